Background: an optimization exercise with open tools, aiming at small area, a short achievable clock period and few clock cycles per item. Do not read the settings as production practice. Where RTL was checked, it was by simulation tests only, not by an equivalence proof against the original. Order is by start time. A run may have started before the one above it ended, and the first run may already hold edits. Some runs may be left out. An edit can pass the tests and still lose a function that they never use. No functional check of the RTL was part of runs 3 to 14, 19, 25, 32, 34, 38, 39, 48 to 50, 53 and 54. The flow treats the clock pin as an ideal source, which a real chip does not have. Power is estimated from default activity; no workload was simulated.

==> design.v <==
`timescale 1ns / 1ps
module FIXED_Arbiter#(
    parameter       P_CHANNEL_NUM   =   8
)(
    input                           i_clk               ,
    input                           i_rst               ,
    input  [P_CHANNEL_NUM - 1 : 0]  i_req               ,
    input  [P_CHANNEL_NUM - 1 : 0]  i_first_priority    ,
    input                           i_req_valid         ,
    output [P_CHANNEL_NUM - 1 : 0]  o_grant             ,
    output                          o_grant_valid       
);
reg  [P_CHANNEL_NUM - 1 : 0]    ro_grant        ;
reg                             ro_grant_valid  ;
wire [2*P_CHANNEL_NUM - 1 : 0]  req_sub_first_priority  ;
wire [2*P_CHANNEL_NUM - 1 : 0]  w_double_req    ;
wire [2*P_CHANNEL_NUM - 1 : 0]  w_double_grant  ;
assign req_sub_first_priority = w_double_req - i_first_priority;
assign w_double_req = {i_req,i_req};
assign w_double_grant = w_double_req & (~req_sub_first_priority);
assign o_grant = ro_grant;
assign o_grant_valid = i_req_valid ? 1'b1 : 1'b0;
always @(*)begin
    if(i_rst)
        ro_grant = 'd0;
    else if(i_req_valid)
        ro_grant = w_double_grant[P_CHANNEL_NUM - 1 : 0] | w_double_grant[2*P_CHANNEL_NUM - 1 : P_CHANNEL_NUM];
    else
        ro_grant = 'd0;   
end
always @(posedge i_clk or posedge i_rst)begin
    if(i_rst)
        ro_grant_valid <= 'd0;
    else if(i_req_valid)
        ro_grant_valid <= 1'b1;
    else
        ro_grant_valid <= 'd0;   
end
endmodule
`timescale 1ns / 1ps
module Optical_4x4ctrl_module#(
    parameter       P_BAR   =   1'b0,
    parameter       P_CROSS =   1'b1   
)(
    input           i_clk           ,
    input           i_rst           ,
    input  [7 :0]   i_4x4_req       ,
    input           i_4x4_valid     ,
    output [5 :0]   o_switch_grant  ,
    output          o_grant_valid   ,
    input           i_config_end   
);
reg         ro_grant_valid  ;
reg  [5 :0] ro_switch_grant ;
reg  [5 :0] ro_switch_grant_reg ;
wire [7 :0] w_4x4_req       ;  
assign o_switch_grant = {ro_switch_grant[0],ro_switch_grant[1],ro_switch_grant[2],ro_switch_grant[3],ro_switch_grant[4],ro_switch_grant[5]} ;
assign o_grant_valid  = i_4x4_valid ? 1'b1 : 1'b0  ;
assign w_4x4_req = {i_4x4_req[1:0],i_4x4_req[3:2],i_4x4_req[5:4],i_4x4_req[7:6]};
always @(*)begin
    ro_switch_grant = 'd0;
    if(i_4x4_valid)
        case (w_4x4_req)
            {2'd0,2'd1,2'd2,2'd3}   :   ro_switch_grant = {P_BAR,P_BAR,P_BAR,P_BAR,P_CROSS,P_CROSS}; 
            {2'd0,2'd1,2'd3,2'd2}   :   ro_switch_grant = {P_BAR,P_BAR,P_BAR,P_BAR,P_CROSS,P_BAR}; 
            {2'd0,2'd2,2'd1,2'd3}   :   ro_switch_grant = {P_BAR,P_CROSS,P_BAR,P_BAR,P_CROSS,P_CROSS}; 
            {2'd0,2'd2,2'd3,2'd1}   :   ro_switch_grant = {P_BAR,P_CROSS,P_BAR,P_CROSS,P_CROSS,P_CROSS}; 
            {2'd0,2'd3,2'd1,2'd2}   :   ro_switch_grant = {P_BAR,P_CROSS,P_BAR,P_BAR,P_CROSS,P_BAR}; 
            {2'd0,2'd3,2'd2,2'd1}   :   ro_switch_grant = {P_BAR,P_CROSS,P_BAR,P_CROSS,P_CROSS,P_BAR}; 
            {2'd1,2'd0,2'd2,2'd3}   :   ro_switch_grant = {P_CROSS,P_BAR,P_BAR,P_CROSS,P_CROSS,P_BAR}; 
            {2'd1,2'd0,2'd3,2'd2}   :   ro_switch_grant = {P_CROSS,P_BAR,P_BAR,P_BAR,P_CROSS,P_BAR}; 
            {2'd1,2'd2,2'd0,2'd3}   :   ro_switch_grant = {P_CROSS,P_CROSS,P_BAR,P_BAR,P_CROSS,P_CROSS}; 
            {2'd1,2'd2,2'd3,2'd0}   :   ro_switch_grant = {P_CROSS,P_CROSS,P_BAR,P_CROSS,P_CROSS,P_CROSS}; 
            {2'd1,2'd3,2'd0,2'd2}   :   ro_switch_grant = {P_CROSS,P_CROSS,P_BAR,P_BAR,P_CROSS,P_BAR}; 
            {2'd1,2'd3,2'd2,2'd0}   :   ro_switch_grant = {P_CROSS,P_CROSS,P_BAR,P_CROSS,P_CROSS,P_BAR}; 
            {2'd2,2'd0,2'd1,2'd3}   :   ro_switch_grant = {P_CROSS,P_BAR,P_CROSS,P_CROSS,P_CROSS,P_BAR}; 
            {2'd2,2'd0,2'd3,2'd1}   :   ro_switch_grant = {P_CROSS,P_BAR,P_CROSS,P_BAR,P_CROSS,P_BAR}; 
            {2'd2,2'd1,2'd0,2'd3}   :   ro_switch_grant = {P_CROSS,P_CROSS,P_CROSS,P_BAR,P_BAR,P_BAR}; 
            {2'd2,2'd1,2'd3,2'd0}   :   ro_switch_grant = {P_CROSS,P_CROSS,P_CROSS,P_CROSS,P_BAR,P_BAR}; 
            {2'd2,2'd3,2'd0,2'd1}   :   ro_switch_grant = {P_CROSS,P_CROSS,P_CROSS,P_BAR,P_CROSS,P_BAR}; 
            {2'd2,2'd3,2'd1,2'd0}   :   ro_switch_grant = {P_CROSS,P_CROSS,P_CROSS,P_CROSS,P_CROSS,P_BAR}; 
            {2'd3,2'd0,2'd1,2'd2}   :   ro_switch_grant = {P_CROSS,P_BAR,P_CROSS,P_CROSS,P_CROSS,P_CROSS}; 
            {2'd3,2'd0,2'd2,2'd1}   :   ro_switch_grant = {P_CROSS,P_BAR,P_CROSS,P_BAR,P_CROSS,P_CROSS}; 
            {2'd3,2'd1,2'd0,2'd2}   :   ro_switch_grant = {P_CROSS,P_CROSS,P_CROSS,P_BAR,P_BAR,P_CROSS}; 
            {2'd3,2'd1,2'd2,2'd0}   :   ro_switch_grant = {P_CROSS,P_CROSS,P_CROSS,P_CROSS,P_BAR,P_CROSS}; 
            {2'd3,2'd2,2'd0,2'd1}   :   ro_switch_grant = {P_CROSS,P_CROSS,P_CROSS,P_BAR,P_CROSS,P_CROSS}; 
            {2'd3,2'd2,2'd1,2'd0}   :   ro_switch_grant = {P_CROSS,P_CROSS,P_CROSS,P_CROSS,P_CROSS,P_CROSS}; 
        endcase
    else
        ro_switch_grant = ro_switch_grant_reg;
end
always @(posedge i_clk)begin
    ro_switch_grant_reg <= ro_switch_grant;
end
always @(*)begin
    ro_grant_valid = 'd0;
    if(i_4x4_valid)
        ro_grant_valid = 'd1;
end
endmodule
`timescale 1ns / 1ps
module Optical_8x8ctrl_OUT#(
    parameter       P_BAR       =   1'b0,
    parameter       P_CROSS     =   1'b1,
    parameter       P_DSTWIDTH  =   3   ,
    parameter       P_PORTNUM   =   8   ,
    parameter       P_SWITCHNUM =   4      
)(
    input                                   i_clk           ,
    input                                   i_rst           ,
    input  [P_DSTWIDTH*P_PORTNUM - 1:0]     i_8x8out_req    ,
    input                                   i_8x8out_valid  ,
    output [P_SWITCHNUM - 1:0]              o_switch_grant  ,
    output                                  o_grant_valid   ,
    input                                   i_config_end             
);
reg  [P_DSTWIDTH*P_PORTNUM - 1:0]   ri_8x8out_req   ;
reg                                 ri_8x8out_valid ;
reg  [P_SWITCHNUM - 1:0]            ro_switch_grant ;
reg                                 ro_grant_valid  ;
assign o_switch_grant = ro_switch_grant;
assign o_grant_valid  = i_8x8out_valid ? 1'b1 : 1'b0 ;
always @(posedge i_clk or posedge i_rst)begin
    if(i_rst)begin
        ri_8x8out_req   <= 'd0;
        ri_8x8out_valid <= 'd0;
    end
    else begin
        ri_8x8out_req   <= i_8x8out_req  ;
        ri_8x8out_valid <= i_8x8out_valid;        
    end
end
genvar i;
generate
    for(i = 0 ; i < P_SWITCHNUM ; i = i + 1)begin
        always @(*)begin
            if(i_rst)
                ro_switch_grant[i] = 'd0;
            else if(i_8x8out_valid && (i_8x8out_req[3*2*i +: 3] == (2*i)))
                ro_switch_grant[i] = P_BAR;
            else
                ro_switch_grant[i] = P_CROSS;
        end
    end
endgenerate
always @(posedge i_clk or posedge i_rst)begin
    if(i_rst)
        ro_grant_valid <= 'd0;
    else if(i_config_end)
        ro_grant_valid <= 'd0;
    else if(ri_8x8out_valid)
        ro_grant_valid <= 'd1;    
    else
        ro_grant_valid <= 'd0;
end
endmodule
`timescale 1ns / 1ps
module Optical_8x8ctrl_IN#(
    parameter       P_BAR       =   1'b0,
    parameter       P_CROSS     =   1'b1,
    parameter       P_DSTWIDTH  =   3   ,
    parameter       P_PORTNUM   =   8   ,
    parameter       P_SWITCHNUM =   4   ,
    parameter       P_INTER     =   4   
)(
    input                                   i_clk           ,
    input                                   i_rst           ,
    input  [P_DSTWIDTH*P_PORTNUM - 1:0]     i_8x8in_req     ,
    input                                   i_8x8in_valid   ,
    output [P_SWITCHNUM - 1:0]              o_switch_grant  ,
    output                                  o_grant_valid   ,
    output [P_DSTWIDTH*P_PORTNUM - 1:0]     o_8x8out_req    ,
    output                                  o_8x8out_valid  ,
    output [7 :0]                           o_4x4_req_1     ,
    output [7 :0]                           o_4x4_req_2     ,
    output                                  o_4x4_valid     ,
    input                                   i_config_end    
);
reg  [P_SWITCHNUM - 1:0]            r_switch_grant      ;
reg                                 r_grant_valid       ;
reg  [P_SWITCHNUM - 1:0]            ro_switch_grant [P_INTER - 1 : 0]   ;
reg  [P_SWITCHNUM - 1:0]            ro_switch_grant_reg  [P_INTER - 1 : 0];
reg                                 ro_grant_valid  [P_INTER - 1 : 0]    ;
reg                                 ro_grant_valid_1d   ;
reg                                 r_config_continue [P_INTER - 1 : 0]  ;
reg                                 r_config_continue_reg [P_INTER - 1 : 0]  ;
reg  [P_DSTWIDTH*P_PORTNUM - 1:0]   ro_8x8out_req       ;
reg  [P_DSTWIDTH*P_PORTNUM - 1:0]   ro_8x8out_req_reg      ;
reg                                 ro_8x8out_valid     ;
reg  [7 :0]                         ro_4x4_req_1     [P_INTER - 1 : 0]   ;
reg  [7 :0]                         ro_4x4_req_2     [P_INTER - 1 : 0]   ;
reg  [7 :0]                         ro_4x4_req_1_reg [P_INTER - 1 : 0]   ;
reg  [7 :0]                         ro_4x4_req_2_reg [P_INTER - 1 : 0]   ;
reg                                 ro_4x4_valid        ;
reg  [7 :0]                         ro_4x4_req_1_1d     ;
reg  [7 :0]                         ro_4x4_req_2_1d     ;
reg                                 ro_4x4_valid_1d        ;
reg                                 ri_8x8in_valid      ;
reg                                 ri_8x8in_valid_1d   ;
reg  [P_DSTWIDTH*P_PORTNUM - 1:0]   ri_8x8in_req        ;   
reg  [P_DSTWIDTH-1 :0]  dstOf_8x8port [P_PORTNUM - 1 :0];
reg  [P_DSTWIDTH-1 :0]  dstOf_8x8port_reg [P_PORTNUM - 1 :0];
reg  [P_DSTWIDTH-1 :0]  dstOf_8x8endport [P_PORTNUM - 1 :0];
reg  [P_DSTWIDTH-1 :0]  dstOf_8x8endport_reg [P_PORTNUM - 1 :0];
reg  [P_DSTWIDTH-2 :0]  dstOf_4x4port [P_PORTNUM - 1 :0];   
reg  [P_DSTWIDTH-2 :0]  dstOf_4x4port_reg [P_PORTNUM - 1 :0];
reg                     r_req_4x4module_out_valid [P_INTER - 1 : 0]      ;
reg  [3 :0]             r_first_priority  [P_INTER - 1 : 0]               ;
reg  [3 :0]             r_first_priority_reg  [P_INTER - 1 : 0]               ;
reg  [3 :0]             r_req_4x4module_out0  [P_INTER - 1 : 0]          ;
reg  [3 :0]             r_req_4x4module_out1  [P_INTER - 1 : 0]          ;
reg  [3 :0]             r_req_4x4module_out2  [P_INTER - 1 : 0]          ;
reg  [3 :0]             r_req_4x4module_out3  [P_INTER - 1 : 0]          ;
reg  [3 :0]             r_req_4x4module_out0_reg [P_INTER - 1 : 0]       ;
reg  [3 :0]             r_req_4x4module_out1_reg [P_INTER - 1 : 0]       ;
reg  [3 :0]             r_req_4x4module_out2_reg [P_INTER - 1 : 0]       ;
reg  [3 :0]             r_req_4x4module_out3_reg [P_INTER - 1 : 0]       ;
reg  [2 :0]             r_config_cnt [P_INTER - 1 : 0];
reg  [2 :0]             r_config_cnt_reg [P_INTER - 1 : 0];
wire [3 :0]             w_grant_4x4module_out0       [P_INTER - 1 : 0]  ;
wire [3 :0]             w_grant_4x4module_out1       [P_INTER - 1 : 0]  ;
wire [3 :0]             w_grant_4x4module_out2       [P_INTER - 1 : 0]  ;
wire [3 :0]             w_grant_4x4module_out3       [P_INTER - 1 : 0]  ;
wire [3 :0]             w_grant_4x4module_out_valid  [P_INTER - 1 : 0]  ; 
assign o_switch_grant   = r_switch_grant    ;
assign o_grant_valid    = r_grant_valid     ;
assign o_8x8out_req     = ro_8x8out_req     ;
assign o_8x8out_valid   = ro_4x4_valid_1d   ;
assign o_4x4_req_1      = ro_4x4_req_1_1d   ;
assign o_4x4_req_2      = ro_4x4_req_2_1d   ;
assign o_4x4_valid      = ro_4x4_valid_1d   ;
integer i;
always @(*)begin
    if(i_rst)begin
        for(i = 0 ; i < P_PORTNUM ; i = i + 1)
            dstOf_8x8port[i] = 'd0;
    end
    else if(i_8x8in_valid)begin
        for(i = 0 ; i < P_PORTNUM ; i = i + 1)
            dstOf_8x8port[i] = i_8x8in_req[P_DSTWIDTH*i +: P_DSTWIDTH];
    end
    else if(i_config_end)begin
        for(i = 0 ; i < P_PORTNUM ; i = i + 1)
            dstOf_8x8port[i] = 'd0;
    end
    else begin
        for(i = 0 ; i < P_PORTNUM ; i = i + 1)
            dstOf_8x8port[i] = dstOf_8x8port_reg[i];
    end
end
always @(posedge i_clk or posedge i_rst) begin
    if(i_rst)begin
        for(i = 0 ; i < P_PORTNUM ; i = i + 1)
            dstOf_8x8port_reg[i] <= 'd0;
    end
    else begin
        for(i = 0 ; i < P_PORTNUM ; i = i + 1)
            dstOf_8x8port_reg[i] <= dstOf_8x8port[i];
    end
end
integer j;
always @(*)begin
    if(i_rst)begin
        for(j = 0 ; j < P_PORTNUM ; j = j + 1)
            dstOf_4x4port[j] = 'd0;
    end
    else if(i_8x8in_valid)begin
        for(j = 0 ; j < P_PORTNUM ; j = j + 1)
            dstOf_4x4port[j] = dstOf_8x8port[j] >> 1;
    end
    else if(i_config_end)begin
        for(j = 0 ; j < P_PORTNUM ; j = j + 1)
            dstOf_4x4port[j] = 'd0;
    end
    else begin
        for(j = 0 ; j < P_PORTNUM ; j = j + 1)
            dstOf_4x4port[j] = dstOf_4x4port_reg[j];
    end
end
always @(posedge i_clk or posedge i_rst) begin
    if(i_rst)begin
        for(j = 0 ; j < P_PORTNUM ; j = j + 1)
            dstOf_4x4port_reg[j] <= 'd0;
    end
    else begin
        for(j = 0 ; j < P_PORTNUM ; j = j + 1)
            dstOf_4x4port_reg[j] <= dstOf_4x4port[j];
    end
end
genvar m;
genvar gen_i;
generate
    for(gen_i = 0 ; gen_i < P_INTER ; gen_i = gen_i + 1)begin
        always @(*)begin
            if(i_rst)
                r_first_priority[gen_i] = 4'b0001;
            else if(r_grant_valid)
                r_first_priority[gen_i] = 4'b0001;
            else if(i_8x8in_valid && gen_i == 0)
                r_first_priority[gen_i] = 4'b0001;
            else if(r_config_continue[gen_i - 1] && (ro_switch_grant[gen_i][0] != ro_switch_grant[gen_i - 1][0]) && gen_i > 0)
                r_first_priority[gen_i] = 4'b0001;
            else if(r_config_continue[gen_i - 1] && (ro_switch_grant[gen_i][1] != ro_switch_grant[gen_i - 1][1]) && gen_i > 0)
                r_first_priority[gen_i] = 4'b0010;
            else if(r_config_continue[gen_i - 1] && (ro_switch_grant[gen_i][2] != ro_switch_grant[gen_i - 1][2]) && gen_i > 0)
                r_first_priority[gen_i] = 4'b0100;
            else if(r_config_continue[gen_i - 1] && (ro_switch_grant[gen_i][3] != ro_switch_grant[gen_i - 1][3]) && gen_i > 0)
                r_first_priority[gen_i] = 4'b1000;
            else
                r_first_priority[gen_i] = 4'b0001;
        end
        always @(posedge i_clk or posedge i_rst)begin
            if(i_rst)
                r_first_priority_reg[gen_i] <= 4'b0001;
            else
                r_first_priority_reg[gen_i] <= r_first_priority[gen_i];
        end
        for(m = 0 ; m < 4 ; m = m + 1)begin
            always @(*)begin
                if(i_rst || r_grant_valid)
                    ro_switch_grant[gen_i][m] = P_BAR;
                else if(gen_i == 0)
                    ro_switch_grant[gen_i][m] = P_BAR;
                else if(gen_i > 0 && r_req_4x4module_out0[gen_i-1][m] && !w_grant_4x4module_out0[gen_i-1][m] && w_grant_4x4module_out_valid[gen_i-1][0])
                    ro_switch_grant[gen_i][m] = ~ro_switch_grant[gen_i-1][m];
                else if(gen_i > 0 && r_req_4x4module_out1[gen_i-1][m] && !w_grant_4x4module_out1[gen_i-1][m] && w_grant_4x4module_out_valid[gen_i-1][1])
                    ro_switch_grant[gen_i][m] = ~ro_switch_grant[gen_i-1][m];
                else if(gen_i > 0 && r_req_4x4module_out2[gen_i-1][m] && !w_grant_4x4module_out2[gen_i-1][m] && w_grant_4x4module_out_valid[gen_i-1][2])
                    ro_switch_grant[gen_i][m] = ~ro_switch_grant[gen_i-1][m];
                else if(gen_i > 0 && r_req_4x4module_out3[gen_i-1][m] && !w_grant_4x4module_out3[gen_i-1][m] && w_grant_4x4module_out_valid[gen_i-1][3])
                    ro_switch_grant[gen_i][m] = ~ro_switch_grant[gen_i-1][m];
                else
                    ro_switch_grant[gen_i][m] = ro_switch_grant[gen_i-1][m];
            end
            always @(posedge i_clk)begin
                if(i_rst)
                    ro_switch_grant_reg[gen_i][m] <= 'd0;
                else
                    ro_switch_grant_reg[gen_i][m] <= ro_switch_grant[gen_i][m];
            end
        end
        for(m = 0 ; m < 4 ; m = m + 1)begin
            always @(*)begin
                if(i_rst || r_grant_valid)begin
                    r_req_4x4module_out0[gen_i][m] = 'd0;
                    r_req_4x4module_out1[gen_i][m] = 'd0;
                    r_req_4x4module_out2[gen_i][m] = 'd0;
                    r_req_4x4module_out3[gen_i][m] = 'd0;
                end
                else if(i_8x8in_valid && gen_i == 0)begin
                    r_req_4x4module_out0[gen_i][m] = (dstOf_4x4port[2*m] == 0) ? 1'b1 : 1'b0;
                    r_req_4x4module_out1[gen_i][m] = (dstOf_4x4port[2*m] == 1) ? 1'b1 : 1'b0;
                    r_req_4x4module_out2[gen_i][m] = (dstOf_4x4port[2*m] == 2) ? 1'b1 : 1'b0;
                    r_req_4x4module_out3[gen_i][m] = (dstOf_4x4port[2*m] == 3) ? 1'b1 : 1'b0;
                end
                else if(r_config_continue[gen_i - 1] && gen_i > 0)begin
                    r_req_4x4module_out0[gen_i][m] = (ro_switch_grant[gen_i][m] == P_BAR) ? (dstOf_4x4port[2*m] == 0) : (dstOf_4x4port[2*m + 1] == 0);
                    r_req_4x4module_out1[gen_i][m] = (ro_switch_grant[gen_i][m] == P_BAR) ? (dstOf_4x4port[2*m] == 1) : (dstOf_4x4port[2*m + 1] == 1);
                    r_req_4x4module_out2[gen_i][m] = (ro_switch_grant[gen_i][m] == P_BAR) ? (dstOf_4x4port[2*m] == 2) : (dstOf_4x4port[2*m + 1] == 2);
                    r_req_4x4module_out3[gen_i][m] = (ro_switch_grant[gen_i][m] == P_BAR) ? (dstOf_4x4port[2*m] == 3) : (dstOf_4x4port[2*m + 1] == 3);         
                end
                else if(!r_config_continue[gen_i - 1] && gen_i > 0) begin
                    r_req_4x4module_out0[gen_i][m] = r_req_4x4module_out0[gen_i-1][m];
                    r_req_4x4module_out1[gen_i][m] = r_req_4x4module_out1[gen_i-1][m];
                    r_req_4x4module_out2[gen_i][m] = r_req_4x4module_out2[gen_i-1][m];
                    r_req_4x4module_out3[gen_i][m] = r_req_4x4module_out3[gen_i-1][m];
                end
                else begin
                    r_req_4x4module_out0[gen_i][m] = r_req_4x4module_out0_reg[gen_i][m];
                    r_req_4x4module_out1[gen_i][m] = r_req_4x4module_out1_reg[gen_i][m];
                    r_req_4x4module_out2[gen_i][m] = r_req_4x4module_out2_reg[gen_i][m];
                    r_req_4x4module_out3[gen_i][m] = r_req_4x4module_out3_reg[gen_i][m];                    
                end
            end
            always @(posedge i_clk or posedge i_rst) begin
                if(i_rst)begin
                    r_req_4x4module_out0_reg[gen_i][m] <= 'd0;
                    r_req_4x4module_out1_reg[gen_i][m] <= 'd0;
                    r_req_4x4module_out2_reg[gen_i][m] <= 'd0;
                    r_req_4x4module_out3_reg[gen_i][m] <= 'd0;
                end
                else begin
                    r_req_4x4module_out0_reg[gen_i][m] <= r_req_4x4module_out0[gen_i][m];
                    r_req_4x4module_out1_reg[gen_i][m] <= r_req_4x4module_out1[gen_i][m];
                    r_req_4x4module_out2_reg[gen_i][m] <= r_req_4x4module_out2[gen_i][m];
                    r_req_4x4module_out3_reg[gen_i][m] <= r_req_4x4module_out3[gen_i][m];
                end
            end
        end
        always @(*)begin
            if(i_rst || r_grant_valid)
                r_req_4x4module_out_valid[gen_i] = 'd0;
            else if(i_8x8in_valid && gen_i == 0)
                r_req_4x4module_out_valid[gen_i] = 'd1;
            else if(r_config_continue[gen_i - 1] && gen_i > 0)
                r_req_4x4module_out_valid[gen_i] = 'd1;
            else
                r_req_4x4module_out_valid[gen_i] = 'd0;
        end
        always @(*)begin
            if(i_rst || r_grant_valid)
                ro_grant_valid[gen_i] = 'd0;
            else if(&w_grant_4x4module_out_valid[gen_i])
                ro_grant_valid[gen_i] = 'd1;
            else
                ro_grant_valid[gen_i] = 'd0;
        end
        always @(*)begin
            if(i_rst || r_grant_valid)
                r_config_continue[gen_i] = 'd0;
            else if(ro_grant_valid[gen_i] && (ro_4x4_req_1[gen_i][1:0] + ro_4x4_req_1[gen_i][3:2] + ro_4x4_req_1[gen_i][5:4] + ro_4x4_req_1[gen_i][7:6] != 'd6))
                r_config_continue[gen_i] = 'd1;
            else if((ro_4x4_req_1[gen_i][1:0] + ro_4x4_req_1[gen_i][3:2] + ro_4x4_req_1[gen_i][5:4] + ro_4x4_req_1[gen_i][7:6] == 'd6) 
                    && ((ro_4x4_req_1[gen_i][1:0] == ro_4x4_req_1[gen_i][3:2]) || (ro_4x4_req_1[gen_i][1:0] == ro_4x4_req_1[gen_i][5:4])
                    ||  (ro_4x4_req_1[gen_i][1:0] == ro_4x4_req_1[gen_i][7:6]) || (ro_4x4_req_1[gen_i][3:2] == ro_4x4_req_1[gen_i][5:4])
                    ||  (ro_4x4_req_1[gen_i][3:2] == ro_4x4_req_1[gen_i][7:6]) || (ro_4x4_req_1[gen_i][5:4] == ro_4x4_req_1[gen_i][7:6])))
                r_config_continue[gen_i] = 'd1;
            else
                r_config_continue[gen_i] = r_config_continue_reg[gen_i];
        end
        always @(posedge i_clk or posedge i_rst)begin
            if(i_rst)
                r_config_continue_reg[gen_i] <= 'd0;
            else
                r_config_continue_reg[gen_i] <= r_config_continue[gen_i];
        end
        always @(*)begin
            if(i_rst || r_grant_valid)
                r_config_cnt[gen_i] = 'd0;
            else if(gen_i == 0)
                r_config_cnt[gen_i] = 'd0;
            else if(gen_i > 0 && r_config_continue[gen_i - 1] && ro_grant_valid[gen_i - 1])
                r_config_cnt[gen_i] = r_config_cnt[gen_i - 1] + 1;
            else if(gen_i > 0 && !r_config_continue[gen_i - 1] && ro_grant_valid[gen_i - 1])
                r_config_cnt[gen_i] = r_config_cnt[gen_i - 1];
            else
                r_config_cnt[gen_i] = r_config_cnt[gen_i - 1];
        end
        always @(posedge i_clk or posedge i_rst)begin
            if(i_rst)
                r_config_cnt_reg[gen_i] <= 'd0;
            else
                r_config_cnt_reg[gen_i] <= r_config_cnt[gen_i];
        end
        for(m = 0 ; m < 4 ; m = m + 1)begin
            always @(*)begin
                if(i_rst || r_grant_valid)
                    ro_4x4_req_1[gen_i][2*m +: 2] = 'd0;
                else if(ro_switch_grant[gen_i][m] == P_BAR && ro_grant_valid[gen_i])
                    ro_4x4_req_1[gen_i][2*m +: 2] = dstOf_4x4port[2*m];
                else if(ro_switch_grant[gen_i][m] != P_BAR && ro_grant_valid[gen_i])
                    ro_4x4_req_1[gen_i][2*m +: 2] = dstOf_4x4port[2*m + 1];
                else
                    ro_4x4_req_1[gen_i][2*m +: 2] = ro_4x4_req_1_reg[gen_i][2*m +: 2];
            end
            always @(posedge i_clk)begin
                ro_4x4_req_1_reg[gen_i][2*m +: 2] <= ro_4x4_req_1[gen_i][2*m +: 2];
            end
            always @(*)begin
                if(i_rst || r_grant_valid)
                    ro_4x4_req_2[gen_i][2*m +: 2] = 'd0;
                else if(ro_switch_grant[gen_i][m] == P_BAR && ro_grant_valid[gen_i])
                    ro_4x4_req_2[gen_i][2*m +: 2] = dstOf_4x4port[2*m + 1];
                else if(ro_switch_grant[gen_i][m] != P_BAR && ro_grant_valid[gen_i])
                    ro_4x4_req_2[gen_i][2*m +: 2] = dstOf_4x4port[2*m];
                else
                    ro_4x4_req_2[gen_i][2*m +: 2] = ro_4x4_req_2_reg[gen_i][2*m +: 2];
            end
            always @(posedge i_clk)begin
                ro_4x4_req_2_reg[gen_i][2*m +: 2] <= ro_4x4_req_2[gen_i][2*m +: 2];
            end
        end
        FIXED_Arbiter#(
            .P_CHANNEL_NUM      (4                                      )
        )FIXED_Arbiter_u0(      
            .i_clk              (i_clk                                  ),
            .i_rst              (i_rst                                  ),
            .i_req              (r_req_4x4module_out0[gen_i]            ),
            .i_first_priority   (r_first_priority[gen_i]                ),
            .i_req_valid        (r_req_4x4module_out_valid[gen_i]       ),
            .o_grant            (w_grant_4x4module_out0[gen_i]          ),
            .o_grant_valid      (w_grant_4x4module_out_valid[gen_i][0]  )  
        );
        FIXED_Arbiter#(
            .P_CHANNEL_NUM      (4                          )
        )FIXED_Arbiter_u1(
            .i_clk              (i_clk                      ),
            .i_rst              (i_rst                      ),
            .i_req              (r_req_4x4module_out1[gen_i]            ),
            .i_first_priority   (r_first_priority[gen_i]                ),
            .i_req_valid        (r_req_4x4module_out_valid[gen_i]       ),
            .o_grant            (w_grant_4x4module_out1[gen_i]          ),
            .o_grant_valid      (w_grant_4x4module_out_valid[gen_i][1]  ) 
        );
        FIXED_Arbiter#(
            .P_CHANNEL_NUM      (4                          )
        )FIXED_Arbiter_u2(
            .i_clk              (i_clk                      ),
            .i_rst              (i_rst                      ),
            .i_req              (r_req_4x4module_out2[gen_i]            ),
            .i_first_priority   (r_first_priority[gen_i]                ),
            .i_req_valid        (r_req_4x4module_out_valid[gen_i]       ),
            .o_grant            (w_grant_4x4module_out2[gen_i]          ),
            .o_grant_valid      (w_grant_4x4module_out_valid[gen_i][2]  ) 
        );
        FIXED_Arbiter#(
            .P_CHANNEL_NUM      (4                          )
        )FIXED_Arbiter_u3(
            .i_clk              (i_clk                      ),
            .i_rst              (i_rst                      ),
            .i_req              (r_req_4x4module_out3[gen_i]            ),
            .i_first_priority   (r_first_priority[gen_i]                ),
            .i_req_valid        (r_req_4x4module_out_valid[gen_i]       ),
            .o_grant            (w_grant_4x4module_out3[gen_i]          ),
            .o_grant_valid      (w_grant_4x4module_out_valid[gen_i][3]  ) 
        );
    end
endgenerate
always @(posedge i_clk or posedge i_rst)begin
    if(i_rst)begin
        ri_8x8in_valid <= 'd0;
        ri_8x8in_valid_1d <= 'd0;
        ri_8x8in_req <= 'd0;     
    end
    else begin
        ri_8x8in_valid <= i_8x8in_valid; 
        ri_8x8in_valid_1d <= ri_8x8in_valid;
        ri_8x8in_req <= i_8x8in_req;      
    end
end
always @(posedge i_clk or posedge i_rst)begin
    if(i_rst)
        ro_grant_valid_1d <= 'd0;
    else if(ro_grant_valid[r_config_cnt[P_INTER - 1]] && !r_config_continue[r_config_cnt[P_INTER - 1]])
        ro_grant_valid_1d  <= ro_grant_valid[r_config_cnt[P_INTER - 1]];
    else
        ro_grant_valid_1d <= 'd0;
end
always @(posedge i_clk or posedge i_rst)begin
    if(i_rst)begin
        r_switch_grant <= 'd0;
        r_grant_valid  <= 'd0;
    end
    else if(!r_config_continue[r_config_cnt[P_INTER - 1]] && ro_grant_valid[r_config_cnt[P_INTER - 1]])begin
        r_switch_grant <= ro_switch_grant[r_config_cnt[P_INTER - 1]];
        r_grant_valid  <= ro_grant_valid[r_config_cnt[P_INTER - 1]] ;
    end
    else begin
        r_switch_grant <= 'd0;
        r_grant_valid  <= 'd0;
    end
end
always @(*)begin
    if(i_rst)
        ro_4x4_valid = 'd0;
    else if(!r_config_continue[r_config_cnt[P_INTER - 1]] && ro_grant_valid[r_config_cnt[P_INTER - 1]])
        ro_4x4_valid = 'd1;
    else
        ro_4x4_valid = 'd0;
end
always @(posedge i_clk or posedge i_rst)begin
    if(i_rst)
        ro_4x4_valid_1d <= 'd0;
    else
        ro_4x4_valid_1d <= ro_4x4_valid;
end
always @(posedge i_clk)begin
    ro_4x4_req_1_1d <= ro_4x4_req_1 [r_config_cnt[P_INTER - 1]];
    ro_4x4_req_2_1d <= ro_4x4_req_2 [r_config_cnt[P_INTER - 1]];
end
integer t;
always @(posedge i_clk or posedge i_rst)begin
    if(i_rst)begin
        for(t = 0 ; t < 4 ; t = t + 1)begin
            dstOf_8x8endport[2*t] <= 'd0;
            dstOf_8x8endport[2*t + 1] <= 'd0;
        end
    end   
    else if(ro_grant_valid[r_config_cnt[P_INTER - 1]] && (!r_config_continue[r_config_cnt[P_INTER - 1]]))begin
        for(t = 0 ; t < 4 ; t = t + 1)begin
            if(ro_switch_grant[r_config_cnt[P_INTER - 1]][t] == P_BAR)begin
                if(dstOf_4x4port[2*t] == 0)
                    dstOf_8x8endport[0] <= dstOf_8x8port[2*t];            
                else if(dstOf_4x4port[2*t] == 1)
                    dstOf_8x8endport[2] <= dstOf_8x8port[2*t];             
                else if(dstOf_4x4port[2*t] == 2)
                    dstOf_8x8endport[4] <= dstOf_8x8port[2*t];          
                else if(dstOf_4x4port[2*t] == 3)
                    dstOf_8x8endport[6] <= dstOf_8x8port[2*t];   
            end
            else begin
                if(dstOf_4x4port[2*t + 1] == 0)
                    dstOf_8x8endport[0] <= dstOf_8x8port[2*t + 1];            
                else if(dstOf_4x4port[2*t + 1] == 1)
                    dstOf_8x8endport[2] <= dstOf_8x8port[2*t + 1];             
                else if(dstOf_4x4port[2*t + 1] == 2)
                    dstOf_8x8endport[4] <= dstOf_8x8port[2*t + 1];          
                else if(dstOf_4x4port[2*t + 1] == 3)
                    dstOf_8x8endport[6] <= dstOf_8x8port[2*t + 1];
            end
        end
    end
    else begin
        for(t = 0 ; t < 4 ; t = t + 1)begin
            dstOf_8x8endport[2*t] <= 'd0;
            dstOf_8x8endport[2*t + 1] <= 'd0;
        end           
    end   
end
integer out_n;
always @(*)begin
    if(i_rst)begin
        for(out_n = 0 ; out_n < P_PORTNUM ; out_n = out_n + 1)begin
            ro_8x8out_req[P_DSTWIDTH*out_n +: P_DSTWIDTH] = 'd0;
        end
    end
    else if(ro_grant_valid_1d)begin
        for(out_n = 0 ; out_n < P_PORTNUM ; out_n = out_n + 1)begin
            ro_8x8out_req[P_DSTWIDTH*out_n +: P_DSTWIDTH] = dstOf_8x8endport[out_n];
        end        
    end
    else begin
        for(out_n = 0 ; out_n < P_PORTNUM ; out_n = out_n + 1)begin
            ro_8x8out_req[P_DSTWIDTH*out_n +: P_DSTWIDTH] = ro_8x8out_req_reg[P_DSTWIDTH*out_n +: P_DSTWIDTH];
        end        
    end
end
always @(posedge i_clk)begin
    ro_8x8out_req_reg <= ro_8x8out_req;
end
endmodule
`timescale 1ns / 1ps
module Optical_8x8ctrl_top#(
    parameter       P_BAR       =   1'b0,
    parameter       P_CROSS     =   1'b1,
    parameter       P_DSTWIDTH  =   3   ,
    parameter       P_PORTNUM   =   8   ,
    parameter       P_SWITCHNUM =   4      
)(
    input                                   i_clk           ,
    input                                   i_rst           ,
    input  [P_DSTWIDTH*P_PORTNUM - 1:0]     i_8x8_req       ,
    input                                   i_8x8_valid     ,
    output [19:0]                           o_grant_8x8     ,
    output                                  o_grant_valid   
);
wire                                r_config_end        ;
reg                                 r_8x8in_grant_valid ;
reg                                 r_4x4_grant_valid_1 ;
reg                                 r_4x4_grant_valid_2 ;
reg                                 r_8x8out_grant_valid;
reg  [3 :0]                         r_grant_8x8in       ;
reg  [3 :0]                         r_grant_8x8out      ;
reg  [5 :0]                         r_grant_4x4_1       ;
reg  [5 :0]                         r_grant_4x4_2       ;
wire [3 :0]                         w_grant_8x8in       ;
wire [3 :0]                         w_grant_8x8out      ;
wire [5 :0]                         w_grant_4x4_1       ;
wire [5 :0]                         w_grant_4x4_2       ;
wire                                w_8x8in_grant_valid ;
wire                                w_4x4_grant_valid_1 ;
wire                                w_4x4_grant_valid_2 ;
wire                                w_8x8out_grant_valid;
wire [P_DSTWIDTH*P_PORTNUM - 1:0]   w_8x8out_req        ;
wire                                w_8x8out_valid      ;
wire [7 :0]                         w_4x4_req_1         ;
wire [7 :0]                         w_4x4_req_2         ;
wire                                w_4x4_valid         ;
Optical_8x8ctrl_IN#(
    .P_BAR              (P_BAR              ),
    .P_CROSS            (P_CROSS            ),
    .P_DSTWIDTH         (P_DSTWIDTH         ),
    .P_PORTNUM          (P_PORTNUM          ),
    .P_SWITCHNUM        (P_SWITCHNUM        )   
)Optical_8x8ctrl_IN_u0(
    .i_clk              (i_clk              ),
    .i_rst              (i_rst              ),
    .i_8x8in_req        (i_8x8_req          ),
    .i_8x8in_valid      (i_8x8_valid        ),
    .o_switch_grant     (w_grant_8x8in      ),
    .o_grant_valid      (w_8x8in_grant_valid),
    .o_8x8out_req       (w_8x8out_req       ),
    .o_8x8out_valid     (w_8x8out_valid     ),
    .o_4x4_req_1        (w_4x4_req_1        ),
    .o_4x4_req_2        (w_4x4_req_2        ),
    .o_4x4_valid        (w_4x4_valid        ),
    .i_config_end       (r_config_end       ) 
);
Optical_4x4ctrl_module#(
    .P_BAR              (P_BAR              ),
    .P_CROSS            (P_CROSS            )   
)Optical_4x4ctrl_module_u0(
    .i_clk              (i_clk              ),
    .i_rst              (i_rst              ),
    .i_4x4_req          (w_4x4_req_1        ),
    .i_4x4_valid        (w_4x4_valid        ),
    .o_switch_grant     (w_grant_4x4_1      ),
    .o_grant_valid      (w_4x4_grant_valid_1),
    .i_config_end       (r_config_end       ) 
);
Optical_4x4ctrl_module#(
    .P_BAR              (P_BAR              ),
    .P_CROSS            (P_CROSS            )   
)Optical_4x4ctrl_module_u1(
    .i_clk              (i_clk              ),
    .i_rst              (i_rst              ),
    .i_4x4_req          (w_4x4_req_2        ),
    .i_4x4_valid        (w_4x4_valid        ),
    .o_switch_grant     (w_grant_4x4_2      ),
    .o_grant_valid      (w_4x4_grant_valid_2),
    .i_config_end       (r_config_end       ) 
);
Optical_8x8ctrl_OUT#(
    .P_BAR              (P_BAR              ),
    .P_CROSS            (P_CROSS            ),
    .P_DSTWIDTH         (P_DSTWIDTH         ),
    .P_PORTNUM          (P_PORTNUM          ),
    .P_SWITCHNUM        (P_SWITCHNUM        )     
)Optical_8x8ctrl_OUT_u0(
    .i_clk              (i_clk              ),
    .i_rst              (i_rst              ),
    .i_8x8out_req       (w_8x8out_req       ),
    .i_8x8out_valid     (w_8x8out_valid     ),
    .o_switch_grant     (w_grant_8x8out     ),
    .o_grant_valid      (w_8x8out_grant_valid),
    .i_config_end       (r_config_end       ) 
);
assign r_config_end = o_grant_valid;
assign o_grant_8x8 = {r_grant_8x8out,r_grant_8x8in,r_grant_4x4_2,r_grant_4x4_1};
assign o_grant_valid = r_8x8in_grant_valid & r_4x4_grant_valid_1 & r_4x4_grant_valid_2 & r_8x8out_grant_valid;
always @(posedge i_clk or posedge i_rst)begin
    if(i_rst)begin
        r_8x8in_grant_valid <= 'd0;
        r_grant_8x8in       <= 'd0;
    end
    else if(r_config_end)begin
        r_8x8in_grant_valid <= 'd0;
        r_grant_8x8in       <= r_grant_8x8in;  
    end
    else if(w_8x8in_grant_valid)begin
        r_8x8in_grant_valid <= w_8x8in_grant_valid;
        r_grant_8x8in       <= w_grant_8x8in;      
    end
    else begin
        r_8x8in_grant_valid <= r_8x8in_grant_valid;
        r_grant_8x8in       <= r_grant_8x8in      ;        
    end
end
always @(posedge i_clk or posedge i_rst)begin
    if(i_rst)begin
        r_4x4_grant_valid_1 <= 'd0;
        r_grant_4x4_1       <= 'd0;
    end
    else if(r_config_end)begin
        r_4x4_grant_valid_1 <= 'd0;
        r_grant_4x4_1       <= r_grant_4x4_1;  
    end
    else if(w_4x4_grant_valid_1)begin
        r_4x4_grant_valid_1 <= w_4x4_grant_valid_1;
        r_grant_4x4_1       <= w_grant_4x4_1      ;
    end
    else begin
        r_4x4_grant_valid_1 <= r_4x4_grant_valid_1;
        r_grant_4x4_1       <= r_grant_4x4_1      ;        
    end
end
always @(posedge i_clk or posedge i_rst)begin
    if(i_rst)begin
        r_4x4_grant_valid_2 <= 'd0;
        r_grant_4x4_2       <= 'd0;
    end
    else if(r_config_end)begin
        r_4x4_grant_valid_2 <= 'd0;
        r_grant_4x4_2       <= r_grant_4x4_2;  
    end
    else if(w_4x4_grant_valid_2)begin
        r_4x4_grant_valid_2 <= w_4x4_grant_valid_2;
        r_grant_4x4_2       <= w_grant_4x4_2;      
    end
    else begin
        r_4x4_grant_valid_2 <= r_4x4_grant_valid_2;
        r_grant_4x4_2       <= r_grant_4x4_2      ;        
    end
end
always @(posedge i_clk or posedge i_rst)begin
    if(i_rst)begin
        r_8x8out_grant_valid <= 'd0;
        r_grant_8x8out       <= 'd0;
    end
    else if(r_config_end)begin
        r_8x8out_grant_valid <= 'd0;
        r_grant_8x8out       <= r_grant_8x8out;  
    end
    else if(w_8x8out_grant_valid)begin
        r_8x8out_grant_valid <= w_8x8out_grant_valid;
        r_grant_8x8out       <= w_grant_8x8out      ;
    end
    else begin
        r_8x8out_grant_valid <= r_8x8out_grant_valid;
        r_grant_8x8out       <= r_grant_8x8out      ;        
    end
end
endmodule
==> run.sh <==
#!/bin/bash
# synth_recipe.tcl (not shown) runs the flow's synth.tcl, then flattens the netlist and writes it again
# the make line also repeats each setting of config.mk as NAME=value (left out here)
make -C /OpenROAD-flow-scripts/flow DESIGN_CONFIG=/design/flow/config.mk WORK_HOME=/design/flow/orfs CLKGATE_MAP_FILE= SYNTH_SCRIPT=/design/flow/synth_recipe.tcl finish
==> config.mk <==
export PLATFORM = sky130hd
export DESIGN_NAME = Optical_8x8ctrl_top
export DESIGN_NICKNAME = Optical_8x8ctrl_top
export VERILOG_FILES = /design/flow/design.v
export SDC_FILE = /design/flow/constraint.sdc
export NUM_CORES = 4
export LEC_CHECK = 0
export CAP_MARGIN = 20
export CORE_MARGIN = 2
export CORE_UTILIZATION = 40
export SLEW_MARGIN = 20
==> constraint.sdc <==
create_clock -name core_clock -period 19.0 [get_ports {i_clk}]
set_input_delay 3.8000 -clock core_clock [delete_from_list [all_inputs] [get_ports {i_clk}]]
set_output_delay 3.8000 -clock core_clock [all_outputs]
set_load 0.01 [all_outputs]
==> results of run 1 <==
[critical path, delay by kind of cell]
kind	cells	cell delay, ns
and+or+nand+nor	14	2.38
buffers and inverters	9	1.19
adders and majority gates	19	7.14
AOI/OAI and AO/OA	17	3.96
muxes	1	0.22
[kinds of logic after synthesis]
group	count (synthesis)	share of synthesized area [%]
buf+inv	237	6.481
fa+ha+maj	61	5.716
xor+xnor	68	3.722
compound gates	630	28.04
flops	192	26.32
simple gates	843	24.17
mux	86	5.556
[final timing paths]
| kind | startpoint | endpoint | slack [ns] |
|---|---|---|---|
| setup / recovery | i_8x8_req[7] | Optical_8x8ctrl_IN_u0.dstOf_8x8endport[6][2] | 0.66 |
| hold / removal | Optical_8x8ctrl_IN_u0.ro_4x4_req_2_reg[1][1] | Optical_8x8ctrl_IN_u0.ro_4x4_req_2_reg[1][1] | 0.46 |
| max in group asynchronous | i_rst | r_grant_8x8in[2] | 13.84 |
| setup reg to reg | Optical_8x8ctrl_IN_u0.r_grant_valid | Optical_8x8ctrl_IN_u0.dstOf_8x8endport[6][2] | 3.60 |
| min in group asynchronous | i_rst | Optical_8x8ctrl_IN_u0.dstOf_4x4port_reg[7][0] | 4.20 |
| hold reg to reg | Optical_8x8ctrl_IN_u0.ro_4x4_req_2_reg[1][1] | Optical_8x8ctrl_IN_u0.ro_4x4_req_2_reg[1][1] | 0.46 |
[layout make-up]
class | count | area share, %
clock buffers | 20 | 2.526
clock inverters | 12 | 0.6832
inverters | 101 | 2.105
multi-input cells | 1688 | 61.68
flip-flops and latches | 192 | 23.96
well taps | 532 | 3.671
repair buffers | 115 | 5.376
[layer usage]
| metal | track usage, % | wire length, um |
|---|---|---|
| met5 | 0 | 8 |
| met4 | 14.11 | 3335 |
| met3 | 6.671 | 6597 |
| met2 | 45.95 | 29090 |
| met1 | 42.55 | 28770 |
[synthesized netlist by cell type (all sizes together), types with 11 or more instances]
master,count,area (um^2)
and2,21,131.4
dfxtp,92,1842
nor3,53,275.3
nand3,83,415.4
buf,69,439.2
or2,16,100.1
nor2b,24,150.1
nand4,11,75.07
a22oi,25,187.7
a21o,14,106.4
clkbuf,67,251.5
o211ai,42,330.3
mux2,26,296.5
fa,24,480.5
o21a,12,90.09
nor2,256,973.4
or3,18,112.6
a211oi,34,270.3
nand2b,30,187.7
and3,26,162.7
a21oi,137,723.2
nor4,14,93.84
nand3b,16,120.1
ha,37,462.9
mux2i,60,620.6
nand2,244,918.4
xor2,31,271.5
xnor2,37,342.8
o31ai,16,157.7
inv,93,349.1
o21ai,128,689.4
o22ai,21,150.2
dfrtp,100,2502
o221ai,11,108.9
a31oi,26,162.7
[power breakdown]
part           internal [mW]  switching, mW  leakage (nW)  total (mW)
Sequential             0.443         0.0400          2.10       0.483
Combinational          0.308          0.573          4.90       0.881
Clock                  0.192          0.176         0.283       0.368
Total                  0.943          0.790          7.29        1.73
[per-stage QoR]
stage / cell area (um^2) / std cells
after floorplan: 16510 / 2117
after global placement: 17440 / 2624
after detailed placement: 17440 / 2624
after CTS: 18030 / 2656
after global routing: 18130 / 2660
final: 18130 / 2660
[repair_timing]
item | 4_1_cts | 5_1_grt
gates resized for setup | 0 | 13
endpoints found under the hold margin | 0 | 0
setup endpoints to repair | 0 | 19
setup buffers | 0 | 3
==> results.cfg, run 1 <==
[job]
drv_cap = 0

[logic_synthesis]
synthArstFlopShare_pct = 52.08
synth_cells = 2117
avgSynthCellArea_um2 = 7.797
yosysSeqAreaShare_pct = 26.32
syn_area_mm2 = 0.01651
synth_cell_types = 118
yosys_most_used_dff = dfrtp_1
ys_ff_latch = 192
synth-edff-count = 0
ys_warn_count = 59
syn_nets = 2205

[route]
drtPass1Iterations = 7
ant_nets = 0
vias = 17168
vias_per_cell = 6.454
wl_per_cell_um = 25.49
drt_iter0_drc = 1953
finalWirelength_mm = 67.81
drcViolationCount = 0

[grt]
grt_start_max_net_pins = 59
grt_usage_pct = 30.83
grt_overflow = 0
grt_pass1_wl_mm = 102.1
grt_antenna_before_repair = 1
grt_pass1_vias = 15938

[placed_design]
pre_cts_ws_ns = -0.2354
gp_congestion = 1.008
port_buffers = 47
dpl.hpwl_mm = 51.65

[clocking]
clk_path_buf_depth = 2
cts_root_buf = clkbuf_16
clock_latency_ns = 0.47
numCtsBuffers = 17
holdBufCountCts = 0
clkTransAtPathRegs_ns = 0.08
htreeDepth = 4
cts_tree = yes
cts_sinks = 192

[setup_path]
start_kind = input port
crit_fanout = 16
path_class = input port to flip-flop
worst_ep_required_time_ns = 19.36
end_kind = flip-flop
rr_worst_depth = 60
cpMaxStageDelayCell = fa_1
crit_path_max_incr_delay_ns = 0.58
cpMostUsedCell = fa_1
arrival_ns = 18.71

[floorplanning]
dieWidth_um = 207.1
coreArea_mm2 = 0.04074
num_rows = 74
pin_count = 48
initial_core_util_pct = 40.52
die-area_mm2 = 0.04290
die_h_um = 207.1

[layout]
drive_above_1_share_pct = 10.48
n_fill_cell = 4117
diodes = 0
final_nets = 2203
final_common_cell = nor2_1
area_delta_synth_final_pct = 9.839
fin_util_pct = 44.50
layout_common_cells = nor2_1 (248), nand2_1 (242), a21oi_1 (128)
final-seq-area_mm2 = 0.004344
multi_input_area_mm2 = 0.01118

[worst_hold_path]
min_path_cells = 2
hold_path_class = flip-flop to flip-flop

[pwr]
leakagePower_nw = 7.291
finalPower_mw = 1.732
cellPowerDensity_mw_per_mm2 = 95.55
ir_drop_v = 0.00007251

[sta]
period_share_pct = 96.55
max-slew-margin-rel_pct = 28.82
tightest_slew_ns = 1.064
finalWorstSetupSlack_ns = 0.6555
hold_ws_ns = 0.4630
setup_tns_ns = 0
skew_ns = 0.01741
min_period_ns = 18.34
drv_slew = 0
max_freq_ghz = 0.05451
hold_viol_final = 0
finalSetupViolCount = 0

[outcome]
status = complete, no violations
Testbench counts, summed over its fixed seeds: cycles 4,096, items 2,048.
==> run 2, diff against run 1 <==
==> design.v (replaced) <==
`timescale 1ns / 1ps
module Optical_8x8ctrl_top#(
    parameter       P_BAR       =   1'b0,
    parameter       P_CROSS     =   1'b1,
    parameter       P_DSTWIDTH  =   3   ,
    parameter       P_PORTNUM   =   8   ,
    parameter       P_SWITCHNUM =   4
)(
    input                                   i_clk           ,
    input                                   i_rst           ,
    input  [P_DSTWIDTH*P_PORTNUM - 1:0]     i_8x8_req       ,
    input                                   i_8x8_valid     ,
    output [19:0]                           o_grant_8x8     ,
    output                                  o_grant_valid
);
wire [19:0] w_grant;
reg  [19:0] r_grant;
reg         r_valid;
benes8_route u_route (.i_req(i_8x8_req), .o_grant(w_grant));
assign o_grant_8x8   = r_grant;
assign o_grant_valid = r_valid;
always @(posedge i_clk)
    r_grant <= w_grant;
always @(posedge i_clk or posedge i_rst) begin
    if (i_rst) r_valid <= 1'b0;
    else       r_valid <= i_8x8_valid;
end
endmodule
module benes4_route(
    input  [7:0] d,
    output [5:0] g
);
wire [3:0] z0, z1, z2, z3;    
wire [3:0] hi;                
genvar i;
generate
    for (i = 0; i < 4; i = i + 1) begin : g_dec
        assign z0[i] = d[2*i +: 2] == 2'd0;
        assign z1[i] = d[2*i +: 2] == 2'd1;
        assign z2[i] = d[2*i +: 2] == 2'd2;
        assign z3[i] = d[2*i +: 2] == 2'd3;
        assign hi[i] = d[2*i+1];
    end
endgenerate
assign g[0] = ~z0[0];
assign g[1] = z0[2] | z0[3];
assign g[3] = z0[3];
assign g[2] = (hi[0] & (z1[1] | z1[2] | z1[3])) | (hi[1] & (z1[2] | z1[3])) | (hi[2] & z1[3]);
assign g[4] = ~((z1[0] & (hi[1] | hi[2] | hi[3])) | (z1[1] & (hi[2] | hi[3])) | (z1[2] & hi[3]));
assign g[5] = (z3[0] & (z2[1] | z2[2] | z2[3])) | (z3[1] & (z2[2] | z2[3])) | (z3[2] & z2[3]);
endmodule
module benes8_route(
    input  [23:0] i_req,
    output [19:0] o_grant
);
wire [2:0] dst [0:7];
wire [1:0] D   [0:7];
genvar gi;
generate
    for (gi = 0; gi < 8; gi = gi + 1) begin : g_in
        assign dst[gi] = i_req[3*gi +: 3];
        assign D[gi]   = i_req[3*gi+1 +: 2];
    end
endgenerate
wire x1_01 = (D[0] == D[2]) | (D[1] == D[3]);
wire x0_01 = (D[0] == D[3]) | (D[1] == D[2]);
wire x1_02 = (D[0] == D[4]) | (D[1] == D[5]);
wire x0_02 = (D[0] == D[5]) | (D[1] == D[4]);
wire x1_03 = (D[0] == D[6]) | (D[1] == D[7]);
wire x0_03 = (D[0] == D[7]) | (D[1] == D[6]);
wire x1_12 = (D[2] == D[4]) | (D[3] == D[5]);
wire x0_12 = (D[2] == D[5]) | (D[3] == D[4]);
wire x1_13 = (D[2] == D[6]) | (D[3] == D[7]);
wire x0_13 = (D[2] == D[7]) | (D[3] == D[6]);
wire x1_23 = (D[4] == D[6]) | (D[5] == D[7]);
wire x0_23 = (D[4] == D[7]) | (D[5] == D[6]);
wire l_01 = x1_01 | x0_01, l_02 = x1_02 | x0_02, l_03 = x1_03 | x0_03;
wire l_12 = x1_12 | x0_12, l_13 = x1_13 | x0_13, l_23 = x1_23 | x0_23;
wire p_10 = x1_01 | (x1_02 & x0_12) | (x0_02 & x1_12) | (x1_03 & x0_13) | (x0_03 & x1_13);
wire p_20 = x1_02 | (x1_01 & x0_12) | (x0_01 & x1_12) | (x1_03 & x0_23) | (x0_03 & x1_23);
wire c_20 = l_02 | (l_01 & l_12) | (l_03 & l_23);
wire p_21 = x1_12 | (x1_13 & x0_23) | (x0_13 & x1_23);
wire p_30 = x1_03 | (x1_01 & x0_13) | (x0_01 & x1_13) | (x1_02 & x0_23) | (x0_02 & x1_23);
wire c_30 = l_03 | (l_01 & l_13) | (l_02 & l_23);
wire p_31 = x1_13 | (x1_12 & x0_23) | (x0_12 & x1_23);
wire c_31 = l_13 | (l_12 & l_23);
wire [3:0] s;
assign s[0] = 1'b0;
assign s[1] = p_10;
assign s[2] = p_20 | (~c_20 & p_21);
assign s[3] = p_30 | (~c_30 & (p_31 | (~c_31 & x1_23)));
wire [2:0] e0 [0:3];
wire [7:0] d0, d1;
generate
    for (gi = 0; gi < 4; gi = gi + 1) begin : g_sub
        assign e0[gi] = s[gi] ? dst[2*gi+1] : dst[2*gi];
        assign d0[2*gi +: 2] = e0[gi][2:1];
        assign d1[2*gi +: 2] = s[gi] ? D[2*gi] : D[2*gi+1];
    end
endgenerate
wire [5:0] g0, g1;
benes4_route u_sub0 (.d(d0), .g(g0));
benes4_route u_sub1 (.d(d1), .g(g1));
wire [3:0] go;
generate
    for (gi = 0; gi < 4; gi = gi + 1) begin : g_out
        assign go[gi] = ((e0[0][2:1] == gi) & e0[0][0]) | ((e0[1][2:1] == gi) & e0[1][0]) |
                        ((e0[2][2:1] == gi) & e0[2][0]) | ((e0[3][2:1] == gi) & e0[3][0]);
    end
endgenerate
assign o_grant = {go, s, g1, g0};
endmodule
==> run 2 against run 1 <==
Net effect:
- worst hold slack better by 3.2 ns
- synthesized area is 86% lower
- sequential power is 89% lower
- largest power group unchanged
- clock-buffer cell count is 17 lower
- die area is 85% lower
- critical endpoint is now r_grant[16]
- via count is 87% lower
- total power is 88% lower
- combinational power is 87% lower
- critical path depth is 52 lower
- utilization is 4.5 points higher
- still clean
- cell count is 86% lower
- design area is 85% lower
==> results.cfg, run 2 <==
[sta]
finalWorstSetupSlack_ns = 11.93
hold_ws_ns = 3.667
min_period_ns = 7.071
tightest_slew_ns = 0.8738
rsz0062_at_grt = false
hold_viol_final = 0
period_share_pct = 37.21
finalSetupViolCount = 0
max-slew-margin-rel_pct = 41.69
drv_slew = 0
setup_tns_ns = 0
max_freq_ghz = 0.1414

[clocking]
post_cts_buffers = 0
numCtsBuffers = 3
clk_path_buf_depth = 2
cts_root_buf = clkbuf_8
htreeDepth = 1
cts_sinks = 20
ctsResizeCount = 0
clkTransAtPathRegs_ns = 0.07
holdBufCountCts = 0
cts_tree = yes

[logic_synthesis]
syn_nets = 299
ys_warn_count = 2
yosys_most_used_dff = dfxtp_1
yosysSeqAreaShare_pct = 17.82
synth_cells = 272
synth_top_area_share_pct = 17.71
synth_common_cells = xor2_1 (46), dfxtp_1 (19), nand3_1 (13), nand4_1 (13)
synth-edff-count = 0
synthArstFlopShare_pct = 5.000
synth_most_common_cell = xor2_1
avgSynthCellArea_um2 = 8.363
synth_area_leaders = xor2_1 (18%), dfxtp_1 (17%), nand4_1 (3.6%), buf_6 (3.5%), mux2_2 (3.5%)
synth_cell_types = 53
yosysTopAreaCell = xor2_1
ys_ff_latch = 20
syn_area_mm2 = 0.002275

[worst_hold_path]
hold_path_class = input port to asynchronous set/reset pin

[job]
drv_cap = 0

[setup_path]
arrival_ns = 7.26
start_kind = input port
path_class = input port to flip-flop
worst_ep_required_time_ns = 19.19
crit_fanout = 14
end_kind = flip-flop

[layout]
layout.cells.non_filler = 369
largest_register_ffs = 19
final_nets = 325
final_common_cell = xor2_1
area_delta_synth_final_pct = 18.65
top_register = r_grant
diodes = 0
drive_above_1_share_pct = 9.091
layout_common_cells = xor2_1 (46), clkdlybuf4s50_1 (45), dfxtp_1 (19)
n_fill_cell = 526

[grt]
grt_antenna_before_repair = 0
grt_pass1_wl_mm = 9.880
grt_usage_pct = 19.84
grt_start_max_net_pins = 15
grt_pass1_vias = 1880
grt_overflow = 0

[route]
ant_nets = 0
vias = 2173
drcViolationCount = 0
wl_per_cell_um = 16.77
drt_iter0_drc = 202
vias_per_cell = 5.889
finalWirelength_mm = 6.188
drtPass1Iterations = 4

[pwr]
leakagePower_nw = 1.038
finalPower_mw = 0.2068
cellPowerDensity_mw_per_mm2 = 76.63
ir_drop_v = 0.00005269

[floorplanning]
pin_count = 48
coreArea_mm2 = 0.005507
dieWidth_um = 79.41
num_rows = 27
initial_core_util_pct = 41.31
die-area_mm2 = 0.006306
die_h_um = 79.41

[placed_design]
gp_congestion = 0.8748
port_buffers = 45
dpl.hpwl_mm = 4.600
pre_cts_ws_ns = 11.74
dp.cells = 365

[outcome]
status = complete, no violations
-- run 2: cell types whose count changed after synthesis, moves of 81 or more --
cell     before  now
nor2_1      251   12
nand2_1     243   12
a21oi_1     129   12
dfrtp_1     100    1
o21ai_0     102    6
inv_1        85    4
-- run 2: path summary, 6_finish.rpt --
check	end	slack, ns	start
setup / recovery	r_grant[16]	11.93	i_8x8_req[16]
hold / removal	r_valid	3.67	i_rst
max in group asynchronous	r_valid	15.25	i_rst
min in group core_clock	r_valid	3.98	i_8x8_valid
-- run 2: power breakdown --
| part | total, mW | internal, mW | switching, mW |
|---|---|---|---|
| sequential | 0.0532 | 0.0512 | 0.00197 |
| combinational | 0.112 | 0.0501 | 0.0618 |
| clock | 0.0417 | 0.0281 | 0.0136 |
-- run 2: worst max-delay path: stages --
cell,delay (ns)
clkdlybuf4s50_1,0.95
xor2_1,0.17
o22ai_2,0.38
nor2_1,0.12
o2111ai_1,0.73
nand2_1,0.48
or4_1,0.54
nand4_1,0.09
-- run 2: metrics by stage --
stage | instance area, um^2 | util [%]
floorplan | 2275 | -
global placement | 2628 | 47.72
detailed placement | 2628 | 47.72
CTS | 2699 | 49.01
global route | 2699 | 49.01
finish | 2699 | 49.01
-- run 2: cell families (layout without fill, tap and decap cells) --
| logic type | after synthesis | after routing | share of synthesized area (%) |
|---|---|---|---|
| flops | 20 | 20 | 17.82 |
| xor+xnor | 48 | 48 | 19.14 |
| mux | 16 | 16 | 7.866 |
| buf+inv | 28 | 53 | 8.911 |
| other cells | 1 | 1 | 0.1649 |
| compound gates | 76 | 76 | 26.29 |
| simple gates | 83 | 83 | 19.80 |
-- run 2: metal layers --
layer	track usage, %	routed length, um	vias up
met1	28.07	2859	1009
met2	31.02	2761	89
li1	-	-	1062
met4	7.414	158	0
met3	2.036	409	13
met5	0	0	-
-- run 2: cell type report --
class,instances,area (um^2),share of cell area (%)
clock buffers,3,41.29,1.530
clock inverters,1,30.03,1.113
inverters,4,15.01,0.5563
multi-input cells,224,1667,61.75
flip-flops and latches,20,405.4,15.02
well taps,72,90.09,3.338
repair buffers,45,450.4,16.69
Testbench counts for the RTL of run 2, summed over its fixed seeds: cycles 2,048, items 2,048.
==> run 3, diff against run 2 <==
--- a/design.v
+++ b/design.v
@@ -74,21 +74,13 @@
 wire x0_13 = (D[2] == D[7]) | (D[3] == D[6]);
 wire x1_23 = (D[4] == D[6]) | (D[5] == D[7]);
 wire x0_23 = (D[4] == D[7]) | (D[5] == D[6]);
-wire l_01 = x1_01 | x0_01, l_02 = x1_02 | x0_02, l_03 = x1_03 | x0_03;
-wire l_12 = x1_12 | x0_12, l_13 = x1_13 | x0_13, l_23 = x1_23 | x0_23;
-wire p_10 = x1_01 | (x1_02 & x0_12) | (x0_02 & x1_12) | (x1_03 & x0_13) | (x0_03 & x1_13);
-wire p_20 = x1_02 | (x1_01 & x0_12) | (x0_01 & x1_12) | (x1_03 & x0_23) | (x0_03 & x1_23);
-wire c_20 = l_02 | (l_01 & l_12) | (l_03 & l_23);
-wire p_21 = x1_12 | (x1_13 & x0_23) | (x0_13 & x1_23);
-wire p_30 = x1_03 | (x1_01 & x0_13) | (x0_01 & x1_13) | (x1_02 & x0_23) | (x0_02 & x1_23);
-wire c_30 = l_03 | (l_01 & l_13) | (l_02 & l_23);
-wire p_31 = x1_13 | (x1_12 & x0_23) | (x0_12 & x1_23);
-wire c_31 = l_13 | (l_12 & l_23);
 wire [3:0] s;
 assign s[0] = 1'b0;
-assign s[1] = p_10;
-assign s[2] = p_20 | (~c_20 & p_21);
-assign s[3] = p_30 | (~c_30 & (p_31 | (~c_31 & x1_23)));
+assign s[1] = (D[1] == D[3]) | (D[0] == D[2]) |
+              ((D[1] == D[5]) & (D[3] == D[4])) | ((D[1] == D[4]) & (D[3] == D[5])) |
+              ((D[1] == D[7]) & (D[3] == D[6])) | ((D[1] == D[6]) & (D[3] == D[7]));
+assign s[2] = x1_02 | (x1_12 & ~s[1]) | (x0_12 & s[1]);
+assign s[3] = x1_03 | (x1_13 & ~s[1]) | (x0_13 & s[1]) | (x1_23 & ~s[2]) | (x0_23 & s[2]);
 wire [2:0] e0 [0:3];
 wire [7:0] d0, d1;
 generate
==> run 3 against run 2 <==
Net effect:
- still clean
- design area down 14%
- worst hold slack worse by 0.0029 ns
- die area is 15% lower
- total power is 11% lower
- clock-buffer cell count stayed put
- sequential power about the same
- via count down 21%
- largest cell class unchanged
==> results.cfg, run 3 <==
[placed_design]
port_buffers = 45
gp_congestion = 0.8655
dp.cells = 311
pre_cts_ws_ns = 11.52
post_dp_cell_area_mm2 = 0.002258
dpl.hpwl_mm = 3.609

[setup_path]
arrival_ns = 7.35
crit_fanout = 17
worst_ep_required_time_ns = 19.14
start_kind = input port
path_class = input port to flip-flop
worstSetupStartpoint = i_8x8_req[20]
end_kind = flip-flop

[clocking]
clk_path_buf_depth = 2
cts_sinks = 20
ctsResizeCount = 0
post_cts_buffers = 0
numCtsBuffers = 3
cts_tree = yes
htreeDepth = 1
clkTransAtPathRegs_ns = 0.07
cts_root_buf = clkbuf_8
holdBufCountCts = 0

[floorplanning]
initial_core_util_pct = 40.94
pin_count = 48
die-area_mm2 = 0.005338
dieWidth_um = 73.07
num_rows = 25
coreArea_mm2 = 0.004661
die_h_um = 73.07

[pwr]
p_clk_share_pct = 22.9
cellPowerDensity_mw_per_mm2 = 79.30
swShare_pct = 33.10
leakagePower_nw = 0.9228
pwr-share-comb_pct = 48.3
ir_drop_v = 0.00002678
finalPower_mw = 0.1847
p_sw_mw = 0.06115
p_int_mw = 0.1236
pwr-share-seq_pct = 28.8

[logic_synthesis]
yosys_most_used_dff = dfxtp_1
synth_top_area_share_pct = 19.93
synth_cell_types = 56
yosysSeqAreaShare_pct = 21.25
syn_area_mm2 = 0.001908
synth_common_cells = xor2_1 (28), dfxtp_1 (19), o21ai_0 (16), inv_1 (13)
synth_most_common_cell = xor2_1
yosysTopAreaCell = dfxtp_1
synth_area_leaders = dfxtp_1 (20%), xor2_1 (13%), mux2i_1 (6.3%), xnor2_1 (4.6%), buf_4 (4.3%)
synthArstFlopShare_pct = 5.000
avgSynthCellArea_um2 = 8.154
syn_nets = 261
synth_cells = 234
ys_warn_count = 2
ys_ff_latch = 20
synth-edff-count = 0

[grt]
grt_antenna_before_repair = 0
grt_pass1_vias = 1583
grt_pass1_wl_mm = 7.645
grt_start_max_net_pins = 20
grt_overflow = 0
grt_usage_pct = 18.55

[layout]
layout.cells.non_filler = 315
layout_common_cells = clkdlybuf4s50_1 (45), xor2_1 (28), dfxtp_1 (19)
area_delta_synth_final_pct = 22.10
drive_above_1_share_pct = 6.130
design_area_mm2 = 0.002330
final_common_cell = clkdlybuf4s50_1
diodes = 0
n_fill_cell = 441
fin_util_pct = 49.99
final_nets = 289
top_register = r_grant
largest_register_ffs = 19

[route]
wl_met1_mm = 2.233
routed-wl-met3_um = 174
drtPass1Iterations = 4
top_layer = met4
vias_per_cell = 5.457
drt_iter0_drc = 60
drcViolationCount = 0
wl_met2_mm = 2.301
vias = 1719
ant_nets = 0
wl_per_cell_um = 15.22
finalWirelength_mm = 4.795

[sta]
period_share_pct = 37.95
hold_ws_ns = 3.664
max_freq_ghz = 0.1387
finalWorstSetupSlack_ns = 11.79
drv_slew = 0
min_period_ns = 7.210
finalSetupViolCount = 0
setup_tns_ns = 0
tightest_slew_ns = 0.6849
hold_viol_final = 0
rsz0062_at_grt = false
max-slew-margin-rel_pct = 54.34

[job]
drv_cap = 0

[worst_hold_path]
hold_path_class = input port to asynchronous set/reset pin

[outcome]
status = complete, no violations
[run 3: cell count changes after synthesis, moves of 9 or more]
cell / previous run / this run
xor2_1: 46 / 28
nand4_1: 13 / 1
xnor2_1: 0 / 10
o21ai_0: 6 / 16
inv_1: 4 / 13
[run 3: area by class of cell]
type                            instances  area [um^2]  share of cell area, %
Timing Repair Buffer                   46        457.9                  19.66
Clock inverter                          1        30.03                  1.289
Multi-Input combinational cell        178         1279                  54.89
Tap cell                               54        67.56                  2.900
Clock buffer                            3        41.29                  1.772
Sequential cell                        20        405.4                  17.40
Inverter                               13        48.80                  2.095
[run 3: logic make-up after synthesis]
group / synth area share (%)
compound gates: 20.66
xor+xnor: 19.15
buf+inv: 11.74
flops: 21.25
mux: 8.066
other cells: 0.1965
simple gates: 18.95
[run 3: routing by layer]
| metal | global-route usage (%) | up-vias |
|---|---|---|
| li1 | - | 872 |
| met1 | 23.83 | 799 |
| met2 | 32.03 | 41 |
| met3 | 1.657 | 7 |
| met4 | 6.790 | 0 |
| met5 | 0 | - |
[run 3: critical path: stages]
cell and delay, ns:
clkdlybuf4s50_1 0.86, xor2_1 0.21, nor4_1 0.07, or4_4 0.61, or3_1 0.41, a21oi_2 0.21, and2_1 0.61, mux2_2 0.42
o21bai_1 0.15
[run 3: how the worst max path moves through the flow]
stage                  end  cells past startpoint  slack (ns)
3_5_place_dp    r_grant[7]                      9       11.52
2_1_floorplan  r_grant[17]                     12       12.74
5_1_grt         r_grant[7]                      9       11.59
3_3_place_gp    r_grant[7]                      9       11.55
6_report        r_grant[7]                      9       11.79
4_1_cts         r_grant[7]                      9       11.80
[run 3: power groups by stage]
stage	logic [mW]	clock network (mW)	registers (mW)
global route	0.0971	0.0444	0.0541
detailed placement	0.0888	0	0.0545
global placement	0.0884	0	0.0542
CTS	0.0891	0.0436	0.0535
finish	0.0892	0.0422	0.0533
floorplan	0.0563	0	0.0595
==> run 4, diff against run 3 <==
--- a/design.v
+++ b/design.v
@@ -13,14 +13,21 @@
     output [19:0]                           o_grant_8x8     ,
     output                                  o_grant_valid
 );
-wire [19:0] w_grant;
-reg  [19:0] r_grant;
+wire [3:0]  w_s;
+wire [11:0] w_e0;
+wire [7:0]  w_d1;
+reg  [3:1]  r_s;
+reg  [11:0] r_e0;
+reg  [7:0]  r_d1;
 reg         r_valid;
-benes8_route u_route (.i_req(i_8x8_req), .o_grant(w_grant));
-assign o_grant_8x8   = r_grant;
+benes8_route u_route (.i_req(i_8x8_req), .o_s(w_s), .o_e0(w_e0), .o_d1(w_d1));
+benes8_finish u_fin (.i_s({r_s, 1'b0}), .i_e0(r_e0), .i_d1(r_d1), .o_grant(o_grant_8x8));
 assign o_grant_valid = r_valid;
-always @(posedge i_clk)
-    r_grant <= w_grant;
+always @(posedge i_clk) begin
+    r_s  <= w_s[3:1];
+    r_e0 <= w_e0;
+    r_d1 <= w_d1;
+end
 always @(posedge i_clk or posedge i_rst) begin
     if (i_rst) r_valid <= 1'b0;
     else       r_valid <= i_8x8_valid;
@@ -51,7 +58,9 @@
 endmodule
 module benes8_route(
     input  [23:0] i_req,
-    output [19:0] o_grant
+    output [3:0]  o_s,
+    output [11:0] o_e0,
+    output [7:0]  o_d1
 );
 wire [2:0] dst [0:7];
 wire [1:0] D   [0:7];
@@ -81,18 +90,32 @@
               ((D[1] == D[7]) & (D[3] == D[6])) | ((D[1] == D[6]) & (D[3] == D[7]));
 assign s[2] = x1_02 | (x1_12 & ~s[1]) | (x0_12 & s[1]);
 assign s[3] = x1_03 | (x1_13 & ~s[1]) | (x0_13 & s[1]) | (x1_23 & ~s[2]) | (x0_23 & s[2]);
-wire [2:0] e0 [0:3];
-wire [7:0] d0, d1;
 generate
     for (gi = 0; gi < 4; gi = gi + 1) begin : g_sub
-        assign e0[gi] = s[gi] ? dst[2*gi+1] : dst[2*gi];
+        assign o_e0[3*gi +: 3] = s[gi] ? dst[2*gi+1] : dst[2*gi];
+        assign o_d1[2*gi +: 2] = s[gi] ? D[2*gi] : D[2*gi+1];
+    end
+endgenerate
+assign o_s = s;
+endmodule
+module benes8_finish(
+    input  [3:0]  i_s,
+    input  [11:0] i_e0,
+    input  [7:0]  i_d1,
+    output [19:0] o_grant
+);
+genvar gi;
+wire [2:0] e0 [0:3];
+wire [7:0] d0;
+generate
+    for (gi = 0; gi < 4; gi = gi + 1) begin : g_sub
+        assign e0[gi] = i_e0[3*gi +: 3];
         assign d0[2*gi +: 2] = e0[gi][2:1];
-        assign d1[2*gi +: 2] = s[gi] ? D[2*gi] : D[2*gi+1];
     end
 endgenerate
 wire [5:0] g0, g1;
 benes4_route u_sub0 (.d(d0), .g(g0));
-benes4_route u_sub1 (.d(d1), .g(g1));
+benes4_route u_sub1 (.d(i_d1), .g(g1));
 wire [3:0] go;
 generate
     for (gi = 0; gi < 4; gi = gi + 1) begin : g_out
@@ -100,5 +123,5 @@
                         ((e0[2][2:1] == gi) & e0[2][0]) | ((e0[3][2:1] == gi) & e0[3][0]);
     end
 endgenerate
-assign o_grant = {go, s, g1, g0};
+assign o_grant = {go, i_s, g1, g0};
 endmodule
==> run 4 against run 3 <==
Net effect:
- still clean
- worst hold slack lost 0.00076 ns
- total power rose by 0.99%
- clock power increased by 5.2%
- maximum frequency increased by 13%
- first-iteration DRC count is 110% higher
- setup slack gained 0.82 ns
- flip-flop and latch count grew 4
- design area decreased by 7.7%
- non-clock buffer count decreased by 1
- utilization rose by 2.6 points
- sequential share of layout area rose by 5.2 points
- critical path type unchanged
- largest cell class unchanged
- largest power group unchanged
==> results.cfg, run 4 <==
[route]
vias = 1387
drtPass1Iterations = 5
wl_per_cell_um = 14.93
drt_iter0_drc = 125
ant_nets = 0
finalWirelength_mm = 3.898
drcViolationCount = 0
vias_per_cell = 5.314

[outcome]
status = complete, no violations

[floorplanning]
num_rows = 23
die-area_mm2 = 0.004878
die_h_um = 69.85
initial_core_util_pct = 42.44
pin_count = 48
coreArea_mm2 = 0.004086
dieWidth_um = 69.85

[layout]
n_fill_cell = 383
final_common_cell = clkdlybuf4s50_1
area_delta_synth_final_pct = 24.03
design_area_mm2 = 0.002151
diodes = 0
top_register = r_e0
largest_register_ffs = 12
drive_above_1_share_pct = 13.27
fin_util_pct = 52.63
final_nets = 239
layout_common_cells = clkdlybuf4s50_1 (45), xnor2_1 (24), dfxtp_1 (23)
layout.cells.non_filler = 261

[sta]
setup_tns_ns = 0
finalWorstSetupSlack_ns = 12.61
finalSetupViolCount = 0
rsz0062_at_grt = false
hold_viol_final = 0
max_freq_ghz = 0.1566
min_period_ns = 6.388
period_share_pct = 33.62
hold_ws_ns = 3.663
drv_slew = 0

[logic_synthesis]
synth.area.mux_share_pct = 10.82
synth_cells = 181
syn_nets = 208
synth_cell_types = 44
synth_area_leaders = dfxtp_1 (27%), xnor2_1 (12%), xor2_1 (8.1%), buf_6 (7.1%), mux2_2 (6.5%)
ys_warn_count = 3
synth_compound_area_share_pct = 15.37
syn_area_mm2 = 0.001734
synthArstFlopShare_pct = 4.167
yosys_most_used_dff = dfxtp_1
yosys.area_share.simple_pct = 14.21
synth-edff-count = 0
synth_common_cells = xnor2_1 (24), dfxtp_1 (23), xor2_1 (16), buf_6 (11), mux2_2 (10)
synth_most_common_cell = xnor2_1
yosysSeqAreaShare_pct = 27.99
synth_top_area_share_pct = 26.55
avgSynthCellArea_um2 = 9.581
synthXorXnorAreaFrac_pct = 20.20
synth_top_family_by_area = XOR/XNOR gates
synthAdderAreaFrac_pct = 0
yosysTopAreaCell = dfxtp_1
ys_ff_latch = 24

[placed_design]
gp_congestion = 0.9015
dp.cells = 257
pre_cts_ws_ns = 12.30
port_buffers = 45
post_dp_cell_area_mm2 = 0.002079
dpl.hpwl_mm = 2.985

[clocking]
clkTransAtPathRegs_ns = 0.08
numCtsBuffers = 3
htreeDepth = 1
post_cts_buffers = 0
clk_path_buf_depth = 2
holdBufCountCts = 0
cts_root_buf = clkbuf_8
ctsResizeCount = 0
cts_tree = yes
cts_sinks = 24

[pwr]
finalPower_mw = 0.1866
pwr-share-seq_pct = 35.5
ir_drop_v = 0.00002689
leakagePower_nw = 0.8293
pwr-share-comb_pct = 40.7
swShare_pct = 30.04
cellPowerDensity_mw_per_mm2 = 86.75
p_sw_mw = 0.05605
p_clk_share_pct = 23.8
p_int_mw = 0.1305

[setup_path]
worst_ep_required_time_ns = 19.16
start_kind = input port
arrival_ns = 6.55
crit_fanout = 8
end_kind = flip-flop
path_class = input port to flip-flop

[grt]
grt_usage_pct = 16.21
grt_antenna_before_repair = 0
grt_pass1_vias = 1366
grt_pass1_wl_mm = 6.568
grt_start_max_net_pins = 15
grt_overflow = 0

[job]
drv_cap = 0

[worst_hold_path]
hold_path_class = input port to asynchronous set/reset pin
run 4: cell count changes after synthesis, moves of 5 or more:
cell     change
buf_4        -8
buf_6        +5
inv_1        -6
mux2_2       +7
mux2_4       +5
mux2i_1     -12
nor2_1       -8
o21ai_0     -14
xnor2_1     +14
xor2_1      -12
run 4: final cells by class:
cell class	count	area, um^2	share of cell area, %
clock inverter	1	30.03	1.396
inverter	7	26.28	1.222
sequential	24	485.5	22.57
multi-input combinational	131	1055	49.04
timing repair buffer	45	450.4	20.94
tap	50	62.56	2.909
clock buffer	3	41.29	1.920
run 4: final timing paths:
check	depth (start not counted)	start	slack, ns	end
max in group asynchronous	2	i_rst	15.25	r_valid
min	2	i_rst	3.66	r_valid
min in group core_clock	1	i_8x8_req[0]	3.97	r_e0[0]
max	8	i_8x8_req[22]	12.61	r_d1[6]
run 4: power groups by stage:
stage / Combinational (mW) / Clock (mW) / Sequential (mW)
after floorplan: 0.0503 / 0 / 0.0650
after global placement: 0.0749 / 0 / 0.0670
after detailed placement: 0.0763 / 0 / 0.0672
after CTS: 0.0765 / 0.0456 / 0.0661
after global routing: 0.0824 / 0.0480 / 0.0675
final: 0.0759 / 0.0444 / 0.0663
run 4: critical path, stage by stage:
cell             delay [ns]
clkdlybuf4s50_1        0.72
xor2_1                 0.26
and4bb_2               0.28
nor4_4                 0.19
nand2_2                0.20
a221o_1                0.29
a221o_1                0.46
mux2_4                 0.34
run 4: cells by family (layout without fill, tap and decap cells):
kind of cell           count (synthesis)  after routing
flip-flops                            24             24
multiplexers                          15             15
XOR/XNOR                              40             40
other                                  1              1
AO/OA/AOI/OAI                         36             36
AND/OR/NAND/NOR                       39             39
buffers and inverters                 26             56
run 4: routing by layer:
layer	up-vias	GRT usage, %	wire length (um)
li1	691	-	-
met1	653	21.59	1833
met2	39	27.30	1857
met3	4	2.326	168
met4	0	4.274	38
met5	-	0	0
==> run 5, diff against run 4 <==
==> flow/run.sh (new file) <==
#!/bin/bash
# Standard ORFS layout, with plain buffers (instead of delay buffers) on the
# ports and a smaller clock tree. Each tool's output goes to flow.log here;
# ORFS's per-step logs stay under orfs/logs/.
set -euo pipefail
cd "$(dirname "$0")/.."
export BUFFER_PORTS_ARGS="-buffer_cell sky130_fd_sc_hd__buf_2"
bash standard.sh > flow.log 2>&1
==> standard.sh (new file) <==
#!/bin/bash
# synth_recipe.tcl (not shown) runs the flow's synth.tcl, then flattens the netlist and writes it again
# the make line also repeats each setting of config.mk as NAME=value (left out here)
make -C /OpenROAD-flow-scripts/flow DESIGN_CONFIG=/design/flow/config.mk WORK_HOME=/design/flow/orfs CLKGATE_MAP_FILE= SYNTH_SCRIPT=/design/flow/synth_recipe.tcl "${@:-finish}"
removed: run.sh
==> run 5 against run 4 <==
Net effect:
- total power down 13%
- combinational power down 16%
- still clean on timing, DRC and antenna
- critical path type unchanged
- global-route usage fell by 1.4 points
- first-iteration DRC count shrank 42%
==> results.cfg, run 5 <==
[worst_hold_path]
hold_path_class = input port to asynchronous set/reset pin

[layout]
top_register = r_e0
layout_common_cells = buf_2 (45), xnor2_1 (24), dfxtp_1 (23)
design_area_mm2 = 0.001909
final_nets = 239
largest_register_ffs = 12
n_fill_cell = 412
area_delta_synth_final_pct = 10.10
drive_above_1_share_pct = 34.60
final_common_cell = buf_2
diodes = 0

[grt]
grt_overflow = 0
grt_start_max_net_pins = 14
grt_pass1_vias = 1263
grt_antenna_before_repair = 0
grt_usage_pct = 14.84
grt_pass1_wl_mm = 5.892

[logic_synthesis]
synthXorXnorAreaFrac_pct = 20.20
synth_compound_area_share_pct = 15.37
synth_top_family_by_area = XOR/XNOR gates
avgSynthCellArea_um2 = 9.581
ys_warn_count = 3
synthArstFlopShare_pct = 4.167
synth_top_area_share_pct = 26.55
yosysSeqAreaShare_pct = 27.99
synth-edff-count = 0
ys_ff_latch = 24
synth_common_cells = xnor2_1 (24), dfxtp_1 (23), xor2_1 (16), buf_6 (11), mux2_2 (10)
syn_area_mm2 = 0.001734
synth_cell_types = 44
synth_area_leaders = dfxtp_1 (27%), xnor2_1 (12%), xor2_1 (8.1%), buf_6 (7.1%), mux2_2 (6.5%)
synthAdderAreaFrac_pct = 0
yosys.area_share.simple_pct = 14.21
synth_most_common_cell = xnor2_1
synth_cells = 181
yosys_most_used_dff = dfxtp_1
synth.area.mux_share_pct = 10.82
syn_nets = 208
yosysTopAreaCell = dfxtp_1

[clocking]
clkTransAtPathRegs_ns = 0.08
cts_tree = yes
cts_root_buf = clkbuf_8
numCtsBuffers = 3
ctsResizeCount = 0
holdBufCountCts = 0
clk_path_buf_depth = 2
htreeDepth = 1
cts_sinks = 24
post_cts_buffers = 0

[sta]
finalSetupViolCount = 0
hold_viol_final = 0
max_freq_ghz = 0.1698
period_share_pct = 30.99
setup_tns_ns = 0
drv_slew = 0
min_period_ns = 5.888
rsz0062_at_grt = false

[floorplanning]
die_h_um = 69.85
dieWidth_um = 69.85
pin_count = 48
num_rows = 23
coreArea_mm2 = 0.004086
initial_core_util_pct = 42.44
die-area_mm2 = 0.004878

[pwr]
ir_drop_v = 0.00003574
pwr-share-seq_pct = 40.5
p_sw_mw = 0.05409
cellPowerDensity_mw_per_mm2 = 85.46
leakagePower_nw = 0.8246
p_clk_share_pct = 20.6
p_int_mw = 0.1091
finalPower_mw = 0.1632
pwr-share-comb_pct = 38.9
swShare_pct = 33.15

[setup_path]
worst_ep_required_time_ns = 19.15
arrival_ns = 6.04
crit_fanout = 8
end_kind = flip-flop
start_kind = input port
path_class = input port to flip-flop

[outcome]
status = complete, no violations

[route]
wl_per_cell_um = 14.23
vias = 1370
drcViolationCount = 0
finalWirelength_mm = 3.715
drtPass1Iterations = 4
vias_per_cell = 5.249
ant_nets = 0
drt_iter0_drc = 72

[job]
drv_cap = 0

[placed_design]
port_buffers = 45
dpl.hpwl_mm = 2.772
gp_congestion = 0.7913
post_dp_cell_area_mm2 = 0.001854
run 5: cell counts after synthesis:
No cell type changed its count.
run 5: worst paths after layout:
check,startpoint,endpoint,slack (ns),cells past startpoint
setup / recovery,i_8x8_req[16],r_e0[9],13.11,8
max in group asynchronous,i_rst,r_valid,15.56,2
hold / removal,i_rst,r_valid,3.35,2
min in group core_clock,i_8x8_req[0],r_e0[0],3.63,1
run 5: cells by family after synthesis:
| group | after synthesis |
|---|---|
| xor+xnor | 40 |
| compound gates | 36 |
| simple gates | 39 |
| flops | 24 |
| mux | 15 |
| buf+inv | 26 |
| other cells | 1 |
run 5: layout make-up:
class | instances | area (um^2) | share of cell area, %
clock buffers | 4 | 55.05 | 2.883
inverters | 7 | 26.28 | 1.376
multi-input cells | 131 | 1055 | 55.24
flip-flops and latches | 24 | 485.5 | 25.43
well taps | 50 | 62.56 | 3.277
repair buffers | 45 | 225.2 | 11.80
run 5: worst max-delay path, cell delays in order:
cell	delay, ns
buf_2	0.20
xor2_1	0.20
and4bb_4	0.26
nor4_4	0.26
nand2_2	0.19
a221o_1	0.31
a221o_1	0.47
mux2_4	0.35
run 5: metrics by stage:
step	hold slack, ns	instances	setup WS, ns	utilization, %
final	3.354	261	13.11	46.72
after global routing	3.347	261	13.03	46.72
after CTS	3.350	261	13.11	46.72
after detailed placement	3.634	257	12.83	45.38
after global placement	3.632	257	12.86	45.38
after floorplan	3.529	181	13.13	-
run 5: routing by layer:
metal | wire [um] | global-route usage (%) | up-vias
met5 | 0 | 0 | -
met4 | 59 | 6.624 | 0
met3 | 129 | 2.035 | 4
met2 | 1646 | 22.33 | 35
met1 | 1879 | 20.97 | 644
li1 | - | - | 687
run 5: power groups by stage:
stage	registers, mW	logic [mW]	clock network, mW
after floorplan	0.0650	0.0503	0
after global placement	0.0670	0.0633	0
after detailed placement	0.0671	0.0637	0
after CTS	0.0660	0.0640	0.0346
after global routing	0.0673	0.0695	0.0366
final	0.0661	0.0635	0.0336
==> run 6, diff against run 5 <==
--- a/design.v
+++ b/design.v
@@ -71,25 +71,17 @@
         assign D[gi]   = i_req[3*gi+1 +: 2];
     end
 endgenerate
-wire x1_01 = (D[0] == D[2]) | (D[1] == D[3]);
-wire x0_01 = (D[0] == D[3]) | (D[1] == D[2]);
-wire x1_02 = (D[0] == D[4]) | (D[1] == D[5]);
-wire x0_02 = (D[0] == D[5]) | (D[1] == D[4]);
-wire x1_03 = (D[0] == D[6]) | (D[1] == D[7]);
-wire x0_03 = (D[0] == D[7]) | (D[1] == D[6]);
-wire x1_12 = (D[2] == D[4]) | (D[3] == D[5]);
-wire x0_12 = (D[2] == D[5]) | (D[3] == D[4]);
-wire x1_13 = (D[2] == D[6]) | (D[3] == D[7]);
-wire x0_13 = (D[2] == D[7]) | (D[3] == D[6]);
-wire x1_23 = (D[4] == D[6]) | (D[5] == D[7]);
-wire x0_23 = (D[4] == D[7]) | (D[5] == D[6]);
+wire e02 = D[0] == D[2], e04 = D[0] == D[4];
+wire e13 = D[1] == D[3], e14 = D[1] == D[4], e15 = D[1] == D[5];
+wire e16 = D[1] == D[6], e17 = D[1] == D[7];
+wire e24 = D[2] == D[4], e25 = D[2] == D[5], e27 = D[2] == D[7];
+wire e34 = D[3] == D[4], e35 = D[3] == D[5], e36 = D[3] == D[6], e37 = D[3] == D[7];
+wire e47 = D[4] == D[7], e57 = D[5] == D[7];
 wire [3:0] s;
 assign s[0] = 1'b0;
-assign s[1] = (D[1] == D[3]) | (D[0] == D[2]) |
-              ((D[1] == D[5]) & (D[3] == D[4])) | ((D[1] == D[4]) & (D[3] == D[5])) |
-              ((D[1] == D[7]) & (D[3] == D[6])) | ((D[1] == D[6]) & (D[3] == D[7]));
-assign s[2] = x1_02 | (x1_12 & ~s[1]) | (x0_12 & s[1]);
-assign s[3] = x1_03 | (x1_13 & ~s[1]) | (x0_13 & s[1]) | (x1_23 & ~s[2]) | (x0_23 & s[2]);
+assign s[1] = e13 | e02 | (e15 & e34) | (e14 & e35) | (e17 & e36) | (e16 & e37);
+assign s[2] = e04 | e15 | ((e24 | e35) & ~s[1]) | ((e34 | e25) & s[1]);
+assign s[3] = e17 | (e27 & s[1]) | (e37 & ~s[1]) | (e47 & s[2]) | (e57 & ~s[2]);
 generate
     for (gi = 0; gi < 4; gi = gi + 1) begin : g_sub
         assign o_e0[3*gi +: 3] = s[gi] ? dst[2*gi+1] : dst[2*gi];
==> run 6 against run 5 <==
Net effect:
- maximum frequency decreased by 0.24%
- sequential share of layout area is 0.99 points higher
- synthesized area decreased by 9.7%
==> results.cfg, run 6 <==
[outcome]
status = complete, no violations

[logic_synthesis]
yosysSeqAreaShare_pct = 30.99
synth_cells = 170
ys_warn_count = 3
ys_ff_latch = 24
synthArstFlopShare_pct = 4.167
synth_most_common_cell = xor2_1
synth_top_area_share_pct = 29.39
synth_common_cells = xor2_1 (26), dfxtp_1 (23), mux2_2 (10), nor2_1 (9)
synth-edff-count = 0
yosys_most_used_dff = dfxtp_1
syn_nets = 197
synth_cell_types = 40
syn_area_mm2 = 0.001567
yosysTopAreaCell = dfxtp_1
avgSynthCellArea_um2 = 9.215
synth_area_leaders = dfxtp_1 (29%), xor2_1 (15%), mux2_2 (7.2%), mux2_4 (5.8%), xnor2_1 (3.4%)

[pwr]
pwr-share-comb_pct = 38.6
p_sw_mw = 0.05908
pwr-share-seq_pct = 37.7
ir_drop_v = 0.00004131
leakagePower_nw = 0.8356
p_clk_share_pct = 23.7
swShare_pct = 32.51
cellPowerDensity_mw_per_mm2 = 98.88
p_int_mw = 0.1227
finalPower_mw = 0.1817

[setup_path]
crit_path_max_incr_delay_ns = 0.55
end_kind = flip-flop
crit_buf_inv = 1
arrival_ns = 6.05
crit_fanout = 7
cpMaxStageDelayCell = nor4_1
path_class = input port to flip-flop
start_kind = input port
path_cells = buf_2 > xor2_1 > nor4_1 > nor4_4 > nand2_4 > mux2_4 > mux2i_4 > mux2_4
cpMostUsedCell = mux2_4
cpLargestDelayFamily = multiplexers
worst_ep_required_time_ns = 19.15

[layout]
design_area_mm2 = 0.001838
final_nets = 232
top_register = r_e0
final_common_cell = buf_2
layout_common_cells = buf_2 (45), xor2_1 (26), dfxtp_1 (23)
drive_above_1_share_pct = 34.80
diodes = 0
largest_register_ffs = 12
area_delta_synth_final_pct = 17.33

[sta]
min_period_ns = 5.902
finalSetupViolCount = 0
rsz0062_at_grt = false
setup_tns_ns = 0
max-slew-margin-rel_pct = 61.77
max_freq_ghz = 0.1694
tightest_slew_ns = 0.5682
period_share_pct = 31.06
hold_viol_final = 0
drv_slew = 0
finalWorstSetupSlack_ns = 13.10
hold_ws_ns = 3.356

[placed_design]
pre_cts_ws_ns = 12.82
port_buffers = 45
post_dp_cell_area_mm2 = 0.001767
dpl.hpwl_mm = 2.803
gp_congestion = 0.8836

[route]
top_layer = met4
ant_nets = 0
vias = 1354
wl_met1_mm = 1.500
wl_per_cell_um = 13.92
drt_iter0_drc = 65
wl_met2_mm = 1.768
drcViolationCount = 0
routed-wl-met3_um = 206
finalWirelength_mm = 3.507
drtPass1Iterations = 5
vias_per_cell = 5.373

[grt]
grt_antenna_before_repair = 0
grt_usage_pct = 16.53
grt_start_max_net_pins = 15
grt_pass1_wl_mm = 5.720
grt_pass1_vias = 1265
grt_overflow = 0

[floorplanning]
coreArea_mm2 = 0.003716
dieWidth_um = 66.58
pin_count = 48
die-area_mm2 = 0.004433
die_h_um = 66.58
initial_core_util_pct = 42.15
num_rows = 22

[clocking]
htreeDepth = 1
cts_sinks = 24
post_cts_buffers = 0
cts_root_buf = clkbuf_8
numCtsBuffers = 3
clk_path_buf_depth = 2
holdBufCountCts = 0
ctsResizeCount = 0
cts_tree = yes
clkTransAtPathRegs_ns = 0.08

[worst_hold_path]
hold_path_class = input port to asynchronous set/reset pin

[job]
drv_cap = 0
-- run 6: through the flow --
stage	utilization (%)	instances
3_5_place_dp	47.54	248
5_1_grt	49.46	252
3_3_place_gp	47.54	248
4_1_cts	49.46	252
2_1_floorplan	-	170
6_report	49.46	252
-- run 6: worst max path at each step --
| stage | from | to | cells after the start |
|---|---|---|---|
| 3_3_place_gp | i_8x8_req[11] | r_d1[7] | 8 |
| 2_1_floorplan | i_8x8_req[11] | r_d1[6] | 8 |
| 3_5_place_dp | i_8x8_req[11] | r_d1[6] | 8 |
| 6_report | i_8x8_req[11] | r_e0[11] | 8 |
| 4_1_cts | i_8x8_req[11] | r_e0[11] | 8 |
| 5_1_grt | i_8x8_req[11] | r_e0[11] | 8 |
-- run 6: cell type report --
| type | count | area, um^2 |
|---|---|---|
| clock inverters | 1 | 30.03 |
| multi-input cells | 123 | 965.9 |
| repair buffers | 45 | 225.2 |
| inverters | 8 | 30.03 |
| flip-flops and latches | 24 | 485.5 |
| fillers | 370 | 1878 |
| clock buffers | 3 | 41.29 |
| well taps | 48 | 60.06 |
-- run 6: cells by family (layout without fill, tap and decap cells) --
kind of cell | count (synthesis) | count (layout) | synth area share [%]
DFF | 24 | 24 | 30.99
other | 1 | 1 | 0.2394
and+or+nand+nor | 42 | 42 | 14.94
buffers and inverters | 23 | 57 | 7.349
muxes | 18 | 18 | 15.02
AOI/OAI and AO/OA | 30 | 30 | 13.58
xor gates and xnor gates | 32 | 32 | 17.89
-- run 6: routing by layer --
| metal | track usage [%] | vias to the layer above |
|---|---|---|
| li1 | - | 647 |
| met1 | 20.85 | 637 |
| met2 | 29.75 | 68 |
| met3 | 0.5068 | 2 |
| met4 | 6.122 | 0 |
| met5 | 0 | - |
-- run 6: power by group through the flow --
stage	logic [mW]	clock network (mW)	registers, mW
floorplan	0.0519	0	0.0672
global placement	0.0682	0	0.0691
detailed placement	0.0700	0	0.0695
CTS	0.0704	0.0439	0.0683
global route	0.0763	0.0459	0.0699
finish	0.0701	0.0430	0.0686
==> run 7, diff against run 6 <==
--- a/flow/run.sh
+++ b/flow/run.sh
@@ -5,4 +5,5 @@
 set -euo pipefail
 cd "$(dirname "$0")/.."
 export BUFFER_PORTS_ARGS="-buffer_cell sky130_fd_sc_hd__buf_2"
+export SETUP_SLACK_MARGIN=13.8
 bash standard.sh > flow.log 2>&1
==> run 7 against run 6 <==
Net effect:
- synthesized area is the same
- flip-flop and latch count is the same
- total power grew 6.2%
- critical path depth grew 2
- non-clock buffer count grew 13
- clock power shrank 23%
- setup slack gained 0.38 ns
- design area grew 27%
- combinational power grew 29%
- sequential share of layout area shrank 5.2 points
- global-route usage grew 2.8 points
- sequential power grew 2%
==> results.cfg, run 7 <==
[logic_synthesis]
synth_area_leaders = dfxtp_1 (29%), xor2_1 (15%), mux2_2 (7.2%), mux2_4 (5.8%), xnor2_1 (3.4%)
synth-edff-count = 0
synthArstFlopShare_pct = 4.167
ys_ff_latch = 24
avgSynthCellArea_um2 = 9.215
yosys_most_used_dff = dfxtp_1
yosysTopAreaCell = dfxtp_1
synth_cells = 170
yosysSeqAreaShare_pct = 30.99
synth_cell_types = 40
synth_common_cells = xor2_1 (26), dfxtp_1 (23), mux2_2 (10), nor2_1 (9)
syn_area_mm2 = 0.001567
syn_nets = 197
synth_most_common_cell = xor2_1
ys_warn_count = 3
synth_top_area_share_pct = 29.39

[placed_design]
dp.cells = 248
dpl.hpwl_mm = 2.834
port_buffers = 45
gp_congestion = 0.8142
pre_cts_ws_ns = 12.93
post_dp_cell_area_mm2 = 0.001822

[route]
vias = 1402
wl_per_cell_um = 15.33
drcViolationCount = 0
drtPass1Iterations = 4
ant_nets = 0
finalWirelength_mm = 4.063
drt_iter0_drc = 73
vias_per_cell = 5.291

[floorplanning]
die-area_mm2 = 0.004433
initial_core_util_pct = 42.15
dieWidth_um = 66.58
coreArea_mm2 = 0.003716
pin_count = 48
num_rows = 22
die_h_um = 66.58

[grt]
grt_pass1_vias = 1423
grt_pass1_wl_mm = 6.486
grt_antenna_before_repair = 0
grt_start_max_net_pins = 14
grt_usage_pct = 19.36
grt_overflow = 0

[job]
drv_cap = 0

[setup_path]
cpLargestDelayFamily = multiplexers
crit_fanout = 7
start_kind = input port
crit_buf_inv = 3
path_cells = buf_12 > xor2_2 > nor4_4 > nor4_4 > buf_4 > mux2i_2 > nand2_1 > mux2i_4 > buf_12 > mux2_4
crit_path_max_incr_delay_ns = 0.30
worst_ep_required_time_ns = 19.15
arrival_ns = 5.67
cpMaxStageDelayCell = mux2_4
end_kind = flip-flop
path_class = input port to flip-flop

[sta]
max_freq_ghz = 0.1812
min_period_ns = 5.518
hold_viol_final = 0
hold_ws_ns = 3.361
finalSetupViolCount = 0
finalWorstSetupSlack_ns = 13.48
rsz0062_at_grt = true
period_share_pct = 29.04
drv_slew = 0
setup_tns_ns = 0

[layout]
largest_register_ffs = 12
final_common_cell = buf_2
final_nets = 245
n_fill_cell = 297
drive_above_1_share_pct = 52.53
diodes = 0
area_delta_synth_final_pct = 48.96
design_area_mm2 = 0.002333
fin_util_pct = 62.79
layout.cells.non_filler = 265
top_register = r_e0
layout_common_cells = buf_2 (33), dfxtp_1 (16), xor2_1 (13)

[pwr]
cellPowerDensity_mw_per_mm2 = 82.71
p_sw_mw = 0.06610
p_clk_share_pct = 17.1
pwr-share-seq_pct = 36.1
swShare_pct = 34.25
leakagePower_nw = 0.9867
p_int_mw = 0.1269
ir_drop_v = 0.00004184
finalPower_mw = 0.1930
pwr-share-comb_pct = 46.8

[clocking]
cts_sinks = 24
clkTransAtPathRegs_ns = 0.08
clk_path_buf_depth = 2
htreeDepth = 1
numCtsBuffers = 3
cts_root_buf = clkbuf_8
cts_tree = yes

[worst_hold_path]
hold_path_class = input port to asynchronous set/reset pin

[outcome]
status = complete, no violations
## run 7: cell count changes in the layout (fill, tap and decap cells not counted), moves of 3 or more
| cell | before | now |
|---|---|---|
| xor2_1 | 26 | 13 |
| xor2_4 | 0 | 8 |
| dfxtp_2 | 0 | 7 |
| nor4_1 | 3 | 0 |
| dfxtp_1 | 23 | 16 |
| buf_12 | 0 | 8 |
| buf_2 | 45 | 33 |
| buf_6 | 0 | 5 |
| nor4_4 | 1 | 4 |
| buf_4 | 0 | 12 |
| xor2_2 | 0 | 5 |
## run 7: path summary, 6_finish.rpt
check	startpoint	end	slack (ns)	depth (start not counted)
min	i_rst	r_valid	3.36	2
max in group asynchronous	i_rst	r_valid	15.55	2
max	i_8x8_req[11]	r_e0[11]	13.48	10
min in group core_clock	i_8x8_req[0]	r_e0[0]	3.64	1
## run 7: final cells by class
cell class              instances  area, um^2  share of cell area, %
clock buffers                   4       55.05                  2.359
inverters                       8       30.03                  1.287
flip-flops and latches         24       494.2                  21.18
multi-input cells             123        1222                  52.39
well taps                      48       60.06                  2.574
repair buffers                 58       471.7                  20.21
## run 7: repair_timing
action | in CTS | in global routing
setup buffers | 10 | 3
pin swaps | 15 | 3
setup endpoints to repair | 13 | 17
gates resized for setup | 61 | 10
hold buffers | 0 | 0
## run 7: kinds of logic after synthesis
family / Yosys count / synth area share, %
xor+xnor: 32 / 17.89
compound gates: 30 / 13.58
buf+inv: 23 / 7.349
flops: 24 / 30.99
mux: 18 / 15.02
simple gates: 42 / 14.94
other cells: 1 / 0.2394
## run 7: per-layer routing
metal / GRT usage (%) / share of wire (%) / up-vias
met5: 0 / 0 / -
met4: 6.888 / 1.7 / 0
met3: 2.872 / 6.3 / 8
met2: 35.00 / 53 / 55
met1: 23.06 / 39 / 666
li1: - / - / 673
## run 7: power groups by stage
| stage | Clock (mW) | Combinational [mW] | Sequential, mW |
|---|---|---|---|
| after CTS | 0.0339 | 0.0880 | 0.0690 |
| after floorplan | 0 | 0.0545 | 0.0672 |
| final | 0.0330 | 0.0903 | 0.0697 |
| after detailed placement | 0 | 0.0722 | 0.0696 |
| after global placement | 0 | 0.0705 | 0.0692 |
| after global routing | 0.0358 | 0.0983 | 0.0708 |
==> run 8, diff against run 7 <==
--- a/flow/run.sh
+++ b/flow/run.sh
@@ -5,5 +5,5 @@
 set -euo pipefail
 cd "$(dirname "$0")/.."
 export BUFFER_PORTS_ARGS="-buffer_cell sky130_fd_sc_hd__buf_2"
-export SETUP_SLACK_MARGIN=13.8
+export SETUP_SLACK_MARGIN=13.3
 bash standard.sh > flow.log 2>&1
==> run 8 against run 7 <==
Net effect:
- still clean on timing, DRC and antenna
- synthesized area unchanged
- flip-flop and latch count unchanged
- sequential power decreased by 1%
- total power fell by 4.0%
- design area fell by 8.8%
- cell count is 3.0% lower
- critical path type unchanged
- critical endpoint unchanged
- highest routed layer unchanged
==> results.cfg, run 8 <==
[grt]
grt_usage_pct = 18.10
grt_antenna_before_repair = 0
grt_overflow = 0
grt_start_max_net_pins = 14
grt_pass1_vias = 1344
grt_pass1_wl_mm = 6.106

[worst_hold_path]
hold_path_class = input port to asynchronous set/reset pin

[clocking]
clkTransAtPathRegs_ns = 0.08
holdBufCountCts = 0
cts_sinks = 24
cts_tree = yes
cts_root_buf = clkbuf_8
clk_path_buf_depth = 2
numCtsBuffers = 3
htreeDepth = 1

[logic_synthesis]
yosysTopAreaCell = dfxtp_1
synth_most_common_cell = xor2_1
avgSynthCellArea_um2 = 9.215
ys_warn_count = 3
syn_area_mm2 = 0.001567
synth_cells = 170
yosysSeqAreaShare_pct = 30.99
synth-edff-count = 0
synth_cell_types = 40
synthArstFlopShare_pct = 4.167
synth_common_cells = xor2_1 (26), dfxtp_1 (23), mux2_2 (10), nor2_1 (9)
syn_nets = 197
synth_top_area_share_pct = 29.39
ys_ff_latch = 24
synth_area_leaders = dfxtp_1 (29%), xor2_1 (15%), mux2_2 (7.2%), mux2_4 (5.8%), xnor2_1 (3.4%)
yosys_most_used_dff = dfxtp_1

[sta]
finalSetupViolCount = 0
min_period_ns = 5.669
hold_viol_final = 0
period_share_pct = 29.84
rsz0062_at_grt = false
setup_tns_ns = 0
max_freq_ghz = 0.1764
drv_slew = 0
finalWorstSetupSlack_ns = 13.33

[pwr]
leakagePower_nw = 0.9025
cellPowerDensity_mw_per_mm2 = 87.05
ir_drop_v = 0.00004185

[placed_design]
port_buffers = 45
dp.cells = 248
pre_cts_ws_ns = 12.93
dpl.hpwl_mm = 2.834
gp_congestion = 0.8142

[route]
drtPass1Iterations = 4
finalWirelength_mm = 3.752
drt_iter0_drc = 73
drcViolationCount = 0
vias_per_cell = 5.163
vias = 1327
ant_nets = 0
wl_per_cell_um = 14.60

[floorplanning]
coreArea_mm2 = 0.003716
die-area_mm2 = 0.004433
initial_core_util_pct = 42.15
die_h_um = 66.58
dieWidth_um = 66.58
pin_count = 48
num_rows = 22

[setup_path]
start_kind = input port
arrival_ns = 5.82
end_kind = flip-flop
crit_fanout = 7
path_class = input port to flip-flop
worst_ep_required_time_ns = 19.15

[layout]
final_nets = 237
layout.cells.non_filler = 257
largest_register_ffs = 12
diodes = 0
layout_common_cells = buf_2 (36), dfxtp_1 (23), xor2_1 (11)
n_fill_cell = 316
drive_above_1_share_pct = 45.93
area_delta_synth_final_pct = 35.86
final_common_cell = buf_2
top_register = r_e0

[outcome]
status = complete, no violations

[job]
drv_cap = 0
## run 8: path summary, 6_finish.rpt
check,start,end,slack [ns],cells after the start
max,i_8x8_req[4],r_e0[11],13.33,9
min,i_rst,r_valid,3.36,2
max in group asynchronous,i_rst,r_valid,15.55,2
min in group core_clock,i_8x8_req[0],r_e0[0],3.64,1
## run 8: kinds of logic after synthesis
kind of cell,share of synthesized area (%)
and+or+nand+nor,14.94
AOI/OAI and AO/OA,13.58
xor gates and xnor gates,17.89
other,0.2394
buffers and inverters,7.349
DFF,30.99
muxes,15.02
## run 8: area by class of cell
class                      instances  area, um^2  share of cell area [%]
multi-input combinational        123        1192                   56.03
sequential                        24       485.5                   22.81
timing repair buffer              50       305.3                   14.34
tap                               48       60.06                   2.822
clock buffer                       4       55.05                   2.587
inverter                           8       30.03                   1.411
## run 8: timing repair
| item | 4_1_cts | 5_1_grt |
|---|---|---|
| gates cloned | 0 | 0 |
| endpoints found under the hold margin | 0 | 0 |
| pin swaps | 3 | 3 |
| resized for setup | 6 | 27 |
| setup buffers | 2 | 3 |
| endpoints found under the setup margin | 5 | 5 |
## run 8: worst max-delay path: stages
cell and delay, ns:
buf_4 0.20, xor2_2 0.19, o22ai_2 0.13, nor4_4 0.35, nand2_4 0.14, mux2_4 0.36
mux2i_4 0.20, buf_12 0.14, mux2_4 0.30
## run 8: where the power goes
group	switching (mW)	internal, mW	total (mW)
sequential	0.00969	0.0592	0.0689
combinational	0.0397	0.0435	0.0831
clock	0.0148	0.0184	0.0332
## run 8: routing by layer
layer | global-route usage, % | vias up | part of all wire, %
met5 | 0 | - | 0
met4 | 6.888 | 0 | 2.5
met3 | 2.872 | 10 | 5.6
met2 | 31.75 | 46 | 50
met1 | 22.04 | 619 | 42
li1 | - | 652 | -
## run 8: per-stage QoR
stage                     hold slack [ns]  cell area, um^2  total power, mW  util [%]
after detailed placement            3.641             1822           0.1418     49.02
after floorplan                     3.529             1668           0.1217         -
after global routing                3.362             2128           0.1967     57.27
final                               3.360             2128           0.1853     57.27
after CTS                           3.357             1941           0.1796     52.22
after global placement              3.634             1822           0.1397     49.02
==> run 9, diff against run 8 <==
--- a/flow/run.sh
+++ b/flow/run.sh
@@ -5,5 +5,4 @@
 set -euo pipefail
 cd "$(dirname "$0")/.."
 export BUFFER_PORTS_ARGS="-buffer_cell sky130_fd_sc_hd__buf_2"
-export SETUP_SLACK_MARGIN=13.3
 bash standard.sh > flow.log 2>&1
--- a/config.mk
+++ b/config.mk
@@ -5,6 +5,7 @@
 export SDC_FILE = /design/flow/constraint.sdc
 export NUM_CORES = 4
 export LEC_CHECK = 0
+export ABC_AREA = 1
 export CAP_MARGIN = 20
 export CORE_MARGIN = 2
 export CORE_UTILIZATION = 40
==> run 9 against run 8 <==
Net effect:
- die area up 11%
- utilization down 9.6 points
- clock-buffer cell count unchanged
- sequential share of layout area up 0.91 points
- synthesized cell count up 63%
- routed wire length up 16%
- design area down 3.8%
- cell count up 44%
- clock power about the same
- setup slack better by 0.39 ns
- global-route usage up 0.32 points
- largest cell class unchanged
==> results.cfg, run 9 <==
[setup_path]
start_kind = input port
worstSetupStartpoint = i_8x8_req[22]
arrival_ns = 5.43
path_class = input port to flip-flop
crit_fanout = 12
worst_ep_required_time_ns = 19.16
end_kind = flip-flop

[layout]
diodes = 0
n_fill_cell = 462
final_nets = 345
area_delta_synth_final_pct = 16.69
top_register = r_e0
largest_register_ffs = 12
multi_input_area_mm2 = 0.001052
layout.cells.non_filler = 369
design_area_mm2 = 0.002047
final-seq-area_um2 = 485.5
drive_above_1_share_pct = 26.50
layout_common_cells = nand2_1 (103), buf_2 (45), inv_1 (31)
fin_util_pct = 47.67
final_common_cell = nand2_1

[clocking]
cts_sinks = 24
ctsResizeCount = 0
htreeDepth = 1
cts_tree = yes
clk_path_buf_depth = 2
cts_root_buf = clkbuf_8
numCtsBuffers = 3
clkTransAtPathRegs_ns = 0.08
holdBufCountCts = 0
post_cts_buffers = 0

[logic_synthesis]
avgSynthCellArea_um2 = 6.333
syn_nets = 304
ys_warn_count = 3
synth_area_leaders = dfxtp_1 (26%), nand2_1 (22%), inv_1 (6.6%), nor2_1 (3.9%), nand4_1 (3.6%)
syn_area_mm2 = 0.001754
ys_ff_latch = 24
yosys_most_used_dff = dfxtp_1
synth_common_cells = nand2_1 (103), inv_1 (31), dfxtp_1 (23), nor2_1 (18), nand3_1 (12)
yosysSeqAreaShare_pct = 27.67
yosysTopAreaCell = dfxtp_1
synth_cells = 277
synth_cell_types = 34
synth_most_common_cell = nand2_1
synth-edff-count = 0
synthArstFlopShare_pct = 4.167
synth_top_area_share_pct = 26.25

[floorplanning]
coreArea_mm2 = 0.004294
initial_core_util_pct = 40.85
dieWidth_um = 70.22
num_rows = 24
die-area_mm2 = 0.004931
pin_count = 48
die_h_um = 70.22

[route]
wl_per_cell_um = 11.83
drtPass1Iterations = 4
vias = 1796
vias_per_cell = 4.867
ant_nets = 0
drcViolationCount = 0
drt_iter0_drc = 89
finalWirelength_mm = 4.364

[placed_design]
port_buffers = 45
gp_congestion = 0.9109
pre_cts_ws_ns = 13.43
dpl.hpwl_mm = 3.529
post_dp_cell_area_mm2 = 0.001992
dp.cells = 365

[pwr]
ir_drop_v = 0.00002904
cellPowerDensity_mw_per_mm2 = 82.04
leakagePower_nw = 1.143
finalPower_mw = 0.1679

[job]
drv_cap = 0

[sta]
drv_slew = 0
hold_viol_final = 0
setup_tns_ns = 0
finalWorstSetupSlack_ns = 13.72
min_period_ns = 5.277
hold_ws_ns = 3.357
rsz0062_at_grt = false
finalSetupViolCount = 0
max_freq_ghz = 0.1895
period_share_pct = 27.78

[grt]
grt_pass1_wl_mm = 7.300
grt_usage_pct = 18.42
grt_pass1_vias = 1612
grt_overflow = 0
grt_start_max_net_pins = 14
grt_antenna_before_repair = 0

[worst_hold_path]
hold_path_class = input port to asynchronous set/reset pin

[outcome]
status = complete, no violations
run 9: cell count changes after synthesis, sizes merged, moves of 12 or more:
cell   before  now
nand2       9  109
inv         8   41
xor2       26    5
mux2       16    0
nor2        9   24
nand3       5   17
o21ai       1   13
run 9: layout make-up:
class                           count  area share [%]
Clock buffer                        4           2.689
Tap cell                           52           3.178
Timing Repair Buffer               45           11.00
Inverter                           42           8.007
Sequential cell                    24           23.72
Multi-Input combinational cell    202           51.41
run 9: metal layers:
layer | track usage [%] | vias to the layer above | wire [um]
li1 | - | 948 | -
met1 | 25.35 | 802 | 2036
met2 | 31.03 | 44 | 2097
met3 | 1.587 | 2 | 211
met4 | 4.487 | 0 | 20
met5 | 0 | - | 0
run 9: power by group:
part           internal, mW  leakage, nW  switching (mW)
combinational        0.0268        0.908          0.0418
clock                0.0184       0.0288          0.0148
sequential           0.0586        0.206         0.00747
run 9: cell families (layout without fill, tap and decap cells):
group / after synthesis / after routing / share of synthesized area, %
buffers and inverters: 51 / 91 / 12.34
AO/OA/AOI/OAI: 30 / 30 / 11.77
XOR/XNOR: 9 / 9 / 4.493
flip-flops: 24 / 24 / 27.67
other: 1 / 1 / 0.2138
AND/OR/NAND/NOR: 162 / 162 / 43.51
run 9: worst max-delay path, stage by stage:
cell      delay [ns]
buf_2           0.17
inv_2           0.12
nand2_1         0.06
nand2_1         0.06
nor2_1          0.04
nand2_1         0.11
nand3_4         0.13
o21bai_2        0.19
nand3_2         0.31
nand2_4         0.21
nand3_4         0.11
nand2_1         0.07
nand2_1         0.05
run 9: worst max path at each step:
| stage | endpoint | depth (start not counted) |
|---|---|---|
| CTS | r_e0[11] | 13 |
| floorplan | r_d1[4] | 12 |
| global route | r_e0[10] | 13 |
| detailed placement | r_e0[11] | 13 |
| global placement | r_e0[11] | 13 |
| finish | r_e0[11] | 13 |
==> run 10, diff against run 9 <==
==> flow/run.sh (replaced) <==
#!/bin/bash
# Standard ORFS layout (standard.sh) with plain buffers instead of delay
# buffers on the ports and small clock-tree buffers. All tool output goes to
# flow.log in the work folder; ORFS's per-step logs stay under orfs/logs/.
set -euo pipefail
cd "$(dirname "$0")/.."
W=$(pwd)
export DONT_BUFFER_PORTS=1
export PRE_GLOBAL_PLACE_TCL=$W/flow/ports.tcl
export CTS_ARGS="-sink_clustering_enable -repair_clock_nets -buf_list {sky130_fd_sc_hd__clkbuf_2 sky130_fd_sc_hd__clkbuf_4} -root_buf sky130_fd_sc_hd__clkbuf_4 -dont_use_dummy_load"
bash standard.sh > flow.log 2>&1
==> flow/ports.tcl (new file) <==
# Port buffers: a plain buffer on every input and a minimum-size one on every output.
buffer_ports -inputs -buffer_cell sky130_fd_sc_hd__buf_2
buffer_ports -outputs -buffer_cell sky130_fd_sc_hd__buf_1
--- a/config.mk
+++ b/config.mk
@@ -5,7 +5,6 @@
 export SDC_FILE = /design/flow/constraint.sdc
 export NUM_CORES = 4
 export LEC_CHECK = 0
-export ABC_AREA = 1
 export CAP_MARGIN = 20
 export CORE_MARGIN = 2
 export CORE_UTILIZATION = 40
==> run 10 against run 9 <==
Net effect:
- still clean
- worst hold slack got worse by 0.16 ns
- sequential share of layout area is 7.3 points higher
- non-clock buffer count is 45 lower
- via count is 37% lower
==> results.cfg, run 10 <==
[floorplanning]
coreArea_mm2 = 0.003716
initial_core_util_pct = 42.15
num_rows = 22
die-area_mm2 = 0.004433
die_h_um = 66.58
dieWidth_um = 66.58
pin_count = 48

[route]
vias_per_cell = 5.466
drcViolationCount = 0
wl_per_cell_um = 16.15
drt_iter0_drc = 30
ant_nets = 0
vias = 1126
finalWirelength_mm = 3.327
drtPass1Iterations = 4

[setup_path]
path_cells = xor2_1 > nor4_1 > nor4_4 > nand2_4 > mux2_4 > mux2i_4 > mux2_4
start_kind = input port
path_class = input port to flip-flop
worst_ep_required_time_ns = 19.19
end_kind = flip-flop
cpMaxStageDelayCell = nor4_1
arrival_ns = 5.72
cpMostUsedCell = mux2_4
crit_path_max_incr_delay_ns = 0.48
crit_fanout = 7

[logic_synthesis]
synth_top_area_share_pct = 29.39
synth_most_common_cell = xor2_1
avgSynthCellArea_um2 = 9.215
synth_cell_types = 40
syn_nets = 197
yosys_most_used_dff = dfxtp_1
synth_area_leaders = dfxtp_1 (29%), xor2_1 (15%), mux2_2 (7.2%), mux2_4 (5.8%), xnor2_1 (3.4%)
synth-edff-count = 0
ys_warn_count = 3
syn_area_mm2 = 0.001567
yosysSeqAreaShare_pct = 30.99
synthArstFlopShare_pct = 4.167
yosysTopAreaCell = dfxtp_1
ys_ff_latch = 24
synth_cells = 170
synth_common_cells = xor2_1 (26), dfxtp_1 (23), mux2_2 (10), nor2_1 (9)

[layout]
fin_util_pct = 42.09
layout_common_cells = xor2_1 (26), dfxtp_1 (23), mux2_2 (10)
area_delta_synth_final_pct = -0.1597
drive_above_1_share_pct = 15.82
diodes = 0
design_area_mm2 = 0.001564
top_register = r_e0
final_nets = 187
largest_register_ffs = 12
final_common_cell = xor2_1
layout.cells.non_filler = 206
n_fill_cell = 389

[clocking]
cts_tree = yes
clkTransAtPathRegs_ns = 0.12
numCtsBuffers = 3
holdBufCountCts = 0
cts_sinks = 24
htreeDepth = 1
cts_root_buf = clkbuf_4
ctsResizeCount = 0
clk_path_buf_depth = 2
post_cts_buffers = 0

[sta]
drv_slew = 0
tightest_slew_ns = 0.4965
max_freq_ghz = 0.1809
finalWorstSetupSlack_ns = 13.47
setup_tns_ns = 0
finalSetupViolCount = 0
rsz0062_at_grt = false
max-slew-margin-rel_pct = 66.60
hold_ws_ns = 3.194
min_period_ns = 5.529
hold_viol_final = 0
period_share_pct = 29.10

[pwr]
cellPowerDensity_mw_per_mm2 = 92.33
ir_drop_v = 0.00002290
leakagePower_nw = 0.6347
finalPower_mw = 0.1444

[worst_hold_path]
hold_path_class = input port to asynchronous set/reset pin

[outcome]
status = complete, no violations

[grt]
grt_antenna_before_repair = 0
grt_start_max_net_pins = 14
grt_pass1_vias = 1022
grt_pass1_wl_mm = 4.961
grt_usage_pct = 14.68
grt_overflow = 0

[job]
drv_cap = 0

[placed_design]
dpl.hpwl_mm = 2.624
port_buffers = 35
post_dp_cell_area_mm2 = 0.001541
gp_congestion = 0.8477
dp.cells = 203
pre_cts_ws_ns = 13.16
run 10: cell types whose count changed after synthesis, sizes merged, moves of 4 or more:
cell and change:
a22oi +4, buf +5, inv -33, mux2 +16, nand2 -100, nand3 -12
nand4 -11, nor2 -15, nor2b +7, nor4 +4, o21ai -12, xor2 +21
run 10: routing by layer:
metal	global-route usage [%]	wire, um	vias to the layer above
li1	-	-	561
met1	17.51	1449	527
met2	25.25	1610	36
met3	3.716	240	2
met4	5.357	27	0
met5	0	0	-
run 10: cells by family after synthesis:
family                 after synthesis  synth area share [%]
AO/OA/AOI/OAI                       30                 13.58
XOR/XNOR                            32                 17.89
buffers and inverters               23                 7.349
flip-flops                          24                 30.99
multiplexers                        18                 15.02
other                                1                0.2394
AND/OR/NAND/NOR                     42                 14.94
run 10: report_power, final:
group / total, mW / switching (mW) / leakage [nW] / internal [mW]
combinational: 0.0537 / 0.0269 / 0.415 / 0.0267
clock: 0.0209 / 0.0135 / 0.0138 / 0.00738
sequential: 0.0698 / 0.0106 / 0.206 / 0.0593
total: 0.144 / 0.0510 / 0.635 / 0.0934
run 10: area by class of cell:
| class | instances | area [um^2] | area share (%) |
|---|---|---|---|
| well taps | 48 | 60.06 | 3.840 |
| flip-flops and latches | 24 | 485.5 | 31.04 |
| multi-input cells | 123 | 965.9 | 61.76 |
| clock buffers | 3 | 22.52 | 1.440 |
| inverters | 8 | 30.03 | 1.920 |
run 10: worst paths after layout:
path | depth (start not counted) | start | endpoint
worst max-delay path | 7 | i_8x8_req[11] | r_e0[10]
worst min-delay path | 1 | i_rst | r_valid
max in group asynchronous | 1 | i_rst | r_valid
min in group core_clock | 0 | i_8x8_valid | r_valid
run 10: worst max-delay path: cells and delay by family:
| kind | cells | cell delay, ns |
|---|---|---|
| muxes | 3 | 1.05 |
| and+or+nand+nor | 3 | 0.73 |
| xor gates and xnor gates | 1 | 0.15 |
==> run 11, diff against run 10 <==
==> flow/run.sh (replaced) <==
#!/bin/bash
# Standard ORFS layout (standard.sh) with plain buffers instead of delay
# buffers on the ports, minimum-size output-port buffers and smaller clock-tree
# buffers. All tool output goes to flow.log in the work folder; ORFS's per-step
# logs stay under orfs/logs/.
set -euo pipefail
cd "$(dirname "$0")/.."
W=$(pwd)
export BUFFER_PORTS_ARGS="-buffer_cell sky130_fd_sc_hd__buf_2"
export POST_GLOBAL_PLACE_TCL=$W/flow/outbuf.tcl
export CTS_ARGS="-sink_clustering_enable -repair_clock_nets -buf_list {${CTSBUF:-sky130_fd_sc_hd__clkbuf_8}} -root_buf ${CTSROOT:-sky130_fd_sc_hd__clkbuf_4} -dont_use_dummy_load"
bash standard.sh > flow.log 2>&1
==> flow/outbuf.tcl (new file) <==
# After port buffering and global placement: shrink each output port's buffer
# to the minimum size (it drives only the port's load).
foreach inst [get_cells output*] {
  set cell [get_property $inst ref_name]
  if {$cell eq "sky130_fd_sc_hd__buf_2"} {
    replace_cell $inst sky130_fd_sc_hd__buf_1
  }
}
removed: flow/ports.tcl
==> run 11 against run 10 <==
Net effect:
- via count grew 19%
- die area did not move
- critical endpoint is now r_e0[9]
- sequential share of layout area shrank 3.5 points
- largest cell class unchanged
- combinational power is 25% higher
- cell count grew 22%
- maximum frequency down 5.2%
- design area increased by 13%
- sequential power is 1% lower
- critical path depth up 1
==> results.cfg, run 11 <==
[floorplanning]
pin_count = 48
die_h_um = 66.58
initial_core_util_pct = 42.15
die-area_mm2 = 0.004433
dieWidth_um = 66.58
coreArea_mm2 = 0.003716
num_rows = 22

[layout]
final_nets = 232
fin_util_pct = 47.47
largest_register_ffs = 12
drive_above_1_share_pct = 24.63
area_delta_synth_final_pct = 12.62
final_common_cell = xor2_1
design_area_mm2 = 0.001764
layout.cells.non_filler = 251
layout_common_cells = xor2_1 (26), buf_2 (25), dfxtp_1 (23)
diodes = 0
top_register = r_e0

[logic_synthesis]
synth_common_cells = xor2_1 (26), dfxtp_1 (23), mux2_2 (10), nor2_1 (9)
avgSynthCellArea_um2 = 9.215
synth_top_area_share_pct = 29.39
synth-edff-count = 0
syn_nets = 197
synth_cell_types = 40
synth_most_common_cell = xor2_1
synth_cells = 170
yosysSeqAreaShare_pct = 30.99
ys_warn_count = 3
syn_area_mm2 = 0.001567
yosysTopAreaCell = dfxtp_1
yosys_most_used_dff = dfxtp_1
synthArstFlopShare_pct = 4.167
synth_area_leaders = dfxtp_1 (29%), xor2_1 (15%), mux2_2 (7.2%), mux2_4 (5.8%), xnor2_1 (3.4%)
ys_ff_latch = 24

[route]
routed-wl-met3_um = 177
ant_nets = 0
drt_iter0_drc = 81
vias = 1339
drtPass1Iterations = 4
wl_met1_mm = 1.555
vias_per_cell = 5.335
drcViolationCount = 0
wl_per_cell_um = 13.95
wl_met2_mm = 1.729
finalWirelength_mm = 3.501
top_layer = met4

[sta]
finalWorstSetupSlack_ns = 13.17
hold_ws_ns = 3.299
tightest_slew_ns = 0.5366
period_share_pct = 30.70
drv_slew = 0
max_freq_ghz = 0.1715
rsz0062_at_grt = false
min_period_ns = 5.832
max-slew-margin-rel_pct = 63.89
setup_tns_ns = 0
hold_viol_final = 0
finalSetupViolCount = 0

[setup_path]
path_cells = buf_2 > xor2_1 > nor4_1 > nor4_4 > nand2_4 > mux2_4 > mux2i_4 > mux2_4
cpMaxStageDelayCell = nor4_1
worst_ep_required_time_ns = 19.18
crit_fanout = 7
crit_path_max_incr_delay_ns = 0.52
start_kind = input port
path_class = input port to flip-flop
end_kind = flip-flop
arrival_ns = 6.01
cpMostUsedCell = mux2_4

[clocking]
cts_tree = yes
clkTransAtPathRegs_ns = 0.12
clk_path_buf_depth = 2
ctsResizeCount = 0
numCtsBuffers = 3
holdBufCountCts = 0
htreeDepth = 1
post_cts_buffers = 0
cts_sinks = 24
cts_root_buf = clkbuf_4

[grt]
grt_overflow = 0
grt_pass1_vias = 1253
grt_usage_pct = 16.50
grt_pass1_wl_mm = 5.678
grt_antenna_before_repair = 0
grt_start_max_net_pins = 15

[pwr]
finalPower_mw = 0.1558
leakagePower_nw = 0.7567
ir_drop_v = 0.00002478
cellPowerDensity_mw_per_mm2 = 88.33

[outcome]
status = complete, no violations

[placed_design]
dpl.hpwl_mm = 2.772
pre_cts_ws_ns = 12.81
port_buffers = 45
post_dp_cell_area_mm2 = 0.001742
dp.cells = 248

[job]
drv_cap = 0

[worst_hold_path]
hold_path_class = input port to asynchronous set/reset pin
run 11: cell counts after synthesis:
Identical to the previous run, type by type.
run 11: power by group:
| group | leakage [nW] | internal, mW | total [mW] | switching (mW) |
|---|---|---|---|---|
| combinational | 0.537 | 0.0324 | 0.0671 | 0.0347 |
| clock | 0.0138 | 0.00737 | 0.0199 | 0.0125 |
| sequential | 0.206 | 0.0592 | 0.0688 | 0.00964 |
| total | 0.757 | 0.0990 | 0.156 | 0.0568 |
run 11: cell families (layout without fill, tap and decap cells):
| kind of cell | after synthesis | after routing | synth area share, % |
|---|---|---|---|
| xor gates and xnor gates | 32 | 32 | 17.89 |
| muxes | 18 | 18 | 15.02 |
| DFF | 24 | 24 | 30.99 |
| buffers and inverters | 23 | 56 | 7.349 |
| AOI/OAI and AO/OA | 30 | 30 | 13.58 |
| and+or+nand+nor | 42 | 42 | 14.94 |
| other | 1 | 1 | 0.2394 |
run 11: path summary, 6_finish.rpt:
check,slack (ns),to,cells after the start,from
worst max-delay path,13.17,r_e0[9],8,i_8x8_req[11]
worst min-delay path,3.30,r_valid,2,i_rst
max in group asynchronous,15.61,r_valid,2,i_rst
min in group core_clock,3.59,r_valid,1,i_8x8_valid
run 11: cell type report:
type                    count  area (um^2)
repair buffers             45        200.2
multi-input cells         123        965.9
fillers                   363         1952
well taps                  48        60.06
inverters                   8        30.03
flip-flops and latches     24        485.5
clock buffers               3        22.52
run 11: metal layers:
layer  track usage [%]  up-vias
met3            0.5068        4
met5                 0        -
li1                  -      645
met2             29.13       50
met4             6.633        0
met1             21.07      640
run 11: critical path: cells and delay by family:
kind | cells | cell delay (ns)
and+or+nand+nor | 3 | 0.81
muxes | 3 | 1.04
xor gates and xnor gates | 1 | 0.19
buffers and inverters | 1 | 0.16
==> run 12, diff against run 11 <==
--- a/flow/run.sh
+++ b/flow/run.sh
@@ -8,5 +8,5 @@
 W=$(pwd)
 export BUFFER_PORTS_ARGS="-buffer_cell sky130_fd_sc_hd__buf_2"
 export POST_GLOBAL_PLACE_TCL=$W/flow/outbuf.tcl
-export CTS_ARGS="-sink_clustering_enable -repair_clock_nets -buf_list {${CTSBUF:-sky130_fd_sc_hd__clkbuf_8}} -root_buf ${CTSROOT:-sky130_fd_sc_hd__clkbuf_4} -dont_use_dummy_load"
+export CTS_ARGS="-sink_clustering_enable -repair_clock_nets -buf_list {${CTSBUF:-sky130_fd_sc_hd__clkbuf_8}} -root_buf ${CTSROOT:-sky130_fd_sc_hd__clkbuf_8} -dont_use_dummy_load"
 bash standard.sh > flow.log 2>&1
--- a/config.mk
+++ b/config.mk
@@ -7,5 +7,5 @@
 export LEC_CHECK = 0
 export CAP_MARGIN = 20
 export CORE_MARGIN = 2
-export CORE_UTILIZATION = 40
+export CORE_UTILIZATION = 60
 export SLEW_MARGIN = 20
==> run 12 against run 11 <==
Net effect:
- flip-flop and latch count unchanged
- synthesized cell count unchanged
- cell count decreased by 7.2%
- die area decreased by 32%
- largest cell class unchanged
- clock-buffer cell count unchanged
- still clean on timing, DRC and antenna
- highest routed layer unchanged
- first-iteration DRC count decreased by 59%
==> results.cfg, run 12 <==
[logic_synthesis]
synthXorXnorAreaFrac_pct = 17.89
synth.area.mux_share_pct = 15.02
avgSynthCellArea_um2 = 9.215
ys_warn_count = 3
ys_ff_latch = 24
synth_top_area_share_pct = 29.39
yosysSeqAreaShare_pct = 30.99
synth_area_leaders = dfxtp_1 (29%), xor2_1 (15%), mux2_2 (7.2%), mux2_4 (5.8%), xnor2_1 (3.4%)
syn_area_mm2 = 0.001567
yosysTopAreaCell = dfxtp_1
synth-edff-count = 0
yosys_most_used_dff = dfxtp_1
synth_cell_types = 40
synth_top_family_by_area = XOR/XNOR gates
synthArstFlopShare_pct = 4.167
synth_cells = 170
synthAdderAreaFrac_pct = 0
synth_compound_area_share_pct = 13.58
yosys.area_share.simple_pct = 14.94
syn_nets = 197
synth_most_common_cell = xor2_1
synth_common_cells = xor2_1 (26), dfxtp_1 (23), mux2_2 (10), nor2_1 (9)

[sta]
setup_tns_ns = 0
drv_slew = 0
period_share_pct = 30.46
hold_ws_ns = 3.360
min_period_ns = 5.787
finalSetupViolCount = 0
hold_viol_final = 0
max-slew-margin-rel_pct = 66.92
tightest_slew_ns = 0.4917
rsz0062_at_grt = false
max_freq_ghz = 0.1728

[route]
drtPass1Iterations = 4
wl_per_cell_um = 13.43
drt_iter0_drc = 33
vias_per_cell = 5.614
drcViolationCount = 0
finalWirelength_mm = 3.129
vias = 1308
ant_nets = 0

[job]
drv_cap = 0

[layout]
n_fill_cell = 218
layout.cells.non_filler = 233
area_delta_synth_final_pct = 12.38
final_common_cell = xor2_1
design_area_mm2 = 0.001760
drive_above_1_share_pct = 24.63
diodes = 0
top_register = r_e0
largest_register_ffs = 12
layout_common_cells = xor2_1 (26), buf_2 (25), dfxtp_1 (23)
final_nets = 232

[setup_path]
path_cells = buf_2 > xor2_1 > nor4_1 > nor4_4 > nand2_4 > mux2_4 > mux2i_4 > mux2_4
crit_path_max_incr_delay_ns = 0.48
cpMaxStageDelayCell = nor4_1
end_kind = flip-flop
cpMostUsedCell = mux2_4
crit_fanout = 7
path_class = input port to flip-flop
worst_ep_required_time_ns = 19.14
start_kind = input port
arrival_ns = 5.93

[clocking]
post_cts_buffers = 0
htreeDepth = 1
clkTransAtPathRegs_ns = 0.07
holdBufCountCts = 0
cts_root_buf = clkbuf_8
cts_tree = yes
numCtsBuffers = 3
cts_sinks = 24
clk_path_buf_depth = 2
ctsResizeCount = 0

[floorplanning]
dieWidth_um = 55.10
pin_count = 48
die-area_mm2 = 0.003035
initial_core_util_pct = 63.23
die_h_um = 55.10
coreArea_mm2 = 0.002477
num_rows = 18

[placed_design]
dpl.hpwl_mm = 2.443
port_buffers = 45
post_dp_cell_area_mm2 = 0.001719
dp.cells = 230

[grt]
grt_usage_pct = 23.12
grt_overflow = 0
grt_pass1_vias = 1113
grt_start_max_net_pins = 13
grt_antenna_before_repair = 0
grt_pass1_wl_mm = 4.981

[outcome]
status = complete, no violations

[pwr]
ir_drop_v = 0.00007154
leakagePower_nw = 0.7644
cellPowerDensity_mw_per_mm2 = 92.30

[worst_hold_path]
hold_path_class = input port to asynchronous set/reset pin
[run 12: changes by cell type in the layout (fill, tap and decap cells not counted)]
cell      delta
clkbuf_8     +3
clkbuf_4     -3
[run 12: where the power goes]
group	switching, mW	leakage, nW	internal, mW
registers	0.00937	0.206	0.0592
clock network	0.0136	0.0216	0.0141
logic	0.0338	0.537	0.0324
[run 12: final cells by class]
type,instances,area (um^2),share of cell area [%]
timing repair buffer,45,200.2,11.37
clock buffer,3,41.29,2.345
multi-input combinational,123,965.9,54.87
tap,30,37.54,2.132
inverter,8,30.03,1.706
sequential,24,485.5,27.58
[run 12: worst max-delay path by stage]
stage / end / slack [ns] / start / depth (start not counted)
final: r_d1[6] / 13.21 / i_8x8_req[11] / 8
after global routing: r_d1[6] / 13.14 / i_8x8_req[11] / 8
after CTS: r_d1[6] / 13.20 / i_8x8_req[11] / 8
after detailed placement: r_d1[6] / 12.93 / i_8x8_req[11] / 8
after global placement: r_d1[6] / 12.95 / i_8x8_req[11] / 8
after floorplan: r_d1[6] / 13.13 / i_8x8_req[11] / 8
[run 12: metal layers]
layer / global-route usage (%) / wire (um) / up-vias
met5: 0 / 0 / -
met4: 3.659 / 13 / 0
met3: 4.032 / 207 / 2
met2: 41.07 / 1567 / 55
met1: 29.72 / 1340 / 599
li1: - / - / 652
[run 12: through the flow]
step           utilization, %  power [mW]  setup slack (ns)
2_1_floorplan               -      0.1191             13.13
3_3_place_gp            70.40      0.1366             12.95
3_5_place_dp            69.39      0.1359             12.93
4_1_cts                 71.06      0.1635             13.20
5_1_grt                 71.06      0.1738             13.14
6_report                71.06      0.1625             13.21
[run 12: critical path: cells and delay by family]
family | cells | cell delay (ns)
xor gates and xnor gates | 1 | 0.19
buffers and inverters | 1 | 0.16
muxes | 3 | 1.03
and+or+nand+nor | 3 | 0.75
[run 12: kinds of logic after synthesis]
| kind of cell | after synthesis |
|---|---|
| DFF | 24 |
| and+or+nand+nor | 42 |
| buffers and inverters | 23 |
| xor gates and xnor gates | 32 |
| other | 1 |
| muxes | 18 |
| AOI/OAI and AO/OA | 30 |
==> run 13, diff against run 12 <==
--- a/config.mk
+++ b/config.mk
@@ -7,5 +7,5 @@
 export LEC_CHECK = 0
 export CAP_MARGIN = 20
 export CORE_MARGIN = 2
-export CORE_UTILIZATION = 60
+export CORE_UTILIZATION = 40
 export SLEW_MARGIN = 20
==> run 13 against run 12 <==
Net effect:
- design area up 1.3%
- sequential share of layout area down 0.35 points
- highest routed layer unchanged
- die area is 46% higher
- still clean
- total power is 0.69% higher
- global-route usage decreased by 6.5 points
==> results.cfg, run 13 <==
[pwr]
ir_drop_v = 0.00002827
cellPowerDensity_mw_per_mm2 = 91.76
leakagePower_nw = 0.7644
finalPower_mw = 0.1636

[logic_synthesis]
synth-edff-count = 0
avgSynthCellArea_um2 = 9.215
synth_cell_types = 40
syn_nets = 197
synthArstFlopShare_pct = 4.167
yosys_most_used_dff = dfxtp_1
syn_area_mm2 = 0.001567
synth_top_area_share_pct = 29.39
yosysSeqAreaShare_pct = 30.99
synth_cells = 170
synth_area_leaders = dfxtp_1 (29%), xor2_1 (15%), mux2_2 (7.2%), mux2_4 (5.8%), xnor2_1 (3.4%)
ys_warn_count = 3
ys_ff_latch = 24
yosysTopAreaCell = dfxtp_1
synth_common_cells = xor2_1 (26), dfxtp_1 (23), mux2_2 (10), nor2_1 (9)
synth_most_common_cell = xor2_1

[layout]
final_nets = 232
drive_above_1_share_pct = 24.63
layout_common_cells = xor2_1 (26), buf_2 (25), dfxtp_1 (23)
area_delta_synth_final_pct = 13.82
final-seq-area_um2 = 485.5
n_fill_cell = 357
multi_input_area_um2 = 965.9
top_register = r_e0
final_common_cell = xor2_1
largest_register_ffs = 12
fin_util_pct = 47.98
diodes = 0

[outcome]
status = complete, no violations

[clocking]
clkTransAtPathRegs_ns = 0.08
clk_path_buf_depth = 2
cts_root_buf = clkbuf_8
post_cts_buffers = 0
cts_tree = yes
holdBufCountCts = 0
htreeDepth = 1
cts_sinks = 24
ctsResizeCount = 0
numCtsBuffers = 3

[route]
finalWirelength_mm = 3.529
wl_per_cell_um = 14.06
drcViolationCount = 0
vias = 1367
ant_nets = 0
drt_iter0_drc = 74
drtPass1Iterations = 4
vias_per_cell = 5.446

[grt]
grt_antenna_before_repair = 0
grt_pass1_vias = 1256
grt_overflow = 0
grt_pass1_wl_mm = 5.692
grt_start_max_net_pins = 15
grt_usage_pct = 16.57

[sta]
hold_viol_final = 0
drv_slew = 0
max_freq_ghz = 0.1703
min_period_ns = 5.873
period_share_pct = 30.91
tightest_slew_ns = 0.5376
finalSetupViolCount = 0
finalWorstSetupSlack_ns = 13.13
rsz0062_at_grt = false
max-slew-margin-rel_pct = 63.83
setup_tns_ns = 0

[floorplanning]
die-area_mm2 = 0.004433
num_rows = 22
coreArea_mm2 = 0.003716
die_h_um = 66.58
pin_count = 48
initial_core_util_pct = 42.15
dieWidth_um = 66.58

[placed_design]
pre_cts_ws_ns = 12.81
port_buffers = 45
dpl.hpwl_mm = 2.772

[worst_hold_path]
hold_path_class = input port to asynchronous set/reset pin

[setup_path]
crit_path_max_incr_delay_ns = 0.52
cpMaxStageDelayCell = nor4_1
crit_fanout = 7
worst_ep_required_time_ns = 19.14
start_kind = input port
path_class = input port to flip-flop
end_kind = flip-flop
crit_buf_inv = 1
arrival_ns = 6.01
path_cells = buf_2 > xor2_1 > nor4_1 > nor4_4 > nand2_4 > mux2_4 > mux2i_4 > mux2_4
cpMostUsedCell = mux2_4
cpLargestDelayFamily = multiplexers

[job]
drv_cap = 0
## run 13: cell counts after synthesis
Identical to the previous run, type by type.
## run 13: final timing paths
kind	startpoint	to	cells after the start
max	i_8x8_req[11]	r_e0[9]	8
min	i_rst	r_valid	2
max in group asynchronous	i_rst	r_valid	2
min in group core_clock	i_8x8_valid	r_valid	1
## run 13: kinds of logic (layout without fill, tap and decap cells)
| logic type | count (synthesis) | in the layout | synth area share, % |
|---|---|---|---|
| other cells | 1 | 1 | 0.2394 |
| simple gates | 42 | 42 | 14.94 |
| xor+xnor | 32 | 32 | 17.89 |
| flops | 24 | 24 | 30.99 |
| buf+inv | 23 | 56 | 7.349 |
| compound gates | 30 | 30 | 13.58 |
| mux | 18 | 18 | 15.02 |
## run 13: stage by stage
stage               instances  instance area, um^2  hold WS [ns]
CTS                       251                 1783         3.350
global route              251                 1783         3.345
global placement          248                 1767         3.633
detailed placement        248                 1742         3.637
floorplan                 170                 1567         3.529
finish                    251                 1783         3.355
## run 13: cell type report
| class | count | area share, % |
|---|---|---|
| Multi-Input combinational cell | 123 | 54.18 |
| Sequential cell | 24 | 27.23 |
| Timing Repair Buffer | 45 | 11.23 |
| Tap cell | 48 | 3.368 |
| Clock buffer | 3 | 2.316 |
| Inverter | 8 | 1.684 |
## run 13: where the power goes
part	leakage (nW)	switching [mW]	total, mW	internal [mW]
Clock	0.0216	0.0134	0.0275	0.0141
Sequential	0.206	0.00968	0.0689	0.0592
Combinational	0.537	0.0348	0.0672	0.0324
Total	0.764	0.0579	0.164	0.106
## run 13: routing by layer
layer | wire (um) | track usage [%]
met1 | 1523 | 21.07
met2 | 1699 | 29.00
met3 | 234 | 1.014
met4 | 73 | 6.633
met5 | 0 | 0
==> run 14, diff against run 13 <==
==> flow/run.sh (replaced) <==
#!/bin/bash
# The standard layout (standard.sh), changed in four ways:
#  - synthesis maps the logic with this flow's ABC script (flow/abc.script),
#    otherwise it is the standard flow's synthesis script unchanged;
#  - ports get plain buffers (buf_2) instead of delay buffers, and output
#    port buffers are then shrunk to buf_1 (flow/outbuf.tcl);
#  - the clock tree uses clkbuf_8 without dummy loads.
# All tool output goes to flow.log in the work folder; ORFS's per-step logs
# stay under orfs/logs/.
set -euo pipefail
cd "$(dirname "$0")/.."
W=$(pwd)
{ head -n 1 synth_recipe.tcl; cat flow/abc_override.tcl; tail -n +2 synth_recipe.tcl; } > own_synth.tcl
sed "s#SYNTH_SCRIPT=[^ ]*#SYNTH_SCRIPT=$W/own_synth.tcl#" standard.sh > own_standard.sh
grep -q "SYNTH_SCRIPT=$W/own_synth.tcl" own_standard.sh
export OWN_ABC_SCRIPT=$W/flow/abc.script
export BUFFER_PORTS_ARGS="-buffer_cell sky130_fd_sc_hd__buf_2"
export POST_GLOBAL_PLACE_TCL=$W/flow/outbuf.tcl
export CTS_ARGS="-sink_clustering_enable -repair_clock_nets -buf_list {sky130_fd_sc_hd__clkbuf_8} -root_buf sky130_fd_sc_hd__clkbuf_8 -dont_use_dummy_load"
bash own_standard.sh > flow.log 2>&1
==> flow/abc.script (new file) <==
&get -n
&st
&dch
&nf
&st
&syn2
&if -g -K 6
&synch2
&nf
&st
&syn2
&if -g -K 6
&synch2
&nf
&put
==> flow/abc_override.tcl (new file) <==
# Technology mapping with this flow's own ABC script (flow/abc.script) in place
# of ORFS's; everything else in the standard flow's synthesis stays as it is.
proc abc {args} {
  set i [lsearch -exact $args -script]
  if {$i >= 0} { lset args [expr {$i + 1}] $::env(OWN_ABC_SCRIPT) }
  yosys abc {*}$args
}
==> run 14 against run 13 <==
Net effect:
- flip-flop and latch count unchanged
- non-clock buffer count unchanged
- routed wire length decreased by 0.11%
- die area decreased by 8.0%
- utilization increased by 2.9 points
- cell count decreased by 1.2%
- worst hold slack improved by 0.0055 ns
- first-iteration DRC count decreased by 1.4%
- via count decreased by 3.1%
- clock power increased by 2%
- highest routed layer unchanged
==> results.cfg, run 14 <==
[logic_synthesis]
avgSynthCellArea_um2 = 9.243
synth_area_leaders = dfxtp_1 (32%), xor2_1 (16%), mux2_1 (13%), nor2b_1 (3.9%), xnor2_1 (3.7%)
synth_cell_types = 33
syn_nets = 182
synthArstFlopShare_pct = 4.167
synth_cells = 155
yosys_most_used_dff = dfxtp_1
ys_ff_latch = 24
yosysSeqAreaShare_pct = 33.89
synth_top_area_share_pct = 32.14
ys_warn_count = 3
synth_common_cells = xor2_1 (26), dfxtp_1 (23), mux2_1 (16), nor2b_1 (9)
synth_most_common_cell = xor2_1
yosysTopAreaCell = dfxtp_1
synth-edff-count = 0
syn_area_mm2 = 0.001433

[clocking]
clk_path_buf_depth = 2
numCtsBuffers = 3
htreeDepth = 1
cts_tree = yes
clkTransAtPathRegs_ns = 0.07
holdBufCountCts = 0
ctsResizeCount = 0
cts_sinks = 24
post_cts_buffers = 0
cts_root_buf = clkbuf_8

[setup_path]
crit_fanout = 7
start_kind = input port
arrival_ns = 6.65
end_kind = flip-flop
worst_ep_required_time_ns = 19.13
path_class = input port to flip-flop

[route]
top_layer = met4
wl_met2_mm = 1.718
drcViolationCount = 0
wl_per_cell_um = 14.21
finalWirelength_mm = 3.525
ant_nets = 0
vias_per_cell = 5.343
routed-wl-met3_um = 167
drtPass1Iterations = 4
wl_met1_mm = 1.572
vias = 1325
drt_iter0_drc = 73

[sta]
max_freq_ghz = 0.1535
hold_ws_ns = 3.361
tightest_slew_ns = 0.6234
min_period_ns = 6.516
rsz0062_at_grt = false
hold_viol_final = 0
finalSetupViolCount = 0
setup_tns_ns = 0
max-slew-margin-rel_pct = 57.25
finalWorstSetupSlack_ns = 12.48
drv_slew = 0
period_share_pct = 34.29

[grt]
grt_overflow = 0
grt_usage_pct = 17.63
grt_pass1_wl_mm = 5.754
grt_pass1_vias = 1271
grt_antenna_before_repair = 0
grt_start_max_net_pins = 13

[layout]
area_delta_synth_final_pct = 20.35
largest_register_ffs = 12
drive_above_1_share_pct = 13.86
fin_util_pct = 50.87
design_area_mm2 = 0.001724
diodes = 0
final_nets = 231
layout_common_cells = xor2_1 (26), buf_2 (25), dfxtp_1 (23)
layout.cells.non_filler = 248
top_register = r_e0
final_common_cell = xor2_1

[placed_design]
dpl.hpwl_mm = 2.734
port_buffers = 45
post_dp_cell_area_mm2 = 0.001683
pre_cts_ws_ns = 12.26
dp.cells = 245

[job]
drv_cap = 0

[floorplanning]
num_rows = 21
die-area_mm2 = 0.004076
die_h_um = 63.85
dieWidth_um = 63.85
initial_core_util_pct = 42.27
pin_count = 48
coreArea_mm2 = 0.003390

[pwr]
finalPower_mw = 0.1563
swShare_pct = 36.15
pwr-share-seq_pct = 44.2
cellPowerDensity_mw_per_mm2 = 90.63
pwr-share-comb_pct = 37.9
leakagePower_nw = 0.7042
p_int_mw = 0.09977
ir_drop_v = 0.00002956
p_clk_share_pct = 17.9
p_sw_mw = 0.05649

[worst_hold_path]
hold_path_class = input port to asynchronous set/reset pin

[outcome]
status = complete, no violations
==> run 14: cell count changes after synthesis, moves of 4 or more <==
cell	change
buf_2	-8
buf_4	-4
clkinv_1	+7
inv_1	-8
mux2_1	+16
mux2_2	-10
mux2_4	-6
==> run 14: layout make-up <==
type,instances,area (um^2)
clock buffer,3,41.29
inverter,7,26.28
timing repair buffer,45,200.2
tap,46,57.56
fill,324,1665
sequential,24,485.5
multi-input combinational,123,913.4
==> run 14: critical path: stages <==
cell and delay, ns:
buf_2 0.21, xor2_1 0.22, nor4_1 0.10, nor4_1 0.46, nand2_1 0.34, mux2_1 0.51
mux2i_1 0.60, mux2_1 0.41
==> run 14: kinds of logic (layout without fill, tap and decap cells) <==
family / count (synthesis) / after routing / share of synthesized area (%)
buffers and inverters: 8 / 55 / 2.359
AO/OA/AOI/OAI: 30 / 30 / 14.50
XOR/XNOR: 32 / 32 / 19.56
flip-flops: 24 / 24 / 33.89
AND/OR/NAND/NOR: 41 / 41 / 14.76
multiplexers: 19 / 19 / 14.67
other: 1 / 1 / 0.2618
==> run 14: power by group through the flow <==
stage                     Sequential (mW)  Combinational, mW  Clock [mW]
final                              0.0691             0.0592      0.0280
after detailed placement           0.0701             0.0589           0
after global routing               0.0707             0.0652      0.0320
after global placement             0.0695             0.0602           0
after CTS                          0.0689             0.0592      0.0285
after floorplan                    0.0682             0.0392           0
==> run 14: path summary, 6_finish.rpt <==
kind	from	to	slack (ns)
setup / recovery	i_8x8_req[11]	r_d1[6]	12.48
hold / removal	i_rst	r_valid	3.36
max in group asynchronous	i_rst	r_valid	15.56
min in group core_clock	i_8x8_req[0]	r_e0[0]	3.64
==> run 14: per-layer routing <==
metal,global-route usage (%),up-vias
met5,0,-
li1,-,644
met2,30.60,49
met1,21.80,624
met3,2.465,8
met4,7.065,0
==> run 15, diff against run 14 <==
==> design.v (replaced) <==
`timescale 1ns / 1ps
module Optical_8x8ctrl_top#(
    parameter       P_BAR       =   1'b0,
    parameter       P_CROSS     =   1'b1,
    parameter       P_DSTWIDTH  =   3   ,
    parameter       P_PORTNUM   =   8   ,
    parameter       P_SWITCHNUM =   4
)(
    input                                   i_clk           ,
    input                                   i_rst           ,
    input  [P_DSTWIDTH*P_PORTNUM - 1:0]     i_8x8_req       ,
    input                                   i_8x8_valid     ,
    output [19:0]                           o_grant_8x8     ,
    output                                  o_grant_valid
);
wire [3:1] w_s;
wire [8:0] w_e0;
wire       w_b3;
wire [5:0] w_d1;
reg  [3:1] r_s;      
reg  [8:0] r_e0;     
reg        r_b3;     
reg  [5:0] r_d1;     
reg        r_valid;
benes8_in u_in (
    .i_req (i_8x8_req),
    .o_s   (w_s),
    .o_e0  (w_e0),
    .o_b3  (w_b3),
    .o_d1  (w_d1)
);
benes8_out u_out (
    .i_s     (r_s),
    .i_e0    (r_e0),
    .i_b3    (r_b3),
    .i_d1    (r_d1),
    .o_grant (o_grant_8x8)
);
assign o_grant_valid = r_valid;
always @(posedge i_clk) begin
    r_s  <= w_s;
    r_e0 <= w_e0;
    r_b3 <= w_b3;
    r_d1 <= w_d1;
end
always @(posedge i_clk or posedge i_rst) begin
    if (i_rst) r_valid <= 1'b0;
    else       r_valid <= i_8x8_valid;
end
endmodule
module benes8_in(
    input  [23:0] i_req,
    output [3:1]  o_s,
    output [8:0]  o_e0,
    output        o_b3,
    output [5:0]  o_d1
);
wire [2:0] dst [0:7];
wire [1:0] D   [0:7];
genvar gi;
generate
    for (gi = 0; gi < 8; gi = gi + 1) begin : g_in
        assign dst[gi] = i_req[3*gi +: 3];
        assign D[gi]   = i_req[3*gi+1 +: 2];
    end
endgenerate
wire e02 = D[0] == D[2], e04 = D[0] == D[4];
wire e13 = D[1] == D[3], e14 = D[1] == D[4], e15 = D[1] == D[5];
wire e16 = D[1] == D[6], e17 = D[1] == D[7];
wire e24 = D[2] == D[4], e25 = D[2] == D[5], e27 = D[2] == D[7];
wire e34 = D[3] == D[4], e35 = D[3] == D[5], e36 = D[3] == D[6], e37 = D[3] == D[7];
wire e47 = D[4] == D[7], e57 = D[5] == D[7];
wire s1 = e13 | e02 | (e15 & e34) | (e14 & e35) | (e17 & e36) | (e16 & e37);
wire s2_0 = e04 | e15 | e24 | e35;
wire s2_1 = e04 | e15 | e34 | e25;
wire s3_0 = e17 | e37 | (e47 & s2_0) | (e57 & ~s2_0);
wire s3_1 = e17 | e27 | (e47 & s2_1) | (e57 & ~s2_1);
wire s2 = s1 ? s2_1 : s2_0;
wire s3 = s1 ? s3_1 : s3_0;
wire [4:0] pass2_0 = s2_0 ? {D[4], dst[5]} : {D[5], dst[4]};
wire [4:0] pass2_1 = s2_1 ? {D[4], dst[5]} : {D[5], dst[4]};
wire [4:0] pass2   = s1 ? pass2_1 : pass2_0;
wire b3_0 = s3_0 ? dst[7][0] : dst[6][0];
wire b3_1 = s3_1 ? dst[7][0] : dst[6][0];
assign o_s     = {s3, s2, s1};
assign o_e0    = {pass2[2:0], s1 ? dst[3] : dst[2], dst[0]};
assign o_d1    = {pass2[4:3], s1 ? D[2] : D[3], D[1]};
assign o_b3    = s1 ? b3_1 : b3_0;
endmodule
module benes4_route(
    input  [5:0] d,
    output [5:0] g,
    output [3:0] z0, z1, z2, z3
);
genvar i;
generate
    for (i = 0; i < 3; i = i + 1) begin : g_dec
        assign z0[i] = d[2*i +: 2] == 2'd0;
        assign z1[i] = d[2*i +: 2] == 2'd1;
        assign z2[i] = d[2*i +: 2] == 2'd2;
        assign z3[i] = d[2*i +: 2] == 2'd3;
    end
endgenerate
assign z0[3] = ~(z0[0] | z0[1] | z0[2]);
assign z1[3] = ~(z1[0] | z1[1] | z1[2]);
assign z2[3] = ~(z2[0] | z2[1] | z2[2]);
assign z3[3] = ~(z3[0] | z3[1] | z3[2]);
wire [3:0] hi = z2 | z3;
assign g[0] = ~z0[0];
assign g[1] = z0[2] | z0[3];
assign g[3] = z0[3];
assign g[2] = (hi[0] & ~z1[0]) | (hi[1] & (z1[2] | z1[3])) | (hi[2] & z1[3]);
assign g[4] = ~((z1[0] & (hi[1] | hi[2] | hi[3])) | (z1[1] & (hi[2] | hi[3])) | (z1[2] & hi[3]));
assign g[5] = z3[0] | (z3[1] & ~z2[0]) | (z3[2] & z2[3]);
endmodule
module benes8_out(
    input  [3:1] i_s,
    input  [8:0] i_e0,
    input        i_b3,
    input  [5:0] i_d1,
    output [19:0] o_grant
);
wire [5:0] g0, g1;
wire [3:0] z0, z1, z2, z3;
wire [3:0] y0, y1, y2, y3;
benes4_route u_sub0 (
    .d  ({i_e0[8:7], i_e0[5:4], i_e0[2:1]}),
    .g  (g0), .z0 (z0), .z1 (z1), .z2 (z2), .z3 (z3)
);
benes4_route u_sub1 (
    .d  (i_d1),
    .g  (g1), .z0 (y0), .z1 (y1), .z2 (y2), .z3 (y3)
);
wire [3:0] b = {i_b3, i_e0[6], i_e0[3], i_e0[0]};
wire [3:0] go;
assign go[0] = |(z0 & b);
assign go[1] = |(z1 & b);
assign go[2] = |(z2 & b);
assign go[3] = |(z3 & b);
assign o_grant = {go, i_s, 1'b0, g1, g0};
endmodule
==> flow/run.sh (replaced) <==
#!/bin/bash
# Standard ORFS layout (standard.sh) with plain buffers instead of delay
# buffers on the ports, minimum-size output-port buffers and smaller clock-tree
# buffers. All tool output goes to flow.log in the work folder; ORFS's per-step
# logs stay under orfs/logs/.
set -euo pipefail
cd "$(dirname "$0")/.."
W=$(pwd)
export BUFFER_PORTS_ARGS="-buffer_cell sky130_fd_sc_hd__buf_2"
export POST_GLOBAL_PLACE_TCL=$W/flow/outbuf.tcl
export CTS_ARGS="-sink_clustering_enable -repair_clock_nets -buf_list {${CTSBUF:-sky130_fd_sc_hd__clkbuf_8}} -root_buf ${CTSROOT:-sky130_fd_sc_hd__clkbuf_8} -dont_use_dummy_load"
bash standard.sh > flow.log 2>&1
--- a/config.mk
+++ b/config.mk
@@ -7,5 +7,5 @@
 export LEC_CHECK = 0
 export CAP_MARGIN = 20
 export CORE_MARGIN = 2
-export CORE_UTILIZATION = 40
+export CORE_UTILIZATION = 60
 export SLEW_MARGIN = 20
removed: flow/abc.script
removed: flow/abc_override.tcl
==> run 15 against run 14 <==
Net effect:
- still clean
- sequential share of layout area shrank 3.4 points
- sequential power decreased by 18%
- worst hold slack improved by 0.0073 ns
- utilization up 22 points
- flip-flop and latch count decreased by 4
==> results.cfg, run 15 <==
[logic_synthesis]
ys_ff_latch = 20
yosys_most_used_dff = dfxtp_1
synth_most_common_cell = xor2_1
synth_cell_types = 35
synth-edff-count = 0
ys_warn_count = 2
syn_area_mm2 = 0.001449
synth_area_leaders = dfxtp_1 (26%), xor2_1 (16%), mux2_4 (5.2%), mux2_1 (4.7%), nor2_1 (3.6%)
syn_nets = 192
synth_top_area_share_pct = 26.25
avgSynthCellArea_um2 = 8.781
synth_common_cells = xor2_1 (26), dfxtp_1 (19), nor2_1 (14), nand2_1 (12)
yosysSeqAreaShare_pct = 27.98
yosysTopAreaCell = dfxtp_1
synthArstFlopShare_pct = 5.000
synth_cells = 165

[grt]
grt_pass1_vias = 1203
grt_usage_pct = 25.48
grt_start_max_net_pins = 12
grt_antenna_before_repair = 0
grt_overflow = 0
grt_pass1_wl_mm = 5.313

[placed_design]
pre_cts_ws_ns = 13.19
post_dp_cell_area_mm2 = 0.001595
dpl.hpwl_mm = 2.430
dp.cells = 222
port_buffers = 45

[setup_path]
path_class = input port to flip-flop
worst_ep_required_time_ns = 19.14
crit_fanout = 7
start_kind = input port
arrival_ns = 5.70
end_kind = flip-flop

[route]
vias_per_cell = 5.596
drcViolationCount = 0
finalWirelength_mm = 3.136
drtPass1Iterations = 4
ant_nets = 0
vias = 1259
wl_per_cell_um = 13.94
drt_iter0_drc = 24

[sta]
period_share_pct = 29.24
max_freq_ghz = 0.1800
drv_slew = 0
rsz0062_at_grt = false
hold_ws_ns = 3.368
setup_tns_ns = 0
hold_viol_final = 0
finalSetupViolCount = 0
min_period_ns = 5.556
finalWorstSetupSlack_ns = 13.44

[pwr]
leakagePower_nw = 0.6889
ir_drop_v = 0.00006951
p_sw_mw = 0.04992
swShare_pct = 36.14
pwr-share-seq_pct = 40.9
cellPowerDensity_mw_per_mm2 = 84.39
p_clk_share_pct = 18.9
pwr-share-comb_pct = 40.2
finalPower_mw = 0.1381
p_int_mw = 0.08819

[layout]
final_nets = 226
area_delta_synth_final_pct = 12.95
design_area_mm2 = 0.001637
drive_above_1_share_pct = 20.81
final_common_cell = xor2_1
layout_common_cells = xor2_1 (26), buf_2 (25), buf_1 (20)
diodes = 0
fin_util_pct = 72.59
largest_register_ffs = 9
layout.cells.non_filler = 225
top_register = r_e0

[clocking]
cts_tree = yes
htreeDepth = 1
cts_sinks = 20
holdBufCountCts = 0
post_cts_buffers = 0
clkTransAtPathRegs_ns = 0.06
numCtsBuffers = 3
ctsResizeCount = 0
clk_path_buf_depth = 2
cts_root_buf = clkbuf_8

[floorplanning]
die-area_mm2 = 0.002824
coreArea_mm2 = 0.002255
num_rows = 17
dieWidth_um = 53.14
initial_core_util_pct = 64.26
pin_count = 48
die_h_um = 53.14

[worst_hold_path]
hold_path_class = input port to asynchronous set/reset pin

[outcome]
status = complete, no violations

[job]
drv_cap = 0
-- run 15: power by group through the flow --
stage	Sequential, mW	Clock (mW)	Combinational, mW
global route	0.0578	0.0276	0.0616
CTS	0.0563	0.0268	0.0558
finish	0.0565	0.0261	0.0555
detailed placement	0.0572	0	0.0555
global placement	0.0568	0	0.0558
floorplan	0.0552	0	0.0433
-- run 15: worst max-delay path, cell delays in order --
cell	delay (ns)
buf_2	0.20
xor2_1	0.29
nor4_2	0.11
nor4_4	0.39
o31ai_4	0.21
mux2i_4	0.35
mux2_4	0.34
-- run 15: area by class of cell --
type | count | area (um^2)
clock buffer | 3 | 41.29
fill | 189 | 618.1
inverter | 4 | 15.01
multi-input combinational | 125 | 939.7
sequential | 20 | 405.4
tap | 28 | 35.03
timing repair buffer | 45 | 200.2
-- run 15: layer usage --
metal,wire [um],GRT usage [%],vias up
met2,1644,46.04,37
met3,162,5.367,2
li1,-,-,628
met5,0,0,-
met4,14,5.128,0
met1,1314,30.84,592
-- run 15: cells by family after synthesis --
kind of cell,count (synthesis),synth area share (%)
other,1,0.2588
buffers and inverters,20,7.168
muxes,14,12.78
AOI/OAI and AO/OA,33,15.80
and+or+nand+nor,45,16.67
DFF,20,27.98
xor gates and xnor gates,32,19.34
-- run 15: final timing paths --
| path | slack (ns) | depth (start not counted) | end | startpoint |
|---|---|---|---|---|
| worst max-delay path | 13.44 | 7 | r_d1[4] | i_8x8_req[11] |
| worst min-delay path | 3.37 | 2 | r_valid | i_rst |
| max in group asynchronous | 15.54 | 2 | r_valid | i_rst |
| min in group core_clock | 3.65 | 1 | r_e0[0] | i_8x8_req[0] |
Testbench counts for the RTL of run 15, summed over its fixed seeds: cycles 2,048, items 2,048.
==> run 16, diff against run 15 <==
--- a/config.mk
+++ b/config.mk
@@ -6,6 +6,6 @@
 export NUM_CORES = 4
 export LEC_CHECK = 0
 export CAP_MARGIN = 20
-export CORE_MARGIN = 2
-export CORE_UTILIZATION = 60
+export CORE_AREA = 2 2 64 64
+export DIE_AREA = 0 0 66 66
 export SLEW_MARGIN = 20
==> run 16 against run 15 <==
Net effect:
- utilization decreased by 28 points
- sequential share of layout area decreased by 0.37 points
- still clean on timing, DRC and antenna
- synthesized area did not move
- routed wire length down 2.1%
- cell count increased by 8.9%
- worst hold slack improved by 0.0021 ns
- clock power is 2% lower
- first-iteration DRC count grew to 6.1 times the previous value
- critical path type unchanged
- synthesized cell count stayed put
- highest routed layer unchanged
- maximum frequency is 0.26% higher
- largest power group unchanged
- global-route usage decreased by 11 points
==> results.cfg, run 16 <==
[layout]
top_register = r_e0
n_fill_cell = 386
drive_above_1_share_pct = 20.81
layout.cells.non_filler = 245
layout_common_cells = xor2_1 (26), buf_2 (25), buf_1 (20)
final_common_cell = xor2_1
final_nets = 226
design_area_mm2 = 0.001662
largest_register_ffs = 9
diodes = 0
area_delta_synth_final_pct = 14.68

[clocking]
numCtsBuffers = 3
clkTransAtPathRegs_ns = 0.07
htreeDepth = 1
cts_sinks = 20
clk_path_buf_depth = 2
cts_tree = yes
ctsResizeCount = 0
post_cts_buffers = 0
holdBufCountCts = 0
cts_root_buf = clkbuf_8

[floorplanning]
num_rows = 22
dieWidth_um = 66
coreArea_mm2 = 0.003689
pin_count = 48
die-area_mm2 = 0.004356
die_h_um = 66
initial_core_util_pct = 39.28

[sta]
hold_viol_final = 0
max_freq_ghz = 0.1805
min_period_ns = 5.542
period_share_pct = 29.17
finalSetupViolCount = 0
rsz0062_at_grt = false
drv_slew = 0
setup_tns_ns = 0

[logic_synthesis]
syn_area_mm2 = 0.001449
synth-edff-count = 0
synth_cells = 165
ys_warn_count = 2
avgSynthCellArea_um2 = 8.781
synth_area_leaders = dfxtp_1 (26%), xor2_1 (16%), mux2_4 (5.2%), mux2_1 (4.7%), nor2_1 (3.6%)
yosys_most_used_dff = dfxtp_1
ys_ff_latch = 20
syn_nets = 192
synth_cell_types = 35
synth_top_area_share_pct = 26.25
yosysTopAreaCell = dfxtp_1
synth_most_common_cell = xor2_1
yosysSeqAreaShare_pct = 27.98
synthArstFlopShare_pct = 5.000
synth_common_cells = xor2_1 (26), dfxtp_1 (19), nor2_1 (14), nand2_1 (12)

[setup_path]
end_kind = flip-flop
path_class = input port to flip-flop
start_kind = input port
crit_fanout = 7
arrival_ns = 5.68
worst_ep_required_time_ns = 19.14
worstSetupStartpoint = i_8x8_req[11]

[pwr]
cellPowerDensity_mw_per_mm2 = 82.45
ir_drop_v = 0.00002604
leakagePower_nw = 0.6889

[route]
finalWirelength_mm = 3.071
wl_per_cell_um = 12.53
drcViolationCount = 0
ant_nets = 0
drt_iter0_drc = 146
vias = 1221
drtPass1Iterations = 4
vias_per_cell = 4.984

[grt]
grt_usage_pct = 14.65
grt_pass1_vias = 1037
grt_pass1_wl_mm = 4.933
grt_overflow = 0
grt_start_max_net_pins = 12
grt_antenna_before_repair = 0

[placed_design]
port_buffers = 45
dpl.hpwl_mm = 2.353
post_dp_cell_area_mm2 = 0.001620
dp.cells = 242

[job]
drv_cap = 0

[worst_hold_path]
hold_path_class = input port to asynchronous set/reset pin

[outcome]
status = complete, no violations
==> run 16: cell counts after synthesis <==
Identical to the previous run, type by type.
==> run 16: metal layers <==
layer | part of all wire, % | global-route usage (%) | routed length [um]
met3 | 6.2 | 2.044 | 189
met2 | 46 | 21.84 | 1406
met4 | 1.2 | 6.122 | 38
met1 | 47 | 21.00 | 1436
met5 | 0 | 0 | 0
==> run 16: path summary, 6_finish.rpt <==
kind	endpoint	slack (ns)	cells past startpoint
max in group asynchronous	r_valid	15.54	2
worst max-delay path	r_e0[6]	13.46	7
worst min-delay path	r_valid	3.37	2
min in group core_clock	r_valid	3.66	1
==> run 16: cell families (layout without fill, tap and decap cells) <==
logic type      Yosys count  count (layout)  synth area share (%)
mux                      14              14                 12.78
flops                    20              20                 27.98
simple gates             45              45                 16.67
buf+inv                  20              52                 7.168
other cells               1               1                0.2588
xor+xnor                 32              32                 19.34
compound gates           33              33                 15.80
==> run 16: critical path, cell delays in order <==
cell and delay (ns):
buf_2 0.21, xor2_1 0.24, nor4_2 0.11, nor4_4 0.40
o31ai_4 0.21, mux2i_4 0.38, mux2_4 0.33
==> run 16: power by group <==
part           internal, mW  switching [mW]
Sequential           0.0487         0.00773
Clock                0.0140          0.0115
Combinational        0.0254          0.0297
==> run 16: stage by stage <==
step                      power (mW)  hold slack (ns)  setup WS, ns  utilization, %
after global routing          0.1477            3.366         13.38           45.05
after detailed placement      0.1125            3.636         13.20           43.93
final                         0.1370            3.370         13.46           45.05
after CTS                     0.1385            3.363         13.47           45.05
after floorplan              0.09845            3.529         13.45               -
after global placement        0.1147            3.635         13.18           44.61
==> run 16: final cells by class <==
| cell class | instances | area, um^2 | share of cell area [%] |
|---|---|---|---|
| Timing Repair Buffer | 45 | 200.2 | 12.05 |
| Inverter | 4 | 15.01 | 0.9036 |
| Clock buffer | 3 | 41.29 | 2.485 |
| Sequential cell | 20 | 405.4 | 24.40 |
| Multi-Input combinational cell | 125 | 939.7 | 56.55 |
| Tap cell | 48 | 60.06 | 3.614 |
==> run 17, diff against run 16 <==
--- a/flow/run.sh
+++ b/flow/run.sh
@@ -8,5 +8,5 @@
 W=$(pwd)
 export BUFFER_PORTS_ARGS="-buffer_cell sky130_fd_sc_hd__buf_2"
 export POST_GLOBAL_PLACE_TCL=$W/flow/outbuf.tcl
-export CTS_ARGS="-sink_clustering_enable -repair_clock_nets -buf_list {${CTSBUF:-sky130_fd_sc_hd__clkbuf_8}} -root_buf ${CTSROOT:-sky130_fd_sc_hd__clkbuf_8} -dont_use_dummy_load"
+export CTS_ARGS="-sink_clustering_enable -sink_clustering_size 30 -sink_clustering_max_diameter 200 -repair_clock_nets -buf_list {sky130_fd_sc_hd__clkbuf_8} -root_buf sky130_fd_sc_hd__clkbuf_8 -dont_use_dummy_load"
 bash standard.sh > flow.log 2>&1
==> run 17 against run 16 <==
Net effect:
- largest cell class unchanged
- highest routed layer unchanged
- cell count unchanged
- sequential power about the same
- flip-flop and latch count unchanged
==> results.cfg, run 17 <==
[logic_synthesis]
yosys_most_used_dff = dfxtp_1
synth_top_area_share_pct = 26.25
synth.area.mux_share_pct = 12.78
synth_top_family_by_area = XOR/XNOR gates
synth-edff-count = 0
syn_nets = 192
yosysSeqAreaShare_pct = 27.98
synth_common_cells = xor2_1 (26), dfxtp_1 (19), nor2_1 (14), nand2_1 (12)
ys_ff_latch = 20
ys_warn_count = 2
synth_most_common_cell = xor2_1
synth_cells = 165
synth_compound_area_share_pct = 15.80
yosys.area_share.simple_pct = 16.67
avgSynthCellArea_um2 = 8.781
synthXorXnorAreaFrac_pct = 19.34
syn_area_mm2 = 0.001449
synthArstFlopShare_pct = 5.000
synthAdderAreaFrac_pct = 0
yosysTopAreaCell = dfxtp_1
synth_cell_types = 35
synth_area_leaders = dfxtp_1 (26%), xor2_1 (16%), mux2_4 (5.2%), mux2_1 (4.7%), nor2_1 (3.6%)

[route]
vias_per_cell = 4.984
ant_nets = 0
drt_iter0_drc = 146
finalWirelength_mm = 3.071
drtPass1Iterations = 4
wl_per_cell_um = 12.53
vias = 1221
drcViolationCount = 0

[worst_hold_path]
hold_path_class = input port to asynchronous set/reset pin

[pwr]
leakagePower_nw = 0.6889
swShare_pct = 35.65
p_int_mw = 0.08815
finalPower_mw = 0.1370
p_clk_share_pct = 18.6
pwr-share-comb_pct = 40.2
cellPowerDensity_mw_per_mm2 = 82.45
pwr-share-seq_pct = 41.2
p_sw_mw = 0.04884
ir_drop_v = 0.00002604

[sta]
hold_viol_final = 0
period_share_pct = 29.17
drv_slew = 0
rsz0062_at_grt = false
max_freq_ghz = 0.1805
min_period_ns = 5.542
finalWorstSetupSlack_ns = 13.46
setup_tns_ns = 0
finalSetupViolCount = 0

[layout]
fin_util_pct = 45.05
layout.cells.non_filler = 245
diodes = 0
largest_register_ffs = 9
top_register = r_e0
final_common_cell = xor2_1
drive_above_1_share_pct = 20.81
area_delta_synth_final_pct = 14.68
final_nets = 226
layout_common_cells = xor2_1 (26), buf_2 (25), buf_1 (20)
n_fill_cell = 386

[setup_path]
arrival_ns = 5.68
start_kind = input port
end_kind = flip-flop
worst_ep_required_time_ns = 19.14
path_class = input port to flip-flop
crit_fanout = 7

[floorplanning]
num_rows = 22
die_h_um = 66
die-area_mm2 = 0.004356
initial_core_util_pct = 39.28
dieWidth_um = 66
pin_count = 48
coreArea_mm2 = 0.003689

[grt]
grt_usage_pct = 14.65
grt_start_max_net_pins = 12
grt_pass1_vias = 1037
grt_pass1_wl_mm = 4.933
grt_overflow = 0
grt_antenna_before_repair = 0

[outcome]
status = complete, no violations

[placed_design]
dpl.hpwl_mm = 2.353
pre_cts_ws_ns = 13.20
port_buffers = 45
dp.cells = 242

[job]
drv_cap = 0

[clocking]
post_cts_buffers = 0
ctsResizeCount = 0
clkTransAtPathRegs_ns = 0.07
cts_sinks = 20
cts_tree = yes
holdBufCountCts = 0
clk_path_buf_depth = 2
cts_root_buf = clkbuf_8
numCtsBuffers = 3
htreeDepth = 1
## run 17: cell counts after synthesis
Identical to the previous run, type by type.
## run 17: worst paths after layout
path                                from       to  slack [ns]  depth (start not counted)
max                        i_8x8_req[11]  r_e0[6]       13.46                          7
min                                i_rst  r_valid        3.37                          2
max in group asynchronous          i_rst  r_valid       15.54                          2
min in group core_clock      i_8x8_valid  r_valid        3.66                          1
## run 17: logic make-up after synthesis
kind of cell | Yosys count
buffers and inverters | 20
DFF | 20
xor gates and xnor gates | 32
muxes | 14
and+or+nand+nor | 45
other | 1
AOI/OAI and AO/OA | 33
## run 17: layout make-up
type                    instances  area [um^2]  area share [%]
clock buffers                   3        41.29           2.485
inverters                       4        15.01          0.9036
multi-input cells             125        939.7           56.55
flip-flops and latches         20        405.4           24.40
well taps                      48        60.06           3.614
repair buffers                 45        200.2           12.05
## run 17: worst max-delay path, cell delays in order
cell	delay [ns]
buf_2	0.21
xor2_1	0.24
nor4_2	0.11
nor4_4	0.40
o31ai_4	0.21
mux2i_4	0.38
mux2_4	0.33
## run 17: power by group through the flow
stage                     clock network, mW  registers, mW  logic (mW)
final                                0.0255         0.0564      0.0551
after global routing                 0.0293         0.0577      0.0607
after CTS                            0.0267         0.0563      0.0554
after detailed placement                  0         0.0573      0.0552
after global placement                    0         0.0574      0.0573
after floorplan                           0         0.0552      0.0433
## run 17: metrics by stage
| step | cell area (um^2) | hold slack [ns] |
|---|---|---|
| floorplan | 1449 | 3.529 |
| global placement | 1645 | 3.635 |
| detailed placement | 1620 | 3.636 |
| CTS | 1662 | 3.363 |
| global route | 1662 | 3.366 |
| finish | 1662 | 3.370 |
## run 17: per-layer routing
layer | wire length, um | part of all wire (%) | up-vias | track usage (%)
met1 | 1436 | 47 | 548 | 21.00
met3 | 189 | 6.2 | 2 | 2.044
met4 | 38 | 1.2 | 0 | 6.122
met2 | 1406 | 46 | 43 | 21.84
met5 | 0 | 0 | - | 0
li1 | - | - | 628 | -
==> run 18, diff against run 17 <==
--- a/flow/run.sh
+++ b/flow/run.sh
@@ -8,5 +8,5 @@
 W=$(pwd)
 export BUFFER_PORTS_ARGS="-buffer_cell sky130_fd_sc_hd__buf_2"
 export POST_GLOBAL_PLACE_TCL=$W/flow/outbuf.tcl
-export CTS_ARGS="-sink_clustering_enable -sink_clustering_size 30 -sink_clustering_max_diameter 200 -repair_clock_nets -buf_list {sky130_fd_sc_hd__clkbuf_8} -root_buf sky130_fd_sc_hd__clkbuf_8 -dont_use_dummy_load"
+export CTS_ARGS="-sink_clustering_enable -repair_clock_nets -buf_list {sky130_fd_sc_hd__clkbuf_4} -root_buf sky130_fd_sc_hd__clkbuf_4 -dont_use_dummy_load"
 bash standard.sh > flow.log 2>&1
==> run 18 against run 17 <==
Net effect:
- non-clock buffer count stayed put
- utilization is 0.51 points lower
- sequential share of layout area is 0.28 points higher
- synthesized area stayed put
- first-iteration DRC count is 2.7% lower
- routed wire length is 0.33% higher
- highest routed layer unchanged
==> results.cfg, run 18 <==
[pwr]
leakagePower_nw = 0.6812
ir_drop_v = 0.00002357
cellPowerDensity_mw_per_mm2 = 79.06

[route]
finalWirelength_mm = 3.081
vias_per_cell = 4.988
drt_iter0_drc = 142
wl_per_cell_um = 12.58
ant_nets = 0
vias = 1222
drcViolationCount = 0
drtPass1Iterations = 4

[clocking]
cts_root_buf = clkbuf_4
clkTransAtPathRegs_ns = 0.10
clk_path_buf_depth = 2
cts_sinks = 20
post_cts_buffers = 0
holdBufCountCts = 0
cts_tree = yes
ctsResizeCount = 0
htreeDepth = 1
numCtsBuffers = 3

[floorplanning]
initial_core_util_pct = 39.28
num_rows = 22
dieWidth_um = 66
pin_count = 48
die-area_mm2 = 0.004356
die_h_um = 66
coreArea_mm2 = 0.003689

[layout]
top_register = r_e0
design_area_mm2 = 0.001643
final_common_cell = xor2_1
final_nets = 226
area_delta_synth_final_pct = 13.39
largest_register_ffs = 9
diodes = 0
layout_common_cells = xor2_1 (26), buf_2 (25), buf_1 (20)
drive_above_1_share_pct = 20.81
layout.cells.non_filler = 245

[logic_synthesis]
avgSynthCellArea_um2 = 8.781
synth_top_area_share_pct = 26.25
synth_cells = 165
synth_area_leaders = dfxtp_1 (26%), xor2_1 (16%), mux2_4 (5.2%), mux2_1 (4.7%), nor2_1 (3.6%)
ys_warn_count = 2
yosys_most_used_dff = dfxtp_1
synth_cell_types = 35
yosysTopAreaCell = dfxtp_1
synthArstFlopShare_pct = 5.000
ys_ff_latch = 20
yosysSeqAreaShare_pct = 27.98
synth.area.mux_share_pct = 12.78
synth_most_common_cell = xor2_1
synthAdderAreaFrac_pct = 0
synth_compound_area_share_pct = 15.80
synthXorXnorAreaFrac_pct = 19.34
synth-edff-count = 0
synth_top_family_by_area = XOR/XNOR gates
yosys.area_share.simple_pct = 16.67
syn_nets = 192
synth_common_cells = xor2_1 (26), dfxtp_1 (19), nor2_1 (14), nand2_1 (12)
syn_area_mm2 = 0.001449

[grt]
grt_pass1_vias = 1035
grt_pass1_wl_mm = 4.940
grt_start_max_net_pins = 12
grt_usage_pct = 14.76
grt_overflow = 0
grt_antenna_before_repair = 0

[sta]
setup_tns_ns = 0
min_period_ns = 5.493
period_share_pct = 28.91
hold_viol_final = 0
drv_slew = 0
finalSetupViolCount = 0
finalWorstSetupSlack_ns = 13.51
max_freq_ghz = 0.1820
rsz0062_at_grt = false

[setup_path]
start_kind = input port
crit_fanout = 7
worst_ep_required_time_ns = 19.19
end_kind = flip-flop
arrival_ns = 5.68
path_class = input port to flip-flop

[placed_design]
dp.cells = 242
dpl.hpwl_mm = 2.353
port_buffers = 45
post_dp_cell_area_mm2 = 0.001620
pre_cts_ws_ns = 13.20

[job]
drv_cap = 0

[worst_hold_path]
hold_path_class = input port to asynchronous set/reset pin

[outcome]
status = complete, no violations
==> run 18: worst paths after layout <==
path,endpoint,depth (start not counted),slack [ns],from
worst min-delay path,r_valid,2,3.32,i_rst
worst max-delay path,r_e0[6],7,13.51,i_8x8_req[11]
max in group asynchronous,r_valid,2,15.59,i_rst
min in group core_clock,r_valid,1,3.61,i_8x8_valid
==> run 18: layer usage <==
layer,vias up,track usage (%),routed length [um],part of all wire [%]
li1,631,-,-,-
met1,546,21.00,1443,47
met2,43,21.84,1409,46
met3,2,2.044,193,6.3
met4,0,6.888,34,1.1
met5,-,0,0,0
==> run 18: layout make-up <==
type	instances	area, um^2
Clock buffer	3	22.52
Fill cell	391	2046
Inverter	4	15.01
Multi-Input combinational cell	125	939.7
Sequential cell	20	405.4
Tap cell	48	60.06
Timing Repair Buffer	45	200.2
==> run 18: power breakdown <==
group	total (mW)	leakage (nW)	internal [mW]	switching, mW
clock network	0.0184	0.0138	0.00736	0.0110
registers	0.0564	0.172	0.0486	0.00774
logic	0.0551	0.495	0.0254	0.0297
==> run 18: kinds of logic (layout without fill, tap and decap cells) <==
kind of cell    after synthesis  in the layout
buf+inv                      20             52
compound gates               33             33
other cells                   1              1
flops                        20             20
xor+xnor                     32             32
mux                          14             14
simple gates                 45             45
==> run 18: critical path: stages <==
cell and delay (ns):
buf_2 0.21, xor2_1 0.24, nor4_2 0.11, nor4_4 0.40
o31ai_4 0.21, mux2i_4 0.38, mux2_4 0.33
==> run 18: stage by stage <==
| step | util (%) | power [mW] | hold slack [ns] |
|---|---|---|---|
| floorplan | - | 0.09845 | 3.529 |
| global placement | 44.61 | 0.1147 | 3.635 |
| detailed placement | 43.93 | 0.1125 | 3.636 |
| CTS | 44.54 | 0.1315 | 3.303 |
| global route | 44.54 | 0.1405 | 3.299 |
| finish | 44.54 | 0.1299 | 3.319 |
==> run 19, diff against run 18 <==
--- a/design.v
+++ b/design.v
@@ -71,21 +71,13 @@
 wire e34 = D[3] == D[4], e35 = D[3] == D[5], e36 = D[3] == D[6], e37 = D[3] == D[7];
 wire e47 = D[4] == D[7], e57 = D[5] == D[7];
 wire s1 = e13 | e02 | (e15 & e34) | (e14 & e35) | (e17 & e36) | (e16 & e37);
-wire s2_0 = e04 | e15 | e24 | e35;
-wire s2_1 = e04 | e15 | e34 | e25;
-wire s3_0 = e17 | e37 | (e47 & s2_0) | (e57 & ~s2_0);
-wire s3_1 = e17 | e27 | (e47 & s2_1) | (e57 & ~s2_1);
-wire s2 = s1 ? s2_1 : s2_0;
-wire s3 = s1 ? s3_1 : s3_0;
-wire [4:0] pass2_0 = s2_0 ? {D[4], dst[5]} : {D[5], dst[4]};
-wire [4:0] pass2_1 = s2_1 ? {D[4], dst[5]} : {D[5], dst[4]};
-wire [4:0] pass2   = s1 ? pass2_1 : pass2_0;
-wire b3_0 = s3_0 ? dst[7][0] : dst[6][0];
-wire b3_1 = s3_1 ? dst[7][0] : dst[6][0];
+wire s2 = e04 | e15 | ((e24 | e35) & ~s1) | ((e34 | e25) & s1);
+wire s3 = e17 | (e27 & s1) | (e37 & ~s1) | (e47 & s2) | (e57 & ~s2);
+wire [4:0] pass2 = s2 ? {D[4], dst[5]} : {D[5], dst[4]};
 assign o_s     = {s3, s2, s1};
 assign o_e0    = {pass2[2:0], s1 ? dst[3] : dst[2], dst[0]};
 assign o_d1    = {pass2[4:3], s1 ? D[2] : D[3], D[1]};
-assign o_b3    = s1 ? b3_1 : b3_0;
+assign o_b3    = s3 ? dst[7][0] : dst[6][0];
 endmodule
 module benes4_route(
     input  [5:0] d,
--- a/flow/run.sh
+++ b/flow/run.sh
@@ -8,5 +8,5 @@
 W=$(pwd)
 export BUFFER_PORTS_ARGS="-buffer_cell sky130_fd_sc_hd__buf_2"
 export POST_GLOBAL_PLACE_TCL=$W/flow/outbuf.tcl
-export CTS_ARGS="-sink_clustering_enable -repair_clock_nets -buf_list {sky130_fd_sc_hd__clkbuf_4} -root_buf sky130_fd_sc_hd__clkbuf_4 -dont_use_dummy_load"
+export CTS_ARGS="-sink_clustering_enable -repair_clock_nets -buf_list {${CTSBUF:-sky130_fd_sc_hd__clkbuf_8}} -root_buf ${CTSROOT:-sky130_fd_sc_hd__clkbuf_8} -dont_use_dummy_load"
 bash standard.sh > flow.log 2>&1
==> run 19 against run 18 <==
Net effect:
- first-iteration DRC count down 26%
- combinational power is 4.5% lower
- critical path type unchanged
- sequential share of layout area grew 0.075 points
- still clean
- critical endpoint is now r_b3
- non-clock buffer count is the same
==> results.cfg, run 19 <==
[pwr]
pwr-share-comb_pct = 39.0
leakagePower_nw = 0.6491
p_int_mw = 0.08682
p_sw_mw = 0.04802
p_clk_share_pct = 19.5
ir_drop_v = 0.00002763
swShare_pct = 35.61
pwr-share-seq_pct = 41.4
cellPowerDensity_mw_per_mm2 = 82.33

[logic_synthesis]
syn_nets = 192
synth_most_common_cell = dfxtp_1
yosysTopAreaCell = dfxtp_1
yosysSeqAreaShare_pct = 28.17
synth_top_area_share_pct = 26.43
yosys_most_used_dff = dfxtp_1
ys_ff_latch = 20
syn_area_mm2 = 0.001439
synth-edff-count = 0
synth_cells = 165
synth_area_leaders = dfxtp_1 (26%), xor2_1 (9.7%), xnor2_1 (9.1%), mux2_2 (7.8%), nor2_1 (4.2%)
synth_cell_types = 37
synth_common_cells = dfxtp_1 (19), nor2_1 (16), xor2_1 (16), xnor2_1 (15)
avgSynthCellArea_um2 = 8.720
synthArstFlopShare_pct = 5.000
ys_warn_count = 2

[floorplanning]
pin_count = 48
coreArea_mm2 = 0.003689
dieWidth_um = 66
die_h_um = 66
initial_core_util_pct = 39.01
die-area_mm2 = 0.004356
num_rows = 22

[route]
finalWirelength_mm = 3.086
top_layer = met4
wl_met2_mm = 1.441
wl_met1_mm = 1.479
wl_per_cell_um = 12.65
vias_per_cell = 5.000
drcViolationCount = 0
routed-wl-met3_um = 147
ant_nets = 0
vias = 1220
drt_iter0_drc = 105
drtPass1Iterations = 4

[layout]
layout.cells.non_filler = 244
final_common_cell = buf_2
top_register = r_e0
area_delta_synth_final_pct = 13.83
layout_common_cells = buf_2 (25), buf_1 (20), dfxtp_1 (19)
final_nets = 225
diodes = 0
largest_register_ffs = 9
drive_above_1_share_pct = 24.49

[grt]
grt_pass1_vias = 1133
grt_overflow = 0
grt_antenna_before_repair = 0
grt_start_max_net_pins = 13
grt_usage_pct = 15.41
grt_pass1_wl_mm = 5.202

[clocking]
cts_tree = yes
cts_root_buf = clkbuf_8
htreeDepth = 1
clkTransAtPathRegs_ns = 0.06
holdBufCountCts = 0
post_cts_buffers = 0
clk_path_buf_depth = 2
cts_sinks = 20
numCtsBuffers = 3
ctsResizeCount = 0

[sta]
min_period_ns = 5.712
rsz0062_at_grt = false
hold_ws_ns = 3.377
setup_tns_ns = 0
max_freq_ghz = 0.1751
period_share_pct = 30.06
hold_viol_final = 0
finalSetupViolCount = 0
drv_slew = 0

[setup_path]
worst-path-stages = 8
arrival_ns = 5.84
end_kind = flip-flop
path_class = input port to flip-flop
cpMaxStageDelayCell = or2_1
worst_ep_required_time_ns = 19.13
cpLargestDelayFamily = compound AO/OA/AOI/OAI gates
endpoint = r_b3
worstSetupStartpoint = i_8x8_req[10]
crit_path_max_incr_delay_ns = 0.37
crit_buf_inv = 1
crit_fanout = 7
path_cells = buf_2 > xor2_1 > nor4_2 > a311oi_2 > a21oi_1 > or2_1 > o311ai_4 > mux2_1
start_kind = input port

[placed_design]
port_buffers = 45
dpl.hpwl_mm = 2.396
dp.cells = 241

[worst_hold_path]
hold_path_class = input port to asynchronous set/reset pin

[job]
drv_cap = 0

[outcome]
status = complete, no violations
## run 19: cell types whose count changed in the layout (fill, tap and decap cells not counted), sizes merged, moves of 2 or more
cell | previous run | this run
inv | 4 | 6
mux2i | 3 | 0
nand2 | 12 | 9
nand3 | 7 | 5
nand4 | 0 | 2
nor2 | 14 | 16
nor4 | 4 | 2
o221a | 0 | 2
o22ai | 4 | 0
xnor2 | 6 | 15
xor2 | 26 | 18
## run 19: per-layer routing
| metal | up-vias | global-route usage, % |
|---|---|---|
| li1 | 622 | - |
| met1 | 553 | 20.08 |
| met2 | 43 | 25.88 |
| met3 | 2 | 2.215 |
| met4 | 0 | 5.357 |
| met5 | - | 0 |
## run 19: power groups by stage
| stage | registers [mW] | clock network, mW | logic (mW) |
|---|---|---|---|
| 2_1_floorplan | 0.0548 | 0 | 0.0420 |
| 3_3_place_gp | 0.0568 | 0 | 0.0551 |
| 3_5_place_dp | 0.0566 | 0 | 0.0530 |
| 4_1_cts | 0.0557 | 0.0272 | 0.0532 |
| 5_1_grt | 0.0568 | 0.0289 | 0.0591 |
| 6_report | 0.0559 | 0.0264 | 0.0526 |
## run 19: cell families after synthesis
kind of cell           after synthesis  share of synthesized area, %
flip-flops                          20                         28.17
buffers and inverters               23                         8.695
multiplexers                        11                         8.609
XOR/XNOR                            33                         21.13
AND/OR/NAND/NOR                     43                         14.96
AO/OA/AOI/OAI                       34                         18.17
other                                1                        0.2606
## run 19: area by class of cell
| type | count | area, um^2 |
|---|---|---|
| clock buffer | 3 | 41.29 |
| fill | 383 | 2051 |
| inverter | 6 | 22.52 |
| multi-input combinational | 122 | 908.4 |
| sequential | 20 | 405.4 |
| tap | 48 | 60.06 |
| timing repair buffer | 45 | 200.2 |
## run 19: metrics by stage
stage / cell area (um^2) / total power [mW] / worst slack, ns / utilization (%)
after floorplan: 1439 / 0.09681 / 13.26 / -
after CTS: 1638 / 0.1361 / 13.28 / 44.40
final: 1638 / 0.1348 / 13.29 / 44.40
after global placement: 1622 / 0.1119 / 13.02 / 43.96
after detailed placement: 1597 / 0.1096 / 13.02 / 43.28
after global routing: 1638 / 0.1448 / 13.09 / 44.40
==> run 20, diff against run 19 <==
--- a/design.v
+++ b/design.v
@@ -71,8 +71,12 @@
 wire e34 = D[3] == D[4], e35 = D[3] == D[5], e36 = D[3] == D[6], e37 = D[3] == D[7];
 wire e47 = D[4] == D[7], e57 = D[5] == D[7];
 wire s1 = e13 | e02 | (e15 & e34) | (e14 & e35) | (e17 & e36) | (e16 & e37);
-wire s2 = e04 | e15 | ((e24 | e35) & ~s1) | ((e34 | e25) & s1);
-wire s3 = e17 | (e27 & s1) | (e37 & ~s1) | (e47 & s2) | (e57 & ~s2);
+wire s2_0 = e04 | e15 | e24 | e35;
+wire s2_1 = e04 | e15 | e34 | e25;
+wire s3_0 = e17 | e37 | (e47 & s2_0) | (e57 & ~s2_0);
+wire s3_1 = e17 | e27 | (e47 & s2_1) | (e57 & ~s2_1);
+wire s2 = s1 ? s2_1 : s2_0;
+wire s3 = s1 ? s3_1 : s3_0;
 wire [4:0] pass2 = s2 ? {D[4], dst[5]} : {D[5], dst[4]};
 assign o_s     = {s3, s2, s1};
 assign o_e0    = {pass2[2:0], s1 ? dst[3] : dst[2], dst[0]};
==> run 20 against run 19 <==
Net effect:
- first-iteration DRC count is 27% lower
- synthesized area is 2.2% higher
- combinational power is 7.0% higher
- total power is 2.7% higher
- clock-buffer cell count stayed put
- worst hold slack better by 0.0062 ns
- setup slack better by 0.27 ns
- die area stayed put
- critical path depth is 1 lower
- via count is 0.90% higher
- largest cell class unchanged
- largest power group unchanged
==> results.cfg, run 20 <==
[logic_synthesis]
synth-edff-count = 0
yosys_most_used_dff = dfxtp_1
ys_warn_count = 2
synth_area_leaders = dfxtp_1 (26%), xor2_1 (13%), mux2_2 (6.1%), nor2_1 (5.6%), xnor2_1 (5.4%)
synth_top_area_share_pct = 25.87
synthArstFlopShare_pct = 5.000
syn_area_mm2 = 0.001470
yosysSeqAreaShare_pct = 27.57
synth_cell_types = 38
yosysTopAreaCell = dfxtp_1
ys_ff_latch = 20
avgSynthCellArea_um2 = 8.803
synth_cells = 167
syn_nets = 194
synth_common_cells = nor2_1 (22), xor2_1 (22), dfxtp_1 (19), o21ai_0 (10), xnor2_1 (9)

[layout]
final_common_cell = buf_2
design_area_mm2 = 0.001662
drive_above_1_share_pct = 22.73
diodes = 0
largest_register_ffs = 9
layout.cells.non_filler = 246
fin_util_pct = 45.05
top_register = r_e0
area_delta_synth_final_pct = 13.02
layout_common_cells = buf_2 (25), xor2_1 (22), nor2_1 (22)
final_nets = 227

[sta]
max_freq_ghz = 0.1836
rsz0062_at_grt = false
hold_ws_ns = 3.383
finalWorstSetupSlack_ns = 13.55
drv_slew = 0
min_period_ns = 5.447
hold_viol_final = 0
period_share_pct = 28.67
setup_tns_ns = 0
finalSetupViolCount = 0

[clocking]
htreeDepth = 1
clk_path_buf_depth = 2
numCtsBuffers = 3
post_cts_buffers = 0
cts_tree = yes
holdBufCountCts = 0
ctsResizeCount = 0
cts_sinks = 20
clkTransAtPathRegs_ns = 0.07
cts_root_buf = clkbuf_8

[route]
drtPass1Iterations = 4
drcViolationCount = 0
finalWirelength_mm = 2.949
vias_per_cell = 5.004
vias = 1231
drt_iter0_drc = 77
wl_per_cell_um = 11.99
ant_nets = 0

[setup_path]
path_cells = buf_2 > xor2_1 > nor4_1 > a311oi_1 > nand2_2 > mux2i_4 > mux2_2
start_kind = input port
crit_path_max_incr_delay_ns = 0.39
cpMaxStageDelayCell = mux2i_4
end_kind = flip-flop
crit_fanout = 8
worst_ep_required_time_ns = 19.14
path_class = input port to flip-flop
arrival_ns = 5.59

[grt]
grt_antenna_before_repair = 0
grt_overflow = 0
grt_usage_pct = 14.29
grt_pass1_vias = 1139
grt_pass1_wl_mm = 4.864
grt_start_max_net_pins = 13

[pwr]
cellPowerDensity_mw_per_mm2 = 83.33
leakagePower_nw = 0.6797
finalPower_mw = 0.1385
ir_drop_v = 0.00002615

[floorplanning]
coreArea_mm2 = 0.003689
num_rows = 22
dieWidth_um = 66
die_h_um = 66
die-area_mm2 = 0.004356
initial_core_util_pct = 39.86
pin_count = 48

[job]
drv_cap = 0

[worst_hold_path]
hold_path_class = input port to asynchronous set/reset pin

[placed_design]
dp.cells = 243
dpl.hpwl_mm = 2.331
post_dp_cell_area_mm2 = 0.001620
port_buffers = 45
pre_cts_ws_ns = 13.26

[outcome]
status = complete, no violations
## run 20: cells by family after synthesis
kind of cell / after synthesis / share of synthesized area (%)
other: 1 / 0.2551
buffers and inverters: 21 / 8.510
AOI/OAI and AO/OA: 31 / 17.02
and+or+nand+nor: 47 / 14.47
xor gates and xnor gates: 32 / 19.57
muxes: 15 / 12.60
DFF: 20 / 27.57
## run 20: layout make-up
class / instances / area, um^2
Clock buffer: 3 / 41.29
Fill cell: 415 / 2027
Inverter: 4 / 15.01
Multi-Input combinational cell: 126 / 939.7
Sequential cell: 20 / 405.4
Tap cell: 48 / 60.06
Timing Repair Buffer: 45 / 200.2
## run 20: worst max-delay path: cells and delay by family
family	cells	cell delay [ns]
buffers and inverters	1	0.16
multiplexers	2	0.77
XOR/XNOR	1	0.20
AO/OA/AOI/OAI	1	0.10
AND/OR/NAND/NOR	2	0.55
## run 20: final timing paths
| check | startpoint | end | cells past startpoint |
|---|---|---|---|
| min | i_rst | r_valid | 2 |
| min in group core_clock | i_8x8_req[0] | r_e0[0] | 1 |
| max | i_8x8_req[5] | r_e0[8] | 7 |
| max in group asynchronous | i_rst | r_valid | 2 |
## run 20: where the power goes
part / total [mW] / internal [mW] / switching [mW] / leakage (nW)
combinational: 0.0563 / 0.0267 / 0.0296 / 0.486
sequential: 0.0564 / 0.0489 / 0.00744 / 0.172
clock: 0.0259 / 0.0140 / 0.0118 / 0.0216
total: 0.138 / 0.0896 / 0.0488 / 0.680
## run 20: layer usage
layer,track usage (%),up-vias,wire [um]
met5,0,-,0
met4,5.357,0,27
met3,1.533,2,135
met2,25.13,40,1369
met1,17.86,559,1416
li1,-,630,-
Testbench counts for the RTL of run 20, summed over its fixed seeds: cycles 2,048, items 2,048.
==> run 21, diff against run 20 <==
--- a/flow/run.sh
+++ b/flow/run.sh
@@ -8,5 +8,5 @@
 W=$(pwd)
 export BUFFER_PORTS_ARGS="-buffer_cell sky130_fd_sc_hd__buf_2"
 export POST_GLOBAL_PLACE_TCL=$W/flow/outbuf.tcl
-export CTS_ARGS="-sink_clustering_enable -repair_clock_nets -buf_list {${CTSBUF:-sky130_fd_sc_hd__clkbuf_8}} -root_buf ${CTSROOT:-sky130_fd_sc_hd__clkbuf_8} -dont_use_dummy_load"
+export CTS_ARGS="-sink_clustering_enable -repair_clock_nets -buf_list {sky130_fd_sc_hd__clkbuf_4} -root_buf sky130_fd_sc_hd__clkbuf_4 -dont_use_dummy_load"
 bash standard.sh > flow.log 2>&1
==> flow/outbuf.tcl (replaced) <==
# After port buffering and global placement: shrink to the minimum size the
# buffers of the output ports (each drives only its port's load) and of the
# inputs that feed no comparison (the destinations' bit 0, valid and reset).
set small {i_8x8_valid i_rst}
for {set i 0} {$i < 8} {incr i} { lappend small "i_8x8_req\[[expr {3 * $i}]\]" }
foreach inst [[ord::get_db_block] getInsts] {
  set name [$inst getName]
  if {[[$inst getMaster] getName] ne "sky130_fd_sc_hd__buf_2"} { continue }
  set a [$inst findITerm A]
  if {$a eq "NULL" || [$a getNet] eq "NULL"} { continue }
  set in [[$a getNet] getName]
  if {[string match output* $name] || ([string match input* $name] && [lsearch -exact $small $in] >= 0)} {
    puts "outbuf.tcl: $name ($in) -> buf_1"
    replace_cell [get_cells $name] sky130_fd_sc_hd__buf_1
  }
}
==> run 21 against run 20 <==
Net effect:
- still clean
- synthesized cell count unchanged
- total power down 5.8%
- setup slack better by 0.010 ns
- largest power group unchanged
==> results.cfg, run 21 <==
[setup_path]
end_kind = output pin
start_kind = flip-flop
arrival_ns = 1.64
crit_fanout = 6
crit_buf_inv = 1
cpMaxStageDelayCell = dfxtp_1
cpLargestDelayFamily = flip-flops
path_cells = nor2b_1 > o31ai_1 > a221o_1 > buf_1
crit_path_max_incr_delay_ns = 0.44
path_class = flip-flop to output pin
worst_ep_required_time_ns = 15.20

[logic_synthesis]
synth_cell_types = 38
synth-edff-count = 0
yosys_most_used_dff = dfxtp_1
yosysTopAreaCell = dfxtp_1
ys_ff_latch = 20
yosysSeqAreaShare_pct = 27.57
syn_area_mm2 = 0.001470
synthArstFlopShare_pct = 5.000
synth_area_leaders = dfxtp_1 (26%), xor2_1 (13%), mux2_2 (6.1%), nor2_1 (5.6%), xnor2_1 (5.4%)
synth_cells = 167
synth_common_cells = nor2_1 (22), xor2_1 (22), dfxtp_1 (19), o21ai_0 (10), xnor2_1 (9)
synth_top_area_share_pct = 25.87
ys_warn_count = 2
syn_nets = 194
avgSynthCellArea_um2 = 8.803

[clocking]
ctsResizeCount = 0
cts_sinks = 20
holdBufCountCts = 0
clk_path_buf_depth = 2
htreeDepth = 1
cts_tree = yes
clkTransAtPathRegs_ns = 0.11
numCtsBuffers = 3
post_cts_buffers = 0
cts_root_buf = clkbuf_4

[pwr]
finalPower_mw = 0.1305
swShare_pct = 36.62
ir_drop_v = 0.00002807
p_sw_mw = 0.04778
pwr-share-seq_pct = 43.1
leakagePower_nw = 0.6472
p_clk_share_pct = 14.0
p_int_mw = 0.08268
cellPowerDensity_mw_per_mm2 = 79.96
pwr-share-comb_pct = 42.9

[layout]
diodes = 0
drive_above_1_share_pct = 18.18
design_area_mm2 = 0.001632
final_nets = 227
area_delta_synth_final_pct = 10.98
top_register = r_e0
final_common_cell = buf_1
layout.cells.non_filler = 246
largest_register_ffs = 9
layout_common_cells = buf_1 (29), xor2_1 (22), nor2_1 (22)
fin_util_pct = 44.23

[grt]
grt_overflow = 0
grt_usage_pct = 14.22
grt_pass1_vias = 1090
grt_start_max_net_pins = 13
grt_pass1_wl_mm = 4.774
grt_antenna_before_repair = 0

[placed_design]
port_buffers = 45
pre_cts_ws_ns = 13.27
post_dp_cell_area_mm2 = 0.001609
dp.cells = 243
dpl.hpwl_mm = 2.299

[floorplanning]
num_rows = 22
coreArea_mm2 = 0.003689
die_h_um = 66
initial_core_util_pct = 39.86
dieWidth_um = 66
pin_count = 48
die-area_mm2 = 0.004356

[sta]
drv_slew = 0
setup_tns_ns = 0
max_freq_ghz = 0.1839
min_period_ns = 5.437
hold_viol_final = 0
hold_ws_ns = 3.319
rsz0062_at_grt = false
finalSetupViolCount = 0
period_share_pct = 28.61
finalWorstSetupSlack_ns = 13.56

[route]
vias_per_cell = 4.911
drtPass1Iterations = 4
wl_per_cell_um = 11.80
ant_nets = 0
drt_iter0_drc = 81
vias = 1208
finalWirelength_mm = 2.903
drcViolationCount = 0

[outcome]
status = complete, no violations

[job]
drv_cap = 0

[worst_hold_path]
hold_path_class = input port to asynchronous set/reset pin
## run 21: kinds of logic (layout without fill, tap and decap cells)
family | count (synthesis) | count (layout) | share of synthesized area, %
buffers and inverters | 21 | 52 | 8.510
other | 1 | 1 | 0.2551
muxes | 15 | 15 | 12.60
AOI/OAI and AO/OA | 31 | 31 | 17.02
DFF | 20 | 20 | 27.57
and+or+nand+nor | 47 | 47 | 14.47
xor gates and xnor gates | 32 | 32 | 19.57
## run 21: cell type report
class,instances,area (um^2)
Clock buffer,3,22.52
Timing Repair Buffer,45,188.9
Sequential cell,20,405.4
Tap cell,48,60.06
Inverter,4,15.01
Multi-Input combinational cell,126,939.7
Fill cell,398,2057
## run 21: power by group through the flow
stage	sequential, mW	clock [mW]	combinational (mW)
final	0.0563	0.0183	0.0559
after global routing	0.0576	0.0215	0.0621
after CTS	0.0563	0.0195	0.0565
after detailed placement	0.0573	0	0.0563
after global placement	0.0573	0	0.0587
after floorplan	0.0549	0	0.0457
## run 21: path summary, 6_finish.rpt
path | startpoint | end | slack [ns] | cells past startpoint
max | r_e0[7] | o_grant_8x8[17] | 13.56 | 4
min | i_rst | r_valid | 3.32 | 2
max in group asynchronous | i_rst | r_valid | 15.59 | 2
min in group core_clock | i_8x8_req[0] | r_e0[0] | 3.60 | 1
## run 21: metal layers
layer	GRT usage, %	share of wire [%]	wire length, um	vias up
met5	0	0	0	-
met1	18.28	47	1371	540
li1	-	-	-	634
met3	1.193	5.3	154	2
met2	23.86	46	1343	32
met4	6.888	1.2	34	0
==> run 22, diff against run 21 <==
--- a/flow/run.sh
+++ b/flow/run.sh
@@ -6,7 +6,11 @@
 set -euo pipefail
 cd "$(dirname "$0")/.."
 W=$(pwd)
+{ head -n 1 synth_recipe.tcl; cat flow/abc_override.tcl; tail -n +2 synth_recipe.tcl; } > own_synth.tcl
+sed "s#SYNTH_SCRIPT=[^ ]*#SYNTH_SCRIPT=$W/own_synth.tcl#" standard.sh > own_standard.sh
+grep -q "SYNTH_SCRIPT=$W/own_synth.tcl" own_standard.sh
+export OWN_ABC_SCRIPT=$W/flow/abc.script
 export BUFFER_PORTS_ARGS="-buffer_cell sky130_fd_sc_hd__buf_2"
 export POST_GLOBAL_PLACE_TCL=$W/flow/outbuf.tcl
 export CTS_ARGS="-sink_clustering_enable -repair_clock_nets -buf_list {sky130_fd_sc_hd__clkbuf_4} -root_buf sky130_fd_sc_hd__clkbuf_4 -dont_use_dummy_load"
-bash standard.sh > flow.log 2>&1
+bash own_standard.sh > flow.log 2>&1
==> flow/abc.script (new file) <==
&get -n
&st
&dch
&nf
&st
&syn2
&if -g -K 6
&synch2
&nf
&st
&syn2
&if -g -K 6
&synch2
&nf
&st
&syn2
&if -g -K 6
&synch2
&nf
&st
&syn2
&if -g -K 6
&synch2
&nf
&st
&syn2
&if -g -K 6
&synch2
&nf
&put
topo
stime -c
upsize -c
dnsize -c
==> flow/abc_override.tcl (new file) <==
# Technology mapping with this flow's own ABC script (flow/abc.script) in place
# of ORFS's; everything else in the standard flow's synthesis stays as it is.
proc abc {args} {
  set i [lsearch -exact $args -script]
  if {$i >= 0} { lset args [expr {$i + 1}] $::env(OWN_ABC_SCRIPT) }
  puts "abc_override: using $::env(OWN_ABC_SCRIPT)"
  yosys abc {*}$args
}
==> run 22 against run 21 <==
Net effect:
- still clean
- non-clock buffer count unchanged
- die area unchanged
- cell count stayed put
==> results.cfg, run 22 <==
[layout]
layout_common_cells = buf_1 (29), xor2_1 (22), nor2_1 (22)
final_nets = 227
final_common_cell = buf_1
largest_register_ffs = 9
drive_above_1_share_pct = 14.65
layout.cells.non_filler = 246
top_register = r_e0
n_fill_cell = 407
area_delta_synth_final_pct = 19.32
diodes = 0
design_area_mm2 = 0.001630

[setup_path]
path_cells = buf_2 > xor2_1 > nor4_1 > a311oi_2 > nand2_2 > mux2i_4 > mux2_1
crit_path_max_incr_delay_ns = 0.40
cpLargestDelayFamily = multiplexers
crit_fanout = 8
path_class = input port to flip-flop
start_kind = input port
cpMaxStageDelayCell = nor4_1
worst_ep_required_time_ns = 19.17
arrival_ns = 5.63
crit_buf_inv = 1
end_kind = flip-flop

[grt]
grt_start_max_net_pins = 12
grt_antenna_before_repair = 0
grt_pass1_wl_mm = 5.057
grt_pass1_vias = 1137
grt_usage_pct = 14.80
grt_overflow = 0

[logic_synthesis]
synthAdderAreaFrac_pct = 0
synth_top_area_share_pct = 27.84
yosysTopAreaCell = dfxtp_1
synth_cell_types = 35
syn_nets = 178
synth_area_leaders = dfxtp_1 (28%), xor2_1 (14%), mux2_1 (8.2%), xnor2_1 (6.4%), nor2_1 (6.0%)
avgSynthCellArea_um2 = 9.048
ys_warn_count = 2
synth-edff-count = 0
synth_cells = 151
synth_compound_area_share_pct = 18.77
yosys_most_used_dff = dfxtp_1
yosysSeqAreaShare_pct = 29.67
synthXorXnorAreaFrac_pct = 20.51
ys_ff_latch = 20
yosys.area_share.simple_pct = 15.57
synthArstFlopShare_pct = 5.000
synth_common_cells = nor2_1 (22), xor2_1 (22), dfxtp_1 (19), mux2_1 (10), xnor2_1 (10)
synth.area.mux_share_pct = 13.55
synth_top_family_by_area = XOR/XNOR gates
syn_area_mm2 = 0.001366

[floorplanning]
pin_count = 48
coreArea_mm2 = 0.003689
num_rows = 22
die-area_mm2 = 0.004356
initial_core_util_pct = 37.04
die_h_um = 66
dieWidth_um = 66

[clocking]
holdBufCountCts = 0
clkTransAtPathRegs_ns = 0.09
ctsResizeCount = 0
htreeDepth = 1
post_cts_buffers = 0
numCtsBuffers = 3
cts_tree = yes
clk_path_buf_depth = 2
cts_sinks = 20
cts_root_buf = clkbuf_4

[job]
drv_cap = 0

[sta]
min_period_ns = 5.457
rsz0062_at_grt = false
finalSetupViolCount = 0
finalWorstSetupSlack_ns = 13.54
max_freq_ghz = 0.1833
drv_slew = 0
setup_tns_ns = 0
hold_viol_final = 0
period_share_pct = 28.72

[route]
finalWirelength_mm = 2.928
drt_iter0_drc = 40
drcViolationCount = 0
vias_per_cell = 5.069
vias = 1247
wl_per_cell_um = 11.90
drtPass1Iterations = 4
ant_nets = 0

[placed_design]
pre_cts_ws_ns = 13.22
dpl.hpwl_mm = 2.300
port_buffers = 45
post_dp_cell_area_mm2 = 0.001608
dp.cells = 243

[pwr]
ir_drop_v = 0.00002833
leakagePower_nw = 0.6331
cellPowerDensity_mw_per_mm2 = 80.42

[outcome]
status = complete, no violations

[worst_hold_path]
hold_path_class = input port to asynchronous set/reset pin
## run 22: layer usage
| layer | vias to the layer above | GRT usage [%] | routed length [um] |
|---|---|---|---|
| li1 | 631 | - | - |
| met1 | 573 | 19.88 | 1413 |
| met2 | 41 | 23.74 | 1342 |
| met3 | 2 | 1.874 | 138 |
| met4 | 0 | 6.378 | 34 |
| met5 | - | 0 | 0 |
## run 22: final timing paths
kind                         startpoint  endpoint  cells after the start
min in group core_clock    i_8x8_req[0]   r_e0[0]                      1
max in group asynchronous         i_rst   r_valid                      2
worst max-delay path       i_8x8_req[5]   r_e0[8]                      7
worst min-delay path              i_rst   r_valid                      2
## run 22: report_power, final
part / total, mW / leakage, nW / internal (mW) / switching (mW)
logic: 0.0559 / 0.447 / 0.0256 / 0.0302
clock network: 0.0189 / 0.0138 / 0.00736 / 0.0115
registers: 0.0564 / 0.172 / 0.0488 / 0.00751
## run 22: final cells by class
| type | instances | area (um^2) | area share [%] |
|---|---|---|---|
| multi-input combinational | 126 | 938.4 | 57.56 |
| sequential | 20 | 405.4 | 24.87 |
| inverter | 4 | 15.01 | 0.9210 |
| timing repair buffer | 45 | 188.9 | 11.59 |
| tap | 48 | 60.06 | 3.684 |
| clock buffer | 3 | 22.52 | 1.381 |
## run 22: metrics by stage
stage	power, mW	util [%]	hold slack, ns
finish	0.1311	44.20	3.308
global route	0.1415	44.20	3.296
CTS	0.1325	44.20	3.292
detailed placement	0.1135	43.59	3.610
global placement	0.1157	44.57	3.629
floorplan	0.09572	-	3.523
## run 22: cells by family after synthesis
group                  count (synthesis)
AO/OA/AOI/OAI                         31
XOR/XNOR                              32
buffers and inverters                  5
flip-flops                            20
multiplexers                          15
other                                  1
AND/OR/NAND/NOR                       47
==> run 23, diff against run 22 <==
--- a/flow/abc.script
+++ b/flow/abc.script
@@ -28,7 +28,10 @@
 &synch2
 &nf
 &put
+buffer -c
 topo
 stime -c
 upsize -c
 dnsize -c
+upsize -c
+dnsize -c
==> run 23 against run 22 <==
Net effect:
- critical path depth is 3 lower
- global-route usage fell by 0.58 points
- cell count unchanged
- first-iteration DRC count increased by 100%
- maximum frequency up 0.37%
- synthesized area increased by 7.6%
- utilization about the same
- routed wire length decreased by 0.85%
- sequential share of layout area is essentially flat
- clock-buffer cell count is the same
- critical path type is now flip-flop to output pin
==> results.cfg, run 23 <==
[clocking]
ctsResizeCount = 0
numCtsBuffers = 3
clkTransAtPathRegs_ns = 0.11
post_cts_buffers = 0
cts_root_buf = clkbuf_4
htreeDepth = 1
clk_path_buf_depth = 2
cts_sinks = 20
holdBufCountCts = 0
cts_tree = yes

[placed_design]
pre_cts_ws_ns = 13.27
dpl.hpwl_mm = 2.299
port_buffers = 45

[logic_synthesis]
synth_cell_types = 38
yosys.area_share.simple_pct = 14.47
avgSynthCellArea_um2 = 8.803
yosysTopAreaCell = dfxtp_1
ys_warn_count = 2
synth_compound_area_share_pct = 17.02
synth_top_family_by_area = XOR/XNOR gates
synth_area_leaders = dfxtp_1 (26%), xor2_1 (13%), mux2_2 (6.1%), nor2_1 (5.6%), xnor2_1 (5.4%)
yosys_most_used_dff = dfxtp_1
synthAdderAreaFrac_pct = 0
synth_top_area_share_pct = 25.87
syn_area_mm2 = 0.001470
synth.area.mux_share_pct = 12.60
synth_common_cells = nor2_1 (22), xor2_1 (22), dfxtp_1 (19), o21ai_0 (10), xnor2_1 (9)
synthXorXnorAreaFrac_pct = 19.57
synthArstFlopShare_pct = 5.000
syn_nets = 194
synth_cells = 167
ys_ff_latch = 20
yosysSeqAreaShare_pct = 27.57
synth-edff-count = 0

[grt]
grt_start_max_net_pins = 13
grt_usage_pct = 14.22
grt_pass1_wl_mm = 4.774
grt_pass1_vias = 1090
grt_antenna_before_repair = 0
grt_overflow = 0

[route]
vias_per_cell = 4.911
vias = 1208
drtPass1Iterations = 4
drcViolationCount = 0
top_layer = met4
drt_iter0_drc = 81
ant_nets = 0
routed-wl-met3_um = 154
wl_met2_mm = 1.343
wl_per_cell_um = 11.80
wl_met1_mm = 1.371
finalWirelength_mm = 2.903

[floorplanning]
coreArea_mm2 = 0.003689
num_rows = 22
dieWidth_um = 66
pin_count = 48
initial_core_util_pct = 39.86
die_h_um = 66
die-area_mm2 = 0.004356

[sta]
finalSetupViolCount = 0
hold_ws_ns = 3.319
setup_tns_ns = 0
rsz0062_at_grt = false
hold_viol_final = 0
period_share_pct = 28.61
finalWorstSetupSlack_ns = 13.56
min_period_ns = 5.437
max_freq_ghz = 0.1839
drv_slew = 0

[pwr]
pwr-share-comb_pct = 42.9
p_int_mw = 0.08268
finalPower_mw = 0.1305
swShare_pct = 36.62
p_clk_share_pct = 14.0
cellPowerDensity_mw_per_mm2 = 79.96
leakagePower_nw = 0.6472
p_sw_mw = 0.04778
pwr-share-seq_pct = 43.1
ir_drop_v = 0.00002807

[layout]
drive_above_1_share_pct = 18.18
largest_register_ffs = 9
n_fill_cell = 398
diodes = 0
final-seq-area_um2 = 405.4
area_delta_synth_final_pct = 10.98
layout_common_cells = buf_1 (29), xor2_1 (22), nor2_1 (22)
final_common_cell = buf_1
top_register = r_e0
multi_input_area_um2 = 939.7
final_nets = 227

[setup_path]
path_class = flip-flop to output pin
end_kind = output pin
start_kind = flip-flop
worst_ep_required_time_ns = 15.20
crit_fanout = 6
arrival_ns = 1.64

[job]
drv_cap = 0

[outcome]
status = complete, no violations

[worst_hold_path]
hold_path_class = input port to asynchronous set/reset pin
-- run 23: critical path, stage by stage, from the launching register on --
cell	delay, ns
dfxtp_1	0.44
nor2b_1	0.39
o31ai_1	0.12
a221o_1	0.26
buf_1	0.13
-- run 23: logic make-up (layout without fill, tap and decap cells) --
kind of cell | Yosys count | after routing
compound gates | 31 | 31
xor+xnor | 32 | 32
buf+inv | 21 | 52
flops | 20 | 20
mux | 15 | 15
other cells | 1 | 1
simple gates | 47 | 47
-- run 23: layer usage --
| layer | track usage (%) | vias up |
|---|---|---|
| met5 | 0 | - |
| met4 | 6.888 | 0 |
| met3 | 1.193 | 2 |
| met2 | 23.86 | 32 |
| met1 | 18.28 | 540 |
| li1 | - | 634 |
-- run 23: final timing paths --
kind | start | end | slack (ns) | cells after the start
setup / recovery | r_e0[7] | o_grant_8x8[17] | 13.56 | 4
hold / removal | i_rst | r_valid | 3.32 | 2
max in group asynchronous | i_rst | r_valid | 15.59 | 2
min in group core_clock | i_8x8_req[0] | r_e0[0] | 3.60 | 1
-- run 23: area by class of cell --
type	instances	share of cell area (%)
Multi-Input combinational cell	126	57.59
Timing Repair Buffer	45	11.58
Clock buffer	3	1.380
Sequential cell	20	24.85
Inverter	4	0.9202
Tap cell	48	3.681
-- run 23: power groups by stage --
stage	Clock (mW)	Sequential, mW	Combinational [mW]
after floorplan	0	0.0549	0.0457
after global placement	0	0.0573	0.0587
after detailed placement	0	0.0573	0.0563
after CTS	0.0195	0.0563	0.0565
after global routing	0.0215	0.0576	0.0621
final	0.0183	0.0563	0.0559
-- run 23: per-stage QoR --
| step | instance area, um^2 | std cells | utilization, % |
|---|---|---|---|
| floorplan | 1470 | 167 | - |
| global placement | 1645 | 243 | 44.61 |
| detailed placement | 1609 | 243 | 43.62 |
| CTS | 1632 | 246 | 44.23 |
| global route | 1632 | 246 | 44.23 |
| finish | 1632 | 246 | 44.23 |
==> run 24, diff against run 23 <==
--- a/design.v
+++ b/design.v
@@ -101,13 +101,12 @@
 assign z1[3] = ~(z1[0] | z1[1] | z1[2]);
 assign z2[3] = ~(z2[0] | z2[1] | z2[2]);
 assign z3[3] = ~(z3[0] | z3[1] | z3[2]);
-wire [3:0] hi = z2 | z3;
 assign g[0] = ~z0[0];
-assign g[1] = z0[2] | z0[3];
+assign g[1] = ~z0[0] & ~z0[1];
 assign g[3] = z0[3];
-assign g[2] = (hi[0] & ~z1[0]) | (hi[1] & (z1[2] | z1[3])) | (hi[2] & z1[3]);
-assign g[4] = ~((z1[0] & (hi[1] | hi[2] | hi[3])) | (z1[1] & (hi[2] | hi[3])) | (z1[2] & hi[3]));
-assign g[5] = z3[0] | (z3[1] & ~z2[0]) | (z3[2] & z2[3]);
+assign g[2] = z0[0] ? d[3] : d[1];
+assign g[4] = (d[1] & d[3]) | z1[3];
+assign g[5] = d[1] ? d[0] : (d[3] ? d[2] : d[4]);
 endmodule
 module benes8_out(
     input  [3:1] i_s,
==> flow/run.sh (replaced) <==
#!/bin/bash
# Standard ORFS layout (standard.sh) with plain buffers instead of delay
# buffers on the ports, minimum-size output-port buffers and smaller clock-tree
# buffers. All tool output goes to flow.log in the work folder; ORFS's per-step
# logs stay under orfs/logs/.
set -euo pipefail
cd "$(dirname "$0")/.."
W=$(pwd)
export BUFFER_PORTS_ARGS="-buffer_cell sky130_fd_sc_hd__buf_2"
export POST_GLOBAL_PLACE_TCL=$W/flow/outbuf.tcl
export CTS_ARGS="-sink_clustering_enable -repair_clock_nets -buf_list {sky130_fd_sc_hd__clkbuf_4} -root_buf sky130_fd_sc_hd__clkbuf_4 -dont_use_dummy_load"
bash standard.sh > flow.log 2>&1
removed: flow/abc.script
removed: flow/abc_override.tcl
==> run 24 against run 23 <==
Net effect:
- worst hold slack got worse by 0.034 ns
- total power fell by 3.0%
- flip-flop and latch count is the same
- cell count is 5.3% lower
- critical path depth increased by 3
- non-clock buffer count unchanged
- clock power is essentially flat
- clock-buffer cell count is the same
- sequential power shrank 2%
- largest cell class unchanged
- highest routed layer unchanged
==> results.cfg, run 24 <==
[grt]
grt_pass1_vias = 1065
grt_overflow = 0
grt_pass1_wl_mm = 4.919
grt_usage_pct = 14.74
grt_antenna_before_repair = 0
grt_start_max_net_pins = 13

[logic_synthesis]
synth-edff-count = 0
synth_most_common_cell = xor2_1
yosys_most_used_dff = dfxtp_1
synth_cells = 151
synth_top_area_share_pct = 26.57
syn_nets = 178
synth_common_cells = xor2_1 (24), dfxtp_1 (19), nand2_1 (9), buf_4 (8), nor2_1 (8)
synthArstFlopShare_pct = 5.000
ys_ff_latch = 20
synth_cell_types = 42
ys_warn_count = 2
synth_area_leaders = dfxtp_1 (27%), xor2_1 (15%), mux2_4 (5.2%), buf_4 (4.2%), mux2_2 (3.9%)
yosysSeqAreaShare_pct = 28.32
syn_area_mm2 = 0.001431
yosysTopAreaCell = dfxtp_1
avgSynthCellArea_um2 = 9.479

[sta]
finalSetupViolCount = 0
rsz0062_at_grt = false
tightest_slew_ns = 0.5238
min_period_ns = 5.459
max-slew-margin-rel_pct = 65.08
period_share_pct = 28.73
hold_viol_final = 0
max_freq_ghz = 0.1832
drv_slew = 0
setup_tns_ns = 0

[clocking]
ctsResizeCount = 0
cts_sinks = 20
cts_tree = yes
post_cts_buffers = 0
htreeDepth = 1
holdBufCountCts = 0
clkTransAtPathRegs_ns = 0.11
clk_path_buf_depth = 2
cts_root_buf = clkbuf_4
numCtsBuffers = 3

[route]
drcViolationCount = 0
drtPass1Iterations = 4
ant_nets = 0
finalWirelength_mm = 3.033
vias = 1170
drt_iter0_drc = 102
vias_per_cell = 5.021
wl_per_cell_um = 13.02

[setup_path]
path_class = input port to flip-flop
cpMaxStageDelayCell = mux2i_4
cpLargestDelayFamily = multiplexers
end_kind = flip-flop
crit_buf_inv = 1
start_kind = input port
path_cells = buf_2 > xor2_1 > nor4_2 > nor4_4 > o31ai_4 > mux2i_4 > mux2_4
crit_path_max_incr_delay_ns = 0.46
crit_fanout = 7
arrival_ns = 5.65
worst_ep_required_time_ns = 19.19

[floorplanning]
coreArea_mm2 = 0.003689
die_h_um = 66
pin_count = 48
num_rows = 22
die-area_mm2 = 0.004356
dieWidth_um = 66
initial_core_util_pct = 38.81

[layout]
final_common_cell = buf_1
diodes = 0
layout_common_cells = buf_1 (29), xor2_1 (24), dfxtp_1 (19)
area_delta_synth_final_pct = 11.45
final_nets = 214
top_register = r_e0
fin_util_pct = 43.25
largest_register_ffs = 9
drive_above_1_share_pct = 21.08

[pwr]
cellPowerDensity_mw_per_mm2 = 79.33
ir_drop_v = 0.00003120
leakagePower_nw = 0.6541

[job]
drv_cap = 0

[worst_hold_path]
hold_path_class = input port to asynchronous set/reset pin

[outcome]
status = complete, no violations

[placed_design]
dpl.hpwl_mm = 2.417
port_buffers = 45
-- run 24: changes by cell type after synthesis, sizes merged, moves of 4 or more --
cell	change
o21ai	-5
nor2	-13
xor2	+4
a221o	-4
xnor2	-4
-- run 24: area by class of cell --
class / instances / area [um^2]
clock buffers: 3 / 22.52
inverters: 7 / 26.28
well taps: 48 / 60.06
flip-flops and latches: 20 / 405.4
multi-input cells: 110 / 892.1
repair buffers: 45 / 188.9
fillers: 385 / 2093
-- run 24: routing by layer --
layer	global-route usage [%]	part of all wire [%]	vias up
met5	0	0	-
met4	6.888	0.46	0
met3	1.704	5.6	2
met2	24.49	49	45
met1	18.98	45	546
li1	-	-	577
-- run 24: cells by family (layout without fill, tap and decap cells) --
group                     count (synthesis)  in the layout  synth area share, %
and+or+nand+nor                          36             36                14.60
xor gates and xnor gates                 32             32                20.63
AOI/OAI and AO/OA                        26             26                13.20
buffers and inverters                    21             55                9.353
DFF                                      20             20                28.32
muxes                                    15             15                13.64
other                                     1              1               0.2620
-- run 24: worst paths after layout --
path	startpoint	endpoint	slack, ns	depth (start not counted)
worst max-delay path	i_8x8_req[11]	r_e0[6]	13.54	7
worst min-delay path	i_rst	r_valid	3.29	2
max in group asynchronous	i_rst	r_valid	15.63	2
min in group core_clock	i_8x8_valid	r_valid	3.59	1
-- run 24: power by group --
part           switching, mW  internal (mW)  leakage (nW)
clock network         0.0108        0.00736        0.0138
logic                 0.0288         0.0246         0.468
registers            0.00634         0.0487         0.172
total                 0.0459         0.0807         0.654
-- run 24: through the flow --
step	hold slack, ns	instances	area, um^2	worst slack, ns	total power [mW]
after CTS	3.272	233	1595	13.53	0.1277
after floorplan	3.529	151	1431	13.47	0.09623
after global routing	3.252	233	1595	13.45	0.1361
final	3.285	233	1595	13.54	0.1265
after detailed placement	3.608	230	1573	13.20	0.1093
after global placement	3.633	230	1609	13.22	0.1097
Testbench counts for the RTL of run 24, summed over its fixed seeds: cycles 2,048, items 2,048.
==> run 25, diff against run 24 <==
--- a/design.v
+++ b/design.v
@@ -70,7 +70,7 @@
 wire e24 = D[2] == D[4], e25 = D[2] == D[5], e27 = D[2] == D[7];
 wire e34 = D[3] == D[4], e35 = D[3] == D[5], e36 = D[3] == D[6], e37 = D[3] == D[7];
 wire e47 = D[4] == D[7], e57 = D[5] == D[7];
-wire s1 = e13 | e02 | (e15 & e34) | (e14 & e35) | (e17 & e36) | (e16 & e37);
+wire s1 = e13 | e02 | ((e14 | e15) & (e34 | e35)) | ((e16 | e17) & (e36 | e37));
 wire s2_0 = e04 | e15 | e24 | e35;
 wire s2_1 = e04 | e15 | e34 | e25;
 wire s3_0 = e17 | e37 | (e47 & s2_0) | (e57 & ~s2_0);
==> run 25 against run 24 <==
Net effect:
- sequential share of layout area shrank 0.92 points
- sequential power is essentially flat
- cell count increased by 1.7%
- utilization up 1.6 points
- setup slack gained 0.13 ns
- global-route usage is 0.88 points lower
- die area did not move
- combinational power is 4.5% higher
- non-clock buffer count is the same
==> results.cfg, run 25 <==
[sta]
finalSetupViolCount = 0
rsz0062_at_grt = false
hold_viol_final = 0
setup_tns_ns = 0
finalWorstSetupSlack_ns = 13.67
min_period_ns = 5.334
drv_slew = 0
period_share_pct = 28.07
max_freq_ghz = 0.1875

[placed_design]
dp.cells = 234
pre_cts_ws_ns = 13.37
dpl.hpwl_mm = 2.351
port_buffers = 45
post_dp_cell_area_mm2 = 0.001633

[grt]
grt_pass1_wl_mm = 4.595
grt_overflow = 0
grt_start_max_net_pins = 13
grt_antenna_before_repair = 0
grt_pass1_vias = 1011
grt_usage_pct = 13.86

[clocking]
cts_root_buf = clkbuf_4
holdBufCountCts = 0
htreeDepth = 1
clk_path_buf_depth = 2
ctsResizeCount = 0
numCtsBuffers = 3
clkTransAtPathRegs_ns = 0.12
cts_tree = yes
cts_sinks = 20
post_cts_buffers = 0

[layout]
final_common_cell = buf_1
top_register = r_e0
design_area_mm2 = 0.001655
layout.cells.non_filler = 237
diodes = 0
final_nets = 218
area_delta_synth_final_pct = 11.74
largest_register_ffs = 9
layout_common_cells = buf_1 (29), xor2_1 (20), dfxtp_1 (19)
drive_above_1_share_pct = 16.40

[setup_path]
worst_ep_required_time_ns = 15.20
arrival_ns = 1.53
start_kind = flip-flop
cpLargestDelayFamily = simple AND/OR/NAND/NOR gates
crit_fanout = 6
end_kind = output pin
path_class = flip-flop to output pin
crit_path_max_incr_delay_ns = 0.36
cpMaxStageDelayCell = dfxtp_1
crit_buf_inv = 2
path_cells = inv_1 > nor2_1 > nor4b_1 > a21oi_1 > o211ai_1 > buf_1

[logic_synthesis]
synth_top_area_share_pct = 25.68
yosysSeqAreaShare_pct = 27.36
yosys_most_used_dff = dfxtp_1
ys_ff_latch = 20
synthArstFlopShare_pct = 5.000
ys_warn_count = 2
synth_cell_types = 40
synth_common_cells = xor2_1 (20), dfxtp_1 (19), nor2_1 (17), mux2_1 (10)
syn_nets = 182
syn_area_mm2 = 0.001481
yosysTopAreaCell = dfxtp_1
synth_area_leaders = dfxtp_1 (26%), xor2_1 (12%), mux2_1 (7.6%), xor2_4 (7.4%), xnor2_1 (4.7%)
synth_most_common_cell = xor2_1
avgSynthCellArea_um2 = 9.558
synth_cells = 155
synth-edff-count = 0

[route]
drt_iter0_drc = 77
finalWirelength_mm = 2.925
ant_nets = 0
wl_per_cell_um = 12.34
drtPass1Iterations = 4
vias = 1181
vias_per_cell = 4.983
drcViolationCount = 0

[pwr]
cellPowerDensity_mw_per_mm2 = 78.22
leakagePower_nw = 0.6635
finalPower_mw = 0.1295
ir_drop_v = 0.00002301

[floorplanning]
initial_core_util_pct = 40.16
die-area_mm2 = 0.004356
dieWidth_um = 66
die_h_um = 66
coreArea_mm2 = 0.003689
num_rows = 22
pin_count = 48

[job]
drv_cap = 0

[outcome]
status = complete, no violations

[worst_hold_path]
hold_path_class = input port to asynchronous set/reset pin
## run 25: cell count changes in the layout (fill, tap and decap cells not counted), sizes merged, moves of 2 or more
cell / change
nor4: -4
a211oi: +2
o22ai: +2
a31oi: +2
xor2: -2
xnor2: +2
a22oi: +2
nand3: -2
nor2: +8
## run 25: stage by stage
stage | hold slack (ns) | util [%]
after floorplan | 3.529 | -
after global placement | 3.633 | 45.25
after CTS | 3.264 | 44.88
final | 3.275 | 44.88
after detailed placement | 3.607 | 44.27
after global routing | 3.259 | 44.88
## run 25: path summary, 6_finish.rpt
path | startpoint | to | slack (ns) | cells after the start
max in group asynchronous | i_rst | r_valid | 15.64 | 2
max | r_e0[5] | o_grant_8x8[18] | 13.67 | 6
min in group core_clock | i_8x8_valid | r_valid | 3.59 | 1
min | i_rst | r_valid | 3.27 | 2
## run 25: cell families after synthesis
family | Yosys count | share of synthesized area, %
multiplexers | 16 | 13.18
AO/OA/AOI/OAI | 29 | 15.62
flip-flops | 20 | 27.36
AND/OR/NAND/NOR | 36 | 11.23
other | 1 | 0.2531
XOR/XNOR | 32 | 23.99
buffers and inverters | 21 | 8.362
## run 25: final cells by class
class	count	area, um^2
Timing Repair Buffer	45	188.9
Multi-Input combinational cell	114	952.2
Sequential cell	20	405.4
Tap cell	48	60.06
Inverter	7	26.28
Clock buffer	3	22.52
Fill cell	386	2033
## run 25: where the power goes
part | switching [mW] | internal, mW | total (mW)
sequential | 0.00599 | 0.0490 | 0.0550
combinational | 0.0303 | 0.0255 | 0.0558
clock | 0.0113 | 0.00737 | 0.0187
total | 0.0477 | 0.0818 | 0.129
## run 25: layer usage
metal / vias to the layer above / share of wire, % / track usage [%]
li1: 588 / - / -
met1: 541 / 43 / 17.24
met2: 48 / 48 / 23.11
met3: 4 / 6.1 / 1.704
met4: 0 / 1.9 / 7.653
met5: - / 0 / 0
==> run 26, diff against run 25 <==
--- a/design.v
+++ b/design.v
@@ -70,7 +70,7 @@
 wire e24 = D[2] == D[4], e25 = D[2] == D[5], e27 = D[2] == D[7];
 wire e34 = D[3] == D[4], e35 = D[3] == D[5], e36 = D[3] == D[6], e37 = D[3] == D[7];
 wire e47 = D[4] == D[7], e57 = D[5] == D[7];
-wire s1 = e13 | e02 | ((e14 | e15) & (e34 | e35)) | ((e16 | e17) & (e36 | e37));
+wire s1 = e13 | e02 | (e15 & e34) | (e14 & e35) | (e17 & e36) | (e16 & e37);
 wire s2_0 = e04 | e15 | e24 | e35;
 wire s2_1 = e04 | e15 | e34 | e25;
 wire s3_0 = e17 | e37 | (e47 & s2_0) | (e57 & ~s2_0);
--- a/flow/run.sh
+++ b/flow/run.sh
@@ -8,5 +8,6 @@
 W=$(pwd)
 export BUFFER_PORTS_ARGS="-buffer_cell sky130_fd_sc_hd__buf_2"
 export POST_GLOBAL_PLACE_TCL=$W/flow/outbuf.tcl
+export POST_CTS_TCL=$W/flow/size.tcl
 export CTS_ARGS="-sink_clustering_enable -repair_clock_nets -buf_list {sky130_fd_sc_hd__clkbuf_4} -root_buf sky130_fd_sc_hd__clkbuf_4 -dont_use_dummy_load"
 bash standard.sh > flow.log 2>&1
==> flow/size.tcl (new file) <==
set_propagated_clock [all_clocks]
estimate_parasitics -placement
set size_period [expr {[get_property [lindex [all_clocks] 0] period] * 1e-9}]
set size_block [ord::get_db_block]

proc size_area {} {
  set a 0.0
  foreach inst [$::size_block getInsts] {
    set m [$inst getMaster]
    set n [$m getName]
    if {[string match *tap* $n] || [string match *fill* $n] || [string match *decap* $n]} { continue }
    set a [expr {$a + [$m getWidth] * [$m getHeight]}]
  }
  return $a
}
proc size_cost {} {
  estimate_parasitics -placement
  return [expr {[size_area] * ($::size_period - [sta::worst_slack_cmd max])}]
}
proc size_family {master} {
  if {![regexp {^(sky130_fd_sc_hd__[a-z0-9]+)_([0-9]+)$} $master -> fam drv]} { return {} }
  set out {}
  foreach c [get_lib_cells ${fam}_*] {
    set n [get_name $c]
    if {![regexp "^${fam}_\[0-9\]+\$" $n]} { continue }
    if {[get_property $c dont_use]} { continue }
    lappend out $n
  }
  return $out
}

set cands {}
foreach inst [$size_block getInsts] {
  set m [[$inst getMaster] getName]
  set name [$inst getName]
  if {[$inst isFixed]} { continue }
  if {[string match *df* $m] || [string match *conb* $m] || [string match *tap* $m] || [string match *fill* $m]} { continue }
  if {[string match clkbuf* $name] || [string match clkload* $name]} { continue }
  set fam [size_family $m]
  if {[llength $fam] > 1} { lappend cands [list $name $fam] }
}
set cost [size_cost]
puts "size.tcl: [llength $cands] cells, start cost [format %.4g $cost], ws [format %.3f [expr {[sta::worst_slack_cmd max]*1e9}]]"
for {set pass 0} {$pass < 4} {incr pass} {
  set changed 0
  foreach c $cands {
    lassign $c name fam
    set inst [get_cells $name]
    set cur [get_property $inst ref_name]
    set best $cur
    set bestcost $cost
    foreach alt $fam {
      if {$alt eq $cur} { continue }
      replace_cell $inst $alt
      set k [size_cost]
      if {$k < $bestcost * 0.99999} { set best $alt; set bestcost $k }
    }
    replace_cell $inst $best
    if {$best ne $cur} { incr changed; set cost $bestcost; puts "size.tcl: $name $cur -> $best cost [format %.4g $cost]" }
  }
  puts "size.tcl: pass $pass changed $changed cost [format %.4g $cost] ws [format %.3f [expr {[sta::worst_slack_cmd max]*1e9}]]"
  if {$changed == 0} { break }
}
estimate_parasitics -placement
puts "size.tcl: before dpl ws [format %.3f [expr {[sta::worst_slack_cmd max]*1e9}]]"
detailed_placement
check_placement
estimate_parasitics -placement
puts "size.tcl: final area [expr {[size_area]/1e6}] ws [format %.3f [expr {[sta::worst_slack_cmd max]*1e9}]]"
==> run 26 against run 25 <==
Net effect:
- the flow now stops in clock tree synthesis (4_1_cts)
- synthesized area down 3.4%
- synthesized cell count shrank 2.6%
==> results.cfg, run 26 <==
[outcome]
status = aborted with a tool error
lastStage = clock tree synthesis (4_1_cts)
firstError = Error: cts.tcl, 90 can't read "::size_block": no such variable

[logic_synthesis]
syn_area_mm2 = 0.001431
yosys_most_used_dff = dfxtp_1
avgSynthCellArea_um2 = 9.479
synth_most_common_cell = xor2_1
synth_cells = 151
synth_top_area_share_pct = 26.57
synth_common_cells = xor2_1 (24), dfxtp_1 (19), nand2_1 (9), buf_4 (8), nor2_1 (8)
syn_nets = 178
synth_cell_types = 42
yosysSeqAreaShare_pct = 28.32
yosysTopAreaCell = dfxtp_1
ys_warn_count = 2
ys_ff_latch = 20
synthArstFlopShare_pct = 5.000
synth_area_leaders = dfxtp_1 (27%), xor2_1 (15%), mux2_4 (5.2%), buf_4 (4.2%), mux2_2 (3.9%)
synth-edff-count = 0

[floorplanning]
pin_count = 48
initial_core_util_pct = 38.81
num_rows = 22
die_h_um = 66
dieWidth_um = 66

[placed_design]
dpl.hpwl_mm = 2.417
dp.cells = 230
port_buffers = 45
post_dp_cell_area_mm2 = 0.001573
pre_cts_ws_ns = 13.20

[clocking]
cts_sinks = 20
==> run 26: how the worst max path moves through the flow <==
stage / slack (ns) / to / depth (start not counted)
global placement: 13.22 / r_e0[6] / 7
detailed placement: 13.20 / r_d1[4] / 7
floorplan: 13.47 / r_d1[4] / 7
==> run 26: cells by family after synthesis <==
| kind of cell | count (synthesis) | synth area share, % |
|---|---|---|
| AOI/OAI and AO/OA | 26 | 13.20 |
| xor gates and xnor gates | 32 | 20.63 |
| buffers and inverters | 21 | 9.353 |
| DFF | 20 | 28.32 |
| muxes | 15 | 13.64 |
| other | 1 | 0.2620 |
| and+or+nand+nor | 36 | 14.60 |
==> run 26: power by group through the flow <==
stage | combinational (mW) | clock, mW | sequential [mW]
after detailed placement | 0.0535 | 0 | 0.0558
after floorplan | 0.0413 | 0 | 0.0550
after global placement | 0.0543 | 0 | 0.0554
Testbench counts for the RTL of run 26, summed over its fixed seeds: cycles 2,048, items 2,048.
==> run 27, diff against run 26 <==
--- a/flow/size.tcl
+++ b/flow/size.tcl
@@ -1,7 +1,7 @@
 set_propagated_clock [all_clocks]
 estimate_parasitics -placement
-set size_period [expr {[get_property [lindex [all_clocks] 0] period] * 1e-9}]
-set size_block [ord::get_db_block]
+set ::size_period [expr {[get_property [lindex [all_clocks] 0] period] * 1e-9}]
+set ::size_block [ord::get_db_block]
 
 proc size_area {} {
   set a 0.0
@@ -30,7 +30,7 @@
 }
 
 set cands {}
-foreach inst [$size_block getInsts] {
+foreach inst [$::size_block getInsts] {
   set m [[$inst getMaster] getName]
   set name [$inst getName]
   if {[$inst isFixed]} { continue }
==> run 27 against run 26 <==
Net effect:
- now clean on timing, DRC and antenna
- synthesized area is the same
- synthesized cell count is the same
==> results.cfg, run 27 <==
[logic_synthesis]
syn_nets = 178
yosys_most_used_dff = dfxtp_1
synthXorXnorAreaFrac_pct = 20.63
ys_ff_latch = 20
yosysSeqAreaShare_pct = 28.32
synthAdderAreaFrac_pct = 0
synth_top_area_share_pct = 26.57
synth_top_family_by_area = XOR/XNOR gates
yosys.area_share.simple_pct = 14.60
synth_most_common_cell = xor2_1
synth_cell_types = 42
syn_area_mm2 = 0.001431
avgSynthCellArea_um2 = 9.479
synth_compound_area_share_pct = 13.20
yosysTopAreaCell = dfxtp_1
synth_area_leaders = dfxtp_1 (27%), xor2_1 (15%), mux2_4 (5.2%), buf_4 (4.2%), mux2_2 (3.9%)
synth.area.mux_share_pct = 13.64
ys_warn_count = 2
synthArstFlopShare_pct = 5.000
synth-edff-count = 0
synth_cells = 151
synth_common_cells = xor2_1 (24), dfxtp_1 (19), nand2_1 (9), buf_4 (8), nor2_1 (8)

[floorplanning]
num_rows = 22
die_h_um = 66
initial_core_util_pct = 38.81
die-area_mm2 = 0.004356
pin_count = 48
coreArea_mm2 = 0.003689
dieWidth_um = 66

[route]
wl_per_cell_um = 13.04
vias_per_cell = 5.223
drcViolationCount = 0
drtPass1Iterations = 4
vias = 1217
drt_iter0_drc = 83
ant_nets = 0
finalWirelength_mm = 3.038

[clocking]
cts_sinks = 20
clkTransAtPathRegs_ns = 0.11
cts_tree = yes

[placed_design]
pre_cts_ws_ns = 13.20
dp.cells = 230
dpl.hpwl_mm = 2.417
port_buffers = 45

[pwr]
finalPower_mw = 0.1261
leakagePower_nw = 0.6405
ir_drop_v = 0.00003092
pwr-share-seq_pct = 43.6
p_sw_mw = 0.04585
swShare_pct = 36.36
p_clk_share_pct = 14.5
pwr-share-comb_pct = 41.9
cellPowerDensity_mw_per_mm2 = 80.16
p_int_mw = 0.08023

[sta]
setup_tns_ns = 0
max-slew-margin-rel_pct = 65.09
min_period_ns = 5.464
hold_viol_final = 0
period_share_pct = 28.76
rsz0062_at_grt = false
finalWorstSetupSlack_ns = 13.54
drv_slew = 0
max_freq_ghz = 0.1830
finalSetupViolCount = 0
tightest_slew_ns = 0.5236

[layout]
n_fill_cell = 391
final_nets = 214
layout_common_cells = buf_1 (33), xor2_1 (26), dfxtp_1 (19)
largest_register_ffs = 9
final_common_cell = buf_1
top_register = r_e0
area_delta_synth_final_pct = 9.878
drive_above_1_share_pct = 16.76
layout.cells.non_filler = 233
diodes = 0

[job]
drv_cap = 0

[setup_path]
end_kind = flip-flop
cpMaxStageDelayCell = nor4_4
path_class = input port to flip-flop
worst_ep_required_time_ns = 19.20
start_kind = input port
arrival_ns = 5.66
crit_fanout = 7
path_cells = buf_2 > xor2_1 > nor4_2 > nor4_4 > o31ai_4 > mux2i_4 > mux2_4
crit_path_max_incr_delay_ns = 0.40

[grt]
grt_pass1_wl_mm = 4.933
grt_start_max_net_pins = 13
grt_pass1_vias = 1065
grt_usage_pct = 14.76
grt_overflow = 0
grt_antenna_before_repair = 0

[worst_hold_path]
hold_path_class = input port to asynchronous set/reset pin

[outcome]
status = complete, no violations
[run 27: cell counts after synthesis]
No cell type changed its count.
[run 27: cell families (layout without fill, tap and decap cells)]
| kind of cell | Yosys count | count (layout) |
|---|---|---|
| AO/OA/AOI/OAI | 26 | 26 |
| XOR/XNOR | 32 | 32 |
| buffers and inverters | 21 | 55 |
| flip-flops | 20 | 20 |
| multiplexers | 15 | 15 |
| other | 1 | 1 |
| AND/OR/NAND/NOR | 36 | 36 |
[run 27: through the flow]
stage | cell area (um^2) | hold slack (ns) | utilization (%)
after floorplan | 1431 | 3.529 | -
after global placement | 1609 | 3.633 | 43.62
after detailed placement | 1573 | 3.608 | 42.64
after global routing | 1573 | 3.252 | 42.64
final | 1573 | 3.285 | 42.64
[run 27: routing by layer]
metal	GRT usage (%)	routed length [um]
met1	19.04	1339
met2	24.49	1440
met3	1.704	200
met4	6.888	57
met5	0	0
[run 27: final timing paths]
check,from,slack [ns],cells after the start,endpoint
min in group core_clock,i_8x8_valid,3.59,1,r_valid
setup / recovery,i_8x8_req[10],13.54,7,r_e0[6]
max in group asynchronous,i_rst,15.63,2,r_valid
hold / removal,i_rst,3.28,2,r_valid
[run 27: power groups by stage]
| stage | Clock (mW) | Sequential (mW) | Combinational, mW |
|---|---|---|---|
| 6_report | 0.0182 | 0.0550 | 0.0528 |
| 5_1_grt | 0.0214 | 0.0559 | 0.0581 |
| 3_5_place_dp | 0 | 0.0558 | 0.0535 |
| 3_3_place_gp | 0 | 0.0554 | 0.0543 |
| 2_1_floorplan | 0 | 0.0550 | 0.0413 |
[run 27: critical path, delay by kind of cell]
family	cells	cell delay, ns
multiplexers	2	0.68
AND/OR/NAND/NOR	2	0.50
XOR/XNOR	1	0.25
AO/OA/AOI/OAI	1	0.22
buffers and inverters	1	0.20
[run 27: layout make-up]
cell class	count	area, um^2	share of cell area [%]
Multi-Input combinational cell	110	874.6	55.61
Tap cell	48	60.06	3.819
Clock buffer	3	22.52	1.432
Inverter	7	26.28	1.671
Sequential cell	20	405.4	25.78
Timing Repair Buffer	45	183.9	11.69
==> run 28, diff against run 27 <==
--- a/flow/size.tcl
+++ b/flow/size.tcl
@@ -2,6 +2,8 @@
 estimate_parasitics -placement
 set ::size_period [expr {[get_property [lindex [all_clocks] 0] period] * 1e-9}]
 set ::size_block [ord::get_db_block]
+set ::size_tau 0.03
+set ::size_endpoints [concat [all_registers -data_pins] [all_outputs]]
 
 proc size_area {} {
   set a 0.0
@@ -13,9 +15,23 @@
   }
   return $a
 }
+# The worst setup slack, smoothed (a soft minimum over all endpoints, in ns)
+# so that a change is also credited for speeding up paths nearly as slow as
+# the slowest.
+proc size_soft_slack {} {
+  set sl {}
+  foreach p $::size_endpoints {
+    set v [get_property $p slack_max]
+    if {$v ne "INF" && $v < 1e6} { lappend sl $v }
+  }
+  set m [tcl::mathfunc::min {*}$sl]
+  set sum 0.0
+  foreach v $sl { set sum [expr {$sum + exp(-($v - $m) / $::size_tau)}] }
+  return [expr {$m - $::size_tau * log($sum)}]
+}
 proc size_cost {} {
   estimate_parasitics -placement
-  return [expr {[size_area] * ($::size_period - [sta::worst_slack_cmd max])}]
+  return [expr {[size_area] * ($::size_period * 1e9 - [size_soft_slack])}]
 }
 proc size_family {master} {
   if {![regexp {^(sky130_fd_sc_hd__[a-z0-9]+)_([0-9]+)$} $master -> fam drv]} { return {} }
==> run 28 against run 27 <==
Net effect:
- global-route usage increased by 0.11 points
- via count decreased by 3.9%
- sequential power about the same
- setup slack improved by 0.018 ns
- clock power about the same
- total power decreased by 1.6%
- clock-buffer cell count unchanged
- synthesized area unchanged
- combinational power decreased by 4.4%
- highest routed layer unchanged
==> results.cfg, run 28 <==
[sta]
hold_ws_ns = 3.282
hold_viol_final = 0
min_period_ns = 5.445
rsz0062_at_grt = false
drv_slew = 0
max-slew-margin-rel_pct = 65.38
max_freq_ghz = 0.1836
setup_tns_ns = 0
finalSetupViolCount = 0
period_share_pct = 28.66
tightest_slew_ns = 0.5193

[worst_hold_path]
hold_path_class = input port to asynchronous set/reset pin

[logic_synthesis]
yosys_most_used_dff = dfxtp_1
yosysTopAreaCell = dfxtp_1
synth_top_area_share_pct = 26.57
synth_common_cells = xor2_1 (24), dfxtp_1 (19), nand2_1 (9), buf_4 (8), nor2_1 (8)
synthArstFlopShare_pct = 5.000
synth_cells = 151
avgSynthCellArea_um2 = 9.479
synth_area_leaders = dfxtp_1 (27%), xor2_1 (15%), mux2_4 (5.2%), buf_4 (4.2%), mux2_2 (3.9%)
synth-edff-count = 0
ys_ff_latch = 20
synth_cell_types = 42
syn_area_mm2 = 0.001431
yosysSeqAreaShare_pct = 28.32
ys_warn_count = 2
synth_most_common_cell = xor2_1
syn_nets = 178

[route]
wl_per_cell_um = 12.96
drcViolationCount = 0
vias = 1170
vias_per_cell = 5.021
finalWirelength_mm = 3.019
ant_nets = 0
drtPass1Iterations = 4
drt_iter0_drc = 110

[floorplanning]
dieWidth_um = 66
die-area_mm2 = 0.004356
pin_count = 48
initial_core_util_pct = 38.81
die_h_um = 66
coreArea_mm2 = 0.003689
num_rows = 22

[clocking]
cts_tree = yes
clkTransAtPathRegs_ns = 0.11
cts_sinks = 20

[setup_path]
start_kind = input port
crit_fanout = 7
arrival_ns = 5.64
path_class = input port to flip-flop
worst_ep_required_time_ns = 19.19
end_kind = flip-flop

[placed_design]
post_dp_cell_area_mm2 = 0.001573
dpl.hpwl_mm = 2.417
port_buffers = 45
dp.cells = 230

[layout]
layout_common_cells = buf_1 (34), xor2_1 (26), dfxtp_1 (19)
fin_util_pct = 42.10
layout.cells.non_filler = 233
largest_register_ffs = 9
final_nets = 214
drive_above_1_share_pct = 14.05
final_common_cell = buf_1
top_register = r_e0
diodes = 0
design_area_mm2 = 0.001553
area_delta_synth_final_pct = 8.479

[grt]
grt_antenna_before_repair = 0
grt_pass1_vias = 1081
grt_usage_pct = 14.87
grt_start_max_net_pins = 13
grt_pass1_wl_mm = 4.974
grt_overflow = 0

[outcome]
status = complete, no violations

[job]
drv_cap = 0

[pwr]
leakagePower_nw = 0.6144
ir_drop_v = 0.00003090
cellPowerDensity_mw_per_mm2 = 79.88
## run 28: cell count changes in the layout (fill, tap and decap cells not counted)
cell | before | now
mux2_2 | 4 | 5
mux2_1 | 2 | 6
mux2_4 | 5 | 0
buf_1 | 33 | 34
buf_2 | 12 | 11
## run 28: worst max path at each step
stage | start | cells after the start | to
after floorplan | i_8x8_req[23] | 7 | r_d1[4]
after global placement | i_8x8_req[11] | 7 | r_e0[6]
after detailed placement | i_8x8_req[11] | 7 | r_d1[4]
after global routing | i_8x8_req[13] | 7 | r_d1[5]
final | i_8x8_req[13] | 7 | r_d1[5]
## run 28: kinds of logic after synthesis
group	count (synthesis)	share of synthesized area, %
simple gates	36	14.60
other cells	1	0.2620
buf+inv	21	9.353
compound gates	26	13.20
xor+xnor	32	20.63
flops	20	28.32
mux	15	13.64
## run 28: critical path, stage by stage
cell and delay, ns:
buf_1 0.32, xor2_1 0.21, nor4_2 0.08, nor4_4 0.34
o31ai_4 0.22, mux2i_4 0.31, mux2_1 0.35
## run 28: metal layers
layer	wire length, um	vias up	track usage [%]
li1	-	580	-
met4	14	0	6.888
met5	0	-	0
met3	171	2	1.704
met2	1472	45	24.62
met1	1360	543	19.25
## run 28: cell type report
| type | instances | area [um^2] |
|---|---|---|
| multi-input combinational | 110 | 855.8 |
| clock buffer | 3 | 22.52 |
| tap | 48 | 60.06 |
| sequential | 20 | 405.4 |
| fill | 399 | 2136 |
| timing repair buffer | 45 | 182.7 |
| inverter | 7 | 26.28 |
## run 28: per-stage QoR
stage / power [mW] / setup WS, ns
final: 0.1240 / 13.55
after global routing: 0.1333 / 13.42
after detailed placement: 0.1093 / 13.20
after global placement: 0.1097 / 13.22
after floorplan: 0.09623 / 13.47
## run 28: power breakdown
group / internal (mW) / switching, mW / total, mW
combinational: 0.0224 / 0.0281 / 0.0505
sequential: 0.0486 / 0.00634 / 0.0550
clock: 0.00736 / 0.0111 / 0.0185
==> run 29, diff against run 28 <==
--- a/flow/run.sh
+++ b/flow/run.sh
@@ -1,8 +1,4 @@
 #!/bin/bash
-# Standard ORFS layout (standard.sh) with plain buffers instead of delay
-# buffers on the ports, minimum-size output-port buffers and smaller clock-tree
-# buffers. All tool output goes to flow.log in the work folder; ORFS's per-step
-# logs stay under orfs/logs/.
 set -euo pipefail
 cd "$(dirname "$0")/.."
 W=$(pwd)
==> run 29 against run 28 <==
Net effect:
- still clean
- die area unchanged
- clock-buffer cell count unchanged
- clock power hardly changed
- design area did not move
- global-route usage stayed put
- maximum frequency stayed put
- utilization stayed put
- synthesized area did not move
- total power unchanged
- critical path depth did not move
- routed wire length did not move
- synthesized cell count unchanged
- critical path type unchanged
- highest routed layer unchanged
==> results.cfg, run 29 <==
[layout]
diodes = 0
layout.cells.non_filler = 233
area_delta_synth_final_pct = 8.479
design_area_mm2 = 0.001553
layout_common_cells = buf_1 (34), xor2_1 (26), dfxtp_1 (19)
drive_above_1_share_pct = 14.05
largest_register_ffs = 9
top_register = r_e0
n_fill_cell = 399
final_nets = 214
final_common_cell = buf_1

[logic_synthesis]
syn_area_mm2 = 0.001431
synth_common_cells = xor2_1 (24), dfxtp_1 (19), nand2_1 (9), buf_4 (8), nor2_1 (8)
syn_nets = 178
ys_warn_count = 2
ys_ff_latch = 20
synth_top_area_share_pct = 26.57
yosysTopAreaCell = dfxtp_1
synth-edff-count = 0
synth_cell_types = 42
yosys_most_used_dff = dfxtp_1
avgSynthCellArea_um2 = 9.479
yosysSeqAreaShare_pct = 28.32
synth_most_common_cell = xor2_1
synthArstFlopShare_pct = 5.000
synth_cells = 151
synth_area_leaders = dfxtp_1 (27%), xor2_1 (15%), mux2_4 (5.2%), buf_4 (4.2%), mux2_2 (3.9%)

[pwr]
finalPower_mw = 0.1240
leakagePower_nw = 0.6144
cellPowerDensity_mw_per_mm2 = 79.88
ir_drop_v = 0.00003090

[route]
ant_nets = 0
vias_per_cell = 5.021
finalWirelength_mm = 3.019
drtPass1Iterations = 4
drt_iter0_drc = 110
vias = 1170
drcViolationCount = 0
wl_per_cell_um = 12.96

[setup_path]
crit_fanout = 7
path_cells = buf_1 > xor2_1 > nor4_2 > nor4_4 > o31ai_4 > mux2i_4 > mux2_1
arrival_ns = 5.64
cpMaxStageDelayCell = mux2_1
crit_buf_inv = 1
path_class = input port to flip-flop
start_kind = input port
end_kind = flip-flop
cpLargestDelayFamily = multiplexers
worst_ep_required_time_ns = 19.19
crit_path_max_incr_delay_ns = 0.35

[grt]
grt_pass1_vias = 1081
grt_overflow = 0
grt_antenna_before_repair = 0
grt_pass1_wl_mm = 4.974
grt_start_max_net_pins = 13
grt_usage_pct = 14.87

[sta]
setup_tns_ns = 0
rsz0062_at_grt = false
period_share_pct = 28.66
tightest_slew_ns = 0.5193
finalWorstSetupSlack_ns = 13.55
hold_viol_final = 0
min_period_ns = 5.445
drv_slew = 0
finalSetupViolCount = 0
max_freq_ghz = 0.1836
max-slew-margin-rel_pct = 65.38

[floorplanning]
dieWidth_um = 66
pin_count = 48
num_rows = 22
die-area_mm2 = 0.004356
die_h_um = 66
coreArea_mm2 = 0.003689
initial_core_util_pct = 38.81

[placed_design]
dp.cells = 230
pre_cts_ws_ns = 13.20
port_buffers = 45
dpl.hpwl_mm = 2.417
post_dp_cell_area_mm2 = 0.001573

[clocking]
clkTransAtPathRegs_ns = 0.11
cts_tree = yes
cts_sinks = 20

[job]
drv_cap = 0

[outcome]
status = complete, no violations

[worst_hold_path]
hold_path_class = input port to asynchronous set/reset pin
run 29: cell type report:
class	instances	area (um^2)	area share (%)
repair buffers	45	182.7	11.76
well taps	48	60.06	3.868
clock buffers	3	22.52	1.450
flip-flops and latches	20	405.4	26.11
inverters	7	26.28	1.692
multi-input cells	110	855.8	55.12
run 29: path summary, 6_finish.rpt:
path	slack (ns)	end	depth (start not counted)	from
worst max-delay path	13.55	r_d1[5]	7	i_8x8_req[13]
worst min-delay path	3.28	r_valid	2	i_rst
min in group core_clock	3.59	r_valid	1	i_8x8_valid
max in group asynchronous	15.63	r_valid	2	i_rst
run 29: stage by stage:
| step | hold slack (ns) | utilization [%] |
|---|---|---|
| 2_1_floorplan | 3.529 | - |
| 3_3_place_gp | 3.633 | 43.62 |
| 3_5_place_dp | 3.608 | 42.64 |
| 5_1_grt | 3.252 | 42.10 |
| 6_report | 3.282 | 42.10 |
run 29: layer usage:
layer,GRT usage [%],part of all wire [%],up-vias,wire length (um)
li1,-,-,580,-
met3,1.704,5.7,2,171
met4,6.888,0.46,0,14
met5,0,0,-,0
met2,24.62,49,45,1472
met1,19.25,45,543,1360
run 29: kinds of logic after synthesis:
family | after synthesis | share of synthesized area [%]
AO/OA/AOI/OAI | 26 | 13.20
XOR/XNOR | 32 | 20.63
buffers and inverters | 21 | 9.353
flip-flops | 20 | 28.32
multiplexers | 15 | 13.64
other | 1 | 0.2620
AND/OR/NAND/NOR | 36 | 14.60
run 29: power by group:
part	switching [mW]	internal, mW	leakage (nW)	total [mW]
clock network	0.0111	0.00736	0.0138	0.0185
registers	0.00634	0.0486	0.172	0.0550
logic	0.0281	0.0224	0.429	0.0505
total	0.0456	0.0784	0.614	0.124
==> run 30, diff against run 29 <==
--- a/config.mk
+++ b/config.mk
@@ -5,6 +5,7 @@
 export SDC_FILE = /design/flow/constraint.sdc
 export NUM_CORES = 4
 export LEC_CHECK = 0
+export ABC_AREA = 1
 export CAP_MARGIN = 20
 export CORE_AREA = 2 2 64 64
 export DIE_AREA = 0 0 66 66
==> run 30 against run 29 <==
Net effect:
- synthesized cell count grew 70%
- clock-buffer cell count is the same
- flip-flop and latch count is the same
- sequential share of layout area shrank 1.6 points
- worst hold slack gained 0.0074 ns
- maximum frequency grew 4.9%
- synthesized area grew 12%
- die area is the same
- combinational power shrank 0.8%
- setup slack gained 0.26 ns
- still clean on timing, DRC and antenna
==> results.cfg, run 30 <==
[floorplanning]
dieWidth_um = 66
die-area_mm2 = 0.004356
pin_count = 48
die_h_um = 66
initial_core_util_pct = 43.66
coreArea_mm2 = 0.003689
num_rows = 22

[logic_synthesis]
synth-edff-count = 0
synth_common_cells = nand2_1 (99), inv_1 (27), dfxtp_1 (19), nor2_1 (12)
synth_cell_types = 33
yosys_most_used_dff = dfxtp_1
syn_area_mm2 = 0.001610
synth_area_leaders = dfxtp_1 (24%), nand2_1 (23%), inv_1 (6.3%), nand2_2 (3.9%), xor2_1 (3.3%)
yosysTopAreaCell = dfxtp_1
avgSynthCellArea_um2 = 6.266
synthArstFlopShare_pct = 5.000
synth_top_area_share_pct = 23.62
ys_warn_count = 2
yosysSeqAreaShare_pct = 25.17
synth_cells = 257
syn_nets = 284
ys_ff_latch = 20
synth_most_common_cell = nand2_1

[grt]
grt_pass1_wl_mm = 5.858
grt_pass1_vias = 1352
grt_overflow = 0
grt_antenna_before_repair = 0
grt_usage_pct = 17.18
grt_start_max_net_pins = 13

[pwr]
ir_drop_v = 0.00002156
pwr-share-comb_pct = 41.1
cellPowerDensity_mw_per_mm2 = 73.73
p_clk_share_pct = 15.0
pwr-share-seq_pct = 43.9
leakagePower_nw = 0.8837
p_sw_mw = 0.04813
swShare_pct = 39.49
p_int_mw = 0.07374

[placed_design]
dpl.hpwl_mm = 2.945
port_buffers = 45

[layout]
area_delta_synth_final_pct = 2.642
final-seq-area_um2 = 405.4
multi_input_area_um2 = 850.8
largest_register_ffs = 9
final_nets = 323
drive_above_1_share_pct = 6.463
n_fill_cell = 437
layout_common_cells = nand2_1 (113), buf_1 (43), inv_1 (25)
top_register = r_e0
final_common_cell = nand2_1
diodes = 0

[route]
ant_nets = 0
drcViolationCount = 0
vias = 1565
drtPass1Iterations = 4
finalWirelength_mm = 3.536
wl_per_cell_um = 10.34
drt_iter0_drc = 39
vias_per_cell = 4.576

[setup_path]
start_kind = flip-flop
end_kind = output pin
cpMaxStageDelayCell = dfxtp_1
crit_buf_inv = 2
cpLargestDelayFamily = flip-flops
path_class = flip-flop to output pin
worstSetupStartpoint = r_e0[2]
crit_fanout = 4
path_cells = inv_2 > or2_1 > o22ai_1 > a21oi_1 > o31ai_1 > buf_2
arrival_ns = 1.39
crit_path_max_incr_delay_ns = 0.39
worst_ep_required_time_ns = 15.20

[outcome]
status = complete, no violations

[job]
drv_cap = 0

[worst_hold_path]
hold_path_class = input port to asynchronous set/reset pin

[sta]
hold_ws_ns = 3.289
min_period_ns = 5.189
period_share_pct = 27.31
drv_slew = 0
rsz0062_at_grt = false
max_freq_ghz = 0.1927
finalSetupViolCount = 0
setup_tns_ns = 0
hold_viol_final = 0

[clocking]
cts_tree = yes
clkTransAtPathRegs_ns = 0.11
cts_sinks = 20
==> run 30: changes by cell type in the layout (fill, tap and decap cells not counted), sizes merged, moves of 4 or more <==
cell	before	now
mux2	11	0
nand3	5	10
nor2	9	17
inv	7	38
mux2i	4	0
xor2	26	8
nor4	4	0
nand2	9	113
o21ai	5	14
==> run 30: final timing paths <==
check                                   to  cells past startpoint
min                                r_valid                      2
max                        o_grant_8x8[18]                      6
max in group asynchronous          r_valid                      2
min in group core_clock            r_valid                      1
==> run 30: metal layers <==
| layer | wire length [um] | GRT usage, % | vias to the layer above |
|---|---|---|---|
| li1 | - | - | 859 |
| met1 | 1613 | 20.98 | 678 |
| met2 | 1782 | 31.69 | 26 |
| met3 | 115 | 1.363 | 2 |
| met4 | 25 | 5.357 | 0 |
| met5 | 0 | 0 | - |
==> run 30: cell families (layout without fill, tap and decap cells) <==
kind of cell	Yosys count	in the layout	synth area share, %
flip-flops	20	20	25.17
AO/OA/AOI/OAI	30	30	10.33
XOR/XNOR	12	12	7.459
AND/OR/NAND/NOR	145	145	41.88
other	1	1	0.2329
buffers and inverters	49	86	14.92
==> run 30: final cells by class <==
type,count,share of cell area (%)
Timing Repair Buffer,45,10.37
Multi-Input combinational cell,188,51.48
Inverter,38,8.630
Tap cell,48,3.634
Sequential cell,20,24.53
Clock buffer,3,1.363
==> run 30: through the flow <==
stage | utilization [%] | total power, mW | setup slack (ns) | std cells | area, um^2
floorplan | - | 0.09683 | 14.17 | 257 | 1610
global route | 44.81 | 0.1331 | 13.69 | 342 | 1653
global placement | 48.81 | 0.1124 | 13.85 | 339 | 1800
detailed placement | 47.83 | 0.1107 | 13.85 | 339 | 1764
finish | 44.81 | 0.1219 | 13.81 | 342 | 1653
==> run 30: power by group through the flow <==
| stage | Clock [mW] | Sequential (mW) | Combinational, mW |
|---|---|---|---|
| after floorplan | 0 | 0.0541 | 0.0427 |
| after global placement | 0 | 0.0543 | 0.0581 |
| after detailed placement | 0 | 0.0544 | 0.0563 |
| after global routing | 0.0211 | 0.0544 | 0.0576 |
| final | 0.0183 | 0.0535 | 0.0501 |
==> run 31, diff against run 30 <==
--- a/design.v
+++ b/design.v
@@ -31,17 +31,17 @@
 );
 benes8_out u_out (
     .i_s     (r_s),
-    .i_e0    (r_e0),
-    .i_b3    (r_b3),
-    .i_d1    (r_d1),
+    .i_e0    ({~r_e0[8:3], r_e0[2:0]}),
+    .i_b3    (~r_b3),
+    .i_d1    ({~r_d1[5:2], r_d1[1:0]}),
     .o_grant (o_grant_8x8)
 );
 assign o_grant_valid = r_valid;
 always @(posedge i_clk) begin
     r_s  <= w_s;
-    r_e0 <= w_e0;
-    r_b3 <= w_b3;
-    r_d1 <= w_d1;
+    r_e0 <= {~w_e0[8:3], w_e0[2:0]};
+    r_b3 <= ~w_b3;
+    r_d1 <= {~w_d1[5:2], w_d1[1:0]};
 end
 always @(posedge i_clk or posedge i_rst) begin
     if (i_rst) r_valid <= 1'b0;
--- a/config.mk
+++ b/config.mk
@@ -5,7 +5,6 @@
 export SDC_FILE = /design/flow/constraint.sdc
 export NUM_CORES = 4
 export LEC_CHECK = 0
-export ABC_AREA = 1
 export CAP_MARGIN = 20
 export CORE_AREA = 2 2 64 64
 export DIE_AREA = 0 0 66 66
==> run 31 against run 30 <==
Net effect:
- cell count fell by 31%
- worst hold slack got worse by 0.0063 ns
- still clean
- setup slack got worse by 0.14 ns
- die area did not move
- synthesized area fell by 12%
- largest cell class unchanged
- combinational power fell by 2%
==> results.cfg, run 31 <==
[sta]
rsz0062_at_grt = false
hold_ws_ns = 3.283
drv_slew = 0
hold_viol_final = 0
setup_tns_ns = 0
period_share_pct = 28.02
finalSetupViolCount = 0
max-slew-margin-rel_pct = 64.41
max_freq_ghz = 0.1878
min_period_ns = 5.325
tightest_slew_ns = 0.5306

[logic_synthesis]
synthArstFlopShare_pct = 5.000
syn_area_mm2 = 0.001413
avgSynthCellArea_um2 = 9.114
yosys_most_used_dff = dfxtp_1
ys_ff_latch = 20
synth_area_leaders = dfxtp_1 (27%), xor2_1 (16%), mux2i_1 (9.2%), buf_4 (4.8%), nor2_1 (4.0%)
yosysSeqAreaShare_pct = 28.70
synth_common_cells = xor2_1 (25), dfxtp_1 (19), nor2_1 (15), mux2i_1 (13), buf_4 (9)
ys_warn_count = 2
synth_cells = 155
yosysTopAreaCell = dfxtp_1
synth_top_area_share_pct = 26.93
synth_cell_types = 39
synth-edff-count = 0
synth_most_common_cell = xor2_1
syn_nets = 182

[grt]
grt_usage_pct = 13.90
grt_antenna_before_repair = 0
grt_start_max_net_pins = 12
grt_pass1_wl_mm = 4.623
grt_overflow = 0
grt_pass1_vias = 1030

[route]
vias = 1166
vias_per_cell = 4.962
wl_per_cell_um = 12.37
ant_nets = 0
drt_iter0_drc = 89
drcViolationCount = 0
drtPass1Iterations = 4
finalWirelength_mm = 2.906

[placed_design]
port_buffers = 45
dpl.hpwl_mm = 2.260
post_dp_cell_area_mm2 = 0.001544

[layout]
final_nets = 216
drive_above_1_share_pct = 10.16
diodes = 0
area_delta_synth_final_pct = 6.554
design_area_mm2 = 0.001505
largest_register_ffs = 9
final_common_cell = buf_1
layout_common_cells = buf_1 (34), xor2_1 (28), dfxtp_1 (19)
n_fill_cell = 411
top_register = r_e0

[floorplanning]
initial_core_util_pct = 38.30
num_rows = 22
die_h_um = 66
dieWidth_um = 66
coreArea_mm2 = 0.003689
pin_count = 48
die-area_mm2 = 0.004356

[outcome]
status = complete, no violations

[setup_path]
path_class = flip-flop to output pin
start_kind = flip-flop
arrival_ns = 1.52
end_kind = output pin
worst_ep_required_time_ns = 15.20
crit_fanout = 10

[worst_hold_path]
hold_path_class = input port to asynchronous set/reset pin

[job]
drv_cap = 0

[pwr]
leakagePower_nw = 0.6376
cellPowerDensity_mw_per_mm2 = 81.86
ir_drop_v = 0.00002359

[clocking]
cts_tree = yes
cts_sinks = 20
clkTransAtPathRegs_ns = 0.11
## run 31: final timing paths
kind                                    to        start  cells after the start  slack, ns
setup / recovery           o_grant_8x8[16]      r_e0[2]                      6      13.68
hold / removal                     r_valid        i_rst                      2       3.28
max in group asynchronous          r_valid        i_rst                      2      15.63
min in group core_clock            r_valid  i_8x8_valid                      1       3.59
## run 31: logic make-up after synthesis
| group | Yosys count | share of synthesized area (%) |
|---|---|---|
| flip-flops | 20 | 28.70 |
| AND/OR/NAND/NOR | 31 | 10.81 |
| other | 1 | 0.2655 |
| multiplexers | 16 | 12.67 |
| buffers and inverters | 24 | 10.45 |
| AO/OA/AOI/OAI | 31 | 15.68 |
| XOR/XNOR | 32 | 21.43 |
## run 31: metal layers
metal  global-route usage [%]  routed length (um)  up-vias
met5                        0                   0        -
met4                    7.908                  69        0
met3                    1.533                 159        6
met2                    23.23                1343       35
met1                    17.26                1334      537
li1                         -                   -      588
## run 31: area by class of cell
class | instances | area [um^2] | share of cell area [%]
Multi-Input combinational cell | 111 | 804.5 | 53.45
Sequential cell | 20 | 405.4 | 26.93
Timing Repair Buffer | 45 | 182.7 | 12.14
Tap cell | 48 | 60.06 | 3.990
Inverter | 8 | 30.03 | 1.995
Clock buffer | 3 | 22.52 | 1.496
## run 31: power by group
part	internal, mW	switching (mW)	leakage, nW
logic	0.0217	0.0275	0.452
registers	0.0488	0.00629	0.172
clock network	0.00737	0.0115	0.0138
total	0.0779	0.0453	0.638
## run 31: critical path, cell delays in order (launching register included)
cell and delay [ns]:
dfxtp_1 0.51, nor2_1 0.11, a21oi_1 0.16, and2_1 0.17
nand2b_1 0.06, o211ai_1 0.08, buf_2 0.15
## run 31: metrics by stage
step           std cells  worst slack, ns  power, mW  utilization, %
2_1_floorplan        155            13.72    0.09544               -
3_3_place_gp         232            13.42     0.1103           42.84
3_5_place_dp         232            13.45     0.1084           41.86
5_1_grt              235            13.52     0.1319           40.81
6_report             235            13.68     0.1232           40.81
Testbench counts for the RTL of run 31, summed over its fixed seeds: cycles 2,048, items 2,048.
==> run 32, diff against run 31 <==
--- a/design.v
+++ b/design.v
@@ -70,7 +70,7 @@
 wire e24 = D[2] == D[4], e25 = D[2] == D[5], e27 = D[2] == D[7];
 wire e34 = D[3] == D[4], e35 = D[3] == D[5], e36 = D[3] == D[6], e37 = D[3] == D[7];
 wire e47 = D[4] == D[7], e57 = D[5] == D[7];
-wire s1 = e13 | e02 | (e15 & e34) | (e14 & e35) | (e17 & e36) | (e16 & e37);
+wire s1 = e13 | e02 | ((e14 | e15) & (e34 | e35)) | ((e16 | e17) & (e36 | e37));
 wire s2_0 = e04 | e15 | e24 | e35;
 wire s2_1 = e04 | e15 | e34 | e25;
 wire s3_0 = e17 | e37 | (e47 & s2_0) | (e57 & ~s2_0);
==> run 32 against run 31 <==
Net effect:
- die area did not move
- design area rose by 0.25%
- setup slack improved by 0.0034 ns
- total power rose by 1.2%
- routed wire length rose by 1.4%
- utilization rose by 0.10 points
- maximum frequency barely moved
- sequential power rose by 0.7%
- non-clock buffer count did not move
- critical endpoint is now r_e0[8]
==> results.cfg, run 32 <==
[outcome]
status = complete, no violations

[sta]
rsz0062_at_grt = false
finalSetupViolCount = 0
hold_ws_ns = 3.289
min_period_ns = 5.321
hold_viol_final = 0
period_share_pct = 28.01
drv_slew = 0
max_freq_ghz = 0.1879
setup_tns_ns = 0
finalWorstSetupSlack_ns = 13.68

[setup_path]
crit_path_max_incr_delay_ns = 0.40
cpLargestDelayFamily = multiplexers
path_cells = buf_1 > xor2_1 > nor2_1 > o21ai_1 > nand3_2 > mux2i_4 > mux2i_1
crit_buf_inv = 1
arrival_ns = 5.53
path_class = input port to flip-flop
cpMaxStageDelayCell = mux2i_4
worst_ep_required_time_ns = 19.21
crit_fanout = 8
end_kind = flip-flop
start_kind = input port

[clocking]
cts_sinks = 20
cts_tree = yes
clkTransAtPathRegs_ns = 0.10

[floorplanning]
dieWidth_um = 66
die_h_um = 66
initial_core_util_pct = 38.03
coreArea_mm2 = 0.003689
pin_count = 48
die-area_mm2 = 0.004356
num_rows = 22

[logic_synthesis]
synth_area_leaders = dfxtp_1 (27%), xor2_1 (14%), mux2i_1 (9.3%), xnor2_1 (5.0%), nor2_1 (4.0%)
synth_cell_types = 39
synth_common_cells = xor2_1 (22), dfxtp_1 (19), nor2_1 (15), mux2i_1 (13)
synthXorXnorAreaFrac_pct = 21.05
synth.area.mux_share_pct = 12.76
synth_top_family_by_area = XOR/XNOR gates
yosys_most_used_dff = dfxtp_1
synth_top_area_share_pct = 27.12
synthArstFlopShare_pct = 5.000
synth_compound_area_share_pct = 18.11
synthAdderAreaFrac_pct = 0
yosys.area_share.simple_pct = 9.545
avgSynthCellArea_um2 = 9.049
syn_nets = 182
synth-edff-count = 0
ys_warn_count = 2
synth_cells = 155
synth_most_common_cell = xor2_1
yosysTopAreaCell = dfxtp_1
ys_ff_latch = 20
yosysSeqAreaShare_pct = 28.90
syn_area_mm2 = 0.001403

[placed_design]
pre_cts_ws_ns = 13.51
dpl.hpwl_mm = 2.381
port_buffers = 45

[grt]
grt_usage_pct = 14.16
grt_antenna_before_repair = 0
grt_overflow = 0
grt_pass1_wl_mm = 4.754
grt_start_max_net_pins = 12
grt_pass1_vias = 1099

[layout]
fin_util_pct = 40.91
area_delta_synth_final_pct = 7.583
drive_above_1_share_pct = 6.417
final_common_cell = buf_1
layout_common_cells = buf_1 (44), xor2_1 (24), dfxtp_1 (19)
diodes = 0
top_register = r_e0
final_nets = 216
largest_register_ffs = 9

[route]
drcViolationCount = 0
finalWirelength_mm = 2.947
vias_per_cell = 4.991
ant_nets = 0
drtPass1Iterations = 4
wl_per_cell_um = 12.54
drt_iter0_drc = 82
vias = 1173

[pwr]
finalPower_mw = 0.1247
leakagePower_nw = 0.6123
ir_drop_v = 0.00002654
cellPowerDensity_mw_per_mm2 = 82.64

[job]
drv_cap = 0

[worst_hold_path]
hold_path_class = input port to asynchronous set/reset pin
## run 32: cell types whose count changed after synthesis, moves of 3 or more
cell     delta
buf_2       +5
buf_4       -4
nor4_1      -3
xnor2_1     +4
xor2_1      -3
## run 32: worst paths after layout
kind,slack [ns],cells past startpoint,end,startpoint
max,13.68,7,r_e0[8],i_8x8_req[14]
max in group asynchronous,15.63,2,r_valid,i_rst
min,3.29,2,r_valid,i_rst
min in group core_clock,3.60,1,r_valid,i_8x8_valid
## run 32: logic make-up (layout without fill, tap and decap cells)
group,count (synthesis),count (layout)
AO/OA/AOI/OAI,34,34
XOR/XNOR,32,32
buffers and inverters,24,56
flip-flops,20,20
multiplexers,16,16
other,1,1
AND/OR/NAND/NOR,28,28
## run 32: cell type report
| type | instances | area [um^2] |
|---|---|---|
| Fill cell | 407 | 2180 |
| Multi-Input combinational cell | 111 | 820.8 |
| Sequential cell | 20 | 405.4 |
| Timing Repair Buffer | 45 | 170.2 |
| Tap cell | 48 | 60.06 |
| Inverter | 8 | 30.03 |
| Clock buffer | 3 | 22.52 |
## run 32: routing by layer
metal,up-vias,share of wire (%),GRT usage [%]
li1,587,-,-
met1,523,43,16.86
met2,53,47,24.12
met3,10,6.9,2.044
met4,0,3.0,8.163
met5,-,0,0
## run 32: report_power, final
group	internal (mW)	switching (mW)	total, mW
clock	0.00736	0.0108	0.0182
combinational	0.0224	0.0286	0.0510
sequential	0.0490	0.00655	0.0555
total	0.0787	0.0460	0.125
## run 32: through the flow
step	area, um^2	cells
after floorplan	1403	155
after global placement	1587	232
after detailed placement	1550	232
after global routing	1509	235
final	1509	235
==> run 33, diff against run 32 <==
--- a/design.v
+++ b/design.v
@@ -64,13 +64,12 @@
         assign D[gi]   = i_req[3*gi+1 +: 2];
     end
 endgenerate
-wire e02 = D[0] == D[2], e04 = D[0] == D[4];
-wire e13 = D[1] == D[3], e14 = D[1] == D[4], e15 = D[1] == D[5];
-wire e16 = D[1] == D[6], e17 = D[1] == D[7];
+wire e02 = D[0] == D[2], e04 = D[0] == D[4], e05 = D[0] == D[5];
+wire e13 = D[1] == D[3], e14 = D[1] == D[4], e15 = D[1] == D[5], e17 = D[1] == D[7];
 wire e24 = D[2] == D[4], e25 = D[2] == D[5], e27 = D[2] == D[7];
-wire e34 = D[3] == D[4], e35 = D[3] == D[5], e36 = D[3] == D[6], e37 = D[3] == D[7];
+wire e34 = D[3] == D[4], e35 = D[3] == D[5], e37 = D[3] == D[7];
 wire e47 = D[4] == D[7], e57 = D[5] == D[7];
-wire s1 = e13 | e02 | ((e14 | e15) & (e34 | e35)) | ((e16 | e17) & (e36 | e37));
+wire s1 = e13 | e02 | (e15 & e34) | (e14 & e35) | (e25 & e04) | (e24 & e05);
 wire s2_0 = e04 | e15 | e24 | e35;
 wire s2_1 = e04 | e15 | e34 | e25;
 wire s3_0 = e17 | e37 | (e47 & s2_0) | (e57 & ~s2_0);
--- a/flow/size.tcl
+++ b/flow/size.tcl
@@ -50,7 +50,7 @@
   set m [[$inst getMaster] getName]
   set name [$inst getName]
   if {[$inst isFixed]} { continue }
-  if {[string match *df* $m] || [string match *conb* $m] || [string match *tap* $m] || [string match *fill* $m]} { continue }
+  if {[string match *conb* $m] || [string match *tap* $m] || [string match *fill* $m]} { continue }
   if {[string match clkbuf* $name] || [string match clkload* $name]} { continue }
   set fam [size_family $m]
   if {[llength $fam] > 1} { lappend cands [list $name $fam] }
==> run 33 against run 32 <==
Net effect:
- sequential share of layout area grew 0.29 points
- sequential power hardly changed
- global-route usage decreased by 0.53 points
- setup slack worse by 0.030 ns
- non-clock buffer count is 2 lower
- largest power group unchanged
- combinational power down 4.9%
- critical path type is now flip-flop to output pin
- first-iteration DRC count fell by 27%
- still clean on timing, DRC and antenna
- clock-buffer cell count did not move
- cell count unchanged
- clock power about the same
==> results.cfg, run 33 <==
[logic_synthesis]
yosys_most_used_dff = dfxtp_1
synth_most_common_cell = xor2_1
synth_area_leaders = dfxtp_1 (28%), xor2_1 (19%), mux2i_1 (9.4%), nor2_1 (5.4%), buf_6 (4.9%)
synth_top_area_share_pct = 27.59
ys_warn_count = 2
syn_area_mm2 = 0.001379
synth_cell_types = 36
avgSynthCellArea_um2 = 8.953
yosysTopAreaCell = dfxtp_1
synthArstFlopShare_pct = 5.000
yosysSeqAreaShare_pct = 29.40
synth-edff-count = 0
synth_common_cells = xor2_1 (30), nor2_1 (20), dfxtp_1 (19), mux2i_1 (13), inv_1 (9)
synth_cells = 154
ys_ff_latch = 20
syn_nets = 181

[floorplanning]
dieWidth_um = 66
initial_core_util_pct = 37.38
die-area_mm2 = 0.004356
num_rows = 22
die_h_um = 66
coreArea_mm2 = 0.003689
pin_count = 48

[setup_path]
arrival_ns = 1.55
start_kind = flip-flop
worst_ep_required_time_ns = 15.20
path_class = flip-flop to output pin
end_kind = output pin
crit_fanout = 9

[layout]
layout_common_cells = buf_1 (32), xor2_1 (30), nor2_1 (20)
fin_util_pct = 40.47
area_delta_synth_final_pct = 8.258
largest_register_ffs = 9
final_common_cell = buf_1
final_nets = 216
drive_above_1_share_pct = 11.23
n_fill_cell = 425
design_area_mm2 = 0.001493
top_register = r_e0
diodes = 0

[route]
drcViolationCount = 0
vias_per_cell = 4.830
vias = 1135
drt_iter0_drc = 60
finalWirelength_mm = 2.778
wl_per_cell_um = 11.82
drtPass1Iterations = 4
ant_nets = 0

[outcome]
status = complete, no violations

[clocking]
cts_sinks = 20
clkTransAtPathRegs_ns = 0.11
cts_tree = yes

[grt]
grt_usage_pct = 13.63
grt_overflow = 0
grt_pass1_wl_mm = 4.609
grt_pass1_vias = 1048
grt_antenna_before_repair = 0
grt_start_max_net_pins = 13

[sta]
rsz0062_at_grt = false
max_freq_ghz = 0.1869
finalSetupViolCount = 0
drv_slew = 0
setup_tns_ns = 0
min_period_ns = 5.351
hold_ws_ns = 3.286
period_share_pct = 28.16
hold_viol_final = 0

[job]
drv_cap = 0

[pwr]
leakagePower_nw = 0.6506
ir_drop_v = 0.00002190
finalPower_mw = 0.1223
cellPowerDensity_mw_per_mm2 = 81.94

[placed_design]
dpl.hpwl_mm = 2.158
port_buffers = 43
post_dp_cell_area_mm2 = 0.001513

[worst_hold_path]
hold_path_class = input port to asynchronous set/reset pin
-- run 33: path summary, 6_finish.rpt --
kind / depth (start not counted) / start / slack (ns) / to
setup / recovery: 6 / r_e0[2] / 13.65 / o_grant_8x8[16]
hold / removal: 2 / i_rst / 3.29 / r_valid
max in group asynchronous: 2 / i_rst / 15.63 / r_valid
min in group core_clock: 1 / i_8x8_valid / 3.59 / r_valid
-- run 33: cell families (layout without fill, tap and decap cells) --
logic type      Yosys count  count (layout)  share of synthesized area (%)
xor+xnor                 30              30                          19.06
other cells               1               1                         0.2720
compound gates           30              30                          15.79
buf+inv                  22              55                          10.07
flops                    20              20                          29.40
simple gates             35              35                          12.43
mux                      16              16                          12.98
-- run 33: power breakdown --
group / switching [mW] / internal [mW] / total [mW]
Combinational: 0.0269 / 0.0217 / 0.0485
Clock: 0.0108 / 0.00736 / 0.0181
Sequential: 0.00682 / 0.0488 / 0.0557
-- run 33: cell type report --
| cell class | instances | area (um^2) | share of cell area [%] |
|---|---|---|---|
| tap | 48 | 60.06 | 4.023 |
| clock buffer | 3 | 22.52 | 1.509 |
| timing repair buffer | 43 | 175.2 | 11.74 |
| sequential | 20 | 405.4 | 27.16 |
| inverter | 9 | 33.78 | 2.263 |
| multi-input combinational | 112 | 795.8 | 53.31 |
-- run 33: routing by layer --
layer  GRT usage, %  part of all wire [%]  up-vias
li1               -                     -      585
met4          6.888                   1.8        0
met2          21.72                    46       34
met3          1.193                   5.5        4
met5              0                     0        -
met1          18.33                    47      512
-- run 33: critical path, stage by stage, from the launching register on --
cell	delay, ns
dfxtp_1	0.53
nor2_1	0.12
a21oi_1	0.16
and2_1	0.16
nand2b_1	0.05
o211ai_1	0.08
buf_2	0.15
-- run 33: stage by stage --
stage | instances | setup WS (ns)
detailed placement | 232 | 13.46
global placement | 232 | 13.46
floorplan | 154 | 13.68
finish | 235 | 13.65
global route | 235 | 13.49
Testbench counts for the RTL of run 33, summed over its fixed seeds: cycles 2,048, items 2,048.
==> run 34, diff against run 33 <==
--- a/design.v
+++ b/design.v
@@ -125,11 +125,11 @@
     .d  (i_d1),
     .g  (g1), .z0 (y0), .z1 (y1), .z2 (y2), .z3 (y3)
 );
-wire [3:0] b = {i_b3, i_e0[6], i_e0[3], i_e0[0]};
+wire [2:0] c = {i_e0[6], i_e0[3], i_e0[0]} ^ {3{i_b3}};
 wire [3:0] go;
-assign go[0] = |(z0 & b);
-assign go[1] = |(z1 & b);
-assign go[2] = |(z2 & b);
-assign go[3] = |(z3 & b);
+assign go[0] = i_b3 ^ |(z0[2:0] & c);
+assign go[1] = i_b3 ^ |(z1[2:0] & c);
+assign go[2] = i_b3 ^ |(z2[2:0] & c);
+assign go[3] = i_b3 ^ |(z3[2:0] & c);
 assign o_grant = {go, i_s, 1'b0, g1, g0};
 endmodule
==> run 34 against run 33 <==
Net effect:
- die area did not move
- critical path type is now input port to flip-flop
- largest power group unchanged
- non-clock buffer count did not move
- worst hold slack got worse by 0.0014 ns
- routed wire length rose by 6.8%
- clock power barely moved
==> results.cfg, run 34 <==
[logic_synthesis]
synth_cells = 167
synth_most_common_cell = xor2_1
synthArstFlopShare_pct = 5.000
synth_cell_types = 33
avgSynthCellArea_um2 = 8.391
synth_area_leaders = dfxtp_1 (27%), xor2_1 (19%), mux2i_1 (10%), nor2_1 (4.3%), clkbuf_8 (3.9%)
synth_common_cells = xor2_1 (30), dfxtp_1 (19), nor2_1 (16), mux2i_1 (14), a21oi_1 (10)
ys_ff_latch = 20
synth-edff-count = 0
yosys_most_used_dff = dfxtp_1
ys_warn_count = 2
synth_top_area_share_pct = 27.14
yosysTopAreaCell = dfxtp_1
syn_nets = 194
syn_area_mm2 = 0.001401
yosysSeqAreaShare_pct = 28.93

[floorplanning]
die_h_um = 66
coreArea_mm2 = 0.003689
pin_count = 48
die-area_mm2 = 0.004356
dieWidth_um = 66
initial_core_util_pct = 37.99
num_rows = 22

[layout]
layout_common_cells = buf_1 (31), xor2_1 (30), dfxtp_1 (19)
area_delta_synth_final_pct = 11.34
drive_above_1_share_pct = 9.596
top_register = r_e0
design_area_mm2 = 0.001560
n_fill_cell = 402
final_nets = 227
final_common_cell = buf_1
diodes = 0
largest_register_ffs = 9

[grt]
grt_overflow = 0
grt_antenna_before_repair = 0
grt_start_max_net_pins = 13
grt_pass1_vias = 1109
grt_pass1_wl_mm = 4.919
grt_usage_pct = 14.36

[placed_design]
dpl.hpwl_mm = 2.271
port_buffers = 43
post_dp_cell_area_mm2 = 0.001535
pre_cts_ws_ns = 13.40

[sta]
min_period_ns = 5.268
drv_slew = 0
hold_viol_final = 0
rsz0062_at_grt = false
finalSetupViolCount = 0
setup_tns_ns = 0
max_freq_ghz = 0.1898
period_share_pct = 27.73
finalWorstSetupSlack_ns = 13.73

[setup_path]
end_kind = flip-flop
crit_fanout = 8
worst_ep_required_time_ns = 19.20
start_kind = input port
arrival_ns = 5.47
path_class = input port to flip-flop

[route]
finalWirelength_mm = 2.968
vias = 1204
wl_per_cell_um = 12.07
vias_per_cell = 4.894
drcViolationCount = 0
ant_nets = 0
drt_iter0_drc = 38
drtPass1Iterations = 4

[outcome]
status = complete, no violations

[clocking]
cts_sinks = 20
cts_tree = yes
clkTransAtPathRegs_ns = 0.11

[job]
drv_cap = 0

[pwr]
finalPower_mw = 0.1267
cellPowerDensity_mw_per_mm2 = 81.18
ir_drop_v = 0.00002413
leakagePower_nw = 0.6766

[worst_hold_path]
hold_path_class = input port to asynchronous set/reset pin
run 34: metal layers:
| layer | vias to the layer above | track usage, % | part of all wire, % | routed length, um |
|---|---|---|---|---|
| li1 | 623 | - | - | - |
| met1 | 546 | 18.28 | 48 | 1433 |
| met2 | 33 | 24.75 | 47 | 1385 |
| met3 | 2 | 1.704 | 3.9 | 116 |
| met4 | 0 | 5.357 | 1.1 | 32 |
| met5 | - | 0 | 0 | 0 |
run 34: cell families (layout without fill, tap and decap cells):
| group | Yosys count | after routing | synth area share, % |
|---|---|---|---|
| XOR/XNOR | 30 | 30 | 18.75 |
| AND/OR/NAND/NOR | 40 | 40 | 13.39 |
| other | 1 | 1 | 0.2676 |
| multiplexers | 17 | 17 | 13.21 |
| flip-flops | 20 | 20 | 28.93 |
| AO/OA/AOI/OAI | 35 | 35 | 15.54 |
| buffers and inverters | 24 | 55 | 9.910 |
run 34: path summary, 6_finish.rpt:
| kind | to | from | cells after the start |
|---|---|---|---|
| max | r_e0[7] | i_8x8_req[10] | 7 |
| max in group asynchronous | r_valid | i_rst | 2 |
| min | r_valid | i_rst | 2 |
| min in group core_clock | r_valid | i_8x8_valid | 1 |
run 34: area by class of cell:
type                    instances  area [um^2]  area share [%]
multi-input cells             123        862.1           55.25
repair buffers                 43        176.4           11.31
inverters                       9        33.78           2.165
clock buffers                   3        22.52           1.443
well taps                      48        60.06           3.849
flip-flops and latches         20        405.4           25.98
run 34: critical path, cell delays in order:
cell and delay (ns):
buf_2 0.18, xor2_1 0.17, o22ai_1 0.11, a2111oi_2 0.44, nand2_4 0.19, mux2i_4 0.34
mux2i_1 0.22
run 34: report_power, final:
group	internal [mW]	leakage, nW	switching [mW]
Sequential	0.0488	0.172	0.00868
Combinational	0.0229	0.491	0.0282
Clock	0.00735	0.0138	0.0107
Total	0.0791	0.677	0.0476
run 34: per-stage QoR:
stage	hold WS (ns)	cells	utilization, %
final	3.285	246	42.30
after global routing	3.262	246	42.30
after detailed placement	3.607	243	41.62
after global placement	3.632	243	42.61
after floorplan	3.529	167	-
==> run 35, diff against run 34 <==
--- a/design.v
+++ b/design.v
@@ -125,11 +125,11 @@
     .d  (i_d1),
     .g  (g1), .z0 (y0), .z1 (y1), .z2 (y2), .z3 (y3)
 );
-wire [2:0] c = {i_e0[6], i_e0[3], i_e0[0]} ^ {3{i_b3}};
+wire [3:0] b = {i_b3, i_e0[6], i_e0[3], i_e0[0]};
 wire [3:0] go;
-assign go[0] = i_b3 ^ |(z0[2:0] & c);
-assign go[1] = i_b3 ^ |(z1[2:0] & c);
-assign go[2] = i_b3 ^ |(z2[2:0] & c);
-assign go[3] = i_b3 ^ |(z3[2:0] & c);
+assign go[0] = |(z0 & b);
+assign go[1] = |(z1 & b);
+assign go[2] = |(z2 & b);
+assign go[3] = |(z3 & b);
 assign o_grant = {go, i_s, 1'b0, g1, g0};
 endmodule
==> run 35 against run 34 <==
Net effect:
- via count down 5.7%
- flip-flop and latch count unchanged
- critical path depth fell by 1
- die area unchanged
- critical path type is now flip-flop to output pin
- critical endpoint is now o_grant_8x8[16]
==> results.cfg, run 35 <==
[route]
ant_nets = 0
drcViolationCount = 0
vias_per_cell = 4.830
vias = 1135
drtPass1Iterations = 4
finalWirelength_mm = 2.778
wl_per_cell_um = 11.82
drt_iter0_drc = 60

[sta]
min_period_ns = 5.351
setup_tns_ns = 0
period_share_pct = 28.16
finalWorstSetupSlack_ns = 13.65
drv_slew = 0
max_freq_ghz = 0.1869
hold_ws_ns = 3.286
hold_viol_final = 0
rsz0062_at_grt = false
finalSetupViolCount = 0

[logic_synthesis]
synth_cells = 154
synth_area_leaders = dfxtp_1 (28%), xor2_1 (19%), mux2i_1 (9.4%), nor2_1 (5.4%), buf_6 (4.9%)
yosysSeqAreaShare_pct = 29.40
syn_area_mm2 = 0.001379
synth_most_common_cell = xor2_1
synth_common_cells = xor2_1 (30), nor2_1 (20), dfxtp_1 (19), mux2i_1 (13), inv_1 (9)
ys_ff_latch = 20
synthArstFlopShare_pct = 5.000
avgSynthCellArea_um2 = 8.953
yosysTopAreaCell = dfxtp_1
ys_warn_count = 2
synth-edff-count = 0
synth_cell_types = 36
syn_nets = 181
yosys_most_used_dff = dfxtp_1
synth_top_area_share_pct = 27.59

[grt]
grt_antenna_before_repair = 0
grt_pass1_vias = 1048
grt_pass1_wl_mm = 4.609
grt_usage_pct = 13.63
grt_overflow = 0
grt_start_max_net_pins = 13

[layout]
final_nets = 216
layout.cells.non_filler = 235
layout_common_cells = buf_1 (32), xor2_1 (30), nor2_1 (20)
top_register = r_e0
drive_above_1_share_pct = 11.23
diodes = 0
area_delta_synth_final_pct = 8.258
largest_register_ffs = 9
final_common_cell = buf_1

[pwr]
pwr-share-comb_pct = 39.7
cellPowerDensity_mw_per_mm2 = 81.94
ir_drop_v = 0.00002190
p_sw_mw = 0.04442
swShare_pct = 36.32
finalPower_mw = 0.1223
p_clk_share_pct = 14.8
pwr-share-seq_pct = 45.5
p_int_mw = 0.07788
leakagePower_nw = 0.6506

[setup_path]
path_cells = nor2_1 > a21oi_1 > and2_1 > nand2b_1 > o211ai_1 > buf_2
end_kind = output pin
start_kind = flip-flop
path_class = flip-flop to output pin
cpMaxStageDelayCell = dfxtp_1
crit_buf_inv = 1
cpLargestDelayFamily = flip-flops
crit_fanout = 9
crit_path_max_incr_delay_ns = 0.53
arrival_ns = 1.55
worst_ep_required_time_ns = 15.20

[floorplanning]
die_h_um = 66
pin_count = 48
num_rows = 22
die-area_mm2 = 0.004356
coreArea_mm2 = 0.003689
dieWidth_um = 66
initial_core_util_pct = 37.38

[placed_design]
dpl.hpwl_mm = 2.158
dp.cells = 232
port_buffers = 43
pre_cts_ws_ns = 13.46

[worst_hold_path]
hold_path_class = input port to asynchronous set/reset pin

[clocking]
clkTransAtPathRegs_ns = 0.11
cts_sinks = 20
cts_tree = yes

[job]
drv_cap = 0

[outcome]
status = complete, no violations
==> run 35: cell count changes after synthesis, sizes merged, moves of 3 or more <==
cell	delta
nor2	+4
clkbuf	-7
buf	+5
o21ai	-3
nand3b	-4
a31oi	-3
==> run 35: cells by family (layout without fill, tap and decap cells) <==
| logic type | after synthesis | count (layout) | synth area share [%] |
|---|---|---|---|
| multiplexers | 16 | 16 | 12.98 |
| flip-flops | 20 | 20 | 29.40 |
| AND/OR/NAND/NOR | 35 | 35 | 12.43 |
| other | 1 | 1 | 0.2720 |
| AO/OA/AOI/OAI | 30 | 30 | 15.79 |
| XOR/XNOR | 30 | 30 | 19.06 |
| buffers and inverters | 22 | 55 | 10.07 |
==> run 35: cell type report <==
type                    count  area, um^2
clock buffers               3       22.52
inverters                   9       33.78
well taps                  48       60.06
fillers                   425        2196
flip-flops and latches     20       405.4
multi-input cells         112       795.8
repair buffers             43       175.2
==> run 35: worst max-delay path by stage <==
stage / from / depth (start not counted) / to
global placement: i_8x8_req[17] / 7 / r_e0[6]
global route: r_e0[2] / 6 / o_grant_8x8[16]
detailed placement: i_8x8_req[17] / 7 / r_d1[4]
finish: r_e0[2] / 6 / o_grant_8x8[16]
floorplan: i_8x8_req[17] / 7 / r_d1[4]
==> run 35: per-stage QoR <==
step                instance area [um^2]  util [%]
floorplan                           1379         -
global route                        1493     40.47
detailed placement                  1513     41.01
finish                              1493     40.47
global placement                    1549     41.99
==> run 35: routing by layer <==
layer  up-vias  wire length [um]  GRT usage (%)
met5         -                 0              0
met4         0                49          6.888
met3         4               152          1.193
met2        34              1272          21.72
met1       512              1304          18.33
li1        585                 -              -
==> run 35: power groups by stage <==
stage / logic [mW] / clock network [mW] / registers, mW
floorplan: 0.0402 / 0 / 0.0550
global placement: 0.0534 / 0 / 0.0566
detailed placement: 0.0515 / 0 / 0.0565
global route: 0.0544 / 0.0214 / 0.0566
finish: 0.0485 / 0.0181 / 0.0557
Testbench counts for the RTL of run 35, summed over its fixed seeds: cycles 2,048, items 2,048.
==> run 36, diff against run 35 <==
--- a/config.mk
+++ b/config.mk
@@ -8,4 +8,5 @@
 export CAP_MARGIN = 20
 export CORE_AREA = 2 2 64 64
 export DIE_AREA = 0 0 66 66
+export PLACE_DENSITY = 0.85
 export SLEW_MARGIN = 20
==> run 36 against run 35 <==
Net effect:
- clock power rose by 4%
- largest cell class unchanged
- critical path type is now input port to flip-flop
- maximum frequency rose by 0.52%
- critical path depth rose by 1
- critical endpoint is now r_e0[7]
- still clean
- global-route usage fell by 1.0 points
- clock-buffer cell count did not move
- utilization rose by 0.068 points
- largest power group unchanged
- non-clock buffer count did not move
- die area did not move
- worst hold slack got worse by 0.0019 ns
- cell count did not move
==> results.cfg, run 36 <==
[worst_hold_path]
hold_path_class = input port to asynchronous set/reset pin

[pwr]
swShare_pct = 36.72
p_int_mw = 0.07798
p_clk_share_pct = 15.2
leakagePower_nw = 0.6495
finalPower_mw = 0.1232
p_sw_mw = 0.04526
cellPowerDensity_mw_per_mm2 = 82.42
pwr-share-seq_pct = 45.1
pwr-share-comb_pct = 39.6
ir_drop_v = 0.00002647

[logic_synthesis]
synth_area_leaders = dfxtp_1 (28%), xor2_1 (19%), mux2i_1 (9.4%), nor2_1 (5.4%), buf_6 (4.9%)
synth_common_cells = xor2_1 (30), nor2_1 (20), dfxtp_1 (19), mux2i_1 (13), inv_1 (9)
yosysTopAreaCell = dfxtp_1
syn_area_mm2 = 0.001379
synthArstFlopShare_pct = 5.000
syn_nets = 181
synth_cell_types = 36
avgSynthCellArea_um2 = 8.953
ys_warn_count = 2
synth_top_area_share_pct = 27.59
ys_ff_latch = 20
yosysSeqAreaShare_pct = 29.40
synth-edff-count = 0
synth_most_common_cell = xor2_1
yosys_most_used_dff = dfxtp_1
synth_cells = 154

[grt]
grt_pass1_vias = 991
grt_antenna_before_repair = 0
grt_overflow = 0
grt_pass1_wl_mm = 4.340
grt_usage_pct = 12.62
grt_start_max_net_pins = 13

[sta]
finalSetupViolCount = 0
min_period_ns = 5.323
drv_slew = 0
rsz0062_at_grt = false
period_share_pct = 28.02
hold_viol_final = 0
setup_tns_ns = 0
max_freq_ghz = 0.1879

[layout]
area_delta_synth_final_pct = 8.439
largest_register_ffs = 9
layout.cells.non_filler = 235
multi_input_area_um2 = 795.8
final_nets = 216
final_common_cell = buf_1
final-seq-area_um2 = 409.1
drive_above_1_share_pct = 11.76
n_fill_cell = 412
diodes = 0
layout_common_cells = buf_1 (33), xor2_1 (30), nor2_1 (20)
top_register = r_e0

[placed_design]
dp.cells = 232
port_buffers = 43
dpl.hpwl_mm = 2.146

[floorplanning]
initial_core_util_pct = 37.38
coreArea_mm2 = 0.003689
die-area_mm2 = 0.004356
pin_count = 48
die_h_um = 66
dieWidth_um = 66
num_rows = 22

[setup_path]
crit_fanout = 8
path_class = input port to flip-flop
arrival_ns = 5.54
end_kind = flip-flop
worst_ep_required_time_ns = 19.21
start_kind = input port

[route]
ant_nets = 0
wl_met2_mm = 1.254
routed-wl-met3_um = 123
wl_met1_mm = 1.283
wl_per_cell_um = 11.51
vias_per_cell = 4.902
drt_iter0_drc = 32
drcViolationCount = 0
drtPass1Iterations = 4
finalWirelength_mm = 2.704
vias = 1152
top_layer = met4

[clocking]
cts_sinks = 20
cts_tree = yes
clkTransAtPathRegs_ns = 0.11

[job]
drv_cap = 0

[outcome]
status = complete, no violations
[run 36: final timing paths]
kind	to	slack [ns]	startpoint	cells past startpoint
min in group core_clock	r_valid	3.59	i_8x8_valid	1
max in group asynchronous	r_valid	15.63	i_rst	2
max	r_e0[7]	13.68	i_8x8_req[17]	7
min	r_valid	3.28	i_rst	2
[run 36: worst max-delay path, stage by stage]
cell	delay, ns
buf_2	0.17
xor2_1	0.19
nor4_1	0.38
a2111oi_2	0.09
nand2_2	0.26
mux2i_4	0.43
mux2i_1	0.22
[run 36: area by class of cell]
type	instances	area share, %
Clock buffer	3	1.506
Tap cell	48	4.017
Multi-Input combinational cell	112	53.22
Timing Repair Buffer	43	11.63
Sequential cell	20	27.36
Inverter	9	2.259
[run 36: logic make-up (layout without fill, tap and decap cells)]
group                     count (synthesis)  after routing  share of synthesized area, %
buffers and inverters                    22             55                         10.07
and+or+nand+nor                          35             35                         12.43
DFF                                      20             20                         29.40
other                                     1              1                        0.2720
xor gates and xnor gates                 30             30                         19.06
AOI/OAI and AO/OA                        30             30                         15.79
muxes                                    16             16                         12.98
[run 36: power groups by stage]
stage,sequential [mW],combinational (mW),clock [mW]
after floorplan,0.0550,0.0402,0
after global placement,0.0562,0.0529,0
after detailed placement,0.0563,0.0515,0
after global routing,0.0567,0.0541,0.0218
final,0.0556,0.0488,0.0188
[run 36: metal layers]
layer	up-vias	GRT usage [%]
met4	0	5.357
met2	35	20.58
met5	-	0
met3	4	1.363
met1	531	16.84
li1	582	-
[run 36: per-stage QoR]
| stage | hold WS, ns | setup WS (ns) | instance area, um^2 | util (%) |
|---|---|---|---|---|
| global placement | 3.633 | 13.47 | 1549 | 41.99 |
| finish | 3.285 | 13.68 | 1495 | 40.54 |
| detailed placement | 3.615 | 13.46 | 1513 | 41.01 |
| floorplan | 3.529 | 13.68 | 1379 | - |
| global route | 3.261 | 13.47 | 1495 | 40.54 |
==> run 37, diff against run 36 <==
--- a/config.mk
+++ b/config.mk
@@ -8,5 +8,5 @@
 export CAP_MARGIN = 20
 export CORE_AREA = 2 2 64 64
 export DIE_AREA = 0 0 66 66
-export PLACE_DENSITY = 0.85
+export PLACE_DENSITY = 0.35
 export SLEW_MARGIN = 20
==> run 37 against run 36 <==
Net effect:
- cell count did not move
- first-iteration DRC count rose by 28%
- global-route usage rose by 3.4 points
- via count fell by 1.6%
- combinational power rose by 2%
- routed wire length rose by 16%
- die area did not move
- clock power barely moved
- flip-flop and latch count did not move
- largest power group unchanged
- critical path type unchanged
- synthesized area did not move
- largest cell class unchanged
==> results.cfg, run 37 <==
[outcome]
status = complete, no violations

[floorplanning]
die_h_um = 66
initial_core_util_pct = 37.38
dieWidth_um = 66
coreArea_mm2 = 0.003689
die-area_mm2 = 0.004356
pin_count = 48
num_rows = 22

[setup_path]
crit_fanout = 8
end_kind = flip-flop
arrival_ns = 5.56
path_class = input port to flip-flop
start_kind = input port
worst_ep_required_time_ns = 19.23

[layout]
largest_register_ffs = 9
final_common_cell = buf_1
layout_common_cells = buf_1 (32), xor2_1 (30), nor2_1 (20)
diodes = 0
final_nets = 216
area_delta_synth_final_pct = 8.984
top_register = r_e0
layout.cells.non_filler = 235
drive_above_1_share_pct = 12.83

[pwr]
swShare_pct = 37.13
ir_drop_v = 0.00002030
leakagePower_nw = 0.6521
p_sw_mw = 0.04604
cellPowerDensity_mw_per_mm2 = 82.53
finalPower_mw = 0.1240
pwr-share-seq_pct = 45.1
p_clk_share_pct = 15.0
pwr-share-comb_pct = 40.0
p_int_mw = 0.07797

[route]
wl_per_cell_um = 13.36
drcViolationCount = 0
drtPass1Iterations = 4
vias_per_cell = 4.821
ant_nets = 0
drt_iter0_drc = 41
finalWirelength_mm = 3.140
vias = 1133

[worst_hold_path]
hold_path_class = input port to asynchronous set/reset pin

[sta]
setup_tns_ns = 0
hold_viol_final = 0
drv_slew = 0
max_freq_ghz = 0.1875
rsz0062_at_grt = false
max-slew-margin-rel_pct = 65.70
min_period_ns = 5.332
period_share_pct = 28.06
tightest_slew_ns = 0.5106
finalSetupViolCount = 0

[logic_synthesis]
synth_common_cells = xor2_1 (30), nor2_1 (20), dfxtp_1 (19), mux2i_1 (13), inv_1 (9)
synth-edff-count = 0
avgSynthCellArea_um2 = 8.953
synth_most_common_cell = xor2_1
ys_ff_latch = 20
synth_cells = 154
syn_nets = 181
yosys_most_used_dff = dfxtp_1
synthArstFlopShare_pct = 5.000
synth_top_area_share_pct = 27.59
yosysTopAreaCell = dfxtp_1
syn_area_mm2 = 0.001379
synth_area_leaders = dfxtp_1 (28%), xor2_1 (19%), mux2i_1 (9.4%), nor2_1 (5.4%), buf_6 (4.9%)
synth_cell_types = 36
yosysSeqAreaShare_pct = 29.40
ys_warn_count = 2

[grt]
grt_antenna_before_repair = 0
grt_pass1_vias = 1119
grt_start_max_net_pins = 12
grt_pass1_wl_mm = 5.326
grt_usage_pct = 16.06
grt_overflow = 0

[placed_design]
dpl.hpwl_mm = 2.492
port_buffers = 43
dp.cells = 232

[job]
drv_cap = 0

[clocking]
cts_tree = yes
clkTransAtPathRegs_ns = 0.11
cts_sinks = 20
## run 37: layout make-up
class                   instances  area (um^2)
repair buffers                 43        175.2
fillers                       408         2186
well taps                      48        60.06
multi-input cells             112        802.0
flip-flops and latches         20        409.1
inverters                       9        33.78
clock buffers                   3        22.52
## run 37: final timing paths
path	cells past startpoint	endpoint	startpoint	slack, ns
min in group core_clock	1	r_valid	i_8x8_valid	3.60
max in group asynchronous	2	r_valid	i_rst	15.62
setup / recovery	7	r_d1[4]	i_8x8_req[1]	13.67
hold / removal	2	r_valid	i_rst	3.29
## run 37: worst max-delay path, stage by stage
cell and delay (ns):
buf_1 0.21, xor2_1 0.18, o22ai_1 0.10, a2111oi_2 0.37
nand2_2 0.26, mux2i_4 0.40, mux2i_1 0.24
## run 37: kinds of logic after synthesis
family / count (synthesis) / synth area share (%)
and+or+nand+nor: 35 / 12.43
buffers and inverters: 22 / 10.07
AOI/OAI and AO/OA: 30 / 15.79
muxes: 16 / 12.98
xor gates and xnor gates: 30 / 19.06
other: 1 / 0.2720
DFF: 20 / 29.40
## run 37: stage by stage
step                      hold WS (ns)  utilization [%]  setup slack, ns  instance area (um^2)
after global placement           3.633            41.99            13.42                  1549
final                            3.293            40.74            13.67                  1503
after floorplan                  3.529                -            13.68                  1379
after detailed placement         3.615            41.01            13.41                  1513
after global routing             3.283            40.74            13.52                  1503
## run 37: layer usage
| layer | up-vias | share of wire [%] | global-route usage, % |
|---|---|---|---|
| li1 | 580 | - | - |
| met1 | 526 | 46 | 18.46 |
| met2 | 27 | 51 | 30.30 |
| met3 | 0 | 3.7 | 1.533 |
| met4 | 0 | 0 | 6.122 |
| met5 | - | 0 | 0 |
## run 37: power by group through the flow
stage | Sequential, mW | Clock [mW] | Combinational (mW)
global route | 0.0573 | 0.0213 | 0.0557
detailed placement | 0.0567 | 0 | 0.0525
finish | 0.0559 | 0.0186 | 0.0496
global placement | 0.0564 | 0 | 0.0537
floorplan | 0.0550 | 0 | 0.0402
==> run 38, diff against run 37 <==
--- a/design.v
+++ b/design.v
@@ -33,7 +33,7 @@
     .i_s     (r_s),
     .i_e0    ({~r_e0[8:3], r_e0[2:0]}),
     .i_b3    (~r_b3),
-    .i_d1    ({~r_d1[5:2], r_d1[1:0]}),
+    .i_d1    (r_d1),
     .o_grant (o_grant_8x8)
 );
 assign o_grant_valid = r_valid;
@@ -41,7 +41,7 @@
     r_s  <= w_s;
     r_e0 <= {~w_e0[8:3], w_e0[2:0]};
     r_b3 <= ~w_b3;
-    r_d1 <= {~w_d1[5:2], w_d1[1:0]};
+    r_d1 <= w_d1;
 end
 always @(posedge i_clk or posedge i_rst) begin
     if (i_rst) r_valid <= 1'b0;
--- a/config.mk
+++ b/config.mk
@@ -8,5 +8,4 @@
 export CAP_MARGIN = 20
 export CORE_AREA = 2 2 64 64
 export DIE_AREA = 0 0 66 66
-export PLACE_DENSITY = 0.35
 export SLEW_MARGIN = 20
==> run 38 against run 37 <==
Net effect:
- still clean
- utilization about the same
- critical path depth unchanged
- via count down 0.97%
- design area about the same
- sequential share of layout area down 0.23 points
- synthesized cell count down 1.9%
- routed wire length down 12%
- total power down 0.98%
- combinational power about the same
- clock power down 3%
- global-route usage down 2.6 points
- die area unchanged
- critical path type unchanged
- largest cell class unchanged
- largest power group unchanged
- highest routed layer unchanged
==> results.cfg, run 38 <==
[layout]
top_register = r_e0
drive_above_1_share_pct = 12.50
design_area_mm2 = 0.001501
layout_common_cells = buf_1 (31), xor2_1 (30), dfxtp_1 (19)
final_nets = 213
layout.cells.non_filler = 232
area_delta_synth_final_pct = 12.25
diodes = 0
final_common_cell = buf_1
largest_register_ffs = 9

[placed_design]
post_dp_cell_area_mm2 = 0.001509
dp.cells = 229
port_buffers = 43
pre_cts_ws_ns = 13.25
dpl.hpwl_mm = 2.162

[logic_synthesis]
yosysTopAreaCell = dfxtp_1
synth-edff-count = 0
yosys_most_used_dff = dfxtp_1
ys_ff_latch = 20
yosysSeqAreaShare_pct = 30.31
ys_warn_count = 2
synth_most_common_cell = xor2_1
synthArstFlopShare_pct = 5.000
synth_area_leaders = dfxtp_1 (28%), xor2_1 (20%), mux2i_1 (7.5%), nor2_1 (4.5%), o22ai_1 (2.8%)
synth_cells = 151
syn_area_mm2 = 0.001338
synth_cell_types = 36
synth_top_area_share_pct = 28.44
avgSynthCellArea_um2 = 8.858
syn_nets = 178
synth_common_cells = xor2_1 (30), dfxtp_1 (19), nor2_1 (16), mux2i_1 (10), inv_1 (7)

[grt]
grt_antenna_before_repair = 0
grt_overflow = 0
grt_pass1_wl_mm = 4.547
grt_usage_pct = 13.50
grt_start_max_net_pins = 13
grt_pass1_vias = 995

[route]
routed-wl-met3_um = 147
ant_nets = 0
finalWirelength_mm = 2.776
top_layer = met3
wl_per_cell_um = 11.97
wl_met1_mm = 1.298
vias = 1122
drcViolationCount = 0
wl_met2_mm = 1.329
vias_per_cell = 4.836
drtPass1Iterations = 4
drt_iter0_drc = 69

[floorplanning]
num_rows = 22
pin_count = 48
die-area_mm2 = 0.004356
coreArea_mm2 = 0.003689
dieWidth_um = 66
die_h_um = 66
initial_core_util_pct = 36.26

[clocking]
cts_sinks = 20
clkTransAtPathRegs_ns = 0.11
cts_tree = yes

[setup_path]
arrival_ns = 5.64
crit_path_max_incr_delay_ns = 0.40
crit_buf_inv = 1
cpLargestDelayFamily = multiplexers
worst_ep_required_time_ns = 19.19
path_class = input port to flip-flop
cpMaxStageDelayCell = a2111oi_2
crit_fanout = 8
start_kind = input port
path_cells = buf_2 > xor2_1 > nor2_1 > a2111oi_2 > nand2_2 > mux2i_4 > mux2_1
end_kind = flip-flop

[sta]
hold_viol_final = 0
finalWorstSetupSlack_ns = 13.55
setup_tns_ns = 0
period_share_pct = 28.70
min_period_ns = 5.453
max_freq_ghz = 0.1834
finalSetupViolCount = 0
hold_ws_ns = 3.290
drv_slew = 0
rsz0062_at_grt = false

[job]
drv_cap = 0

[pwr]
cellPowerDensity_mw_per_mm2 = 81.79
leakagePower_nw = 0.6478
ir_drop_v = 0.00002409

[worst_hold_path]
hold_path_class = input port to asynchronous set/reset pin

[outcome]
status = complete, no violations
-- run 38: logic make-up (layout without fill, tap and decap cells) --
kind of cell           Yosys count  in the layout  synth area share, %
AO/OA/AOI/OAI                   28             28                15.53
AND/OR/NAND/NOR                 36             36                13.28
other                            1              1               0.2804
multiplexers                    16             16                13.94
buffers and inverters           20             53                7.016
XOR/XNOR                        30             30                19.64
flip-flops                      20             20                30.31
-- run 38: final cells by class --
class | instances | area (um^2)
fill | 400 | 2187
multi-input combinational | 111 | 810.8
sequential | 20 | 405.4
timing repair buffer | 43 | 176.4
tap | 48 | 60.06
inverter | 7 | 26.28
clock buffer | 3 | 22.52
-- run 38: path summary, 6_finish.rpt --
| kind | depth (start not counted) | from | end | slack [ns] |
|---|---|---|---|---|
| hold / removal | 2 | i_rst | r_valid | 3.29 |
| max in group asynchronous | 2 | i_rst | r_valid | 15.62 |
| setup / recovery | 7 | i_8x8_req[13] | r_d1[4] | 13.55 |
| min in group core_clock | 1 | i_8x8_valid | r_valid | 3.59 |
-- run 38: report_power, final --
group | internal [mW] | leakage (nW) | switching, mW
Sequential | 0.0488 | 0.172 | 0.00617
Clock | 0.00735 | 0.0138 | 0.0107
Combinational | 0.0225 | 0.462 | 0.0272
Total | 0.0787 | 0.648 | 0.0441
-- run 38: metal layers --
layer  vias up  global-route usage, %
li1        575                      -
met1       507                  18.18
met2        40                  22.35
met3         0                  1.022
met4         0                  5.357
met5         -                      0
-- run 38: through the flow --
| stage | total power, mW | util (%) |
|---|---|---|
| final | 0.1228 | 40.71 |
| after global routing | 0.1328 | 40.71 |
| after detailed placement | 0.1077 | 40.91 |
| after global placement | 0.1101 | 41.89 |
| after floorplan | 0.09429 | - |
==> run 39, diff against run 38 <==
--- a/design.v
+++ b/design.v
@@ -31,17 +31,17 @@
 );
 benes8_out u_out (
     .i_s     (r_s),
-    .i_e0    ({~r_e0[8:3], r_e0[2:0]}),
-    .i_b3    (~r_b3),
-    .i_d1    (r_d1),
+    .i_e0    ({r_e0[8:6], ~r_e0[5:3], r_e0[2:0]}),
+    .i_b3    (r_b3),
+    .i_d1    ({r_d1[5:4], ~r_d1[3:2], r_d1[1:0]}),
     .o_grant (o_grant_8x8)
 );
 assign o_grant_valid = r_valid;
 always @(posedge i_clk) begin
     r_s  <= w_s;
-    r_e0 <= {~w_e0[8:3], w_e0[2:0]};
-    r_b3 <= ~w_b3;
-    r_d1 <= w_d1;
+    r_e0 <= {w_e0[8:6], ~w_e0[5:3], w_e0[2:0]};
+    r_b3 <= w_b3;
+    r_d1 <= {w_d1[5:4], ~w_d1[3:2], w_d1[1:0]};
 end
 always @(posedge i_clk or posedge i_rst) begin
     if (i_rst) r_valid <= 1'b0;
==> run 39 against run 38 <==
Net effect:
- still clean
- non-clock buffer count did not move
- sequential power barely moved
- first-iteration DRC count rose by 77%
- sequential share of layout area fell by 0.40 points
- setup slack improved by 0.10 ns
- worst hold slack got worse by 0.011 ns
- maximum frequency rose by 1.9%
- cell count rose by 0.86%
- synthesized area rose by 4.5%
- clock-buffer cell count did not move
- die area did not move
==> results.cfg, run 39 <==
[outcome]
status = complete, no violations

[grt]
use_met1_pct = 19.54
grt_usage_pct = 14.32
grt_antenna_before_repair = 0
grt_start_max_net_pins = 13
grt_pass1_vias = 1046
met2_usage_pct = 21.97
grt_busiest_layer = met2
grt_pass1_wl_mm = 4.850
grt_overflow = 0
use_met3_pct = 2.215

[clocking]
cts_sinks = 20
clkTransAtPathRegs_ns = 0.11
cts_tree = yes

[setup_path]
arrival_ns = 5.52
path_class = input port to flip-flop
start_kind = input port
end_kind = flip-flop
crit_fanout = 8
worst_ep_required_time_ns = 19.16

[layout]
drive_above_1_share_pct = 13.44
layout.cells.non_filler = 234
final_common_cell = buf_1
diodes = 0
top_register = r_e0
n_fill_cell = 414
area_delta_synth_final_pct = 9.400
largest_register_ffs = 9
layout_common_cells = buf_1 (31), xor2_1 (30), dfxtp_1 (18)
final_nets = 215

[logic_synthesis]
synth_common_cells = xor2_1 (30), dfxtp_1 (19), nor2_1 (17), inv_1 (8)
avgSynthCellArea_um2 = 9.135
yosys_most_used_dff = dfxtp_1
synth_cells = 153
yosysSeqAreaShare_pct = 29.01
yosysTopAreaCell = dfxtp_1
syn_area_mm2 = 0.001398
syn_nets = 180
synthArstFlopShare_pct = 5.000
synth_cell_types = 37
ys_warn_count = 2
synth_top_area_share_pct = 27.22
synth-edff-count = 0
ys_ff_latch = 20
synth_area_leaders = dfxtp_1 (27%), xor2_1 (19%), mux2_4 (7.5%), mux2i_1 (5.0%), nor2_1 (4.6%)
synth_most_common_cell = xor2_1

[sta]
max_freq_ghz = 0.1868
min_period_ns = 5.353
setup_tns_ns = 0
rsz0062_at_grt = false
hold_viol_final = 0
period_share_pct = 28.17
drv_slew = 0
finalSetupViolCount = 0

[job]
drv_cap = 0

[floorplanning]
num_rows = 22
dieWidth_um = 66
die_h_um = 66
die-area_mm2 = 0.004356
pin_count = 48
initial_core_util_pct = 37.89
coreArea_mm2 = 0.003689

[pwr]
p_sw_mw = 0.04543
leakagePower_nw = 0.6428
p_clk_share_pct = 14.7
p_int_mw = 0.07853
swShare_pct = 36.65
pwr-share-seq_pct = 44.4
pwr-share-comb_pct = 40.8
cellPowerDensity_mw_per_mm2 = 81.08
ir_drop_v = 0.00002597

[route]
wl_per_cell_um = 12.03
drtPass1Iterations = 4
drcViolationCount = 0
vias_per_cell = 4.944
vias = 1157
ant_nets = 0
drt_iter0_drc = 122
finalWirelength_mm = 2.814

[placed_design]
dp.cells = 231
dpl.hpwl_mm = 2.186
port_buffers = 43

[worst_hold_path]
hold_path_class = input port to asynchronous set/reset pin
==> run 39: cell families after synthesis <==
| logic type | share of synthesized area, % |
|---|---|
| AND/OR/NAND/NOR | 12.00 |
| buffers and inverters | 9.400 |
| other | 0.2683 |
| multiplexers | 14.95 |
| XOR/XNOR | 18.80 |
| AO/OA/AOI/OAI | 15.58 |
| flip-flops | 29.01 |
==> run 39: path summary, 6_finish.rpt <==
path                          startpoint  endpoint  slack (ns)  depth (start not counted)
worst max-delay path       i_8x8_req[17]   r_e0[8]       13.65                          7
worst min-delay path               i_rst   r_valid        3.28                          2
max in group asynchronous          i_rst   r_valid       15.64                          2
min in group core_clock      i_8x8_valid   r_valid        3.59                          1
==> run 39: power groups by stage <==
stage	Sequential, mW	Combinational [mW]	Clock (mW)
floorplan	0.0550	0.0424	0
finish	0.0551	0.0506	0.0183
global route	0.0561	0.0566	0.0219
detailed placement	0.0560	0.0546	0
global placement	0.0562	0.0566	0
==> run 39: worst max-delay path, stage by stage <==
cell and delay (ns):
buf_2 0.17, xor2_1 0.20, nor4_2 0.38, a2111oi_4 0.09, nand2_4 0.18, mux2i_4 0.35
mux2_1 0.35
==> run 39: area by class of cell <==
type | count | area, um^2 | area share (%)
inverters | 9 | 33.78 | 2.209
well taps | 48 | 60.06 | 3.928
clock buffers | 3 | 22.52 | 1.473
repair buffers | 43 | 176.4 | 11.54
flip-flops and latches | 20 | 406.6 | 26.60
multi-input cells | 111 | 829.5 | 54.26
==> run 39: routing by layer <==
layer | up-vias | share of wire, % | wire length [um]
met1 | 516 | 47 | 1332
li1 | 584 | - | -
met2 | 54 | 43 | 1220
met4 | 0 | 1.0 | 28
met3 | 3 | 8.2 | 232
met5 | - | 0 | 0
==> run 39: per-stage QoR <==
| step | instance area, um^2 | total power, mW | util [%] | hold WS, ns | setup slack [ns] |
|---|---|---|---|---|---|
| final | 1529 | 0.1240 | 41.45 | 3.279 | 13.65 |
| after global routing | 1529 | 0.1346 | 41.45 | 3.258 | 13.50 |
| after detailed placement | 1539 | 0.1107 | 41.72 | 3.610 | 13.30 |
| after global placement | 1575 | 0.1128 | 42.71 | 3.632 | 13.30 |
| after floorplan | 1398 | 0.09741 | - | 3.529 | 13.51 |
==> run 40, diff against run 39 <==
--- a/design.v
+++ b/design.v
@@ -31,17 +31,17 @@
 );
 benes8_out u_out (
     .i_s     (r_s),
-    .i_e0    ({r_e0[8:6], ~r_e0[5:3], r_e0[2:0]}),
-    .i_b3    (r_b3),
-    .i_d1    ({r_d1[5:4], ~r_d1[3:2], r_d1[1:0]}),
+    .i_e0    ({~r_e0[8:3], r_e0[2:0]}),
+    .i_b3    (~r_b3),
+    .i_d1    ({~r_d1[5:2], r_d1[1:0]}),
     .o_grant (o_grant_8x8)
 );
 assign o_grant_valid = r_valid;
 always @(posedge i_clk) begin
     r_s  <= w_s;
-    r_e0 <= {w_e0[8:6], ~w_e0[5:3], w_e0[2:0]};
-    r_b3 <= w_b3;
-    r_d1 <= {w_d1[5:4], ~w_d1[3:2], w_d1[1:0]};
+    r_e0 <= {~w_e0[8:3], w_e0[2:0]};
+    r_b3 <= ~w_b3;
+    r_d1 <= {~w_d1[5:2], w_d1[1:0]};
 end
 always @(posedge i_clk or posedge i_rst) begin
     if (i_rst) r_valid <= 1'b0;
==> flow/run.sh (replaced) <==
#!/bin/bash
set -euo pipefail
cd "$(dirname "$0")/.."
W=$(pwd)
{ head -n 1 synth_recipe.tcl; cat flow/abc_override.tcl; tail -n +2 synth_recipe.tcl; } > own_synth.tcl
sed "s#SYNTH_SCRIPT=[^ ]*#SYNTH_SCRIPT=$W/own_synth.tcl#" standard.sh > own_standard.sh
grep -q "SYNTH_SCRIPT=$W/own_synth.tcl" own_standard.sh
export OWN_ABC_SCRIPT=$W/flow/abc.script
export BUFFER_PORTS_ARGS="-buffer_cell sky130_fd_sc_hd__buf_2"
export POST_GLOBAL_PLACE_TCL=$W/flow/outbuf.tcl
export POST_CTS_TCL=$W/flow/size.tcl
export CTS_ARGS="-sink_clustering_enable -repair_clock_nets -buf_list {sky130_fd_sc_hd__clkbuf_4} -root_buf sky130_fd_sc_hd__clkbuf_4 -dont_use_dummy_load"
bash own_standard.sh > flow.log 2>&1
==> flow/abc.script (new file) <==
&get -n
&st
&dch
&nf
&put
==> flow/abc_override.tcl (new file) <==
# Technology mapping with this flow's own ABC script (flow/abc.script) in place
# of ORFS's; everything else in the standard flow's synthesis stays as it is.
proc abc {args} {
  set i [lsearch -exact $args -script]
  if {$i >= 0} { lset args [expr {$i + 1}] $::env(OWN_ABC_SCRIPT) }
  yosys abc {*}$args
}
==> run 40 against run 39 <==
Net effect:
- clock power increased by 3%
- sequential power about the same
- critical path depth decreased by 2
- first-iteration DRC count decreased by 60%
- setup slack improved by 0.16 ns
- critical endpoint is now o_grant_8x8[17]
- highest routed layer unchanged
==> results.cfg, run 40 <==
[outcome]
status = complete, no violations

[floorplanning]
dieWidth_um = 66
coreArea_mm2 = 0.003689
die_h_um = 66
pin_count = 48
initial_core_util_pct = 32.56
die-area_mm2 = 0.004356
num_rows = 22

[pwr]
leakagePower_nw = 0.5921
ir_drop_v = 0.00002230
cellPowerDensity_mw_per_mm2 = 82.08

[grt]
grt_antenna_before_repair = 0
grt_start_max_net_pins = 13
grt_overflow = 0
grt_usage_pct = 13.24
grt_pass1_vias = 967
grt_pass1_wl_mm = 4.450

[setup_path]
start_kind = flip-flop
arrival_ns = 1.39
worst_ep_required_time_ns = 15.20
crit_buf_inv = 1
end_kind = output pin
cpMaxStageDelayCell = dfxtp_1
cpLargestDelayFamily = flip-flops
path_cells = nand2b_1 > nor2_1 > a311oi_1 > o21ai_1 > buf_1
crit_path_max_incr_delay_ns = 0.42
crit_fanout = 6
path_class = flip-flop to output pin

[sta]
min_period_ns = 5.193
period_share_pct = 27.33
finalSetupViolCount = 0
rsz0062_at_grt = false
drv_slew = 0
max_freq_ghz = 0.1926
hold_viol_final = 0
setup_tns_ns = 0

[layout]
area_delta_synth_final_pct = 22.50
largest_register_ffs = 9
layout_common_cells = buf_1 (32), xor2_1 (18), dfxtp_1 (17)
top_register = r_e0
diodes = 0
drive_above_1_share_pct = 10.33
final_nets = 213
fin_util_pct = 39.89
final_common_cell = buf_1

[route]
drt_iter0_drc = 49
drtPass1Iterations = 4
wl_per_cell_um = 11.72
ant_nets = 0
vias = 1094
vias_per_cell = 4.716
finalWirelength_mm = 2.719
drcViolationCount = 0

[logic_synthesis]
ys_ff_latch = 20
ys_warn_count = 2
synth_area_leaders = dfxtp_1 (32%), xor2_1 (13%), mux2i_1 (11%), xnor2_1 (8.8%), nand2_1 (3.4%)
synth_common_cells = dfxtp_1 (19), xor2_1 (18), mux2i_1 (13), xnor2_1 (12)
synthArstFlopShare_pct = 5.000
syn_area_mm2 = 0.001201
yosysTopAreaCell = dfxtp_1
synth_cell_types = 27
synth_most_common_cell = dfxtp_1
yosys_most_used_dff = dfxtp_1
avgSynthCellArea_um2 = 8.641
syn_nets = 166
synth_top_area_share_pct = 31.67
synth_cells = 139
synth-edff-count = 0
yosysSeqAreaShare_pct = 33.75

[worst_hold_path]
hold_path_class = input port to asynchronous set/reset pin

[job]
drv_cap = 0

[clocking]
clkTransAtPathRegs_ns = 0.11
cts_sinks = 20
cts_tree = yes

[placed_design]
port_buffers = 43
dpl.hpwl_mm = 2.124
==> run 40: cell families (layout without fill, tap and decap cells) <==
kind of cell              after synthesis  count (layout)  share of synthesized area, %
AOI/OAI and AO/OA                      28              28                         14.90
xor gates and xnor gates               30              30                         21.87
buffers and inverters                   9              54                         3.125
DFF                                    20              20                         33.75
muxes                                  14              14                         11.77
other                                   1               1                        0.3122
and+or+nand+nor                        37              37                         14.27
==> run 40: power by group <==
| part | switching (mW) | total, mW | internal [mW] |
|---|---|---|---|
| sequential | 0.00611 | 0.0549 | 0.0487 |
| combinational | 0.0260 | 0.0470 | 0.0210 |
| clock | 0.0115 | 0.0189 | 0.00738 |
==> run 40: worst max-delay path by stage <==
stage | start | end | slack [ns] | cells after the start
2_1_floorplan | i_8x8_req[17] | r_d1[4] | 13.67 | 6
3_3_place_gp | i_8x8_req[17] | r_e0[6] | 13.05 | 7
3_5_place_dp | i_8x8_req[16] | r_d1[5] | 13.11 | 7
5_1_grt | r_e0[1] | o_grant_8x8[16] | 13.65 | 5
6_report | r_e0[4] | o_grant_8x8[17] | 13.81 | 5
==> run 40: layout make-up <==
type | instances | area (um^2)
fillers | 387 | 2217
inverters | 8 | 30.03
clock buffers | 3 | 22.52
multi-input cells | 110 | 775.7
flip-flops and latches | 20 | 407.9
well taps | 48 | 60.06
repair buffers | 43 | 175.2
==> run 40: routing by layer <==
metal	global-route usage (%)	wire, um	vias to the layer above
li1	-	-	576
met4	6.122	44	0
met1	17.94	1276	484
met3	1.874	159	4
met2	20.71	1238	30
met5	0	0	-
==> run 40: stage by stage <==
step	hold slack (ns)	instances	worst slack (ns)	instance area, um^2	power (mW)
after floorplan	3.523	139	13.67	1201	0.08500
after global placement	3.630	229	13.05	1469	0.1033
after detailed placement	3.613	229	13.11	1433	0.1011
after global routing	3.241	232	13.65	1471	0.1319
final	3.277	232	13.81	1471	0.1208
Testbench counts for the RTL of run 40, summed over its fixed seeds: cycles 2,048, items 2,048.
==> run 41, diff against run 40 <==
==> flow/abc.script (replaced) <==
&get -n
&st
&dch
&nf
&st
&syn2
&if -g -K 6
&synch2
&nf
&st
&syn2
&if -g -K 6
&synch2
&nf
&st
&syn2
&if -g -K 6
&synch2
&nf
&st
&syn2
&if -g -K 6
&synch2
&nf
&st
&syn2
&if -g -K 6
&synch2
&nf
&put
topo
stime -c
==> run 41 against run 40 <==
Net effect:
- critical path depth is 2 higher
- first-iteration DRC count is 110% higher
- design area is 1.8% higher
- flip-flop and latch count stayed put
==> results.cfg, run 41 <==
[pwr]
ir_drop_v = 0.00002125
swShare_pct = 36.62
p_clk_share_pct = 14.9
p_sw_mw = 0.04500
finalPower_mw = 0.1229
p_int_mw = 0.07786
cellPowerDensity_mw_per_mm2 = 82.03
leakagePower_nw = 0.6257
pwr-share-seq_pct = 45.5
pwr-share-comb_pct = 39.6

[sta]
min_period_ns = 5.302
finalSetupViolCount = 0
hold_ws_ns = 3.283
hold_viol_final = 0
tightest_slew_ns = 0.5165
period_share_pct = 27.91
max-slew-margin-rel_pct = 65.30
finalWorstSetupSlack_ns = 13.70
rsz0062_at_grt = false
max_freq_ghz = 0.1886
drv_slew = 0
setup_tns_ns = 0

[logic_synthesis]
synth_area_leaders = dfxtp_1 (31%), xor2_1 (22%), mux2i_1 (11%), nor2_1 (6.1%), a21oi_1 (3.3%)
yosys_most_used_dff = dfxtp_1
synthArstFlopShare_pct = 5.000
synth_cells = 142
avgSynthCellArea_um2 = 8.600
synth-edff-count = 0
synth_most_common_cell = xor2_1
yosysTopAreaCell = dfxtp_1
ys_warn_count = 2
synth_top_area_share_pct = 31.15
syn_nets = 169
yosysSeqAreaShare_pct = 33.20
syn_area_mm2 = 0.001221
ys_ff_latch = 20
synth_cell_types = 28
synth_common_cells = xor2_1 (30), nor2_1 (20), dfxtp_1 (19), mux2i_1 (14), clkinv_1 (9)

[floorplanning]
num_rows = 22
dieWidth_um = 66
die_h_um = 66
coreArea_mm2 = 0.003689
initial_core_util_pct = 33.11
die-area_mm2 = 0.004356
pin_count = 48

[layout]
final_nets = 216
final_common_cell = buf_1
largest_register_ffs = 9
drive_above_1_share_pct = 11.76
design_area_mm2 = 0.001498
diodes = 0
top_register = r_e0
layout_common_cells = buf_1 (32), xor2_1 (30), nor2_1 (20)
area_delta_synth_final_pct = 22.64
n_fill_cell = 421

[setup_path]
arrival_ns = 5.51
cpMaxStageDelayCell = a2111oi_2
start_kind = input port
worst_ep_required_time_ns = 19.20
path_class = input port to flip-flop
crit_fanout = 8
path_cells = buf_1 > xor2_1 > o22ai_1 > a2111oi_2 > nand2_2 > mux2i_4 > mux2i_1
crit_buf_inv = 1
crit_path_max_incr_delay_ns = 0.38
cpLargestDelayFamily = multiplexers
end_kind = flip-flop

[route]
wl_per_cell_um = 11.67
finalWirelength_mm = 2.743
ant_nets = 0
drtPass1Iterations = 4
drt_iter0_drc = 104
vias = 1149
vias_per_cell = 4.889
drcViolationCount = 0

[grt]
grt_pass1_wl_mm = 4.422
grt_pass1_vias = 964
grt_usage_pct = 12.85
grt_start_max_net_pins = 13
grt_overflow = 0
grt_antenna_before_repair = 0

[clocking]
cts_tree = yes
clkTransAtPathRegs_ns = 0.11
cts_sinks = 20

[placed_design]
port_buffers = 43
dpl.hpwl_mm = 2.169
pre_cts_ws_ns = 13.01
post_dp_cell_area_mm2 = 0.001453

[worst_hold_path]
hold_path_class = input port to asynchronous set/reset pin

[job]
drv_cap = 0

[outcome]
status = complete, no violations
==> run 41: cell count changes after synthesis, moves of 3 or more <==
cell     delta
a21oi_1     +3
nand2_1     -3
o21ai_0     -3
nor2_1      +9
xor2_1     +12
xnor2_1    -12
nand3_1     -3
==> run 41: final cells by class <==
type	count	area [um^2]	area share [%]
well taps	48	60.06	4.010
clock buffers	3	22.52	1.504
inverters	9	35.03	2.339
flip-flops and latches	20	409.1	27.32
repair buffers	43	175.2	11.70
multi-input cells	112	795.8	53.13
==> run 41: power groups by stage <==
stage / Sequential (mW) / Clock (mW) / Combinational, mW
global placement: 0.0568 / 0 / 0.0483
finish: 0.0559 / 0.0182 / 0.0487
floorplan: 0.0557 / 0 / 0.0308
global route: 0.0570 / 0.0209 / 0.0541
detailed placement: 0.0565 / 0 / 0.0465
==> run 41: kinds of logic (layout without fill, tap and decap cells) <==
kind of cell           Yosys count  in the layout  synth area share (%)
other                            1              1                0.3071
AND/OR/NAND/NOR                 35             35                 11.99
AO/OA/AOI/OAI                   30             30                 16.29
flip-flops                      20             20                 33.20
XOR/XNOR                        30             30                 21.52
multiplexers                    16             16                 13.32
buffers and inverters           10             55                 3.381
==> run 41: per-stage QoR <==
step,cells,utilization [%]
after floorplan,142,-
after global placement,232,40.37
after detailed placement,232,39.38
after global routing,235,40.60
final,235,40.60
==> run 41: worst paths after layout <==
path                       depth (start not counted)  slack [ns]         start  endpoint
min in group core_clock                            1        3.59   i_8x8_valid   r_valid
max                                                7       13.70  i_8x8_req[1]   r_e0[8]
max in group asynchronous                          2       15.64         i_rst   r_valid
min                                                2        3.28         i_rst   r_valid
==> run 41: routing by layer <==
layer	vias up	wire, um	part of all wire [%]	global-route usage, %
met3	2	130	4.7	0.8518
met4	0	27	0.98	5.357
met5	-	0	0	0
met2	33	1220	44	20.33
li1	585	-	-	-
met1	529	1365	50	18.04
==> run 42, diff against run 41 <==
==> flow/abc.script (replaced) <==
strash
dch
map -a
==> run 42 against run 41 <==
Net effect:
- critical path depth is 3 higher
- first-iteration DRC count shrank 44%
- combinational power fell by 9.9%
- still clean on timing, DRC and antenna
- clock power is 3% higher
- critical path type unchanged
==> results.cfg, run 42 <==
[logic_synthesis]
synth_cell_types = 28
synth_cells = 197
synth_area_leaders = dfxtp_1 (30%), nand2_1 (19%), clkinv_1 (9.0%), nor2_1 (5.7%), o21ai_0 (5.2%)
syn_area_mm2 = 0.001255
synth-edff-count = 0
synthArstFlopShare_pct = 5.000
synth_common_cells = nand2_1 (62), clkinv_1 (30), dfxtp_1 (19), nor2_1 (19), o21ai_0 (13)
ys_ff_latch = 20
ys_warn_count = 2
avgSynthCellArea_um2 = 6.370
synth_most_common_cell = nand2_1
synth_top_area_share_pct = 30.31
yosysSeqAreaShare_pct = 32.30
yosys_most_used_dff = dfxtp_1
yosysTopAreaCell = dfxtp_1
syn_nets = 224

[pwr]
swShare_pct = 38.04
cellPowerDensity_mw_per_mm2 = 76.65
pwr-share-comb_pct = 37.8
ir_drop_v = 0.00001983
pwr-share-seq_pct = 46.0
p_int_mw = 0.07196
p_clk_share_pct = 16.2
leakagePower_nw = 0.6109
p_sw_mw = 0.04419

[route]
drt_iter0_drc = 58
finalWirelength_mm = 3.316
drtPass1Iterations = 4
routed-wl-met3_um = 181
wl_per_cell_um = 11.43
wl_met1_mm = 1.643
vias_per_cell = 4.948
wl_met2_mm = 1.449
vias = 1435
top_layer = met4
ant_nets = 0
drcViolationCount = 0

[placed_design]
dpl.hpwl_mm = 2.658
dp.cells = 287
port_buffers = 43

[layout]
final_common_cell = nand2_1
final_nets = 271
area_delta_synth_final_pct = 20.74
layout.cells.non_filler = 290
largest_register_ffs = 9
top_register = r_e0
drive_above_1_share_pct = 7.438
layout_common_cells = nand2_1 (61), buf_1 (35), clkinv_1 (26)
diodes = 0

[sta]
max_freq_ghz = 0.1911
period_share_pct = 27.54
rsz0062_at_grt = false
finalSetupViolCount = 0
min_period_ns = 5.232
hold_viol_final = 0
setup_tns_ns = 0
drv_slew = 0

[clocking]
cts_sinks = 20
cts_tree = yes
clkTransAtPathRegs_ns = 0.11

[setup_path]
cpMostUsedCell = nand2_1
end_kind = flip-flop
worst_ep_required_time_ns = 19.23
path_cells = buf_2 > clkinv_1 > nand2_1 > nand4_1 > o311ai_1 > nor2_4 > clkinv_2 > nand2_1 > nand2_2 > mux2i_1
crit_path_max_incr_delay_ns = 0.43
cpMaxStageDelayCell = o311ai_1
path_class = input port to flip-flop
start_kind = input port
crit_fanout = 13
arrival_ns = 5.47

[grt]
grt_overflow = 0
grt_antenna_before_repair = 0
use_met3_pct = 1.704
grt_pass1_wl_mm = 5.533
grt_start_max_net_pins = 14
grt_pass1_vias = 1205
grt_usage_pct = 16.37
met2_usage_pct = 25.76
grt_busiest_layer = met2
use_met1_pct = 22.65

[job]
drv_cap = 0

[floorplanning]
die-area_mm2 = 0.004356
num_rows = 22
dieWidth_um = 66
die_h_um = 66
coreArea_mm2 = 0.003689
pin_count = 48
initial_core_util_pct = 34.02

[worst_hold_path]
hold_path_class = input port to asynchronous set/reset pin

[outcome]
status = complete, no violations
## run 42: cell types whose count changed after synthesis, sizes merged, moves of 7 or more
cell,change
o21ai,+9
mux2i,-11
nand3,+7
xor2,-28
nand2,+54
nand4,+10
clkinv,+21
## run 42: through the flow
stage	util (%)	worst slack (ns)	hold WS, ns	area, um^2	power, mW
3_5_place_dp	40.30	12.99	3.607	1486	0.09747
2_1_floorplan	-	13.71	3.523	1255	0.08188
6_report	41.08	13.77	3.308	1515	0.1161
5_1_grt	41.08	13.53	3.286	1515	0.1268
3_3_place_gp	41.28	12.96	3.631	1523	0.09950
## run 42: worst max-delay path: cells and delay by family
| kind | cells | cell delay [ns] |
|---|---|---|
| and+or+nand+nor | 5 | 0.61 |
| AOI/OAI and AO/OA | 1 | 0.43 |
| buffers and inverters | 3 | 0.39 |
| muxes | 1 | 0.22 |
## run 42: final cells by class
class | count | area (um^2)
Clock buffer | 3 | 22.52
Timing Repair Buffer | 43 | 171.4
Multi-Input combinational cell | 146 | 737.0
Tap cell | 48 | 60.06
Inverter | 30 | 117.6
Sequential cell | 20 | 406.6
Fill cell | 430 | 2173
## run 42: final timing paths
check	to	start	slack [ns]	cells after the start
worst min-delay path	r_valid	i_rst	3.31	2
worst max-delay path	r_e0[6]	i_8x8_req[7]	13.77	10
min in group core_clock	r_e0[0]	i_8x8_req[0]	3.59	1
max in group asynchronous	r_valid	i_rst	15.61	2
## run 42: kinds of logic (layout without fill, tap and decap cells)
family                    Yosys count  in the layout  synth area share [%]
xor gates and xnor gates            4              4                 2.792
DFF                                20             20                 32.30
and+or+nand+nor                   103            103                 34.60
AOI/OAI and AO/OA                  35             35                 18.05
muxes                               3              3                 2.393
other                               1              1                0.2988
buffers and inverters              31             76                 9.572
## run 42: power by group through the flow
stage	sequential, mW	combinational (mW)	clock, mW
3_5_place_dp	0.0543	0.0432	0
2_1_floorplan	0.0539	0.0280	0
3_3_place_gp	0.0543	0.0452	0
6_report	0.0535	0.0439	0.0188
5_1_grt	0.0546	0.0505	0.0217
==> run 43, diff against run 42 <==
==> flow/abc.script (replaced) <==
&get -n
&st
&syn2
&dch
&nf
&put
==> run 43 against run 42 <==
Net effect:
- synthesized area is 3.4% lower
- total power increased by 3.3%
- synthesized cell count shrank 30%
- critical path type is now flip-flop to output pin
- largest power group unchanged
- cell count fell by 21%
- clock-buffer cell count is the same
==> results.cfg, run 43 <==
[outcome]
status = complete, no violations

[floorplanning]
pin_count = 48
coreArea_mm2 = 0.003689
dieWidth_um = 66
initial_core_util_pct = 32.87
die_h_um = 66
num_rows = 22
die-area_mm2 = 0.004356

[logic_synthesis]
synth_top_area_share_pct = 31.37
synth_cell_types = 34
synth_common_cells = dfxtp_1 (19), xor2_1 (16), xnor2_1 (14), mux2i_1 (11), o21ai_0 (9)
syn_area_mm2 = 0.001212
yosysTopAreaCell = dfxtp_1
yosys_most_used_dff = dfxtp_1
synthArstFlopShare_pct = 5.000
avgSynthCellArea_um2 = 8.850
synth-edff-count = 0
synth_most_common_cell = dfxtp_1
ys_ff_latch = 20
yosysSeqAreaShare_pct = 33.44
synth_area_leaders = dfxtp_1 (31%), xor2_1 (12%), xnor2_1 (10%), mux2i_1 (9.1%), o21ai_0 (3.7%)
synth_cells = 137
ys_warn_count = 2
syn_nets = 164

[clocking]
cts_tree = yes
cts_sinks = 20
clkTransAtPathRegs_ns = 0.11

[sta]
rsz0062_at_grt = false
hold_ws_ns = 3.308
period_share_pct = 28.19
max_freq_ghz = 0.1867
finalWorstSetupSlack_ns = 13.64
setup_tns_ns = 0
hold_viol_final = 0
drv_slew = 0
finalSetupViolCount = 0
min_period_ns = 5.356

[layout]
drive_above_1_share_pct = 9.341
area_delta_synth_final_pct = 21.26
layout.cells.non_filler = 230
n_fill_cell = 408
final_nets = 211
fin_util_pct = 39.86
diodes = 0
largest_register_ffs = 9
top_register = r_e0
layout_common_cells = buf_1 (36), dfxtp_1 (17), xor2_1 (16)
final_common_cell = buf_1
design_area_mm2 = 0.001470

[placed_design]
dp.cells = 227
post_dp_cell_area_mm2 = 0.001444
dpl.hpwl_mm = 2.146
port_buffers = 43
pre_cts_ws_ns = 12.92

[setup_path]
path_class = flip-flop to output pin
worst_ep_required_time_ns = 15.20
start_kind = flip-flop
crit_fanout = 6
arrival_ns = 1.56
end_kind = output pin

[route]
drtPass1Iterations = 4
drt_iter0_drc = 39
finalWirelength_mm = 2.697
drcViolationCount = 0
wl_per_cell_um = 11.73
ant_nets = 0
vias_per_cell = 4.883
vias = 1123

[job]
drv_cap = 0

[grt]
use_met3_pct = 2.044
met2_usage_pct = 20.08
grt_pass1_wl_mm = 4.250
grt_usage_pct = 12.70
grt_pass1_vias = 949
grt_overflow = 0
grt_busiest_layer = met2
use_met1_pct = 16.77
grt_antenna_before_repair = 0
grt_start_max_net_pins = 12

[pwr]
finalPower_mw = 0.1200
ir_drop_v = 0.00002302
cellPowerDensity_mw_per_mm2 = 81.59
leakagePower_nw = 0.5740

[worst_hold_path]
hold_path_class = input port to asynchronous set/reset pin
[run 43: cell types whose count changed after synthesis, moves of 6 or more]
| cell | before | now |
|---|---|---|
| nand2_1 | 62 | 6 |
| clkinv_1 | 30 | 8 |
| nor2_1 | 19 | 5 |
| xor2_1 | 2 | 16 |
| xnor2_1 | 2 | 14 |
| mux2i_1 | 3 | 11 |
| nand4_1 | 10 | 3 |
| nand3_1 | 7 | 1 |
[run 43: worst max-delay path, cell delays in order, from the launching register on]
cell and delay, ns:
dfxtp_1 0.38, nor2_2 0.15, a21oi_1 0.07, and2_1 0.15, nor2b_1 0.12, a211o_1 0.26
buf_1 0.12
[run 43: layout make-up]
type                            instances  area [um^2]  area share (%)
Timing Repair Buffer                   43        170.2           11.57
Sequential cell                        20        407.9           27.74
Tap cell                               48        60.06           4.085
Clock buffer                            3        22.52           1.532
Inverter                                8        31.28           2.128
Multi-Input combinational cell        108        778.2           52.94
[run 43: per-layer routing]
metal | routed length [um] | share of wire (%) | up-vias
met1 | 1236 | 46 | 511
met3 | 181 | 6.7 | 2
met5 | 0 | 0 | -
met2 | 1245 | 46 | 33
met4 | 34 | 1.3 | 0
li1 | - | - | 577
[run 43: worst paths after layout]
path                         startpoint               to  slack, ns  cells past startpoint
min in group core_clock    i_8x8_req[0]          r_e0[0]       3.59                      1
max                             r_e0[2]  o_grant_8x8[16]      13.64                      6
max in group asynchronous         i_rst          r_valid      15.61                      2
min                               i_rst          r_valid       3.31                      2
[run 43: kinds of logic (layout without fill, tap and decap cells)]
family	Yosys count	after routing	synth area share (%)
AO/OA/AOI/OAI	36	36	18.68
XOR/XNOR	30	30	21.67
AND/OR/NAND/NOR	28	28	11.87
flip-flops	20	20	33.44
multiplexers	13	13	10.94
buffers and inverters	9	54	3.096
other	1	1	0.3093
[run 43: where the power goes]
| part | internal (mW) | switching, mW | leakage, nW |
|---|---|---|---|
| logic | 0.0210 | 0.0254 | 0.388 |
| clock network | 0.00736 | 0.0113 | 0.0138 |
| registers | 0.0486 | 0.00625 | 0.172 |
| total | 0.0770 | 0.0430 | 0.574 |
==> run 44, diff against run 43 <==
==> flow/abc.script (replaced) <==
&get -n
&st
&dch
&nf
&put
--- a/flow/abc_override.tcl
+++ b/flow/abc_override.tcl
@@ -3,5 +3,6 @@
 proc abc {args} {
   set i [lsearch -exact $args -script]
   if {$i >= 0} { lset args [expr {$i + 1}] $::env(OWN_ABC_SCRIPT) }
+  puts "abc_override: abc [join $args]"
   yosys abc {*}$args
 }
==> run 44 against run 43 <==
Net effect:
- utilization about the same
- worst hold slack worse by 0.031 ns
- largest cell class unchanged
- clock power about the same
==> results.cfg, run 44 <==
[layout]
layout_common_cells = buf_1 (32), xor2_1 (18), dfxtp_1 (17)
design_area_mm2 = 0.001471
multi_input_area_um2 = 775.7
fin_util_pct = 39.89
drive_above_1_share_pct = 10.33
top_register = r_e0
final-seq-area_um2 = 407.9
diodes = 0
largest_register_ffs = 9
area_delta_synth_final_pct = 22.50
n_fill_cell = 387
final_common_cell = buf_1
final_nets = 213

[route]
drcViolationCount = 0
drtPass1Iterations = 4
finalWirelength_mm = 2.719
wl_met1_mm = 1.276
drt_iter0_drc = 49
top_layer = met4
wl_per_cell_um = 11.72
wl_met2_mm = 1.238
ant_nets = 0
vias = 1094
routed-wl-met3_um = 159
vias_per_cell = 4.716

[grt]
grt_pass1_wl_mm = 4.450
grt_start_max_net_pins = 13
grt_overflow = 0
grt_pass1_vias = 967
use_met1_pct = 17.94
grt_antenna_before_repair = 0
grt_busiest_layer = met2
grt_usage_pct = 13.24
use_met3_pct = 1.874
met2_usage_pct = 20.71

[sta]
period_share_pct = 27.33
finalWorstSetupSlack_ns = 13.81
hold_viol_final = 0
min_period_ns = 5.193
finalSetupViolCount = 0
drv_slew = 0
setup_tns_ns = 0
max_freq_ghz = 0.1926
rsz0062_at_grt = false

[logic_synthesis]
synth_cells = 139
ys_ff_latch = 20
synth_most_common_cell = dfxtp_1
synth-edff-count = 0
ys_warn_count = 2
synthArstFlopShare_pct = 5.000
syn_nets = 166
synth_cell_types = 27
avgSynthCellArea_um2 = 8.641
yosys_most_used_dff = dfxtp_1
syn_area_mm2 = 0.001201
yosysSeqAreaShare_pct = 33.75
synth_top_area_share_pct = 31.67
synth_common_cells = dfxtp_1 (19), xor2_1 (18), mux2i_1 (13), xnor2_1 (12)
yosysTopAreaCell = dfxtp_1
synth_area_leaders = dfxtp_1 (32%), xor2_1 (13%), mux2i_1 (11%), xnor2_1 (8.8%), nand2_1 (3.4%)

[floorplanning]
coreArea_mm2 = 0.003689
num_rows = 22
die-area_mm2 = 0.004356
die_h_um = 66
pin_count = 48
dieWidth_um = 66
initial_core_util_pct = 32.56

[setup_path]
arrival_ns = 1.39
worst_ep_required_time_ns = 15.20
crit_fanout = 6
end_kind = output pin
start_kind = flip-flop
path_cells = nand2b_1 > nor2_1 > a311oi_1 > o21ai_1 > buf_1
cpMaxStageDelayCell = dfxtp_1
crit_path_max_incr_delay_ns = 0.42
path_class = flip-flop to output pin

[pwr]
ir_drop_v = 0.00002230
finalPower_mw = 0.1208
p_sw_mw = 0.04363
cellPowerDensity_mw_per_mm2 = 82.08
swShare_pct = 36.13
leakagePower_nw = 0.5921
p_clk_share_pct = 15.6
p_int_mw = 0.07714
pwr-share-comb_pct = 38.9
pwr-share-seq_pct = 45.4

[job]
drv_cap = 0

[outcome]
status = complete, no violations

[placed_design]
port_buffers = 43
dpl.hpwl_mm = 2.124
post_dp_cell_area_mm2 = 0.001433
pre_cts_ws_ns = 13.11

[clocking]
cts_tree = yes
cts_sinks = 20
clkTransAtPathRegs_ns = 0.11

[worst_hold_path]
hold_path_class = input port to asynchronous set/reset pin
==> run 44: cell types whose count changed after synthesis, sizes merged, moves of 2 or more <==
| cell | previous run | this run |
|---|---|---|
| nor2 | 5 | 11 |
| a2bb2oi | 2 | 0 |
| mux2i | 11 | 13 |
| nand2 | 6 | 11 |
| a311oi | 0 | 2 |
| a21oi | 8 | 5 |
| o21ai | 9 | 7 |
| xor2 | 16 | 18 |
| nand4 | 3 | 0 |
| xnor2 | 14 | 12 |
| nand3 | 1 | 3 |
| o211ai | 1 | 3 |
==> run 44: kinds of logic (layout without fill, tap and decap cells) <==
group / after synthesis / in the layout / synth area share [%]
AND/OR/NAND/NOR: 37 / 37 / 14.27
XOR/XNOR: 30 / 30 / 21.87
AO/OA/AOI/OAI: 28 / 28 / 14.90
flip-flops: 20 / 20 / 33.75
multiplexers: 14 / 14 / 11.77
buffers and inverters: 9 / 54 / 3.125
other: 1 / 1 / 0.3122
==> run 44: per-stage QoR <==
step | instances | hold slack (ns)
2_1_floorplan | 139 | 3.523
3_3_place_gp | 229 | 3.630
3_5_place_dp | 229 | 3.613
5_1_grt | 232 | 3.241
6_report | 232 | 3.277
==> run 44: worst paths after layout <==
kind | startpoint | slack (ns) | to
setup / recovery | r_e0[4] | 13.81 | o_grant_8x8[17]
hold / removal | i_rst | 3.28 | r_valid
max in group asynchronous | i_rst | 15.64 | r_valid
min in group core_clock | i_8x8_valid | 3.59 | r_valid
==> run 44: layout make-up <==
cell class | instances | area share [%]
tap | 48 | 4.082
multi-input combinational | 110 | 52.72
inverter | 8 | 2.041
sequential | 20 | 27.72
clock buffer | 3 | 1.531
timing repair buffer | 43 | 11.90
==> run 44: critical path, delay by kind of cell, from the launching register on <==
kind | cells | cell delay [ns]
buffers and inverters | 1 | 0.13
DFF | 1 | 0.42
and+or+nand+nor | 2 | 0.20
AOI/OAI and AO/OA | 2 | 0.36
==> run 44: power by group through the flow <==
stage | Clock (mW) | Sequential [mW] | Combinational [mW]
finish | 0.0189 | 0.0549 | 0.0470
detailed placement | 0 | 0.0557 | 0.0454
global placement | 0 | 0.0558 | 0.0476
global route | 0.0229 | 0.0561 | 0.0530
floorplan | 0 | 0.0550 | 0.0300
==> run 45, diff against run 44 <==
==> flow/abc.script (replaced) <==
&get -n
&st
&dch
&nf -p
&put
==> run 45 against run 44 <==
Net effect:
- global-route usage increased by 0.63 points
- sequential share of layout area is 0.088 points lower
- clock power decreased by 2%
- non-clock buffer count unchanged
- combinational power rose by 1%
- synthesized cell count is 0.72% higher
- via count is 1.9% higher
- die area stayed put
- worst hold slack better by 0.0068 ns
- design area grew 0.94%
- first-iteration DRC count rose by 6.1%
==> results.cfg, run 45 <==
[floorplanning]
die_h_um = 66
coreArea_mm2 = 0.003689
initial_core_util_pct = 32.63
dieWidth_um = 66
die-area_mm2 = 0.004356
num_rows = 22
pin_count = 48

[logic_synthesis]
synth_most_common_cell = dfxtp_1
yosys_most_used_dff = dfxtp_1
syn_nets = 167
synth_common_cells = dfxtp_1 (19), xor2_1 (18), mux2i_1 (13), xnor2_1 (12)
ys_ff_latch = 20
avgSynthCellArea_um2 = 8.598
yosysSeqAreaShare_pct = 33.68
yosysTopAreaCell = dfxtp_1
syn_area_mm2 = 0.001204
synth_cells = 140
synth_top_area_share_pct = 31.60
synth-edff-count = 0
synth_cell_types = 26
synth_area_leaders = dfxtp_1 (32%), xor2_1 (13%), mux2i_1 (11%), xnor2_1 (8.7%), nand2_1 (3.4%)
ys_warn_count = 2
synthArstFlopShare_pct = 5.000

[layout]
drive_above_1_share_pct = 11.89
design_area_mm2 = 0.001485
diodes = 0
layout_common_cells = buf_1 (31), xor2_1 (18), dfxtp_1 (15)
final_common_cell = buf_1
largest_register_ffs = 9
final_nets = 214
n_fill_cell = 412
top_register = r_e0
final-seq-area_um2 = 410.4
area_delta_synth_final_pct = 23.39
multi_input_area_um2 = 785.8

[route]
drt_iter0_drc = 52
ant_nets = 0
drcViolationCount = 0
vias = 1115
wl_per_cell_um = 11.95
drtPass1Iterations = 4
finalWirelength_mm = 2.784
vias_per_cell = 4.785

[clocking]
cts_sinks = 20
cts_tree = yes
clkTransAtPathRegs_ns = 0.11

[placed_design]
port_buffers = 43
post_dp_cell_area_mm2 = 0.001435
dpl.hpwl_mm = 2.144

[sta]
rsz0062_at_grt = false
hold_viol_final = 0
period_share_pct = 27.26
max_freq_ghz = 0.1931
min_period_ns = 5.179
drv_slew = 0
finalSetupViolCount = 0
setup_tns_ns = 0

[pwr]
ir_drop_v = 0.00002288
cellPowerDensity_mw_per_mm2 = 81.56
finalPower_mw = 0.1211
leakagePower_nw = 0.6001

[job]
drv_cap = 0

[grt]
grt_start_max_net_pins = 12
grt_antenna_before_repair = 0
grt_pass1_wl_mm = 4.650
grt_overflow = 0
grt_usage_pct = 13.87
grt_pass1_vias = 1035

[worst_hold_path]
hold_path_class = input port to asynchronous set/reset pin

[setup_path]
endpoint = r_e0[8]
worstSetupStartpoint = i_8x8_req[17]
end_kind = flip-flop
arrival_ns = 5.39
worst_ep_required_time_ns = 19.21
start_kind = input port
path_class = input port to flip-flop
crit_fanout = 8

[outcome]
status = complete, no violations
==> run 45: cell count changes after synthesis <==
cell / previous run / this run
nand2b_1: 4 / 6
nand3_1: 3 / 4
nand3b_1: 1 / 0
o211ai_1: 3 / 2
==> run 45: worst max-delay path, cell delays in order <==
cell	delay, ns
buf_2	0.17
xor2_1	0.18
nor2_1	0.20
a32oi_1	0.18
nand3_4	0.21
mux2i_4	0.41
mux2i_1	0.24
==> run 45: per-layer routing <==
layer / vias up / GRT usage (%) / share of wire (%) / routed length [um]
li1: 578 / - / - / -
met1: 502 / 17.79 / 48 / 1344
met2: 33 / 22.60 / 46 / 1278
met3: 2 / 2.215 / 4.8 / 134
met4: 0 / 6.633 / 0.97 / 27
met5: - / 0 / 0 / 0
==> run 45: kinds of logic after synthesis <==
family | share of synthesized area, %
and+or+nand+nor | 15.07
xor gates and xnor gates | 21.83
AOI/OAI and AO/OA | 14.24
DFF | 33.68
muxes | 11.75
buffers and inverters | 3.119
other | 0.3116
==> run 45: how the worst min path moves through the flow <==
stage / startpoint / to / slack, ns / depth (start not counted)
floorplan: i_rst / r_valid / 3.52 / 1
global placement: i_rst / r_valid / 3.63 / 2
detailed placement: i_rst / r_valid / 3.61 / 2
global route: i_rst / r_valid / 3.28 / 2
finish: i_rst / r_valid / 3.28 / 2
==> run 45: area by class of cell <==
class | count | share of cell area [%]
clock buffer | 3 | 1.516
inverter | 8 | 2.022
multi-input combinational | 111 | 52.91
sequential | 20 | 27.63
tap | 48 | 4.044
timing repair buffer | 43 | 11.88
==> run 45: stage by stage <==
stage / std cells / utilization (%) / worst slack (ns) / hold slack (ns)
after floorplan: 140 / - / 13.67 / 3.523
after global placement: 230 / 39.89 / 13.01 / 3.631
after detailed placement: 230 / 38.91 / 13.06 / 3.613
after global routing: 233 / 40.26 / 13.69 / 3.275
final: 233 / 40.26 / 13.82 / 3.284
==> run 45: power by group <==
part	switching (mW)	internal [mW]
sequential	0.00598	0.0489
clock	0.0112	0.00737
combinational	0.0265	0.0213
==> run 46, diff against run 45 <==
==> flow/abc.script (replaced) <==
&get -n
&st
&dch
&nf -R 10
&put
==> run 46 against run 45 <==
Net effect:
- via count is 1.9% lower
- non-clock buffer count stayed put
- utilization shrank 0.37 points
- still clean
- first-iteration DRC count is 5.8% lower
==> results.cfg, run 46 <==
[pwr]
p_sw_mw = 0.04363
pwr-share-comb_pct = 38.9
p_int_mw = 0.07714
leakagePower_nw = 0.5921
swShare_pct = 36.13
p_clk_share_pct = 15.6
pwr-share-seq_pct = 45.4
ir_drop_v = 0.00002230
cellPowerDensity_mw_per_mm2 = 82.08

[route]
vias = 1094
top_layer = met4
drt_iter0_drc = 49
wl_met1_mm = 1.276
wl_met2_mm = 1.238
ant_nets = 0
vias_per_cell = 4.716
drcViolationCount = 0
finalWirelength_mm = 2.719
drtPass1Iterations = 4
routed-wl-met3_um = 159
wl_per_cell_um = 11.72

[setup_path]
crit_buf_inv = 1
arrival_ns = 1.39
cpMaxStageDelayCell = dfxtp_1
start_kind = flip-flop
crit_fanout = 6
path_cells = nand2b_1 > nor2_1 > a311oi_1 > o21ai_1 > buf_1
cpLargestDelayFamily = flip-flops
worst_ep_required_time_ns = 15.20
path_class = flip-flop to output pin
end_kind = output pin
crit_path_max_incr_delay_ns = 0.42

[logic_synthesis]
ys_warn_count = 2
synth_most_common_cell = dfxtp_1
yosysSeqAreaShare_pct = 33.75
synth_area_leaders = dfxtp_1 (32%), xor2_1 (13%), mux2i_1 (11%), xnor2_1 (8.8%), nand2_1 (3.4%)
synth-edff-count = 0
synth_cell_types = 27
synth_top_area_share_pct = 31.67
syn_area_mm2 = 0.001201
synth_cells = 139
yosysTopAreaCell = dfxtp_1
ys_ff_latch = 20
avgSynthCellArea_um2 = 8.641
syn_nets = 166
synthArstFlopShare_pct = 5.000
yosys_most_used_dff = dfxtp_1
synth_common_cells = dfxtp_1 (19), xor2_1 (18), mux2i_1 (13), xnor2_1 (12)

[layout]
largest_register_ffs = 9
area_delta_synth_final_pct = 22.50
final_common_cell = buf_1
diodes = 0
top_register = r_e0
drive_above_1_share_pct = 10.33
design_area_mm2 = 0.001471
final_nets = 213
layout_common_cells = buf_1 (32), xor2_1 (18), dfxtp_1 (17)

[placed_design]
pre_cts_ws_ns = 13.11
dpl.hpwl_mm = 2.124
post_dp_cell_area_mm2 = 0.001433
port_buffers = 43

[grt]
grt_start_max_net_pins = 13
grt_antenna_before_repair = 0
grt_pass1_wl_mm = 4.450
grt_usage_pct = 13.24
grt_overflow = 0
grt_pass1_vias = 967

[floorplanning]
coreArea_mm2 = 0.003689
num_rows = 22
pin_count = 48
initial_core_util_pct = 32.56
die-area_mm2 = 0.004356
dieWidth_um = 66
die_h_um = 66

[sta]
min_period_ns = 5.193
setup_tns_ns = 0
rsz0062_at_grt = false
hold_viol_final = 0
finalSetupViolCount = 0
period_share_pct = 27.33
drv_slew = 0
max_freq_ghz = 0.1926
finalWorstSetupSlack_ns = 13.81

[job]
drv_cap = 0

[clocking]
clkTransAtPathRegs_ns = 0.11
cts_tree = yes
cts_sinks = 20

[outcome]
status = complete, no violations

[worst_hold_path]
hold_path_class = input port to asynchronous set/reset pin
## run 46: changes by cell type in the layout (fill, tap and decap cells not counted), sizes merged
| cell | delta |
|---|---|
| nand3 | -1 |
| o211ai | +1 |
| nand3b | +1 |
| nand2b | -2 |
## run 46: final cells by class
cell class	count	area, um^2
Multi-Input combinational cell	110	775.7
Fill cell	387	2217
Timing Repair Buffer	43	175.2
Tap cell	48	60.06
Inverter	8	30.03
Sequential cell	20	407.9
Clock buffer	3	22.52
## run 46: logic make-up after synthesis
kind of cell	synth area share [%]
flops	33.75
buf+inv	3.125
simple gates	14.27
other cells	0.3122
compound gates	14.90
mux	11.77
xor+xnor	21.87
## run 46: path summary, 6_finish.rpt
check	cells past startpoint	to	from	slack [ns]
min in group core_clock	1	r_valid	i_8x8_valid	3.59
max in group asynchronous	2	r_valid	i_rst	15.64
min	2	r_valid	i_rst	3.28
max	5	o_grant_8x8[17]	r_e0[4]	13.81
## run 46: metrics by stage
stage	hold WS (ns)	power [mW]	util, %	std cells
2_1_floorplan	3.523	0.08500	-	139
3_3_place_gp	3.630	0.1033	39.82	229
3_5_place_dp	3.613	0.1011	38.84	229
5_1_grt	3.241	0.1319	39.89	232
6_report	3.277	0.1208	39.89	232
## run 46: power by group through the flow
| stage | Sequential (mW) | Combinational [mW] | Clock [mW] |
|---|---|---|---|
| floorplan | 0.0550 | 0.0300 | 0 |
| detailed placement | 0.0557 | 0.0454 | 0 |
| global route | 0.0561 | 0.0530 | 0.0229 |
| global placement | 0.0558 | 0.0476 | 0 |
| finish | 0.0549 | 0.0470 | 0.0189 |
## run 46: layer usage
layer,GRT usage [%],vias to the layer above
li1,-,576
met1,17.94,484
met2,20.71,30
met3,1.874,4
met4,6.122,0
met5,0,-
==> run 47, diff against run 46 <==
==> flow/abc.script (replaced) <==
&get -n
&st
&dch
&nf -R 20
&put
==> run 47 against run 46 <==
Net effect:
- design area decreased by 0.34%
- routed wire length increased by 1.9%
- first-iteration DRC count increased by 16%
- worst hold slack improved by 0.016 ns
- die area unchanged
- synthesized cell count decreased by 2.9%
- sequential share of layout area decreased by 0.076 points
- synthesized area decreased by 1.4%
- global-route usage increased by 0.99 points
- critical endpoint is now o_grant_8x8[16]
==> results.cfg, run 47 <==
[outcome]
status = complete, no violations

[logic_synthesis]
ys_ff_latch = 20
synthArstFlopShare_pct = 5.000
synth_common_cells = dfxtp_1 (19), xor2_1 (18), mux2i_1 (13), xnor2_1 (12), nand2_1 (10)
synth_most_common_cell = dfxtp_1
ys_warn_count = 2
yosys_most_used_dff = dfxtp_1
synth_area_leaders = dfxtp_1 (32%), xor2_1 (13%), mux2i_1 (11%), xnor2_1 (8.9%), nand2_1 (3.2%)
yosysSeqAreaShare_pct = 34.21
yosysTopAreaCell = dfxtp_1
synth-edff-count = 0
syn_nets = 162
syn_area_mm2 = 0.001185
synth_cell_types = 28
synth_cells = 135
synth_top_area_share_pct = 32.10
avgSynthCellArea_um2 = 8.777

[layout]
largest_register_ffs = 9
n_fill_cell = 432
drive_above_1_share_pct = 10.56
area_delta_synth_final_pct = 23.76
final_common_cell = buf_1
layout_common_cells = buf_1 (31), dfxtp_1 (19), xor2_1 (18)
final_nets = 209
top_register = r_e0
diodes = 0

[sta]
drv_slew = 0
finalWorstSetupSlack_ns = 13.76
min_period_ns = 5.237
tightest_slew_ns = 0.4902
hold_viol_final = 0
period_share_pct = 27.56
max_freq_ghz = 0.1910
setup_tns_ns = 0
rsz0062_at_grt = false
finalSetupViolCount = 0
max-slew-margin-rel_pct = 66.68

[floorplanning]
pin_count = 48
dieWidth_um = 66
coreArea_mm2 = 0.003689
num_rows = 22
initial_core_util_pct = 32.12
die_h_um = 66
die-area_mm2 = 0.004356

[worst_hold_path]
hold_path_class = input port to asynchronous set/reset pin

[route]
wl_per_cell_um = 12.15
ant_nets = 0
finalWirelength_mm = 2.770
drcViolationCount = 0
drtPass1Iterations = 4
vias = 1117
vias_per_cell = 4.899
drt_iter0_drc = 57

[grt]
grt_pass1_wl_mm = 4.905
grt_start_max_net_pins = 11
grt_usage_pct = 14.23
grt_overflow = 0
grt_antenna_before_repair = 0
grt_pass1_vias = 1080

[setup_path]
start_kind = flip-flop
end_kind = output pin
path_class = flip-flop to output pin
crit_fanout = 8
arrival_ns = 1.44
worst_ep_required_time_ns = 15.20

[pwr]
cellPowerDensity_mw_per_mm2 = 82.29
ir_drop_v = 0.00003019
leakagePower_nw = 0.5829

[placed_design]
port_buffers = 43
pre_cts_ws_ns = 12.96
dpl.hpwl_mm = 2.124

[job]
drv_cap = 0

[clocking]
cts_sinks = 20
clkTransAtPathRegs_ns = 0.10
cts_tree = yes
run 47: changes by cell type after synthesis, moves of 2 or more:
cell	previous run	this run
a211oi_1	0	3
nand4_1	0	3
nor2_1	11	9
nor3_1	4	2
o211ai_1	3	1
or4_1	2	0
run 47: layer usage:
metal  part of all wire, %  wire [um]  GRT usage, %  up-vias
met2                    45       1248         22.35       37
met5                     0          0             0        -
met3                   6.0        167         2.385        6
met1                    47       1310         19.04      504
li1                      -          -             -      570
met4                   1.6         44         6.378        0
run 47: stage by stage:
step / hold WS [ns] / instances / utilization [%] / total power [mW] / cell area [um^2]
2_1_floorplan: 3.523 / 135 / - / 0.08449 / 1185
3_3_place_gp: 3.629 / 225 / 39.38 / 0.1027 / 1453
3_5_place_dp: 3.612 / 225 / 38.40 / 0.1007 / 1416
5_1_grt: 3.278 / 228 / 39.76 / 0.1313 / 1466
6_report: 3.293 / 228 / 39.76 / 0.1207 / 1466
run 47: path summary, 6_finish.rpt:
path | start | to | slack, ns
min in group core_clock | i_8x8_req[0] | r_e0[0] | 3.59
max | r_e0[1] | o_grant_8x8[16] | 13.76
max in group asynchronous | i_rst | r_valid | 15.63
min | i_rst | r_valid | 3.29
run 47: final cells by class:
class / count / area [um^2] / share of cell area [%]
tap: 48 / 60.06 / 4.096
timing repair buffer: 43 / 176.4 / 12.03
sequential: 20 / 405.4 / 27.64
multi-input combinational: 106 / 772.0 / 52.64
inverter: 8 / 30.03 / 2.048
clock buffer: 3 / 22.52 / 1.536
run 47: logic make-up after synthesis:
| logic type | count (synthesis) | share of synthesized area [%] |
|---|---|---|
| compound gates | 30 | 16.58 |
| xor+xnor | 30 | 22.18 |
| buf+inv | 9 | 3.168 |
| flops | 20 | 34.21 |
| mux | 13 | 10.98 |
| other cells | 1 | 0.3165 |
| simple gates | 32 | 12.57 |
run 47: worst max-delay path: stages, from the launching register on:
cell and delay [ns]:
dfxtp_1 0.48, nor2_1 0.13, a21oi_1 0.17, nand2_1 0.09
o21ai_1 0.12, buf_1 0.16
run 47: power breakdown:
part	internal, mW	switching (mW)	total [mW]
Clock	0.00737	0.0119	0.0193
Sequential	0.0487	0.00623	0.0549
Combinational	0.0203	0.0262	0.0465
==> run 48, diff against run 47 <==
--- a/design.v
+++ b/design.v
@@ -70,12 +70,8 @@
 wire e34 = D[3] == D[4], e35 = D[3] == D[5], e37 = D[3] == D[7];
 wire e47 = D[4] == D[7], e57 = D[5] == D[7];
 wire s1 = e13 | e02 | (e15 & e34) | (e14 & e35) | (e25 & e04) | (e24 & e05);
-wire s2_0 = e04 | e15 | e24 | e35;
-wire s2_1 = e04 | e15 | e34 | e25;
-wire s3_0 = e17 | e37 | (e47 & s2_0) | (e57 & ~s2_0);
-wire s3_1 = e17 | e27 | (e47 & s2_1) | (e57 & ~s2_1);
-wire s2 = s1 ? s2_1 : s2_0;
-wire s3 = s1 ? s3_1 : s3_0;
+wire s2 = e04 | e15 | ((e24 | e35) & ~s1) | ((e34 | e25) & s1);
+wire s3 = e17 | (e27 & s1) | (e37 & ~s1) | (e47 & s2) | (e57 & ~s2);
 wire [4:0] pass2 = s2 ? {D[4], dst[5]} : {D[5], dst[4]};
 assign o_s     = {s3, s2, s1};
 assign o_e0    = {pass2[2:0], s1 ? dst[3] : dst[2], dst[0]};
==> flow/abc.script (replaced) <==
&get -n
&st
&dch
&nf
&put
==> run 48 against run 47 <==
Net effect:
- still clean
- utilization shrank 0.14 points
- die area is the same
- total power shrank 1.6%
- first-iteration DRC count grew 25%
- critical path type is now input port to flip-flop
- largest cell class unchanged
==> results.cfg, run 48 <==
[outcome]
status = complete, no violations

[logic_synthesis]
synth_cells = 138
ys_ff_latch = 20
synth_cell_types = 32
synth-edff-count = 0
synth_area_leaders = dfxtp_1 (32%), xnor2_1 (17%), mux2i_1 (10%), nand2_1 (4.4%), xor2_1 (4.4%)
syn_nets = 165
synthArstFlopShare_pct = 5.000
ys_warn_count = 2
synthAdderAreaFrac_pct = 0
synthXorXnorAreaFrac_pct = 21.83
yosysSeqAreaShare_pct = 33.68
synth_top_area_share_pct = 31.60
synth_compound_area_share_pct = 16.32
synth.area.mux_share_pct = 9.979
yosys_most_used_dff = dfxtp_1
yosys.area_share.simple_pct = 14.45
syn_area_mm2 = 0.001204
synth_most_common_cell = xnor2_1
synth_common_cells = xnor2_1 (24), dfxtp_1 (19), nand2_1 (14), mux2i_1 (12), clkinv_1 (9)
yosysTopAreaCell = dfxtp_1
avgSynthCellArea_um2 = 8.722
synth_top_family_by_area = XOR/XNOR gates

[floorplanning]
dieWidth_um = 66
num_rows = 22
die-area_mm2 = 0.004356
die_h_um = 66
coreArea_mm2 = 0.003689
pin_count = 48
initial_core_util_pct = 32.63

[sta]
min_period_ns = 5.268
rsz0062_at_grt = false
period_share_pct = 27.73
hold_viol_final = 0
setup_tns_ns = 0
drv_slew = 0
finalSetupViolCount = 0
max_freq_ghz = 0.1898

[placed_design]
post_dp_cell_area_mm2 = 0.001435
port_buffers = 43
dpl.hpwl_mm = 2.186

[pwr]
finalPower_mw = 0.1188
leakagePower_nw = 0.5637
cellPowerDensity_mw_per_mm2 = 81.29
ir_drop_v = 0.00002075

[setup_path]
worst-path-stages = 8
crit_path_max_incr_delay_ns = 0.33
crit_buf_inv = 1
cpMaxStageDelayCell = o311ai_1
start_kind = input port
arrival_ns = 5.47
path_class = input port to flip-flop
end_kind = flip-flop
cpLargestDelayFamily = compound AO/OA/AOI/OAI gates
path_cells = buf_2 > xnor2_1 > a22oi_1 > and4_1 > nand2_2 > o311ai_1 > a211o_1 > mux2i_1
worst_ep_required_time_ns = 19.21
crit_fanout = 7

[layout]
n_fill_cell = 415
design_area_mm2 = 0.001461
area_delta_synth_final_pct = 21.41
final_nets = 212
largest_register_ffs = 9
drive_above_1_share_pct = 10.38
final_common_cell = buf_1
diodes = 0
layout_common_cells = buf_1 (32), xnor2_1 (24), dfxtp_1 (17)
top_register = r_e0

[grt]
grt_start_max_net_pins = 13
grt_overflow = 0
grt_usage_pct = 14.09
grt_pass1_vias = 984
grt_antenna_before_repair = 0
grt_pass1_wl_mm = 4.719

[route]
vias = 1140
drcViolationCount = 0
finalWirelength_mm = 2.817
wl_per_cell_um = 12.19
vias_per_cell = 4.935
drtPass1Iterations = 4
drt_iter0_drc = 71
ant_nets = 0

[job]
drv_cap = 0

[clocking]
cts_sinks = 20
cts_tree = yes
clkTransAtPathRegs_ns = 0.12

[worst_hold_path]
hold_path_class = input port to asynchronous set/reset pin
[run 48: changes by cell type in the layout (fill, tap and decap cells not counted), sizes merged, moves of 2 or more]
cell    delta
nand2      +4
a211oi     -3
xor2      -12
a22o       +2
xnor2     +12
nor2       -6
o22ai      -2
[run 48: per-stage QoR]
step | worst slack [ns] | hold WS, ns | cells | utilization, %
finish | 13.73 | 3.274 | 231 | 39.62
detailed placement | 13.27 | 3.613 | 228 | 38.91
floorplan | 13.69 | 3.523 | 138 | -
global placement | 13.26 | 3.630 | 228 | 39.89
global route | 13.61 | 3.257 | 231 | 39.62
[run 48: worst max-delay path by stage]
stage	start	end	slack, ns
finish	i_8x8_req[10]	r_b3	13.73
global route	i_8x8_req[2]	r_b3	13.61
detailed placement	i_8x8_req[13]	r_b3	13.27
global placement	i_8x8_req[13]	r_b3	13.26
floorplan	i_8x8_req[13]	r_b3	13.69
[run 48: cell families (layout without fill, tap and decap cells)]
family / Yosys count / count (layout)
and+or+nand+nor: 35 / 35
AOI/OAI and AO/OA: 30 / 30
xor gates and xnor gates: 30 / 30
DFF: 20 / 20
muxes: 12 / 12
buffers and inverters: 10 / 55
other: 1 / 1
[run 48: layout make-up]
cell class                 instances  area [um^2]  area share, %
multi-input combinational        108        760.7          52.05
inverter                           9        35.03          2.397
sequential                        20        407.9          27.91
tap                               48        60.06          4.110
timing repair buffer              43        175.2          11.99
clock buffer                       3        22.52          1.541
[run 48: routing by layer]
metal	up-vias	share of wire, %	GRT usage (%)
met3	5	6.6	1.704
met1	511	49	20.00
li1	581	-	-
met5	-	0	0
met4	0	1.9	7.143
met2	43	42	20.83
[run 48: report_power, final]
part           internal (mW)  switching, mW
clock network        0.00737         0.0114
logic                 0.0204         0.0252
registers             0.0484        0.00600
total                 0.0763         0.0425
==> run 49, diff against run 48 <==
--- a/design.v
+++ b/design.v
@@ -70,9 +70,15 @@
 wire e34 = D[3] == D[4], e35 = D[3] == D[5], e37 = D[3] == D[7];
 wire e47 = D[4] == D[7], e57 = D[5] == D[7];
 wire s1 = e13 | e02 | (e15 & e34) | (e14 & e35) | (e25 & e04) | (e24 & e05);
-wire s2 = e04 | e15 | ((e24 | e35) & ~s1) | ((e34 | e25) & s1);
-wire s3 = e17 | (e27 & s1) | (e37 & ~s1) | (e47 & s2) | (e57 & ~s2);
-wire [4:0] pass2 = s2 ? {D[4], dst[5]} : {D[5], dst[4]};
+wire s2_0 = e04 | e15 | e24 | e35;
+wire s2_1 = e04 | e15 | e34 | e25;
+wire s3_0 = e17 | e37 | (e47 & s2_0) | (e57 & ~s2_0);
+wire s3_1 = e17 | e27 | (e47 & s2_1) | (e57 & ~s2_1);
+wire s2 = s1 ? s2_1 : s2_0;
+wire s3 = s1 ? s3_1 : s3_0;
+wire [4:0] pass2_0 = s2_0 ? {D[4], dst[5]} : {D[5], dst[4]};
+wire [4:0] pass2_1 = s2_1 ? {D[4], dst[5]} : {D[5], dst[4]};
+wire [4:0] pass2   = s1 ? pass2_1 : pass2_0;
 assign o_s     = {s3, s2, s1};
 assign o_e0    = {pass2[2:0], s1 ? dst[3] : dst[2], dst[0]};
 assign o_d1    = {pass2[4:3], s1 ? D[2] : D[3], D[1]};
==> run 49 against run 48 <==
Net effect:
- setup slack improved by 0.024 ns
- still clean
- first-iteration DRC count rose by 2.8%
- critical endpoint unchanged
- global-route usage fell by 0.38 points
==> results.cfg, run 49 <==
[outcome]
status = complete, no violations

[sta]
finalSetupViolCount = 0
min_period_ns = 5.244
max_freq_ghz = 0.1907
max-slew-margin-rel_pct = 66.72
period_share_pct = 27.60
tightest_slew_ns = 0.4965
hold_viol_final = 0
drv_slew = 0
setup_tns_ns = 0
rsz0062_at_grt = false
hold_ws_ns = 3.309

[logic_synthesis]
synth_most_common_cell = dfxtp_1
yosysSeqAreaShare_pct = 31.21
syn_nets = 180
yosys_most_used_dff = dfxtp_1
synth_top_area_share_pct = 29.29
avgSynthCellArea_um2 = 8.489
synth_common_cells = dfxtp_1 (19), xor2_1 (18), nand2_1 (16), mux2i_1 (13), xnor2_1 (12)
ys_ff_latch = 20
synth_cell_types = 27
yosysTopAreaCell = dfxtp_1
ys_warn_count = 2
synthArstFlopShare_pct = 5.000
synth_area_leaders = dfxtp_1 (29%), xor2_1 (12%), mux2i_1 (10%), xnor2_1 (8.1%), mux2_1 (5.2%)
syn_area_mm2 = 0.001299
synth-edff-count = 0
synth_cells = 153

[layout]
largest_register_ffs = 9
diodes = 0
area_delta_synth_final_pct = 21.29
final_common_cell = buf_1
n_fill_cell = 420
final_nets = 227
top_register = r_e0
layout_common_cells = buf_1 (31), xor2_1 (18), dfxtp_1 (18)
layout.cells.non_filler = 246
drive_above_1_share_pct = 12.63
design_area_mm2 = 0.001575

[floorplanning]
die-area_mm2 = 0.004356
num_rows = 22
pin_count = 48
coreArea_mm2 = 0.003689
dieWidth_um = 66
die_h_um = 66
initial_core_util_pct = 35.21

[setup_path]
path_class = input port to flip-flop
end_kind = flip-flop
crit_fanout = 9
start_kind = input port
arrival_ns = 5.43
worst_ep_required_time_ns = 19.19

[placed_design]
dp.cells = 243
dpl.hpwl_mm = 2.264
port_buffers = 43
post_dp_cell_area_mm2 = 0.001530

[route]
drt_iter0_drc = 73
vias_per_cell = 4.959
wl_per_cell_um = 11.99
ant_nets = 0
finalWirelength_mm = 2.950
drtPass1Iterations = 4
vias = 1220
drcViolationCount = 0

[grt]
grt_start_max_net_pins = 19
grt_antenna_before_repair = 0
grt_overflow = 0
grt_pass1_wl_mm = 4.581
grt_usage_pct = 13.71
grt_pass1_vias = 1007

[clocking]
cts_sinks = 20
clkTransAtPathRegs_ns = 0.10
cts_tree = yes

[pwr]
finalPower_mw = 0.1293
ir_drop_v = 0.00002932
cellPowerDensity_mw_per_mm2 = 82.07
leakagePower_nw = 0.6201

[worst_hold_path]
hold_path_class = input port to asynchronous set/reset pin

[job]
drv_cap = 0
## run 49: cell count changes after synthesis, sizes merged, moves of 3 or more
cell,before,now
nand4,4,0
o21ai,8,11
nor2,3,10
xor2,6,18
mux2,0,6
xnor2,24,12
## run 49: logic make-up (layout without fill, tap and decap cells)
group | Yosys count | after routing | synth area share, %
AND/OR/NAND/NOR | 41 | 41 | 14.35
AO/OA/AOI/OAI | 33 | 33 | 15.80
XOR/XNOR | 30 | 30 | 20.23
flip-flops | 20 | 20 | 31.21
multiplexers | 19 | 19 | 15.22
buffers and inverters | 9 | 54 | 2.890
other | 1 | 1 | 0.2887
## run 49: layout make-up
| class | count | area, um^2 | area share, % |
|---|---|---|---|
| flip-flops and latches | 20 | 406.6 | 25.81 |
| well taps | 48 | 60.06 | 3.813 |
| inverters | 8 | 30.03 | 1.906 |
| repair buffers | 43 | 178.9 | 11.36 |
| multi-input cells | 124 | 877.1 | 55.68 |
| clock buffers | 3 | 22.52 | 1.430 |
## run 49: power breakdown
group	switching [mW]	leakage (nW)	internal (mW)	total, mW
clock network	0.0109	0.0138	0.00736	0.0183
registers	0.00725	0.172	0.0496	0.0569
logic	0.0301	0.434	0.0241	0.0541
## run 49: metal layers
layer	vias to the layer above	part of all wire [%]	track usage, %
li1	635	-	-
met1	544	51	19.17
met2	39	42	20.71
met3	2	5.6	2.044
met4	0	0.92	6.122
met5	-	0	0
## run 49: worst paths after layout
path / slack (ns) / cells after the start / endpoint / from
min in group core_clock: 3.60 / 1 / r_e0[0] / i_8x8_req[0]
hold / removal: 3.31 / 2 / r_valid / i_rst
max in group asynchronous: 15.61 / 2 / r_valid / i_rst
setup / recovery: 13.76 / 7 / r_b3 / i_8x8_req[17]
## run 49: metrics by stage
stage | setup slack [ns] | utilization [%]
after floorplan | 13.50 | -
after global placement | 12.92 | 42.47
after detailed placement | 12.89 | 41.49
after global routing | 13.58 | 42.71
final | 13.76 | 42.71
## run 49: critical path, stage by stage
cell and delay (ns):
buf_2 0.21, xor2_1 0.20, o22ai_1 0.20, nor3_2 0.43, o211ai_1 0.17, mux2_2 0.30, mux2i_1 0.13
==> run 50, diff against run 49 <==
--- a/design.v
+++ b/design.v
@@ -31,17 +31,17 @@
 );
 benes8_out u_out (
     .i_s     (r_s),
-    .i_e0    ({~r_e0[8:3], r_e0[2:0]}),
+    .i_e0    (~r_e0),
     .i_b3    (~r_b3),
-    .i_d1    ({~r_d1[5:2], r_d1[1:0]}),
+    .i_d1    (~r_d1),
     .o_grant (o_grant_8x8)
 );
 assign o_grant_valid = r_valid;
 always @(posedge i_clk) begin
     r_s  <= w_s;
-    r_e0 <= {~w_e0[8:3], w_e0[2:0]};
+    r_e0 <= ~w_e0;
     r_b3 <= ~w_b3;
-    r_d1 <= {~w_d1[5:2], w_d1[1:0]};
+    r_d1 <= ~w_d1;
 end
 always @(posedge i_clk or posedge i_rst) begin
     if (i_rst) r_valid <= 1'b0;
@@ -76,9 +76,7 @@
 wire s3_1 = e17 | e27 | (e47 & s2_1) | (e57 & ~s2_1);
 wire s2 = s1 ? s2_1 : s2_0;
 wire s3 = s1 ? s3_1 : s3_0;
-wire [4:0] pass2_0 = s2_0 ? {D[4], dst[5]} : {D[5], dst[4]};
-wire [4:0] pass2_1 = s2_1 ? {D[4], dst[5]} : {D[5], dst[4]};
-wire [4:0] pass2   = s1 ? pass2_1 : pass2_0;
+wire [4:0] pass2 = s2 ? {D[4], dst[5]} : {D[5], dst[4]};
 assign o_s     = {s3, s2, s1};
 assign o_e0    = {pass2[2:0], s1 ? dst[3] : dst[2], dst[0]};
 assign o_d1    = {pass2[4:3], s1 ? D[2] : D[3], D[1]};
==> run 50 against run 49 <==
Net effect:
- utilization down 3.2 points
- cell count down 5.3%
- die area is the same
- clock power fell by 2%
- critical path depth is 3 lower
- combinational power shrank 16%
- routed wire length shrank 7.2%
- sequential share of layout area up 2.1 points
- maximum frequency is 1.8% lower
- synthesized cell count decreased by 8.5%
==> results.cfg, run 50 <==
[outcome]
status = complete, no violations

[placed_design]
dpl.hpwl_mm = 2.127
post_dp_cell_area_mm2 = 0.001441
dp.cells = 230
port_buffers = 43
pre_cts_ws_ns = 13.29

[logic_synthesis]
synth-edff-count = 0
ys_warn_count = 2
syn_nets = 167
synth_cells = 140
yosysTopAreaCell = dfxtp_1
synth_area_leaders = dfxtp_1 (31%), xor2_1 (16%), mux2i_1 (9.9%), xnor2_1 (5.8%), o22ai_1 (4.1%)
avgSynthCellArea_um2 = 8.642
synth_common_cells = xor2_1 (22), dfxtp_1 (19), mux2i_1 (12), clkinv_1 (9), nor2_1 (9)
synthArstFlopShare_pct = 5.000
syn_area_mm2 = 0.001210
synth_top_area_share_pct = 31.44
synth_cell_types = 32
ys_ff_latch = 20
yosysSeqAreaShare_pct = 33.51
yosys_most_used_dff = dfxtp_1
synth_most_common_cell = xor2_1

[layout]
design_area_mm2 = 0.001459
multi_input_area_um2 = 768.2
diodes = 0
final-seq-area_um2 = 407.9
area_delta_synth_final_pct = 20.58
fin_util_pct = 39.55
top_register = r_e0
final_common_cell = buf_1
layout.cells.non_filler = 233
final_nets = 214
n_fill_cell = 409
layout_common_cells = buf_1 (39), xor2_1 (22), dfxtp_1 (17)
drive_above_1_share_pct = 5.946
largest_register_ffs = 9

[setup_path]
arrival_ns = 1.54
cpLargestDelayFamily = simple AND/OR/NAND/NOR gates
crit_fanout = 9
end_kind = output pin
crit_path_max_incr_delay_ns = 0.53
worstSetupStartpoint = r_e0[2]
worst_ep_required_time_ns = 15.20
path_cells = o22ai_1 > nor3_1 > or4_1 > buf_1
cpMaxStageDelayCell = or4_1
start_kind = flip-flop
crit_buf_inv = 1
path_class = flip-flop to output pin

[route]
vias_per_cell = 4.803
drcViolationCount = 0
vias = 1119
wl_per_cell_um = 11.75
drtPass1Iterations = 4
drt_iter0_drc = 74
ant_nets = 0
finalWirelength_mm = 2.737

[clocking]
cts_sinks = 20
clkTransAtPathRegs_ns = 0.11
cts_tree = yes

[floorplanning]
dieWidth_um = 66
die-area_mm2 = 0.004356
pin_count = 48
num_rows = 22
initial_core_util_pct = 32.80
coreArea_mm2 = 0.003689
die_h_um = 66

[worst_hold_path]
hold_path_class = input port to asynchronous set/reset pin

[sta]
hold_viol_final = 0
finalSetupViolCount = 0
max_freq_ghz = 0.1872
min_period_ns = 5.342
period_share_pct = 28.11
rsz0062_at_grt = false
finalWorstSetupSlack_ns = 13.66
drv_slew = 0
hold_ws_ns = 3.322
setup_tns_ns = 0

[pwr]
ir_drop_v = 0.00002085
leakagePower_nw = 0.5865
cellPowerDensity_mw_per_mm2 = 80.99
finalPower_mw = 0.1182

[grt]
grt_pass1_vias = 1034
grt_pass1_wl_mm = 4.629
grt_antenna_before_repair = 0
grt_start_max_net_pins = 13
grt_usage_pct = 13.68
grt_overflow = 0

[job]
drv_cap = 0
## run 50: power by group
part	switching, mW	total, mW	leakage [nW]	internal [mW]
combinational	0.0253	0.0453	0.401	0.0200
clock	0.0106	0.0179	0.0138	0.00735
sequential	0.00612	0.0549	0.172	0.0488
## run 50: cell families (layout without fill, tap and decap cells)
family	after synthesis	in the layout	synth area share [%]
AOI/OAI and AO/OA	26	26	13.75
xor gates and xnor gates	30	30	21.72
buffers and inverters	10	55	3.413
DFF	20	20	33.50
muxes	13	13	10.86
other	1	1	0.3099
and+or+nand+nor	40	40	16.44
## run 50: per-layer routing
| metal | track usage, % | vias up | wire [um] |
|---|---|---|---|
| li1 | - | 576 | - |
| met1 | 19.00 | 500 | 1395 |
| met2 | 20.58 | 39 | 1158 |
| met3 | 1.874 | 4 | 139 |
| met4 | 6.888 | 0 | 44 |
| met5 | 0 | - | 0 |
## run 50: final cells by class
cell class,instances,share of cell area (%)
inverters,9,2.316
well taps,48,4.117
clock buffers,3,1.544
flip-flops and latches,20,27.96
repair buffers,43,11.41
multi-input cells,110,52.66
## run 50: final timing paths
path | cells past startpoint | endpoint
max | 4 | o_grant_8x8[19]
min | 2 | r_valid
max in group asynchronous | 2 | r_valid
min in group core_clock | 1 | r_valid
==> run 51, diff against run 50 <==
--- a/design.v
+++ b/design.v
@@ -31,17 +31,17 @@
 );
 benes8_out u_out (
     .i_s     (r_s),
-    .i_e0    (~r_e0),
+    .i_e0    ({~r_e0[8:3], r_e0[2:0]}),
     .i_b3    (~r_b3),
-    .i_d1    (~r_d1),
+    .i_d1    ({~r_d1[5:2], r_d1[1:0]}),
     .o_grant (o_grant_8x8)
 );
 assign o_grant_valid = r_valid;
 always @(posedge i_clk) begin
     r_s  <= w_s;
-    r_e0 <= ~w_e0;
+    r_e0 <= {~w_e0[8:3], w_e0[2:0]};
     r_b3 <= ~w_b3;
-    r_d1 <= ~w_d1;
+    r_d1 <= {~w_d1[5:2], w_d1[1:0]};
 end
 always @(posedge i_clk or posedge i_rst) begin
     if (i_rst) r_valid <= 1'b0;
--- a/config.mk
+++ b/config.mk
@@ -8,4 +8,5 @@
 export CAP_MARGIN = 20
 export CORE_AREA = 2 2 64 64
 export DIE_AREA = 0 0 66 66
+export PLACE_DENSITY = 0.85
 export SLEW_MARGIN = 20
==> run 51 against run 50 <==
Net effect:
- still clean
- synthesized area is 0.72% lower
- sequential power about the same
- routed wire length is 0.40% higher
- total power rose by 2.2%
- clock power increased by 4%
- utilization grew 0.37 points
- die area unchanged
- global-route usage is 0.47 points lower
- flip-flop and latch count unchanged
- setup slack improved by 0.13 ns
- clock-buffer cell count unchanged
- non-clock buffer count is the same
==> results.cfg, run 51 <==
[setup_path]
crit_fanout = 8
end_kind = flip-flop
path_class = input port to flip-flop
start_kind = input port
arrival_ns = 5.42
worst_ep_required_time_ns = 19.21

[pwr]
ir_drop_v = 0.00002263
leakagePower_nw = 0.5896
finalPower_mw = 0.1208
cellPowerDensity_mw_per_mm2 = 82.04

[clocking]
cts_tree = yes
clkTransAtPathRegs_ns = 0.11
cts_sinks = 20

[placed_design]
dpl.hpwl_mm = 2.159
pre_cts_ws_ns = 13.04
port_buffers = 43

[grt]
grt_pass1_wl_mm = 4.464
grt_usage_pct = 13.21
grt_busiest_layer = met2
grt_overflow = 0
use_met1_pct = 16.93
grt_antenna_before_repair = 0
met2_usage_pct = 22.47
grt_pass1_vias = 1017
use_met3_pct = 1.533
grt_start_max_net_pins = 12

[job]
drv_cap = 0

[route]
vias_per_cell = 4.828
wl_per_cell_um = 11.84
routed-wl-met3_um = 115
wl_met1_mm = 1.242
wl_met2_mm = 1.364
finalWirelength_mm = 2.748
top_layer = met4
drt_iter0_drc = 53
drtPass1Iterations = 4
ant_nets = 0
drcViolationCount = 0
vias = 1120

[sta]
drv_slew = 0
finalSetupViolCount = 0
hold_viol_final = 0
finalWorstSetupSlack_ns = 13.79
hold_ws_ns = 3.282
min_period_ns = 5.213
period_share_pct = 27.44
setup_tns_ns = 0
max_freq_ghz = 0.1918
rsz0062_at_grt = false

[floorplanning]
dieWidth_um = 66
die_h_um = 66
die-area_mm2 = 0.004356
num_rows = 22
pin_count = 48
initial_core_util_pct = 32.56
coreArea_mm2 = 0.003689

[logic_synthesis]
synth_top_area_share_pct = 31.67
ys_ff_latch = 20
synth_most_common_cell = dfxtp_1
synth_area_leaders = dfxtp_1 (32%), xor2_1 (13%), mux2i_1 (11%), xnor2_1 (8.8%), nand2_1 (3.4%)
avgSynthCellArea_um2 = 8.641
synth-edff-count = 0
ys_warn_count = 2
synth_cell_types = 27
yosys_most_used_dff = dfxtp_1
yosysTopAreaCell = dfxtp_1
synthArstFlopShare_pct = 5.000
synth_cells = 139
synth_common_cells = dfxtp_1 (19), xor2_1 (18), mux2i_1 (13), xnor2_1 (12)
syn_nets = 166
yosysSeqAreaShare_pct = 33.75
syn_area_mm2 = 0.001201

[layout]
final_nets = 213
n_fill_cell = 409
final_common_cell = buf_1
drive_above_1_share_pct = 9.783
largest_register_ffs = 9
top_register = r_e0
area_delta_synth_final_pct = 22.60
diodes = 0
layout_common_cells = buf_1 (33), xor2_1 (18), dfxtp_1 (17)

[worst_hold_path]
hold_path_class = input port to asynchronous set/reset pin

[outcome]
status = complete, no violations
run 51: cell types whose count changed in the layout (fill, tap and decap cells not counted), moves of 3 or more:
cell | previous run | this run
o22ai_1 | 8 | 5
o21ai_0 | 7 | 4
buf_1 | 39 | 33
nand2_1 | 8 | 11
buf_2 | 4 | 9
a21oi_1 | 1 | 5
xor2_1 | 22 | 18
xnor2_1 | 8 | 12
o211ai_1 | 0 | 3
run 51: through the flow:
step	util, %	cell area [um^2]	instances
2_1_floorplan	-	1201	139
3_3_place_gp	39.82	1469	229
3_5_place_dp	38.84	1433	229
5_1_grt	39.93	1473	232
6_report	39.93	1473	232
run 51: cell families (layout without fill, tap and decap cells):
group | count (synthesis) | in the layout | share of synthesized area (%)
AND/OR/NAND/NOR | 37 | 37 | 14.27
buffers and inverters | 9 | 54 | 3.125
AO/OA/AOI/OAI | 28 | 28 | 14.90
multiplexers | 14 | 14 | 11.77
flip-flops | 20 | 20 | 33.75
XOR/XNOR | 30 | 30 | 21.87
other | 1 | 1 | 0.3122
run 51: critical path, stage by stage:
cell and delay [ns]:
buf_2 0.16, xor2_1 0.17, nor2_1 0.21, a32oi_1 0.16, nand3_2 0.27, mux2i_4 0.42, mux2i_1 0.22
run 51: area by class of cell:
cell class,count,area (um^2),area share [%]
multi-input cells,110,775.7,52.68
flip-flops and latches,20,407.9,27.70
repair buffers,43,176.4,11.98
well taps,48,60.06,4.078
inverters,8,30.03,2.039
clock buffers,3,22.52,1.529
run 51: report_power, final:
| part | switching [mW] | total, mW | internal, mW |
|---|---|---|---|
| combinational | 0.0265 | 0.0474 | 0.0209 |
| clock | 0.0113 | 0.0186 | 0.00736 |
| sequential | 0.00599 | 0.0548 | 0.0488 |
run 51: final timing paths:
| path | slack [ns] | from | to | depth (start not counted) |
|---|---|---|---|---|
| max | 13.79 | i_8x8_req[17] | r_e0[8] | 7 |
| min in group core_clock | 3.59 | i_8x8_valid | r_valid | 1 |
| min | 3.28 | i_rst | r_valid | 2 |
| max in group asynchronous | 15.64 | i_rst | r_valid | 2 |
Testbench counts for the RTL of run 51, summed over its fixed seeds: cycles 2,048, items 2,048.
==> run 52, diff against run 51 <==
--- a/config.mk
+++ b/config.mk
@@ -8,5 +8,5 @@
 export CAP_MARGIN = 20
 export CORE_AREA = 2 2 64 64
 export DIE_AREA = 0 0 66 66
-export PLACE_DENSITY = 0.85
+export GPL_TIMING_DRIVEN = 0
 export SLEW_MARGIN = 20
==> run 52 against run 51 <==
Net effect:
- utilization rose by 0.068 points
- worst hold slack improved by 0.0014 ns
- combinational power hardly changed
- largest power group unchanged
==> results.cfg, run 52 <==
[sta]
setup_tns_ns = 0
min_period_ns = 5.197
max_freq_ghz = 0.1924
period_share_pct = 27.35
rsz0062_at_grt = false
hold_viol_final = 0
drv_slew = 0
finalSetupViolCount = 0

[setup_path]
start_kind = input port
crit_buf_inv = 1
crit_fanout = 8
crit_path_max_incr_delay_ns = 0.40
path_cells = buf_2 > xor2_1 > nor2_1 > a32oi_1 > nand3_2 > mux2i_4 > mux2i_1
path_class = input port to flip-flop
worst_ep_required_time_ns = 19.20
end_kind = flip-flop
cpLargestDelayFamily = multiplexers
cpMaxStageDelayCell = mux2i_4
worst-path-stages = 7
worstSetupStartpoint = i_8x8_req[17]
arrival_ns = 5.40

[layout]
largest_register_ffs = 9
layout_common_cells = buf_1 (33), xor2_1 (18), dfxtp_1 (17)
area_delta_synth_final_pct = 22.81
layout.cells.non_filler = 233
design_area_mm2 = 0.001475
drive_above_1_share_pct = 10.27
final_nets = 214
diodes = 0
final_common_cell = buf_1
top_register = r_e0

[floorplanning]
pin_count = 48
dieWidth_um = 66
coreArea_mm2 = 0.003689
die_h_um = 66
die-area_mm2 = 0.004356
initial_core_util_pct = 32.56
num_rows = 22

[route]
ant_nets = 0
drtPass1Iterations = 4
drcViolationCount = 0
vias_per_cell = 4.760
finalWirelength_mm = 2.728
wl_per_cell_um = 11.71
vias = 1109
drt_iter0_drc = 60

[pwr]
p_clk_share_pct = 15.2
p_sw_mw = 0.04332
leakagePower_nw = 0.5933
ir_drop_v = 0.00001859
p_int_mw = 0.07717
cellPowerDensity_mw_per_mm2 = 81.68
pwr-share-comb_pct = 39.3
pwr-share-seq_pct = 45.5
swShare_pct = 35.96
finalPower_mw = 0.1205

[logic_synthesis]
synth_cells = 139
ys_ff_latch = 20
synth_most_common_cell = dfxtp_1
ys_warn_count = 2
yosysSeqAreaShare_pct = 33.75
synth_area_leaders = dfxtp_1 (32%), xor2_1 (13%), mux2i_1 (11%), xnor2_1 (8.8%), nand2_1 (3.4%)
syn_area_mm2 = 0.001201
yosys_most_used_dff = dfxtp_1
synthArstFlopShare_pct = 5.000
avgSynthCellArea_um2 = 8.641
synth_top_area_share_pct = 31.67
syn_nets = 166
synth_common_cells = dfxtp_1 (19), xor2_1 (18), mux2i_1 (13), xnor2_1 (12)
yosysTopAreaCell = dfxtp_1
synth_cell_types = 27
synth-edff-count = 0

[grt]
grt_start_max_net_pins = 13
grt_antenna_before_repair = 0
grt_usage_pct = 13.31
grt_overflow = 0
grt_pass1_vias = 996
grt_pass1_wl_mm = 4.554

[outcome]
status = complete, no violations

[placed_design]
dp.cells = 230
post_dp_cell_area_mm2 = 0.001440
port_buffers = 43

[clocking]
cts_tree = yes
clkTransAtPathRegs_ns = 0.11
cts_sinks = 20

[worst_hold_path]
hold_path_class = input port to asynchronous set/reset pin

[job]
drv_cap = 0
==> run 52: cell counts after synthesis <==
No cell type changed its count.
==> run 52: cell type report <==
| type | count | area, um^2 |
|---|---|---|
| Buffer | 1 | 3.754 |
| Multi-Input combinational cell | 110 | 775.7 |
| Sequential cell | 20 | 407.9 |
| Tap cell | 48 | 60.06 |
| Fill cell | 415 | 2213 |
| Clock buffer | 3 | 22.52 |
| Timing Repair Buffer | 43 | 175.2 |
| Inverter | 8 | 30.03 |
==> run 52: metal layers <==
layer	GRT usage, %	share of wire (%)	vias to the layer above
li1	-	-	576
met1	18.77	48	501
met2	20.71	46	30
met3	0.6814	4.9	2
met4	6.378	1.0	0
met5	0	0	-
==> run 52: cell families (layout without fill, tap and decap cells) <==
logic type             Yosys count  in the layout  share of synthesized area (%)
AND/OR/NAND/NOR                 37             37                          14.27
XOR/XNOR                        30             30                          21.87
AO/OA/AOI/OAI                   28             28                          14.90
flip-flops                      20             20                          33.75
multiplexers                    14             14                          11.77
buffers and inverters            9             55                          3.125
other                            1              1                         0.3122
==> run 52: worst paths after layout <==
path | slack (ns) | endpoint
min in group core_clock | 3.59 | r_valid
max in group asynchronous | 15.64 | r_valid
worst max-delay path | 13.80 | r_e0[7]
worst min-delay path | 3.28 | r_valid
==> run 52: power groups by stage <==
stage | combinational, mW | sequential (mW) | clock, mW
after floorplan | 0.0300 | 0.0550 | 0
after global placement | 0.0477 | 0.0558 | 0
after detailed placement | 0.0457 | 0.0556 | 0
after global routing | 0.0527 | 0.0562 | 0.0219
final | 0.0473 | 0.0548 | 0.0183
==> run 52: per-stage QoR <==
stage	hold WS, ns	util, %	setup slack (ns)
global route	3.254	39.99	13.65
global placement	3.631	40.03	13.05
floorplan	3.523	-	13.67
detailed placement	3.613	39.04	13.09
finish	3.284	39.99	13.80
==> run 53, diff against run 52 <==
--- a/design.v
+++ b/design.v
@@ -69,7 +69,7 @@
 wire e24 = D[2] == D[4], e25 = D[2] == D[5], e27 = D[2] == D[7];
 wire e34 = D[3] == D[4], e35 = D[3] == D[5], e37 = D[3] == D[7];
 wire e47 = D[4] == D[7], e57 = D[5] == D[7];
-wire s1 = e13 | e02 | (e15 & e34) | (e14 & e35) | (e25 & e04) | (e24 & e05);
+wire s1 = e13 | e02 | ((e14 | e15) & (e34 | e35)) | ((e04 | e05) & (e24 | e25));
 wire s2_0 = e04 | e15 | e24 | e35;
 wire s2_1 = e04 | e15 | e34 | e25;
 wire s3_0 = e17 | e37 | (e47 & s2_0) | (e57 & ~s2_0);
--- a/config.mk
+++ b/config.mk
@@ -8,5 +8,4 @@
 export CAP_MARGIN = 20
 export CORE_AREA = 2 2 64 64
 export DIE_AREA = 0 0 66 66
-export GPL_TIMING_DRIVEN = 0
 export SLEW_MARGIN = 20
==> run 53 against run 52 <==
Net effect:
- synthesized area fell by 0.21%
- die area did not move
- global-route usage fell by 0.70 points
- sequential share of layout area rose by 0.16 points
- first-iteration DRC count fell by 12%
- design area fell by 0.59%
==> results.cfg, run 53 <==
[layout]
final_nets = 212
top_register = r_e0
diodes = 0
final_common_cell = buf_1
largest_register_ffs = 9
n_fill_cell = 414
layout_common_cells = buf_1 (33), xor2_1 (18), dfxtp_1 (17)
drive_above_1_share_pct = 9.836
area_delta_synth_final_pct = 22.34

[logic_synthesis]
synth_top_area_share_pct = 31.73
synth_cells = 138
yosys_most_used_dff = dfxtp_1
synth_most_common_cell = dfxtp_1
synth_common_cells = dfxtp_1 (19), xor2_1 (18), mux2i_1 (13), xnor2_1 (12), nand2_1 (10)
synth-edff-count = 0
yosysTopAreaCell = dfxtp_1
synth_area_leaders = dfxtp_1 (32%), xor2_1 (13%), mux2i_1 (11%), xnor2_1 (8.8%), o21ai_0 (3.8%)
yosysSeqAreaShare_pct = 33.82
avgSynthCellArea_um2 = 8.686
ys_warn_count = 2
syn_area_mm2 = 0.001199
synthArstFlopShare_pct = 5.000
ys_ff_latch = 20
synth_cell_types = 26
syn_nets = 165

[sta]
drv_slew = 0
setup_tns_ns = 0
period_share_pct = 27.45
max_freq_ghz = 0.1917
finalSetupViolCount = 0
min_period_ns = 5.216
tightest_slew_ns = 0.5178
max-slew-margin-rel_pct = 64.80
hold_viol_final = 0
rsz0062_at_grt = false
finalWorstSetupSlack_ns = 13.78

[pwr]
p_int_mw = 0.07730
cellPowerDensity_mw_per_mm2 = 82.76
leakagePower_nw = 0.5897
ir_drop_v = 0.00002523
pwr-share-seq_pct = 45.4
pwr-share-comb_pct = 39.1
p_clk_share_pct = 15.4
p_sw_mw = 0.04407
swShare_pct = 36.31

[setup_path]
path_class = input port to flip-flop
cpLargestDelayFamily = multiplexers
crit_fanout = 8
end_kind = flip-flop
crit_path_max_incr_delay_ns = 0.50
start_kind = input port
cpMaxStageDelayCell = mux2i_2
arrival_ns = 5.43
worst_ep_required_time_ns = 19.21
crit_buf_inv = 1
path_cells = buf_1 > xor2_1 > o22ai_1 > o21ai_1 > nand3_4 > mux2i_2 > mux2i_1

[route]
finalWirelength_mm = 2.742
wl_per_cell_um = 11.87
vias_per_cell = 4.913
vias = 1135
drcViolationCount = 0
drtPass1Iterations = 4
drt_iter0_drc = 53
ant_nets = 0

[placed_design]
pre_cts_ws_ns = 13.08
port_buffers = 43
dpl.hpwl_mm = 2.141

[outcome]
status = complete, no violations

[floorplanning]
dieWidth_um = 66
die-area_mm2 = 0.004356
num_rows = 22
initial_core_util_pct = 32.50
pin_count = 48
coreArea_mm2 = 0.003689
die_h_um = 66

[clocking]
cts_tree = yes
clkTransAtPathRegs_ns = 0.11
cts_sinks = 20

[grt]
grt_pass1_wl_mm = 4.264
grt_pass1_vias = 946
grt_usage_pct = 12.61
grt_antenna_before_repair = 0
grt_start_max_net_pins = 13
grt_overflow = 0

[worst_hold_path]
hold_path_class = input port to asynchronous set/reset pin

[job]
drv_cap = 0
[run 53: cell types whose count changed after synthesis, sizes merged]
cell   change
a22oi      +1
o21ai      +2
nand2      -1
nor2       -2
o22ai      +1
a32oi      -1
a31oi      -1
[run 53: area by class of cell]
type | instances | area [um^2] | area share (%)
timing repair buffer | 43 | 173.9 | 11.86
tap | 48 | 60.06 | 4.096
sequential | 20 | 407.9 | 27.82
clock buffer | 3 | 22.52 | 1.536
inverter | 8 | 30.03 | 2.048
multi-input combinational | 109 | 772.0 | 52.64
[run 53: worst max path at each step]
stage,startpoint,end,slack (ns),cells past startpoint
after global placement,i_8x8_req[7],r_e0[6],13.08,7
final,i_8x8_req[2],r_e0[7],13.78,7
after global routing,i_8x8_req[17],r_e0[8],13.62,7
after detailed placement,i_8x8_req[7],r_d1[5],13.08,7
after floorplan,i_8x8_req[14],r_d1[4],13.66,6
[run 53: cell families (layout without fill, tap and decap cells)]
group | count (synthesis) | count (layout) | share of synthesized area (%)
XOR/XNOR | 30 | 30 | 21.92
buffers and inverters | 9 | 54 | 3.132
other | 1 | 1 | 0.3129
flip-flops | 20 | 20 | 33.82
AO/OA/AOI/OAI | 30 | 30 | 15.66
AND/OR/NAND/NOR | 34 | 34 | 13.36
multiplexers | 14 | 14 | 11.79
[run 53: layer usage]
layer,track usage [%],part of all wire [%],up-vias
met3,0.5111,6.5,4
met1,17.22,46,512
met5,0,0,-
met2,19.95,45,46
li1,-,-,573
met4,6.888,2.0,0
[run 53: power groups by stage]
stage	Combinational, mW	Clock (mW)	Sequential, mW
5_1_grt	0.0523	0.0215	0.0563
3_3_place_gp	0.0481	0	0.0561
6_report	0.0475	0.0187	0.0552
2_1_floorplan	0.0305	0	0.0552
3_5_place_dp	0.0461	0	0.0560
[run 53: per-stage QoR]
| step | instance area [um^2] | util [%] | std cells | total power [mW] | hold slack (ns) |
|---|---|---|---|---|---|
| finish | 1466 | 39.76 | 231 | 0.1214 | 3.279 |
| global route | 1466 | 39.76 | 231 | 0.1301 | 3.255 |
| detailed placement | 1430 | 38.77 | 228 | 0.1021 | 3.609 |
| global placement | 1466 | 39.76 | 228 | 0.1042 | 3.632 |
| floorplan | 1199 | - | 138 | 0.08570 | 3.523 |
==> run 54, diff against run 53 <==
--- a/design.v
+++ b/design.v
@@ -69,7 +69,7 @@
 wire e24 = D[2] == D[4], e25 = D[2] == D[5], e27 = D[2] == D[7];
 wire e34 = D[3] == D[4], e35 = D[3] == D[5], e37 = D[3] == D[7];
 wire e47 = D[4] == D[7], e57 = D[5] == D[7];
-wire s1 = e13 | e02 | ((e14 | e15) & (e34 | e35)) | ((e04 | e05) & (e24 | e25));
+wire s1 = e13 | e02 | (e15 & e34) | (e14 & e35) | (e25 & e04) | (e24 & e05);
 wire s2_0 = e04 | e15 | e24 | e35;
 wire s2_1 = e04 | e15 | e34 | e25;
 wire s3_0 = e17 | e37 | (e47 & s2_0) | (e57 & ~s2_0);
@@ -125,11 +125,11 @@
     .d  (i_d1),
     .g  (g1), .z0 (y0), .z1 (y1), .z2 (y2), .z3 (y3)
 );
-wire [3:0] b = {i_b3, i_e0[6], i_e0[3], i_e0[0]};
+wire [2:0] c = {i_e0[6], i_e0[3], i_e0[0]} ^ {3{i_b3}};
 wire [3:0] go;
-assign go[0] = |(z0 & b);
-assign go[1] = |(z1 & b);
-assign go[2] = |(z2 & b);
-assign go[3] = |(z3 & b);
+assign go[0] = i_b3 ^ |(z0[2:0] & c);
+assign go[1] = i_b3 ^ |(z1[2:0] & c);
+assign go[2] = i_b3 ^ |(z2[2:0] & c);
+assign go[3] = i_b3 ^ |(z3[2:0] & c);
 assign o_grant = {go, i_s, 1'b0, g1, g0};
 endmodule
==> run 54 against run 53 <==
Net effect:
- still clean
- utilization up 0.44 points
- synthesized area up 2.1%
- routed wire length down 4.1%
- global-route usage up 0.25 points
- synthesized cell count up 0.72%
- worst hold slack better by 0.0031 ns
- critical path depth down 2
- die area unchanged
- first-iteration DRC count up 17%
- flip-flop and latch count unchanged
- non-clock buffer count unchanged
- largest cell class unchanged
==> results.cfg, run 54 <==
[outcome]
status = complete, no violations

[setup_path]
cpMaxStageDelayCell = dfxtp_4
endpoint = o_grant_8x8[18]
crit_path_max_incr_delay_ns = 0.39
worst_ep_required_time_ns = 15.20
path_cells = xnor2_1 > o32ai_1 > a21oi_1 > xor2_1 > buf_2
worst-path-stages = 5
worstSetupStartpoint = r_b3
start_kind = flip-flop
end_kind = output pin
crit_buf_inv = 1
path_class = flip-flop to output pin
arrival_ns = 1.64
cpLargestDelayFamily = XOR/XNOR gates
crit_fanout = 8

[pwr]
p_clk_share_pct = 14.5
swShare_pct = 37.44
pwr-share-seq_pct = 42.5
pwr-share-comb_pct = 43.0
p_int_mw = 0.08087
p_sw_mw = 0.04839
ir_drop_v = 0.00002291
cellPowerDensity_mw_per_mm2 = 87.18
leakagePower_nw = 0.5862

[logic_synthesis]
synth-edff-count = 0
synth_cell_types = 27
synthArstFlopShare_pct = 5.000
synth_area_leaders = dfxtp_1 (31%), xor2_1 (16%), xnor2_1 (11%), mux2i_1 (11%), o22ai_1 (3.6%)
yosys_most_used_dff = dfxtp_1
yosysTopAreaCell = dfxtp_1
synth_top_area_share_pct = 31.08
syn_nets = 166
synth_most_common_cell = xor2_1
synth_common_cells = xor2_1 (22), dfxtp_1 (19), xnor2_1 (16), mux2i_1 (13)
ys_warn_count = 2
yosysSeqAreaShare_pct = 33.13
synth_cells = 139
ys_ff_latch = 20
syn_area_mm2 = 0.001224
avgSynthCellArea_um2 = 8.803

[sta]
setup_tns_ns = 0
hold_viol_final = 0
rsz0062_at_grt = false
finalSetupViolCount = 0
max_freq_ghz = 0.1840
drv_slew = 0
period_share_pct = 28.61
max-slew-margin-rel_pct = 65.71
min_period_ns = 5.435
tightest_slew_ns = 0.5044
finalWorstSetupSlack_ns = 13.56

[grt]
grt_pass1_vias = 971
grt_overflow = 0
grt_start_max_net_pins = 12
grt_pass1_wl_mm = 4.298
grt_usage_pct = 12.87
grt_antenna_before_repair = 0

[floorplanning]
coreArea_mm2 = 0.003689
dieWidth_um = 66
num_rows = 22
die-area_mm2 = 0.004356
die_h_um = 66
pin_count = 48
initial_core_util_pct = 33.18

[placed_design]
post_dp_cell_area_mm2 = 0.001455
port_buffers = 43
dpl.hpwl_mm = 2.121
pre_cts_ws_ns = 13.01

[route]
drt_iter0_drc = 62
vias = 1104
routed-wl-met3_um = 116
drcViolationCount = 0
wl_per_cell_um = 11.33
ant_nets = 0
drtPass1Iterations = 4
vias_per_cell = 4.759
top_layer = met4
wl_met2_mm = 1.244
wl_met1_mm = 1.234
finalWirelength_mm = 2.629

[clocking]
clkTransAtPathRegs_ns = 0.11
cts_sinks = 20
cts_tree = yes

[layout]
design_area_mm2 = 0.001483
n_fill_cell = 429
final_nets = 213
layout_common_cells = buf_1 (35), xor2_1 (22), dfxtp_1 (18)
area_delta_synth_final_pct = 21.17
drive_above_1_share_pct = 8.152
final_common_cell = buf_1
largest_register_ffs = 9
diodes = 0
top_register = r_e0

[job]
drv_cap = 0

[worst_hold_path]
hold_path_class = input port to asynchronous set/reset pin
==> run 54: final cells by class <==
class | instances | area (um^2) | area share, %
repair buffers | 43 | 171.4 | 11.56
clock buffers | 3 | 22.52 | 1.519
well taps | 48 | 60.06 | 4.051
multi-input cells | 109 | 785.8 | 53.00
flip-flops and latches | 20 | 409.1 | 27.59
inverters | 9 | 33.78 | 2.278
==> run 54: power groups by stage <==
stage	Clock [mW]	Sequential [mW]	Combinational (mW)
2_1_floorplan	0	0.0556	0.0369
3_3_place_gp	0	0.0558	0.0574
3_5_place_dp	0	0.0559	0.0550
5_1_grt	0.0218	0.0562	0.0615
6_report	0.0187	0.0550	0.0556
==> run 54: how the worst min path moves through the flow <==
stage | to | slack, ns | startpoint | depth (start not counted)
6_report | r_valid | 3.28 | i_rst | 2
5_1_grt | r_valid | 3.27 | i_rst | 2
3_5_place_dp | r_valid | 3.61 | i_rst | 2
3_3_place_gp | r_valid | 3.63 | i_rst | 2
2_1_floorplan | r_valid | 3.52 | i_rst | 1
==> run 54: cells by family after synthesis <==
group	Yosys count	synth area share (%)
buffers and inverters	10	3.374
AOI/OAI and AO/OA	26	13.50
DFF	20	33.13
and+or+nand+nor	30	10.94
other	1	0.3065
xor gates and xnor gates	38	27.20
muxes	14	11.55
==> run 54: routing by layer <==
metal,vias to the layer above,GRT usage (%)
li1,574,-
met1,500,16.41
met2,28,21.72
met3,2,1.193
met4,0,6.122
met5,-,0
==> run 54: per-stage QoR <==
stage / hold slack [ns] / power (mW) / std cells / util, %
final: 3.282 / 0.1293 / 232 / 40.20
after global routing: 3.275 / 0.1395 / 232 / 40.20
after detailed placement: 3.611 / 0.1108 / 229 / 39.45
after global placement: 3.630 / 0.1131 / 229 / 40.43
after floorplan: 3.523 / 0.09254 / 139 / -

[re-timing with driven ports]
No port has a modelled driver above. Below, the same layouts with a new extraction and two added sets of constraints.
Step 1 assumes that a clkbuf_16 drives the clock port and a buf_2 every other input.
Step 2 adds t to the input delays and takes it off the output delays; t is the mean of the earliest and latest rising clock arrival at the registers after step 1. Input paths then give back, and output paths get back, about the clock's delay inside the block.
Slacks: no drivers / after step 1 / after step 2; pairs: no drivers / after step 1.
| run | t, ns | setup WS [ns] | worst setup path at the end | worst register clock-pin slew, ns |
|---|---|---|---|---|
| run 1 | 0.519 | 0.655 / 0.691 / 0.172 | input to register | 0.08 / 0.08 |
| run 2 | 0.283 | 11.929 / 11.935 / 11.651 | input to register | 0.08 / 0.08 |
| run 3 | 0.286 | 11.790 / 11.793 / 11.507 | input to register | 0.07 / 0.07 |
| run 4 | 0.286 | 12.612 / 12.606 / 12.320 | input to register | 0.08 / 0.08 |
| run 5 | 0.289 | 13.112 / 13.117 / 12.828 | input to register | 0.08 / 0.08 |
| run 6 | 0.280 | 13.098 / 13.103 / 12.824 | input to register | 0.08 / 0.08 |
| run 7 | 0.280 | 13.482 / 13.453 / 13.172 | input to register | 0.08 / 0.08 |
| run 8 | 0.282 | 13.331 / 13.334 / 13.052 | input to register | 0.08 / 0.08 |
| run 9 | 0.280 | 13.723 / 13.720 / 13.441 | input to register | 0.08 / 0.08 |
| run 10 | 0.318 | 13.471 / 13.371 / 13.053 | input to register | 0.12 / 0.12 |
| run 11 | 0.314 | 13.168 / 13.172 / 12.859 | input to register | 0.12 / 0.12 |
| run 12 | 0.275 | 13.213 / 13.214 / 12.939 | input to register | 0.07 / 0.07 |
| run 13 | 0.276 | 13.127 / 13.134 / 12.857 | input to register | 0.08 / 0.08 |
| run 14 | 0.278 | 12.484 / 12.487 / 12.209 | input to register | 0.07 / 0.07 |
| run 15 | 0.272 | 13.444 / 13.447 / 13.175 | input to register | 0.07 / 0.07 |
| run 16 | 0.269 | 13.458 / 13.462 / 13.193 | input to register | 0.07 / 0.07 |
| run 17 | 0.269 | 13.458 / 13.462 / 13.193 | input to register | 0.07 / 0.07 |
| run 18 | 0.305 | 13.506 / 13.507 / 13.202 | input to register | 0.10 / 0.10 |
| run 19 | 0.273 | 13.288 / 13.287 / 13.014 | input to register | 0.07 / 0.07 |
| run 20 | 0.270 | 13.553 / 13.560 / 13.290 | input to register | 0.07 / 0.07 |
| run 21 | 0.306 | 13.564 / 13.540 / 13.296 | input to register | 0.11 / 0.11 |
| run 22 | 0.307 | 13.543 / 13.523 / 13.239 | input to register | 0.11 / 0.11 |
| run 23 | 0.306 | 13.564 / 13.540 / 13.296 | input to register | 0.11 / 0.11 |
| run 24 | 0.303 | 13.541 / 13.545 / 13.241 | input to register | 0.11 / 0.11 |
| run 25 | 0.313 | 13.666 / 13.640 / 13.362 | input to register | 0.12 / 0.12 |
| run 27 | 0.304 | 13.536 / 13.536 / 13.232 | input to register | 0.11 / 0.11 |
| run 28 | 0.305 | 13.555 / 13.552 / 13.247 | input to register | 0.11 / 0.11 |
| run 29 | 0.305 | 13.555 / 13.552 / 13.247 | input to register | 0.11 / 0.11 |
| run 30 | 0.304 | 13.811 / 13.788 / 13.624 | input to register | 0.11 / 0.11 |
| run 31 | 0.309 | 13.676 / 13.653 / 13.408 | input to register | 0.11 / 0.11 |
| run 32 | 0.305 | 13.679 / 13.666 / 13.372 | input to register | 0.10 / 0.10 |
| run 33 | 0.303 | 13.649 / 13.628 / 13.385 | input to register | 0.11 / 0.11 |
| run 34 | 0.301 | 13.732 / 13.722 / 13.431 | input to register | 0.11 / 0.11 |
| run 35 | 0.303 | 13.649 / 13.628 / 13.385 | input to register | 0.11 / 0.11 |
| run 36 | 0.306 | 13.677 / 13.679 / 13.373 | input to register | 0.11 / 0.11 |
| run 37 | 0.304 | 13.668 / 13.668 / 13.363 | input to register | 0.11 / 0.11 |
| run 38 | 0.299 | 13.547 / 13.544 / 13.248 | input to register | 0.11 / 0.11 |
| run 39 | 0.305 | 13.647 / 13.646 / 13.342 | input to register | 0.11 / 0.11 |
| run 40 | 0.314 | 13.807 / 13.783 / 13.532 | input to register | 0.11 / 0.11 |
| run 41 | 0.302 | 13.698 / 13.683 / 13.395 | input to register | 0.11 / 0.11 |
| run 42 | 0.310 | 13.768 / 13.772 / 13.462 | input to register | 0.11 / 0.11 |
| run 43 | 0.307 | 13.644 / 13.620 / 13.373 | input to register | 0.11 / 0.11 |
| run 44 | 0.314 | 13.807 / 13.783 / 13.532 | input to register | 0.11 / 0.11 |
| run 45 | 0.308 | 13.821 / 13.825 / 13.516 | input to register | 0.11 / 0.11 |
| run 46 | 0.314 | 13.807 / 13.783 / 13.532 | input to register | 0.11 / 0.11 |
| run 47 | 0.310 | 13.763 / 13.742 / 13.461 | input to register | 0.10 / 0.10 |
| run 48 | 0.309 | 13.731 / 13.733 / 13.423 | input to register | 0.12 / 0.12 |
| run 49 | 0.304 | 13.756 / 13.752 / 13.452 | input to register | 0.10 / 0.10 |
| run 50 | 0.303 | 13.658 / 13.634 / 13.387 | input to register | 0.11 / 0.11 |
| run 51 | 0.305 | 13.787 / 13.790 / 13.485 | input to register | 0.11 / 0.11 |
| run 52 | 0.304 | 13.804 / 13.806 / 13.501 | input to register | 0.11 / 0.11 |
| run 53 | 0.311 | 13.784 / 13.784 / 13.473 | input to register | 0.11 / 0.11 |
| run 54 | 0.306 | 13.565 / 13.541 / 13.289 | input to register | 0.11 / 0.11 |
After both steps setup and hold are still met in every run listed. For run 1, which loses most, drivers alone change the setup slack by +0.036 ns; drivers and shift together by -0.483 ns.
